This design comes from an exercise in tuning for small area and a short achievable clock period on the open sky130 flow, not from production work. RTL that was checked went through simulation tests only; none was proved equivalent to the original. Runs are listed by start time; runs that overlapped did not see each other's results, and the first one shown may already differ from the original design. Not every run is shown, and edits may drop behaviour that the tests do not exercise. Function not checked in runs 2 to 9, 12, 13, 16, 18, 19, 22, 24, 26, 27, 29, 31, 32, 35 and 36: the RTL went through the layout flow alone. Power and IR drop assume default switching activity.

--- flow/run.sh ---
#!/bin/bash
# synth_recipe.tcl (not shown) runs the flow's synth.tcl, then flattens the netlist and writes it again
# the make line also repeats each setting of config.mk as NAME=value (left out here)
make -C /OpenROAD-flow-scripts/flow DESIGN_CONFIG=/design/flow/config.mk WORK_HOME=/design/flow/orfs CLKGATE_MAP_FILE= SYNTH_SCRIPT=/design/flow/synth_recipe.tcl finish
--- flow/config.mk ---
export PLATFORM = sky130hd
export DESIGN_NAME = arm16_core
export DESIGN_NICKNAME = arm16_core
export VERILOG_FILES = /design/flow/design.v
export SDC_FILE = /design/flow/constraint.sdc
export NUM_CORES = 4
export LEC_CHECK = 0
export CAP_MARGIN = 20
export CORE_MARGIN = 2
export CORE_UTILIZATION = 40
export SLEW_MARGIN = 20
--- flow/constraint.sdc ---
create_clock -name core_clock -period 8.5 [get_ports {clk}]
set_input_delay 1.7000 -clock core_clock [delete_from_list [all_inputs] [get_ports {clk}]]
set_output_delay 1.7000 -clock core_clock [all_outputs]
set_load 0.01 [all_outputs]
--- flow/design.v ---
`timescale 1ns / 1ps
module ALU(
    output [15:0] s,
    output C,
	 output N,
	 output Z,
	 output V,
    input [15:0] a,
    input [15:0] b,
    input cin,
	 input [2:0] op
    );
wire [16:0] r;
assign r =
  op == 0 ? b :
  op == 1 ? a & b :
  op == 2 ? ~b :
  op == 3 ? a ^ b :
  op == 4 ? a + b :
  op == 5 ? a + b + cin :
  op == 6 ? a + (~b) + 1 :
  op == 7 ? a + (~b) + cin : 0;
assign s = r[15:0];
assign C = r[16];
assign N = r[15];
assign Z = r[15:0] == 0;
assign V = (~a[15])&((~b[15])^op[1])&r[15] | a[15]&(b[15]^op[1])&(~r[15]);
endmodule
`timescale 1ns / 1ps
module register(
    output reg [15:0] q,
    input clk,
    input load,
    input [15:0] d
    );
always @ (posedge clk) begin
  if (load == 1)
    q <= d;
  else
    q <= q;
end
endmodule
`timescale 1ns / 1ps
module programcounter(
    output reg [15:0] q,
    input clk,
    input load,
    input [15:0] d,
    input count
    );
always @ (posedge clk) begin
  if (load == 1)
    q <= d;
  else
    if (count == 1)
      q <= q + 16'h2;
    else
	   q <= q;
end
endmodule
`timescale 1ns / 1ps
module arm16_core(
    input clk,
    input rst,
    output [15:0] mem_addr,
    input [15:0] mem_rdata,
    input [3:0] dbg_sel,
    output [15:0] dbg,
    output exec
    );
wire clock = clk;
wire [15:0] ir_reg;
wire [15:0] ir_data;
wire ir_load;
register ir_(ir_reg, clock, ir_load | rst, rst ? 16'h0 : ir_data);
wire r0_load, r1_load, r2_load, r3_load, r4_load, r5_load, r6_load, r7_load;
wire r7_count;
wire [15:0] out_reg;
wire [15:0] wr_data = rst ? 16'h0 : out_reg;
wire [15:0] r0_reg;
register r0_(r0_reg, clock, r0_load | rst, wr_data);
wire [15:0] r1_reg;
register r1_(r1_reg, clock, r1_load | rst, wr_data);
wire [15:0] r2_reg;
register r2_(r2_reg, clock, r2_load | rst, wr_data);
wire [15:0] r3_reg;
register r3_(r3_reg, clock, r3_load | rst, wr_data);
wire [15:0] r4_reg;
register r4_(r4_reg, clock, r4_load | rst, wr_data);
wire [15:0] r5_reg;
register r5_(r5_reg, clock, r5_load | rst, wr_data);
wire [15:0] r6_reg;
register r6_(r6_reg, clock, r6_load | rst, wr_data);
wire [15:0] r7_reg;
programcounter r7_(r7_reg, clock, r7_load | rst, wr_data, r7_count);
wire [15:0] in1_reg;
wire [2:0] in1_select;
assign in1_reg =
  in1_select == 0 ? r0_reg :
  in1_select == 1 ? r1_reg :
  in1_select == 2 ? r2_reg :
  in1_select == 3 ? r3_reg :
  in1_select == 4 ? r4_reg :
  in1_select == 5 ? r5_reg :
  in1_select == 6 ? r6_reg :
  in1_select == 7 ? r7_reg :
  0;
wire [15:0] in2_reg;
wire [2:0] in2_select;
assign in2_reg =
  in2_select == 0 ? r0_reg :
  in2_select == 1 ? r1_reg :
  in2_select == 2 ? r2_reg :
  in2_select == 3 ? r3_reg :
  in2_select == 4 ? r4_reg :
  in2_select == 5 ? r5_reg :
  in2_select == 6 ? r6_reg :
  in2_select == 7 ? r7_reg :
  0;
wire [15:0] in3_reg;
wire [15:0] alu_out;
wire [2:0] alu_op;
wire C, N, Z, V;
ALU alu_(alu_out, C, N, Z, V, in1_reg, in3_reg, 1'b0, alu_op);
wire [15:0] ram_out = mem_rdata;
assign mem_addr = alu_out;
wire out_ramnotalu;
assign out_reg = out_ramnotalu ? ram_out : alu_out;
assign ir_data = out_reg;
microcode microcode_(exec, clock, rst);
assign r7_count = ~exec;
assign in1_select
  = ~exec
  || ir_reg[15:13] == 3'b110
  || ir_reg[15:11] == 5'b11100 && ir_reg[7:4] == 4'b1111
  ? 3'd7  
  : ir_reg[10:8];
assign in2_select
  = ir_reg[15:14] == 2'b01
  ? ir_reg[13:11]  
  : ir_reg[2:0];  
assign in3_reg
  = ~exec
  ? 16'h0  
  : ir_reg[15:14] != 2'b11
  ? {8'b00000000, ir_reg[7:0]}  
  : ir_reg[15:13] == 3'b110
  ? { ir_reg[8], ir_reg[8], ir_reg[8], ir_reg[8], ir_reg[8], ir_reg[8], ir_reg[8], ir_reg[8:0] }  
  : ir_reg[15:11] == 5'b11100
  ? { 12'b000000000000, ir_reg[3:0] }  
  : in2_reg;  
assign alu_op =
	~exec ? 3'b100 :  
	ir_reg[15:14] == 2'b10 ? ir_reg[13:11] :  
	ir_reg[15:13] == 3'b110 ? 3'b100 :  
	ir_reg[6:4];  
assign out_ramnotalu = ~exec ? 1 : 0;
assign ir_load = ~exec;
wire [2:0] temp_load;
assign temp_load =
  ir_reg[15:14] == 2'b10 ? ir_reg[10:8] :  
  3'd7;  
assign r0_load = exec && temp_load == 3'b000;
assign r1_load = exec && temp_load == 3'b001;
assign r2_load = exec && temp_load == 3'b010;
assign r3_load = exec && temp_load == 3'b011;
assign r4_load = exec && temp_load == 3'b100;
assign r5_load = exec && temp_load == 3'b101;
assign r6_load = exec && temp_load == 3'b110;
assign r7_load = exec && temp_load == 3'b111;
wire [3:0] switches = dbg_sel;
assign dbg =
  switches == 0 ? r0_reg :
  switches == 1 ? r1_reg :
  switches == 2 ? r2_reg :
  switches == 3 ? r3_reg :
  switches == 4 ? r4_reg :
  switches == 5 ? r5_reg :
  switches == 6 ? r6_reg :
  switches == 7 ? r7_reg :
  switches == 8 ? ir_reg : 0;
endmodule
module microcode(
  output reg exec,
  input clk,
  input rst
  );
always @ (posedge clk) begin
 if (rst)
   exec <= 1'b0;
 else
   exec <= ~exec;
end
endmodule
==> results.sh, run 1 <==
export IMPL_status="no timing/DRC/antenna violations"
export IMPL_gr_usage_all_layers=0.329
export IMPL_pre_cts_ws_ns=0.365
export IMPL_seqCellArea_um2=4340
export IMPL_netlist_area_um2=11400
export IMPL_worst_slew_pin_slew_ns=1.16
export IMPL_insertion_delay_ns=0.45
export IMPL_cp_arrival_ns=6.55
export IMPL_cts_root_buffer="clkbuf_16"
export IMPL_fin_nets=1403
export IMPL_slew_headroom=0.228
export IMPL_grt_pass1_vias=11000
export IMPL_hold_ws_ns=0.942
export IMPL_fin_crit_sh=0.971
export IMPL_synth_edff_count=144
export IMPL_area_growth_syn_to_layout_pct=17.4
export IMPL_crit_path_start_kind="flip-flop"
export IMPL_cts_htree_levels=4
export IMPL_core_um2=27900
export IMPL_synth_net_count=1338
export IMPL_drt_initial_drc_count=2054
export IMPL_setup_viol=0
export IMPL_antenna_found_initial=0
export IMPL_grt_max_degree=34
export IMPL_ant_nets=0
export IMPL_finalHoldViolCount=0
export IMPL_avgSynthCellArea_um2=8.87
export IMPL_min_path_type="reg2reg"
export IMPL_grt_overflow_total=0
export IMPL_final_cell_mix="144 x edfxtp_1, 136 x nand2_1, 113 x nor2_1, 108 x a21oi_1, 75 x buf_4"
export IMPL_cts_setup_buffers=0
export IMPL_synth_cells=1281
export IMPL_wirelength_um=50200
export IMPL_clk_pin_slew_ns=0.07
export IMPL_vias=11800
export IMPL_diodes=0
export IMPL_viasPerCell=6.79
export IMPL_drtPass1Iterations=12
export IMPL_avgRoutedWirePerCell_um=28.9
export IMPL_die_area_um2=29800
export IMPL_fin_crit_ns=8.25
export IMPL_dp_hpwl_um=37100
export IMPL_cts_tree="yes"
export IMPL_power_density_nw_per_um2=239
export IMPL_gp_congestion=1.02
export IMPL_grt_pass1_wl_um=73200
export IMPL_clockBufferDepth=2
export IMPL_cts_made_buffers=17
export IMPL_port_buffers=54
export IMPL_crit_type="reg2out"
export IMPL_leakage_uw=0.00497
export IMPL_final_common_cell="edfxtp_1"
export IMPL_peakVddDrop_mv=0.140
export IMPL_fill_cells=2631
export IMPL_drive_above_1_share=0.121
export IMPL_rows=61
export IMPL_dieHeight_um=173
export IMPL_die_x_um=173
export IMPL_yosys_warnings=3
export IMPL_setup_tns_ns=0
export IMPL_async_reset_ff_frac=0
export IMPL_cp_end_kind="output port"
export IMPL_synth_distinct_cells=87
export IMPL_finalWorstSetupSlack_ns=0.249
export IMPL_synth_seq_area_share=0.382
export IMPL_report_final_slew_viol_count=0
export IMPL_worst_ep_required_time_ns=6.80
export IMPL_drv_cap=0
export IMPL_multi_input_area_um2=6650
export IMPL_rsz0062_at_grt="no"
export IMPL_skew_ns=0.0154
export IMPL_drc=0
export IMPL_pin_count=55
export IMPL_cts_sinks=145
export IMPL_path_max_fanout=13
export IMPL_initial_core_util=0.408
export IMPL_synth_seq_cells=145
export IMPL_synthFlopType="edfxtp_1"
export IMPL_max_freq_mhz=121
Yosys cell counts (6+ instances only):
| master | n | share of area |
|---|---|---|
| a211oi_1 | 25 | 0.017 |
| a21o_1 | 11 | 0.0073 |
| a21oi_1 | 112 | 0.049 |
| a221o_1 | 11 | 0.0097 |
| a221oi_1 | 23 | 0.018 |
| a222oi_1 | 27 | 0.024 |
| a22o_1 | 16 | 0.012 |
| a22oi_1 | 40 | 0.026 |
| a311oi_1 | 6 | 0.0046 |
| a31oi_1 | 17 | 0.0094 |
| a32oi_1 | 9 | 0.0069 |
| and2_1 | 11 | 0.0061 |
| and3_1 | 19 | 0.010 |
| buf_2 | 10 | 0.0044 |
| clkbuf_1 | 67 | 0.022 |
| edfxtp_1 | 144 | 0.38 |
| ha_1 | 33 | 0.036 |
| inv_1 | 51 | 0.017 |
| mux2i_1 | 30 | 0.026 |
| nand2_1 | 136 | 0.045 |
| nand2b_1 | 15 | 0.0083 |
| nand3_1 | 42 | 0.018 |
| nor2_1 | 118 | 0.039 |
| nor2b_1 | 9 | 0.0050 |
| nor3_1 | 19 | 0.0084 |
| o2111ai_1 | 6 | 0.0046 |
| o211ai_1 | 16 | 0.011 |
| o21a_1 | 9 | 0.0059 |
| o21ai_0 | 75 | 0.033 |
| o22ai_1 | 16 | 0.0088 |
| o31ai_1 | 10 | 0.0066 |
| o32ai_1 | 6 | 0.0046 |
| xnor2_1 | 26 | 0.020 |
| xor2_1 | 7 | 0.0054 |
path summary, 6_finish.rpt:
| check | slack, ns | end | cells after the start | from |
|---|---|---|---|---|
| max | 0.25 | mem_addr[15] | 18 | ir_.q[15] |
| min | 0.94 | r7_.q[15] | 3 | r7_.q[15] |
| max reg2reg | 2.25 | r6_.q[11] | 17 | ir_.q[15] |
| min reg2reg | 0.94 | r7_.q[15] | 3 | r7_.q[15] |
stage by stage:
step,util,instances,area (um2),power [uW]
global placement,0.455,1705,12700,2410
CTS,0.476,1737,13200,3130
detailed placement,0.455,1705,12700,2410
global route,0.479,1737,13300,3320
finish,0.479,1737,13300,3190
floorplan,-,1281,11400,1870
cell families (layout without fill, tap and decap cells):
| kind of cell | Yosys count | count (layout) | share of synthesized area |
|---|---|---|---|
| AO/OA/AOI/OAI | 487 | 487 | 0.304 |
| XOR/XNOR | 33 | 33 | 0.0254 |
| adder cells (fa/ha/maj) | 35 | 35 | 0.0399 |
| buffers and inverters | 136 | 214 | 0.0471 |
| flip-flops | 145 | 145 | 0.382 |
| multiplexers | 35 | 35 | 0.0314 |
| AND/OR/NAND/NOR | 410 | 410 | 0.170 |
worst max-delay path, stage by stage (launching register included):
cell and delay, ns:
edfxtp_1 0.41, buf_4 0.19, nor4bb_1 0.56, a31o_4 0.34, a221oi_1 0.13, a2111oi_1 0.56
a311oi_2 0.16, nand2b_1 0.24, ha_1 0.42, a211oi_1 0.27, o21bai_1 0.16, a21oi_1 0.28
xnor2_1 0.26, o2111ai_4 0.28, or4b_4 0.61, o311a_1 0.32, a211oi_2 0.34, inv_1 0.08
clkdlybuf4s50_1 0.48
sequential cells by signal (all words and copies together), names as in the netlist:
name and cells:
ir_.q 16, r0_.q 16, r1_.q 16, r2_.q 16, r3_.q 16, r4_.q 16
r5_.q 16, r6_.q 16, r7_.q 16, microcode_.exec 1
layout make-up:
| type | count | area share |
|---|---|---|
| tap | 378 | 0.0355 |
| timing repair buffer | 130 | 0.0842 |
| sequential | 145 | 0.326 |
| clock inverter | 15 | 0.00994 |
| inverter | 52 | 0.0146 |
| multi-input combinational | 1000 | 0.498 |
| clock buffer | 17 | 0.0319 |
where the power goes:
part           switching, uW  total, uW  internal (uW)
Clock                    319        722            403
Combinational            908       1460            548
Sequential               115       1010            895
timing repair:
action	CTS	global route
endpoints found under the setup margin	2	9
cloned	0	0
hold endpoints to repair	0	0
resized for setup	2	17
hold buffers	0	0
routing by layer:
metal | part of all wire | track usage | up-vias | wire length [um]
li1 | - | - | 5123 | -
met1 | 0.40 | 0.446 | 5693 | 20300
met2 | 0.45 | 0.511 | 809 | 22400
met3 | 0.11 | 0.0717 | 163 | 5410
met4 | 0.043 | 0.136 | 0 | 2140
met5 | 0 | 0 | - | 0
==> inputs of run 2 (changes only) <==
==> flow/design.v (replaced) <==
module ALU(
    output [15:0] s,
    input [15:0] a,
    input [15:0] b,
    input [2:0] op
    );
wire inv = op[2] & op[1];            
wire cin = op[2] & op[1] & ~op[0];   
wire [15:0] bx = b ^ {16{inv}};
wire [15:0] sum = a + bx + {15'd0, cin};
assign s =
  op[2]          ? sum :
  op[1:0] == 2'd0 ? b :
  op[1:0] == 2'd1 ? a & b :
  op[1:0] == 2'd2 ? ~b :
                    a ^ b;
endmodule
module arm16_core(
    input clk,
    input rst,
    output [15:0] mem_addr,
    input [15:0] mem_rdata,
    input [3:0] dbg_sel,
    output [15:0] dbg,
    output exec
    );
reg ex;
reg [15:0] ir;
reg [15:0] r0, r1, r2, r3, r4, r5, r6, r7;
assign exec = ex;
assign mem_addr = r7;
wire a_pc = ~ex | ir[15:13] == 3'b110 | (ir[15:11] == 5'b11100 & ir[7:4] == 4'b1111);
wire [2:0] a_sel = a_pc ? 3'd7 : ir[10:8];
reg [15:0] a;
always @* begin
  case (a_sel)
    3'd0: a = r0;
    3'd1: a = r1;
    3'd2: a = r2;
    3'd3: a = r3;
    3'd4: a = r4;
    3'd5: a = r5;
    3'd6: a = r6;
    default: a = r7;
  endcase
end
reg [15:0] rb;
always @* begin
  case (ir[2:0])
    3'd0: rb = r0;
    3'd1: rb = r1;
    3'd2: rb = r2;
    3'd3: rb = r3;
    3'd4: rb = r4;
    3'd5: rb = r5;
    3'd6: rb = r6;
    default: rb = r7;
  endcase
end
wire [15:0] b =
  ~ex                   ? 16'd2 :
  ir[15:14] != 2'b11    ? {8'h00, ir[7:0]} :
  ~ir[13]               ? {{7{ir[8]}}, ir[8:0]} :
  ir[12:11] == 2'b00    ? {12'h000, ir[3:0]} :
                          rb;
wire [2:0] op =
  ~ex                   ? 3'd4 :
  ir[15:14] == 2'b10    ? ir[13:11] :
  ir[15:13] == 3'b110   ? 3'd4 :
                          ir[6:4];
wire [15:0] y;
ALU alu_(y, a, b, op);
wire [15:0] wd = rst ? 16'h0 : y;
wire [2:0] dst = ir[15:14] == 2'b10 ? ir[10:8] : 3'd7;
wire we = ex & ~rst;
always @(posedge clk) begin
  ex <= ~rst & ~ex;
  if (rst | ~ex) ir <= rst ? 16'h0 : mem_rdata;
  if (rst | we & dst == 3'd0) r0 <= wd;
  if (rst | we & dst == 3'd1) r1 <= wd;
  if (rst | we & dst == 3'd2) r2 <= wd;
  if (rst | we & dst == 3'd3) r3 <= wd;
  if (rst | we & dst == 3'd4) r4 <= wd;
  if (rst | we & dst == 3'd5) r5 <= wd;
  if (rst | we & dst == 3'd6) r6 <= wd;
  if (rst | ~ex | we & dst == 3'd7) r7 <= wd;
end
reg [15:0] d;
always @* begin
  case (dbg_sel)
    4'd0: d = r0;
    4'd1: d = r1;
    4'd2: d = r2;
    4'd3: d = r3;
    4'd4: d = r4;
    4'd5: d = r5;
    4'd6: d = r6;
    4'd7: d = r7;
    4'd8: d = ir;
    default: d = 16'h0;
  endcase
end
assign dbg = d;
endmodule
==> run 2 against run 1 <==
  * Clock skew down 0.0085 ns
  * Combinational power down 61%
  * Highest routed layer unchanged
  * Critical endpoint is now dbg[8]
  * Critical path depth down 7
  * Largest cell class unchanged
  * Largest power group is now registers
  * Worst hold slack worse by 0.18 ns
  * First-iteration DRC count down 42%
  * Total power down 24%
==> results.sh, run 2 <==
export IMPL_holdPathStages=1
export IMPL_cts_made_buffers=17
export IMPL_place_inst=1171
export IMPL_drv_cap=0
export IMPL_setup_viol=0
export IMPL_cts_setup_buffers=0
export IMPL_path_depth=11
export IMPL_comb_power_share=0.232
export IMPL_synth_seq_cells=145
export IMPL_drt_initial_drc_count=1183
export IMPL_avgSynthCellArea_um2=10.7
export IMPL_async_reset_ff_frac=0
export IMPL_synth_distinct_cells=72
export IMPL_synth_cells=860
export IMPL_critPathMaxStageDelay_ns=0.60
export IMPL_path_max_fanout=29
export IMPL_leakage_uw=0.00391
export IMPL_vias=8111
export IMPL_switching_share=0.314
export IMPL_cp_end_kind="output port"
export IMPL_grt_overflow_total=0
export IMPL_setup_tns_ns=0
export IMPL_die_x_um=156
export IMPL_synth_net_count=914
export IMPL_viasPerCell=6.74
export IMPL_min_path_type="reg2reg"
export IMPL_grt_pass1_wl_um=48200
export IMPL_drc=0
export IMPL_cts_hold_buffers=0
export IMPL_path_cells="clkdlybuf4s50_1, buf_4, nand2b_1, nor2_1, buf_4, a22o_1, a221oi_1, and3_1, a21boi_0, o22ai_1, clkdlybuf4s50_1"
export IMPL_worst_path_max_delay_cell="clkdlybuf4s50_1"
export IMPL_synth_most_common_cell="edfxtp_1"
export IMPL_cp_arrival_ns=4.99
export IMPL_max_freq_mhz=149
export IMPL_fin_crit_ns=6.69
export IMPL_rows=55
export IMPL_antenna_found_initial=0
export IMPL_power_frac_clock=0.333
export IMPL_area_growth_syn_to_layout_pct=16.9
export IMPL_cts_resized=0
export IMPL_synthFlopType="edfxtp_1"
export IMPL_skew_ns=0.00691
export IMPL_cts_sinks=145
export IMPL_rsz0062_at_grt="no"
export IMPL_clockBufferDepth=2
export IMPL_clk_pin_slew_ns=0.06
export IMPL_synth_area_leaders="edfxtp_1 47%, a22oi_1 5.3%, ha_1 4.1%"
export IMPL_grt_pass1_vias=7531
export IMPL_core_um2=22600
export IMPL_gp_congestion=0.968
export IMPL_crit_path_start_kind="input pin"
export IMPL_gr_usage_all_layers=0.269
export IMPL_pin_count=55
export IMPL_fin_nets=959
export IMPL_wirelength_um=32700
export IMPL_intPower_uw=1660
export IMPL_diodes=0
export IMPL_cts_root_buffer="clkbuf_16"
export IMPL_avgRoutedWirePerCell_um=27.2
export IMPL_ant_nets=0
export IMPL_slew_headroom=0.261
export IMPL_drive_above_1_share=0.119
export IMPL_netlist_top_cell_by_area="edfxtp_1"
export IMPL_final_common_cell="edfxtp_1"
export IMPL_synth_seq_area_share=0.470
export IMPL_worst_ep_required_time_ns=6.80
export IMPL_grt_max_degree=47
export IMPL_fin_crit_sh=0.788
export IMPL_initial_core_util=0.408
export IMPL_synth_top_cell_area_share=0.468
export IMPL_cts_htree_levels=4
export IMPL_status="no timing/DRC/antenna violations"
export IMPL_dp_hpwl_um=22300
export IMPL_yosys_warnings=1
export IMPL_drtPass1Iterations=8
export IMPL_fill_cells=2074
export IMPL_insertion_delay_ns=0.43
export IMPL_hold_ws_ns=0.761
export IMPL_report_final_slew_viol_count=0
export IMPL_ys_top_cells_by_count="144 x edfxtp_1, 65 x a22oi_1, 55 x nand2_1, 51 x o21ai_0, 43 x nor2_1"
export IMPL_die_area_um2=24300
export IMPL_final_cells=1203
export IMPL_synth_edff_count=144
export IMPL_cp_top_family="buffers and inverters"
export IMPL_power_density_nw_per_um2=224
export IMPL_fin_util=0.477
export IMPL_finalHoldViolCount=0
export IMPL_worst_path_buf_inv=4
export IMPL_netlist_area_um2=9240
export IMPL_final_cell_mix="144 x edfxtp_1, 65 x a22oi_1, 55 x nand2_1, 54 x clkdlybuf4s50_1, 49 x o21ai_0"
export IMPL_worst_slew_pin_slew_ns=1.08
export IMPL_port_buffers=54
export IMPL_worstRegToRegCells=16
export IMPL_crit_type="in2out"
export IMPL_cts_tree="yes"
export IMPL_dieHeight_um=156
export IMPL_p_switching_uw=759
export IMPL_p_seq_frac=0.435
export IMPL_peakVddDrop_mv=0.143
-- run 2: kinds of logic (layout without fill, tap and decap cells) --
logic type,after synthesis,in the layout,share of synthesized area
buffers and inverters,76,134,0.0371
adders and majority gates,32,32,0.0449
muxes,35,35,0.0523
and+or+nand+nor,220,220,0.118
AOI/OAI and AO/OA,326,326,0.253
DFF,145,145,0.470
xor gates and xnor gates,26,26,0.0246
-- run 2: final timing paths --
path	start	end	slack, ns
setup / recovery	dbg_sel[3]	dbg[8]	1.81
hold reg to reg	ex	ex	0.76
hold / removal	ex	ex	0.76
setup reg to reg	ir[11]	r6[14]	2.08
-- run 2: area by class of cell --
type | instances | area [um2] | area share
clock inverters | 14 | 203 | 0.0188
well taps | 285 | 357 | 0.0330
flip-flops and latches | 145 | 4340 | 0.402
clock buffers | 18 | 429 | 0.0397
inverters | 17 | 63.8 | 0.00591
repair buffers | 85 | 773 | 0.0716
multi-input cells | 639 | 4640 | 0.429
-- run 2: power by group through the flow --
stage | Clock (uW) | Combinational (uW) | Sequential [uW]
floorplan | 0 | 344 | 1010
global placement | 0 | 545 | 1060
detailed placement | 0 | 548 | 1060
CTS | 811 | 551 | 1050
global route | 837 | 608 | 1060
finish | 805 | 563 | 1050
-- run 2: stage by stage --
stage,total power [uW],setup WS (ns),cell area [um2]
6_report,2420,1.81,10800
2_1_floorplan,1360,3.47,9240
5_1_grt,2510,1.72,10800
3_3_place_gp,1610,1.94,10200
3_5_place_dp,1610,1.90,10200
4_1_cts,2410,1.90,10800
-- run 2: routing by layer --
layer	global-route usage	routed length (um)	vias to the layer above
met3	0.0700	3830	94
met4	0.0957	1110	0
li1	-	-	3548
met2	0.397	14200	585
met1	0.384	13600	3884
met5	0	0	-
==> inputs of run 3 (changes only) <==
--- a/flow/config.mk
+++ b/flow/config.mk
@@ -9,3 +9,4 @@
 export CORE_MARGIN = 2
 export CORE_UTILIZATION = 40
+export SETUP_SLACK_MARGIN = 4
 export SLEW_MARGIN = 20
==> run 3 against run 2 <==
  * Global-route usage rose by 0.95 points
  * Non-clock buffer count rose by 66
  * Fmax increased by 35%
  * Register-to-register slack better by 1.9 ns
  * Sequential share of layout area decreased by 4.4 points
  * Cell area up 12%
  * Worst hold slack worse by 0.17 ns
  * Critical path depth unchanged
  * Area after synthesis unchanged
  * Combinational power grew 24%
  * Die area unchanged
==> results.sh, run 3 <==
export IMPL_status="no timing/DRC/antenna violations"
export IMPL_rows=55
export IMPL_min_path_type="reg2reg"
export IMPL_pre_cts_ws_ns=1.99
export IMPL_synthFlopType="edfxtp_1"
export IMPL_clk_pin_slew_ns=0.06
export IMPL_viasPerCell=6.74
export IMPL_avgRoutedWirePerCell_um=27.6
export IMPL_dieHeight_um=156
export IMPL_area_growth_syn_to_layout_pct=31.1
export IMPL_cts_tree="yes"
export IMPL_drv_cap=0
export IMPL_rsz0062_at_grt="yes"
export IMPL_synth_edff_count=144
export IMPL_peakVddDrop_mv=0.145
export IMPL_r2r_end="r6[13]"
export IMPL_synth_cells=860
export IMPL_cts_root_buffer="clkbuf_16"
export IMPL_critPathMaxStageDelay_ns=0.20
export IMPL_dp_hpwl_um=22200
export IMPL_cts_htree_levels=4
export IMPL_cp_common_cell="buf_12"
export IMPL_setup_tns_ns=0
export IMPL_r2r_start="ir[4]"
export IMPL_cts_hold_buffers=0
export IMPL_slew_headroom=0.272
export IMPL_avgSynthCellArea_um2=10.7
export IMPL_synth_net_count=914
export IMPL_crit_path_start_kind="input pin"
export IMPL_ant_nets=0
export IMPL_final_common_cell="edfxtp_1"
export IMPL_vias=8551
export IMPL_min_from="ex"
export IMPL_worst_ep_required_time_ns=6.80
export IMPL_diodes=0
export IMPL_drc=0
export IMPL_antenna_found_initial=0
export IMPL_core_um2=22600
export IMPL_netlist_area_um2=9240
export IMPL_fin_crit_sh=0.582
export IMPL_synth_area_leaders="edfxtp_1 47%, a22oi_1 5.3%, ha_1 4.1%"
export IMPL_grt_max_degree=47
export IMPL_grt_pass1_wl_um=49800
export IMPL_setup_viol=0
export IMPL_power_density_nw_per_um2=207
export IMPL_insertion_delay_ns=0.43
export IMPL_ys_top_cells_by_count="144 x edfxtp_1, 65 x a22oi_1, 55 x nand2_1, 51 x o21ai_0, 43 x nor2_1"
export IMPL_cp_top_family="compound AO/OA/AOI/OAI gates"
export IMPL_netlist_top_cell_by_area="edfxtp_1"
export IMPL_grt_pass1_vias=8100
export IMPL_final_cell_mix="144 x edfxtp_1, 69 x buf_4, 61 x a22oi_1, 50 x nand2_1"
export IMPL_worst_path_max_delay_cell="a22o_1"
export IMPL_worstRegToRegCells=17
export IMPL_drtPass1Iterations=6
export IMPL_finalHoldViolCount=0
export IMPL_leakage_uw=0.00452
export IMPL_clockBufferDepth=2
export IMPL_path_max_fanout=7
export IMPL_drt_initial_drc_count=1023
export IMPL_finalWorstSetupSlack_ns=3.55
export IMPL_synth_top_cell_area_share=0.468
export IMPL_synth_most_common_cell="edfxtp_1"
export IMPL_whs_endpoint="ex"
export IMPL_worst_path_buf_inv=4
export IMPL_drive_above_1_share=0.302
export IMPL_holdPathStages=2
export IMPL_synth_seq_area_share=0.470
export IMPL_cts_made_buffers=17
export IMPL_cts_sinks=145
export IMPL_max_freq_mhz=202
export IMPL_crit_type="in2out"
export IMPL_rrSetupSlack_ns=3.96
export IMPL_path_cells="buf_12, nand2b_4, nor3_4, buf_12, buf_12, a22o_1, a221oi_2, and3_1, a21boi_2, o22ai_2, buf_2"
export IMPL_gp_congestion=0.968
export IMPL_pin_count=55
export IMPL_grt_overflow_total=0
export IMPL_gr_usage_all_layers=0.279
export IMPL_cp_end_kind="output port"
export IMPL_yosys_warnings=1
export IMPL_initial_core_util=0.408
export IMPL_async_reset_ff_frac=0
export IMPL_wirelength_um=35000
export IMPL_worst_slew_pin_slew_ns=1.08
export IMPL_port_buffers=54
export IMPL_synth_seq_cells=145
export IMPL_report_final_slew_viol_count=0
export IMPL_skew_ns=0.00783
export IMPL_synth_distinct_cells=72
export IMPL_die_x_um=156
export IMPL_cp_arrival_ns=3.25
export IMPL_fin_crit_ns=4.95
export IMPL_fin_nets=1025
export IMPL_die_area_um2=24300
-- run 3: metrics by stage --
step | hold slack, ns | util | power, uW | cells | instance area [um2]
final | 0.595 | 0.535 | 2500 | 1269 | 12100
after global routing | 0.617 | 0.535 | 2580 | 1269 | 12100
after CTS | 0.632 | 0.509 | 2400 | 1250 | 11500
after detailed placement | 0.607 | 0.451 | 1610 | 1165 | 10200
after global placement | 0.607 | 0.451 | 1610 | 1165 | 10200
after floorplan | 0.798 | - | 1360 | 860 | 9430
-- run 3: repair_timing --
action,CTS,global route
buffers inserted,52,19
pin swaps,38,53
gates resized for setup,163,87
setup endpoints to repair,136,112
endpoints found under the hold margin,0,0
gates cloned,1,0
-- run 3: final cells by class --
class	count	area [um2]
Fill cell	1903	10500
Tap cell	285	357
Clock inverter	15	160
Multi-Input combinational cell	639	5310
Clock buffer	17	425
Sequential cell	145	4340
Inverter	17	67.6
Timing Repair Buffer	151	1460
-- run 3: routing by layer --
| metal | up-vias | wire (um) | global-route usage |
|---|---|---|---|
| met5 | - | 0 | 0 |
| met4 | 0 | 1620 | 0.136 |
| met3 | 140 | 4170 | 0.0856 |
| met2 | 624 | 15700 | 0.427 |
| met1 | 4114 | 13500 | 0.360 |
| li1 | 3673 | - | - |
-- run 3: logic make-up after synthesis --
| family | Yosys count | share of synthesized area |
|---|---|---|
| flip-flops | 145 | 0.470 |
| adder cells (fa/ha/maj) | 32 | 0.0449 |
| AND/OR/NAND/NOR | 220 | 0.118 |
| multiplexers | 35 | 0.0523 |
| XOR/XNOR | 26 | 0.0246 |
| AO/OA/AOI/OAI | 326 | 0.253 |
| buffers and inverters | 76 | 0.0371 |
-- run 3: worst max path at each step --
stage | from | to | slack [ns] | cells past startpoint
after detailed placement | dbg_sel[2] | dbg[8] | 1.99 | 8
after floorplan | dbg_sel[3] | dbg[13] | 3.89 | 8
after global placement | dbg_sel[2] | dbg[8] | 2.04 | 8
final | dbg_sel[0] | dbg[2] | 3.55 | 11
after global routing | dbg_sel[3] | dbg[10] | 3.52 | 10
after CTS | dbg_sel[0] | dbg[2] | 3.60 | 11
-- run 3: power breakdown --
group	internal (uW)	total (uW)	switching [uW]
logic	309	699	391
clock network	435	748	312
registers	935	1060	121
-- run 3: worst min-delay path: stages, from the launching register on --
cell and delay, ns:
dfxtp_1 0.31, buf_6 0.17, nor2_1 0.09
==> inputs of run 4 (changes only) <==
--- a/flow/config.mk
+++ b/flow/config.mk
@@ -9,4 +9,4 @@
 export CORE_MARGIN = 2
 export CORE_UTILIZATION = 40
-export SETUP_SLACK_MARGIN = 4
+export SETUP_SLACK_MARGIN = 3
 export SLEW_MARGIN = 20
==> run 4 against run 3 <==
  * Still clean
  * Fmax is 8.4% lower
  * Non-clock buffer count is 51 lower
  * Clock skew hardly changed
  * Clock power is 8.0% higher
  * First-iteration DRC count is 5.6% lower
  * Critical path depth stayed put
  * Via count is 4.2% lower
  * Critical path type unchanged
==> results.sh, run 4 <==
export IMPL_status="no timing/DRC/antenna violations"
export IMPL_dpl_cell_area_um2=10200
export IMPL_p_seq_frac=0.432
export IMPL_setup_viol=0
export IMPL_fin_nets=974
export IMPL_finalHoldViolCount=0
export IMPL_place_inst=1171
export IMPL_die_area_um2=24300
export IMPL_min_path_type="reg2reg"
export IMPL_insertion_delay_ns=0.43
export IMPL_drive_above_1_share=0.159
export IMPL_synth_distinct_cells=72
export IMPL_grt_overflow_total=0
export IMPL_antenna_found_initial=0
export IMPL_pre_cts_ws_ns=1.90
export IMPL_setup_tns_ns=0
export IMPL_comb_power_share=0.236
export IMPL_drv_cap=0
export IMPL_clockBufferDepth=2
export IMPL_fin_crit_sh=0.636
export IMPL_netlist_top_cell_by_area="edfxtp_1"
export IMPL_fin_crit_ns=5.40
export IMPL_synthFlopType="edfxtp_1"
export IMPL_cts_root_buffer="clkbuf_16"
export IMPL_dp_hpwl_um=22300
export IMPL_cp_arrival_ns=3.70
export IMPL_power_frac_clock=0.332
export IMPL_pin_count=55
export IMPL_port_buffers=54
export IMPL_path_max_fanout=10
export IMPL_vias=8194
export IMPL_intPower_uw=1670
export IMPL_worstRegToRegCells=18
export IMPL_cts_htree_levels=4
export IMPL_synth_seq_area_share=0.470
export IMPL_r2r_end="r1[11]"
export IMPL_drt_initial_drc_count=966
export IMPL_startpoint="dbg_sel[3]"
export IMPL_peakVddDrop_mv=0.143
export IMPL_grt_pass1_vias=7643
export IMPL_synth_cells=860
export IMPL_initial_core_util=0.408
export IMPL_report_final_slew_viol_count=0
export IMPL_cp_end_kind="output port"
export IMPL_viasPerCell=6.73
export IMPL_grt_pass1_wl_um=49000
export IMPL_power_density_nw_per_um2=221
export IMPL_synth_edff_count=144
export IMPL_p_total_uw=2440
export IMPL_rrSetupSlack_ns=3.25
export IMPL_drtPass1Iterations=8
export IMPL_core_um2=22600
export IMPL_diodes=0
export IMPL_finalWorstSetupSlack_ns=3.10
export IMPL_crit_type="in2out"
export IMPL_worst_slew_pin_slew_ns=1.02
export IMPL_yosys_warnings=1
export IMPL_stdcell_area_um2=11100
export IMPL_gr_usage_all_layers=0.275
export IMPL_crit_path_start_kind="input pin"
export IMPL_avgRoutedWirePerCell_um=27.3
export IMPL_r2r_start="ir[12]"
export IMPL_slew_headroom=0.318
export IMPL_leakage_uw=0.00407
export IMPL_synth_net_count=914
export IMPL_max_freq_mhz=185
export IMPL_skew_ns=0.00771
export IMPL_die_x_um=156
export IMPL_cts_made_buffers=17
export IMPL_gp_congestion=0.968
export IMPL_rows=55
export IMPL_wirelength_um=33200
export IMPL_final_cell_mix="144 x edfxtp_1, 65 x a22oi_1, 54 x nand2_1, 47 x o21ai_0"
export IMPL_ys_top_cells_by_count="144 x edfxtp_1, 65 x a22oi_1, 55 x nand2_1, 51 x o21ai_0, 43 x nor2_1"
export IMPL_cts_hold_buffers=0
export IMPL_drc=0
export IMPL_synth_top_cell_area_share=0.468
export IMPL_ant_nets=0
export IMPL_clk_pin_slew_ns=0.06
export IMPL_p_switching_uw=770
export IMPL_worstSetupEndpoint="dbg[3]"
export IMPL_cts_tree="yes"
export IMPL_switching_share=0.316
export IMPL_rsz0062_at_grt="no"
export IMPL_final_common_cell="edfxtp_1"
export IMPL_worst_ep_required_time_ns=6.80
export IMPL_avgSynthCellArea_um2=10.7
export IMPL_synth_most_common_cell="edfxtp_1"
export IMPL_synth_seq_cells=145
export IMPL_dieHeight_um=156
export IMPL_netlist_area_um2=9240
export IMPL_cts_sinks=145
export IMPL_async_reset_ff_frac=0
export IMPL_synth_area_leaders="edfxtp_1 47%, a22oi_1 5.3%, ha_1 4.1%"
export IMPL_area_growth_syn_to_layout_pct=19.6
export IMPL_final_cells=1218
export IMPL_grt_max_degree=47
[run 4: power groups by stage]
stage	Sequential, uW	Clock [uW]	Combinational, uW
detailed placement	1060	0	548
CTS	1050	811	557
floorplan	1010	0	344
finish	1050	808	576
global route	1060	839	621
global placement	1060	0	545
[run 4: logic make-up (layout without fill, tap and decap cells)]
kind of cell	after synthesis	after routing	share of synthesized area
AOI/OAI and AO/OA	326	326	0.253
and+or+nand+nor	220	220	0.118
DFF	145	145	0.470
buffers and inverters	76	149	0.0371
muxes	35	35	0.0523
adders and majority gates	32	32	0.0449
xor gates and xnor gates	26	26	0.0246
[run 4: per-stage QoR]
stage / utilization / hold slack (ns)
finish: 0.488 / 0.602
global route: 0.488 / 0.629
CTS: 0.486 / 0.599
detailed placement: 0.449 / 0.732
global placement: 0.449 / 0.720
floorplan: - / 0.798
[run 4: how the worst min path moves through the flow]
stage | startpoint | end | slack (ns) | depth (start not counted)
floorplan | ex | ex | 0.80 | 3
global placement | ex | ex | 0.72 | 1
detailed placement | ex | ex | 0.73 | 1
CTS | ex | ex | 0.60 | 1
global route | ex | ex | 0.63 | 1
finish | ex | ex | 0.60 | 1
[run 4: critical path: stages]
cell             delay, ns
clkdlybuf4s15_2       0.25
buf_12                0.11
nand2b_4              0.15
nor2_4                0.05
buf_4                 0.19
a22o_1                0.24
a221oi_1              0.19
and3_1                0.24
a21boi_1              0.17
o22ai_1               0.09
dlygate4sd2_1         0.30
[run 4: cell type report]
| type | count | area [um2] |
|---|---|---|
| fill | 2045 | 11600 |
| clock buffer | 18 | 429 |
| tap | 285 | 357 |
| clock inverter | 14 | 203 |
| inverter | 17 | 63.8 |
| timing repair buffer | 100 | 923 |
| sequential | 145 | 4350 |
| multi-input combinational | 639 | 4730 |
[run 4: timing repair]
| action | CTS | global route |
|---|---|---|
| setup buffers | 13 | 1 |
| pin swaps | 4 | 3 |
| gates resized for setup | 37 | 32 |
| cloned | 1 | 0 |
| setup endpoints to repair | 64 | 88 |
[run 4: per-layer routing]
| metal | up-vias | track usage | wire [um] |
|---|---|---|---|
| met5 | - | 0 | 0 |
| met4 | 0 | 0.108 | 1290 |
| met2 | 602 | 0.400 | 14200 |
| met1 | 3888 | 0.388 | 13200 |
| li1 | 3587 | - | - |
| met3 | 117 | 0.0758 | 4480 |
==> inputs of run 5 (changes only) <==
--- a/flow/config.mk
+++ b/flow/config.mk
@@ -8,5 +8,5 @@
 export CAP_MARGIN = 20
 export CORE_MARGIN = 2
-export CORE_UTILIZATION = 40
-export SETUP_SLACK_MARGIN = 3
+export CORE_UTILIZATION = 60
+export SETUP_SLACK_MARGIN = 4
 export SLEW_MARGIN = 20
==> run 5 against run 4 <==
  * Still clean
  * Die area decreased by 33%
  * Clock power decreased by 5.0%
  * Wire length increased by 13%
  * Cell area increased by 12%
  * Fmax increased by 8.1%
  * Sequential power about the same
  * Combinational power increased by about 30%
  * Global-route usage increased by 17 points
  * Critical endpoint is now dbg[8]
  * Largest cell class unchanged
  * Highest routed layer unchanged
==> results.sh, run 5 <==
export IMPL_status="no timing/DRC/antenna violations"
export IMPL_avgSynthCellArea_um2=10.7
export IMPL_setup_tns_ns=0
export IMPL_peakVddDrop_mv=0.172
export IMPL_path_max_fanout=7
export IMPL_p_total_uw=2580
export IMPL_crit_path_start_kind="input pin"
export IMPL_synth_net_count=914
export IMPL_core_um2=15100
export IMPL_setup_viol=0
export IMPL_ys_top_cells_by_count="144 x edfxtp_1, 65 x a22oi_1, 55 x nand2_1, 51 x o21ai_0, 43 x nor2_1"
export IMPL_rsz0062_at_grt="yes"
export IMPL_synth_distinct_cells=72
export IMPL_grt_use_met3=0.119
export IMPL_gp_congestion=0.989
export IMPL_cp_end_kind="output port"
export IMPL_die_x_um=128
export IMPL_viasPerCell=7.84
export IMPL_gr_usage_all_layers=0.444
export IMPL_min_path_type="reg2reg"
export IMPL_leakage_uw=0.00476
export IMPL_rows=45
export IMPL_clk_pin_slew_ns=0.06
export IMPL_report_final_slew_viol_count=0
export IMPL_finalWorstSetupSlack_ns=3.50
export IMPL_antenna_found_initial=0
export IMPL_area_growth_syn_to_layout_pct=34.1
export IMPL_critPathMaxStageDelay_ns=0.23
export IMPL_grt_pass1_vias=8661
export IMPL_cp_arrival_ns=3.30
export IMPL_synth_top_cell_area_share=0.468
export IMPL_fin_crit_sh=0.588
export IMPL_power_density_nw_per_um2=208
export IMPL_ant_nets=0
export IMPL_skew_ns=0.0183
export IMPL_port_buffers=54
export IMPL_netlist_area_um2=9240
export IMPL_drive_above_1_share=0.321
export IMPL_dieHeight_um=128
export IMPL_worstRegToRegCells=19
export IMPL_met1_usage=0.558
export IMPL_wirelength_um=37700
export IMPL_cts_sinks=145
export IMPL_grt_overflow_total=0
export IMPL_worst_ep_required_time_ns=6.80
export IMPL_diodes=0
export IMPL_synth_edff_count=144
export IMPL_netlist_top_cell_by_area="edfxtp_1"
export IMPL_fin_nets=1065
export IMPL_pin_count=55
export IMPL_synthFlopType="edfxtp_1"
export IMPL_synth_area_leaders="edfxtp_1 47%, a22oi_1 5.3%, ha_1 4.1%"
export IMPL_worst_slew_pin_slew_ns=1.20
export IMPL_synth_cells=860
export IMPL_finalHoldViolCount=0
export IMPL_cts_htree_levels=4
export IMPL_synth_seq_cells=145
export IMPL_async_reset_ff_frac=0
export IMPL_use_met2=0.669
export IMPL_synth_most_common_cell="edfxtp_1"
export IMPL_final_common_cell="edfxtp_1"
export IMPL_final_cell_mix="144 x edfxtp_1, 98 x buf_4, 64 x a22oi_1, 50 x nand2_1, 39 x o21ai_0"
export IMPL_initial_core_util=0.610
export IMPL_insertion_delay_ns=0.44
export IMPL_drc=0
export IMPL_pre_cts_ws_ns=1.91
export IMPL_cp_common_cell="buf_12"
export IMPL_drt_initial_drc_count=1784
export IMPL_drv_cap=0
export IMPL_vias=9498
export IMPL_worst_path_max_delay_cell="and3_1"
export IMPL_fin_util=0.818
export IMPL_die_area_um2=16400
export IMPL_path_cells="buf_16, nand2b_4, buf_12, nor2_4, buf_12, a22oi_1, and3_1, a21boi_2, o22ai_1, buf_2"
export IMPL_slew_headroom=0.195
export IMPL_grt_max_degree=47
export IMPL_fin_crit_ns=5.00
export IMPL_drtPass1Iterations=6
export IMPL_cts_root_buffer="clkbuf_16"
export IMPL_cts_tree="yes"
export IMPL_hold_ws_ns=0.575
export IMPL_synth_seq_area_share=0.470
export IMPL_cts_made_buffers=17
export IMPL_grt_pass1_wl_um=52900
export IMPL_yosys_warnings=1
export IMPL_dp_hpwl_um=21800
export IMPL_holdPathStages=1
export IMPL_avgRoutedWirePerCell_um=31.1
export IMPL_clockBufferDepth=2
export IMPL_max_freq_mhz=200
export IMPL_crit_type="in2out"
export IMPL_grt_busiest_layer="met2"
## run 5: worst max-delay path, delay by kind of cell
kind / cells / cell delay [ns]
AND/OR/NAND/NOR: 3 / 0.54
buffers and inverters: 4 / 0.59
AO/OA/AOI/OAI: 3 / 0.45
## run 5: layer usage
metal,up-vias,wire length [um]
met2,1045,16000
met1,4412,12500
met4,0,3670
li1,3768,-
met3,273,5540
met5,-,0
## run 5: cells by family after synthesis
logic type / Yosys count / synth area share
compound gates: 326 / 0.253
xor+xnor: 26 / 0.0246
fa+ha+maj: 32 / 0.0449
buf+inv: 76 / 0.0371
flops: 145 / 0.470
mux: 35 / 0.0523
simple gates: 220 / 0.118
## run 5: cell type report
type,instances,area (um2)
flip-flops and latches,145,4350
inverters,17,63.8
multi-input cells,639,5290
clock inverters,15,184
fillers,857,2750
clock buffers,17,425
repair buffers,191,1850
well taps,188,235
## run 5: per-stage QoR
step,std cells,area (um2)
after detailed placement,1067,10100
after CTS,1179,11800
after global placement,1067,10100
after floorplan,860,9430
after global routing,1212,12400
final,1212,12400
## run 5: power by group
group          switching, uW  leakage, uW  internal, uW
clock                    345     0.000295           423
sequential               125      0.00152           934
combinational            420      0.00295           329
## run 5: what timing repair did
item | 4_1_cts | 5_1_grt
hold buffers | 0 | 0
setup endpoints to repair | 136 | 114
resized for setup | 209 | 59
gates cloned | 2 | 1
buffers inserted | 78 | 32
pin swaps | 50 | 50
## run 5: worst paths after layout
check	slack, ns	endpoint	from
max	3.50	dbg[8]	dbg_sel[3]
min	0.58	ex	ex
max reg2reg	3.72	r5[15]	ir[12]
min reg2reg	0.58	ex	ex
==> inputs of run 6 (changes only) <==
--- a/flow/config.mk
+++ b/flow/config.mk
@@ -8,5 +8,8 @@
 export CAP_MARGIN = 20
 export CORE_MARGIN = 2
-export CORE_UTILIZATION = 60
+export CORE_UTILIZATION = 40
+export CTS_BUF_LIST = sky130_fd_sc_hd__clkbuf_8
+export CTS_CLUSTER_DIAMETER = 100
+export CTS_CLUSTER_SIZE = 40
 export SETUP_SLACK_MARGIN = 4
 export SLEW_MARGIN = 20
==> run 6 against run 5 <==
  * Sequential cell count did not move
  * First-iteration DRC count fell by 37%
  * Area after synthesis did not move
  * Cell count rose by 5.9%
  * Sequential power barely moved
  * Register-to-register slack improved by 0.24 ns
  * Worst hold slack improved by 0.071 ns
  * Sequential share of layout area rose by 0.75 points
  * Clock power fell by 28%
  * Via count fell by 8.4%
  * Synthesized cell count did not move
==> results.sh, run 6 <==
export IMPL_vias=8699
export IMPL_report_final_slew_viol_count=0
export IMPL_grt_pass1_vias=8159
export IMPL_leakage_uw=0.00454
export IMPL_synth_seq_cells=145
export IMPL_max_freq_mhz=202
export IMPL_cts_hold_buffers=0
export IMPL_viasPerCell=6.78
export IMPL_wirelength_um=35400
export IMPL_drtPass1Iterations=7
export IMPL_clockBufferDepth=2
export IMPL_status="no timing/DRC/antenna violations"
export IMPL_dieHeight_um=156
export IMPL_die_area_um2=24300
export IMPL_diodes=0
export IMPL_area_growth_syn_to_layout_pct=31.2
export IMPL_cts_root_buffer="clkbuf_8"
export IMPL_die_x_um=156
export IMPL_gr_usage_all_layers=0.282
export IMPL_ant_nets=0
export IMPL_cp_arrival_ns=3.26
export IMPL_place_inst=1165
export IMPL_path_max_fanout=7
export IMPL_skew_ns=0.0117
export IMPL_fin_nets=1039
export IMPL_insertion_delay_ns=0.45
export IMPL_initial_core_util=0.408
export IMPL_power_density_nw_per_um2=191
export IMPL_rsz0062_at_grt="yes"
export IMPL_avgSynthCellArea_um2=10.7
export IMPL_cp_end_kind="output port"
export IMPL_gp_congestion=0.968
export IMPL_core_um2=22600
export IMPL_finalHoldViolCount=0
export IMPL_netlist_area_um2=9240
export IMPL_fin_crit_sh=0.584
export IMPL_netlist_top_cell_by_area="edfxtp_1"
export IMPL_wl_met3_um=4270
export IMPL_async_reset_ff_frac=0
export IMPL_grt_max_degree=47
export IMPL_yosys_warnings=1
export IMPL_grt_overflow_total=0
export IMPL_setup_tns_ns=0
export IMPL_cts_sinks=145
export IMPL_synth_top_cell_area_share=0.468
export IMPL_synth_edff_count=144
export IMPL_synthFlopType="edfxtp_1"
export IMPL_cts_htree_levels=4
export IMPL_worst_ep_required_time_ns=6.80
export IMPL_min_path_type="reg2reg"
export IMPL_fin_crit_ns=4.96
export IMPL_final_common_cell="edfxtp_1"
export IMPL_grt_pass1_wl_um=50300
export IMPL_worst_slew_pin_slew_ns=1.06
export IMPL_port_buffers=54
export IMPL_ys_top_cells_by_count="144 x edfxtp_1, 65 x a22oi_1, 55 x nand2_1, 51 x o21ai_0, 43 x nor2_1"
export IMPL_wl_met2_um=15800
export IMPL_antenna_found_initial=0
export IMPL_top_layer="met4"
export IMPL_p_total_uw=2310
export IMPL_clk_pin_slew_ns=0.09
export IMPL_slew_headroom=0.288
export IMPL_synth_area_leaders="edfxtp_1 47%, a22oi_1 5.3%, ha_1 4.1%"
export IMPL_synth_distinct_cells=72
export IMPL_peakVddDrop_mv=0.109
export IMPL_cts_tree="yes"
export IMPL_avgRoutedWirePerCell_um=27.6
export IMPL_synth_most_common_cell="edfxtp_1"
export IMPL_pin_count=55
export IMPL_drive_above_1_share=0.322
export IMPL_synth_cells=860
export IMPL_setup_viol=0
export IMPL_drv_cap=0
export IMPL_rows=55
export IMPL_synth_net_count=914
export IMPL_drt_met1_wl_um=13500
export IMPL_final_cells=1283
export IMPL_synth_seq_area_share=0.470
export IMPL_crit_path_start_kind="input pin"
export IMPL_cts_made_buffers=17
export IMPL_drc=0
export IMPL_drt_initial_drc_count=1119
export IMPL_dp_hpwl_um=22200
export IMPL_final_cell_mix="144 x edfxtp_1, 71 x buf_4, 58 x a22oi_1, 48 x nand2_1, 38 x o21ai_0"
export IMPL_crit_type="in2out"
==> run 6: cell types whose count changed in the layout (fill, tap and decap cells not counted), moves of 6 or more <==
cell and change:
a22oi_2 +6, nand3_2 +6, clkbuf_8 +17, buf_6 +7
a22oi_1 -6, clkbuf_16 -18, nand3_1 -6, buf_4 -27
==> run 6: timing repair <==
item                       4_1_cts  5_1_grt
gates resized for setup        197       70
pin swaps                       57       46
gates cloned                     1        0
setup buffers                   63       22
setup endpoints to repair      136       88
hold endpoints to repair         0        0
==> run 6: worst max-delay path, stage by stage <==
cell and delay (ns):
buf_16 0.11, nand2b_4 0.15, buf_6 0.12, nor3_4 0.20
buf_12 0.17, buf_8 0.14, a22oi_2 0.06, and3_4 0.20
buf_4 0.13, o22ai_2 0.12, buf_2 0.15
==> run 6: final timing paths <==
check / slack, ns / depth (start not counted) / from / to
setup / recovery: 3.54 / 11 / dbg_sel[3] / dbg[0]
hold / removal: 0.65 / 2 / ex / ex
setup reg to reg: 3.96 / 19 / ir[11] / r4[13]
hold reg to reg: 0.65 / 2 / ex / ex
==> run 6: cell type report <==
type	instances	area (um2)
Clock buffer	17	234
Clock inverter	15	160
Fill cell	1904	10500
Inverter	17	67.6
Multi-Input combinational cell	639	5350
Sequential cell	145	4340
Tap cell	285	357
Timing Repair Buffer	165	1610
==> run 6: cells by family after synthesis <==
| family | synth area share |
|---|---|
| buf+inv | 0.0371 |
| xor+xnor | 0.0246 |
| simple gates | 0.118 |
| fa+ha+maj | 0.0449 |
| compound gates | 0.253 |
| mux | 0.0523 |
| flops | 0.470 |
==> run 6: through the flow <==
stage / util / setup slack [ns] / area (um2) / hold WS (ns)
global route: 0.535 / 3.49 / 12100 / 0.673
finish: 0.535 / 3.54 / 12100 / 0.646
global placement: 0.451 / 2.04 / 10200 / 0.607
CTS: 0.514 / 3.59 / 11600 / 0.645
detailed placement: 0.451 / 1.99 / 10200 / 0.607
floorplan: - / 3.89 / 9430 / 0.798
==> run 6: layer usage <==
layer  vias to the layer above  global-route usage
met4                         0               0.123
li1                       3694                   -
met1                      4159               0.372
met5                         -                   0
met3                       145              0.0733
met2                       701               0.440
==> run 6: where the power goes <==
part / leakage (uW) / internal [uW] / switching [uW]
clock network: 0.000188 / 264 / 286
logic: 0.00283 / 313 / 394
registers: 0.00152 / 933 / 122
total: 0.00454 / 1510 / 802
==> inputs of run 7 (changes only) <==
==> flow/design.v (replaced) <==
module ALU(
    output [15:0] s,
    input [15:0] a,
    input [15:0] b,
    input inv,
    input cin,
    input ar,
    input la
    );
wire [15:0] bx = b ^ {16{inv}};
wire [15:0] p = a ^ bx;
wire [15:0] g = a & bx;
wire [15:0] g1, p1, g2, p2, g3, p3, g4;
genvar i;
generate for (i = 0; i < 16; i = i + 1) begin : pf
  if (i == 0) begin
    assign g1[i] = g[0] | p[0] & cin; assign p1[i] = 1'b0;
  end else if (i == 1) begin
    assign g1[i] = g[1] | p[1] & g1[0]; assign p1[i] = 1'b0;
  end else if (i % 2 == 1) begin
    assign g1[i] = g[i] | p[i] & g[i-1]; assign p1[i] = p[i] & p[i-1];
  end else begin
    assign g1[i] = g[i]; assign p1[i] = p[i];
  end
  if (i % 4 >= 2) begin
    assign g2[i] = g1[i] | p1[i] & g1[(i/4)*4+1]; assign p2[i] = p1[i] & p1[(i/4)*4+1];
  end else begin
    assign g2[i] = g1[i]; assign p2[i] = p1[i];
  end
  if (i % 8 >= 4) begin
    assign g3[i] = g2[i] | p2[i] & g2[(i/8)*8+3]; assign p3[i] = p2[i] & p2[(i/8)*8+3];
  end else begin
    assign g3[i] = g2[i]; assign p3[i] = p2[i];
  end
  if (i >= 8) begin
    assign g4[i] = g3[i] | p3[i] & g3[7];
  end else begin
    assign g4[i] = g3[i];
  end
end endgenerate
wire [15:0] c = {g4[14:0], cin};   
assign s = la ? g : p ^ (c & {16{ar}});
endmodule
module regmux8(
    output [15:0] q,
    input [7:0] sel,
    input [15:0] r0, r1, r2, r3, r4, r5, r6, r7
    );
assign q =
  {16{sel[0]}} & r0 | {16{sel[1]}} & r1 | {16{sel[2]}} & r2 | {16{sel[3]}} & r3 |
  {16{sel[4]}} & r4 | {16{sel[5]}} & r5 | {16{sel[6]}} & r6 | {16{sel[7]}} & r7;
endmodule
module dbgmux(
    output [15:0] q,
    input [3:0] s,
    input [15:0] r0, r1, r2, r3, r4, r5, r6, r7, ir
    );
wire [8:0] h;
dbgdec dec_(h, s);
dbgsel sel_(q, h, r0, r1, r2, r3, r4, r5, r6, r7, ir);
endmodule
module dbgdec(
    output [8:0] h,
    input [3:0] s
    );
assign h[0] = s == 4'd0;
assign h[1] = s == 4'd1;
assign h[2] = s == 4'd2;
assign h[3] = s == 4'd3;
assign h[4] = s == 4'd4;
assign h[5] = s == 4'd5;
assign h[6] = s == 4'd6;
assign h[7] = s == 4'd7;
assign h[8] = s == 4'd8;
endmodule
module dbgsel(
    output [15:0] q,
    input [8:0] h,
    input [15:0] r0, r1, r2, r3, r4, r5, r6, r7, ir
    );
assign q =
  {16{h[0]}} & r0 | {16{h[1]}} & r1 | {16{h[2]}} & r2 | {16{h[3]}} & r3 |
  {16{h[4]}} & r4 | {16{h[5]}} & r5 | {16{h[6]}} & r6 | {16{h[7]}} & r7 |
  {16{h[8]}} & ir;
endmodule
module arm16_core(
    input clk,
    input rst,
    output [15:0] mem_addr,
    input [15:0] mem_rdata,
    input [3:0] dbg_sel,
    output [15:0] dbg,
    output exec
    );
reg ex;
reg [15:0] ir;
reg [15:0] r0, r1, r2, r3, r4, r5, r6, r7;
reg [7:0] asel;             
reg [7:0] bsel;             
reg bk_lo, bk_mid, bk_hi;   
reg inv, cin, ar, la;       
assign exec = ex;
assign mem_addr = r7;
wire [15:0] m = mem_rdata;
wire m_b = m[15:13] == 3'b110;
wire m_alui = m[15:14] == 2'b10;
wire m_a7 = m_b | (m[15:11] == 5'b11100 & m[7:4] == 4'b1111);
wire [2:0] m_asel = m_a7 ? 3'd7 : m[10:8];
wire m_breg = m[15:13] == 3'b111 & m[12:11] != 2'b00;
wire m_bk8 = m[15:14] != 2'b11;
wire m_bk4 = m[15:11] == 5'b11100;
wire [2:0] m_op = m_alui ? m[13:11] : m_b ? 3'd4 : m[6:4];
wire m_anone = m_op == 3'd0 | m_op == 3'd2;   
wire fetch_next = rst | ex;   
always @(posedge clk) begin
  ex <= ~rst & ~ex;
  if (fetch_next) begin
    asel <= 8'h80;            
    bsel <= 8'h00;
    bk_lo <= 1'b0;
    bk_mid <= 1'b0;
    bk_hi <= 1'b0;
    inv <= 1'b0;
    cin <= 1'b0;
    ar <= 1'b1;
    la <= 1'b0;
  end else begin
    asel <= m_anone ? 8'h00 : 8'h01 << m_asel;
    bsel <= m_breg ? 8'h01 << m[2:0] : 8'h00;
    bk_lo <= m_bk8 | m_b | m_bk4;
    bk_mid <= m_bk8 | m_b;
    bk_hi <= m_b;
    inv <= m_op == 3'd2 | m_op == 3'd6 | m_op == 3'd7;
    cin <= m_op == 3'd6;
    ar <= m_op[2];
    la <= m_op == 3'd1;
  end
end
wire [15:0] a, rb;
regmux8 amux_(a, asel, r0, r1, r2, r3, r4, r5, r6, r7);
regmux8 bmux_(rb, bsel, r0, r1, r2, r3, r4, r5, r6, r7);
wire [15:0] imm = {{7{bk_hi & ir[8]}}, bk_hi & ir[8], {4{bk_mid}} & ir[7:4], {4{bk_lo}} & ir[3:0]};
wire [15:0] b = rb | imm | {14'd0, ~ex, 1'b0};
wire [15:0] y;
ALU alu_(y, a, b, inv, cin, ar, la);
wire [15:0] wd = rst ? 16'h0 : y;
wire [2:0] dst = ir[15:14] == 2'b10 ? ir[10:8] : 3'd7;
wire we = ex & ~rst;
always @(posedge clk) begin
  if (rst | ~ex) ir <= rst ? 16'h0 : mem_rdata;
  if (rst | we & dst == 3'd0) r0 <= wd;
  if (rst | we & dst == 3'd1) r1 <= wd;
  if (rst | we & dst == 3'd2) r2 <= wd;
  if (rst | we & dst == 3'd3) r3 <= wd;
  if (rst | we & dst == 3'd4) r4 <= wd;
  if (rst | we & dst == 3'd5) r5 <= wd;
  if (rst | we & dst == 3'd6) r6 <= wd;
  if (rst | ~ex | we & dst == 3'd7) r7 <= wd;
end
dbgmux dbg_(dbg, dbg_sel, r0, r1, r2, r3, r4, r5, r6, r7, ir);
endmodule
--- a/flow/config.mk
+++ b/flow/config.mk
@@ -9,7 +9,6 @@
 export CORE_MARGIN = 2
 export CORE_UTILIZATION = 40
-export CTS_BUF_LIST = sky130_fd_sc_hd__clkbuf_8
-export CTS_CLUSTER_DIAMETER = 100
-export CTS_CLUSTER_SIZE = 40
+export CTS_BUF_LIST = sky130_fd_sc_hd__clkbuf_4 sky130_fd_sc_hd__clkbuf_8
 export SETUP_SLACK_MARGIN = 4
 export SLEW_MARGIN = 20
+export SYNTH_HIERARCHICAL = 1
==> run 7 against run 6 <==
  * Combinational power is 41% lower
  * Wire length is 9.0% lower
  * Clock power is 6.4% higher
  * Clock skew is 0.0081 ns higher
  * Critical path type unchanged
==> results.sh, run 7 <==
export IMPL_synth_fa_ha_area_frac=0.0222
export IMPL_synth_net_count=771
export IMPL_area_growth_syn_to_layout_pct=18.7
export IMPL_skew_ns=0.0198
export IMPL_setup_tns_ns=0
export IMPL_power_density_nw_per_um2=203
export IMPL_rsz0062_at_grt="yes"
export IMPL_pin_count=55
export IMPL_vias=7657
export IMPL_cts_sinks=168
export IMPL_cts_hold_buffers=0
export IMPL_viasPerCell=6.91
export IMPL_holdPathStages=2
export IMPL_place_inst=1032
export IMPL_avgSynthCellArea_um2=12.3
export IMPL_finalWorstSetupSlack_ns=3.76
export IMPL_grt_max_degree=40
export IMPL_max_freq_mhz=211
export IMPL_r2r_end="r2[15]"
export IMPL_cts_root_buffer="clkbuf_8"
export IMPL_initial_core_util=0.410
export IMPL_report_final_slew_viol_count=0
export IMPL_gp_congestion=0.933
export IMPL_drc=0
export IMPL_synth_edff_count=144
export IMPL_grt_pass1_wl_um=47400
export IMPL_dieHeight_um=154
export IMPL_grt_overflow_total=0
export IMPL_cp_end_kind="output port"
export IMPL_drv_cap=0
export IMPL_synth_distinct_cells=56
export IMPL_dp_hpwl_um=18600
export IMPL_netlist_top_cell_by_area="edfxtp_1"
export IMPL_cts_htree_levels=4
export IMPL_synth_cells=733
export IMPL_worst_slew_pin_slew_ns=1.07
export IMPL_ys_top_cells_by_count="144 x edfxtp_1, 139 x a22oi_1, 38 x nand2_1, 35 x nand4_1, 34 x buf_6"
export IMPL_synth_compound_area_frac=0.234
export IMPL_yosys_area_share_xor_xnor=0.0301
export IMPL_clk_pin_slew_ns=0.10
export IMPL_synth_seq_cells=168
export IMPL_synthSimpleGateAreaFrac=0.119
export IMPL_min_path_type="reg2reg"
export IMPL_ant_nets=0
export IMPL_yosys_warnings=7
export IMPL_async_reset_ff_frac=0
export IMPL_antenna_found_initial=0
export IMPL_diodes=0
export IMPL_worst_path_max_delay_cell="a22o_4"
export IMPL_synth_top_family_by_area="compound AO/OA/AOI/OAI gates"
export IMPL_dpl_cell_area_um2=9630
export IMPL_path_max_fanout=6
export IMPL_fin_crit_ns=4.74
export IMPL_grt_pass1_vias=7528
export IMPL_critPathMaxStageDelay_ns=0.24
export IMPL_setup_viol=0
export IMPL_drtPass1Iterations=9
export IMPL_gr_usage_all_layers=0.271
export IMPL_worst_ep_required_time_ns=6.80
export IMPL_synth_area_leaders="edfxtp_1 48%, a22oi_1 12%, dfxtp_1 5.3%"
export IMPL_finalHoldViolCount=0
export IMPL_pre_cts_ws_ns=2.81
export IMPL_port_buffers=54
export IMPL_fin_nets=853
export IMPL_cp_arrival_ns=3.04
export IMPL_clockBufferDepth=2
export IMPL_wirelength_um=32200
export IMPL_synth_seq_area_share=0.533
export IMPL_drive_above_1_share=0.208
export IMPL_rows=54
export IMPL_fin_crit_sh=0.558
export IMPL_core_um2=22000
export IMPL_die_area_um2=23700
export IMPL_synth_top_cell_area_share=0.480
export IMPL_crit_type="in2out"
export IMPL_r2r_start="bsel[2]"
export IMPL_whs_endpoint="inv"
export IMPL_path_cells="buf_12, nor4_4, buf_4, buf_6, buf_4, buf_6, a22o_4, a221oi_2, nand3_1, buf_2"
export IMPL_final_common_cell="edfxtp_1"
export IMPL_synth_most_common_cell="edfxtp_1"
export IMPL_final_cells=1108
export IMPL_peakVddDrop_mv=0.101
export IMPL_synth_mux_area_frac=0.00125
export IMPL_netlist_area_um2=9010
export IMPL_final_cell_mix="144 x edfxtp_1, 139 x a22oi_1, 37 x nand2_1, 35 x nand4_1, 34 x clkdlybuf4s50_1"
export IMPL_worstRegToRegCells=12
export IMPL_stdcell_area_um2=10700
export IMPL_min_from="ex"
export IMPL_drt_initial_drc_count=1341
export IMPL_cts_tree="yes"
export IMPL_slew_headroom=0.285
export IMPL_leakage_uw=0.00393
export IMPL_avgRoutedWirePerCell_um=29.0
export IMPL_cts_made_buffers=17
export IMPL_fin_util=0.487
export IMPL_die_x_um=154
export IMPL_crit_path_start_kind="input pin"
export IMPL_synthFlopType="edfxtp_1"
export IMPL_status="no timing/DRC/antenna violations"
export IMPL_rrSetupSlack_ns=4.27
export IMPL_insertion_delay_ns=0.48
run 7: worst max path at each step:
stage / from / to / slack, ns / cells after the start
floorplan: dbg_sel[1] / dbg[11] / 4.07 / 4
global placement: dbg_sel[3] / dbg[15] / 2.86 / 6
detailed placement: dbg_sel[2] / dbg[14] / 2.81 / 6
CTS: dbg_sel[2] / dbg[10] / 3.76 / 9
global route: dbg_sel[1] / dbg[2] / 3.72 / 10
finish: dbg_sel[1] / dbg[2] / 3.76 / 10
run 7: per-layer routing:
| layer | share of wire | GRT usage | vias to the layer above |
|---|---|---|---|
| li1 | - | - | 3169 |
| met1 | 0.37 | 0.346 | 3601 |
| met2 | 0.44 | 0.410 | 690 |
| met3 | 0.14 | 0.0862 | 197 |
| met4 | 0.057 | 0.144 | 0 |
| met5 | 0 | 0 | - |
run 7: Yosys stat by module, one instance, submodules excluded, excerpt:
module,cell area [um2],flip-flops and latches,copies in the design
ALU,966,0,1
dbgdec,90.1,0,1
dbgsel,801,0,1
regmux8,779,0,2
arm16_core,5600,168,1
run 7: kinds of logic after synthesis:
kind of cell / Yosys count
DFF: 168
adders and majority gates: 16
AOI/OAI and AO/OA: 261
muxes: 1
buffers and inverters: 66
xor gates and xnor gates: 31
and+or+nand+nor: 190
run 7: cell type report:
class                      count  area, um2
clock buffer                  17        234
clock inverter                15        176
fill                        1894      11300
inverter                       9       33.8
multi-input combinational    501       3860
sequential                   168       4810
tap                          280        350
timing repair buffer         118       1230
run 7: worst max-delay path, delay by kind of cell:
kind | cells | cell delay (ns)
and+or+nand+nor | 2 | 0.14
AOI/OAI and AO/OA | 2 | 0.45
buffers and inverters | 6 | 0.75
run 7: stage by stage:
stage	hold WS, ns	total power (uW)
final	0.936	2170
after global routing	0.963	2250
after CTS	0.909	2160
after detailed placement	0.879	1570
after global placement	0.885	1560
after floorplan	0.741	1380
run 7: report_power, final:
part / switching [uW] / total [uW] / internal (uW)
Combinational: 235 / 415 / 180
Clock: 335 / 585 / 250
Sequential: 122 / 1170 / 1050
Total: 692 / 2170 / 1480
run 7: what timing repair did:
action | in CTS | in global routing
buffers inserted | 33 | 3
endpoints found under the setup margin | 16 | 29
pin swaps | 32 | 11
resized for setup | 133 | 11
gates cloned | 7 | 0
==> inputs of run 8 (changes only) <==
--- a/flow/config.mk
+++ b/flow/config.mk
@@ -9,6 +9,6 @@
 export CORE_MARGIN = 2
 export CORE_UTILIZATION = 40
-export CTS_BUF_LIST = sky130_fd_sc_hd__clkbuf_4 sky130_fd_sc_hd__clkbuf_8
-export SETUP_SLACK_MARGIN = 4
+export CTS_BUF_LIST = sky130_fd_sc_hd__clkbuf_8
+export SETUP_SLACK_MARGIN = 4.3
 export SLEW_MARGIN = 20
 export SYNTH_HIERARCHICAL = 1
==> run 8 against run 7 <==
  * Sequential cell count is the same
  * Clock power about the same
  * Non-clock buffer count shrank 10
  * Clock skew decreased by 0.0055 ns
  * Cell count down 0.99%
  * Sequential power about the same
  * Largest power group unchanged
  * Highest routed layer unchanged
==> results.sh, run 8 <==
export IMPL_status="no timing/DRC/antenna violations"
export IMPL_worst_path_max_delay_cell="a221oi_4"
export IMPL_cts_htree_levels=4
export IMPL_gp_congestion=0.872
export IMPL_grt_overflow_total=0
export IMPL_synth_distinct_cells=56
export IMPL_avgSynthCellArea_um2=12.3
export IMPL_pin_count=55
export IMPL_gr_usage_all_layers=0.274
export IMPL_rows=54
export IMPL_fin_crit_ns=4.62
export IMPL_path_max_fanout=5
export IMPL_setup_tns_ns=0
export IMPL_ys_top_cells_by_count="144 x edfxtp_1, 139 x a22oi_1, 38 x nand2_1, 35 x nand4_1, 34 x buf_6"
export IMPL_cp_top_family="buffers and inverters"
export IMPL_finalWorstSetupSlack_ns=3.88
export IMPL_fill_cells=1883
export IMPL_drt_initial_drc_count=1242
export IMPL_worstRegToRegCells=10
export IMPL_final_cell_mix="144 x edfxtp_1, 133 x a22oi_1, 38 x nand2_1, 35 x nand4_1, 34 x clkdlybuf4s50_1"
export IMPL_worst_path_buf_inv=4
export IMPL_synth_most_common_cell="edfxtp_1"
export IMPL_final_cells=1097
export IMPL_die_area_um2=23700
export IMPL_worst_slew_pin_slew_ns=1.13
export IMPL_peakVddDrop_mv=0.0931
export IMPL_cts_sinks=168
export IMPL_netlist_top_cell_by_area="edfxtp_1"
export IMPL_dieHeight_um=154
export IMPL_die_x_um=154
export IMPL_cp_end_kind="output port"
export IMPL_avgRoutedWirePerCell_um=29.7
export IMPL_power_density_nw_per_um2=203
export IMPL_grt_pass1_vias=7413
export IMPL_synth_area_leaders="edfxtp_1 48%, a22oi_1 12%, dfxtp_1 5.3%"
export IMPL_port_buffers=54
export IMPL_clockBufferDepth=2
export IMPL_finalHoldViolCount=0
export IMPL_insertion_delay_ns=0.48
export IMPL_startpoint="dbg_sel[2]"
export IMPL_fin_nets=842
export IMPL_drive_above_1_share=0.212
export IMPL_dp_hpwl_um=18700
export IMPL_slew_headroom=0.244
export IMPL_final_common_cell="edfxtp_1"
export IMPL_place_inst=1027
export IMPL_setup_viol=0
export IMPL_skew_ns=0.0142
export IMPL_ant_nets=0
export IMPL_yosys_warnings=7
export IMPL_critPathMaxStageDelay_ns=0.29
export IMPL_async_reset_ff_frac=0
export IMPL_fin_crit_sh=0.544
export IMPL_cts_root_buffer="clkbuf_8"
export IMPL_drtPass1Iterations=8
export IMPL_core_um2=22000
export IMPL_initial_core_util=0.410
export IMPL_seqCellArea_um2=4810
export IMPL_netlist_area_um2=9010
export IMPL_r2r_end="r2[15]"
export IMPL_area_growth_syn_to_layout_pct=18.9
export IMPL_wirelength_um=32600
export IMPL_synth_net_count=771
export IMPL_cts_tree="yes"
export IMPL_antenna_found_initial=0
export IMPL_cts_made_buffers=17
export IMPL_synthFlopType="edfxtp_1"
export IMPL_crit_path_start_kind="input pin"
export IMPL_min_path_type="reg2reg"
export IMPL_drv_cap=0
export IMPL_synth_edff_count=144
export IMPL_path_cells="buf_12, and4bb_4, buf_12, buf_8, a221oi_4, nand3_2, buf_6"
export IMPL_viasPerCell=6.87
export IMPL_synth_seq_area_share=0.533
export IMPL_rrSetupSlack_ns=4.58
export IMPL_r2r_start="asel[2]"
export IMPL_crit_type="in2out"
export IMPL_path_depth=7
export IMPL_vias=7534
export IMPL_fin_util=0.488
export IMPL_cp_arrival_ns=2.92
export IMPL_drc=0
export IMPL_multi_input_area_um2=3950
export IMPL_grt_max_degree=40
export IMPL_leakage_uw=0.00393
export IMPL_synth_top_cell_area_share=0.480
export IMPL_worst_ep_required_time_ns=6.80
export IMPL_clk_pin_slew_ns=0.09
export IMPL_worstSetupEndpoint="dbg[6]"
export IMPL_report_final_slew_viol_count=0
export IMPL_grt_pass1_wl_um=47500
export IMPL_cts_hold_buffers=0
export IMPL_max_freq_mhz=216
export IMPL_diodes=0
export IMPL_cp_common_cell="buf_12"
export IMPL_synth_seq_cells=168
export IMPL_synth_cells=733
export IMPL_pre_cts_ws_ns=2.37
export IMPL_rsz0062_at_grt="yes"
run 8: cell counts after synthesis:
Identical to the previous run, type by type.
run 8: how the worst min path moves through the flow:
stage | start | endpoint | slack, ns | depth (start not counted)
final | ex | bk_lo | 0.91 | 2
after global routing | ex | bk_hi | 0.94 | 2
after CTS | ex | bk_mid | 0.91 | 2
after detailed placement | ex | bk_mid | 0.89 | 2
after global placement | ex | bk_mid | 0.89 | 2
after floorplan | ex | asel[0] | 0.74 | 2
run 8: where the power goes:
group	switching [uW]	total [uW]	internal, uW
Sequential	125	1180	1050
Clock	314	586	271
Combinational	230	414	184
Total	669	2180	1510
run 8: final cells by class:
cell class,count,share of cell area
Clock buffer,18,0.0231
Clock inverter,14,0.0133
Inverter,9,0.00315
Multi-Input combinational cell,500,0.369
Sequential cell,168,0.449
Tap cell,280,0.0327
Timing Repair Buffer,108,0.110
run 8: logic make-up after synthesis:
| family | Yosys count | share of synthesized area |
|---|---|---|
| mux | 1 | 0.00125 |
| xor+xnor | 31 | 0.0301 |
| compound gates | 261 | 0.234 |
| simple gates | 190 | 0.119 |
| buf+inv | 66 | 0.0604 |
| flops | 168 | 0.533 |
| fa+ha+maj | 16 | 0.0222 |
run 8: per-module statistics from Yosys (local to each module, per instance), a selection:
module | cells inside | copies in the design | area [um2]
regmux8 | 96 | 2 | 779
dbgsel | 93 | 1 | 801
arm16_core | 298 | 1 | 5600
dbgdec | 9 | 1 | 90.1
ALU | 141 | 1 | 966
run 8: layer usage:
layer  vias to the layer above  wire length (um)  track usage  share of wire
met2                       593             14600        0.427           0.45
met3                       125              4000       0.0784           0.12
met1                      3661             12500        0.354           0.38
li1                       3155                 -            -              -
met5                         -                 0            0              0
met4                         0              1520        0.129          0.047
run 8: tightest hold or removal path: cells and delay by family, from the launching register on:
kind,cells,cell delay [ns]
DFF,1,0.53
and+or+nand+nor,2,0.34
run 8: repair_timing:
item,CTS,global route
pin swaps,27,13
setup buffers,27,1
gates resized for setup,142,22
gates cloned,10,0
endpoints found under the setup margin,16,96
run 8: metrics by stage:
step | power (uW) | hold slack, ns | instance area [um2]
floorplan | 1390 | 0.741 | 9110
global placement | 1550 | 0.885 | 9650
detailed placement | 1570 | 0.891 | 9670
CTS | 2160 | 0.908 | 10600
global route | 2250 | 0.945 | 10700
finish | 2180 | 0.908 | 10700
==> inputs of run 9 (changes only) <==
--- a/flow/design.v
+++ b/flow/design.v
@@ -96,45 +96,21 @@
 reg [15:0] ir;
 reg [15:0] r0, r1, r2, r3, r4, r5, r6, r7;
-reg [7:0] asel;             
-reg [7:0] bsel;             
-reg bk_lo, bk_mid, bk_hi;   
-reg inv, cin, ar, la;       
 assign exec = ex;
 assign mem_addr = r7;
-wire [15:0] m = mem_rdata;
-wire m_b = m[15:13] == 3'b110;
-wire m_alui = m[15:14] == 2'b10;
-wire m_a7 = m_b | (m[15:11] == 5'b11100 & m[7:4] == 4'b1111);
-wire [2:0] m_asel = m_a7 ? 3'd7 : m[10:8];
-wire m_breg = m[15:13] == 3'b111 & m[12:11] != 2'b00;
-wire m_bk8 = m[15:14] != 2'b11;
-wire m_bk4 = m[15:11] == 5'b11100;
-wire [2:0] m_op = m_alui ? m[13:11] : m_b ? 3'd4 : m[6:4];
-wire m_anone = m_op == 3'd0 | m_op == 3'd2;   
-wire fetch_next = rst | ex;   
-always @(posedge clk) begin
-  ex <= ~rst & ~ex;
-  if (fetch_next) begin
-    asel <= 8'h80;            
-    bsel <= 8'h00;
-    bk_lo <= 1'b0;
-    bk_mid <= 1'b0;
-    bk_hi <= 1'b0;
-    inv <= 1'b0;
-    cin <= 1'b0;
-    ar <= 1'b1;
-    la <= 1'b0;
-  end else begin
-    asel <= m_anone ? 8'h00 : 8'h01 << m_asel;
-    bsel <= m_breg ? 8'h01 << m[2:0] : 8'h00;
-    bk_lo <= m_bk8 | m_b | m_bk4;
-    bk_mid <= m_bk8 | m_b;
-    bk_hi <= m_b;
-    inv <= m_op == 3'd2 | m_op == 3'd6 | m_op == 3'd7;
-    cin <= m_op == 3'd6;
-    ar <= m_op[2];
-    la <= m_op == 3'd1;
-  end
-end
+wire i_b = ir[15:13] == 3'b110;
+wire i_alui = ir[15:14] == 2'b10;
+wire i_a7 = i_b | (ir[15:11] == 5'b11100 & ir[7:4] == 4'b1111);
+wire [2:0] i_op = i_alui ? ir[13:11] : i_b ? 3'd4 : ir[6:4];
+wire i_anone = i_op == 3'd0 | i_op == 3'd2;   
+wire i_breg = ir[15:13] == 3'b111 & ir[12:11] != 2'b00;
+wire [7:0] asel = ~ex | i_a7 & ~i_anone ? 8'h80 : i_anone ? 8'h00 : 8'h01 << ir[10:8];
+wire [7:0] bsel = ex & i_breg ? 8'h01 << ir[2:0] : 8'h00;
+wire bk_lo = ex & (ir[15:14] != 2'b11 | i_b | ir[15:11] == 5'b11100);
+wire bk_mid = ex & (ir[15:14] != 2'b11 | i_b);
+wire bk_hi = ex & i_b;
+wire inv = ex & (i_op == 3'd2 | i_op == 3'd6 | i_op == 3'd7);
+wire cin = ex & i_op == 3'd6;
+wire ar = ~ex | i_op[2];
+wire la = ex & i_op == 3'd1;
 wire [15:0] a, rb;
 regmux8 amux_(a, asel, r0, r1, r2, r3, r4, r5, r6, r7);
@@ -145,7 +121,8 @@
 ALU alu_(y, a, b, inv, cin, ar, la);
 wire [15:0] wd = rst ? 16'h0 : y;
-wire [2:0] dst = ir[15:14] == 2'b10 ? ir[10:8] : 3'd7;
+wire [2:0] dst = i_alui ? ir[10:8] : 3'd7;
 wire we = ex & ~rst;
 always @(posedge clk) begin
+  ex <= ~rst & ~ex;
   if (rst | ~ex) ir <= rst ? 16'h0 : mem_rdata;
   if (rst | we & dst == 3'd0) r0 <= wd;
--- a/flow/config.mk
+++ b/flow/config.mk
@@ -9,6 +9,6 @@
 export CORE_MARGIN = 2
 export CORE_UTILIZATION = 40
-export CTS_BUF_LIST = sky130_fd_sc_hd__clkbuf_8
-export SETUP_SLACK_MARGIN = 4.3
+export CTS_BUF_LIST = sky130_fd_sc_hd__clkbuf_4 sky130_fd_sc_hd__clkbuf_8
+export SETUP_SLACK_MARGIN = 4
 export SLEW_MARGIN = 20
 export SYNTH_HIERARCHICAL = 1
==> run 9 against run 8 <==
  * Still clean
  * Clock power rose by 4.1%
  * Die area decreased by 4.6%
  * Critical path depth unchanged
==> results.sh, run 9 <==
export IMPL_switching_share=0.311
export IMPL_yosys_area_share_xor_xnor=0.0316
export IMPL_fin_crit_ns=4.69
export IMPL_synth_top_family_by_area="compound AO/OA/AOI/OAI gates"
export IMPL_path_cells="buf_12, and4b_4, buf_12, a22o_1, a221oi_2, nand3_1, buf_2"
export IMPL_finalHoldViolCount=0
export IMPL_status="no timing/DRC/antenna violations"
export IMPL_stdcell_area_um2=11000
export IMPL_comb_power_share=0.215
export IMPL_final_common_cell="edfxtp_1"
export IMPL_p_seq_frac=0.497
export IMPL_async_reset_ff_frac=0
export IMPL_synth_compound_area_frac=0.247
export IMPL_setup_viol=0
export IMPL_synth_seq_cells=145
export IMPL_skew_ns=0.0117
export IMPL_grt_max_degree=44
export IMPL_wirelength_um=33800
export IMPL_grt_pass1_wl_um=47500
export IMPL_report_final_slew_viol_count=0
export IMPL_fin_nets=881
export IMPL_intPower_uw=1460
export IMPL_synth_distinct_cells=65
export IMPL_synth_cells=709
export IMPL_clk_pin_slew_ns=0.09
export IMPL_dpl_cell_area_um2=9240
export IMPL_initial_core_util=0.408
export IMPL_synthFlopType="edfxtp_1"
export IMPL_crit_type="in2out"
export IMPL_ant_nets=0
export IMPL_synth_net_count=747
export IMPL_netlist_top_cell_by_area="edfxtp_1"
export IMPL_avgRoutedWirePerCell_um=29.8
export IMPL_port_buffers=54
export IMPL_gr_usage_all_layers=0.292
export IMPL_core_um2=21000
export IMPL_power_frac_clock=0.288
export IMPL_synth_most_common_cell="edfxtp_1"
export IMPL_drive_above_1_share=0.311
export IMPL_synth_mux_area_frac=0
export IMPL_ys_top_cells_by_count="144 x edfxtp_1, 140 x a22oi_1, 36 x nor2b_1, 35 x nand4_1, 34 x buf_6"
export IMPL_final_cell_mix="144 x edfxtp_1, 133 x a22oi_1, 80 x buf_4, 35 x nand4_1, 34 x clkdlybuf4s50_1"
export IMPL_leakage_uw=0.00407
export IMPL_antenna_found_initial=0
export IMPL_viasPerCell=7.06
export IMPL_power_density_nw_per_um2=192
export IMPL_cts_sinks=145
export IMPL_pre_cts_ws_ns=2.30
export IMPL_path_max_fanout=10
export IMPL_p_total_uw=2120
export IMPL_min_path_type="reg2reg"
export IMPL_cts_root_buffer="clkbuf_8"
export IMPL_fin_crit_sh=0.552
export IMPL_insertion_delay_ns=0.47
export IMPL_drt_initial_drc_count=1870
export IMPL_synth_edff_count=144
export IMPL_slew_headroom=0.278
export IMPL_cts_hold_buffers=0
export IMPL_worst_path_buf_inv=3
export IMPL_drc=0
export IMPL_crit_path_start_kind="input pin"
export IMPL_synth_top_cell_area_share=0.504
export IMPL_grt_overflow_total=0
export IMPL_rsz0062_at_grt="yes"
export IMPL_vias=7987
export IMPL_setup_tns_ns=0
export IMPL_grt_pass1_vias=7707
export IMPL_yosys_warnings=7
export IMPL_synthSimpleGateAreaFrac=0.130
export IMPL_cp_common_cell="buf_12"
export IMPL_area_growth_syn_to_layout_pct=28.5
export IMPL_max_freq_mhz=213
export IMPL_gp_congestion=0.907
export IMPL_worst_ep_required_time_ns=6.80
export IMPL_drtPass1Iterations=8
export IMPL_rows=53
export IMPL_netlist_area_um2=8590
export IMPL_fin_util=0.525
export IMPL_die_x_um=151
export IMPL_cp_top_family="compound AO/OA/AOI/OAI gates"
export IMPL_dieHeight_um=151
export IMPL_pin_count=55
export IMPL_cts_htree_levels=4
export IMPL_dp_hpwl_um=18100
export IMPL_cts_tree="yes"
export IMPL_worst_path_max_delay_cell="a221oi_2"
export IMPL_die_area_um2=22700
export IMPL_cp_arrival_ns=2.99
export IMPL_cts_made_buffers=17
export IMPL_synth_area_leaders="edfxtp_1 50%, a22oi_1 12%, buf_6 4.5%"
export IMPL_critPathMaxStageDelay_ns=0.29
export IMPL_synth_fa_ha_area_frac=0.0233
export IMPL_drv_cap=0
export IMPL_clockBufferDepth=2
export IMPL_peakVddDrop_mv=0.109
export IMPL_worst_slew_pin_slew_ns=1.08
export IMPL_p_switching_uw=658
export IMPL_finalWorstSetupSlack_ns=3.81
export IMPL_diodes=0
export IMPL_synth_seq_area_share=0.506
export IMPL_avgSynthCellArea_um2=12.1
export IMPL_cp_end_kind="output port"
run 9: cell types whose count changed after synthesis, moves of 5 or more:
| cell | delta |
|---|---|
| dfxtp_1 | -23 |
| nand2_1 | -9 |
| nand3b_1 | -5 |
| o21ai_0 | +6 |
| o21ai_1 | -7 |
run 9: worst paths after layout:
path             to  cells past startpoint       start  slack [ns]
max          dbg[6]                      7  dbg_sel[0]        3.81
min              ex                      1          ex        0.53
max reg2reg  r7[14]                     15      ir[12]        4.04
min reg2reg      ex                      1          ex        0.53
run 9: metrics by stage:
stage	cells	hold slack (ns)
after global routing	1131	0.576
after CTS	1106	0.553
final	1131	0.534
after floorplan	709	0.655
after global placement	1001	0.631
after detailed placement	1001	0.639
run 9: cell type report:
| class | count | area [um2] |
|---|---|---|
| Fill cell | 1738 | 9990 |
| Clock inverter | 15 | 206 |
| Inverter | 5 | 18.8 |
| Multi-Input combinational cell | 499 | 4150 |
| Clock buffer | 17 | 234 |
| Timing Repair Buffer | 175 | 1740 |
| Sequential cell | 145 | 4350 |
| Tap cell | 275 | 344 |
run 9: logic make-up (layout without fill, tap and decap cells):
logic type	Yosys count	count (layout)
buffers and inverters	65	212
DFF	145	145
xor gates and xnor gates	31	31
and+or+nand+nor	188	188
adders and majority gates	16	16
AOI/OAI and AO/OA	264	264
run 9: what timing repair did:
action | in CTS | in global routing
buffers inserted | 69 | 22
pin swaps | 47 | 34
gates cloned | 4 | 3
resized for setup | 152 | 56
endpoints found under the setup margin | 128 | 115
run 9: power by group through the flow:
stage | Clock [uW] | Combinational [uW] | Sequential [uW]
3_3_place_gp | 0 | 363 | 1050
4_1_cts | 609 | 404 | 1040
3_5_place_dp | 0 | 370 | 1060
2_1_floorplan | 0 | 223 | 1020
5_1_grt | 640 | 479 | 1060
6_report | 610 | 455 | 1050
run 9: per-module statistics from Yosys, one instance, submodules excluded, excerpt:
module | cells inside | copies in the design | cell area [um2] | flops+latches
dbgdec | 9 | 1 | 90.1 | 0
regmux8 | 96 | 2 | 779 | 0
ALU | 136 | 1 | 952 | 0
dbgsel | 93 | 1 | 801 | 0
arm16_core | 279 | 1 | 5180 | 145
run 9: per-layer routing:
| metal | track usage | wire (um) |
|---|---|---|
| met2 | 0.435 | 14800 |
| met4 | 0.167 | 1960 |
| met1 | 0.373 | 11800 |
| met5 | 0 | 0 |
| met3 | 0.0927 | 5130 |
run 9: worst register-to-register path, cell delays in order (launching register included):
cell and delay, ns:
edfxtp_1 0.45, buf_4 0.17, or4_4 0.56, nand3b_4 0.20
nor4_2 0.06, clkbuf_8 0.22, a22oi_1 0.21, nand4_1 0.23
ha_4 0.33, and4_4 0.21, a221o_1 0.39, a221oi_4 0.42
o21ai_2 0.15, xnor2_1 0.14, o21ai_0 0.14, nor2b_2 0.37
==> inputs of run 10 (changes only) <==
--- a/flow/design.v
+++ b/flow/design.v
@@ -42,4 +42,16 @@
 assign s = la ? g : p ^ (c & {16{ar}});
 endmodule
+module c_aoi222(output y, input a1, a2, b1, b2, c1, c2);
+assign y = ~(a1 & a2 | b1 & b2 | c1 & c2);
+endmodule
+module c_aoi22(output y, input a1, a2, b1, b2);
+assign y = ~(a1 & a2 | b1 & b2);
+endmodule
+module c_nand3(output y, input a, b, c);
+assign y = ~(a & b & c);
+endmodule
+module c_nand4(output y, input a, b, c, d);
+assign y = ~(a & b & c & d);
+endmodule
 module regmux8(
     output [15:0] q,
@@ -47,7 +59,33 @@
     input [15:0] r0, r1, r2, r3, r4, r5, r6, r7
     );
-assign q =
-  {16{sel[0]}} & r0 | {16{sel[1]}} & r1 | {16{sel[2]}} & r2 | {16{sel[3]}} & r3 |
-  {16{sel[4]}} & r4 | {16{sel[5]}} & r5 | {16{sel[6]}} & r6 | {16{sel[7]}} & r7;
+wire [15:0] t0, t1, t2;
+genvar i;
+generate for (i = 0; i < 16; i = i + 1) begin : sl
+  c_aoi222 u0(t0[i], sel[0], r0[i], sel[1], r1[i], sel[2], r2[i]);
+  c_aoi222 u1(t1[i], sel[3], r3[i], sel[4], r4[i], sel[5], r5[i]);
+  c_aoi22 u2(t2[i], sel[6], r6[i], sel[7], r7[i]);
+  c_nand3 u3(q[i], t0[i], t1[i], t2[i]);
+end endgenerate
+endmodule
+module bmux(
+    output [15:0] q,
+    input [7:0] sel,
+    input [15:0] r0, r1, r2, r3, r4, r5, r6, r7,
+    input [15:0] k,
+    input [15:0] x,
+    input two_n
+    );
+wire [15:0] t0, t1, t2;
+genvar i;
+generate for (i = 0; i < 16; i = i + 1) begin : sl
+  c_aoi222 u0(t0[i], sel[0], r0[i], sel[1], r1[i], sel[2], r2[i]);
+  c_aoi222 u1(t1[i], sel[3], r3[i], sel[4], r4[i], sel[5], r5[i]);
+  c_aoi222 u2(t2[i], sel[6], r6[i], sel[7], r7[i], k[i], x[i]);
+  if (i == 1) begin : two
+    c_nand4 u3(q[i], t0[i], t1[i], t2[i], two_n);
+  end else begin : one
+    c_nand3 u3(q[i], t0[i], t1[i], t2[i]);
+  end
+end endgenerate
 endmodule
 module dbgmux(
@@ -58,5 +96,12 @@
 wire [8:0] h;
 dbgdec dec_(h, s);
-dbgsel sel_(q, h, r0, r1, r2, r3, r4, r5, r6, r7, ir);
+wire [15:0] t0, t1, t2;
+genvar i;
+generate for (i = 0; i < 16; i = i + 1) begin : sl
+  c_aoi222 u0(t0[i], h[0], r0[i], h[1], r1[i], h[2], r2[i]);
+  c_aoi222 u1(t1[i], h[3], r3[i], h[4], r4[i], h[5], r5[i]);
+  c_aoi222 u2(t2[i], h[6], r6[i], h[7], r7[i], h[8], ir[i]);
+  c_nand3 u3(q[i], t0[i], t1[i], t2[i]);
+end endgenerate
 endmodule
 module dbgdec(
@@ -73,14 +118,4 @@
 assign h[7] = s == 4'd7;
 assign h[8] = s == 4'd8;
-endmodule
-module dbgsel(
-    output [15:0] q,
-    input [8:0] h,
-    input [15:0] r0, r1, r2, r3, r4, r5, r6, r7, ir
-    );
-assign q =
-  {16{h[0]}} & r0 | {16{h[1]}} & r1 | {16{h[2]}} & r2 | {16{h[3]}} & r3 |
-  {16{h[4]}} & r4 | {16{h[5]}} & r5 | {16{h[6]}} & r6 | {16{h[7]}} & r7 |
-  {16{h[8]}} & ir;
 endmodule
 module arm16_core(
@@ -113,9 +148,9 @@
 wire ar = ~ex | i_op[2];
 wire la = ex & i_op == 3'd1;
-wire [15:0] a, rb;
+wire [15:0] a;
 regmux8 amux_(a, asel, r0, r1, r2, r3, r4, r5, r6, r7);
-regmux8 bmux_(rb, bsel, r0, r1, r2, r3, r4, r5, r6, r7);
-wire [15:0] imm = {{7{bk_hi & ir[8]}}, bk_hi & ir[8], {4{bk_mid}} & ir[7:4], {4{bk_lo}} & ir[3:0]};
-wire [15:0] b = rb | imm | {14'd0, ~ex, 1'b0};
+wire [15:0] b;
+bmux bmux_(b, bsel, r0, r1, r2, r3, r4, r5, r6, r7,
+  {{8{bk_hi}}, {4{bk_mid}}, {4{bk_lo}}}, {{8{ir[8]}}, ir[7:0]}, ex);
 wire [15:0] y;
 ALU alu_(y, a, b, inv, cin, ar, la);
--- a/flow/config.mk
+++ b/flow/config.mk
@@ -9,6 +9,6 @@
 export CORE_MARGIN = 2
 export CORE_UTILIZATION = 40
-export CTS_BUF_LIST = sky130_fd_sc_hd__clkbuf_4 sky130_fd_sc_hd__clkbuf_8
-export SETUP_SLACK_MARGIN = 4
+export CTS_BUF_LIST = sky130_fd_sc_hd__clkbuf_8
+export SETUP_SLACK_MARGIN = 4.3
 export SLEW_MARGIN = 20
 export SYNTH_HIERARCHICAL = 1
==> run 10 against run 9 <==
  * Area after synthesis shrank 8.5%
  * Critical path depth stayed put
  * Wire length fell by 5.7%
  * Non-clock buffer count up 24
  * Clock power shrank 13%
  * Die area is 8.3% lower
  * Register-to-register slack lost 0.07 ns
  * Count of clock-buffer cells in the layout stayed put
  * Worst setup slack improved by 0.031 ns
  * Critical path type unchanged
==> results.sh, run 10 <==
export IMPL_rows=51
export IMPL_fin_crit_ns=4.66
export IMPL_skew_ns=0.0189
export IMPL_cts_root_buffer="clkbuf_8"
export IMPL_drc=0
export IMPL_power_density_nw_per_um2=187
export IMPL_setup_viol=0
export IMPL_synth_net_count=629
export IMPL_min_path_type="reg2reg"
export IMPL_cp_end_kind="output port"
export IMPL_rrSetupSlack_ns=3.97
export IMPL_wirelength_um=31800
export IMPL_area_growth_syn_to_layout_pct=39.5
export IMPL_crit_type="in2out"
export IMPL_synth_edff_count=144
export IMPL_synth_top_cell_area_share=0.550
export IMPL_r2r_end="r1[12]"
export IMPL_path_max_fanout=6
export IMPL_drtPass1Iterations=16
export IMPL_synth_most_common_cell="edfxtp_1"
export IMPL_grt_pass1_vias=7620
export IMPL_worst_slew_pin_slew_ns=1.09
export IMPL_clk_pin_slew_ns=0.09
export IMPL_die_x_um=144
export IMPL_avgSynthCellArea_um2=13.3
export IMPL_cts_sinks=145
export IMPL_rsz0062_at_grt="yes"
export IMPL_cts_tree="yes"
export IMPL_viasPerCell=7.08
export IMPL_core_um2=19400
export IMPL_cp_arrival_ns=2.96
export IMPL_grt_overflow_total=0
export IMPL_synth_area_leaders="edfxtp_1 55%, a222oi_1 16%, nand3_1 3.2%"
export IMPL_diodes=0
export IMPL_clockBufferDepth=2
export IMPL_dieHeight_um=144
export IMPL_avgRoutedWirePerCell_um=29.6
export IMPL_drv_cap=0
export IMPL_die_area_um2=20800
export IMPL_fill_cells=1561
export IMPL_synth_cells=591
export IMPL_crit_path_start_kind="input pin"
export IMPL_final_common_cell="edfxtp_1"
export IMPL_p_total_uw=2050
export IMPL_cts_hold_buffers=0
export IMPL_async_reset_ff_frac=0
export IMPL_netlist_top_cell_by_area="edfxtp_1"
export IMPL_worstSetupEndpoint="dbg[8]"
export IMPL_antenna_found_initial=0
export IMPL_gp_congestion=0.907
export IMPL_max_freq_mhz=215
export IMPL_ant_nets=0
export IMPL_cts_made_buffers=17
export IMPL_insertion_delay_ns=0.47
export IMPL_cts_htree_levels=4
export IMPL_fin_crit_sh=0.548
export IMPL_peakVddDrop_mv=0.119
export IMPL_r2r_start="ir[14]"
export IMPL_drive_above_1_share=0.353
export IMPL_fin_nets=835
export IMPL_drt_initial_drc_count=1863
export IMPL_startpoint="dbg_sel[3]"
export IMPL_setup_tns_ns=0
export IMPL_leakage_uw=0.00410
export IMPL_vias=7612
export IMPL_synth_seq_area_share=0.553
export IMPL_worst_ep_required_time_ns=6.80
export IMPL_synth_distinct_cells=63
export IMPL_netlist_area_um2=7860
export IMPL_gr_usage_all_layers=0.309
export IMPL_pin_count=55
export IMPL_dp_hpwl_um=16700
export IMPL_grt_pass1_wl_um=45900
export IMPL_synth_seq_cells=145
export IMPL_status="no timing/DRC/antenna violations"
export IMPL_port_buffers=54
export IMPL_initial_core_util=0.405
export IMPL_report_final_slew_viol_count=0
export IMPL_slew_headroom=0.270
export IMPL_min_from="ex"
export IMPL_yosys_warnings=7
export IMPL_worstRegToRegCells=15
export IMPL_ys_top_cells_by_count="144 x edfxtp_1, 128 x a222oi_1, 50 x nand3_1, 35 x nor2b_1, 27 x nand2_1"
export IMPL_finalHoldViolCount=0
export IMPL_grt_max_degree=37
export IMPL_final_cell_mix="144 x edfxtp_1, 128 x a222oi_1, 101 x buf_4, 50 x nand3_1, 34 x clkdlybuf4s50_1"
export IMPL_synthFlopType="edfxtp_1"
[run 10: cell types whose count changed in the layout (fill, tap and decap cells not counted), moves of 11 or more]
cell / previous run / this run
a22o_1: 12 / 1
a222oi_1: 16 / 128
nand4_1: 35 / 3
buf_4: 80 / 101
nand3_1: 22 / 50
a221oi_2: 16 / 0
a22oi_1: 133 / 0
[run 10: kinds of logic after synthesis]
group           Yosys count  share of synthesized area
compound gates          206                      0.248
simple gates            172                      0.124
xor+xnor                 30                     0.0334
fa+ha+maj                16                     0.0255
buf+inv                  21                     0.0142
mux                       1                    0.00143
flops                   145                      0.553
[run 10: what timing repair did]
item,in CTS,in global routing
hold endpoints to repair,0,0
resized for setup,184,19
setup buffers,110,3
pin swaps,84,32
gates cloned,11,1
endpoints found under the setup margin,144,120
[run 10: worst min path at each step]
stage	slack, ns	cells after the start	end
4_1_cts	0.56	1	ex
6_report	0.58	1	ex
5_1_grt	0.60	1	ex
3_3_place_gp	0.62	1	ex
2_1_floorplan	0.61	2	ex
3_5_place_dp	0.64	1	ex
[run 10: where the power goes]
part | total [uW] | internal (uW) | switching [uW]
combinational | 483 | 225 | 258
clock | 532 | 258 | 275
sequential | 1030 | 929 | 106
total | 2050 | 1410 | 638
[run 10: metal layers]
metal / share of wire / track usage / wire length, um
met5: 0 / 0 / 0
met4: 0.064 / 0.171 / 2050
met3: 0.14 / 0.100 / 4600
met2: 0.43 / 0.470 / 13800
met1: 0.36 / 0.390 / 11300
[run 10: layout make-up]
type                            count  area (um2)  share of cell area
Clock buffer                       17         234              0.0214
Clock inverter                     15         145              0.0132
Inverter                            6        22.5             0.00206
Multi-Input combinational cell    428        3950               0.360
Sequential cell                   145        4350               0.397
Tap cell                          265         332              0.0303
Timing Repair Buffer              199        1930               0.176
[run 10: per-stage QoR]
step	cell area, um2	hold slack [ns]	util	instances	setup slack, ns
after floorplan	8040	0.610	-	591	4.20
after global placement	9040	0.615	0.466	917	2.29
after detailed placement	9060	0.638	0.467	918	2.65
after CTS	10800	0.565	0.559	1071	3.88
after global routing	11000	0.598	0.565	1075	3.83
final	11000	0.583	0.565	1075	3.84
[run 10: Yosys stat by module (local to each module, per instance), excerpt]
module      cells inside  area [um2]  copies in the design  flops+latches
ALU                  136        1000                     1              0
c_aoi222               1        10.0                   128              0
c_nand3                1        5.00                    47              0
c_nand4                1        6.26                     1              0
c_aoi22                1        12.5                    16              0
arm16_core           254        5040                     1            145
dbgdec                 9        90.1                     1              0
[run 10: worst max-delay path, cell delays in order]
cell and delay [ns]:
buf_12 0.11, nor4b_4 0.13, buf_6 0.15, buf_12 0.15, a222oi_1 0.42, nand3_1 0.13, buf_2 0.17
==> inputs of run 11 (changes only) <==
==> flow/flow/run.sh (new file) <==
#!/bin/bash
# Own layout flow: the standard flow (standard synthesis, ORFS steps), with
#  - port buffers of the smallest buffer cell (every port still gets one),
#  - CTS without dummy clock loads.
# Each ORFS step writes its own log under orfs/logs/; make's output goes to make_finish.log.
set -euo pipefail
cd "$(dirname "$0")/.."
export BUFFER_PORTS_ARGS="-buffer_cell sky130_fd_sc_hd__buf_1"
export CTS_ARGS="-sink_clustering_enable -repair_clock_nets -buf_list sky130_fd_sc_hd__clkbuf_8 -dont_use_dummy_load"
bash standard.sh finish > make_finish.log 2>&1
==> flow/standard.sh (new file) <==
#!/bin/bash
# synth_recipe.tcl (not shown) runs the flow's synth.tcl, then flattens the netlist and writes it again
# the make line also repeats each setting of config.mk as NAME=value (left out here)
make -C /OpenROAD-flow-scripts/flow DESIGN_CONFIG=/design/flow/config.mk WORK_HOME=/design/flow/orfs CLKGATE_MAP_FILE= SYNTH_SCRIPT=/design/flow/synth_recipe.tcl "${@:-finish}"
removed: flow/run.sh
==> run 11 against run 10 <==
  * Still clean on timing, DRC and antenna
  * Utilization is 3.7 points lower
  * Sequential power barely moved
  * Worst hold slack got worse by 0.040 ns
  * Synthesized cell count stayed put
  * First-iteration DRC count down 1.6%
  * Non-clock buffer count is 43 lower
  * Total power fell by 7.9%
  * Register-to-register slack gained 0.07 ns
  * Clock power shrank 23%
  * Combinational power down 7.9%
  * Critical path type unchanged
  * Highest routed layer unchanged
==> results.sh, run 11 <==
export IMPL_status="no timing/DRC/antenna violations"
export IMPL_yosys_warnings=7
export IMPL_netlist_area_um2=7860
export IMPL_fin_nets=793
export IMPL_synth_seq_cells=145
export IMPL_p_seq_frac=0.549
export IMPL_worst_ep_required_time_ns=6.80
export IMPL_ys_top_cells_by_count="144 x edfxtp_1, 128 x a222oi_1, 50 x nand3_1, 35 x nor2b_1, 27 x nand2_1"
export IMPL_drc=0
export IMPL_cts_sinks=145
export IMPL_synthSimpleGateAreaFrac=0.124
export IMPL_cp_end_kind="output port"
export IMPL_area_growth_syn_to_layout_pct=30.3
export IMPL_switching_share=0.310
export IMPL_leakage_uw=0.00370
export IMPL_crit_type="in2out"
export IMPL_port_buffers=54
export IMPL_rsz0062_at_grt="yes"
export IMPL_clk_pin_slew_ns=0.06
export IMPL_max_freq_mhz=219
export IMPL_setup_viol=0
export IMPL_skew_ns=0.0220
export IMPL_cts_htree_levels=4
export IMPL_async_reset_ff_frac=0
export IMPL_synth_compound_area_frac=0.248
export IMPL_hold_ws_ns=0.543
export IMPL_crit_path_start_kind="input pin"
export IMPL_final_common_cell="edfxtp_1"
export IMPL_power_frac_clock=0.216
export IMPL_synth_distinct_cells=63
export IMPL_synth_most_common_cell="edfxtp_1"
export IMPL_initial_core_util=0.405
export IMPL_synth_top_family_by_area="compound AO/OA/AOI/OAI gates"
export IMPL_drtPass1Iterations=12
export IMPL_intPower_uw=1300
export IMPL_wirelength_um=30400
export IMPL_drt_initial_drc_count=1834
export IMPL_synthFlopType="edfxtp_1"
export IMPL_grt_max_degree=37
export IMPL_p_switching_uw=585
export IMPL_synth_fa_ha_area_frac=0.0255
export IMPL_core_um2=19400
export IMPL_avgSynthCellArea_um2=13.3
export IMPL_p_total_uw=1890
export IMPL_fin_crit_sh=0.537
export IMPL_viasPerCell=7.26
export IMPL_synth_edff_count=144
export IMPL_synth_area_leaders="edfxtp_1 55%, a222oi_1 16%, nand3_1 3.2%"
export IMPL_cts_made_buffers=17
export IMPL_gp_congestion=0.921
export IMPL_worst_path_max_delay_cell="a222oi_1"
export IMPL_synth_seq_area_share=0.553
export IMPL_netlist_top_cell_by_area="edfxtp_1"
export IMPL_pin_count=55
export IMPL_drv_cap=0
export IMPL_fin_crit_ns=4.56
export IMPL_whs_endpoint="ex"
export IMPL_r2r_start="ir[14]"
export IMPL_cp_top_family="simple AND/OR/NAND/NOR gates"
export IMPL_path_max_fanout=8
export IMPL_worst_path_buf_inv=2
export IMPL_finalHoldViolCount=0
export IMPL_cp_arrival_ns=2.86
export IMPL_avgRoutedWirePerCell_um=29.9
export IMPL_synth_top_cell_area_share=0.550
export IMPL_r2r_end="r0[12]"
export IMPL_startpoint="dbg_sel[0]"
export IMPL_insertion_delay_ns=0.47
export IMPL_diodes=0
export IMPL_grt_pass1_vias=7460
export IMPL_grt_pass1_wl_um=44400
export IMPL_peakVddDrop_mv=0.114
export IMPL_die_area_um2=20800
export IMPL_comb_power_share=0.236
export IMPL_antenna_found_initial=0
export IMPL_die_x_um=144
export IMPL_cts_hold_buffers=0
export IMPL_min_path_type="reg2reg"
export IMPL_setup_tns_ns=0
export IMPL_min_from="ex"
export IMPL_dieHeight_um=144
export IMPL_final_cell_mix="144 x edfxtp_1, 128 x a222oi_1, 73 x buf_4, 50 x nand3_1, 33 x buf_1"
export IMPL_fin_util=0.528
export IMPL_path_cells="buf_12, and4bb_4, a222oi_1, nand3_1, buf_2"
export IMPL_grt_overflow_total=0
export IMPL_fill_cells=1664
export IMPL_synth_mux_area_frac=0.00143
export IMPL_cts_tree="yes"
export IMPL_dp_hpwl_um=17100
export IMPL_drive_above_1_share=0.315
export IMPL_rrSetupSlack_ns=4.04
export IMPL_ant_nets=0
export IMPL_worst_slew_pin_slew_ns=1.22
export IMPL_gr_usage_all_layers=0.295
export IMPL_yosys_area_share_xor_xnor=0.0334
export IMPL_cts_root_buffer="clkbuf_8"
export IMPL_report_final_slew_viol_count=0
export IMPL_power_density_nw_per_um2=184
export IMPL_vias=7386
export IMPL_critPathMaxStageDelay_ns=0.44
export IMPL_slew_headroom=0.184
export IMPL_synth_cells=591
export IMPL_worstRegToRegCells=17
export IMPL_clockBufferDepth=2
export IMPL_rows=51
export IMPL_holdPathStages=1
export IMPL_synth_net_count=629
## run 11: power by group through the flow
stage                     clock network (uW)  registers (uW)  logic (uW)
final                                    407            1040         445
after global routing                     439            1050         475
after CTS                                410            1030         420
after detailed placement                   0            1050         334
after global placement                     0            1040         323
after floorplan                            0            1020         228
## run 11: layout make-up
class                           count  area [um2]  share of cell area
Sequential cell                   145        4350               0.424
Multi-Input combinational cell    429        3990               0.390
Timing Repair Buffer              156        1310               0.128
Tap cell                          265         332              0.0324
Clock buffer                       17         234              0.0228
Inverter                            6        22.5             0.00220
## run 11: worst max-delay path by stage
stage / cells after the start / to / slack [ns]
2_1_floorplan: 3 / dbg[0] / 4.20
3_3_place_gp: 14 / r4[13] / 3.01
3_5_place_dp: 14 / r1[13] / 2.96
4_1_cts: 5 / dbg[6] / 3.97
5_1_grt: 17 / r6[12] / 3.90
6_report: 5 / dbg[6] / 3.94
## run 11: layer usage
layer,track usage,vias up,part of all wire
met2,0.459,675,0.45
met3,0.0772,133,0.14
li1,-,3019,-
met5,0,-,0
met1,0.374,3559,0.36
met4,0.172,0,0.050
## run 11: what timing repair did
item,in CTS,in global routing
buffers inserted,65,8
gates resized for setup,104,13
pin swaps,79,12
gates cloned,11,0
setup endpoints to repair,144,120
## run 11: Yosys stat by module, one instance, submodules excluded, a selection
module      times used  flip-flops and latches
arm16_core           1                     145
ALU                  1                       0
dbgdec               1                       0
c_aoi22             16                       0
c_aoi222           128                       0
c_nand4              1                       0
c_nand3             47                       0
## run 11: through the flow
step	instance area, um2	worst slack, ns	instances
2_1_floorplan	8040	4.20	591
3_3_place_gp	8690	3.01	914
3_5_place_dp	8740	2.96	917
4_1_cts	10100	3.97	1010
5_1_grt	10200	3.90	1018
6_report	10200	3.94	1018
## run 11: cell families (layout without fill, tap and decap cells)
kind of cell / count (synthesis) / count (layout)
compound gates: 206 / 206
xor+xnor: 30 / 30
fa+ha+maj: 16 / 16
buf+inv: 21 / 179
flops: 145 / 145
mux: 1 / 1
simple gates: 172 / 176
==> inputs of run 12 (changes only) <==
--- a/flow/design.v
+++ b/flow/design.v
@@ -96,12 +96,5 @@
 wire [8:0] h;
 dbgdec dec_(h, s);
-wire [15:0] t0, t1, t2;
-genvar i;
-generate for (i = 0; i < 16; i = i + 1) begin : sl
-  c_aoi222 u0(t0[i], h[0], r0[i], h[1], r1[i], h[2], r2[i]);
-  c_aoi222 u1(t1[i], h[3], r3[i], h[4], r4[i], h[5], r5[i]);
-  c_aoi222 u2(t2[i], h[6], r6[i], h[7], r7[i], h[8], ir[i]);
-  c_nand3 u3(q[i], t0[i], t1[i], t2[i]);
-end endgenerate
+dbgsel sel_(q, h, r0, r1, r2, r3, r4, r5, r6, r7, ir);
 endmodule
 module dbgdec(
@@ -119,4 +112,14 @@
 assign h[8] = s == 4'd8;
 endmodule
+module dbgsel(
+    output [15:0] q,
+    input [8:0] h,
+    input [15:0] r0, r1, r2, r3, r4, r5, r6, r7, ir
+    );
+assign q =
+  {16{h[0]}} & r0 | {16{h[1]}} & r1 | {16{h[2]}} & r2 | {16{h[3]}} & r3 |
+  {16{h[4]}} & r4 | {16{h[5]}} & r5 | {16{h[6]}} & r6 | {16{h[7]}} & r7 |
+  {16{h[8]}} & ir;
+endmodule
 module arm16_core(
     input clk,
@@ -131,21 +134,45 @@
 reg [15:0] ir;
 reg [15:0] r0, r1, r2, r3, r4, r5, r6, r7;
+reg [7:0] asel;             
+reg [7:0] bsel;             
+reg bk_lo, bk_mid, bk_hi;   
+reg inv, cin, ar, la;       
 assign exec = ex;
 assign mem_addr = r7;
-wire i_b = ir[15:13] == 3'b110;
-wire i_alui = ir[15:14] == 2'b10;
-wire i_a7 = i_b | (ir[15:11] == 5'b11100 & ir[7:4] == 4'b1111);
-wire [2:0] i_op = i_alui ? ir[13:11] : i_b ? 3'd4 : ir[6:4];
-wire i_anone = i_op == 3'd0 | i_op == 3'd2;   
-wire i_breg = ir[15:13] == 3'b111 & ir[12:11] != 2'b00;
-wire [7:0] asel = ~ex | i_a7 & ~i_anone ? 8'h80 : i_anone ? 8'h00 : 8'h01 << ir[10:8];
-wire [7:0] bsel = ex & i_breg ? 8'h01 << ir[2:0] : 8'h00;
-wire bk_lo = ex & (ir[15:14] != 2'b11 | i_b | ir[15:11] == 5'b11100);
-wire bk_mid = ex & (ir[15:14] != 2'b11 | i_b);
-wire bk_hi = ex & i_b;
-wire inv = ex & (i_op == 3'd2 | i_op == 3'd6 | i_op == 3'd7);
-wire cin = ex & i_op == 3'd6;
-wire ar = ~ex | i_op[2];
-wire la = ex & i_op == 3'd1;
+wire [15:0] m = mem_rdata;
+wire m_b = m[15:13] == 3'b110;
+wire m_alui = m[15:14] == 2'b10;
+wire m_a7 = m_b | (m[15:11] == 5'b11100 & m[7:4] == 4'b1111);
+wire [2:0] m_asel = m_a7 ? 3'd7 : m[10:8];
+wire m_breg = m[15:13] == 3'b111 & m[12:11] != 2'b00;
+wire m_bk8 = m[15:14] != 2'b11;
+wire m_bk4 = m[15:11] == 5'b11100;
+wire [2:0] m_op = m_alui ? m[13:11] : m_b ? 3'd4 : m[6:4];
+wire m_anone = m_op == 3'd0 | m_op == 3'd2;   
+wire fetch_next = rst | ex;   
+always @(posedge clk) begin
+  ex <= ~rst & ~ex;
+  if (fetch_next) begin
+    asel <= 8'h80;            
+    bsel <= 8'h00;
+    bk_lo <= 1'b0;
+    bk_mid <= 1'b0;
+    bk_hi <= 1'b0;
+    inv <= 1'b0;
+    cin <= 1'b0;
+    ar <= 1'b1;
+    la <= 1'b0;
+  end else begin
+    asel <= m_anone ? 8'h00 : 8'h01 << m_asel;
+    bsel <= m_breg ? 8'h01 << m[2:0] : 8'h00;
+    bk_lo <= m_bk8 | m_b | m_bk4;
+    bk_mid <= m_bk8 | m_b;
+    bk_hi <= m_b;
+    inv <= m_op == 3'd2 | m_op == 3'd6 | m_op == 3'd7;
+    cin <= m_op == 3'd6;
+    ar <= m_op[2];
+    la <= m_op == 3'd1;
+  end
+end
 wire [15:0] a;
 regmux8 amux_(a, asel, r0, r1, r2, r3, r4, r5, r6, r7);
@@ -156,8 +183,7 @@
 ALU alu_(y, a, b, inv, cin, ar, la);
 wire [15:0] wd = rst ? 16'h0 : y;
-wire [2:0] dst = i_alui ? ir[10:8] : 3'd7;
+wire [2:0] dst = ir[15:14] == 2'b10 ? ir[10:8] : 3'd7;
 wire we = ex & ~rst;
 always @(posedge clk) begin
-  ex <= ~rst & ~ex;
   if (rst | ~ex) ir <= rst ? 16'h0 : mem_rdata;
   if (rst | we & dst == 3'd0) r0 <= wd;
==> flow/run.sh (new file) <==
#!/bin/bash
# synth_recipe.tcl (not shown) runs the flow's synth.tcl, then flattens the netlist and writes it again
# the make line also repeats each setting of config.mk as NAME=value (left out here)
make -C /OpenROAD-flow-scripts/flow DESIGN_CONFIG=/design/flow/config.mk WORK_HOME=/design/flow/orfs CLKGATE_MAP_FILE= SYNTH_SCRIPT=/design/flow/synth_recipe.tcl finish
removed: flow/flow/run.sh
removed: flow/standard.sh
==> run 12 against run 11 <==
  * Critical path depth rose by 3
  * Worst setup slack worse by 0.15 ns
  * Largest power group unchanged
  * Sequential cell count rose by 23
  * Utilization shrank 2.6 points
  * Wire length up 5.7%
  * Worst hold slack better by 0.35 ns
  * Critical path type unchanged
  * Still clean on timing, DRC and antenna
  * Clock power increased by 37%
  * Die area increased by 8.0%
  * Register-to-register slack improved by 0.37 ns
  * Area after synthesis is 8.3% higher
  * Synthesized cell count is 9.8% higher
  * Non-clock buffer count down 40
==> results.sh, run 12 <==
export IMPL_finalHoldViolCount=0
export IMPL_worstSetupEndpoint="dbg[5]"
export IMPL_grt_pass1_wl_um=46500
export IMPL_netlist_area_um2=8510
export IMPL_setup_viol=0
export IMPL_synth_seq_area_share=0.565
export IMPL_path_depth=8
export IMPL_vias=7496
export IMPL_initial_core_util=0.406
export IMPL_worst_ep_required_time_ns=6.80
export IMPL_grt_overflow_total=0
export IMPL_insertion_delay_ns=0.48
export IMPL_cts_made_buffers=17
export IMPL_worst_path_buf_inv=5
export IMPL_synthSimpleGateAreaFrac=0.114
export IMPL_final_cell_mix="144 x edfxtp_1, 96 x a222oi_1, 56 x nand3_1"
export IMPL_clk_pin_slew_ns=0.10
export IMPL_skew_ns=0.0152
export IMPL_fin_crit_ns=4.71
export IMPL_rows=53
export IMPL_pin_count=55
export IMPL_viasPerCell=7.15
export IMPL_peakVddDrop_mv=0.0970
export IMPL_yosys_warnings=7
export IMPL_power_density_nw_per_um2=205
export IMPL_synth_mux_area_frac=0.00132
export IMPL_synth_distinct_cells=56
export IMPL_min_path_type="reg2reg"
export IMPL_synth_net_count=687
export IMPL_die_area_um2=22500
export IMPL_slew_headroom=0.225
export IMPL_synth_area_leaders="edfxtp_1 51%, a222oi_1 11%, dfxtp_1 5.6%"
export IMPL_gr_usage_all_layers=0.287
export IMPL_worst_path_max_delay_cell="nor4b_4"
export IMPL_core_um2=21000
export IMPL_r2r_start="asel[1]"
export IMPL_drc=0
export IMPL_cp_common_cell="buf_4"
export IMPL_wirelength_um=32100
export IMPL_cts_tree="yes"
export IMPL_dpl_cell_area_um2=9490
export IMPL_grt_pass1_vias=7284
export IMPL_grt_max_degree=40
export IMPL_path_max_fanout=13
export IMPL_yosys_area_share_xor_xnor=0.0319
export IMPL_dp_hpwl_um=18000
export IMPL_leakage_uw=0.00386
export IMPL_worst_slew_pin_slew_ns=1.16
export IMPL_synth_fa_ha_area_frac=0.0235
export IMPL_drv_cap=0
export IMPL_startpoint="dbg_sel[0]"
export IMPL_fin_nets=798
export IMPL_setup_tns_ns=0
export IMPL_ys_top_cells_by_count="144 x edfxtp_1, 96 x a222oi_1, 56 x nand3_1, 35 x nand2_1, 32 x nor2b_1"
export IMPL_synth_cells=649
export IMPL_diodes=0
export IMPL_rrSetupSlack_ns=4.41
export IMPL_final_common_cell="edfxtp_1"
export IMPL_area_growth_syn_to_layout_pct=23.6
export IMPL_max_freq_mhz=212
export IMPL_cp_top_family="buffers and inverters"
export IMPL_netlist_top_cell_by_area="edfxtp_1"
export IMPL_cp_arrival_ns=3.01
export IMPL_synth_seq_cells=168
export IMPL_final_cells=1048
export IMPL_clockBufferDepth=2
export IMPL_ant_nets=0
export IMPL_stdcell_area_um2=10500
export IMPL_place_inst=966
export IMPL_status="no timing/DRC/antenna violations"
export IMPL_port_buffers=54
export IMPL_cp_end_kind="output port"
export IMPL_drive_above_1_share=0.247
export IMPL_cts_htree_levels=4
export IMPL_synth_top_family_by_area="compound AO/OA/AOI/OAI gates"
export IMPL_drt_initial_drc_count=1551
export IMPL_cts_sinks=168
export IMPL_rsz0062_at_grt="yes"
export IMPL_path_cells="buf_12, buf_4, nor4b_4, buf_6, buf_4, a22oi_1, nand3_1, buf_2"
export IMPL_synth_edff_count=144
export IMPL_synthFlopType="edfxtp_1"
export IMPL_worstRegToRegCells=10
export IMPL_antenna_found_initial=0
export IMPL_crit_path_start_kind="input pin"
export IMPL_die_x_um=150
export IMPL_avgRoutedWirePerCell_um=30.7
export IMPL_fin_crit_sh=0.554
export IMPL_critPathMaxStageDelay_ns=0.29
export IMPL_r2r_end="r7[15]"
export IMPL_synth_compound_area_frac=0.244
export IMPL_gp_congestion=0.930
export IMPL_avgSynthCellArea_um2=13.1
export IMPL_synth_most_common_cell="edfxtp_1"
export IMPL_holdPathStages=2
export IMPL_synth_top_cell_area_share=0.508
export IMPL_drtPass1Iterations=10
export IMPL_fill_cells=1829
export IMPL_async_reset_ff_frac=0
export IMPL_cts_root_buffer="clkbuf_8"
export IMPL_dieHeight_um=150
export IMPL_crit_type="in2out"
export IMPL_report_final_slew_viol_count=0
-- run 12: changes by cell type in the layout (fill, tap and decap cells not counted), moves of 11 or more --
cell	previous run	this run
a221oi_2	0	17
a22o_1	1	13
buf_4	73	34
a222oi_1	128	96
dfxtp_1	0	13
nor2b_4	11	0
buf_1	33	0
clkdlybuf4s50_1	0	34
a22oi_1	0	16
-- run 12: metal layers --
metal,track usage,up-vias,share of wire
li1,-,3065,-
met1,0.393,3622,0.38
met2,0.425,657,0.43
met3,0.0787,152,0.14
met4,0.132,0,0.050
met5,0,-,0
-- run 12: worst min-delay path by stage --
stage          start      end  slack (ns)
4_1_cts           ex   bk_mid        0.86
3_3_place_gp      ex    bk_lo        0.84
5_1_grt           ex    bk_lo        0.93
3_5_place_dp      ex   bk_mid        0.84
2_1_floorplan     ex  asel[0]        0.74
6_report          ex    bk_hi        0.89
-- run 12: final cells by class --
class	instances	area, um2	share of cell area
timing repair buffer	116	1190	0.113
clock buffer	18	248	0.0236
inverter	9	33.8	0.00321
multi-input combinational	448	3760	0.357
tap	275	344	0.0327
clock inverter	14	126	0.0120
sequential	168	4820	0.458
-- run 12: per-stage QoR --
step	hold slack (ns)	worst slack, ns	total power [uW]	utilization
final	0.895	3.79	2160	0.502
after global routing	0.925	3.74	2240	0.502
after CTS	0.855	3.82	2140	0.493
after detailed placement	0.841	2.56	1580	0.453
after global placement	0.839	2.66	1560	0.453
after floorplan	0.741	4.16	1390	-
-- run 12: logic make-up after synthesis --
logic type | count (synthesis)
buffers and inverters | 34
and+or+nand+nor | 179
adders and majority gates | 16
AOI/OAI and AO/OA | 220
DFF | 168
xor gates and xnor gates | 31
muxes | 1
-- run 12: worst reg2reg max path, cell delays in order (launching register included) --
cell and delay, ns:
dfxtp_1 1.07, a222oi_1 0.20, nand3_1 0.18, ha_1 0.28
a21o_1 0.24, a221o_1 0.39, a221oi_4 0.45, o21ai_2 0.19
a221oi_2 0.23, nand3b_1 0.13, nor2b_1 0.49
-- run 12: timing repair --
action / in CTS / in global routing
cloned: 4 / 2
buffers inserted: 35 / 9
hold buffers: 0 / 0
pin swaps: 14 / 14
endpoints found under the setup margin: 32 / 86
gates resized for setup: 125 / 24
-- run 12: where the power goes --
part           total (uW)  switching [uW]  leakage [uW]  internal (uW)
registers            1180             126       0.00172           1050
logic                 418             230       0.00195            188
clock network         559             336      0.000197            223
total                2160             692       0.00386           1460
-- run 12: per-module statistics from Yosys (local to each module, per instance), a selection --
| module | cell area [um2] | copies in the design |
|---|---|---|
| c_aoi22 | 12.5 | 16 |
| dbgsel | 801 | 1 |
| dbgdec | 90.1 | 1 |
| ALU | 977 | 1 |
| c_nand3 | 5.00 | 31 |
| c_aoi222 | 10.0 | 80 |
| c_nand4 | 6.26 | 1 |
| arm16_core | 5480 | 1 |
==> inputs of run 13 (changes only) <==
==> flow/flow/run.sh (new file) <==
#!/bin/bash
# Own layout flow: the standard flow (standard synthesis, ORFS steps), with
#  - port buffers of the smallest buffer cell (every port still gets one),
#  - CTS without dummy clock loads.
# Each ORFS step writes its own log under orfs/logs/; make's output goes to make_finish.log.
set -euo pipefail
cd "$(dirname "$0")/.."
export BUFFER_PORTS_ARGS="-buffer_cell sky130_fd_sc_hd__buf_1"
export CTS_ARGS="-sink_clustering_enable -repair_clock_nets -buf_list sky130_fd_sc_hd__clkbuf_8 -dont_use_dummy_load"
bash standard.sh finish > make_finish.log 2>&1
==> flow/standard.sh (new file) <==
#!/bin/bash
# synth_recipe.tcl (not shown) runs the flow's synth.tcl, then flattens the netlist and writes it again
# the make line also repeats each setting of config.mk as NAME=value (left out here)
make -C /OpenROAD-flow-scripts/flow DESIGN_CONFIG=/design/flow/config.mk WORK_HOME=/design/flow/orfs CLKGATE_MAP_FILE= SYNTH_SCRIPT=/design/flow/synth_recipe.tcl "${@:-finish}"
removed: flow/run.sh
==> run 13 against run 12 <==
  * Die area did not move
  * Critical endpoint is now dbg[4]
  * Worst hold slack barely moved
  * Critical path type unchanged
  * Total power fell by 7.4%
  * Highest routed layer unchanged
  * Still clean on timing, DRC and antenna
  * Fmax rose by 0.91%
  * Synthesized cell count did not move
==> results.sh, run 13 <==
export IMPL_skew_ns=0.0213
export IMPL_ant_nets=0
export IMPL_viasPerCell=7.32
export IMPL_netlist_area_um2=8510
export IMPL_path_cells="clkbuf_16, buf_4, nor4b_4, buf_6, a222oi_1, nand3_1, buf_2"
export IMPL_cp_top_family="buffers and inverters"
export IMPL_grt_pass1_vias=7108
export IMPL_cts_sinks=168
export IMPL_rrSetupSlack_ns=4.45
export IMPL_gr_usage_all_layers=0.284
export IMPL_slew_headroom=0.233
export IMPL_worst_ep_required_time_ns=6.80
export IMPL_final_cell_mix="144 x edfxtp_1, 96 x a222oi_1, 56 x nand3_1, 35 x nand2_1, 33 x buf_1"
export IMPL_avgSynthCellArea_um2=13.1
export IMPL_grt_max_degree=40
export IMPL_drtPass1Iterations=10
export IMPL_dieHeight_um=150
export IMPL_die_x_um=150
export IMPL_synth_cells=649
export IMPL_area_growth_syn_to_layout_pct=17.5
export IMPL_r2r_end="r1[12]"
export IMPL_crit_type="in2out"
export IMPL_place_inst=965
export IMPL_path_max_fanout=16
export IMPL_drive_above_1_share=0.206
export IMPL_fin_crit_ns=4.66
export IMPL_cts_hold_buffers=0
export IMPL_status="no timing/DRC/antenna violations"
export IMPL_avgRoutedWirePerCell_um=31.8
export IMPL_crit_path_start_kind="input pin"
export IMPL_power_density_nw_per_um2=200
export IMPL_cts_root_buffer="clkbuf_8"
export IMPL_fin_util=0.477
export IMPL_drc=0
export IMPL_die_area_um2=22500
export IMPL_worst_path_max_delay_cell="buf_6"
export IMPL_synth_distinct_cells=56
export IMPL_synth_seq_cells=168
export IMPL_cp_arrival_ns=2.96
export IMPL_final_common_cell="edfxtp_1"
export IMPL_max_freq_mhz=214
export IMPL_initial_core_util=0.406
export IMPL_cts_made_buffers=17
export IMPL_clockBufferDepth=2
export IMPL_dp_hpwl_um=18100
export IMPL_min_path_type="reg2reg"
export IMPL_diodes=0
export IMPL_synth_top_cell_area_share=0.508
export IMPL_async_reset_ff_frac=0
export IMPL_stdcell_area_um2=9990
export IMPL_antenna_found_initial=0
export IMPL_ys_top_cells_by_count="144 x edfxtp_1, 96 x a222oi_1, 56 x nand3_1, 35 x nand2_1, 32 x nor2b_1"
export IMPL_r2r_start="bsel[4]"
export IMPL_synth_edff_count=144
export IMPL_peakVddDrop_mv=0.0915
export IMPL_synthFlopType="edfxtp_1"
export IMPL_finalHoldViolCount=0
export IMPL_fin_crit_sh=0.549
export IMPL_grt_pass1_wl_um=45800
export IMPL_holdPathStages=2
export IMPL_final_cells=1007
export IMPL_port_buffers=54
export IMPL_clk_pin_slew_ns=0.08
export IMPL_min_from="ex"
export IMPL_yosys_warnings=7
export IMPL_setup_viol=0
export IMPL_worst_slew_pin_slew_ns=1.15
export IMPL_core_um2=21000
export IMPL_pin_count=55
export IMPL_insertion_delay_ns=0.46
export IMPL_fill_cells=1880
export IMPL_wirelength_um=32000
export IMPL_fin_nets=772
export IMPL_cp_end_kind="output port"
export IMPL_leakage_uw=0.00358
export IMPL_cts_htree_levels=4
export IMPL_cts_tree="yes"
export IMPL_dpl_cell_area_um2=9170
export IMPL_worstRegToRegCells=11
export IMPL_synth_most_common_cell="edfxtp_1"
export IMPL_worst_path_buf_inv=4
export IMPL_synth_net_count=687
export IMPL_whs_endpoint="bk_lo"
export IMPL_netlist_top_cell_by_area="edfxtp_1"
export IMPL_gp_congestion=0.898
export IMPL_drt_initial_drc_count=1775
export IMPL_critPathMaxStageDelay_ns=0.30
export IMPL_vias=7372
export IMPL_rows=53
export IMPL_setup_tns_ns=0
export IMPL_report_final_slew_viol_count=0
export IMPL_grt_overflow_total=0
export IMPL_synth_seq_area_share=0.565
export IMPL_drv_cap=0
export IMPL_rsz0062_at_grt="yes"
export IMPL_synth_area_leaders="edfxtp_1 51%, a222oi_1 11%, dfxtp_1 5.6%"
-- run 13: cell count changes in the layout (fill, tap and decap cells not counted), sizes merged --
| cell | previous run | this run |
|---|---|---|
| buf | 79 | 85 |
| clkbuf | 20 | 21 |
| clkdlybuf4s50 | 34 | 0 |
| clkinv | 4 | 0 |
| inv | 19 | 9 |
-- run 13: worst max-delay path by stage --
stage                     from  slack (ns)  depth (start not counted)  endpoint
finish              dbg_sel[3]        3.84                          7    dbg[4]
floorplan           dbg_sel[1]        4.16                          6   dbg[10]
global placement    dbg_sel[1]        3.37                          6   dbg[14]
detailed placement  dbg_sel[1]        3.31                          6   dbg[14]
CTS                 dbg_sel[2]        3.88                          7    dbg[5]
global route        dbg_sel[1]        3.81                          8    dbg[4]
-- run 13: power breakdown --
group | internal (uW) | switching (uW) | total (uW)
clock network | 177 | 253 | 430
registers | 1050 | 128 | 1180
logic | 158 | 229 | 386
-- run 13: timing repair --
item	CTS	global route
pin swaps	12	13
resized for setup	54	20
gates cloned	5	3
setup endpoints to repair	33	88
setup buffers	15	2
-- run 13: modules after synthesis (local to each module, per instance), excerpt --
module,flops+latches,area (um2),times used
arm16_core,168,5480,1
ALU,0,977,1
c_nand3,0,5.00,31
dbgsel,0,801,1
c_nand4,0,6.26,1
dbgdec,0,90.1,1
c_aoi22,0,12.5,16
c_aoi222,0,10.0,80
-- run 13: worst reg2reg max path, delay by kind of cell (launching register included) --
family / cells / cell delay [ns]
compound gates: 6 / 1.52
xor+xnor: 2 / 0.30
fa+ha+maj: 1 / 0.29
flops: 1 / 1.08
simple gates: 2 / 0.58
-- run 13: per-stage QoR --
stage	hold slack (ns)	total power [uW]	setup WS, ns
final	0.894	2000	3.84
after global routing	0.919	2070	3.81
after CTS	0.876	1980	3.88
after detailed placement	0.865	1540	3.31
after global placement	0.874	1520	3.37
after floorplan	0.741	1390	4.16
-- run 13: logic make-up (layout without fill, tap and decap cells) --
group           after synthesis  in the layout  share of synthesized area
compound gates              220            220                      0.244
simple gates                179            180                      0.114
flops                       168            168                      0.565
buf+inv                      34            116                     0.0206
xor+xnor                     31             31                     0.0319
fa+ha+maj                    16             16                     0.0235
mux                           1              1                    0.00132
-- run 13: area by class of cell --
class | instances | area (um2) | area share
Sequential cell | 168 | 4810 | 0.482
Multi-Input combinational cell | 448 | 3760 | 0.376
Timing Repair Buffer | 90 | 808 | 0.0809
Tap cell | 275 | 344 | 0.0344
Clock buffer | 17 | 234 | 0.0234
Inverter | 9 | 33.8 | 0.00338
-- run 13: routing by layer --
metal / track usage / part of all wire
met1: 0.393 / 0.38
met2: 0.412 / 0.42
met3: 0.0787 / 0.15
met4: 0.132 / 0.050
met5: 0 / 0
==> inputs of run 14 (changes only) <==
==> flow/design.v: back to that of run 10 <==
--- a/flow/config.mk
+++ b/flow/config.mk
@@ -10,5 +10,5 @@
 export CORE_UTILIZATION = 40
 export CTS_BUF_LIST = sky130_fd_sc_hd__clkbuf_8
-export SETUP_SLACK_MARGIN = 4.3
+export SETUP_SLACK_MARGIN = 3.0
 export SLEW_MARGIN = 20
 export SYNTH_HIERARCHICAL = 1
==> run 14 against run 13 <==
  * Largest power group unchanged
  * Count of clock-buffer cells in the layout is the same
  * Cell count down 6.4%
  * First-iteration DRC count shrank 7.9%
  * Sequential cell count down 23
  * Clock power down 5.1%
==> results.sh, run 14 <==
export IMPL_status="no timing/DRC/antenna violations"
export IMPL_yosys_warnings=7
export IMPL_antenna_found_initial=1
export IMPL_diodes=0
export IMPL_min_path_type="reg2reg"
export IMPL_drtPass1Iterations=10
export IMPL_wirelength_um=28600
export IMPL_vias=6894
export IMPL_fin_nets=718
export IMPL_drc=0
export IMPL_synth_net_count=629
export IMPL_async_reset_ff_frac=0
export IMPL_synth_cells=591
export IMPL_slew_headroom=0.239
export IMPL_netlist_area_um2=7860
export IMPL_fin_crit_ns=5.28
export IMPL_ant_nets=0
export IMPL_skew_ns=0.0173
export IMPL_area_growth_syn_to_layout_pct=13.6
export IMPL_worst_slew_pin_slew_ns=1.13
export IMPL_avgRoutedWirePerCell_um=30.4
export IMPL_cts_root_buffer="clkbuf_8"
export IMPL_synthFlopType="edfxtp_1"
export IMPL_grt_pass1_vias=6621
export IMPL_port_buffers=54
export IMPL_cts_htree_levels=4
export IMPL_cts_hold_buffers=0
export IMPL_grt_pass1_wl_um=41200
export IMPL_grt_overflow_total=0
export IMPL_insertion_delay_ns=0.46
export IMPL_crit_path_start_kind="flip-flop"
export IMPL_drive_above_1_share=0.158
export IMPL_core_um2=19400
export IMPL_die_area_um2=20800
export IMPL_final_cell_mix="144 x edfxtp_1, 128 x a222oi_1, 53 x buf_1, 50 x nand3_1, 35 x nor2b_1"
export IMPL_grt_max_degree=37
export IMPL_cts_sinks=145
export IMPL_clockBufferDepth=2
export IMPL_setup_tns_ns=0
export IMPL_report_final_slew_viol_count=0
export IMPL_gp_congestion=0.901
export IMPL_synth_area_leaders="edfxtp_1 55%, a222oi_1 16%, nand3_1 3.2%"
export IMPL_worst_ep_required_time_ns=8.68
export IMPL_crit_type="reg2reg"
export IMPL_seqCellArea_um2=4340
export IMPL_dieHeight_um=144
export IMPL_power_density_nw_per_um2=200
export IMPL_drv_cap=0
export IMPL_synth_most_common_cell="edfxtp_1"
export IMPL_path_max_fanout=16
export IMPL_setup_viol=0
export IMPL_multi_input_area_um2=3550
export IMPL_max_freq_mhz=189
export IMPL_final_common_cell="edfxtp_1"
export IMPL_ys_top_cells_by_count="144 x edfxtp_1, 128 x a222oi_1, 50 x nand3_1, 35 x nor2b_1, 27 x nand2_1"
export IMPL_cp_end_kind="flip-flop"
export IMPL_rows=51
export IMPL_gr_usage_all_layers=0.277
export IMPL_clk_pin_slew_ns=0.07
export IMPL_synth_seq_cells=145
export IMPL_cts_made_buffers=17
export IMPL_synth_distinct_cells=63
export IMPL_synth_seq_area_share=0.553
export IMPL_drt_initial_drc_count=1635
export IMPL_viasPerCell=7.31
export IMPL_fill_cells=1748
export IMPL_cp_arrival_ns=5.46
export IMPL_fin_crit_sh=0.621
export IMPL_finalHoldViolCount=0
export IMPL_pre_cts_ws_ns=3.24
export IMPL_synth_top_cell_area_share=0.550
export IMPL_netlist_top_cell_by_area="edfxtp_1"
export IMPL_initial_core_util=0.405
export IMPL_pin_count=55
export IMPL_die_x_um=144
export IMPL_avgSynthCellArea_um2=13.3
export IMPL_fin_util=0.460
export IMPL_finalWorstSetupSlack_ns=3.22
export IMPL_cts_tree="yes"
export IMPL_leakage_uw=0.00308
export IMPL_peakVddDrop_mv=0.0976
export IMPL_rsz0062_at_grt="no"
export IMPL_dp_hpwl_um=17300
export IMPL_synth_edff_count=144
[run 14: cell types whose count changed after synthesis, sizes merged, moves of 5 or more]
cell / before / now
a221oi: 19 / 0
xnor2: 13 / 7
clkbuf: 13 / 6
a22o: 19 / 1
xor2: 18 / 23
a22oi: 33 / 17
dfxtp: 24 / 1
a222oi: 96 / 128
nand3: 56 / 50
nand2: 35 / 27
[run 14: worst paths after layout]
| check | from | to | slack, ns | cells after the start |
|---|---|---|---|---|
| worst max-delay path | ir[14] | r6[15] | 3.22 | 14 |
| worst min-delay path | ex | ex | 0.63 | 1 |
| worst max register to register | ir[14] | r6[15] | 3.22 | 14 |
| worst min register to register | ex | ex | 0.63 | 1 |
[run 14: report_power, final]
part / switching, uW / total (uW) / internal [uW]
sequential: 108 / 1040 / 930
combinational: 213 / 340 / 127
clock: 232 / 408 / 176
total: 553 / 1790 / 1230
[run 14: cell type report]
cell class / instances / area share
tap: 265 / 0.0372
multi-input combinational: 425 / 0.398
sequential: 145 / 0.487
inverter: 6 / 0.00252
timing repair buffer: 85 / 0.0489
clock buffer: 17 / 0.0262
[run 14: per-module statistics from Yosys (local to each module, per instance), excerpt]
| module | flops+latches | cell area, um2 |
|---|---|---|
| c_nand3 | 0 | 5.00 |
| c_aoi22 | 0 | 12.5 |
| dbgdec | 0 | 90.1 |
| c_aoi222 | 0 | 10.0 |
| ALU | 0 | 1000 |
| c_nand4 | 0 | 6.26 |
| arm16_core | 145 | 5040 |
[run 14: what timing repair did]
item                                    CTS  global route
buffers inserted                          0             0
hold endpoints to repair                  0             0
gates resized for setup                   0             1
endpoints found under the setup margin    0            32
[run 14: metrics by stage]
step | area [um2] | total power (uW) | std cells | hold WS, ns
global placement | 8680 | 1360 | 926 | 0.598
floorplan | 7860 | 1240 | 591 | 0.600
finish | 8920 | 1790 | 943 | 0.629
CTS | 8910 | 1780 | 943 | 0.621
global route | 8920 | 1850 | 943 | 0.689
detailed placement | 8680 | 1380 | 926 | 0.605
[run 14: worst max-delay path, stage by stage (launching register included)]
cell and delay, ns:
edfxtp_1 0.77, nand4bb_1 0.23, o211ai_2 0.58, nor4_2 0.11, buf_4 0.27, a222oi_1 0.44, nand3_1 0.16, ha_1 0.38
a21o_1 0.24, a221o_1 0.34, a221o_1 0.51, a32oi_2 0.27, nand4b_1 0.12, o211ai_1 0.10, nor2b_1 0.49
[run 14: cells by family (layout without fill, tap and decap cells)]
logic type,after synthesis,in the layout,share of synthesized area
compound gates,206,206,0.248
simple gates,172,172,0.124
flops,145,145,0.553
xor+xnor,30,30,0.0334
buf+inv,21,108,0.0142
fa+ha+maj,16,16,0.0255
mux,1,1,0.00143
[run 14: layer usage]
layer,global-route usage,wire length (um)
met4,0.113,935
met3,0.0868,4230
met5,0,0
met2,0.409,12400
met1,0.379,11100
==> inputs of run 15 (changes only) <==
--- a/flow/design.v
+++ b/flow/design.v
@@ -94,14 +94,9 @@
     input [15:0] r0, r1, r2, r3, r4, r5, r6, r7, ir
     );
-wire [8:0] h;
-dbgdec dec_(h, s);
-wire [15:0] t0, t1, t2;
-genvar i;
-generate for (i = 0; i < 16; i = i + 1) begin : sl
-  c_aoi222 u0(t0[i], h[0], r0[i], h[1], r1[i], h[2], r2[i]);
-  c_aoi222 u1(t1[i], h[3], r3[i], h[4], r4[i], h[5], r5[i]);
-  c_aoi222 u2(t2[i], h[6], r6[i], h[7], r7[i], h[8], ir[i]);
-  c_nand3 u3(q[i], t0[i], t1[i], t2[i]);
-end endgenerate
+wire [8:0] hl, hh;
+dbgdec decl_(hl, s);
+dbgdec dech_(hh, s);
+dbgsel sell_(q[7:0], hl, r0[7:0], r1[7:0], r2[7:0], r3[7:0], r4[7:0], r5[7:0], r6[7:0], r7[7:0], ir[7:0]);
+dbgsel selh_(q[15:8], hh, r0[15:8], r1[15:8], r2[15:8], r3[15:8], r4[15:8], r5[15:8], r6[15:8], r7[15:8], ir[15:8]);
 endmodule
 module dbgdec(
@@ -119,4 +114,14 @@
 assign h[8] = s == 4'd8;
 endmodule
+module dbgsel(
+    output [7:0] q,
+    input [8:0] h,
+    input [7:0] r0, r1, r2, r3, r4, r5, r6, r7, ir
+    );
+assign q =
+  {8{h[0]}} & r0 | {8{h[1]}} & r1 | {8{h[2]}} & r2 | {8{h[3]}} & r3 |
+  {8{h[4]}} & r4 | {8{h[5]}} & r5 | {8{h[6]}} & r6 | {8{h[7]}} & r7 |
+  {8{h[8]}} & ir;
+endmodule
 module arm16_core(
     input clk,
@@ -131,21 +136,45 @@
 reg [15:0] ir;
 reg [15:0] r0, r1, r2, r3, r4, r5, r6, r7;
+reg [7:0] asel;             
+reg [7:0] bsel;             
+reg bk_lo, bk_mid, bk_hi;   
+reg inv, cin, ar, la;       
 assign exec = ex;
 assign mem_addr = r7;
-wire i_b = ir[15:13] == 3'b110;
-wire i_alui = ir[15:14] == 2'b10;
-wire i_a7 = i_b | (ir[15:11] == 5'b11100 & ir[7:4] == 4'b1111);
-wire [2:0] i_op = i_alui ? ir[13:11] : i_b ? 3'd4 : ir[6:4];
-wire i_anone = i_op == 3'd0 | i_op == 3'd2;   
-wire i_breg = ir[15:13] == 3'b111 & ir[12:11] != 2'b00;
-wire [7:0] asel = ~ex | i_a7 & ~i_anone ? 8'h80 : i_anone ? 8'h00 : 8'h01 << ir[10:8];
-wire [7:0] bsel = ex & i_breg ? 8'h01 << ir[2:0] : 8'h00;
-wire bk_lo = ex & (ir[15:14] != 2'b11 | i_b | ir[15:11] == 5'b11100);
-wire bk_mid = ex & (ir[15:14] != 2'b11 | i_b);
-wire bk_hi = ex & i_b;
-wire inv = ex & (i_op == 3'd2 | i_op == 3'd6 | i_op == 3'd7);
-wire cin = ex & i_op == 3'd6;
-wire ar = ~ex | i_op[2];
-wire la = ex & i_op == 3'd1;
+wire [15:0] m = mem_rdata;
+wire m_b = m[15:13] == 3'b110;
+wire m_alui = m[15:14] == 2'b10;
+wire m_a7 = m_b | (m[15:11] == 5'b11100 & m[7:4] == 4'b1111);
+wire [2:0] m_asel = m_a7 ? 3'd7 : m[10:8];
+wire m_breg = m[15:13] == 3'b111 & m[12:11] != 2'b00;
+wire m_bk8 = m[15:14] != 2'b11;
+wire m_bk4 = m[15:11] == 5'b11100;
+wire [2:0] m_op = m_alui ? m[13:11] : m_b ? 3'd4 : m[6:4];
+wire m_anone = m_op == 3'd0 | m_op == 3'd2;   
+wire fetch_next = rst | ex;   
+always @(posedge clk) begin
+  ex <= ~rst & ~ex;
+  if (fetch_next) begin
+    asel <= 8'h80;            
+    bsel <= 8'h00;
+    bk_lo <= 1'b0;
+    bk_mid <= 1'b0;
+    bk_hi <= 1'b0;
+    inv <= 1'b0;
+    cin <= 1'b0;
+    ar <= 1'b1;
+    la <= 1'b0;
+  end else begin
+    asel <= m_anone ? 8'h00 : 8'h01 << m_asel;
+    bsel <= m_breg ? 8'h01 << m[2:0] : 8'h00;
+    bk_lo <= m_bk8 | m_b | m_bk4;
+    bk_mid <= m_bk8 | m_b;
+    bk_hi <= m_b;
+    inv <= m_op == 3'd2 | m_op == 3'd6 | m_op == 3'd7;
+    cin <= m_op == 3'd6;
+    ar <= m_op[2];
+    la <= m_op == 3'd1;
+  end
+end
 wire [15:0] a;
 regmux8 amux_(a, asel, r0, r1, r2, r3, r4, r5, r6, r7);
@@ -156,8 +185,7 @@
 ALU alu_(y, a, b, inv, cin, ar, la);
 wire [15:0] wd = rst ? 16'h0 : y;
-wire [2:0] dst = i_alui ? ir[10:8] : 3'd7;
+wire [2:0] dst = ir[15:14] == 2'b10 ? ir[10:8] : 3'd7;
 wire we = ex & ~rst;
 always @(posedge clk) begin
-  ex <= ~rst & ~ex;
   if (rst | ~ex) ir <= rst ? 16'h0 : mem_rdata;
   if (rst | we & dst == 3'd0) r0 <= wd;
--- a/flow/config.mk
+++ b/flow/config.mk
@@ -10,5 +10,5 @@
 export CORE_UTILIZATION = 40
 export CTS_BUF_LIST = sky130_fd_sc_hd__clkbuf_8
-export SETUP_SLACK_MARGIN = 3.0
+export SETUP_SLACK_MARGIN = 3.6
 export SLEW_MARGIN = 20
 export SYNTH_HIERARCHICAL = 1
==> run 15 against run 14 <==
  * First-iteration DRC count increased by 6.1%
  * Die area rose by 9.8%
  * Clock skew is 0.011 ns higher
  * Utilization shrank 1.2 points
  * Synthesized cell count rose by 13%
  * Critical endpoint is now dbg[0]
  * Largest power group unchanged
==> results.sh, run 15 <==
export IMPL_port_buffers=54
export IMPL_slew_headroom=0.189
export IMPL_setup_viol=0
export IMPL_peakVddDrop_mv=0.127
export IMPL_drc=0
export IMPL_die_area_um2=22800
export IMPL_clk_pin_slew_ns=0.08
export IMPL_cts_root_buffer="clkbuf_8"
export IMPL_netlist_top_cell_by_area="edfxtp_1"
export IMPL_drtPass1Iterations=10
export IMPL_rsz0062_at_grt="no"
export IMPL_min_path_type="reg2reg"
export IMPL_report_final_slew_viol_count=0
export IMPL_cts_hold_buffers=0
export IMPL_ant_nets=0
export IMPL_antenna_found_initial=0
export IMPL_rows=53
export IMPL_path_max_fanout=18
export IMPL_diodes=0
export IMPL_synth_most_common_cell="edfxtp_1"
export IMPL_core_um2=21200
export IMPL_wirelength_um=30400
export IMPL_gr_usage_all_layers=0.268
export IMPL_dp_hpwl_um=18600
export IMPL_fill_cells=1895
export IMPL_synth_cells=670
export IMPL_grt_max_degree=40
export IMPL_use_met2=0.390
export IMPL_met1_usage=0.366
export IMPL_pin_count=55
export IMPL_grt_pass1_vias=6946
export IMPL_viasPerCell=7.30
export IMPL_final_cells=1003
export IMPL_place_inst=986
export IMPL_seqCellArea_um2=4800
export IMPL_cts_tree="yes"
export IMPL_cts_sinks=168
export IMPL_cts_made_buffers=17
export IMPL_final_common_cell="edfxtp_1"
export IMPL_power_density_nw_per_um2=207
export IMPL_synth_seq_area_share=0.555
export IMPL_synth_net_count=708
export IMPL_avgRoutedWirePerCell_um=30.3
export IMPL_dieHeight_um=151
export IMPL_avgSynthCellArea_um2=12.9
export IMPL_worst_slew_pin_slew_ns=1.22
export IMPL_insertion_delay_ns=0.47
export IMPL_fin_crit_sh=0.569
export IMPL_crit_path_start_kind="input pin"
export IMPL_synth_distinct_cells=53
export IMPL_grt_busiest_layer="met2"
export IMPL_final_cell_mix="144 x edfxtp_1, 96 x a222oi_1, 54 x nand3_1, 49 x buf_1, 36 x nand2_1"
export IMPL_grt_overflow_total=0
export IMPL_die_x_um=151
export IMPL_drt_initial_drc_count=1734
export IMPL_synth_edff_count=144
export IMPL_initial_core_util=0.409
export IMPL_cts_resized=4
export IMPL_synth_seq_cells=168
export IMPL_netlist_area_um2=8650
export IMPL_skew_ns=0.0281
export IMPL_synth_top_cell_area_share=0.500
export IMPL_gp_congestion=0.910
export IMPL_async_reset_ff_frac=0
export IMPL_leakage_uw=0.00324
export IMPL_status="no timing/DRC/antenna violations"
export IMPL_finalHoldViolCount=0
export IMPL_drv_cap=0
export IMPL_grt_use_met3=0.0892
export IMPL_cts_setup_buffers=0
export IMPL_r2r_start="bsel[6]"
export IMPL_synth_area_leaders="edfxtp_1 50%, a222oi_1 11%, dfxtp_1 5.6%"
export IMPL_min_from="ex"
export IMPL_cts_htree_levels=4
export IMPL_fin_nets=768
export IMPL_cp_end_kind="output port"
export IMPL_crit_type="in2out"
export IMPL_fin_crit_ns=4.83
export IMPL_cp_arrival_ns=3.13
export IMPL_synthFlopType="edfxtp_1"
export IMPL_startpoint="dbg_sel[2]"
export IMPL_rrSetupSlack_ns=4.30
export IMPL_grt_pass1_wl_um=44000
export IMPL_clockBufferDepth=2
export IMPL_multi_input_area_um2=3690
export IMPL_ys_top_cells_by_count="144 x edfxtp_1, 96 x a222oi_1, 54 x nand3_1, 38 x nand2_1, 32 x nor2b_1"
export IMPL_vias=7326
export IMPL_area_growth_syn_to_layout_pct=9.38
export IMPL_yosys_warnings=7
export IMPL_drive_above_1_share=0.132
export IMPL_max_freq_mhz=207
export IMPL_worst_ep_required_time_ns=6.80
export IMPL_p_total_uw=1960
export IMPL_setup_tns_ns=0
[run 15: changes by cell type after synthesis, moves of 6 or more]
cell and delta:
a221oi_2 +16, a222oi_1 -32, a22o_1 +19, a22oi_1 +17, clkbuf_1 +8, dfxtp_1 +23
inv_1 +9, nand2_1 +11, xnor2_1 +8, xor2_1 -6
[run 15: path summary, 6_finish.rpt]
path                 end  cells after the start
setup reg to reg  r5[13]                     11
setup / recovery  dbg[0]                      5
hold reg to reg    bk_lo                      2
hold / removal     bk_lo                      2
[run 15: final cells by class]
class	count	share of cell area
inverter	15	0.00595
timing repair buffer	71	0.0356
multi-input combinational	457	0.390
clock buffer	17	0.0247
sequential	168	0.508
tap	275	0.0364
[run 15: metrics by stage]
step                      instance area [um2]   util  hold slack (ns)  setup WS [ns]
after floorplan                          8650      -            0.741           4.23
after global placement                   9220  0.436            0.896           3.52
after detailed placement                 9220  0.436            0.894           3.46
after CTS                                9460  0.447            0.908           3.71
after global routing                     9470  0.447            0.958           3.62
final                                    9470  0.447            0.926           3.67
[run 15: per-layer routing]
| layer | wire length (um) | part of all wire | vias to the layer above |
|---|---|---|---|
| met2 | 12900 | 0.42 | 645 |
| met4 | 1200 | 0.040 | 0 |
| met1 | 11900 | 0.39 | 3550 |
| met5 | 0 | 0 | - |
| met3 | 4460 | 0.15 | 118 |
| li1 | - | - | 3013 |
[run 15: worst max-delay path: stages]
cell      delay, ns
buf_2          0.25
and4bb_2       0.40
a222oi_1       0.38
nand3_1        0.21
buf_1          0.17
[run 15: report_power, final]
| group | total (uW) | internal (uW) | switching, uW |
|---|---|---|---|
| Sequential | 1170 | 1050 | 123 |
| Clock | 434 | 177 | 257 |
| Combinational | 350 | 132 | 218 |
[run 15: cell families after synthesis]
| group | synth area share |
|---|---|
| xor+xnor | 0.0324 |
| compound gates | 0.245 |
| flops | 0.555 |
| buf+inv | 0.0252 |
| simple gates | 0.119 |
| fa+ha+maj | 0.0231 |
[run 15: Yosys stat by module, one instance, submodules excluded, excerpt]
module | times used | cells inside | cell area (um2) | flip-flops and latches
arm16_core | 1 | 280 | 5480 | 168
ALU | 1 | 146 | 987 | 0
dbgsel | 2 | 49 | 423 | 0
dbgdec | 2 | 9 | 90.1 | 0
c_aoi22 | 16 | 1 | 12.5 | 0
c_aoi222 | 80 | 1 | 10.0 | 0
c_nand4 | 1 | 1 | 6.26 | 0
c_nand3 | 31 | 1 | 5.00 | 0
==> inputs of run 16 (changes only) <==
--- a/flow/design.v
+++ b/flow/design.v
@@ -94,9 +94,7 @@
     input [15:0] r0, r1, r2, r3, r4, r5, r6, r7, ir
     );
-wire [8:0] hl, hh;
-dbgdec decl_(hl, s);
-dbgdec dech_(hh, s);
-dbgsel sell_(q[7:0], hl, r0[7:0], r1[7:0], r2[7:0], r3[7:0], r4[7:0], r5[7:0], r6[7:0], r7[7:0], ir[7:0]);
-dbgsel selh_(q[15:8], hh, r0[15:8], r1[15:8], r2[15:8], r3[15:8], r4[15:8], r5[15:8], r6[15:8], r7[15:8], ir[15:8]);
+wire [8:0] h;
+dbgdec dec_(h, s);
+dbgsel sel_(q, h, r0, r1, r2, r3, r4, r5, r6, r7, ir);
 endmodule
 module dbgdec(
@@ -115,12 +113,12 @@
 endmodule
 module dbgsel(
-    output [7:0] q,
+    output [15:0] q,
     input [8:0] h,
-    input [7:0] r0, r1, r2, r3, r4, r5, r6, r7, ir
+    input [15:0] r0, r1, r2, r3, r4, r5, r6, r7, ir
     );
 assign q =
-  {8{h[0]}} & r0 | {8{h[1]}} & r1 | {8{h[2]}} & r2 | {8{h[3]}} & r3 |
-  {8{h[4]}} & r4 | {8{h[5]}} & r5 | {8{h[6]}} & r6 | {8{h[7]}} & r7 |
-  {8{h[8]}} & ir;
+  {16{h[0]}} & r0 | {16{h[1]}} & r1 | {16{h[2]}} & r2 | {16{h[3]}} & r3 |
+  {16{h[4]}} & r4 | {16{h[5]}} & r5 | {16{h[6]}} & r6 | {16{h[7]}} & r7 |
+  {16{h[8]}} & ir;
 endmodule
 module arm16_core(
==> run 16 against run 15 <==
  * Non-clock buffer count is 5 lower
  * Worst setup slack got worse by 0.013 ns
  * Utilization shrank 0.21 points
  * Sequential share of layout area increased by 0.72 points
  * Clock skew is 0.0032 ns higher
  * Register-to-register slack got worse by 0.22 ns
  * Count of clock-buffer cells in the layout is the same
  * Critical endpoint is now dbg[6]
  * Largest cell class unchanged
==> results.sh, run 16 <==
export IMPL_status="no timing/DRC/antenna violations"
export IMPL_cts_sinks=168
export IMPL_initial_core_util=0.406
export IMPL_clk_pin_slew_ns=0.10
export IMPL_synth_net_count=687
export IMPL_port_buffers=54
export IMPL_drive_above_1_share=0.127
export IMPL_area_growth_syn_to_layout_pct=9.69
export IMPL_power_density_nw_per_um2=210
export IMPL_cts_made_buffers=17
export IMPL_die_area_um2=22500
export IMPL_drc=0
export IMPL_cts_htree_levels=4
export IMPL_fin_util=0.445
export IMPL_worst_ep_required_time_ns=6.80
export IMPL_ys_top_cells_by_count="144 x edfxtp_1, 96 x a222oi_1, 56 x nand3_1, 35 x nand2_1, 32 x nor2b_1"
export IMPL_cts_tree="yes"
export IMPL_setup_viol=0
export IMPL_drt_initial_drc_count=1728
export IMPL_synth_edff_count=144
export IMPL_wirelength_um=29800
export IMPL_report_final_slew_viol_count=0
export IMPL_cts_hold_buffers=0
export IMPL_max_freq_mhz=206
export IMPL_setup_tns_ns=0
export IMPL_diodes=0
export IMPL_crit_path_start_kind="input pin"
export IMPL_vias=7145
export IMPL_ant_nets=0
export IMPL_rows=53
export IMPL_avgRoutedWirePerCell_um=30.3
export IMPL_clockBufferDepth=2
export IMPL_cp_end_kind="output port"
export IMPL_cts_root_buffer="clkbuf_8"
export IMPL_min_path_type="reg2reg"
export IMPL_netlist_area_um2=8510
export IMPL_rsz0062_at_grt="no"
export IMPL_cp_arrival_ns=3.15
export IMPL_fill_cells=1946
export IMPL_gp_congestion=0.895
export IMPL_die_x_um=150
export IMPL_grt_overflow_total=0
export IMPL_worst_slew_pin_slew_ns=1.17
export IMPL_synth_distinct_cells=56
export IMPL_yosys_warnings=7
export IMPL_avgSynthCellArea_um2=13.1
export IMPL_antenna_found_initial=0
export IMPL_grt_pass1_wl_um=43100
export IMPL_viasPerCell=7.28
export IMPL_synth_seq_area_share=0.565
export IMPL_leakage_uw=0.00321
export IMPL_dp_hpwl_um=17900
export IMPL_netlist_top_cell_by_area="edfxtp_1"
export IMPL_final_cell_mix="144 x edfxtp_1, 96 x a222oi_1, 56 x nand3_1, 49 x buf_1, 34 x nand2_1"
export IMPL_peakVddDrop_mv=0.0875
export IMPL_dieHeight_um=150
export IMPL_insertion_delay_ns=0.48
export IMPL_finalHoldViolCount=0
export IMPL_p_total_uw=1960
export IMPL_gr_usage_all_layers=0.265
export IMPL_synth_seq_cells=168
export IMPL_core_um2=21000
export IMPL_drv_cap=0
export IMPL_fin_nets=747
export IMPL_drtPass1Iterations=10
export IMPL_path_max_fanout=16
export IMPL_slew_headroom=0.221
export IMPL_synth_most_common_cell="edfxtp_1"
export IMPL_synth_top_cell_area_share=0.508
export IMPL_grt_pass1_vias=6891
export IMPL_synth_area_leaders="edfxtp_1 51%, a222oi_1 11%, dfxtp_1 5.6%"
export IMPL_final_common_cell="edfxtp_1"
export IMPL_hold_ws_ns=0.945
export IMPL_async_reset_ff_frac=0
export IMPL_pin_count=55
export IMPL_stdcell_area_um2=9330
export IMPL_skew_ns=0.0312
export IMPL_dpl_cell_area_um2=9080
export IMPL_synth_cells=649
export IMPL_grt_max_degree=40
export IMPL_fin_crit_ns=4.85
export IMPL_crit_type="in2out"
export IMPL_synthFlopType="edfxtp_1"
export IMPL_fin_crit_sh=0.570
run 16: cell count changes in the layout (fill, tap and decap cells not counted), moves of 5 or more:
| cell | previous run | this run |
|---|---|---|
| a221oi_2 | 16 | 10 |
| a221oi_1 | 1 | 8 |
| a22o_1 | 20 | 13 |
| nor4b_1 | 7 | 1 |
| a22o_2 | 0 | 6 |
| buf_4 | 17 | 12 |
| inv_1 | 15 | 9 |
| and4bb_2 | 6 | 0 |
run 16: path summary, 6_finish.rpt:
| path | from | end | slack (ns) | depth (start not counted) |
|---|---|---|---|---|
| setup / recovery | dbg_sel[0] | dbg[6] | 3.65 | 7 |
| hold / removal | ex | inv | 0.94 | 2 |
| setup reg to reg | bsel[0] | r1[15] | 4.08 | 11 |
| hold reg to reg | ex | inv | 0.94 | 2 |
run 16: cells by family after synthesis:
logic type,count (synthesis),synth area share
buf+inv,34,0.0206
xor+xnor,31,0.0319
compound gates,220,0.244
flops,168,0.565
mux,1,0.00132
simple gates,179,0.114
fa+ha+maj,16,0.0235
run 16: layer usage:
metal	global-route usage	part of all wire	vias up
met5	0	0	-
met4	0.135	0.055	0
met3	0.0774	0.14	136
met2	0.391	0.43	662
met1	0.355	0.37	3417
li1	-	-	2930
run 16: layout make-up:
type / instances / area (um2) / share of cell area
clock buffer: 17 / 234 / 0.0251
inverter: 9 / 33.8 / 0.00362
multi-input combinational: 447 / 3620 / 0.388
sequential: 168 / 4800 / 0.515
tap: 275 / 344 / 0.0369
timing repair buffer: 66 / 299 / 0.0320
run 16: Yosys stat by module (local to each module, per instance), a selection:
module	copies in the design	cells
ALU	1	139
arm16_core	1	280
c_aoi22	16	1
c_aoi222	80	1
c_nand3	31	1
c_nand4	1	1
dbgdec	1	9
dbgsel	1	93
run 16: what timing repair did:
| item | in CTS | in global routing |
|---|---|---|
| setup endpoints to repair | 16 | 15 |
| resized for setup | 4 | 4 |
| pin swaps | 0 | 0 |
| buffers inserted | 0 | 0 |
| cloned | 0 | 0 |
| hold endpoints to repair | 0 | 0 |
run 16: metrics by stage:
step	cells	setup WS, ns
floorplan	649	3.81
global placement	965	3.52
detailed placement	965	3.48
CTS	982	3.60
global route	982	3.60
finish	982	3.65
run 16: critical path, stage by stage:
cell      delay (ns)
clkbuf_2        0.17
nor4_2          0.31
buf_4           0.36
a22o_1          0.23
a221oi_2        0.05
nand3_1         0.15
buf_1           0.17
run 16: power breakdown:
part	internal (uW)	leakage [uW]	switching (uW)
Combinational	135	0.00138	218
Sequential	1050	0.00171	123
Clock	177	0.000122	254
Total	1370	0.00321	595
==> inputs of run 17 (changes only) <==
==> flow/design.v: back to that of run 10 <==
==> run 17 against run 16 <==
  * Critical path depth shrank 2
  * Clock power shrank 7.7%
  * Count of clock-buffer cells in the layout is the same
  * Total power shrank 8.2%
  * Cell count shrank 1.2%
  * Via count shrank 2.5%
  * Worst hold slack lost 0.41 ns
==> results.sh, run 17 <==
export IMPL_status="no timing/DRC/antenna violations"
export IMPL_insertion_delay_ns=0.46
export IMPL_synth_seq_cells=145
export IMPL_peakVddDrop_mv=0.0927
export IMPL_ys_top_cells_by_count="144 x edfxtp_1, 128 x a222oi_1, 50 x nand3_1, 35 x nor2b_1, 27 x nand2_1"
export IMPL_grt_pass1_vias=6879
export IMPL_multi_input_area_um2=3660
export IMPL_die_x_um=144
export IMPL_rsz0062_at_grt="no"
export IMPL_synth_cells=591
export IMPL_finalWorstSetupSlack_ns=3.59
export IMPL_cp_end_kind="output port"
export IMPL_dieHeight_um=144
export IMPL_fin_nets=745
export IMPL_fin_crit_ns=4.91
export IMPL_dpl_cell_area_um2=8760
export IMPL_cts_sinks=145
export IMPL_seqCellArea_um2=4350
export IMPL_synth_most_common_cell="edfxtp_1"
export IMPL_crit_type="in2out"
export IMPL_worst_ep_required_time_ns=6.80
export IMPL_fin_crit_sh=0.578
export IMPL_vias=6967
export IMPL_pin_count=55
export IMPL_synth_distinct_cells=63
export IMPL_grt_overflow_total=0
export IMPL_netlist_top_cell_by_area="edfxtp_1"
export IMPL_rows=51
export IMPL_clk_pin_slew_ns=0.07
export IMPL_drtPass1Iterations=13
export IMPL_dp_hpwl_um=17900
export IMPL_min_path_type="reg2reg"
export IMPL_report_final_slew_viol_count=0
export IMPL_area_growth_syn_to_layout_pct=17.9
export IMPL_synth_area_leaders="edfxtp_1 55%, a222oi_1 16%, nand3_1 3.2%"
export IMPL_initial_core_util=0.405
export IMPL_cts_tree="yes"
export IMPL_grt_pass1_wl_um=41500
export IMPL_netlist_area_um2=7860
export IMPL_avgRoutedWirePerCell_um=29.4
export IMPL_finalHoldViolCount=0
export IMPL_cts_root_buffer="clkbuf_8"
export IMPL_avgSynthCellArea_um2=13.3
export IMPL_synth_net_count=629
export IMPL_cts_htree_levels=4
export IMPL_setup_tns_ns=0
export IMPL_synthFlopType="edfxtp_1"
export IMPL_antenna_found_initial=0
export IMPL_drv_cap=0
export IMPL_gr_usage_all_layers=0.277
export IMPL_setup_viol=0
export IMPL_power_density_nw_per_um2=194
export IMPL_synth_edff_count=144
export IMPL_slew_headroom=0.304
export IMPL_die_area_um2=20800
export IMPL_fill_cells=1749
export IMPL_clockBufferDepth=2
export IMPL_cp_arrival_ns=3.21
export IMPL_skew_ns=0.0297
export IMPL_leakage_uw=0.00327
export IMPL_diodes=0
export IMPL_p_total_uw=1800
export IMPL_final_common_cell="edfxtp_1"
export IMPL_synth_top_cell_area_share=0.550
export IMPL_synth_seq_area_share=0.553
export IMPL_drc=0
export IMPL_drt_initial_drc_count=1783
export IMPL_viasPerCell=7.18
export IMPL_core_um2=19400
export IMPL_stdcell_area_um2=9260
export IMPL_worst_slew_pin_slew_ns=1.04
export IMPL_async_reset_ff_frac=0
export IMPL_final_cell_mix="144 x edfxtp_1, 128 x a222oi_1, 56 x buf_4, 50 x nand3_1, 49 x buf_1"
export IMPL_max_freq_mhz=204
export IMPL_ant_nets=0
export IMPL_gp_congestion=0.941
export IMPL_crit_path_start_kind="input pin"
export IMPL_rrSetupSlack_ns=3.77
export IMPL_wirelength_um=28500
export IMPL_cts_made_buffers=17
export IMPL_pre_cts_ws_ns=3.19
export IMPL_drive_above_1_share=0.213
export IMPL_cts_hold_buffers=0
export IMPL_fin_util=0.477
export IMPL_yosys_warnings=7
export IMPL_port_buffers=54
export IMPL_grt_max_degree=37
export IMPL_path_max_fanout=16
## run 17: cell count changes after synthesis, moves of 8 or more
cell      change
a222oi_1     +32
a22o_1       -12
a221oi_1      -8
nand2_1       -8
a22oi_1      -17
dfxtp_1      -23
a221oi_2     -10
## run 17: cell type report
cell class | instances | area share
clock buffers | 17 | 0.0253
inverters | 6 | 0.00243
multi-input cells | 425 | 0.395
flip-flops and latches | 145 | 0.469
well taps | 265 | 0.0358
repair buffers | 112 | 0.0717
## run 17: cell families after synthesis
kind of cell | synth area share
multiplexers | 0.00143
AND/OR/NAND/NOR | 0.124
AO/OA/AOI/OAI | 0.248
flip-flops | 0.553
XOR/XNOR | 0.0334
adder cells (fa/ha/maj) | 0.0255
buffers and inverters | 0.0142
## run 17: power breakdown
group | total (uW) | leakage, uW | internal [uW] | switching [uW]
sequential | 1030 | 0.00153 | 930 | 104
clock | 397 | 0.000122 | 176 | 222
combinational | 368 | 0.00163 | 143 | 225
total | 1800 | 0.00327 | 1250 | 551
## run 17: final timing paths
check,start,end,cells past startpoint
worst max-delay path,dbg_sel[3],dbg[14],5
worst min-delay path,ex,ex,1
worst max register to register,ir[15],r0[12],15
worst min register to register,ex,ex,1
## run 17: worst max-delay path, cell delays in order
cell and delay, ns:
buf_2 0.23, and4b_2 0.46, a222oi_1 0.51, nand3_1 0.14, buf_1 0.15
## run 17: through the flow
stage / cells / hold WS [ns]
final: 970 / 0.539
after global routing: 970 / 0.568
after CTS: 950 / 0.631
after detailed placement: 930 / 0.594
after global placement: 929 / 0.587
after floorplan: 591 / 0.600
## run 17: per-module statistics from Yosys, one instance, submodules excluded, a selection
module	copies in the design	cells inside	cell area [um2]
ALU	1	136	1000
arm16_core	1	254	5040
c_aoi22	16	1	12.5
dbgdec	1	9	90.1
c_nand4	1	1	6.26
c_nand3	47	1	5.00
c_aoi222	128	1	10.0
## run 17: timing repair
| action | CTS | global route |
|---|---|---|
| setup endpoints to repair | 96 | 90 |
| resized for setup | 16 | 9 |
| buffers inserted | 3 | 20 |
| pin swaps | 1 | 2 |
| endpoints found under the hold margin | 0 | 0 |
## run 17: metal layers
layer,wire length [um],GRT usage,vias up
met3,3890,0.0808,130
li1,-,-,2907
met1,10700,0.367,3327
met5,0,0,-
met4,1460,0.150,0
met2,12400,0.410,603
==> inputs of run 18 (changes only) <==
--- a/flow/design.v
+++ b/flow/design.v
@@ -94,13 +94,16 @@
     input [15:0] r0, r1, r2, r3, r4, r5, r6, r7, ir
     );
-wire [8:0] h;
-dbgdec dec_(h, s);
-wire [15:0] t0, t1, t2;
+wire [8:0] hl, hh;
+dbgdec decl_(hl, s);
+dbgdec dech_(hh, s);
+wire [15:0] t0, t1, t2, t3;
 genvar i;
 generate for (i = 0; i < 16; i = i + 1) begin : sl
-  c_aoi222 u0(t0[i], h[0], r0[i], h[1], r1[i], h[2], r2[i]);
-  c_aoi222 u1(t1[i], h[3], r3[i], h[4], r4[i], h[5], r5[i]);
-  c_aoi222 u2(t2[i], h[6], r6[i], h[7], r7[i], h[8], ir[i]);
-  c_nand3 u3(q[i], t0[i], t1[i], t2[i]);
+  wire [8:0] h = i < 8 ? hl : hh;
+  c_aoi22 u0(t0[i], h[0], r0[i], h[1], r1[i]);
+  c_aoi22 u1(t1[i], h[2], r2[i], h[3], r3[i]);
+  c_aoi22 u2(t2[i], h[4], r4[i], h[5], r5[i]);
+  c_aoi222 u3(t3[i], h[6], r6[i], h[7], r7[i], h[8], ir[i]);
+  c_nand4 u4(q[i], t0[i], t1[i], t2[i], t3[i]);
 end endgenerate
 endmodule
==> run 18 against run 17 <==
  * Utilization is 0.23 points higher
  * Critical path type unchanged
  * Fmax grew 0.98%
  * Global-route usage fell by 0.88 points
  * Still clean on timing, DRC and antenna
  * Wire length increased by 2.6%
  * Largest cell class unchanged
==> results.sh, run 18 <==
export IMPL_netlist_top_cell_by_area="edfxtp_1"
export IMPL_ys_top_cells_by_count="144 x edfxtp_1, 96 x a222oi_1, 65 x a22oi_2, 35 x nor2b_1, 34 x nand3_1"
export IMPL_cts_sinks=145
export IMPL_drive_above_1_share=0.278
export IMPL_area_growth_syn_to_layout_pct=17.7
export IMPL_critPathMaxStageDelay_ns=0.53
export IMPL_p_seq_frac=0.578
export IMPL_worst_path_max_delay_cell="a222oi_1"
export IMPL_cp_top_family="simple AND/OR/NAND/NOR gates"
export IMPL_peakVddDrop_mv=0.101
export IMPL_place_inst=956
export IMPL_synth_distinct_cells=63
export IMPL_cp_arrival_ns=3.16
export IMPL_synth_seq_cells=145
export IMPL_worst_path_buf_inv=2
export IMPL_leakage_uw=0.00327
export IMPL_rows=52
export IMPL_fin_crit_sh=0.572
export IMPL_synth_area_leaders="edfxtp_1 52%, a222oi_1 12%, a22oi_2 9.9%"
export IMPL_drc=0
export IMPL_antenna_found_initial=0
export IMPL_clk_pin_slew_ns=0.07
export IMPL_p_total_uw=1810
export IMPL_final_cells=996
export IMPL_synth_edff_count=144
export IMPL_clockBufferDepth=2
export IMPL_setup_viol=0
export IMPL_cts_htree_levels=4
export IMPL_synth_seq_area_share=0.527
export IMPL_wirelength_um=29200
export IMPL_vias=7139
export IMPL_intPower_uw=1250
export IMPL_path_max_fanout=18
export IMPL_gp_congestion=0.928
export IMPL_cts_hold_buffers=0
export IMPL_grt_max_degree=37
export IMPL_core_um2=20200
export IMPL_fill_cells=1778
export IMPL_fin_util=0.480
export IMPL_grt_pass1_wl_um=42900
export IMPL_min_path_type="reg2reg"
export IMPL_cts_made_buffers=17
export IMPL_fin_crit_ns=4.86
export IMPL_async_reset_ff_frac=0
export IMPL_drv_cap=0
export IMPL_insertion_delay_ns=0.45
export IMPL_dieHeight_um=148
export IMPL_initial_core_util=0.408
export IMPL_skew_ns=0.0208
export IMPL_synth_most_common_cell="edfxtp_1"
export IMPL_die_area_um2=21800
export IMPL_ant_nets=0
export IMPL_worst_ep_required_time_ns=6.80
export IMPL_crit_path_start_kind="input pin"
export IMPL_cp_end_kind="output port"
export IMPL_yosys_warnings=7
export IMPL_crit_type="in2out"
export IMPL_avgSynthCellArea_um2=13.4
export IMPL_netlist_area_um2=8250
export IMPL_synth_cells=616
export IMPL_pre_cts_ws_ns=3.13
export IMPL_pin_count=55
export IMPL_comb_power_share=0.202
export IMPL_power_density_nw_per_um2=186
export IMPL_drt_initial_drc_count=1579
export IMPL_dp_hpwl_um=18300
export IMPL_switching_share=0.310
export IMPL_gr_usage_all_layers=0.268
export IMPL_finalHoldViolCount=0
export IMPL_synth_top_cell_area_share=0.524
export IMPL_setup_tns_ns=0
export IMPL_p_switching_uw=560
export IMPL_report_final_slew_viol_count=0
export IMPL_cts_tree="yes"
export IMPL_synthFlopType="edfxtp_1"
export IMPL_fin_nets=766
export IMPL_grt_overflow_total=0
export IMPL_finalWorstSetupSlack_ns=3.64
export IMPL_final_common_cell="edfxtp_1"
export IMPL_grt_pass1_vias=6935
export IMPL_cts_root_buffer="clkbuf_8"
export IMPL_synth_net_count=654
export IMPL_slew_headroom=0.284
export IMPL_rsz0062_at_grt="no"
export IMPL_viasPerCell=7.17
export IMPL_max_freq_mhz=206
export IMPL_final_cell_mix="144 x edfxtp_1, 96 x a222oi_1, 65 x a22oi_2, 50 x buf_4, 50 x buf_1"
export IMPL_die_x_um=148
export IMPL_status="no timing/DRC/antenna violations"
export IMPL_power_frac_clock=0.219
export IMPL_port_buffers=54
export IMPL_avgRoutedWirePerCell_um=29.3
export IMPL_worst_slew_pin_slew_ns=1.07
export IMPL_path_cells="buf_4, and4bb_4, a222oi_1, nand4_1, buf_1"
export IMPL_drtPass1Iterations=10
export IMPL_diodes=0
run 18: timing repair:
action / in CTS / in global routing
setup endpoints to repair: 96 / 81
setup buffers: 14 / 9
pin swaps: 3 / 4
gates resized for setup: 20 / 11
run 18: final timing paths:
| check | from | to | slack, ns | cells past startpoint |
|---|---|---|---|---|
| worst max-delay path | dbg_sel[3] | dbg[14] | 3.64 | 5 |
| worst min-delay path | ex | ex | 0.55 | 1 |
| worst max register to register | ir[13] | r2[12] | 3.79 | 14 |
| worst min register to register | ex | ex | 0.55 | 1 |
run 18: power by group through the flow:
stage	sequential (uW)	combinational [uW]	clock [uW]
after global routing	1060	395	435
after detailed placement	1060	343	0
after floorplan	1030	229	0
final	1050	366	397
after CTS	1040	355	408
after global placement	1050	330	0
run 18: layout make-up:
type,count,area (um2),area share
Clock buffer,17,234,0.0241
Timing Repair Buffer,108,693,0.0714
Sequential cell,145,4350,0.448
Inverter,6,22.5,0.00232
Tap cell,270,338,0.0348
Multi-Input combinational cell,450,4070,0.420
run 18: layer usage:
layer	GRT usage	wire, um
met1	0.371	11600
met2	0.390	12600
met4	0.138	1260
met5	0	0
met3	0.0688	3760
run 18: cells by family (layout without fill, tap and decap cells):
logic type | after synthesis | count (layout) | share of synthesized area
flip-flops | 145 | 145 | 0.527
multiplexers | 1 | 1 | 0.00137
adder cells (fa/ha/maj) | 16 | 16 | 0.0243
buffers and inverters | 21 | 131 | 0.0135
XOR/XNOR | 30 | 30 | 0.0319
AO/OA/AOI/OAI | 222 | 222 | 0.270
AND/OR/NAND/NOR | 181 | 181 | 0.132
run 18: Yosys stat by module, one instance, submodules excluded, a selection:
module	flops+latches	times used	cells
ALU	0	1	136
arm16_core	145	1	254
c_aoi22	0	64	1
c_aoi222	0	96	1
c_nand3	0	31	1
c_nand4	0	17	1
dbgdec	0	2	9
run 18: through the flow:
step / hold WS [ns] / cell area, um2
4_1_cts: 0.635 / 9560
5_1_grt: 0.573 / 9710
3_3_place_gp: 0.578 / 9110
6_report: 0.550 / 9710
3_5_place_dp: 0.615 / 9140
2_1_floorplan: 0.600 / 8300
run 18: worst register-to-register path, cell delays in order (launching register included):
cell and delay [ns]:
edfxtp_1 0.57, or4b_4 0.62, o31ai_4 0.17, nor4_2 0.09, buf_4 0.27, a222oi_1 0.42, nand3_1 0.16, ha_1 0.38
and4_4 0.20, a221o_1 0.28, a221o_2 0.50, a32oi_2 0.26, xor2_1 0.19, o21ai_1 0.07, nor2b_2 0.24
==> inputs of run 19 (changes only) <==
--- a/flow/design.v
+++ b/flow/design.v
@@ -134,21 +134,45 @@
 reg [15:0] ir;
 reg [15:0] r0, r1, r2, r3, r4, r5, r6, r7;
+reg [7:0] asel;             
+reg [7:0] bsel;             
+reg bk_lo, bk_mid, bk_hi;   
+reg inv, cin, ar, la;       
 assign exec = ex;
 assign mem_addr = r7;
-wire i_b = ir[15:13] == 3'b110;
-wire i_alui = ir[15:14] == 2'b10;
-wire i_a7 = i_b | (ir[15:11] == 5'b11100 & ir[7:4] == 4'b1111);
-wire [2:0] i_op = i_alui ? ir[13:11] : i_b ? 3'd4 : ir[6:4];
-wire i_anone = i_op == 3'd0 | i_op == 3'd2;   
-wire i_breg = ir[15:13] == 3'b111 & ir[12:11] != 2'b00;
-wire [7:0] asel = ~ex | i_a7 & ~i_anone ? 8'h80 : i_anone ? 8'h00 : 8'h01 << ir[10:8];
-wire [7:0] bsel = ex & i_breg ? 8'h01 << ir[2:0] : 8'h00;
-wire bk_lo = ex & (ir[15:14] != 2'b11 | i_b | ir[15:11] == 5'b11100);
-wire bk_mid = ex & (ir[15:14] != 2'b11 | i_b);
-wire bk_hi = ex & i_b;
-wire inv = ex & (i_op == 3'd2 | i_op == 3'd6 | i_op == 3'd7);
-wire cin = ex & i_op == 3'd6;
-wire ar = ~ex | i_op[2];
-wire la = ex & i_op == 3'd1;
+wire [15:0] m = mem_rdata;
+wire m_b = m[15:13] == 3'b110;
+wire m_alui = m[15:14] == 2'b10;
+wire m_a7 = m_b | (m[15:11] == 5'b11100 & m[7:4] == 4'b1111);
+wire [2:0] m_asel = m_a7 ? 3'd7 : m[10:8];
+wire m_breg = m[15:13] == 3'b111 & m[12:11] != 2'b00;
+wire m_bk8 = m[15:14] != 2'b11;
+wire m_bk4 = m[15:11] == 5'b11100;
+wire [2:0] m_op = m_alui ? m[13:11] : m_b ? 3'd4 : m[6:4];
+wire m_anone = m_op == 3'd0 | m_op == 3'd2;   
+wire fetch_next = rst | ex;   
+always @(posedge clk) begin
+  ex <= ~rst & ~ex;
+  if (fetch_next) begin
+    asel <= 8'h80;            
+    bsel <= 8'h00;
+    bk_lo <= 1'b0;
+    bk_mid <= 1'b0;
+    bk_hi <= 1'b0;
+    inv <= 1'b0;
+    cin <= 1'b0;
+    ar <= 1'b1;
+    la <= 1'b0;
+  end else begin
+    asel <= m_anone ? 8'h00 : 8'h01 << m_asel;
+    bsel <= m_breg ? 8'h01 << m[2:0] : 8'h00;
+    bk_lo <= m_bk8 | m_b | m_bk4;
+    bk_mid <= m_bk8 | m_b;
+    bk_hi <= m_b;
+    inv <= m_op == 3'd2 | m_op == 3'd6 | m_op == 3'd7;
+    cin <= m_op == 3'd6;
+    ar <= m_op[2];
+    la <= m_op == 3'd1;
+  end
+end
 wire [15:0] a;
 regmux8 amux_(a, asel, r0, r1, r2, r3, r4, r5, r6, r7);
@@ -159,8 +183,7 @@
 ALU alu_(y, a, b, inv, cin, ar, la);
 wire [15:0] wd = rst ? 16'h0 : y;
-wire [2:0] dst = i_alui ? ir[10:8] : 3'd7;
+wire [2:0] dst = ir[15:14] == 2'b10 ? ir[10:8] : 3'd7;
 wire we = ex & ~rst;
 always @(posedge clk) begin
-  ex <= ~rst & ~ex;
   if (rst | ~ex) ir <= rst ? 16'h0 : mem_rdata;
   if (rst | we & dst == 3'd0) r0 <= wd;
==> run 19 against run 18 <==
  * Largest power group unchanged
  * Die area rose by 5.2%
  * Wire length grew 4.3%
  * Sequential cell count increased by 23
  * Cell area up 0.72%
  * Critical path type unchanged
  * Synthesized cell count is 4.4% higher
  * Total power grew 9.3%
  * Critical endpoint is now dbg[7]
  * Sequential share of layout area is 4.4 points higher
==> results.sh, run 19 <==
export IMPL_cts_htree_levels=4
export IMPL_synthFlopType="edfxtp_1"
export IMPL_insertion_delay_ns=0.46
export IMPL_cts_root_buffer="clkbuf_8"
export IMPL_avgSynthCellArea_um2=13.5
export IMPL_ant_nets=0
export IMPL_cts_sinks=168
export IMPL_power_density_nw_per_um2=202
export IMPL_grt_overflow_total=0
export IMPL_setup_viol=0
export IMPL_worst_ep_required_time_ns=6.80
export IMPL_wirelength_um=30500
export IMPL_crit_path_start_kind="input pin"
export IMPL_antenna_found_initial=0
export IMPL_grt_pass1_wl_um=44200
export IMPL_final_common_cell="edfxtp_1"
export IMPL_core_um2=21200
export IMPL_port_buffers=54
export IMPL_finalHoldViolCount=0
export IMPL_gr_usage_all_layers=0.268
export IMPL_cp_arrival_ns=3.12
export IMPL_synth_edff_count=144
export IMPL_netlist_area_um2=8690
export IMPL_final_cell_mix="144 x edfxtp_1, 96 x a222oi_1, 67 x a22oi_2, 49 x buf_1, 38 x nand3_1"
export IMPL_drv_cap=0
export IMPL_pre_cts_ws_ns=3.04
export IMPL_yosys_warnings=7
export IMPL_clockBufferDepth=2
export IMPL_netlist_top_cell_by_area="edfxtp_1"
export IMPL_vias=7235
export IMPL_rsz0062_at_grt="no"
export IMPL_area_growth_syn_to_layout_pct=12.5
export IMPL_drt_initial_drc_count=1781
export IMPL_dieHeight_um=151
export IMPL_leakage_uw=0.00329
export IMPL_report_final_slew_viol_count=0
export IMPL_worst_slew_pin_slew_ns=1.11
export IMPL_diodes=0
export IMPL_fin_crit_sh=0.567
export IMPL_path_cells="buf_2, nor4b_1, buf_4, a222oi_1, nand4_1, buf_1"
export IMPL_worst_path_max_delay_cell="a222oi_1"
export IMPL_avgRoutedWirePerCell_um=30.5
export IMPL_dp_hpwl_um=18600
export IMPL_rows=53
export IMPL_setup_tns_ns=0
export IMPL_worst_path_buf_inv=3
export IMPL_status="no timing/DRC/antenna violations"
export IMPL_synth_area_leaders="edfxtp_1 50%, a222oi_1 11%, a22oi_2 9.6%"
export IMPL_critPathMaxStageDelay_ns=0.39
export IMPL_pin_count=55
export IMPL_synth_seq_cells=168
export IMPL_cts_tree="yes"
export IMPL_async_reset_ff_frac=0
export IMPL_synth_net_count=681
export IMPL_synth_cells=643
export IMPL_peakVddDrop_mv=0.104
export IMPL_min_path_type="reg2reg"
export IMPL_grt_pass1_vias=7054
export IMPL_synth_most_common_cell="edfxtp_1"
export IMPL_cp_end_kind="output port"
export IMPL_slew_headroom=0.257
export IMPL_grt_max_degree=40
export IMPL_cts_made_buffers=17
export IMPL_crit_type="in2out"
export IMPL_fill_cells=1845
export IMPL_die_area_um2=22900
export IMPL_max_freq_mhz=208
export IMPL_gp_congestion=0.904
export IMPL_drc=0
export IMPL_fin_crit_ns=4.82
export IMPL_path_max_fanout=18
export IMPL_synth_top_cell_area_share=0.498
export IMPL_cp_top_family="buffers and inverters"
export IMPL_hold_ws_ns=0.898
export IMPL_fin_nets=764
export IMPL_finalWorstSetupSlack_ns=3.68
export IMPL_synth_seq_area_share=0.553
export IMPL_initial_core_util=0.411
export IMPL_skew_ns=0.0293
export IMPL_clk_pin_slew_ns=0.08
export IMPL_synth_distinct_cells=54
export IMPL_drtPass1Iterations=12
export IMPL_viasPerCell=7.24
export IMPL_drive_above_1_share=0.200
export IMPL_die_x_um=151
export IMPL_ys_top_cells_by_count="144 x edfxtp_1, 96 x a222oi_1, 67 x a22oi_2, 38 x nand3_1, 34 x nor2b_1"
run 19: cell types whose count changed in the layout (fill, tap and decap cells not counted), sizes merged, moves of 4 or more:
cell / delta
a22oi: +4
buf: -30
dfxtp: +23
nand2: +6
nand3: +4
run 19: final cells by class:
class	instances	area (um2)	area share
Sequential cell	168	4800	0.491
Multi-Input combinational cell	453	3920	0.401
Timing Repair Buffer	79	443	0.0453
Tap cell	275	344	0.0352
Clock buffer	17	234	0.0239
Inverter	7	26.3	0.00269
run 19: logic make-up (layout without fill, tap and decap cells):
kind of cell,Yosys count,after routing,synth area share
and+or+nand+nor,185,185,0.123
DFF,168,168,0.553
xor gates and xnor gates,30,30,0.0302
adders and majority gates,16,16,0.0230
buffers and inverters,22,103,0.0105
AOI/OAI and AO/OA,222,222,0.260
run 19: per-layer routing:
layer  track usage  vias up  part of all wire
li1              -     3004                 -
met4         0.130        0             0.037
met2         0.395      623              0.44
met5             0        -                 0
met3        0.0747      108              0.14
met1         0.364     3500              0.38
run 19: what timing repair did:
| action | 4_1_cts | 5_1_grt |
|---|---|---|
| setup buffers | 3 | 0 |
| cloned | 0 | 0 |
| gates resized for setup | 10 | 5 |
| pin swaps | 1 | 0 |
| setup endpoints to repair | 16 | 15 |
| endpoints found under the hold margin | 0 | 0 |
| hold buffers | 0 | 0 |
run 19: final timing paths:
path                            cells past startpoint        from     end  slack [ns]
worst min register to register                      2          ex  bk_mid        0.90
worst max-delay path                                6  dbg_sel[1]  dbg[7]        3.68
worst max register to register                     11     bsel[2]  r6[10]        4.21
worst min-delay path                                2          ex  bk_mid        0.90
run 19: where the power goes:
part / total (uW) / switching (uW) / internal, uW
clock network: 434 / 257 / 177
logic: 371 / 230 / 141
registers: 1170 / 120 / 1050
total: 1980 / 607 / 1370
run 19: through the flow:
step                      area [um2]  power [uW]  cells   util
final                           9780        1980    999  0.462
after global routing            9780        2050    999  0.462
after detailed placement        9450        1550    978  0.447
after floorplan                 8740        1400    643      -
after CTS                       9760        1970    998  0.462
after global placement          9450        1530    978  0.447
run 19: Yosys stat by module (local to each module, per instance), excerpt:
module      cells inside  flops+latches  copies in the design
c_aoi222               1              0                    96
ALU                  137              0                     1
arm16_core           280            168                     1
c_nand3                1              0                    31
dbgdec                 9              0                     2
c_aoi22                1              0                    64
c_nand4                1              0                    17
run 19: tightest hold or removal path, cell delays in order (launching register included):
cell and delay (ns):
dfxtp_1 0.53, or2_2 0.26, a31oi_1 0.07
==> inputs of run 20 (changes only) <==
--- a/flow/design.v
+++ b/flow/design.v
@@ -97,14 +97,6 @@
 dbgdec decl_(hl, s);
 dbgdec dech_(hh, s);
-wire [15:0] t0, t1, t2, t3;
-genvar i;
-generate for (i = 0; i < 16; i = i + 1) begin : sl
-  wire [8:0] h = i < 8 ? hl : hh;
-  c_aoi22 u0(t0[i], h[0], r0[i], h[1], r1[i]);
-  c_aoi22 u1(t1[i], h[2], r2[i], h[3], r3[i]);
-  c_aoi22 u2(t2[i], h[4], r4[i], h[5], r5[i]);
-  c_aoi222 u3(t3[i], h[6], r6[i], h[7], r7[i], h[8], ir[i]);
-  c_nand4 u4(q[i], t0[i], t1[i], t2[i], t3[i]);
-end endgenerate
+dbgsel sell_(q[7:0], hl, r0[7:0], r1[7:0], r2[7:0], r3[7:0], r4[7:0], r5[7:0], r6[7:0], r7[7:0], ir[7:0]);
+dbgsel selh_(q[15:8], hh, r0[15:8], r1[15:8], r2[15:8], r3[15:8], r4[15:8], r5[15:8], r6[15:8], r7[15:8], ir[15:8]);
 endmodule
 module dbgdec(
@@ -121,4 +113,14 @@
 assign h[7] = s == 4'd7;
 assign h[8] = s == 4'd8;
+endmodule
+module dbgsel(
+    output [7:0] q,
+    input [8:0] h,
+    input [7:0] r0, r1, r2, r3, r4, r5, r6, r7, ir
+    );
+assign q =
+  {8{h[0]}} & r0 | {8{h[1]}} & r1 | {8{h[2]}} & r2 | {8{h[3]}} & r3 |
+  {8{h[4]}} & r4 | {8{h[5]}} & r5 | {8{h[6]}} & r6 | {8{h[7]}} & r7 |
+  {8{h[8]}} & ir;
 endmodule
 module arm16_core(
--- a/flow/config.mk
+++ b/flow/config.mk
@@ -10,5 +10,5 @@
 export CORE_UTILIZATION = 40
 export CTS_BUF_LIST = sky130_fd_sc_hd__clkbuf_8
-export SETUP_SLACK_MARGIN = 3.6
+export SETUP_SLACK_MARGIN = 3.9
 export SLEW_MARGIN = 20
 export SYNTH_HIERARCHICAL = 1
==> run 20 against run 19 <==
  * Non-clock buffer count up 3
  * Cell count up 1.5%
  * Register-to-register slack better by 0.02 ns
  * Critical endpoint is now dbg[6]
  * Utilization up 0.077 points
  * Sequential power about the same
  * Combinational power down 2%
  * Fmax up 5.0%
  * Largest cell class unchanged
  * Critical path depth up 1
  * Total power down 0.31%
  * Clock power about the same
==> results.sh, run 20 <==
export IMPL_status="no timing/DRC/antenna violations"
export IMPL_crit_type="in2out"
export IMPL_synth_top_cell_area_share=0.500
export IMPL_power_frac_clock=0.220
export IMPL_slew_headroom=0.194
export IMPL_synth_edff_count=144
export IMPL_ys_top_cells_by_count="144 x edfxtp_1, 96 x a222oi_1, 54 x nand3_1, 38 x nand2_1, 32 x nor2b_1"
export IMPL_final_cell_mix="144 x edfxtp_1, 96 x a222oi_1, 54 x nand3_1, 41 x buf_1, 36 x nand2_1"
export IMPL_grt_overflow_total=0
export IMPL_avgRoutedWirePerCell_um=30.4
export IMPL_switching_share=0.305
export IMPL_drc=0
export IMPL_report_final_slew_viol_count=0
export IMPL_final_cells=1014
export IMPL_clockBufferDepth=2
export IMPL_power_density_nw_per_um2=201
export IMPL_drv_cap=0
export IMPL_skew_ns=0.0315
export IMPL_wirelength_um=30800
export IMPL_synth_cells=670
export IMPL_core_um2=21200
export IMPL_intPower_uw=1370
export IMPL_leakage_uw=0.00339
export IMPL_cp_arrival_ns=2.88
export IMPL_dp_hpwl_um=18600
export IMPL_yosys_warnings=7
export IMPL_synth_distinct_cells=53
export IMPL_antenna_found_initial=0
export IMPL_synth_most_common_cell="edfxtp_1"
export IMPL_fin_crit_sh=0.539
export IMPL_worst_ep_required_time_ns=6.80
export IMPL_peakVddDrop_mv=0.127
export IMPL_final_common_cell="edfxtp_1"
export IMPL_synth_net_count=708
export IMPL_synthFlopType="edfxtp_1"
export IMPL_port_buffers=54
export IMPL_min_from="ex"
export IMPL_startpoint="dbg_sel[0]"
export IMPL_fin_crit_ns=4.58
export IMPL_area_growth_syn_to_layout_pct=13.2
export IMPL_cts_tree="yes"
export IMPL_max_freq_mhz=218
export IMPL_cp_end_kind="output port"
export IMPL_drt_initial_drc_count=1853
export IMPL_clk_pin_slew_ns=0.07
export IMPL_drtPass1Iterations=9
export IMPL_avgSynthCellArea_um2=12.9
export IMPL_gr_usage_all_layers=0.269
export IMPL_setup_viol=0
export IMPL_async_reset_ff_frac=0
export IMPL_path_max_fanout=18
export IMPL_setup_tns_ns=0
export IMPL_hold_ws_ns=0.921
export IMPL_synth_seq_cells=168
export IMPL_netlist_area_um2=8650
export IMPL_cts_sinks=168
export IMPL_cts_made_buffers=17
export IMPL_vias=7343
export IMPL_cts_htree_levels=4
export IMPL_netlist_top_cell_by_area="edfxtp_1"
export IMPL_cts_root_buffer="clkbuf_8"
export IMPL_die_x_um=151
export IMPL_synth_seq_area_share=0.555
export IMPL_worst_slew_pin_slew_ns=1.21
export IMPL_p_seq_frac=0.595
export IMPL_cts_hold_buffers=0
export IMPL_synth_area_leaders="edfxtp_1 50%, a222oi_1 11%, dfxtp_1 5.6%"
export IMPL_insertion_delay_ns=0.47
export IMPL_p_switching_uw=601
export IMPL_initial_core_util=0.409
export IMPL_dieHeight_um=151
export IMPL_ant_nets=0
export IMPL_crit_path_start_kind="input pin"
export IMPL_drive_above_1_share=0.162
export IMPL_place_inst=986
export IMPL_die_area_um2=22800
export IMPL_grt_pass1_vias=6991
export IMPL_rsz0062_at_grt="no"
export IMPL_diodes=0
export IMPL_rows=53
export IMPL_viasPerCell=7.24
export IMPL_finalHoldViolCount=0
export IMPL_grt_pass1_wl_um=44200
export IMPL_r2r_start="bsel[6]"
export IMPL_comb_power_share=0.185
export IMPL_pin_count=55
export IMPL_grt_max_degree=40
export IMPL_fin_nets=779
export IMPL_min_path_type="reg2reg"
export IMPL_gp_congestion=0.910
## run 20: changes by cell type after synthesis, moves of 8 or more
cell      change
a22o_1       +16
inv_1         +8
a221oi_2     +16
a22oi_2      -51
a22oi_1      +15
o21ai_0      +13
xnor2_1      +10
nand3_1      +16
nand4_1      -15
xor2_1        -8
## run 20: power by group through the flow
stage / clock, uW / sequential (uW) / combinational, uW
6_report: 433 / 1170 / 365
5_1_grt: 461 / 1180 / 396
4_1_cts: 437 / 1170 / 351
3_5_place_dp: 0 / 1180 / 344
3_3_place_gp: 0 / 1180 / 334
2_1_floorplan: 0 / 1150 / 228
## run 20: worst paths after layout
kind	endpoint	slack, ns	depth (start not counted)
setup reg to reg	r2[12]	4.23	11
setup / recovery	dbg[6]	3.92	7
hold reg to reg	bk_lo	0.92	2
hold / removal	bk_lo	0.92	2
## run 20: cells by family after synthesis
kind of cell | Yosys count | share of synthesized area
XOR/XNOR | 32 | 0.0324
AO/OA/AOI/OAI | 225 | 0.245
AND/OR/NAND/NOR | 184 | 0.119
buffers and inverters | 45 | 0.0252
flip-flops | 168 | 0.555
adder cells (fa/ha/maj) | 16 | 0.0231
## run 20: routing by layer
| metal | global-route usage | vias up | wire length (um) |
|---|---|---|---|
| met5 | 0 | - | 0 |
| met4 | 0.110 | 0 | 1010 |
| met3 | 0.0846 | 101 | 4510 |
| met2 | 0.397 | 675 | 13300 |
| met1 | 0.369 | 3533 | 12000 |
| li1 | - | 3034 | - |
## run 20: modules after synthesis (local to each module, per instance), excerpt
module      flip-flops and latches  cell area [um2]  cells inside  times used
arm16_core                     168             5480           280           1
ALU                              0              987           146           1
dbgsel                           0              423            49           2
dbgdec                           0             90.1             9           2
c_aoi22                          0             12.5             1          16
c_aoi222                         0             10.0             1          80
c_nand4                          0             6.26             1           1
c_nand3                          0             5.00             1          31
## run 20: repair_timing
item / in CTS / in global routing
resized for setup: 23 / 21
endpoints found under the setup margin: 16 / 16
cloned: 0 / 3
pin swaps: 4 / 14
buffers inserted: 4 / 4
## run 20: worst max-delay path: stages
cell,delay [ns]
buf_12,0.13
nor4b_2,0.28
buf_4,0.28
a22o_1,0.18
a221oi_2,0.04
nand3_1,0.11
buf_1,0.16
## run 20: per-stage QoR
stage	power [uW]	utilization	cell area (um2)	setup slack (ns)
3_5_place_dp	1530	0.436	9220	3.46
5_1_grt	2040	0.463	9790	3.89
3_3_place_gp	1510	0.436	9220	3.52
4_1_cts	1950	0.453	9580	3.88
2_1_floorplan	1380	-	8650	4.23
6_report	1970	0.463	9790	3.92
## run 20: final cells by class
class / count / area [um2]
fill: 1866 / 11400
sequential: 168 / 4800
multi-input combinational: 457 / 3770
timing repair buffer: 82 / 578
tap: 275 / 344
clock buffer: 17 / 234
inverter: 15 / 56.3
==> inputs of run 21 (changes only) <==
--- a/flow/config.mk
+++ b/flow/config.mk
@@ -10,5 +10,5 @@
 export CORE_UTILIZATION = 40
 export CTS_BUF_LIST = sky130_fd_sc_hd__clkbuf_8
-export SETUP_SLACK_MARGIN = 3.9
+export SETUP_SLACK_MARGIN = 4.2
 export SLEW_MARGIN = 20
 export SYNTH_HIERARCHICAL = 1
==> run 21 against run 20 <==
  * Clock skew shrank 0.0045 ns
  * Via count grew 0.99%
  * Area after synthesis is the same
  * Count of clock-buffer cells in the layout is the same
  * Worst setup slack gained 0.051 ns
  * Sequential cell count is the same
  * First-iteration DRC count shrank 0.70%
  * Combinational power grew 4%
  * Largest cell class unchanged
  * Cell count grew 1.1%
  * Sequential power is essentially flat
  * Sequential share of layout area shrank 1.5 points
  * Critical endpoint is now dbg[0]
  * Wire length grew 2.3%
==> results.sh, run 21 <==
export IMPL_status="no timing/DRC/antenna violations"
export IMPL_peakVddDrop_mv=0.128
export IMPL_fin_nets=790
export IMPL_grt_overflow_total=0
export IMPL_fin_util=0.478
export IMPL_fin_crit_sh=0.533
export IMPL_crit_path_start_kind="input pin"
export IMPL_drive_above_1_share=0.196
export IMPL_synth_area_leaders="edfxtp_1 50%, a222oi_1 11%, dfxtp_1 5.6%"
export IMPL_final_common_cell="edfxtp_1"
export IMPL_avgRoutedWirePerCell_um=30.7
export IMPL_core_um2=21200
export IMPL_ys_top_cells_by_count="144 x edfxtp_1, 96 x a222oi_1, 54 x nand3_1, 38 x nand2_1, 32 x nor2b_1"
export IMPL_r2r_start="bsel[1]"
export IMPL_rrSetupSlack_ns=4.29
export IMPL_holdPathStages=2
export IMPL_antenna_found_initial=0
export IMPL_drc=0
export IMPL_r2r_end="r2[12]"
export IMPL_area_growth_syn_to_layout_pct=16.9
export IMPL_cts_sinks=168
export IMPL_dieHeight_um=151
export IMPL_die_area_um2=22800
export IMPL_synth_most_common_cell="edfxtp_1"
export IMPL_min_from="ex"
export IMPL_synth_seq_cells=168
export IMPL_leakage_uw=0.00357
export IMPL_p_total_uw=1990
export IMPL_fin_crit_ns=4.53
export IMPL_synth_seq_area_share=0.555
export IMPL_whs_endpoint="bk_lo"
export IMPL_slew_headroom=0.221
export IMPL_synth_distinct_cells=53
export IMPL_cts_root_buffer="clkbuf_8"
export IMPL_netlist_top_cell_by_area="edfxtp_1"
export IMPL_grt_max_degree=40
export IMPL_path_max_fanout=9
export IMPL_pin_count=55
export IMPL_cp_arrival_ns=2.83
export IMPL_worstRegToRegCells=11
export IMPL_async_reset_ff_frac=0
export IMPL_cts_made_buffers=17
export IMPL_drv_cap=0
export IMPL_port_buffers=54
export IMPL_synthFlopType="edfxtp_1"
export IMPL_synth_top_cell_area_share=0.500
export IMPL_vias=7416
export IMPL_min_path_type="reg2reg"
export IMPL_die_x_um=151
export IMPL_final_cell_mix="144 x edfxtp_1, 96 x a222oi_1, 54 x nand3_1, 36 x nand2_1, 33 x buf_1"
export IMPL_cts_tree="yes"
export IMPL_worst_slew_pin_slew_ns=1.17
export IMPL_report_final_slew_viol_count=0
export IMPL_synth_edff_count=144
export IMPL_netlist_area_um2=8650
export IMPL_power_density_nw_per_um2=197
export IMPL_cp_end_kind="output port"
export IMPL_synth_cells=670
export IMPL_finalHoldViolCount=0
export IMPL_grt_pass1_vias=7216
export IMPL_grt_pass1_wl_um=45800
export IMPL_gr_usage_all_layers=0.278
export IMPL_clk_pin_slew_ns=0.07
export IMPL_dp_hpwl_um=18600
export IMPL_avgSynthCellArea_um2=12.9
export IMPL_wirelength_um=31500
export IMPL_drtPass1Iterations=13
export IMPL_rows=53
export IMPL_gp_congestion=0.910
export IMPL_drt_initial_drc_count=1840
export IMPL_max_freq_mhz=221
export IMPL_diodes=0
export IMPL_rsz0062_at_grt="yes"
export IMPL_viasPerCell=7.24
export IMPL_worst_ep_required_time_ns=6.80
export IMPL_synth_net_count=708
export IMPL_ant_nets=0
export IMPL_clockBufferDepth=2
export IMPL_insertion_delay_ns=0.47
export IMPL_cts_htree_levels=4
export IMPL_skew_ns=0.0270
export IMPL_setup_tns_ns=0
export IMPL_crit_type="in2out"
export IMPL_yosys_warnings=7
export IMPL_initial_core_util=0.409
export IMPL_setup_viol=0
## run 21: how the worst max path moves through the flow
stage | cells after the start | end | start | slack (ns)
2_1_floorplan | 5 | dbg[14] | dbg_sel[3] | 4.23
3_3_place_gp | 6 | dbg[14] | dbg_sel[1] | 3.52
3_5_place_dp | 5 | dbg[0] | dbg_sel[2] | 3.46
4_1_cts | 5 | dbg[0] | dbg_sel[1] | 3.99
5_1_grt | 6 | dbg[10] | dbg_sel[3] | 3.91
6_report | 5 | dbg[0] | dbg_sel[1] | 3.97
## run 21: cell families (layout without fill, tap and decap cells)
logic type,count (synthesis),in the layout,synth area share
flops,168,168,0.555
xor+xnor,32,32,0.0324
simple gates,184,184,0.119
compound gates,225,225,0.245
fa+ha+maj,16,16,0.0231
buf+inv,45,125,0.0252
## run 21: final cells by class
class	instances	area [um2]
Tap cell	275	344
Sequential cell	168	4810
Fill cell	1841	11000
Clock buffer	17	234
Multi-Input combinational cell	457	3820
Timing Repair Buffer	93	851
Inverter	15	56.3
## run 21: power by group
group          internal, uW  switching (uW)
combinational           156             224
clock                   177             258
sequential             1050             125
total                  1380             607
## run 21: through the flow
stage / setup slack [ns] / area (um2) / hold WS, ns / std cells
after detailed placement: 3.46 / 9220 / 0.894 / 986
after CTS: 3.99 / 10100 / 0.908 / 1024
after floorplan: 4.23 / 8650 / 0.741 / 670
final: 3.97 / 10100 / 0.941 / 1025
after global placement: 3.52 / 9220 / 0.896 / 986
after global routing: 3.91 / 10100 / 0.958 / 1025
## run 21: per-module statistics from Yosys (local to each module, per instance), a selection
module / flops+latches / cell area, um2
c_aoi22: 0 / 12.5
arm16_core: 168 / 5480
ALU: 0 / 987
c_aoi222: 0 / 10.0
dbgdec: 0 / 90.1
c_nand3: 0 / 5.00
## run 21: per-layer routing
| metal | part of all wire | GRT usage | vias to the layer above |
|---|---|---|---|
| met1 | 0.39 | 0.384 | 3572 |
| met2 | 0.43 | 0.408 | 665 |
| met4 | 0.037 | 0.121 | 0 |
| li1 | - | - | 3060 |
| met5 | 0 | 0.00682 | - |
| met3 | 0.14 | 0.0807 | 119 |
## run 21: worst max-delay path: stages
cell	delay [ns]
buf_16	0.12
and4bb_4	0.26
a222oi_1	0.35
nand3_1	0.21
buf_2	0.19
## run 21: timing repair
item / in CTS / in global routing
pin swaps: 46 / 17
hold buffers: 0 / 0
resized for setup: 72 / 7
setup endpoints to repair: 16 / 58
buffers inserted: 12 / 1
cloned: 9 / 0
==> inputs of run 22 (changes only) <==
--- a/flow/design.v
+++ b/flow/design.v
@@ -54,4 +54,15 @@
 assign y = ~(a & b & c & d);
 endmodule
+module c_a21o(output y, input a1, a2, b1);
+assign y = a1 & a2 | b1;
+endmodule
+module aomux8(
+    output y,
+    input [7:0] s,
+    input [7:0] r
+    );
+assign y = ~(~(s[0] & r[0] | s[1] & r[1]) & ~(s[2] & r[2] | s[3] & r[3]) &
+             ~(s[4] & r[4] | s[5] & r[5]) & ~(s[6] & r[6] | s[7] & r[7]));
+endmodule
 module regmux8(
     output [15:0] q,
@@ -59,11 +70,7 @@
     input [15:0] r0, r1, r2, r3, r4, r5, r6, r7
     );
-wire [15:0] t0, t1, t2;
 genvar i;
 generate for (i = 0; i < 16; i = i + 1) begin : sl
-  c_aoi222 u0(t0[i], sel[0], r0[i], sel[1], r1[i], sel[2], r2[i]);
-  c_aoi222 u1(t1[i], sel[3], r3[i], sel[4], r4[i], sel[5], r5[i]);
-  c_aoi22 u2(t2[i], sel[6], r6[i], sel[7], r7[i]);
-  c_nand3 u3(q[i], t0[i], t1[i], t2[i]);
+  aomux8 u(q[i], sel, {r7[i], r6[i], r5[i], r4[i], r3[i], r2[i], r1[i], r0[i]});
 end endgenerate
 endmodule
@@ -97,6 +104,11 @@
 dbgdec decl_(hl, s);
 dbgdec dech_(hh, s);
-dbgsel sell_(q[7:0], hl, r0[7:0], r1[7:0], r2[7:0], r3[7:0], r4[7:0], r5[7:0], r6[7:0], r7[7:0], ir[7:0]);
-dbgsel selh_(q[15:8], hh, r0[15:8], r1[15:8], r2[15:8], r3[15:8], r4[15:8], r5[15:8], r6[15:8], r7[15:8], ir[15:8]);
+wire [15:0] t;
+genvar i;
+generate for (i = 0; i < 16; i = i + 1) begin : sl
+  wire [8:0] h = i < 8 ? hl : hh;
+  aomux8 u0(t[i], h[7:0], {r7[i], r6[i], r5[i], r4[i], r3[i], r2[i], r1[i], r0[i]});
+  c_a21o u1(q[i], h[8], ir[i], t[i]);
+end endgenerate
 endmodule
 module dbgdec(
@@ -113,14 +125,4 @@
 assign h[7] = s == 4'd7;
 assign h[8] = s == 4'd8;
-endmodule
-module dbgsel(
-    output [7:0] q,
-    input [8:0] h,
-    input [7:0] r0, r1, r2, r3, r4, r5, r6, r7, ir
-    );
-assign q =
-  {8{h[0]}} & r0 | {8{h[1]}} & r1 | {8{h[2]}} & r2 | {8{h[3]}} & r3 |
-  {8{h[4]}} & r4 | {8{h[5]}} & r5 | {8{h[6]}} & r6 | {8{h[7]}} & r7 |
-  {8{h[8]}} & ir;
 endmodule
 module arm16_core(
--- a/flow/config.mk
+++ b/flow/config.mk
@@ -10,5 +10,5 @@
 export CORE_UTILIZATION = 40
 export CTS_BUF_LIST = sky130_fd_sc_hd__clkbuf_8
-export SETUP_SLACK_MARGIN = 4.2
+export SETUP_SLACK_MARGIN = 3.9
 export SLEW_MARGIN = 20
 export SYNTH_HIERARCHICAL = 1
==> run 22 against run 21 <==
  * Cell area decreased by 2.2%
  * Sequential share of layout area increased by 1.0 points
  * Register-to-register slack got worse by 0.07 ns
  * Wire length decreased by 1.5%
  * Fmax decreased by 2.7%
  * Non-clock buffer count decreased by 15
  * Critical endpoint is now dbg[7]
  * Largest cell class unchanged
==> results.sh, run 22 <==
export IMPL_drtPass1Iterations=8
export IMPL_die_x_um=150
export IMPL_drc=0
export IMPL_netlist_area_um2=8490
export IMPL_path_max_fanout=18
export IMPL_fin_nets=800
export IMPL_drive_above_1_share=0.133
export IMPL_grt_pass1_vias=7382
export IMPL_leakage_uw=0.00349
export IMPL_skew_ns=0.0443
export IMPL_seqCellArea_um2=4810
export IMPL_gr_usage_all_layers=0.272
export IMPL_fin_crit_sh=0.548
export IMPL_antenna_found_initial=0
export IMPL_pin_count=55
export IMPL_dieHeight_um=150
export IMPL_cts_root_buffer="clkbuf_8"
export IMPL_synth_cells=679
export IMPL_gp_congestion=0.946
export IMPL_setup_viol=0
export IMPL_final_common_cell="edfxtp_1"
export IMPL_port_buffers=54
export IMPL_synth_most_common_cell="edfxtp_1"
export IMPL_die_area_um2=22400
export IMPL_synth_seq_cells=168
export IMPL_hold_ws_ns=0.947
export IMPL_synth_area_leaders="edfxtp_1 51%, a22oi_1 11%, a222oi_1 5.7%"
export IMPL_fin_crit_ns=4.66
export IMPL_rsz0062_at_grt="yes"
export IMPL_cts_made_buffers=17
export IMPL_cts_tree="yes"
export IMPL_report_final_slew_viol_count=0
export IMPL_crit_path_start_kind="input pin"
export IMPL_grt_max_degree=40
export IMPL_cts_sinks=168
export IMPL_avgSynthCellArea_um2=12.5
export IMPL_synth_top_cell_area_share=0.509
export IMPL_area_growth_syn_to_layout_pct=16.5
export IMPL_min_path_type="reg2reg"
export IMPL_crit_type="in2out"
export IMPL_cp_arrival_ns=2.96
export IMPL_grt_overflow_total=0
export IMPL_ys_top_cells_by_count="144 x edfxtp_1, 130 x a22oi_1, 48 x a222oi_1, 36 x nand2_1, 35 x nand4_1"
export IMPL_initial_core_util=0.405
export IMPL_insertion_delay_ns=0.48
export IMPL_final_cells=1035
export IMPL_dp_hpwl_um=18600
export IMPL_drt_initial_drc_count=1547
export IMPL_place_inst=1004
export IMPL_peakVddDrop_mv=0.103
export IMPL_cts_hold_buffers=0
export IMPL_netlist_top_cell_by_area="edfxtp_1"
export IMPL_synth_seq_area_share=0.566
export IMPL_ant_nets=0
export IMPL_core_um2=21000
export IMPL_diodes=0
export IMPL_finalHoldViolCount=0
export IMPL_final_cell_mix="144 x edfxtp_1, 116 x a22oi_1, 48 x a222oi_1, 41 x buf_1"
export IMPL_yosys_warnings=7
export IMPL_worst_ep_required_time_ns=6.80
export IMPL_async_reset_ff_frac=0
export IMPL_fin_util=0.472
export IMPL_multi_input_area_um2=3870
export IMPL_viasPerCell=7.26
export IMPL_synth_net_count=717
export IMPL_status="no timing/DRC/antenna violations"
export IMPL_grt_pass1_wl_um=44300
export IMPL_rows=53
export IMPL_worst_slew_pin_slew_ns=1.16
export IMPL_cp_end_kind="output port"
export IMPL_synth_distinct_cells=52
export IMPL_avgRoutedWirePerCell_um=30.0
export IMPL_synthFlopType="edfxtp_1"
export IMPL_slew_headroom=0.225
export IMPL_cts_htree_levels=4
export IMPL_wirelength_um=31000
export IMPL_vias=7509
export IMPL_power_density_nw_per_um2=201
export IMPL_clk_pin_slew_ns=0.11
export IMPL_drv_cap=0
export IMPL_max_freq_mhz=215
export IMPL_fill_cells=1876
export IMPL_setup_tns_ns=0
export IMPL_clockBufferDepth=2
export IMPL_synth_edff_count=144
[run 22: repair_timing]
action                                  in CTS  in global routing
pin swaps                                   11                 17
cloned                                       0                  5
buffers inserted                             5                  4
gates resized for setup                     57                 27
endpoints found under the setup margin      16                 14
[run 22: final timing paths]
path / from / endpoint / slack [ns] / depth (start not counted)
max: dbg_sel[1] / dbg[7] / 3.84 / 7
min: ex / bk_lo / 0.95 / 2
max reg2reg: bsel[6] / r3[6] / 4.22 / 11
min reg2reg: ex / bk_lo / 0.95 / 2
[run 22: area by class of cell]
type,instances,area share
Tap cell,275,0.0348
Inverter,10,0.00379
Multi-Input combinational cell,487,0.392
Sequential cell,168,0.486
Clock buffer,17,0.0237
Timing Repair Buffer,78,0.0603
[run 22: kinds of logic after synthesis]
kind of cell	Yosys count	share of synthesized area
buffers and inverters	24	0.0106
adders and majority gates	16	0.0236
and+or+nand+nor	188	0.129
AOI/OAI and AO/OA	252	0.239
xor gates and xnor gates	31	0.0320
DFF	168	0.566
[run 22: per-layer routing]
metal / up-vias / track usage / wire, um / share of wire
li1: 3071 / - / - / -
met1: 3612 / 0.352 / 11600 / 0.37
met2: 657 / 0.407 / 13700 / 0.44
met3: 169 / 0.0710 / 3970 / 0.13
met4: 0 / 0.172 / 1820 / 0.059
met5: - / 0 / 0 / 0
[run 22: report_power, final]
part	switching, uW	leakage, uW	internal (uW)
logic	222	0.00166	148
clock network	258	0.000122	177
registers	128	0.00171	1050
[run 22: worst max-delay path, stage by stage]
cell	delay (ns)
buf_16	0.14
nor4b_2	0.33
buf_4	0.27
a22oi_1	0.12
nand4_1	0.12
a21o_1	0.10
buf_1	0.16
[run 22: per-module statistics from Yosys, one instance, submodules excluded, a selection]
module / flops+latches / cell area (um2) / cells / copies in the design
dbgdec: 0 / 90.1 / 9 / 2
c_nand4: 0 / 6.26 / 1 / 1
arm16_core: 168 / 5480 / 280 / 1
c_nand3: 0 / 5.00 / 1 / 15
c_a21o: 0 / 7.51 / 1 / 16
aomux8: 0 / 36.3 / 5 / 32
c_aoi222: 0 / 10.0 / 1 / 48
ALU: 0 / 991 / 141 / 1
[run 22: metrics by stage]
step           total power, uW  setup WS [ns]  cell area [um2]
6_report                  1990           3.84             9890
3_3_place_gp              1510           2.81             9140
4_1_cts                   1960           3.90             9640
3_5_place_dp              1530           3.05             9150
2_1_floorplan             1370           3.93             8500
5_1_grt                   2050           3.81             9890
==> inputs of run 23 (changes only) <==
--- a/flow/design.v
+++ b/flow/design.v
@@ -54,15 +54,4 @@
 assign y = ~(a & b & c & d);
 endmodule
-module c_a21o(output y, input a1, a2, b1);
-assign y = a1 & a2 | b1;
-endmodule
-module aomux8(
-    output y,
-    input [7:0] s,
-    input [7:0] r
-    );
-assign y = ~(~(s[0] & r[0] | s[1] & r[1]) & ~(s[2] & r[2] | s[3] & r[3]) &
-             ~(s[4] & r[4] | s[5] & r[5]) & ~(s[6] & r[6] | s[7] & r[7]));
-endmodule
 module regmux8(
     output [15:0] q,
@@ -70,7 +59,11 @@
     input [15:0] r0, r1, r2, r3, r4, r5, r6, r7
     );
+wire [15:0] t0, t1, t2;
 genvar i;
 generate for (i = 0; i < 16; i = i + 1) begin : sl
-  aomux8 u(q[i], sel, {r7[i], r6[i], r5[i], r4[i], r3[i], r2[i], r1[i], r0[i]});
+  c_aoi222 u0(t0[i], sel[0], r0[i], sel[1], r1[i], sel[2], r2[i]);
+  c_aoi222 u1(t1[i], sel[3], r3[i], sel[4], r4[i], sel[5], r5[i]);
+  c_aoi22 u2(t2[i], sel[6], r6[i], sel[7], r7[i]);
+  c_nand3 u3(q[i], t0[i], t1[i], t2[i]);
 end endgenerate
 endmodule
@@ -104,11 +97,6 @@
 dbgdec decl_(hl, s);
 dbgdec dech_(hh, s);
-wire [15:0] t;
-genvar i;
-generate for (i = 0; i < 16; i = i + 1) begin : sl
-  wire [8:0] h = i < 8 ? hl : hh;
-  aomux8 u0(t[i], h[7:0], {r7[i], r6[i], r5[i], r4[i], r3[i], r2[i], r1[i], r0[i]});
-  c_a21o u1(q[i], h[8], ir[i], t[i]);
-end endgenerate
+dbgsel sell_(q[7:0], hl, r0[7:0], r1[7:0], r2[7:0], r3[7:0], r4[7:0], r5[7:0], r6[7:0], r7[7:0], ir[7:0]);
+dbgsel selh_(q[15:8], hh, r0[15:8], r1[15:8], r2[15:8], r3[15:8], r4[15:8], r5[15:8], r6[15:8], r7[15:8], ir[15:8]);
 endmodule
 module dbgdec(
@@ -125,4 +113,14 @@
 assign h[7] = s == 4'd7;
 assign h[8] = s == 4'd8;
+endmodule
+module dbgsel(
+    output [7:0] q,
+    input [8:0] h,
+    input [7:0] r0, r1, r2, r3, r4, r5, r6, r7, ir
+    );
+assign q =
+  {8{h[0]}} & r0 | {8{h[1]}} & r1 | {8{h[2]}} & r2 | {8{h[3]}} & r3 |
+  {8{h[4]}} & r4 | {8{h[5]}} & r5 | {8{h[6]}} & r6 | {8{h[7]}} & r7 |
+  {8{h[8]}} & ir;
 endmodule
 module arm16_core(
--- a/flow/config.mk
+++ b/flow/config.mk
@@ -8,7 +8,7 @@
 export CAP_MARGIN = 20
 export CORE_MARGIN = 2
-export CORE_UTILIZATION = 40
+export CORE_UTILIZATION = 55
 export CTS_BUF_LIST = sky130_fd_sc_hd__clkbuf_8
-export SETUP_SLACK_MARGIN = 3.9
+export SETUP_SLACK_MARGIN = 4.2
 export SLEW_MARGIN = 20
 export SYNTH_HIERARCHICAL = 1
==> run 23 against run 22 <==
  * Critical path type unchanged
  * Largest cell class unchanged
  * Clock skew down 0.015 ns
  * Cell count down 6.2%
  * Sequential power about the same
  * Wire length down 2.2%
  * Critical path depth unchanged
  * Non-clock buffer count up 25
  * Register-to-register slack better by 0.14 ns
==> results.sh, run 23 <==
export IMPL_status="no timing/DRC/antenna violations"
export IMPL_crit_path_start_kind="input pin"
export IMPL_setup_tns_ns=0
export IMPL_synth_cells=670
export IMPL_ant_nets=0
export IMPL_finalWorstSetupSlack_ns=3.94
export IMPL_stdcell_area_um2=10200
export IMPL_clockBufferDepth=2
export IMPL_die_area_um2=16800
export IMPL_synth_distinct_cells=53
export IMPL_peakVddDrop_mv=0.115
export IMPL_grt_pass1_wl_um=43400
export IMPL_insertion_delay_ns=0.47
export IMPL_area_growth_syn_to_layout_pct=18.2
export IMPL_initial_core_util=0.565
export IMPL_synth_area_leaders="edfxtp_1 50%, a222oi_1 11%, dfxtp_1 5.6%"
export IMPL_gr_usage_all_layers=0.357
export IMPL_worst_ep_required_time_ns=6.80
export IMPL_dieHeight_um=129
export IMPL_die_x_um=129
export IMPL_skew_ns=0.0297
export IMPL_r2r_start="bsel[4]"
export IMPL_cts_made_buffers=17
export IMPL_place_inst=920
export IMPL_min_path_type="reg2reg"
export IMPL_crit_type="in2out"
export IMPL_drc=0
export IMPL_max_freq_mhz=219
export IMPL_viasPerCell=7.79
export IMPL_ys_top_cells_by_count="144 x edfxtp_1, 96 x a222oi_1, 54 x nand3_1, 38 x nand2_1, 32 x nor2b_1"
export IMPL_grt_overflow_total=0
export IMPL_synth_seq_area_share=0.555
export IMPL_final_cell_mix="144 x edfxtp_1, 96 x a222oi_1, 54 x nand3_1, 38 x nand2_1, 33 x buf_1"
export IMPL_holdPathStages=2
export IMPL_netlist_area_um2=8650
export IMPL_avgSynthCellArea_um2=12.9
export IMPL_grt_pass1_vias=7277
export IMPL_async_reset_ff_frac=0
export IMPL_pre_cts_ws_ns=3.42
export IMPL_port_buffers=54
export IMPL_setup_viol=0
export IMPL_antenna_found_initial=0
export IMPL_path_max_fanout=8
export IMPL_core_um2=15300
export IMPL_intPower_uw=1390
export IMPL_leakage_uw=0.00366
export IMPL_p_switching_uw=598
export IMPL_synthFlopType="edfxtp_1"
export IMPL_min_from="ex"
export IMPL_power_frac_clock=0.213
export IMPL_worst_slew_pin_slew_ns=1.19
export IMPL_yosys_warnings=7
export IMPL_cts_htree_levels=4
export IMPL_finalHoldViolCount=0
export IMPL_fin_nets=800
export IMPL_drive_above_1_share=0.212
export IMPL_pin_count=55
export IMPL_grt_max_degree=40
export IMPL_p_seq_frac=0.592
export IMPL_diodes=0
export IMPL_cts_root_buffer="clkbuf_8"
export IMPL_final_cells=971
export IMPL_synth_net_count=708
export IMPL_avgRoutedWirePerCell_um=31.3
export IMPL_comb_power_share=0.194
export IMPL_drtPass1Iterations=10
export IMPL_vias=7560
export IMPL_whs_endpoint="bk_lo"
export IMPL_cts_sinks=168
export IMPL_netlist_top_cell_by_area="edfxtp_1"
export IMPL_wirelength_um=30400
export IMPL_dp_hpwl_um=17400
export IMPL_cts_tree="yes"
export IMPL_slew_headroom=0.203
export IMPL_final_common_cell="edfxtp_1"
export IMPL_fin_crit_ns=4.56
export IMPL_clk_pin_slew_ns=0.07
export IMPL_switching_share=0.301
export IMPL_gp_congestion=0.901
export IMPL_rrSetupSlack_ns=4.36
export IMPL_synth_top_cell_area_share=0.500
export IMPL_r2r_end="r3[14]"
export IMPL_synth_most_common_cell="edfxtp_1"
export IMPL_report_final_slew_viol_count=0
export IMPL_synth_edff_count=144
export IMPL_worstRegToRegCells=11
export IMPL_power_density_nw_per_um2=194
export IMPL_fin_crit_sh=0.536
export IMPL_rows=45
export IMPL_rsz0062_at_grt="yes"
export IMPL_cp_arrival_ns=2.86
export IMPL_drt_initial_drc_count=1722
export IMPL_fill_cells=1163
export IMPL_synth_seq_cells=168
export IMPL_drv_cap=0
export IMPL_cp_end_kind="output port"
export IMPL_dpl_cell_area_um2=9130
## run 23: changes by cell type in the layout (fill, tap and decap cells not counted), moves of 16 or more
cell      previous run  this run
a22oi_1            116        13
a222oi_1            48        96
a21o_1              17         0
nand3_1             20        54
nand4_1             35         3
a22o_1               3        19
## run 23: layer usage
| metal | wire length [um] | GRT usage | vias up |
|---|---|---|---|
| met5 | 72 | 0.0324 | - |
| met3 | 4750 | 0.116 | 143 |
| met1 | 11200 | 0.489 | 3610 |
| li1 | - | - | 3073 |
| met2 | 13100 | 0.519 | 732 |
| met4 | 1250 | 0.163 | 2 |
## run 23: cells by family after synthesis
family | count (synthesis) | synth area share
buffers and inverters | 45 | 0.0252
adder cells (fa/ha/maj) | 16 | 0.0231
XOR/XNOR | 32 | 0.0324
AO/OA/AOI/OAI | 225 | 0.245
flip-flops | 168 | 0.555
AND/OR/NAND/NOR | 184 | 0.119
## run 23: timing repair
action,4_1_cts,5_1_grt
pin swaps,33,28
cloned,7,4
resized for setup,67,25
hold buffers,0,0
setup endpoints to repair,16,34
buffers inserted,15,6
## run 23: worst max-delay path: stages
cell and delay, ns:
buf_16 0.13, nor4_4 0.31, buf_6 0.22, a22o_1 0.19, a221oi_2 0.04, nand3_1 0.12
buf_2 0.13
## run 23: modules after synthesis, one instance, submodules excluded, a selection
module      flops+latches  copies in the design  cells
arm16_core            168                     1    280
ALU                     0                     1    146
dbgsel                  0                     2     49
dbgdec                  0                     2      9
c_aoi22                 0                    16      1
c_aoi222                0                    80      1
c_nand4                 0                     1      1
c_nand3                 0                    31      1
## run 23: worst max path at each step
stage / startpoint / endpoint / slack, ns / cells past startpoint
finish: dbg_sel[2] / dbg[8] / 3.94 / 7
global route: dbg_sel[0] / dbg[8] / 3.92 / 6
CTS: dbg_sel[1] / dbg[14] / 3.99 / 6
detailed placement: dbg_sel[1] / dbg[14] / 3.42 / 6
global placement: dbg_sel[1] / dbg[14] / 3.52 / 6
floorplan: dbg_sel[3] / dbg[14] / 4.23 / 5
## run 23: power by group through the flow
stage               logic (uW)  registers, uW  clock network, uW
floorplan                  228           1150                  0
global placement           330           1180                  0
detailed placement         337           1180                  0
CTS                        364           1170                429
global route               417           1180                453
finish                     386           1180                424
## run 23: metrics by stage
stage	hold WS, ns	util	total power, uW
5_1_grt	0.895	0.668	2050
2_1_floorplan	0.741	-	1380
3_5_place_dp	0.823	0.596	1520
4_1_cts	0.838	0.648	1960
3_3_place_gp	0.831	0.596	1510
6_report	0.851	0.668	1990
## run 23: cell type report
cell class / count / area, um2 / area share
Clock buffer: 17 / 234 / 0.0229
Multi-Input combinational cell: 457 / 3880 / 0.380
Sequential cell: 168 / 4810 / 0.470
Inverter: 15 / 56.3 / 0.00550
Timing Repair Buffer: 103 / 981 / 0.0959
Tap cell: 211 / 264 / 0.0258
==> inputs of run 24 (changes only) <==
--- a/flow/design.v
+++ b/flow/design.v
@@ -54,4 +54,15 @@
 assign y = ~(a & b & c & d);
 endmodule
+module c_a21o(output y, input a1, a2, b1);
+assign y = a1 & a2 | b1;
+endmodule
+module aomux8(
+    output y,
+    input [7:0] s,
+    input [7:0] r
+    );
+assign y = ~(~(s[0] & r[0] | s[1] & r[1]) & ~(s[2] & r[2] | s[3] & r[3]) &
+             ~(s[4] & r[4] | s[5] & r[5]) & ~(s[6] & r[6] | s[7] & r[7]));
+endmodule
 module regmux8(
     output [15:0] q,
@@ -59,11 +70,7 @@
     input [15:0] r0, r1, r2, r3, r4, r5, r6, r7
     );
-wire [15:0] t0, t1, t2;
 genvar i;
 generate for (i = 0; i < 16; i = i + 1) begin : sl
-  c_aoi222 u0(t0[i], sel[0], r0[i], sel[1], r1[i], sel[2], r2[i]);
-  c_aoi222 u1(t1[i], sel[3], r3[i], sel[4], r4[i], sel[5], r5[i]);
-  c_aoi22 u2(t2[i], sel[6], r6[i], sel[7], r7[i]);
-  c_nand3 u3(q[i], t0[i], t1[i], t2[i]);
+  aomux8 u(q[i], sel, {r7[i], r6[i], r5[i], r4[i], r3[i], r2[i], r1[i], r0[i]});
 end endgenerate
 endmodule
@@ -97,6 +104,11 @@
 dbgdec decl_(hl, s);
 dbgdec dech_(hh, s);
-dbgsel sell_(q[7:0], hl, r0[7:0], r1[7:0], r2[7:0], r3[7:0], r4[7:0], r5[7:0], r6[7:0], r7[7:0], ir[7:0]);
-dbgsel selh_(q[15:8], hh, r0[15:8], r1[15:8], r2[15:8], r3[15:8], r4[15:8], r5[15:8], r6[15:8], r7[15:8], ir[15:8]);
+wire [15:0] t;
+genvar i;
+generate for (i = 0; i < 16; i = i + 1) begin : sl
+  wire [8:0] h = i < 8 ? hl : hh;
+  aomux8 u0(t[i], h[7:0], {r7[i], r6[i], r5[i], r4[i], r3[i], r2[i], r1[i], r0[i]});
+  c_a21o u1(q[i], h[8], ir[i], t[i]);
+end endgenerate
 endmodule
 module dbgdec(
@@ -113,14 +125,4 @@
 assign h[7] = s == 4'd7;
 assign h[8] = s == 4'd8;
-endmodule
-module dbgsel(
-    output [7:0] q,
-    input [8:0] h,
-    input [7:0] r0, r1, r2, r3, r4, r5, r6, r7, ir
-    );
-assign q =
-  {8{h[0]}} & r0 | {8{h[1]}} & r1 | {8{h[2]}} & r2 | {8{h[3]}} & r3 |
-  {8{h[4]}} & r4 | {8{h[5]}} & r5 | {8{h[6]}} & r6 | {8{h[7]}} & r7 |
-  {8{h[8]}} & ir;
 endmodule
 module arm16_core(
--- a/flow/config.mk
+++ b/flow/config.mk
@@ -10,5 +10,5 @@
 export CORE_UTILIZATION = 55
 export CTS_BUF_LIST = sky130_fd_sc_hd__clkbuf_8
-export SETUP_SLACK_MARGIN = 4.2
+export SETUP_SLACK_MARGIN = 3.9
 export SLEW_MARGIN = 20
 export SYNTH_HIERARCHICAL = 1
==> run 24 against run 23 <==
  * Sequential share of layout area grew 3.2 points
  * Critical path depth is the same
  * Utilization shrank 3.6 points
  * Combinational power shrank 8.0%
  * Via count shrank 2.3%
  * Clock power grew 0.9%
  * Die area shrank 1.8%
  * Worst setup slack lost 0.048 ns
  * Cell count shrank 3.1%
  * Sequential power is essentially flat
  * First-iteration DRC count shrank 0.64%
  * Critical endpoint is now dbg[12]
  * Largest cell class unchanged
==> results.sh, run 24 <==
export IMPL_cts_tree="yes"
export IMPL_report_final_slew_viol_count=0
export IMPL_skew_ns=0.0318
export IMPL_ys_top_cells_by_count="144 x edfxtp_1, 130 x a22oi_1, 48 x a222oi_1, 36 x nand2_1, 35 x nand4_1"
export IMPL_viasPerCell=7.85
export IMPL_core_um2=15100
export IMPL_worst_path_max_delay_cell="buf_4"
export IMPL_max_freq_mhz=217
export IMPL_seqCellArea_um2=4810
export IMPL_crit_type="in2out"
export IMPL_status="no timing/DRC/antenna violations"
export IMPL_wl_met3_um=4620
export IMPL_leakage_uw=0.00338
export IMPL_dieHeight_um=128
export IMPL_cts_sinks=168
export IMPL_synth_most_common_cell="edfxtp_1"
export IMPL_cp_arrival_ns=2.91
export IMPL_fill_cells=1164
export IMPL_cts_root_buffer="clkbuf_8"
export IMPL_rrSetupSlack_ns=4.19
export IMPL_synth_net_count=717
export IMPL_cts_made_buffers=17
export IMPL_dp_hpwl_um=17800
export IMPL_pin_count=55
export IMPL_netlist_top_cell_by_area="edfxtp_1"
export IMPL_slew_headroom=0.190
export IMPL_fin_nets=793
export IMPL_gr_usage_all_layers=0.364
export IMPL_worst_path_buf_inv=3
export IMPL_synth_top_cell_area_share=0.509
export IMPL_fin_crit_sh=0.542
export IMPL_grt_pass1_wl_um=43200
export IMPL_drv_cap=0
export IMPL_whs_endpoint="bk_mid"
export IMPL_cts_htree_levels=4
export IMPL_setup_viol=0
export IMPL_clockBufferDepth=2
export IMPL_synth_seq_area_share=0.566
export IMPL_crit_path_start_kind="input pin"
export IMPL_wirelength_um=29900
export IMPL_peakVddDrop_mv=0.117
export IMPL_multi_input_area_um2=3790
export IMPL_grt_max_degree=40
export IMPL_worst_slew_pin_slew_ns=1.21
export IMPL_vias=7389
export IMPL_path_cells="buf_16, nor4b_2, buf_4, a22oi_1, nand4_1, a21o_1, buf_2"
export IMPL_antenna_found_initial=0
export IMPL_clk_pin_slew_ns=0.10
export IMPL_finalHoldViolCount=0
export IMPL_fin_crit_ns=4.61
export IMPL_setup_tns_ns=0
export IMPL_rows=45
export IMPL_avgRoutedWirePerCell_um=31.7
export IMPL_rsz0062_at_grt="yes"
export IMPL_critPathMaxStageDelay_ns=0.20
export IMPL_cp_end_kind="output port"
export IMPL_worst_ep_required_time_ns=6.80
export IMPL_async_reset_ff_frac=0
export IMPL_diodes=0
export IMPL_drc=0
export IMPL_port_buffers=54
export IMPL_netlist_area_um2=8490
export IMPL_final_common_cell="edfxtp_1"
export IMPL_holdPathStages=2
export IMPL_area_growth_syn_to_layout_pct=12.7
export IMPL_avgSynthCellArea_um2=12.5
export IMPL_min_from="ex"
export IMPL_r2r_start="bsel[6]"
export IMPL_top_layer="met4"
export IMPL_synth_distinct_cells=52
export IMPL_cp_top_family="buffers and inverters"
export IMPL_power_density_nw_per_um2=205
export IMPL_r2r_end="r0[6]"
export IMPL_drive_above_1_share=0.108
export IMPL_ant_nets=0
export IMPL_die_x_um=128
export IMPL_grt_overflow_total=0
export IMPL_initial_core_util=0.561
export IMPL_drt_met1_wl_um=11500
export IMPL_synth_cells=679
export IMPL_synth_edff_count=144
export IMPL_die_area_um2=16400
export IMPL_path_max_fanout=18
export IMPL_grt_pass1_vias=7139
export IMPL_gp_congestion=0.927
export IMPL_synth_area_leaders="edfxtp_1 51%, a22oi_1 11%, a222oi_1 5.7%"
export IMPL_drtPass1Iterations=8
export IMPL_worstRegToRegCells=11
export IMPL_insertion_delay_ns=0.47
export IMPL_min_path_type="reg2reg"
export IMPL_synth_seq_cells=168
export IMPL_wl_met2_um=12500
export IMPL_p_total_uw=1960
export IMPL_synthFlopType="edfxtp_1"
export IMPL_yosys_warnings=7
export IMPL_final_cell_mix="144 x edfxtp_1, 126 x a22oi_1, 48 x a222oi_1, 45 x buf_1, 35 x nand4_1"
export IMPL_drt_initial_drc_count=1711
export IMPL_cts_hold_buffers=0
run 24: cell count changes after synthesis, sizes merged, moves of 7 or more:
cell,delta
a22oi,+97
a222oi,-48
nand3,-34
nand4,+32
a21o,+17
a22o,-17
a221oi,-15
buf,-13
xnor2,-7
run 24: cells by family after synthesis:
logic type / count (synthesis) / synth area share
fa+ha+maj: 16 / 0.0236
flops: 168 / 0.566
compound gates: 252 / 0.239
buf+inv: 24 / 0.0106
xor+xnor: 31 / 0.0320
simple gates: 188 / 0.129
run 24: worst register-to-register path: cells and delay by family, from the launching register on:
family / cells / cell delay (ns)
compound gates: 5 / 1.57
xor+xnor: 2 / 0.31
fa+ha+maj: 1 / 0.28
flops: 1 / 1.07
simple gates: 3 / 0.79
run 24: metal layers:
layer / up-vias / track usage
li1: 3053 / -
met1: 3523 / 0.513
met2: 693 / 0.511
met3: 120 / 0.131
met4: 0 / 0.153
met5: - / 0
run 24: worst max path at each step:
stage | startpoint | endpoint | slack (ns) | cells after the start
after floorplan | dbg_sel[1] | dbg[0] | 3.93 | 4
after CTS | dbg_sel[1] | dbg[10] | 3.86 | 6
final | dbg_sel[2] | dbg[12] | 3.89 | 7
after global routing | dbg_sel[0] | dbg[8] | 3.82 | 7
after detailed placement | dbg_sel[1] | dbg[10] | 2.87 | 6
after global placement | dbg_sel[1] | dbg[10] | 3.02 | 6
run 24: cell type report:
| cell class | instances | share of cell area |
|---|---|---|
| Multi-Input combinational cell | 487 | 0.396 |
| Tap cell | 188 | 0.0246 |
| Sequential cell | 168 | 0.502 |
| Timing Repair Buffer | 71 | 0.0487 |
| Clock buffer | 17 | 0.0245 |
| Inverter | 10 | 0.00392 |
run 24: repair_timing:
| item | 4_1_cts | 5_1_grt |
|---|---|---|
| resized for setup | 24 | 23 |
| pin swaps | 3 | 10 |
| setup buffers | 3 | 3 |
| setup endpoints to repair | 16 | 16 |
| cloned | 0 | 0 |
run 24: through the flow:
| stage | worst slack (ns) | hold WS (ns) | util | std cells | cell area (um2) |
|---|---|---|---|---|---|
| 2_1_floorplan | 3.93 | 0.741 | - | 679 | 8500 |
| 3_3_place_gp | 3.02 | 0.862 | 0.596 | 918 | 9030 |
| 3_5_place_dp | 2.87 | 0.864 | 0.597 | 918 | 9040 |
| 4_1_cts | 3.86 | 0.906 | 0.622 | 938 | 9420 |
| 5_1_grt | 3.82 | 0.952 | 0.632 | 941 | 9570 |
| 6_report | 3.89 | 0.889 | 0.632 | 941 | 9570 |
run 24: power breakdown:
group / switching, uW / internal (uW) / leakage, uW
Combinational: 215 / 139 / 0.00155
Sequential: 124 / 1050 / 0.00171
Clock: 251 / 177 / 0.000122
run 24: per-module statistics from Yosys (local to each module, per instance), a selection:
module	cells	copies in the design	cell area, um2	flops+latches
c_nand3	1	15	5.00	0
arm16_core	280	1	5480	168
c_aoi222	1	48	10.0	0
c_a21o	1	16	7.51	0
ALU	141	1	991	0
dbgdec	9	2	90.1	0
c_nand4	1	1	6.26	0
aomux8	5	32	36.3	0
==> inputs of run 25 (changes only) <==
--- a/flow/design.v
+++ b/flow/design.v
@@ -54,15 +54,4 @@
 assign y = ~(a & b & c & d);
 endmodule
-module c_a21o(output y, input a1, a2, b1);
-assign y = a1 & a2 | b1;
-endmodule
-module aomux8(
-    output y,
-    input [7:0] s,
-    input [7:0] r
-    );
-assign y = ~(~(s[0] & r[0] | s[1] & r[1]) & ~(s[2] & r[2] | s[3] & r[3]) &
-             ~(s[4] & r[4] | s[5] & r[5]) & ~(s[6] & r[6] | s[7] & r[7]));
-endmodule
 module regmux8(
     output [15:0] q,
@@ -70,7 +59,11 @@
     input [15:0] r0, r1, r2, r3, r4, r5, r6, r7
     );
+wire [15:0] t0, t1, t2;
 genvar i;
 generate for (i = 0; i < 16; i = i + 1) begin : sl
-  aomux8 u(q[i], sel, {r7[i], r6[i], r5[i], r4[i], r3[i], r2[i], r1[i], r0[i]});
+  c_aoi222 u0(t0[i], sel[0], r0[i], sel[1], r1[i], sel[2], r2[i]);
+  c_aoi222 u1(t1[i], sel[3], r3[i], sel[4], r4[i], sel[5], r5[i]);
+  c_aoi22 u2(t2[i], sel[6], r6[i], sel[7], r7[i]);
+  c_nand3 u3(q[i], t0[i], t1[i], t2[i]);
 end endgenerate
 endmodule
@@ -104,11 +97,6 @@
 dbgdec decl_(hl, s);
 dbgdec dech_(hh, s);
-wire [15:0] t;
-genvar i;
-generate for (i = 0; i < 16; i = i + 1) begin : sl
-  wire [8:0] h = i < 8 ? hl : hh;
-  aomux8 u0(t[i], h[7:0], {r7[i], r6[i], r5[i], r4[i], r3[i], r2[i], r1[i], r0[i]});
-  c_a21o u1(q[i], h[8], ir[i], t[i]);
-end endgenerate
+dbgsel sell_(q[7:0], hl, r0[7:0], r1[7:0], r2[7:0], r3[7:0], r4[7:0], r5[7:0], r6[7:0], r7[7:0], ir[7:0]);
+dbgsel selh_(q[15:8], hh, r0[15:8], r1[15:8], r2[15:8], r3[15:8], r4[15:8], r5[15:8], r6[15:8], r7[15:8], ir[15:8]);
 endmodule
 module dbgdec(
@@ -125,4 +113,14 @@
 assign h[7] = s == 4'd7;
 assign h[8] = s == 4'd8;
+endmodule
+module dbgsel(
+    output [7:0] q,
+    input [8:0] h,
+    input [7:0] r0, r1, r2, r3, r4, r5, r6, r7, ir
+    );
+assign q =
+  {8{h[0]}} & r0 | {8{h[1]}} & r1 | {8{h[2]}} & r2 | {8{h[3]}} & r3 |
+  {8{h[4]}} & r4 | {8{h[5]}} & r5 | {8{h[6]}} & r6 | {8{h[7]}} & r7 |
+  {8{h[8]}} & ir;
 endmodule
 module arm16_core(
--- a/flow/config.mk
+++ b/flow/config.mk
@@ -8,5 +8,5 @@
 export CAP_MARGIN = 20
 export CORE_MARGIN = 2
-export CORE_UTILIZATION = 55
+export CORE_UTILIZATION = 65
 export CTS_BUF_LIST = sky130_fd_sc_hd__clkbuf_8
 export SETUP_SLACK_MARGIN = 3.9
==> run 25 against run 24 <==
  * Sequential cell count unchanged
  * Utilization increased by 9.5 points
  * Via count barely moved
  * Cell area down 0.27%
  * Sequential power hardly changed
  * Global-route usage is 2.6 points higher
  * Register-to-register slack gained 0.19 ns
  * Fmax grew 0.63%
  * Die area shrank 13%
  * Count of clock-buffer cells in the layout is the same
  * Critical path type unchanged
==> results.sh, run 25 <==
export IMPL_synth_net_count=708
export IMPL_vias=7388
export IMPL_dieHeight_um=119
export IMPL_peakVddDrop_mv=0.127
export IMPL_leakage_uw=0.00333
export IMPL_port_buffers=54
export IMPL_cts_hold_buffers=0
export IMPL_synth_edff_count=144
export IMPL_finalWorstSetupSlack_ns=3.92
export IMPL_status="no timing/DRC/antenna violations"
export IMPL_setup_viol=0
export IMPL_synth_cells=670
export IMPL_power_density_nw_per_um2=204
export IMPL_stdcell_area_um2=9540
export IMPL_final_common_cell="edfxtp_1"
export IMPL_cts_made_buffers=17
export IMPL_clockBufferDepth=2
export IMPL_initial_core_util=0.659
export IMPL_viasPerCell=8.10
export IMPL_dp_hpwl_um=16800
export IMPL_dpl_cell_area_um2=9080
export IMPL_rows=42
export IMPL_drv_cap=0
export IMPL_fin_util=0.726
export IMPL_report_final_slew_viol_count=0
export IMPL_ant_nets=0
export IMPL_synth_distinct_cells=53
export IMPL_setup_tns_ns=0
export IMPL_drc=0
export IMPL_clk_pin_slew_ns=0.09
export IMPL_synth_area_leaders="edfxtp_1 50%, a222oi_1 11%, dfxtp_1 5.6%"
export IMPL_wirelength_um=27800
export IMPL_slew_headroom=0.216
export IMPL_p_switching_uw=585
export IMPL_crit_path_start_kind="input pin"
export IMPL_avgSynthCellArea_um2=12.9
export IMPL_drt_initial_drc_count=1974
export IMPL_min_path_type="reg2reg"
export IMPL_path_max_fanout=18
export IMPL_ys_top_cells_by_count="144 x edfxtp_1, 96 x a222oi_1, 54 x nand3_1, 38 x nand2_1, 32 x nor2b_1"
export IMPL_synth_seq_area_share=0.555
export IMPL_rsz0062_at_grt="yes"
export IMPL_finalHoldViolCount=0
export IMPL_grt_pass1_wl_um=40800
export IMPL_final_cell_mix="144 x edfxtp_1, 96 x a222oi_1, 54 x nand3_1, 44 x buf_1, 38 x nand2_1"
export IMPL_fin_crit_sh=0.539
export IMPL_worst_slew_pin_slew_ns=1.17
export IMPL_grt_max_degree=40
export IMPL_fin_nets=776
export IMPL_power_frac_clock=0.218
export IMPL_cts_tree="yes"
export IMPL_crit_type="in2out"
export IMPL_comb_power_share=0.181
export IMPL_cts_sinks=168
export IMPL_max_freq_mhz=218
export IMPL_async_reset_ff_frac=0
export IMPL_synth_most_common_cell="edfxtp_1"
export IMPL_die_x_um=119
export IMPL_cp_end_kind="output port"
export IMPL_switching_share=0.300
export IMPL_die_area_um2=14300
export IMPL_netlist_top_cell_by_area="edfxtp_1"
export IMPL_intPower_uw=1370
export IMPL_drive_above_1_share=0.152
export IMPL_diodes=0
export IMPL_antenna_found_initial=0
export IMPL_insertion_delay_ns=0.46
export IMPL_fin_crit_ns=4.58
export IMPL_final_cells=912
export IMPL_skew_ns=0.0244
export IMPL_synth_seq_cells=168
export IMPL_grt_overflow_total=0
export IMPL_yosys_warnings=7
export IMPL_pre_cts_ws_ns=3.19
export IMPL_synth_top_cell_area_share=0.500
export IMPL_p_seq_frac=0.601
export IMPL_place_inst=883
export IMPL_cts_root_buffer="clkbuf_8"
export IMPL_area_growth_syn_to_layout_pct=10.3
export IMPL_avgRoutedWirePerCell_um=30.5
export IMPL_pin_count=55
export IMPL_gp_congestion=1.01
export IMPL_synthFlopType="edfxtp_1"
export IMPL_drtPass1Iterations=13
export IMPL_netlist_area_um2=8650
export IMPL_grt_pass1_vias=6976
export IMPL_cts_htree_levels=4
export IMPL_cp_arrival_ns=2.88
export IMPL_worst_ep_required_time_ns=6.80
export IMPL_gr_usage_all_layers=0.391
export IMPL_core_um2=13100
-- run 25: area by class of cell --
class                   count  area, um2
flip-flops and latches    168       4800
multi-input cells         457       3760
repair buffers             79        464
inverters                  15       56.3
well taps                 176        220
fillers                   927       3600
clock buffers              17        234
-- run 25: cell families (layout without fill, tap and decap cells) --
logic type               count (synthesis)  after routing  share of synthesized area
buffers and inverters                   45            111                     0.0252
adder cells (fa/ha/maj)                 16             16                     0.0231
XOR/XNOR                                32             32                     0.0324
AND/OR/NAND/NOR                        184            184                      0.119
AO/OA/AOI/OAI                          225            225                      0.245
flip-flops                             168            168                      0.555
-- run 25: per-module statistics from Yosys, one instance, submodules excluded, a selection --
module | copies in the design | flops+latches | cell area, um2 | cells inside
c_nand3 | 31 | 0 | 5.00 | 1
ALU | 1 | 0 | 987 | 146
arm16_core | 1 | 168 | 5480 | 280
c_nand4 | 1 | 0 | 6.26 | 1
dbgsel | 2 | 0 | 423 | 49
c_aoi22 | 16 | 0 | 12.5 | 1
-- run 25: timing repair --
action,4_1_cts,5_1_grt
hold endpoints to repair,0,0
resized for setup,20,17
cloned,0,0
setup endpoints to repair,16,16
pin swaps,3,7
buffers inserted,7,5
-- run 25: critical path, stage by stage --
cell and delay, ns:
buf_6 0.15, nor4b_1 0.34, buf_4 0.28, a222oi_1 0.12, nand3_1 0.13, buf_1 0.16
-- run 25: per-layer routing --
| metal | vias up | global-route usage | routed length [um] |
|---|---|---|---|
| met3 | 158 | 0.135 | 4970 |
| met1 | 3411 | 0.549 | 10100 |
| li1 | 3023 | - | - |
| met5 | - | 0 | 0 |
| met4 | 0 | 0.171 | 1270 |
| met2 | 796 | 0.552 | 11500 |
-- run 25: worst paths after layout --
kind	startpoint	end	slack (ns)	cells past startpoint
worst min-delay path	ex	inv	0.84	2
worst max register to register	bsel[0]	r0[14]	4.38	11
worst max-delay path	dbg_sel[0]	dbg[15]	3.92	6
worst min register to register	ex	inv	0.84	2
-- run 25: power groups by stage --
stage                     clock network (uW)  registers, uW  logic (uW)
after CTS                                425           1160         341
after floorplan                            0           1150         228
after global routing                     454           1180         380
after global placement                     0           1170         325
final                                    426           1170         353
after detailed placement                   0           1180         333
-- run 25: metrics by stage --
step                hold WS [ns]  total power, uW
floorplan                  0.741             1380
global placement           0.830             1500
detailed placement         0.850             1510
CTS                        0.842             1930
global route               0.872             2020
finish                     0.843             1950
==> inputs of run 26 (changes only) <==
--- a/flow/design.v
+++ b/flow/design.v
@@ -54,4 +54,15 @@
 assign y = ~(a & b & c & d);
 endmodule
+module c_a21o(output y, input a1, a2, b1);
+assign y = a1 & a2 | b1;
+endmodule
+module aomux8(
+    output y,
+    input [7:0] s,
+    input [7:0] r
+    );
+assign y = ~(~(s[0] & r[0] | s[1] & r[1]) & ~(s[2] & r[2] | s[3] & r[3]) &
+             ~(s[4] & r[4] | s[5] & r[5]) & ~(s[6] & r[6] | s[7] & r[7]));
+endmodule
 module regmux8(
     output [15:0] q,
@@ -59,11 +70,7 @@
     input [15:0] r0, r1, r2, r3, r4, r5, r6, r7
     );
-wire [15:0] t0, t1, t2;
 genvar i;
 generate for (i = 0; i < 16; i = i + 1) begin : sl
-  c_aoi222 u0(t0[i], sel[0], r0[i], sel[1], r1[i], sel[2], r2[i]);
-  c_aoi222 u1(t1[i], sel[3], r3[i], sel[4], r4[i], sel[5], r5[i]);
-  c_aoi22 u2(t2[i], sel[6], r6[i], sel[7], r7[i]);
-  c_nand3 u3(q[i], t0[i], t1[i], t2[i]);
+  aomux8 u(q[i], sel, {r7[i], r6[i], r5[i], r4[i], r3[i], r2[i], r1[i], r0[i]});
 end endgenerate
 endmodule
@@ -94,9 +101,16 @@
     input [15:0] r0, r1, r2, r3, r4, r5, r6, r7, ir
     );
-wire [8:0] hl, hh;
-dbgdec decl_(hl, s);
-dbgdec dech_(hh, s);
-dbgsel sell_(q[7:0], hl, r0[7:0], r1[7:0], r2[7:0], r3[7:0], r4[7:0], r5[7:0], r6[7:0], r7[7:0], ir[7:0]);
-dbgsel selh_(q[15:8], hh, r0[15:8], r1[15:8], r2[15:8], r3[15:8], r4[15:8], r5[15:8], r6[15:8], r7[15:8], ir[15:8]);
+wire [8:0] h0, h1, h2, h3;
+dbgdec dec0_(h0, s);
+dbgdec dec1_(h1, s);
+dbgdec dec2_(h2, s);
+dbgdec dec3_(h3, s);
+wire [15:0] t;
+genvar i;
+generate for (i = 0; i < 16; i = i + 1) begin : sl
+  wire [8:0] h = i < 4 ? h0 : i < 8 ? h1 : i < 12 ? h2 : h3;
+  aomux8 u0(t[i], h[7:0], {r7[i], r6[i], r5[i], r4[i], r3[i], r2[i], r1[i], r0[i]});
+  c_a21o u1(q[i], h[8], ir[i], t[i]);
+end endgenerate
 endmodule
 module dbgdec(
@@ -113,14 +127,4 @@
 assign h[7] = s == 4'd7;
 assign h[8] = s == 4'd8;
-endmodule
-module dbgsel(
-    output [7:0] q,
-    input [8:0] h,
-    input [7:0] r0, r1, r2, r3, r4, r5, r6, r7, ir
-    );
-assign q =
-  {8{h[0]}} & r0 | {8{h[1]}} & r1 | {8{h[2]}} & r2 | {8{h[3]}} & r3 |
-  {8{h[4]}} & r4 | {8{h[5]}} & r5 | {8{h[6]}} & r6 | {8{h[7]}} & r7 |
-  {8{h[8]}} & ir;
 endmodule
 module arm16_core(
--- a/flow/config.mk
+++ b/flow/config.mk
@@ -8,5 +8,5 @@
 export CAP_MARGIN = 20
 export CORE_MARGIN = 2
-export CORE_UTILIZATION = 65
+export CORE_UTILIZATION = 55
 export CTS_BUF_LIST = sky130_fd_sc_hd__clkbuf_8
 export SETUP_SLACK_MARGIN = 3.9
==> run 26 against run 25 <==
  * Fmax down 1.7%
  * Via count increased by 13%
  * Total power increased by 5.8%
  * Critical path type unchanged
  * Largest power group unchanged
==> results.sh, run 26 <==
export IMPL_cp_end_kind="output port"
export IMPL_cts_made_buffers=17
export IMPL_avgRoutedWirePerCell_um=33.8
export IMPL_finalHoldViolCount=0
export IMPL_setup_tns_ns=0
export IMPL_crit_type="in2out"
export IMPL_core_um2=15300
export IMPL_synth_net_count=735
export IMPL_worst_ep_required_time_ns=6.80
export IMPL_rows=45
export IMPL_path_cells="buf_16, clkbuf_16, and4bb_2, a22oi_1, nand4_1, a21o_1, clkbuf_2"
export IMPL_worst_slew_pin_slew_ns=1.20
export IMPL_grt_max_degree=40
export IMPL_fin_crit_ns=4.66
export IMPL_synth_seq_area_share=0.554
export IMPL_grt_pass1_wl_um=47400
export IMPL_setup_viol=0
export IMPL_hold_ws_ns=0.954
export IMPL_final_cell_mix="144 x edfxtp_1, 88 x a22oi_1, 48 x a222oi_1, 42 x a22oi_2, 35 x nand4_1"
export IMPL_fill_cells=1084
export IMPL_synth_area_leaders="edfxtp_1 50%, a22oi_1 11%, a222oi_1 5.5%"
export IMPL_ys_top_cells_by_count="144 x edfxtp_1, 130 x a22oi_1, 48 x a222oi_1, 36 x nand2_1, 35 x nand4_1"
export IMPL_dp_hpwl_um=18700
export IMPL_grt_overflow_total=0
export IMPL_area_growth_syn_to_layout_pct=24.1
export IMPL_initial_core_util=0.566
export IMPL_insertion_delay_ns=0.48
export IMPL_cts_tree="yes"
export IMPL_yosys_warnings=7
export IMPL_cts_htree_levels=4
export IMPL_drtPass1Iterations=12
export IMPL_path_max_fanout=7
export IMPL_synth_cells=697
export IMPL_min_path_type="reg2reg"
export IMPL_cts_root_buffer="clkbuf_8"
export IMPL_peakVddDrop_mv=0.164
export IMPL_worst_path_max_delay_cell="and4bb_2"
export IMPL_final_common_cell="edfxtp_1"
export IMPL_synth_distinct_cells=52
export IMPL_gr_usage_all_layers=0.390
export IMPL_wirelength_um=34200
export IMPL_multi_input_area_um2=4350
export IMPL_viasPerCell=8.26
export IMPL_avgSynthCellArea_um2=12.4
export IMPL_max_freq_mhz=215
export IMPL_drt_initial_drc_count=2193
export IMPL_gp_congestion=0.920
export IMPL_netlist_area_um2=8670
export IMPL_crit_path_start_kind="input pin"
export IMPL_synthFlopType="edfxtp_1"
export IMPL_die_area_um2=16800
export IMPL_clockBufferDepth=2
export IMPL_netlist_top_cell_by_area="edfxtp_1"
export IMPL_vias=8360
export IMPL_grt_pass1_vias=7701
export IMPL_fin_nets=841
export IMPL_critPathMaxStageDelay_ns=0.29
export IMPL_cts_hold_buffers=0
export IMPL_skew_ns=0.0384
export IMPL_drc=0
export IMPL_synth_seq_cells=168
export IMPL_drv_cap=0
export IMPL_cp_arrival_ns=2.96
export IMPL_seqCellArea_um2=4800
export IMPL_report_final_slew_viol_count=0
export IMPL_pin_count=55
export IMPL_ant_nets=0
export IMPL_synth_most_common_cell="edfxtp_1"
export IMPL_slew_headroom=0.199
export IMPL_power_density_nw_per_um2=192
export IMPL_dieHeight_um=130
export IMPL_port_buffers=54
export IMPL_synth_top_cell_area_share=0.499
export IMPL_status="no timing/DRC/antenna violations"
export IMPL_rsz0062_at_grt="yes"
export IMPL_diodes=0
export IMPL_die_x_um=130
export IMPL_cts_sinks=168
export IMPL_antenna_found_initial=0
export IMPL_drive_above_1_share=0.222
export IMPL_fin_crit_sh=0.548
export IMPL_synth_edff_count=144
export IMPL_clk_pin_slew_ns=0.08
export IMPL_async_reset_ff_frac=0
export IMPL_leakage_uw=0.00386
## run 26: cell types whose count changed after synthesis, sizes merged, moves of 13 or more
cell    before  now
buf         15    2
a21o         0   17
a22oi       33  130
a222oi      96   48
nand3       54   20
a22o        20    3
nand4        3   35
a221oi      17    2
## run 26: path summary, 6_finish.rpt
path	start	end	slack (ns)	cells past startpoint
setup / recovery	dbg_sel[2]	dbg[13]	3.84	7
hold / removal	ex	bk_lo	0.95	2
setup reg to reg	bsel[6]	r0[6]	4.06	11
hold reg to reg	ex	bk_lo	0.95	2
## run 26: Yosys stat by module, one instance, submodules excluded, excerpt
module	area, um2	cells	copies in the design	flip-flops and latches
arm16_core	5480	280	1	168
ALU	991	141	1	0
dbgdec	90.1	9	4	0
aomux8	36.3	5	32	0
c_aoi222	10.0	1	48	0
c_a21o	7.51	1	16	0
c_nand4	6.26	1	1	0
c_nand3	5.00	1	15	0
## run 26: stage by stage
| stage | utilization | worst slack (ns) | std cells | power (uW) | area, um2 |
|---|---|---|---|---|---|
| finish | 0.703 | 3.84 | 1012 | 2060 | 10800 |
| global route | 0.703 | 3.79 | 1012 | 2110 | 10800 |
| CTS | 0.671 | 3.87 | 997 | 2000 | 10300 |
| detailed placement | 0.601 | 3.10 | 957 | 1530 | 9210 |
| global placement | 0.600 | 3.11 | 957 | 1520 | 9200 |
| floorplan | - | 4.24 | 697 | 1370 | 8670 |
## run 26: area by class of cell
class,instances,share of cell area
clock buffers,17,0.0217
inverters,10,0.00349
multi-input cells,505,0.405
flip-flops and latches,168,0.447
well taps,211,0.0245
repair buffers,101,0.0990
## run 26: kinds of logic after synthesis
family / share of synthesized area
flip-flops: 0.554
adder cells (fa/ha/maj): 0.0231
AND/OR/NAND/NOR: 0.147
buffers and inverters: 0.0104
XOR/XNOR: 0.0313
AO/OA/AOI/OAI: 0.234
## run 26: repair_timing
action | CTS | global route
buffers inserted | 13 | 5
gates cloned | 10 | 10
setup endpoints to repair | 16 | 16
resized for setup | 100 | 57
pin swaps | 22 | 38
## run 26: critical path: cells and delay by family
family | cells | cell delay [ns]
AOI/OAI and AO/OA | 2 | 0.41
buffers and inverters | 3 | 0.43
and+or+nand+nor | 2 | 0.42
## run 26: per-layer routing
metal | track usage | wire length [um]
met4 | 0.211 | 2570
met2 | 0.565 | 14200
met5 | 0 | 0
met3 | 0.129 | 5550
met1 | 0.522 | 11900
## run 26: power by group
group	switching (uW)	leakage (uW)	total (uW)	internal [uW]
combinational	255	0.00203	433	178
sequential	143	0.00171	1200	1050
clock	256	0.000122	433	177
total	654	0.00386	2060	1410
==> inputs of run 27 (changes only) <==
--- a/flow/config.mk
+++ b/flow/config.mk
@@ -10,5 +10,5 @@
 export CORE_UTILIZATION = 55
 export CTS_BUF_LIST = sky130_fd_sc_hd__clkbuf_8
-export SETUP_SLACK_MARGIN = 3.9
+export SETUP_SLACK_MARGIN = 4.2
 export SLEW_MARGIN = 20
 export SYNTH_HIERARCHICAL = 1
==> run 27 against run 26 <==
  * Count of clock-buffer cells in the layout unchanged
  * Wire length up 0.31%
  * Via count down 0.61%
  * First-iteration DRC count up 0.73%
  * Cell area about the same
  * Sequential cell count unchanged
  * Non-clock buffer count down 1
  * Highest routed layer unchanged
  * Total power about the same
  * Cell count about the same
  * Clock power about the same
  * Register-to-register slack better by 0.34 ns
  * Sequential power about the same
==> results.sh, run 27 <==
export IMPL_status="no timing/DRC/antenna violations"
export IMPL_drc=0
export IMPL_synth_area_leaders="edfxtp_1 50%, a22oi_1 11%, a222oi_1 5.5%"
export IMPL_final_cell_mix="144 x edfxtp_1, 93 x a22oi_1, 48 x a222oi_1, 37 x a22oi_2, 35 x nand4_1"
export IMPL_drt_initial_drc_count=2209
export IMPL_die_x_um=130
export IMPL_skew_ns=0.0378
export IMPL_netlist_top_cell_by_area="edfxtp_1"
export IMPL_wirelength_um=34300
export IMPL_fin_crit_sh=0.551
export IMPL_initial_core_util=0.566
export IMPL_gr_usage_all_layers=0.401
export IMPL_synthSimpleGateAreaFrac=0.147
export IMPL_finalHoldViolCount=0
export IMPL_viasPerCell=8.22
export IMPL_cts_made_buffers=17
export IMPL_dieHeight_um=130
export IMPL_cts_root_buffer="clkbuf_8"
export IMPL_place_inst=957
export IMPL_final_cells=1011
export IMPL_synth_mux_area_frac=0
export IMPL_drtPass1Iterations=10
export IMPL_setup_tns_ns=0
export IMPL_vias=8309
export IMPL_clockBufferDepth=2
export IMPL_synth_top_cell_area_share=0.499
export IMPL_worst_ep_required_time_ns=6.80
export IMPL_setup_viol=0
export IMPL_max_freq_mhz=213
export IMPL_clk_pin_slew_ns=0.08
export IMPL_slew_headroom=0.231
export IMPL_avgRoutedWirePerCell_um=33.9
export IMPL_area_growth_syn_to_layout_pct=24.0
export IMPL_rows=45
export IMPL_min_path_type="reg2reg"
export IMPL_antenna_found_initial=0
export IMPL_synth_cells=697
export IMPL_cp_end_kind="output port"
export IMPL_diodes=0
export IMPL_port_buffers=54
export IMPL_crit_type="in2out"
export IMPL_die_area_um2=16800
export IMPL_fin_nets=840
export IMPL_grt_overflow_total=0
export IMPL_synth_seq_cells=168
export IMPL_worst_slew_pin_slew_ns=1.15
export IMPL_grt_pass1_wl_um=48500
export IMPL_min_from="ex"
export IMPL_r2r_start="asel[2]"
export IMPL_peakVddDrop_mv=0.160
export IMPL_netlist_area_um2=8670
export IMPL_startpoint="dbg_sel[0]"
export IMPL_synth_compound_area_frac=0.234
export IMPL_grt_max_degree=40
export IMPL_yosys_area_share_xor_xnor=0.0313
export IMPL_path_max_fanout=9
export IMPL_fin_crit_ns=4.68
export IMPL_rrSetupSlack_ns=4.40
export IMPL_drive_above_1_share=0.229
export IMPL_rsz0062_at_grt="yes"
export IMPL_synthFlopType="edfxtp_1"
export IMPL_power_density_nw_per_um2=192
export IMPL_core_um2=15300
export IMPL_drv_cap=0
export IMPL_ys_top_cells_by_count="144 x edfxtp_1, 130 x a22oi_1, 48 x a222oi_1, 36 x nand2_1, 35 x nand4_1"
export IMPL_finalWorstSetupSlack_ns=3.82
export IMPL_synth_edff_count=144
export IMPL_synth_top_family_by_area="compound AO/OA/AOI/OAI gates"
export IMPL_pre_cts_ws_ns=3.10
export IMPL_yosys_warnings=7
export IMPL_cts_tree="yes"
export IMPL_pin_count=55
export IMPL_crit_path_start_kind="input pin"
export IMPL_cts_sinks=168
export IMPL_synth_seq_area_share=0.554
export IMPL_report_final_slew_viol_count=0
export IMPL_leakage_uw=0.00386
export IMPL_grt_pass1_vias=7685
export IMPL_synth_distinct_cells=52
export IMPL_gp_congestion=0.920
export IMPL_avgSynthCellArea_um2=12.4
export IMPL_insertion_delay_ns=0.48
export IMPL_synth_fa_ha_area_frac=0.0231
export IMPL_synth_most_common_cell="edfxtp_1"
export IMPL_synth_net_count=735
export IMPL_cts_htree_levels=4
export IMPL_ant_nets=0
export IMPL_final_common_cell="edfxtp_1"
export IMPL_cp_arrival_ns=2.98
export IMPL_async_reset_ff_frac=0
export IMPL_dp_hpwl_um=18700
## run 27: cell type report
cell class              count  area (um2)
flip-flops and latches    168        4820
fillers                  1068        4570
multi-input cells         505        4320
repair buffers            100        1070
well taps                 211         264
clock buffers              17         234
inverters                  10        37.5
## run 27: routing by layer
| layer | wire length (um) | up-vias | GRT usage |
|---|---|---|---|
| met5 | 0 | - | 0 |
| met4 | 2350 | 0 | 0.204 |
| met3 | 5550 | 267 | 0.139 |
| met2 | 14500 | 970 | 0.585 |
| met1 | 11900 | 3854 | 0.533 |
| li1 | - | 3218 | - |
## run 27: repair_timing
| action | CTS | global route |
|---|---|---|
| pin swaps | 45 | 28 |
| gates resized for setup | 117 | 44 |
| hold buffers | 0 | 0 |
| buffers inserted | 14 | 3 |
| setup endpoints to repair | 16 | 32 |
| endpoints found under the hold margin | 0 | 0 |
| gates cloned | 15 | 5 |
## run 27: stage by stage
stage          hold WS (ns)  utilization  instance area, um2  power [uW]
6_report              0.975        0.702               10700        2060
5_1_grt               0.986        0.702               10700        2110
4_1_cts               0.950        0.683               10500        2010
3_5_place_dp          0.936        0.601                9210        1530
3_3_place_gp          0.943        0.600                9200        1520
2_1_floorplan         0.741            -                8670        1370
## run 27: where the power goes
group / internal [uW] / switching [uW] / leakage, uW
sequential: 1050 / 143 / 0.00172
clock: 176 / 259 / 0.000122
combinational: 179 / 251 / 0.00202
total: 1410 / 653 / 0.00386
## run 27: critical path, cell delays in order
cell and delay, ns:
buf_16 0.14, buf_16 0.16, and4b_2 0.27, a22oi_2 0.21, nand4_1 0.17, a21o_1 0.19, buf_2 0.13
## run 27: path summary, 6_finish.rpt
kind | to | cells past startpoint
setup / recovery | dbg[11] | 7
hold / removal | bk_lo | 2
setup reg to reg | r0[6] | 10
hold reg to reg | bk_lo | 2
## run 27: cell families (layout without fill, tap and decap cells)
| family | count (synthesis) | count (layout) |
|---|---|---|
| AOI/OAI and AO/OA | 252 | 252 |
| and+or+nand+nor | 206 | 206 |
| DFF | 168 | 168 |
| xor gates and xnor gates | 31 | 31 |
| buffers and inverters | 24 | 127 |
| adders and majority gates | 16 | 16 |
## run 27: per-module statistics from Yosys, one instance, submodules excluded, a selection
module      area (um2)  cells inside
ALU                991           141
aomux8            36.3             5
arm16_core        5480           280
c_a21o            7.51             1
c_aoi222          10.0             1
c_nand3           5.00             1
dbgdec            90.1             9
==> inputs of run 28 (changes only) <==
--- a/flow/design.v
+++ b/flow/design.v
@@ -54,15 +54,4 @@
 assign y = ~(a & b & c & d);
 endmodule
-module c_a21o(output y, input a1, a2, b1);
-assign y = a1 & a2 | b1;
-endmodule
-module aomux8(
-    output y,
-    input [7:0] s,
-    input [7:0] r
-    );
-assign y = ~(~(s[0] & r[0] | s[1] & r[1]) & ~(s[2] & r[2] | s[3] & r[3]) &
-             ~(s[4] & r[4] | s[5] & r[5]) & ~(s[6] & r[6] | s[7] & r[7]));
-endmodule
 module regmux8(
     output [15:0] q,
@@ -70,7 +59,11 @@
     input [15:0] r0, r1, r2, r3, r4, r5, r6, r7
     );
+wire [15:0] t0, t1, t2;
 genvar i;
 generate for (i = 0; i < 16; i = i + 1) begin : sl
-  aomux8 u(q[i], sel, {r7[i], r6[i], r5[i], r4[i], r3[i], r2[i], r1[i], r0[i]});
+  c_aoi222 u0(t0[i], sel[0], r0[i], sel[1], r1[i], sel[2], r2[i]);
+  c_aoi222 u1(t1[i], sel[3], r3[i], sel[4], r4[i], sel[5], r5[i]);
+  c_aoi22 u2(t2[i], sel[6], r6[i], sel[7], r7[i]);
+  c_nand3 u3(q[i], t0[i], t1[i], t2[i]);
 end endgenerate
 endmodule
@@ -101,16 +94,9 @@
     input [15:0] r0, r1, r2, r3, r4, r5, r6, r7, ir
     );
-wire [8:0] h0, h1, h2, h3;
-dbgdec dec0_(h0, s);
-dbgdec dec1_(h1, s);
-dbgdec dec2_(h2, s);
-dbgdec dec3_(h3, s);
-wire [15:0] t;
-genvar i;
-generate for (i = 0; i < 16; i = i + 1) begin : sl
-  wire [8:0] h = i < 4 ? h0 : i < 8 ? h1 : i < 12 ? h2 : h3;
-  aomux8 u0(t[i], h[7:0], {r7[i], r6[i], r5[i], r4[i], r3[i], r2[i], r1[i], r0[i]});
-  c_a21o u1(q[i], h[8], ir[i], t[i]);
-end endgenerate
+wire [8:0] hl, hh;
+dbgdec decl_(hl, s);
+dbgdec dech_(hh, s);
+dbgsel sell_(q[7:0], hl, r0[7:0], r1[7:0], r2[7:0], r3[7:0], r4[7:0], r5[7:0], r6[7:0], r7[7:0], ir[7:0]);
+dbgsel selh_(q[15:8], hh, r0[15:8], r1[15:8], r2[15:8], r3[15:8], r4[15:8], r5[15:8], r6[15:8], r7[15:8], ir[15:8]);
 endmodule
 module dbgdec(
@@ -127,4 +113,14 @@
 assign h[7] = s == 4'd7;
 assign h[8] = s == 4'd8;
+endmodule
+module dbgsel(
+    output [7:0] q,
+    input [8:0] h,
+    input [7:0] r0, r1, r2, r3, r4, r5, r6, r7, ir
+    );
+assign q =
+  {8{h[0]}} & r0 | {8{h[1]}} & r1 | {8{h[2]}} & r2 | {8{h[3]}} & r3 |
+  {8{h[4]}} & r4 | {8{h[5]}} & r5 | {8{h[6]}} & r6 | {8{h[7]}} & r7 |
+  {8{h[8]}} & ir;
 endmodule
 module arm16_core(
--- a/flow/config.mk
+++ b/flow/config.mk
@@ -10,5 +10,5 @@
 export CORE_UTILIZATION = 55
 export CTS_BUF_LIST = sky130_fd_sc_hd__clkbuf_8
-export SETUP_SLACK_MARGIN = 4.2
+export SETUP_SLACK_MARGIN = 3.9
 export SLEW_MARGIN = 20
 export SYNTH_HIERARCHICAL = 1
==> run 28 against run 27 <==
  * Sequential share of layout area up 5.2 points
  * Worst hold slack worse by 0.14 ns
  * Non-clock buffer count fell by 25
  * Sequential power hardly changed
  * Clock power decreased by 2%
  * First-iteration DRC count decreased by 24%
  * Critical endpoint is now dbg[15]
  * Wire length is 16% lower
  * Critical path type unchanged
==> results.sh, run 28 <==
export IMPL_grt_max_degree=40
export IMPL_async_reset_ff_frac=0
export IMPL_min_path_type="reg2reg"
export IMPL_drv_cap=0
export IMPL_crit_type="in2out"
export IMPL_cts_root_buffer="clkbuf_8"
export IMPL_skew_ns=0.0296
export IMPL_final_cell_mix="144 x edfxtp_1, 96 x a222oi_1, 54 x nand3_1, 46 x buf_1, 38 x nand2_1"
export IMPL_drive_above_1_share=0.146
export IMPL_synth_seq_area_share=0.555
export IMPL_die_area_um2=16800
export IMPL_netlist_area_um2=8650
export IMPL_holdPathStages=2
export IMPL_dp_hpwl_um=17400
export IMPL_clockBufferDepth=2
export IMPL_avgSynthCellArea_um2=12.9
export IMPL_worstRegToRegCells=11
export IMPL_use_met2=0.493
export IMPL_fin_crit_ns=4.58
export IMPL_worst_slew_pin_slew_ns=1.19
export IMPL_fin_crit_sh=0.539
export IMPL_vias=7391
export IMPL_power_density_nw_per_um2=203
export IMPL_viasPerCell=7.84
export IMPL_grt_use_met3=0.122
export IMPL_max_freq_mhz=218
export IMPL_cts_made_buffers=17
export IMPL_rows=45
export IMPL_drc=0
export IMPL_cts_htree_levels=4
export IMPL_insertion_delay_ns=0.47
export IMPL_gp_congestion=0.901
export IMPL_wirelength_um=28800
export IMPL_r2r_end="r4[14]"
export IMPL_cp_end_kind="output port"
export IMPL_ys_top_cells_by_count="144 x edfxtp_1, 96 x a222oi_1, 54 x nand3_1, 38 x nand2_1, 32 x nor2b_1"
export IMPL_initial_core_util=0.565
export IMPL_cts_tree="yes"
export IMPL_fin_nets=772
export IMPL_gr_usage_all_layers=0.347
export IMPL_synth_seq_cells=168
export IMPL_diodes=0
export IMPL_drtPass1Iterations=13
export IMPL_min_from="ex"
export IMPL_grt_pass1_wl_um=42000
export IMPL_cts_hold_buffers=0
export IMPL_synth_distinct_cells=53
export IMPL_synth_cells=670
export IMPL_area_growth_syn_to_layout_pct=11.0
export IMPL_crit_path_start_kind="input pin"
export IMPL_synth_top_cell_area_share=0.500
export IMPL_fill_cells=1244
export IMPL_rrSetupSlack_ns=4.19
export IMPL_slew_headroom=0.208
export IMPL_synth_most_common_cell="edfxtp_1"
export IMPL_ant_nets=0
export IMPL_status="no timing/DRC/antenna violations"
export IMPL_cts_sinks=168
export IMPL_port_buffers=54
export IMPL_clk_pin_slew_ns=0.07
export IMPL_core_um2=15300
export IMPL_setup_viol=0
export IMPL_grt_overflow_total=0
export IMPL_finalHoldViolCount=0
export IMPL_drt_initial_drc_count=1679
export IMPL_p_total_uw=1950
export IMPL_report_final_slew_viol_count=0
export IMPL_antenna_found_initial=0
export IMPL_final_common_cell="edfxtp_1"
export IMPL_netlist_top_cell_by_area="edfxtp_1"
export IMPL_die_x_um=129
export IMPL_yosys_warnings=7
export IMPL_synth_area_leaders="edfxtp_1 50%, a222oi_1 11%, dfxtp_1 5.6%"
export IMPL_synth_net_count=708
export IMPL_synthFlopType="edfxtp_1"
export IMPL_r2r_start="bsel[3]"
export IMPL_peakVddDrop_mv=0.115
export IMPL_path_max_fanout=18
export IMPL_whs_endpoint="bk_lo"
export IMPL_avgRoutedWirePerCell_um=30.5
export IMPL_pin_count=55
export IMPL_rsz0062_at_grt="no"
export IMPL_leakage_uw=0.00332
export IMPL_grt_busiest_layer="met2"
export IMPL_setup_tns_ns=0
export IMPL_cp_arrival_ns=2.88
export IMPL_worst_ep_required_time_ns=6.80
export IMPL_met1_usage=0.479
export IMPL_synth_edff_count=144
export IMPL_grt_pass1_vias=7030
export IMPL_dieHeight_um=129
run 28: cell count changes after synthesis, moves of 16 or more:
cell / delta
a22oi_1: -113
a222oi_1: +48
nand3_1: +34
nand4_1: -32
a21o_1: -17
a22o_1: +17
a221oi_2: +16
a22oi_2: +16
run 28: layout make-up:
class	count	area [um2]	area share
inverters	15	56.3	0.00586
well taps	211	264	0.0275
flip-flops and latches	168	4800	0.500
multi-input cells	457	3760	0.391
repair buffers	75	490	0.0510
clock buffers	17	234	0.0244
run 28: logic make-up (layout without fill, tap and decap cells):
logic type,Yosys count,in the layout,synth area share
compound gates,225,225,0.245
simple gates,184,184,0.119
flops,168,168,0.555
buf+inv,45,107,0.0252
xor+xnor,32,32,0.0324
fa+ha+maj,16,16,0.0231
run 28: modules after synthesis (local to each module, per instance), a selection:
module      times used  cell area [um2]  flip-flops and latches  cells inside
dbgdec               2             90.1                       0             9
c_nand3             31             5.00                       0             1
ALU                  1              987                       0           146
c_aoi22             16             12.5                       0             1
dbgsel               2              423                       0            49
arm16_core           1             5480                     168           280
run 28: critical path, cell delays in order:
cell and delay (ns):
buf_6 0.14, nor4b_2 0.17, buf_4 0.20, a222oi_1 0.33, nand3_1 0.18, buf_1 0.16
run 28: per-stage QoR:
step | hold WS [ns] | worst slack (ns) | cell area, um2 | std cells | util
after CTS | 0.838 | 3.88 | 9460 | 940 | 0.617
final | 0.837 | 3.92 | 9610 | 943 | 0.627
after global placement | 0.831 | 3.52 | 9130 | 920 | 0.596
after detailed placement | 0.823 | 3.42 | 9130 | 920 | 0.596
after global routing | 0.895 | 3.88 | 9610 | 943 | 0.627
after floorplan | 0.741 | 4.23 | 8650 | 670 | -
run 28: worst max path at each step:
| stage | start | end | cells after the start |
|---|---|---|---|
| 6_report | dbg_sel[2] | dbg[15] | 6 |
| 3_3_place_gp | dbg_sel[1] | dbg[14] | 6 |
| 5_1_grt | dbg_sel[0] | dbg[0] | 6 |
| 4_1_cts | dbg_sel[3] | dbg[4] | 6 |
| 2_1_floorplan | dbg_sel[3] | dbg[14] | 5 |
| 3_5_place_dp | dbg_sel[1] | dbg[14] | 6 |
run 28: where the power goes:
part           internal (uW)  switching (uW)  total [uW]
Clock                    177             248         425
Sequential              1050             123        1170
Combinational            140             216         356
Total                   1370             587        1950
run 28: layer usage:
metal | up-vias | share of wire
met5 | - | 0.0022
met4 | 2 | 0.040
met3 | 120 | 0.16
met2 | 704 | 0.42
met1 | 3552 | 0.38
li1 | 3013 | -
run 28: repair_timing:
action | 4_1_cts | 5_1_grt
setup buffers | 3 | 0
gates resized for setup | 17 | 18
cloned | 0 | 1
endpoints found under the setup margin | 16 | 16
pin swaps | 3 | 8
endpoints found under the hold margin | 0 | 0
==> inputs of run 29 (changes only) <==
--- a/flow/design.v
+++ b/flow/design.v
@@ -54,4 +54,15 @@
 assign y = ~(a & b & c & d);
 endmodule
+module c_a21o(output y, input a1, a2, b1);
+assign y = a1 & a2 | b1;
+endmodule
+module aomux8(
+    output y,
+    input [7:0] s,
+    input [7:0] r
+    );
+assign y = ~(~(s[0] & r[0] | s[1] & r[1]) & ~(s[2] & r[2] | s[3] & r[3]) &
+             ~(s[4] & r[4] | s[5] & r[5]) & ~(s[6] & r[6] | s[7] & r[7]));
+endmodule
 module regmux8(
     output [15:0] q,
@@ -59,11 +70,7 @@
     input [15:0] r0, r1, r2, r3, r4, r5, r6, r7
     );
-wire [15:0] t0, t1, t2;
 genvar i;
 generate for (i = 0; i < 16; i = i + 1) begin : sl
-  c_aoi222 u0(t0[i], sel[0], r0[i], sel[1], r1[i], sel[2], r2[i]);
-  c_aoi222 u1(t1[i], sel[3], r3[i], sel[4], r4[i], sel[5], r5[i]);
-  c_aoi22 u2(t2[i], sel[6], r6[i], sel[7], r7[i]);
-  c_nand3 u3(q[i], t0[i], t1[i], t2[i]);
+  aomux8 u(q[i], sel, {r7[i], r6[i], r5[i], r4[i], r3[i], r2[i], r1[i], r0[i]});
 end endgenerate
 endmodule
@@ -97,6 +104,11 @@
 dbgdec decl_(hl, s);
 dbgdec dech_(hh, s);
-dbgsel sell_(q[7:0], hl, r0[7:0], r1[7:0], r2[7:0], r3[7:0], r4[7:0], r5[7:0], r6[7:0], r7[7:0], ir[7:0]);
-dbgsel selh_(q[15:8], hh, r0[15:8], r1[15:8], r2[15:8], r3[15:8], r4[15:8], r5[15:8], r6[15:8], r7[15:8], ir[15:8]);
+wire [15:0] t;
+genvar i;
+generate for (i = 0; i < 16; i = i + 1) begin : sl
+  wire [8:0] h = i < 8 ? hl : hh;
+  aomux8 u0(t[i], h[7:0], {r7[i], r6[i], r5[i], r4[i], r3[i], r2[i], r1[i], r0[i]});
+  c_a21o u1(q[i], h[8], ir[i], t[i]);
+end endgenerate
 endmodule
 module dbgdec(
@@ -113,14 +125,4 @@
 assign h[7] = s == 4'd7;
 assign h[8] = s == 4'd8;
-endmodule
-module dbgsel(
-    output [7:0] q,
-    input [8:0] h,
-    input [7:0] r0, r1, r2, r3, r4, r5, r6, r7, ir
-    );
-assign q =
-  {8{h[0]}} & r0 | {8{h[1]}} & r1 | {8{h[2]}} & r2 | {8{h[3]}} & r3 |
-  {8{h[4]}} & r4 | {8{h[5]}} & r5 | {8{h[6]}} & r6 | {8{h[7]}} & r7 |
-  {8{h[8]}} & ir;
 endmodule
 module arm16_core(
--- a/flow/config.mk
+++ b/flow/config.mk
@@ -10,5 +10,5 @@
 export CORE_UTILIZATION = 55
 export CTS_BUF_LIST = sky130_fd_sc_hd__clkbuf_8
-export SETUP_SLACK_MARGIN = 3.9
+export SETUP_SLACK_MARGIN = 3.7
 export SLEW_MARGIN = 20
 export SYNTH_HIERARCHICAL = 1
==> run 29 against run 28 <==
  * Still clean on timing, DRC and antenna
  * Critical path depth did not move
  * Cell area decreased by 2.9%
  * Total power decreased by 0.54%
  * Register-to-register slack gained 0.04 ns
  * Cell count fell by 0.64%
  * Sequential cell count stayed put
  * Synthesized cell count up 1.3%
  * Die area decreased by 1.8%
  * Non-clock buffer count fell by 8
  * Utilization is 1.1 points lower
  * Area after synthesis down 1.9%
  * Count of clock-buffer cells in the layout unchanged
  * Critical endpoint is now dbg[11]
  * Largest cell class unchanged
  * Largest power group unchanged
==> results.sh, run 29 <==
export IMPL_initial_core_util=0.561
export IMPL_die_x_um=128
export IMPL_netlist_area_um2=8490
export IMPL_intPower_uw=1360
export IMPL_worst_slew_pin_slew_ns=1.21
export IMPL_synth_seq_cells=168
export IMPL_synth_cells=679
export IMPL_synth_distinct_cells=52
export IMPL_fill_cells=1207
export IMPL_die_area_um2=16400
export IMPL_finalWorstSetupSlack_ns=3.71
export IMPL_final_cell_mix="144 x edfxtp_1, 130 x a22oi_1, 49 x buf_1, 48 x a222oi_1, 36 x nand2_1"
export IMPL_drive_above_1_share=0.0828
export IMPL_rrSetupSlack_ns=4.23
export IMPL_vias=7369
export IMPL_netlist_top_cell_by_area="edfxtp_1"
export IMPL_finalHoldViolCount=0
export IMPL_setup_viol=0
export IMPL_status="no timing/DRC/antenna violations"
export IMPL_gr_usage_all_layers=0.356
export IMPL_peakVddDrop_mv=0.107
export IMPL_grt_pass1_wl_um=42100
export IMPL_avgSynthCellArea_um2=12.5
export IMPL_synth_net_count=717
export IMPL_grt_overflow_total=0
export IMPL_seqCellArea_um2=4810
export IMPL_drtPass1Iterations=9
export IMPL_worstSetupEndpoint="dbg[11]"
export IMPL_cts_root_buffer="clkbuf_8"
export IMPL_cts_tree="yes"
export IMPL_synth_most_common_cell="edfxtp_1"
export IMPL_synthFlopType="edfxtp_1"
export IMPL_power_density_nw_per_um2=208
export IMPL_drv_cap=0
export IMPL_port_buffers=54
export IMPL_async_reset_ff_frac=0
export IMPL_p_seq_frac=0.603
export IMPL_cp_end_kind="output port"
export IMPL_fin_nets=789
export IMPL_min_path_type="reg2reg"
export IMPL_grt_pass1_vias=6893
export IMPL_drc=0
export IMPL_comb_power_share=0.181
export IMPL_r2r_start="bsel[0]"
export IMPL_skew_ns=0.0302
export IMPL_drt_initial_drc_count=1550
export IMPL_final_common_cell="edfxtp_1"
export IMPL_fin_crit_ns=4.79
export IMPL_switching_share=0.299
export IMPL_gp_congestion=0.905
export IMPL_synth_top_cell_area_share=0.509
export IMPL_worstRegToRegCells=11
export IMPL_slew_headroom=0.195
export IMPL_max_freq_mhz=209
export IMPL_cts_hold_buffers=0
export IMPL_avgRoutedWirePerCell_um=31.1
export IMPL_path_max_fanout=18
export IMPL_area_growth_syn_to_layout_pct=9.92
export IMPL_grt_max_degree=40
export IMPL_fin_crit_sh=0.564
export IMPL_multi_input_area_um2=3700
export IMPL_wirelength_um=29100
export IMPL_viasPerCell=7.86
export IMPL_hold_ws_ns=0.886
export IMPL_power_frac_clock=0.216
export IMPL_synth_edff_count=144
export IMPL_pin_count=55
export IMPL_clockBufferDepth=2
export IMPL_antenna_found_initial=0
export IMPL_core_um2=15100
export IMPL_setup_tns_ns=0
export IMPL_dieHeight_um=128
export IMPL_leakage_uw=0.00330
export IMPL_synth_seq_area_share=0.566
export IMPL_crit_path_start_kind="input pin"
export IMPL_cp_arrival_ns=3.09
export IMPL_pre_cts_ws_ns=3.20
export IMPL_clk_pin_slew_ns=0.09
export IMPL_cts_setup_buffers=0
export IMPL_cts_sinks=168
export IMPL_r2r_end="r2[6]"
export IMPL_synth_area_leaders="edfxtp_1 51%, a22oi_1 11%, a222oi_1 5.7%"
export IMPL_ant_nets=0
export IMPL_cts_made_buffers=17
export IMPL_p_switching_uw=580
export IMPL_rows=45
export IMPL_startpoint="dbg_sel[2]"
export IMPL_cts_htree_levels=4
export IMPL_insertion_delay_ns=0.46
export IMPL_rsz0062_at_grt="no"
export IMPL_crit_type="in2out"
export IMPL_worst_ep_required_time_ns=6.80
export IMPL_diodes=0
export IMPL_report_final_slew_viol_count=0
export IMPL_dp_hpwl_um=17600
export IMPL_ys_top_cells_by_count="144 x edfxtp_1, 130 x a22oi_1, 48 x a222oi_1, 36 x nand2_1, 35 x nand4_1"
export IMPL_yosys_warnings=7
## run 29: modules after synthesis, one instance, submodules excluded, a selection
module      flip-flops and latches  cells  area, um2
arm16_core                     168    280       5480
c_a21o                           0      1       7.51
aomux8                           0      5       36.3
c_aoi222                         0      1       10.0
c_nand4                          0      1       6.26
ALU                              0    141        991
c_nand3                          0      1       5.00
## run 29: worst min-delay path by stage
stage | startpoint | end | slack, ns | depth (start not counted)
floorplan | ex | asel[0] | 0.74 | 2
global placement | ex | bk_lo | 0.85 | 2
detailed placement | ex | bk_hi | 0.91 | 2
CTS | ex | bk_mid | 0.89 | 2
global route | ex | bk_mid | 0.92 | 2
finish | ex | bk_mid | 0.89 | 2
## run 29: layout make-up
cell class | count | share of cell area
repair buffers | 67 | 0.0343
well taps | 188 | 0.0252
clock buffers | 17 | 0.0251
inverters | 10 | 0.00402
multi-input cells | 487 | 0.397
flip-flops and latches | 168 | 0.515
## run 29: power groups by stage
| stage | logic [uW] | clock network, uW | registers [uW] |
|---|---|---|---|
| 6_report | 352 | 420 | 1170 |
| 5_1_grt | 381 | 457 | 1180 |
| 4_1_cts | 343 | 426 | 1160 |
| 3_5_place_dp | 340 | 0 | 1180 |
| 3_3_place_gp | 332 | 0 | 1180 |
| 2_1_floorplan | 225 | 0 | 1150 |
## run 29: repair_timing
item,4_1_cts,5_1_grt
endpoints found under the setup margin,16,7
pin swaps,1,2
resized for setup,11,6
## run 29: cells by family after synthesis
| logic type | share of synthesized area |
|---|---|
| buffers and inverters | 0.0106 |
| XOR/XNOR | 0.0320 |
| AO/OA/AOI/OAI | 0.239 |
| AND/OR/NAND/NOR | 0.129 |
| flip-flops | 0.566 |
| adder cells (fa/ha/maj) | 0.0236 |
## run 29: per-layer routing
| metal | routed length (um) | track usage | part of all wire |
|---|---|---|---|
| met5 | 0 | 0 | 0 |
| met4 | 1510 | 0.202 | 0.052 |
| met3 | 4990 | 0.134 | 0.17 |
| met2 | 11700 | 0.478 | 0.40 |
| met1 | 10900 | 0.495 | 0.38 |
## run 29: worst max-delay path, cell delays in order
cell	delay, ns
buf_4	0.21
and4bb_4	0.34
a22oi_1	0.22
nand4_1	0.27
a21o_1	0.23
buf_1	0.12
## run 29: through the flow
stage / instance area (um2) / power [uW] / util / cells
6_report: 9330 / 1940 / 0.616 / 937
3_3_place_gp: 9030 / 1510 / 0.596 / 920
5_1_grt: 9330 / 2020 / 0.616 / 937
2_1_floorplan: 8490 / 1370 / - / 679
3_5_place_dp: 9040 / 1520 / 0.597 / 920
4_1_cts: 9310 / 1930 / 0.614 / 937
==> inputs of run 30 (changes only) <==
--- a/flow/design.v
+++ b/flow/design.v
@@ -54,15 +54,4 @@
 assign y = ~(a & b & c & d);
 endmodule
-module c_a21o(output y, input a1, a2, b1);
-assign y = a1 & a2 | b1;
-endmodule
-module aomux8(
-    output y,
-    input [7:0] s,
-    input [7:0] r
-    );
-assign y = ~(~(s[0] & r[0] | s[1] & r[1]) & ~(s[2] & r[2] | s[3] & r[3]) &
-             ~(s[4] & r[4] | s[5] & r[5]) & ~(s[6] & r[6] | s[7] & r[7]));
-endmodule
 module regmux8(
     output [15:0] q,
@@ -70,7 +59,11 @@
     input [15:0] r0, r1, r2, r3, r4, r5, r6, r7
     );
+wire [15:0] t0, t1, t2;
 genvar i;
 generate for (i = 0; i < 16; i = i + 1) begin : sl
-  aomux8 u(q[i], sel, {r7[i], r6[i], r5[i], r4[i], r3[i], r2[i], r1[i], r0[i]});
+  c_aoi222 u0(t0[i], sel[0], r0[i], sel[1], r1[i], sel[2], r2[i]);
+  c_aoi222 u1(t1[i], sel[3], r3[i], sel[4], r4[i], sel[5], r5[i]);
+  c_aoi22 u2(t2[i], sel[6], r6[i], sel[7], r7[i]);
+  c_nand3 u3(q[i], t0[i], t1[i], t2[i]);
 end endgenerate
 endmodule
@@ -104,11 +97,6 @@
 dbgdec decl_(hl, s);
 dbgdec dech_(hh, s);
-wire [15:0] t;
-genvar i;
-generate for (i = 0; i < 16; i = i + 1) begin : sl
-  wire [8:0] h = i < 8 ? hl : hh;
-  aomux8 u0(t[i], h[7:0], {r7[i], r6[i], r5[i], r4[i], r3[i], r2[i], r1[i], r0[i]});
-  c_a21o u1(q[i], h[8], ir[i], t[i]);
-end endgenerate
+dbgsel sell_(q[7:0], hl, r0[7:0], r1[7:0], r2[7:0], r3[7:0], r4[7:0], r5[7:0], r6[7:0], r7[7:0], ir[7:0]);
+dbgsel selh_(q[15:8], hh, r0[15:8], r1[15:8], r2[15:8], r3[15:8], r4[15:8], r5[15:8], r6[15:8], r7[15:8], ir[15:8]);
 endmodule
 module dbgdec(
@@ -125,4 +113,14 @@
 assign h[7] = s == 4'd7;
 assign h[8] = s == 4'd8;
+endmodule
+module dbgsel(
+    output [7:0] q,
+    input [8:0] h,
+    input [7:0] r0, r1, r2, r3, r4, r5, r6, r7, ir
+    );
+assign q =
+  {8{h[0]}} & r0 | {8{h[1]}} & r1 | {8{h[2]}} & r2 | {8{h[3]}} & r3 |
+  {8{h[4]}} & r4 | {8{h[5]}} & r5 | {8{h[6]}} & r6 | {8{h[7]}} & r7 |
+  {8{h[8]}} & ir;
 endmodule
 module arm16_core(
--- a/flow/config.mk
+++ b/flow/config.mk
@@ -10,5 +10,6 @@
 export CORE_UTILIZATION = 55
 export CTS_BUF_LIST = sky130_fd_sc_hd__clkbuf_8
-export SETUP_SLACK_MARGIN = 3.7
+export PLACE_DENSITY = 0.75
+export SETUP_SLACK_MARGIN = 3.9
 export SLEW_MARGIN = 20
 export SYNTH_HIERARCHICAL = 1
==> run 30 against run 29 <==
  * Area after synthesis increased by 1.9%
  * Largest power group unchanged
  * Register-to-register slack improved by 0.05 ns
  * Sequential cell count unchanged
  * Count of clock-buffer cells in the layout unchanged
  * Critical endpoint is now dbg[0]
  * Worst hold slack improved by 0.0017 ns
  * Utilization increased by 0.62 points
  * Via count increased by 0.42%
  * Sequential share of layout area decreased by 1.1 points
  * Still clean on timing, DRC and antenna
==> results.sh, run 30 <==
export IMPL_min_from="ex"
export IMPL_finalHoldViolCount=0
export IMPL_synth_edff_count=144
export IMPL_whs_endpoint="inv"
export IMPL_avgRoutedWirePerCell_um=30.3
export IMPL_grt_pass1_vias=7175
export IMPL_worst_ep_required_time_ns=6.80
export IMPL_dp_hpwl_um=17600
export IMPL_port_buffers=54
export IMPL_fin_nets=772
export IMPL_initial_core_util=0.565
export IMPL_worstRegToRegCells=11
export IMPL_cts_root_buffer="clkbuf_8"
export IMPL_rsz0062_at_grt="yes"
export IMPL_insertion_delay_ns=0.45
export IMPL_ys_top_cells_by_count="144 x edfxtp_1, 96 x a222oi_1, 54 x nand3_1, 38 x nand2_1, 32 x nor2b_1"
export IMPL_synth_top_cell_area_share=0.500
export IMPL_async_reset_ff_frac=0
export IMPL_max_freq_mhz=218
export IMPL_cts_made_buffers=17
export IMPL_die_area_um2=16800
export IMPL_cts_tree="yes"
export IMPL_path_max_fanout=18
export IMPL_rrSetupSlack_ns=4.28
export IMPL_place_inst=919
export IMPL_crit_path_start_kind="input pin"
export IMPL_ant_nets=0
export IMPL_drt_initial_drc_count=1749
export IMPL_final_cell_mix="144 x edfxtp_1, 96 x a222oi_1, 54 x nand3_1, 40 x buf_1, 38 x nand2_1"
export IMPL_setup_viol=0
export IMPL_slew_headroom=0.195
export IMPL_clockBufferDepth=2
export IMPL_grt_max_degree=40
export IMPL_report_final_slew_viol_count=0
export IMPL_hold_ws_ns=0.888
export IMPL_cts_sinks=168
export IMPL_min_path_type="reg2reg"
export IMPL_fin_crit_sh=0.540
export IMPL_final_cells=943
export IMPL_die_x_um=129
export IMPL_synth_net_count=708
export IMPL_drc=0
export IMPL_cp_arrival_ns=2.89
export IMPL_vias=7400
export IMPL_area_growth_syn_to_layout_pct=10.2
export IMPL_holdPathStages=2
export IMPL_viasPerCell=7.85
export IMPL_synth_distinct_cells=53
export IMPL_grt_overflow_total=0
export IMPL_cts_htree_levels=4
export IMPL_fin_util=0.622
export IMPL_power_density_nw_per_um2=205
export IMPL_netlist_area_um2=8650
export IMPL_p_total_uw=1960
export IMPL_clk_pin_slew_ns=0.08
export IMPL_synth_most_common_cell="edfxtp_1"
export IMPL_drv_cap=0
export IMPL_drive_above_1_share=0.150
export IMPL_cts_hold_buffers=0
export IMPL_dieHeight_um=129
export IMPL_worst_slew_pin_slew_ns=1.21
export IMPL_synth_cells=670
export IMPL_crit_type="in2out"
export IMPL_cp_end_kind="output port"
export IMPL_setup_tns_ns=0
export IMPL_grt_pass1_wl_um=42200
export IMPL_fin_crit_ns=4.59
export IMPL_synth_seq_cells=168
export IMPL_rows=45
export IMPL_core_um2=15300
export IMPL_diodes=0
export IMPL_drtPass1Iterations=14
export IMPL_r2r_start="bsel[6]"
export IMPL_gp_congestion=0.951
export IMPL_r2r_end="r6[10]"
export IMPL_wirelength_um=28600
export IMPL_synth_seq_area_share=0.555
export IMPL_status="no timing/DRC/antenna violations"
export IMPL_yosys_warnings=7
export IMPL_peakVddDrop_mv=0.114
export IMPL_synthFlopType="edfxtp_1"
export IMPL_synth_area_leaders="edfxtp_1 50%, a222oi_1 11%, dfxtp_1 5.6%"
export IMPL_antenna_found_initial=0
export IMPL_final_common_cell="edfxtp_1"
export IMPL_avgSynthCellArea_um2=12.9
export IMPL_leakage_uw=0.00332
export IMPL_gr_usage_all_layers=0.343
export IMPL_skew_ns=0.0250
export IMPL_pin_count=55
export IMPL_netlist_top_cell_by_area="edfxtp_1"
[run 30: kinds of logic (layout without fill, tap and decap cells)]
logic type	count (synthesis)	in the layout	synth area share
flip-flops	168	168	0.555
XOR/XNOR	32	32	0.0324
buffers and inverters	45	107	0.0252
AND/OR/NAND/NOR	184	184	0.119
AO/OA/AOI/OAI	225	225	0.245
adder cells (fa/ha/maj)	16	16	0.0231
[run 30: metrics by stage]
stage	area [um2]	setup WS [ns]
floorplan	8650	4.23
global placement	9120	3.54
detailed placement	9120	3.48
CTS	9440	3.90
global route	9530	3.89
finish	9530	3.91
[run 30: repair_timing]
action,in CTS,in global routing
resized for setup,22,13
endpoints found under the setup margin,16,16
setup buffers,2,3
pin swaps,2,7
[run 30: critical path: stages]
cell,delay (ns)
buf_6,0.14
nor4_2,0.27
buf_4,0.24
a22o_1,0.19
a221oi_2,0.05
nand3_1,0.13
buf_2,0.15
[run 30: area by class of cell]
| class | instances | area [um2] |
|---|---|---|
| multi-input combinational | 457 | 3730 |
| tap | 211 | 264 |
| fill | 1233 | 5780 |
| sequential | 168 | 4800 |
| clock buffer | 17 | 234 |
| inverter | 15 | 56.3 |
| timing repair buffer | 75 | 443 |
[run 30: worst max-delay path by stage]
stage	startpoint	endpoint
5_1_grt	dbg_sel[0]	dbg[0]
3_3_place_gp	dbg_sel[1]	dbg[14]
4_1_cts	dbg_sel[2]	dbg[14]
2_1_floorplan	dbg_sel[3]	dbg[14]
6_report	dbg_sel[0]	dbg[0]
3_5_place_dp	dbg_sel[1]	dbg[14]
[run 30: modules after synthesis, one instance, submodules excluded, excerpt]
module      cell area (um2)  cells inside  flops+latches
c_nand4                6.26             1              0
arm16_core             5480           280            168
ALU                     987           146              0
c_aoi22                12.5             1              0
c_nand3                5.00             1              0
c_aoi222               10.0             1              0
dbgdec                 90.1             9              0
dbgsel                  423            49              0
[run 30: routing by layer]
layer,track usage,wire length [um],up-vias
li1,-,-,3012
met1,0.450,10100,3486
met2,0.502,12300,760
met3,0.139,4780,142
met4,0.160,1440,0
met5,0,0,-
[run 30: where the power goes]
group / leakage (uW) / switching (uW) / internal [uW]
registers: 0.00171 / 124 / 1050
logic: 0.00148 / 217 / 138
clock network: 0.000122 / 249 / 177
total: 0.00332 / 591 / 1370
==> inputs of run 31 (changes only) <==
--- a/flow/design.v
+++ b/flow/design.v
@@ -54,4 +54,15 @@
 assign y = ~(a & b & c & d);
 endmodule
+module c_a21o(output y, input a1, a2, b1);
+assign y = a1 & a2 | b1;
+endmodule
+module aomux8(
+    output y,
+    input [7:0] s,
+    input [7:0] r
+    );
+assign y = ~(~(s[0] & r[0] | s[1] & r[1]) & ~(s[2] & r[2] | s[3] & r[3]) &
+             ~(s[4] & r[4] | s[5] & r[5]) & ~(s[6] & r[6] | s[7] & r[7]));
+endmodule
 module regmux8(
     output [15:0] q,
@@ -59,11 +70,7 @@
     input [15:0] r0, r1, r2, r3, r4, r5, r6, r7
     );
-wire [15:0] t0, t1, t2;
 genvar i;
 generate for (i = 0; i < 16; i = i + 1) begin : sl
-  c_aoi222 u0(t0[i], sel[0], r0[i], sel[1], r1[i], sel[2], r2[i]);
-  c_aoi222 u1(t1[i], sel[3], r3[i], sel[4], r4[i], sel[5], r5[i]);
-  c_aoi22 u2(t2[i], sel[6], r6[i], sel[7], r7[i]);
-  c_nand3 u3(q[i], t0[i], t1[i], t2[i]);
+  aomux8 u(q[i], sel, {r7[i], r6[i], r5[i], r4[i], r3[i], r2[i], r1[i], r0[i]});
 end endgenerate
 endmodule
@@ -97,6 +104,11 @@
 dbgdec decl_(hl, s);
 dbgdec dech_(hh, s);
-dbgsel sell_(q[7:0], hl, r0[7:0], r1[7:0], r2[7:0], r3[7:0], r4[7:0], r5[7:0], r6[7:0], r7[7:0], ir[7:0]);
-dbgsel selh_(q[15:8], hh, r0[15:8], r1[15:8], r2[15:8], r3[15:8], r4[15:8], r5[15:8], r6[15:8], r7[15:8], ir[15:8]);
+wire [15:0] t;
+genvar i;
+generate for (i = 0; i < 16; i = i + 1) begin : sl
+  wire [8:0] h = i < 8 ? hl : hh;
+  aomux8 u0(t[i], h[7:0], {r7[i], r6[i], r5[i], r4[i], r3[i], r2[i], r1[i], r0[i]});
+  c_a21o u1(q[i], h[8], ir[i], t[i]);
+end endgenerate
 endmodule
 module dbgdec(
@@ -113,14 +125,4 @@
 assign h[7] = s == 4'd7;
 assign h[8] = s == 4'd8;
-endmodule
-module dbgsel(
-    output [7:0] q,
-    input [8:0] h,
-    input [7:0] r0, r1, r2, r3, r4, r5, r6, r7, ir
-    );
-assign q =
-  {8{h[0]}} & r0 | {8{h[1]}} & r1 | {8{h[2]}} & r2 | {8{h[3]}} & r3 |
-  {8{h[4]}} & r4 | {8{h[5]}} & r5 | {8{h[6]}} & r6 | {8{h[7]}} & r7 |
-  {8{h[8]}} & ir;
 endmodule
 module arm16_core(
==> run 31 against run 30 <==
  * Critical endpoint is now dbg[10]
  * Via count rose by 0.45%
  * Count of clock-buffer cells in the layout unchanged
  * Clock power is 0.9% lower
  * Die area down 1.8%
  * Synthesized cell count increased by 1.3%
  * Utilization increased by 0.84 points
==> results.sh, run 31 <==
export IMPL_synth_seq_area_share=0.566
export IMPL_p_total_uw=1960
export IMPL_path_max_fanout=18
export IMPL_crit_type="in2out"
export IMPL_drtPass1Iterations=16
export IMPL_avgRoutedWirePerCell_um=30.5
export IMPL_grt_pass1_wl_um=42300
export IMPL_synthFlopType="edfxtp_1"
export IMPL_cts_tree="yes"
export IMPL_ys_top_cells_by_count="144 x edfxtp_1, 130 x a22oi_1, 48 x a222oi_1, 36 x nand2_1, 35 x nand4_1"
export IMPL_core_um2=15100
export IMPL_critPathMaxStageDelay_ns=0.31
export IMPL_synth_edff_count=144
export IMPL_seqCellArea_um2=4800
export IMPL_finalHoldViolCount=0
export IMPL_worstRegToRegCells=11
export IMPL_cp_end_kind="output port"
export IMPL_drv_cap=0
export IMPL_status="no timing/DRC/antenna violations"
export IMPL_rows=45
export IMPL_drc=0
export IMPL_grt_max_degree=40
export IMPL_vias=7433
export IMPL_gr_usage_all_layers=0.350
export IMPL_pin_count=55
export IMPL_final_common_cell="edfxtp_1"
export IMPL_synth_seq_cells=168
export IMPL_area_growth_syn_to_layout_pct=12.5
export IMPL_grt_pass1_vias=7208
export IMPL_cts_sinks=168
export IMPL_cts_root_buffer="clkbuf_8"
export IMPL_multi_input_area_um2=3760
export IMPL_gp_congestion=0.993
export IMPL_dp_hpwl_um=17200
export IMPL_fill_cells=1125
export IMPL_cts_htree_levels=4
export IMPL_leakage_uw=0.00340
export IMPL_grt_overflow_total=0
export IMPL_avgSynthCellArea_um2=12.5
export IMPL_path_cells="buf_12, and4bb_4, a22oi_1, nand4_1, a21o_1, clkbuf_2"
export IMPL_fin_crit_ns=4.62
export IMPL_async_reset_ff_frac=0
export IMPL_worst_path_max_delay_cell="and4bb_4"
export IMPL_yosys_warnings=7
export IMPL_max_freq_mhz=216
export IMPL_initial_core_util=0.561
export IMPL_insertion_delay_ns=0.47
export IMPL_rsz0062_at_grt="yes"
export IMPL_ant_nets=0
export IMPL_cts_hold_buffers=0
export IMPL_synth_net_count=717
export IMPL_fin_crit_sh=0.544
export IMPL_synth_most_common_cell="edfxtp_1"
export IMPL_cts_made_buffers=17
export IMPL_worst_slew_pin_slew_ns=1.13
export IMPL_setup_tns_ns=0
export IMPL_skew_ns=0.0392
export IMPL_drt_initial_drc_count=1931
export IMPL_wirelength_um=28700
export IMPL_netlist_top_cell_by_area="edfxtp_1"
export IMPL_clockBufferDepth=2
export IMPL_setup_viol=0
export IMPL_cp_arrival_ns=2.92
export IMPL_synth_top_cell_area_share=0.509
export IMPL_slew_headroom=0.245
export IMPL_viasPerCell=7.89
export IMPL_min_path_type="reg2reg"
export IMPL_die_x_um=128
export IMPL_synth_distinct_cells=52
export IMPL_holdPathStages=2
export IMPL_die_area_um2=16400
export IMPL_clk_pin_slew_ns=0.08
export IMPL_report_final_slew_viol_count=0
export IMPL_diodes=0
export IMPL_antenna_found_initial=0
export IMPL_synth_cells=679
export IMPL_drive_above_1_share=0.109
export IMPL_port_buffers=54
export IMPL_power_density_nw_per_um2=205
export IMPL_crit_path_start_kind="input pin"
export IMPL_fin_nets=794
export IMPL_final_cell_mix="144 x edfxtp_1, 124 x a22oi_1, 48 x a222oi_1, 43 x buf_1, 36 x nand2_1"
export IMPL_peakVddDrop_mv=0.146
export IMPL_synth_area_leaders="edfxtp_1 51%, a22oi_1 11%, a222oi_1 5.7%"
export IMPL_dieHeight_um=128
export IMPL_worst_ep_required_time_ns=6.80
export IMPL_netlist_area_um2=8490
[run 31: cell types whose count changed after synthesis, moves of 7 or more]
cell,before,now
nand4_1,3,35
a22oi_1,17,130
a21o_1,0,17
a22oi_2,16,0
a221oi_2,16,0
a222oi_1,96,48
a22o_1,20,3
xnor2_1,15,8
nand3_1,54,20
buf_2,7,0
[run 31: critical path, delay by kind of cell]
kind / cells / cell delay, ns
AND/OR/NAND/NOR: 2 / 0.55
AO/OA/AOI/OAI: 2 / 0.40
buffers and inverters: 2 / 0.26
[run 31: per-stage QoR]
step	utilization	area (um2)	worst slack (ns)	std cells	hold slack (ns)
2_1_floorplan	-	8500	3.93	679	0.741
3_3_place_gp	0.595	9010	3.10	917	0.823
3_5_place_dp	0.595	9010	2.94	917	0.828
4_1_cts	0.621	9400	3.90	939	0.850
5_1_grt	0.631	9560	3.89	942	0.883
6_report	0.631	9560	3.88	942	0.871
[run 31: what timing repair did]
action                                  4_1_cts  5_1_grt
gates resized for setup                      35       22
pin swaps                                     6        7
gates cloned                                  0        2
endpoints found under the setup margin       16       16
setup buffers                                 5        0
[run 31: routing by layer]
layer,routed length (um),global-route usage
met1,10300,0.470
met2,12300,0.514
met3,4880,0.151
met4,1220,0.118
met5,0,0
[run 31: kinds of logic (layout without fill, tap and decap cells)]
| logic type | count (synthesis) | in the layout | share of synthesized area |
|---|---|---|---|
| compound gates | 252 | 252 | 0.239 |
| simple gates | 188 | 188 | 0.129 |
| flops | 168 | 168 | 0.566 |
| xor+xnor | 31 | 31 | 0.0320 |
| buf+inv | 24 | 99 | 0.0106 |
| fa+ha+maj | 16 | 16 | 0.0236 |
[run 31: cell type report]
cell class,instances,area share
sequential,168,0.503
multi-input combinational,487,0.394
timing repair buffer,72,0.0503
tap,188,0.0246
clock buffer,17,0.0245
inverter,10,0.00393
[run 31: Yosys stat by module, one instance, submodules excluded, excerpt]
module	cells inside	flip-flops and latches
ALU	141	0
aomux8	5	0
arm16_core	280	168
c_a21o	1	0
c_aoi222	1	0
c_nand3	1	0
c_nand4	1	0
dbgdec	9	0
[run 31: worst paths after layout]
path	start	to	slack (ns)
setup / recovery	dbg_sel[3]	dbg[10]	3.88
hold / removal	ex	bk_mid	0.87
setup reg to reg	bsel[6]	r3[6]	4.23
hold reg to reg	ex	bk_mid	0.87
[run 31: power breakdown]
group          leakage (uW)  internal (uW)  switching [uW]
clock network      0.000122            176             246
logic               0.00156            140             218
registers           0.00171           1050             126
total               0.00340           1370             590
==> inputs of run 32 (changes only) <==
--- a/flow/flow/run.sh
+++ b/flow/flow/run.sh
@@ -7,4 +7,4 @@
 cd "$(dirname "$0")/.."
 export BUFFER_PORTS_ARGS="-buffer_cell sky130_fd_sc_hd__buf_1"
-export CTS_ARGS="-sink_clustering_enable -repair_clock_nets -buf_list sky130_fd_sc_hd__clkbuf_8 -dont_use_dummy_load"
+export CTS_ARGS="-sink_clustering_enable -repair_clock_nets -sink_clustering_size 50 -sink_clustering_max_diameter 300 -root_buf sky130_fd_sc_hd__clkbuf_8 -buf_list sky130_fd_sc_hd__clkbuf_16 -dont_use_dummy_load"
 bash standard.sh finish > make_finish.log 2>&1
--- a/flow/config.mk
+++ b/flow/config.mk
@@ -10,5 +10,4 @@
 export CORE_UTILIZATION = 55
 export CTS_BUF_LIST = sky130_fd_sc_hd__clkbuf_8
-export PLACE_DENSITY = 0.75
 export SETUP_SLACK_MARGIN = 3.9
 export SLEW_MARGIN = 20
==> run 32 against run 31 <==
  * Fmax about the same
  * Area after synthesis unchanged
  * Utilization increased by 1.3 points
  * Count of clock-buffer cells in the layout unchanged
  * First-iteration DRC count decreased by 5.5%
  * Synthesized cell count unchanged
  * Critical endpoint is now dbg[12]
==> results.sh, run 32 <==
export IMPL_status="no timing/DRC/antenna violations"
export IMPL_fill_cells=1126
export IMPL_antenna_found_initial=0
export IMPL_pre_cts_ws_ns=2.87
export IMPL_worst_ep_required_time_ns=6.80
export IMPL_drc=0
export IMPL_rows=45
export IMPL_crit_path_start_kind="input pin"
export IMPL_p_switching_uw=617
export IMPL_multi_input_area_um2=3780
export IMPL_drt_initial_drc_count=1824
export IMPL_async_reset_ff_frac=0
export IMPL_area_growth_syn_to_layout_pct=14.8
export IMPL_cts_made_buffers=17
export IMPL_stdcell_area_um2=9750
export IMPL_dieHeight_um=128
export IMPL_drive_above_1_share=0.105
export IMPL_diodes=0
export IMPL_skew_ns=0.0214
export IMPL_p_seq_frac=0.550
export IMPL_port_buffers=54
export IMPL_fin_util=0.644
export IMPL_cts_hold_buffers=0
export IMPL_rsz0062_at_grt="yes"
export IMPL_leakage_uw=0.00346
export IMPL_synth_most_common_cell="edfxtp_1"
export IMPL_seqCellArea_um2=4810
export IMPL_final_cell_mix="144 x edfxtp_1, 126 x a22oi_1, 48 x a222oi_1, 46 x buf_1, 35 x nand4_1"
export IMPL_synth_area_leaders="edfxtp_1 51%, a22oi_1 11%, a222oi_1 5.7%"
export IMPL_dpl_cell_area_um2=9040
export IMPL_clk_pin_slew_ns=0.07
export IMPL_intPower_uw=1530
export IMPL_setup_viol=0
export IMPL_vias=7510
export IMPL_wirelength_um=30000
export IMPL_peakVddDrop_mv=0.143
export IMPL_grt_overflow_total=0
export IMPL_drv_cap=0
export IMPL_setup_tns_ns=0
export IMPL_max_freq_mhz=216
export IMPL_pin_count=55
export IMPL_viasPerCell=7.99
export IMPL_synth_net_count=717
export IMPL_drtPass1Iterations=22
export IMPL_holdPathStages=2
export IMPL_finalHoldViolCount=0
export IMPL_synth_cells=679
export IMPL_cts_root_buffer="clkbuf_8"
export IMPL_synth_edff_count=144
export IMPL_switching_share=0.288
export IMPL_finalWorstSetupSlack_ns=3.88
export IMPL_core_um2=15100
export IMPL_ant_nets=0
export IMPL_synth_distinct_cells=52
export IMPL_slew_headroom=0.222
export IMPL_comb_power_share=0.166
export IMPL_final_common_cell="edfxtp_1"
export IMPL_cp_arrival_ns=2.92
export IMPL_cts_tree="yes"
export IMPL_ys_top_cells_by_count="144 x edfxtp_1, 130 x a22oi_1, 48 x a222oi_1, 36 x nand2_1, 35 x nand4_1"
export IMPL_yosys_warnings=7
export IMPL_worstRegToRegCells=11
export IMPL_avgRoutedWirePerCell_um=31.9
export IMPL_netlist_area_um2=8490
export IMPL_synth_seq_cells=168
export IMPL_gp_congestion=0.927
export IMPL_crit_type="in2out"
export IMPL_grt_pass1_wl_um=43400
export IMPL_synth_top_cell_area_share=0.509
export IMPL_final_cells=940
export IMPL_gr_usage_all_layers=0.367
export IMPL_synthFlopType="edfxtp_1"
export IMPL_dp_hpwl_um=17800
export IMPL_power_frac_clock=0.284
export IMPL_fin_crit_sh=0.544
export IMPL_netlist_top_cell_by_area="edfxtp_1"
export IMPL_path_max_fanout=18
export IMPL_place_inst=918
export IMPL_cts_sinks=168
export IMPL_fin_crit_ns=4.62
export IMPL_initial_core_util=0.561
export IMPL_report_final_slew_viol_count=0
export IMPL_cts_htree_levels=4
export IMPL_die_x_um=128
export IMPL_power_density_nw_per_um2=220
export IMPL_insertion_delay_ns=0.54
export IMPL_fin_nets=792
export IMPL_die_area_um2=16400
export IMPL_min_path_type="reg2reg"
export IMPL_grt_max_degree=40
export IMPL_cp_end_kind="output port"
export IMPL_avgSynthCellArea_um2=12.5
export IMPL_clockBufferDepth=2
export IMPL_worst_slew_pin_slew_ns=1.17
export IMPL_synth_seq_area_share=0.566
export IMPL_grt_pass1_vias=7173
## run 32: modules after synthesis (local to each module, per instance), excerpt
| module | cells | flip-flops and latches | copies in the design | area (um2) |
|---|---|---|---|---|
| c_nand3 | 1 | 0 | 15 | 5.00 |
| aomux8 | 5 | 0 | 32 | 36.3 |
| ALU | 141 | 0 | 1 | 991 |
| c_nand4 | 1 | 0 | 1 | 6.26 |
| arm16_core | 280 | 168 | 1 | 5480 |
| c_a21o | 1 | 0 | 16 | 7.51 |
| dbgdec | 9 | 0 | 2 | 90.1 |
| c_aoi222 | 1 | 0 | 48 | 10.0 |
## run 32: power by group through the flow
stage	Clock, uW	Combinational [uW]	Sequential [uW]
6_report	608	356	1180
4_1_cts	609	343	1170
3_5_place_dp	0	335	1190
3_3_place_gp	0	327	1180
5_1_grt	640	388	1190
2_1_floorplan	0	225	1150
## run 32: per-stage QoR
step / power (uW) / hold WS, ns
floorplan: 1370 / 0.741
global placement: 1510 / 0.862
detailed placement: 1520 / 0.864
CTS: 2120 / 0.892
global route: 2220 / 0.934
finish: 2140 / 0.887
## run 32: cell type report
type	instances	share of cell area
multi-input combinational	487	0.388
clock buffer	17	0.0425
inverter	10	0.00385
timing repair buffer	70	0.0484
tap	188	0.0241
sequential	168	0.493
## run 32: kinds of logic (layout without fill, tap and decap cells)
family                     Yosys count  count (layout)  share of synthesized area
buffers and inverters               24              97                     0.0106
AOI/OAI and AO/OA                  252             252                      0.239
DFF                                168             168                      0.566
and+or+nand+nor                    188             188                      0.129
adders and majority gates           16              16                     0.0236
xor gates and xnor gates            31              31                     0.0320
## run 32: what timing repair did
| action | in CTS | in global routing |
|---|---|---|
| pin swaps | 4 | 9 |
| setup buffers | 3 | 1 |
| gates resized for setup | 25 | 20 |
| endpoints found under the hold margin | 0 | 0 |
| gates cloned | 0 | 1 |
| setup endpoints to repair | 16 | 16 |
## run 32: layer usage
layer  track usage  share of wire  wire (um)  up-vias
met3         0.129           0.16       4730      144
met4         0.154          0.042       1250        0
met2         0.516           0.42      12500      720
li1              -              -          -     3064
met1         0.516           0.38      11500     3582
met5             0              0          0        -
## run 32: final timing paths
path	start	end	slack, ns
setup reg to reg	bsel[6]	r3[6]	4.24
setup / recovery	dbg_sel[2]	dbg[12]	3.88
hold / removal	ex	bk_mid	0.89
hold reg to reg	ex	bk_mid	0.89
## run 32: critical path, cell delays in order
cell and delay [ns]:
buf_12 0.14, nor4b_2 0.16, buf_4 0.20, a22oi_1 0.20
nand4_1 0.18, a21o_1 0.20, buf_2 0.14
==> inputs of run 33 (changes only) <==
--- a/flow/design.v
+++ b/flow/design.v
@@ -56,4 +56,19 @@
 module c_a21o(output y, input a1, a2, b1);
 assign y = a1 & a2 | b1;
+endmodule
+module c_a22o(output y, input a1, a2, b1, b2);
+assign y = a1 & a2 | b1 & b2;
+endmodule
+module regnext(
+    output [15:0] d,
+    input ld,
+    input hd,
+    input [15:0] n,
+    input [15:0] q
+    );
+genvar i;
+generate for (i = 0; i < 16; i = i + 1) begin : sl
+  c_a22o u(d[i], ld, n[i], hd, q[i]);
+end endgenerate
 endmodule
 module aomux8(
@@ -186,17 +201,30 @@
 wire [15:0] y;
 ALU alu_(y, a, b, inv, cin, ar, la);
-wire [15:0] wd = rst ? 16'h0 : y;
 wire [2:0] dst = ir[15:14] == 2'b10 ? ir[10:8] : 3'd7;
-wire we = ex & ~rst;
+wire [7:0] wsel = 8'h01 << dst;
+wire [7:0] ld = {8{~rst}} & ({8{ex}} & wsel | {~ex, 7'd0});
+wire [7:0] hd = {8{~rst}} & ~({8{ex}} & wsel | {~ex, 7'd0});
+wire ld_ir = ~rst & ~ex;
+wire hd_ir = ~rst & ex;
+wire [15:0] d0, d1, d2, d3, d4, d5, d6, d7, d_ir;
+regnext n0_(d0, ld[0], hd[0], y, r0);
+regnext n1_(d1, ld[1], hd[1], y, r1);
+regnext n2_(d2, ld[2], hd[2], y, r2);
+regnext n3_(d3, ld[3], hd[3], y, r3);
+regnext n4_(d4, ld[4], hd[4], y, r4);
+regnext n5_(d5, ld[5], hd[5], y, r5);
+regnext n6_(d6, ld[6], hd[6], y, r6);
+regnext n7_(d7, ld[7], hd[7], y, r7);
+regnext nir_(d_ir, ld_ir, hd_ir, mem_rdata, ir);
 always @(posedge clk) begin
-  if (rst | ~ex) ir <= rst ? 16'h0 : mem_rdata;
-  if (rst | we & dst == 3'd0) r0 <= wd;
-  if (rst | we & dst == 3'd1) r1 <= wd;
-  if (rst | we & dst == 3'd2) r2 <= wd;
-  if (rst | we & dst == 3'd3) r3 <= wd;
-  if (rst | we & dst == 3'd4) r4 <= wd;
-  if (rst | we & dst == 3'd5) r5 <= wd;
-  if (rst | we & dst == 3'd6) r6 <= wd;
-  if (rst | ~ex | we & dst == 3'd7) r7 <= wd;
+  ir <= d_ir;
+  r0 <= d0;
+  r1 <= d1;
+  r2 <= d2;
+  r3 <= d3;
+  r4 <= d4;
+  r5 <= d5;
+  r6 <= d6;
+  r7 <= d7;
 end
 dbgmux dbg_(dbg, dbg_sel, r0, r1, r2, r3, r4, r5, r6, r7, ir);
--- a/flow/flow/run.sh
+++ b/flow/flow/run.sh
@@ -7,4 +7,4 @@
 cd "$(dirname "$0")/.."
 export BUFFER_PORTS_ARGS="-buffer_cell sky130_fd_sc_hd__buf_1"
-export CTS_ARGS="-sink_clustering_enable -repair_clock_nets -sink_clustering_size 50 -sink_clustering_max_diameter 300 -root_buf sky130_fd_sc_hd__clkbuf_8 -buf_list sky130_fd_sc_hd__clkbuf_16 -dont_use_dummy_load"
+export CTS_ARGS="-sink_clustering_enable -repair_clock_nets -buf_list sky130_fd_sc_hd__clkbuf_8 -dont_use_dummy_load"
 bash standard.sh finish > make_finish.log 2>&1
--- a/flow/config.mk
+++ b/flow/config.mk
@@ -10,5 +10,5 @@
 export CORE_UTILIZATION = 55
 export CTS_BUF_LIST = sky130_fd_sc_hd__clkbuf_8
-export SETUP_SLACK_MARGIN = 3.9
+export SETUP_SLACK_MARGIN = 4.2
 export SLEW_MARGIN = 20
 export SYNTH_HIERARCHICAL = 1
==> run 33 against run 32 <==
  * Highest routed layer unchanged
  * Die area is 3.4% lower
  * Cell area is 2.3% higher
  * Clock skew grew 0.015 ns
  * Worst setup slack worse by 0.031 ns
  * Largest power group unchanged
  * Global-route usage is 7.9 points higher
  * Largest cell class is now multi-input combinational cells
==> results.sh, run 33 <==
export IMPL_status="no timing/DRC/antenna violations"
export IMPL_ys_top_cells_by_count="168 x dfxtp_1, 146 x a22o_1, 130 x a22oi_1, 48 x a222oi_1, 35 x nand4_1"
export IMPL_cts_made_buffers=17
export IMPL_synth_top_cell_area_share=0.411
export IMPL_die_area_um2=15900
export IMPL_port_buffers=54
export IMPL_ant_nets=0
export IMPL_grt_pass1_vias=9070
export IMPL_worst_slew_pin_slew_ns=1.22
export IMPL_grt_overflow_total=0
export IMPL_leakage_uw=0.00373
export IMPL_path_max_fanout=6
export IMPL_worst_ep_required_time_ns=6.80
export IMPL_rsz0062_at_grt="yes"
export IMPL_setup_viol=0
export IMPL_slew_headroom=0.184
export IMPL_core_um2=14500
export IMPL_antenna_found_initial=0
export IMPL_synth_cells=799
export IMPL_clockBufferDepth=2
export IMPL_dieHeight_um=126
export IMPL_synth_distinct_cells=57
export IMPL_wirelength_um=36200
export IMPL_diodes=0
export IMPL_crit_path_start_kind="input pin"
export IMPL_synth_net_count=837
export IMPL_netlist_top_cell_by_area="dfxtp_1"
export IMPL_cts_sinks=168
export IMPL_grt_max_degree=35
export IMPL_die_x_um=126
export IMPL_cp_end_kind="output port"
export IMPL_drive_above_1_share=0.190
export IMPL_insertion_delay_ns=0.48
export IMPL_worst_path_max_delay_cell="nor4b_4"
export IMPL_grt_pass1_wl_um=54000
export IMPL_drc=0
export IMPL_synth_edff_count=0
export IMPL_cts_tree="yes"
export IMPL_synthFlopType="dfxtp_1"
export IMPL_synth_seq_cells=168
export IMPL_rows=44
export IMPL_final_common_cell="dfxtp_1"
export IMPL_fin_crit_ns=4.65
export IMPL_yosys_warnings=7
export IMPL_crit_type="in2out"
export IMPL_area_growth_syn_to_layout_pct=21.7
export IMPL_fin_nets=945
export IMPL_drt_initial_drc_count=2511
export IMPL_finalHoldViolCount=0
export IMPL_drv_cap=0
export IMPL_cts_root_buffer="clkbuf_8"
export IMPL_skew_ns=0.0366
export IMPL_viasPerCell=8.54
export IMPL_report_final_slew_viol_count=0
export IMPL_netlist_area_um2=8190
export IMPL_p_total_uw=1550
export IMPL_drtPass1Iterations=13
export IMPL_cp_common_cell="buf_6"
export IMPL_gp_congestion=0.932
export IMPL_clk_pin_slew_ns=0.08
export IMPL_synth_most_common_cell="dfxtp_1"
export IMPL_avgSynthCellArea_um2=10.3
export IMPL_vias=9302
export IMPL_max_freq_mhz=215
export IMPL_dp_hpwl_um=20000
export IMPL_initial_core_util=0.564
export IMPL_power_density_nw_per_um2=155
export IMPL_async_reset_ff_frac=0
export IMPL_avgRoutedWirePerCell_um=33.2
export IMPL_synth_area_leaders="dfxtp_1 41%, a22o_1 16%, a22oi_1 12%"
export IMPL_synth_seq_area_share=0.411
export IMPL_critPathMaxStageDelay_ns=0.45
export IMPL_final_cell_mix="161 x dfxtp_1, 146 x a22o_1, 89 x a22oi_1, 48 x a222oi_1, 41 x a22oi_2"
export IMPL_cp_arrival_ns=2.95
export IMPL_cts_hold_buffers=0
export IMPL_setup_tns_ns=0
export IMPL_fin_crit_sh=0.547
export IMPL_peakVddDrop_mv=0.114
export IMPL_cts_htree_levels=4
export IMPL_min_path_type="reg2reg"
export IMPL_gr_usage_all_layers=0.446
export IMPL_path_cells="buf_16, nor4b_4, buf_6, a22oi_1, nand4_1, a21o_1, buf_6"
export IMPL_pin_count=55
-- run 33: routing by layer --
metal / part of all wire / vias up / wire (um) / global-route usage
met5: 0 / - / 0 / 0
met4: 0.081 / 0 / 2930 / 0.256
met3: 0.17 / 341 / 6090 / 0.190
met2: 0.40 / 1000 / 14500 / 0.637
met1: 0.35 / 4314 / 12700 / 0.562
li1: - / 3647 / - / -
-- run 33: area by class of cell --
| class | count | area, um2 |
|---|---|---|
| Clock buffer | 17 | 234 |
| Tap cell | 184 | 230 |
| Inverter | 7 | 27.5 |
| Fill cell | 1104 | 4560 |
| Timing Repair Buffer | 102 | 925 |
| Sequential cell | 168 | 3370 |
| Multi-Input combinational cell | 611 | 5180 |
-- run 33: path summary, 6_finish.rpt --
path / start / endpoint / slack, ns / depth (start not counted)
setup / recovery: dbg_sel[3] / dbg[1] / 3.85 / 7
setup reg to reg: bsel[4] / r0[9] / 4.18 / 11
hold / removal: ir[13] / ir[13] / 0.48 / 1
hold reg to reg: ir[13] / ir[13] / 0.48 / 1
-- run 33: kinds of logic after synthesis --
group	after synthesis	synth area share
xor gates and xnor gates	31	0.0331
and+or+nand+nor	163	0.117
AOI/OAI and AO/OA	401	0.405
DFF	168	0.411
buffers and inverters	20	0.0104
adders and majority gates	16	0.0244
-- run 33: worst max-delay path: cells and delay by family --
kind	cells	cell delay, ns
buffers and inverters	3	0.46
AND/OR/NAND/NOR	2	0.57
AO/OA/AOI/OAI	2	0.22
-- run 33: Yosys stat by module (local to each module, per instance), a selection --
| module | cells | area (um2) | flip-flops and latches | copies in the design |
|---|---|---|---|---|
| arm16_core | 256 | 3920 | 168 | 1 |
| ALU | 141 | 991 | 0 | 1 |
| dbgdec | 9 | 90.1 | 0 | 2 |
| aomux8 | 5 | 36.3 | 0 | 32 |
| c_aoi222 | 1 | 10.0 | 0 | 48 |
| c_a22o | 1 | 8.76 | 0 | 144 |
| c_a21o | 1 | 7.51 | 0 | 16 |
| c_nand4 | 1 | 6.26 | 0 | 1 |
| c_nand3 | 1 | 5.00 | 0 | 15 |
-- run 33: power by group --
group / internal (uW) / leakage [uW] / switching [uW] / total [uW]
clock network: 177 / 0.000122 / 258 / 435
registers: 806 / 0.00136 / 42.9 / 849
logic: 98.9 / 0.00224 / 164 / 263
-- run 33: what timing repair did --
item	in CTS	in global routing
pin swaps	53	31
setup endpoints to repair	24	96
cloned	10	1
setup buffers	23	0
resized for setup	112	27
-- run 33: metrics by stage --
stage          std cells  utilization  worst slack, ns  cell area (um2)  hold WS (ns)
2_1_floorplan        799            -             4.21             8270         0.440
3_3_place_gp        1038        0.605             2.90             8790         0.454
3_5_place_dp        1038        0.605             2.75             8790         0.460
4_1_cts             1088        0.678             4.02             9850         0.483
5_1_grt             1089        0.686             3.83             9970         0.501
6_report            1089        0.686             3.85             9970         0.481
==> inputs of run 34 (changes only) <==
--- a/flow/config.mk
+++ b/flow/config.mk
@@ -10,5 +10,5 @@
 export CORE_UTILIZATION = 55
 export CTS_BUF_LIST = sky130_fd_sc_hd__clkbuf_8
-export SETUP_SLACK_MARGIN = 4.2
+export SETUP_SLACK_MARGIN = 3.6
 export SLEW_MARGIN = 20
 export SYNTH_HIERARCHICAL = 1
==> run 34 against run 33 <==
  * Utilization is 6.0 points lower
  * Critical path depth is 1 lower
  * Combinational power is 15% lower
  * Sequential share of layout area is 3.2 points higher
  * Synthesized cell count stayed put
  * Register-to-register slack worse by 0.32 ns
  * Global-route usage is 3.5 points lower
  * Critical endpoint is now dbg[10]
==> results.sh, run 34 <==
export IMPL_synth_seq_area_share=0.411
export IMPL_p_seq_frac=0.563
export IMPL_crit_type="in2out"
export IMPL_skew_ns=0.0207
export IMPL_power_frac_clock=0.288
export IMPL_gp_congestion=0.932
export IMPL_path_cells="clkbuf_4, and4b_2, a22oi_1, nand4_1, a21o_1, buf_1"
export IMPL_peakVddDrop_mv=0.107
export IMPL_clockBufferDepth=2
export IMPL_rrSetupSlack_ns=3.86
export IMPL_netlist_area_um2=8190
export IMPL_leakage_uw=0.00336
export IMPL_core_um2=14500
export IMPL_min_path_type="reg2reg"
export IMPL_fin_nets=922
export IMPL_status="no timing/DRC/antenna violations"
export IMPL_final_cell_mix="167 x dfxtp_1, 146 x a22o_1, 130 x a22oi_1, 50 x buf_1, 48 x a222oi_1"
export IMPL_diodes=0
export IMPL_vias=8724
export IMPL_grt_pass1_wl_um=49700
export IMPL_fin_crit_ns=4.93
export IMPL_cp_end_kind="output port"
export IMPL_async_reset_ff_frac=0
export IMPL_rsz0062_at_grt="yes"
export IMPL_ant_nets=0
export IMPL_finalHoldViolCount=0
export IMPL_dp_hpwl_um=19600
export IMPL_comb_power_share=0.149
export IMPL_synth_distinct_cells=57
export IMPL_setup_viol=0
export IMPL_report_final_slew_viol_count=0
export IMPL_gr_usage_all_layers=0.410
export IMPL_setup_tns_ns=0
export IMPL_ys_top_cells_by_count="168 x dfxtp_1, 146 x a22o_1, 130 x a22oi_1, 48 x a222oi_1, 35 x nand4_1"
export IMPL_drive_above_1_share=0.0873
export IMPL_grt_overflow_total=0
export IMPL_synth_most_common_cell="dfxtp_1"
export IMPL_p_switching_uw=443
export IMPL_synth_seq_cells=168
export IMPL_area_growth_syn_to_layout_pct=11.0
export IMPL_final_common_cell="dfxtp_1"
export IMPL_antenna_found_initial=0
export IMPL_worst_path_buf_inv=2
export IMPL_drv_cap=0
export IMPL_slew_headroom=0.164
export IMPL_initial_core_util=0.564
export IMPL_pin_count=55
export IMPL_synthFlopType="dfxtp_1"
export IMPL_cts_htree_levels=4
export IMPL_place_inst=1047
export IMPL_fill_cells=1244
export IMPL_die_area_um2=15900
export IMPL_cp_top_family="simple AND/OR/NAND/NOR gates"
export IMPL_synth_area_leaders="dfxtp_1 41%, a22o_1 16%, a22oi_1 12%"
export IMPL_port_buffers=54
export IMPL_max_freq_mhz=203
export IMPL_netlist_top_cell_by_area="dfxtp_1"
export IMPL_final_cells=1066
export IMPL_dieHeight_um=126
export IMPL_synth_cells=799
export IMPL_synth_top_cell_area_share=0.411
export IMPL_synth_edff_count=0
export IMPL_critPathMaxStageDelay_ns=0.40
export IMPL_yosys_warnings=7
export IMPL_cp_arrival_ns=3.23
export IMPL_cts_tree="yes"
export IMPL_insertion_delay_ns=0.46
export IMPL_fin_crit_sh=0.579
export IMPL_crit_path_start_kind="input pin"
export IMPL_switching_share=0.296
export IMPL_cts_made_buffers=17
export IMPL_avgSynthCellArea_um2=10.3
export IMPL_cts_hold_buffers=0
export IMPL_rows=44
export IMPL_clk_pin_slew_ns=0.07
export IMPL_cts_root_buffer="clkbuf_8"
export IMPL_synth_net_count=837
export IMPL_intPower_uw=1050
export IMPL_drt_initial_drc_count=1869
export IMPL_worst_ep_required_time_ns=6.80
export IMPL_wirelength_um=33300
export IMPL_worst_slew_pin_slew_ns=1.25
export IMPL_path_max_fanout=18
export IMPL_grt_pass1_vias=8219
export IMPL_drtPass1Iterations=9
export IMPL_viasPerCell=8.18
export IMPL_worst_path_max_delay_cell="and4b_2"
export IMPL_die_x_um=126
export IMPL_drc=0
export IMPL_power_density_nw_per_um2=165
export IMPL_grt_max_degree=35
export IMPL_cts_sinks=168
export IMPL_avgRoutedWirePerCell_um=31.3
## run 34: worst paths after layout
kind	cells past startpoint	endpoint	start
setup / recovery	6	dbg[10]	dbg_sel[1]
hold / removal	1	ir[12]	ir[12]
setup reg to reg	11	r5[6]	bsel[0]
hold reg to reg	1	ir[12]	ir[12]
## run 34: power groups by stage
| stage | logic (uW) | clock network (uW) | registers (uW) |
|---|---|---|---|
| 6_report | 223 | 431 | 844 |
| 2_1_floorplan | 134 | 0 | 848 |
| 3_5_place_dp | 210 | 0 | 859 |
| 5_1_grt | 237 | 456 | 846 |
| 3_3_place_gp | 206 | 0 | 858 |
| 4_1_cts | 212 | 431 | 841 |
## run 34: cell type report
type	instances	area, um2	share of cell area
multi-input combinational	611	4830	0.531
sequential	168	3360	0.370
timing repair buffer	79	409	0.0450
clock buffer	17	234	0.0257
tap	184	230	0.0253
inverter	7	27.5	0.00303
## run 34: what timing repair did
action,in CTS,in global routing
pin swaps,0,3
gates resized for setup,6,6
setup buffers,0,1
endpoints found under the setup margin,16,7
## run 34: per-layer routing
metal,GRT usage,share of wire
met3,0.205,0.17
met4,0.209,0.061
met5,0,0
met2,0.557,0.40
met1,0.535,0.37
## run 34: logic make-up (layout without fill, tap and decap cells)
logic type                 count (synthesis)  count (layout)  share of synthesized area
AOI/OAI and AO/OA                        401             401                      0.405
buffers and inverters                     20             103                     0.0104
and+or+nand+nor                          163             163                      0.117
adders and majority gates                 16              16                     0.0244
xor gates and xnor gates                  31              31                     0.0331
DFF                                      168             168                      0.411
## run 34: per-stage QoR
step	total power [uW]	area (um2)	setup WS, ns	util	hold WS [ns]
2_1_floorplan	982	8190	3.90	-	0.440
3_3_place_gp	1060	8790	3.27	0.605	0.452
3_5_place_dp	1070	8790	3.22	0.605	0.457
4_1_cts	1480	9050	3.63	0.623	0.479
5_1_grt	1540	9090	3.59	0.626	0.515
6_report	1500	9090	3.57	0.626	0.480
## run 34: Yosys stat by module (local to each module, per instance), excerpt
| module | cell area [um2] | cells | times used | flip-flops and latches |
|---|---|---|---|---|
| c_nand4 | 6.26 | 1 | 1 | 0 |
| c_nand3 | 5.00 | 1 | 15 | 0 |
| c_a21o | 7.51 | 1 | 16 | 0 |
| dbgdec | 90.1 | 9 | 2 | 0 |
| c_aoi222 | 10.0 | 1 | 48 | 0 |
| aomux8 | 36.3 | 5 | 32 | 0 |
| ALU | 991 | 141 | 1 | 0 |
| c_a22o | 8.76 | 1 | 144 | 0 |
==> inputs of run 35 (changes only) <==
--- a/flow/design.v
+++ b/flow/design.v
@@ -111,4 +111,13 @@
 end endgenerate
 endmodule
+module c_inv(output y, input a);
+assign y = ~a;
+endmodule
+module c_nand2(output y, input a, b);
+assign y = ~(a & b);
+endmodule
+module c_nor2(output y, input a, b);
+assign y = ~(a | b);
+endmodule
 module dbgmux(
     output [15:0] q,
@@ -116,7 +125,24 @@
     input [15:0] r0, r1, r2, r3, r4, r5, r6, r7, ir
     );
-wire [8:0] hl, hh;
-dbgdec decl_(hl, s);
-dbgdec dech_(hh, s);
+wire [3:0] sn;
+c_inv i0_(sn[0], s[0]);
+c_inv i1_(sn[1], s[1]);
+c_inv i2_(sn[2], s[2]);
+c_inv i3_(sn[3], s[3]);
+wire [3:0] lo_n;   
+wire [2:0] hi_n;   
+c_nand2 l0_(lo_n[0], sn[1], sn[0]);
+c_nand2 l1_(lo_n[1], sn[1], s[0]);
+c_nand2 l2_(lo_n[2], s[1], sn[0]);
+c_nand2 l3_(lo_n[3], s[1], s[0]);
+c_nand2 h0_(hi_n[0], sn[3], sn[2]);
+c_nand2 h1_(hi_n[1], sn[3], s[2]);
+c_nand2 h2_(hi_n[2], s[3], sn[2]);
+wire [8:0] hl, hh;   
+genvar j;
+generate for (j = 0; j < 9; j = j + 1) begin : dec
+  c_nor2 ul(hl[j], lo_n[j % 4], hi_n[j / 4]);
+  c_nor2 uh(hh[j], lo_n[j % 4], hi_n[j / 4]);
+end endgenerate
 wire [15:0] t;
 genvar i;
@@ -126,18 +152,4 @@
   c_a21o u1(q[i], h[8], ir[i], t[i]);
 end endgenerate
-endmodule
-module dbgdec(
-    output [8:0] h,
-    input [3:0] s
-    );
-assign h[0] = s == 4'd0;
-assign h[1] = s == 4'd1;
-assign h[2] = s == 4'd2;
-assign h[3] = s == 4'd3;
-assign h[4] = s == 4'd4;
-assign h[5] = s == 4'd5;
-assign h[6] = s == 4'd6;
-assign h[7] = s == 4'd7;
-assign h[8] = s == 4'd8;
 endmodule
 module arm16_core(
--- a/flow/config.mk
+++ b/flow/config.mk
@@ -10,5 +10,5 @@
 export CORE_UTILIZATION = 55
 export CTS_BUF_LIST = sky130_fd_sc_hd__clkbuf_8
-export SETUP_SLACK_MARGIN = 3.6
+export SETUP_SLACK_MARGIN = 3.9
 export SLEW_MARGIN = 20
 export SYNTH_HIERARCHICAL = 1
==> run 35 against run 34 <==
  * Die area shrank 0.63%
  * Area after synthesis shrank 0.66%
  * Combinational power grew 13%
  * Worst hold slack is essentially flat
  * Wire length grew 1.8%
  * Cell count grew 1.5%
  * Largest power group unchanged
  * Utilization grew 2.9 points
  * Synthesized cell count grew 0.88%
==> results.sh, run 35 <==
export IMPL_worst_path_max_delay_cell="nand4_1"
export IMPL_gp_congestion=0.999
export IMPL_worst_ep_required_time_ns=6.80
export IMPL_cp_top_family="simple AND/OR/NAND/NOR gates"
export IMPL_skew_ns=0.0284
export IMPL_drtPass1Iterations=15
export IMPL_drv_cap=0
export IMPL_worstRegToRegCells=11
export IMPL_crit_type="in2out"
export IMPL_rrSetupSlack_ns=3.94
export IMPL_synth_seq_cells=168
export IMPL_netlist_area_um2=8140
export IMPL_insertion_delay_ns=0.48
export IMPL_cts_sinks=168
export IMPL_finalHoldViolCount=0
export IMPL_peakVddDrop_mv=0.145
export IMPL_dieHeight_um=126
export IMPL_final_cell_mix="168 x dfxtp_1, 147 x a22o_1, 119 x a22oi_1, 48 x a222oi_1, 40 x buf_1"
export IMPL_status="no timing/DRC/antenna violations"
export IMPL_pin_count=55
export IMPL_min_path_type="reg2reg"
export IMPL_cts_made_buffers=17
export IMPL_path_depth=9
export IMPL_gr_usage_all_layers=0.417
export IMPL_async_reset_ff_frac=0
export IMPL_rows=44
export IMPL_netlist_top_cell_by_area="dfxtp_1"
export IMPL_grt_max_degree=34
export IMPL_intPower_uw=1060
export IMPL_synth_cells=806
export IMPL_diodes=0
export IMPL_area_growth_syn_to_layout_pct=16.4
export IMPL_core_um2=14500
export IMPL_p_switching_uw=457
export IMPL_avgRoutedWirePerCell_um=31.4
export IMPL_max_freq_mhz=215
export IMPL_ant_nets=0
export IMPL_grt_overflow_total=0
export IMPL_grt_pass1_vias=8297
export IMPL_cp_end_kind="output port"
export IMPL_grt_pass1_wl_um=50600
export IMPL_fin_crit_ns=4.65
export IMPL_synth_most_common_cell="dfxtp_1"
export IMPL_avgSynthCellArea_um2=10.1
export IMPL_hold_ws_ns=0.481
export IMPL_critPathMaxStageDelay_ns=0.24
export IMPL_fin_nets=938
export IMPL_leakage_uw=0.00354
export IMPL_initial_core_util=0.562
export IMPL_port_buffers=54
export IMPL_comb_power_share=0.165
export IMPL_power_frac_clock=0.283
export IMPL_synth_distinct_cells=56
export IMPL_cts_root_buffer="clkbuf_8"
export IMPL_crit_path_start_kind="input pin"
export IMPL_synth_top_cell_area_share=0.413
export IMPL_cts_htree_levels=4
export IMPL_fin_crit_sh=0.547
export IMPL_antenna_found_initial=0
export IMPL_startpoint="dbg_sel[3]"
export IMPL_wirelength_um=33900
export IMPL_synth_area_leaders="dfxtp_1 41%, a22o_1 16%, a22oi_1 12%"
export IMPL_synth_net_count=844
export IMPL_drive_above_1_share=0.145
export IMPL_worst_slew_pin_slew_ns=1.29
export IMPL_switching_share=0.301
export IMPL_path_max_fanout=8
export IMPL_drc=0
export IMPL_ys_top_cells_by_count="168 x dfxtp_1, 147 x a22o_1, 130 x a22oi_1, 48 x a222oi_1, 40 x nor2_1"
export IMPL_report_final_slew_viol_count=0
export IMPL_dp_hpwl_um=20500
export IMPL_cp_arrival_ns=2.95
export IMPL_clk_pin_slew_ns=0.08
export IMPL_synth_edff_count=0
export IMPL_power_density_nw_per_um2=161
export IMPL_die_area_um2=15800
export IMPL_cts_tree="yes"
export IMPL_rsz0062_at_grt="yes"
export IMPL_vias=8882
export IMPL_drt_initial_drc_count=2664
export IMPL_clockBufferDepth=2
export IMPL_worstSetupEndpoint="dbg[12]"
export IMPL_r2r_start="bsel[0]"
export IMPL_synth_seq_area_share=0.413
export IMPL_worst_path_buf_inv=4
export IMPL_slew_headroom=0.139
export IMPL_r2r_end="r1[12]"
export IMPL_p_seq_frac=0.551
export IMPL_viasPerCell=8.21
export IMPL_die_x_um=126
export IMPL_synthFlopType="dfxtp_1"
export IMPL_final_common_cell="dfxtp_1"
export IMPL_yosys_warnings=7
export IMPL_path_cells="buf_8, inv_8, nand2_8, nor2_4, buf_12, a22oi_1, nand4_1, a21o_1, buf_2"
export IMPL_setup_viol=0
export IMPL_setup_tns_ns=0
[run 35: logic make-up (layout without fill, tap and decap cells)]
family,Yosys count,count (layout),share of synthesized area
xor gates and xnor gates,30,30,0.0323
adders and majority gates,16,16,0.0246
and+or+nand+nor,167,167,0.106
AOI/OAI and AO/OA,403,403,0.411
buffers and inverters,22,114,0.0125
DFF,168,168,0.413
[run 35: cell type report]
type | instances | area (um2)
Multi-Input combinational cell | 616 | 4990
Clock buffer | 17 | 234
Timing Repair Buffer | 89 | 612
Inverter | 8 | 46.3
Sequential cell | 168 | 3360
Tap cell | 184 | 230
Fill cell | 1173 | 5000
[run 35: what timing repair did]
action	in CTS	in global routing
endpoints found under the setup margin	16	16
pin swaps	13	16
buffers inserted	12	4
hold buffers	0	0
gates resized for setup	72	28
[run 35: per-module statistics from Yosys (local to each module, per instance), a selection]
module | flip-flops and latches | cells inside | area (um2) | times used
c_nand2 | 0 | 1 | 3.75 | 7
c_a22o | 0 | 1 | 8.76 | 144
c_a21o | 0 | 1 | 7.51 | 16
c_aoi222 | 0 | 1 | 10.0 | 48
c_inv | 0 | 1 | 3.75 | 4
ALU | 0 | 137 | 1010 | 1
arm16_core | 168 | 256 | 3920 | 1
c_nand4 | 0 | 1 | 6.26 | 1
c_nand3 | 0 | 1 | 5.00 | 15
aomux8 | 0 | 5 | 36.3 | 32
c_nor2 | 0 | 1 | 3.75 | 18
[run 35: metal layers]
| metal | routed length [um] | share of wire | global-route usage |
|---|---|---|---|
| met5 | 0 | 0 | 0.00619 |
| met4 | 2120 | 0.063 | 0.195 |
| met3 | 5630 | 0.17 | 0.170 |
| met2 | 13400 | 0.40 | 0.581 |
| met1 | 12800 | 0.38 | 0.564 |
[run 35: worst min path at each step]
stage | start | endpoint | slack [ns] | cells past startpoint
after detailed placement | ir[11] | ir[11] | 0.46 | 1
after floorplan | ir[11] | ir[11] | 0.44 | 1
after global placement | ir[12] | ir[12] | 0.45 | 1
after global routing | ir[12] | ir[12] | 0.53 | 1
after CTS | ir[11] | ir[11] | 0.48 | 1
final | ir[11] | ir[11] | 0.48 | 1
[run 35: worst reg2reg max path, delay by kind of cell (launching register included)]
kind / cells / cell delay (ns)
compound gates: 6 / 2.07
xor+xnor: 2 / 0.25
fa+ha+maj: 1 / 0.33
flops: 1 / 1.02
simple gates: 2 / 0.82
[run 35: metrics by stage]
step | total power, uW | util | instance area (um2) | instances | setup slack (ns)
6_report | 1520 | 0.654 | 9480 | 1082 | 3.85
5_1_grt | 1560 | 0.654 | 9480 | 1082 | 3.84
4_1_cts | 1500 | 0.644 | 9320 | 1078 | 3.90
3_5_place_dp | 1070 | 0.600 | 8690 | 1049 | 3.32
3_3_place_gp | 1060 | 0.600 | 8690 | 1049 | 3.38
2_1_floorplan | 983 | - | 8140 | 806 | 4.22
[run 35: power by group through the flow]
stage          Combinational [uW]  Clock, uW  Sequential [uW]
3_3_place_gp                  210          0              853
5_1_grt                       263        461              839
3_5_place_dp                  217          0              853
4_1_cts                       234        428              835
6_report                      251        431              839
2_1_floorplan                 135          0              848
==> inputs of run 36 (changes only) <==
--- a/flow/config.mk
+++ b/flow/config.mk
@@ -10,5 +10,5 @@
 export CORE_UTILIZATION = 55
 export CTS_BUF_LIST = sky130_fd_sc_hd__clkbuf_8
-export SETUP_SLACK_MARGIN = 3.9
+export SETUP_SLACK_MARGIN = 4.2
 export SLEW_MARGIN = 20
 export SYNTH_HIERARCHICAL = 1
==> run 36 against run 35 <==
  * Combinational power rose by 3%
  * Critical path type unchanged
  * Largest power group unchanged
  * Still clean on timing, DRC and antenna
  * Clock power barely moved
  * Area after synthesis did not move
  * Largest cell class unchanged
  * Via count rose by 0.82%
  * Highest routed layer unchanged
  * Sequential power barely moved
==> results.sh, run 36 <==
export IMPL_r2r_start="bsel[2]"
export IMPL_cts_sinks=168
export IMPL_ant_nets=0
export IMPL_synthFlopType="dfxtp_1"
export IMPL_clk_pin_slew_ns=0.08
export IMPL_antenna_found_initial=0
export IMPL_peakVddDrop_mv=0.146
export IMPL_stdcell_area_um2=9670
export IMPL_grt_overflow_total=0
export IMPL_clockBufferDepth=2
export IMPL_final_cell_mix="167 x dfxtp_1, 147 x a22o_1, 101 x a22oi_1, 48 x a222oi_1, 36 x buf_1"
export IMPL_fill_cells=1134
export IMPL_min_path_type="reg2reg"
export IMPL_avgSynthCellArea_um2=10.1
export IMPL_gr_usage_all_layers=0.421
export IMPL_setup_viol=0
export IMPL_final_common_cell="dfxtp_1"
export IMPL_fin_nets=940
export IMPL_vias=8955
export IMPL_synth_area_leaders="dfxtp_1 41%, a22o_1 16%, a22oi_1 12%"
export IMPL_die_area_um2=15800
export IMPL_cts_htree_levels=4
export IMPL_holdPathStages=1
export IMPL_startpoint="dbg_sel[3]"
export IMPL_initial_core_util=0.562
export IMPL_port_buffers=54
export IMPL_pin_count=55
export IMPL_dieHeight_um=126
export IMPL_synth_cells=806
export IMPL_core_um2=14500
export IMPL_place_inst=1049
export IMPL_drv_cap=0
export IMPL_slew_headroom=0.162
export IMPL_dp_hpwl_um=20500
export IMPL_power_density_nw_per_um2=158
export IMPL_max_freq_mhz=214
export IMPL_grt_pass1_wl_um=51000
export IMPL_die_x_um=126
export IMPL_async_reset_ff_frac=0
export IMPL_synth_edff_count=0
export IMPL_drive_above_1_share=0.178
export IMPL_rrSetupSlack_ns=4.18
export IMPL_cts_made_buffers=17
export IMPL_netlist_top_cell_by_area="dfxtp_1"
export IMPL_drt_initial_drc_count=2672
export IMPL_wirelength_um=34500
export IMPL_finalHoldViolCount=0
export IMPL_diodes=0
export IMPL_cp_end_kind="output port"
export IMPL_status="no timing/DRC/antenna violations"
export IMPL_rsz0062_at_grt="yes"
export IMPL_min_from="ir[11]"
export IMPL_synth_seq_area_share=0.413
export IMPL_grt_max_degree=34
export IMPL_crit_path_start_kind="input pin"
export IMPL_synth_top_cell_area_share=0.413
export IMPL_fin_crit_ns=4.66
export IMPL_viasPerCell=8.26
export IMPL_synth_distinct_cells=56
export IMPL_area_growth_syn_to_layout_pct=18.8
export IMPL_cts_tree="yes"
export IMPL_fin_crit_sh=0.549
export IMPL_worstRegToRegCells=10
export IMPL_whs_endpoint="ir[11]"
export IMPL_synth_most_common_cell="dfxtp_1"
export IMPL_path_max_fanout=8
export IMPL_cts_root_buffer="clkbuf_8"
export IMPL_yosys_warnings=7
export IMPL_worst_slew_pin_slew_ns=1.25
export IMPL_netlist_area_um2=8140
export IMPL_crit_type="in2out"
export IMPL_avgRoutedWirePerCell_um=31.8
export IMPL_ys_top_cells_by_count="168 x dfxtp_1, 147 x a22o_1, 130 x a22oi_1, 48 x a222oi_1, 40 x nor2_1"
export IMPL_synth_seq_cells=168
export IMPL_hold_ws_ns=0.478
export IMPL_drc=0
export IMPL_report_final_slew_viol_count=0
export IMPL_drtPass1Iterations=14
export IMPL_grt_pass1_vias=8285
export IMPL_setup_tns_ns=0
export IMPL_synth_net_count=844
export IMPL_cp_arrival_ns=2.96
export IMPL_dpl_cell_area_um2=8690
export IMPL_skew_ns=0.0265
export IMPL_insertion_delay_ns=0.48
export IMPL_leakage_uw=0.00358
export IMPL_rows=44
export IMPL_gp_congestion=0.999
export IMPL_r2r_end="r4[5]"
export IMPL_worst_ep_required_time_ns=6.80
export IMPL_final_cells=1084
-- run 36: worst max-delay path: stages --
cell	delay (ns)
buf_8	0.09
inv_8	0.04
nand2_8	0.12
nor2_4	0.06
buf_12	0.15
a22oi_2	0.15
nand4_1	0.26
a21o_1	0.24
buf_2	0.13
-- run 36: worst max-delay path by stage --
stage | depth (start not counted) | end | slack [ns]
2_1_floorplan | 6 | dbg[0] | 4.22
3_3_place_gp | 8 | dbg[10] | 3.38
3_5_place_dp | 7 | dbg[13] | 3.32
4_1_cts | 9 | dbg[12] | 3.94
5_1_grt | 9 | dbg[3] | 3.82
6_report | 9 | dbg[10] | 3.84
-- run 36: kinds of logic (layout without fill, tap and decap cells) --
kind of cell             Yosys count  count (layout)  share of synthesized area
adder cells (fa/ha/maj)           16              16                     0.0246
AO/OA/AOI/OAI                    403             403                      0.411
buffers and inverters             22             116                     0.0125
XOR/XNOR                          30              30                     0.0323
flip-flops                       168             168                      0.413
AND/OR/NAND/NOR                  167             167                      0.106
-- run 36: area by class of cell --
class / count / area [um2] / area share
clock buffer: 17 / 234 / 0.0242
inverter: 8 / 56.3 / 0.00583
multi-input combinational: 616 / 5120 / 0.530
sequential: 168 / 3360 / 0.348
tap: 184 / 230 / 0.0238
timing repair buffer: 91 / 662 / 0.0685
-- run 36: through the flow --
step	total power, uW	setup slack, ns	utilization
2_1_floorplan	983	4.22	-
3_3_place_gp	1060	3.38	0.600
3_5_place_dp	1070	3.32	0.600
4_1_cts	1500	3.94	0.652
5_1_grt	1570	3.82	0.668
6_report	1530	3.84	0.668
-- run 36: modules after synthesis, one instance, submodules excluded, excerpt --
module	cell area, um2	flops+latches
arm16_core	3920	168
c_nand3	5.00	0
aomux8	36.3	0
ALU	1010	0
c_inv	3.75	0
c_nor2	3.75	0
-- run 36: per-layer routing --
metal | share of wire | routed length [um] | vias to the layer above | GRT usage
li1 | - | - | 3619 | -
met1 | 0.37 | 12700 | 4147 | 0.570
met2 | 0.40 | 13800 | 951 | 0.584
met3 | 0.17 | 5860 | 238 | 0.178
met4 | 0.064 | 2210 | 0 | 0.187
met5 | 0 | 0 | - | 0
-- run 36: where the power goes --
group | internal (uW) | switching [uW] | leakage, uW | total (uW)
clock network | 176 | 253 | 0.000122 | 430
registers | 806 | 33.3 | 0.00136 | 839
logic | 84.5 | 174 | 0.00210 | 259
-- run 36: timing repair --
item | in CTS | in global routing
hold buffers | 0 | 0
pin swaps | 34 | 21
gates resized for setup | 103 | 35
buffers inserted | 13 | 5
endpoints found under the setup margin | 16 | 72
==> inputs of run 37 (changes only) <==
--- a/flow/design.v
+++ b/flow/design.v
@@ -119,4 +119,10 @@
 module c_nor2(output y, input a, b);
 assign y = ~(a | b);
+endmodule
+module c_aoi22n(output y, input a1, a2, b1, b2, c1, c2, d1, d2);
+assign y = ~(~(a1 & a2 | b1 & b2) & ~(c1 & c2 | d1 & d2));
+endmodule
+module c_a211o(output y, input a1, a2, b1, c1);
+assign y = a1 & a2 | b1 | c1;
 endmodule
 module dbgmux(
@@ -149,6 +155,8 @@
 generate for (i = 0; i < 16; i = i + 1) begin : sl
   wire [8:0] h = i < 8 ? hl : hh;
-  aomux8 u0(t[i], h[7:0], {r7[i], r6[i], r5[i], r4[i], r3[i], r2[i], r1[i], r0[i]});
-  c_a21o u1(q[i], h[8], ir[i], t[i]);
+  wire u, v;
+  c_aoi22n u0(u, h[0], r0[i], h[1], r1[i], h[2], r2[i], h[3], r3[i]);
+  c_aoi22n u1(v, h[4], r4[i], h[5], r5[i], h[6], r6[i], h[7], r7[i]);
+  c_a211o u2(q[i], h[8], ir[i], u, v);
 end endgenerate
 endmodule
==> run 37 against run 36 <==
  * Worst hold slack improved by 0.041 ns
  * Die area up 0.26%
  * Largest cell class unchanged
  * Area after synthesis up 0.28%
==> results.sh, run 37 <==
export IMPL_status="no timing/DRC/antenna violations"
export IMPL_grt_pass1_wl_um=50300
export IMPL_synthFlopType="dfxtp_1"
export IMPL_synth_area_leaders="dfxtp_1 41%, a22o_1 16%, a22oi_1 12%"
export IMPL_dp_hpwl_um=19800
export IMPL_synth_edff_count=0
export IMPL_drt_initial_drc_count=2157
export IMPL_drtPass1Iterations=12
export IMPL_ant_nets=0
export IMPL_initial_core_util=0.562
export IMPL_path_max_fanout=8
export IMPL_synth_seq_cells=168
export IMPL_clk_pin_slew_ns=0.06
export IMPL_diodes=0
export IMPL_final_common_cell="dfxtp_1"
export IMPL_p_total_uw=1530
export IMPL_fin_nets=959
export IMPL_rsz0062_at_grt="yes"
export IMPL_cts_tree="yes"
export IMPL_dpl_cell_area_um2=8700
export IMPL_yosys_warnings=7
export IMPL_cts_hold_buffers=0
export IMPL_power_density_nw_per_um2=157
export IMPL_port_buffers=54
export IMPL_cts_made_buffers=17
export IMPL_synth_distinct_cells=56
export IMPL_crit_path_start_kind="input pin"
export IMPL_leakage_uw=0.00371
export IMPL_grt_max_degree=35
export IMPL_grt_overflow_total=0
export IMPL_synth_net_count=864
export IMPL_drv_cap=0
export IMPL_fin_crit_ns=4.63
export IMPL_cts_root_buffer="clkbuf_8"
export IMPL_gr_usage_all_layers=0.420
export IMPL_skew_ns=0.0393
export IMPL_cts_htree_levels=4
export IMPL_finalHoldViolCount=0
export IMPL_synth_cells=826
export IMPL_die_area_um2=15800
export IMPL_netlist_area_um2=8160
export IMPL_dieHeight_um=126
export IMPL_crit_type="in2out"
export IMPL_report_final_slew_viol_count=0
export IMPL_antenna_found_initial=0
export IMPL_ys_top_cells_by_count="168 x dfxtp_1, 146 x a22o_1, 130 x a22oi_1, 68 x nand2_1, 48 x a222oi_1"
export IMPL_clockBufferDepth=2
export IMPL_drive_above_1_share=0.170
export IMPL_setup_tns_ns=0
export IMPL_worst_slew_pin_slew_ns=1.29
export IMPL_synth_most_common_cell="dfxtp_1"
export IMPL_pin_count=55
export IMPL_drc=0
export IMPL_final_cell_mix="163 x dfxtp_1, 146 x a22o_1, 99 x a22oi_1, 62 x nand2_1, 48 x a222oi_1"
export IMPL_min_path_type="reg2reg"
export IMPL_async_reset_ff_frac=0
export IMPL_avgRoutedWirePerCell_um=31.6
export IMPL_area_growth_syn_to_layout_pct=19.4
export IMPL_die_x_um=126
export IMPL_insertion_delay_ns=0.48
export IMPL_peakVddDrop_mv=0.141
export IMPL_wirelength_um=34800
export IMPL_fin_util=0.671
export IMPL_worst_ep_required_time_ns=6.80
export IMPL_cp_arrival_ns=2.93
export IMPL_grt_pass1_vias=8221
export IMPL_gp_congestion=0.923
export IMPL_rows=44
export IMPL_vias=8931
export IMPL_avgSynthCellArea_um2=9.88
export IMPL_core_um2=14500
export IMPL_cp_end_kind="output port"
export IMPL_fin_crit_sh=0.545
export IMPL_cts_sinks=168
export IMPL_synth_top_cell_area_share=0.412
export IMPL_stdcell_area_um2=9750
export IMPL_max_freq_mhz=216
export IMPL_setup_viol=0
export IMPL_viasPerCell=8.10
export IMPL_hold_ws_ns=0.519
export IMPL_slew_headroom=0.142
export IMPL_synth_seq_area_share=0.412
export IMPL_netlist_top_cell_by_area="dfxtp_1"
## run 37: cell count changes in the layout (fill, tap and decap cells not counted), sizes merged, moves of 3 or more
cell	previous run	this run
nand2	33	68
a21o	20	1
a211o	0	16
nand4	34	19
a22oi	133	130
inv	7	10
nor2	40	43
xnor2	5	8
## run 37: kinds of logic after synthesis
| family | share of synthesized area |
|---|---|
| compound gates | 0.409 |
| simple gates | 0.109 |
| flops | 0.412 |
| xor+xnor | 0.0333 |
| buf+inv | 0.0123 |
| fa+ha+maj | 0.0245 |
## run 37: power by group
group | internal (uW) | total, uW | switching [uW]
Clock | 177 | 437 | 260
Sequential | 806 | 848 | 41.9
Combinational | 84.7 | 248 | 163
## run 37: path summary, 6_finish.rpt
kind | from | endpoint | slack [ns] | cells after the start
worst max-delay path | dbg_sel[3] | dbg[12] | 3.87 | 10
worst min-delay path | ir[14] | ir[14] | 0.52 | 1
worst max register to register | bsel[2] | r4[15] | 4.33 | 11
worst min register to register | ir[14] | ir[14] | 0.52 | 1
## run 37: per-module statistics from Yosys (local to each module, per instance), excerpt
module | cells inside | cell area [um2] | flip-flops and latches
c_nand2 | 1 | 3.75 | 0
c_nand4 | 1 | 6.26 | 0
c_a22o | 1 | 8.76 | 0
c_aoi22n | 3 | 18.8 | 0
c_a211o | 1 | 8.76 | 0
arm16_core | 256 | 3920 | 168
aomux8 | 5 | 36.3 | 0
c_nor2 | 1 | 3.75 | 0
c_inv | 1 | 3.75 | 0
c_nand3 | 1 | 5.00 | 0
ALU | 141 | 991 | 0
c_aoi222 | 1 | 10.0 | 0
## run 37: metal layers
| metal | vias to the layer above | GRT usage | wire length (um) |
|---|---|---|---|
| met5 | - | 0 | 0 |
| met4 | 0 | 0.216 | 2150 |
| met3 | 222 | 0.166 | 5950 |
| met2 | 865 | 0.578 | 13900 |
| met1 | 4192 | 0.568 | 12800 |
| li1 | 3652 | - | - |
## run 37: critical path: stages
cell and delay (ns):
buf_8 0.09, inv_8 0.04, nand2_8 0.11, buf_4 0.14, nor2_4 0.04, buf_12 0.14, a22oi_2 0.16, nand2_1 0.08
a211o_1 0.27, buf_2 0.16
## run 37: metrics by stage
stage               worst slack (ns)  std cells
finish                          3.87       1103
global route                    3.87       1103
CTS                             3.95       1093
detailed placement              3.32       1067
global placement                3.43       1067
floorplan                       4.22        826
## run 37: area by class of cell
cell class | count | area [um2]
multi-input cells | 634 | 5140
fillers | 1171 | 4790
flip-flops and latches | 168 | 3370
repair buffers | 89 | 706
clock buffers | 17 | 234
well taps | 184 | 230
inverters | 11 | 67.6
## run 37: timing repair
| action | in CTS | in global routing |
|---|---|---|
| pin swaps | 28 | 29 |
| cloned | 0 | 0 |
| buffers inserted | 9 | 10 |
| gates resized for setup | 103 | 50 |
| endpoints found under the setup margin | 16 | 79 |
==> inputs of run 38 (changes only) <==
--- a/flow/design.v
+++ b/flow/design.v
@@ -111,19 +111,4 @@
 end endgenerate
 endmodule
-module c_inv(output y, input a);
-assign y = ~a;
-endmodule
-module c_nand2(output y, input a, b);
-assign y = ~(a & b);
-endmodule
-module c_nor2(output y, input a, b);
-assign y = ~(a | b);
-endmodule
-module c_aoi22n(output y, input a1, a2, b1, b2, c1, c2, d1, d2);
-assign y = ~(~(a1 & a2 | b1 & b2) & ~(c1 & c2 | d1 & d2));
-endmodule
-module c_a211o(output y, input a1, a2, b1, c1);
-assign y = a1 & a2 | b1 | c1;
-endmodule
 module dbgmux(
     output [15:0] q,
@@ -131,33 +116,28 @@
     input [15:0] r0, r1, r2, r3, r4, r5, r6, r7, ir
     );
-wire [3:0] sn;
-c_inv i0_(sn[0], s[0]);
-c_inv i1_(sn[1], s[1]);
-c_inv i2_(sn[2], s[2]);
-c_inv i3_(sn[3], s[3]);
-wire [3:0] lo_n;   
-wire [2:0] hi_n;   
-c_nand2 l0_(lo_n[0], sn[1], sn[0]);
-c_nand2 l1_(lo_n[1], sn[1], s[0]);
-c_nand2 l2_(lo_n[2], s[1], sn[0]);
-c_nand2 l3_(lo_n[3], s[1], s[0]);
-c_nand2 h0_(hi_n[0], sn[3], sn[2]);
-c_nand2 h1_(hi_n[1], sn[3], s[2]);
-c_nand2 h2_(hi_n[2], s[3], sn[2]);
-wire [8:0] hl, hh;   
-genvar j;
-generate for (j = 0; j < 9; j = j + 1) begin : dec
-  c_nor2 ul(hl[j], lo_n[j % 4], hi_n[j / 4]);
-  c_nor2 uh(hh[j], lo_n[j % 4], hi_n[j / 4]);
-end endgenerate
+wire [8:0] hl, hh;
+dbgdec decl_(hl, s);
+dbgdec dech_(hh, s);
 wire [15:0] t;
 genvar i;
 generate for (i = 0; i < 16; i = i + 1) begin : sl
   wire [8:0] h = i < 8 ? hl : hh;
-  wire u, v;
-  c_aoi22n u0(u, h[0], r0[i], h[1], r1[i], h[2], r2[i], h[3], r3[i]);
-  c_aoi22n u1(v, h[4], r4[i], h[5], r5[i], h[6], r6[i], h[7], r7[i]);
-  c_a211o u2(q[i], h[8], ir[i], u, v);
-end endgenerate
+  aomux8 u0(t[i], h[7:0], {r7[i], r6[i], r5[i], r4[i], r3[i], r2[i], r1[i], r0[i]});
+  c_a21o u1(q[i], h[8], ir[i], t[i]);
+end endgenerate
+endmodule
+module dbgdec(
+    output [8:0] h,
+    input [3:0] s
+    );
+assign h[0] = s == 4'd0;
+assign h[1] = s == 4'd1;
+assign h[2] = s == 4'd2;
+assign h[3] = s == 4'd3;
+assign h[4] = s == 4'd4;
+assign h[5] = s == 4'd5;
+assign h[6] = s == 4'd6;
+assign h[7] = s == 4'd7;
+assign h[8] = s == 4'd8;
 endmodule
 module arm16_core(
--- a/flow/config.mk
+++ b/flow/config.mk
@@ -10,5 +10,5 @@
 export CORE_UTILIZATION = 55
 export CTS_BUF_LIST = sky130_fd_sc_hd__clkbuf_8
-export SETUP_SLACK_MARGIN = 4.2
+export SETUP_SLACK_MARGIN = 3.9
 export SLEW_MARGIN = 20
 export SYNTH_HIERARCHICAL = 1
==> run 38 against run 37 <==
  * Worst setup slack got worse by 0.029 ns
  * Register-to-register slack got worse by 0.39 ns
  * Synthesized cell count decreased by 3.3%
  * Cell count decreased by 3.0%
  * Critical path depth decreased by 3
  * Sequential share of layout area increased by 1.3 points
  * Area after synthesis increased by 0.38%
  * Count of clock-buffer cells in the layout unchanged
  * Sequential cell count unchanged
  * Total power decreased by 1.1%
  * Non-clock buffer count decreased by 6
  * Global-route usage decreased by 0.83 points
  * Largest cell class unchanged
  * Highest routed layer unchanged
==> results.sh, run 38 <==
export IMPL_vias=8886
export IMPL_yosys_warnings=7
export IMPL_multi_input_area_um2=4960
export IMPL_clk_pin_slew_ns=0.07
export IMPL_grt_max_degree=35
export IMPL_setup_viol=0
export IMPL_synth_area_leaders="dfxtp_1 41%, a22o_1 16%, a22oi_1 12%"
export IMPL_netlist_area_um2=8190
export IMPL_final_cell_mix="167 x dfxtp_1, 146 x a22o_1, 120 x a22oi_1, 48 x a222oi_1, 46 x buf_1"
export IMPL_ant_nets=0
export IMPL_report_final_slew_viol_count=0
export IMPL_power_density_nw_per_um2=161
export IMPL_fin_nets=926
export IMPL_fill_cells=1200
export IMPL_dp_hpwl_um=20200
export IMPL_cts_hold_buffers=0
export IMPL_path_max_fanout=18
export IMPL_synth_compound_area_frac=0.405
export IMPL_async_reset_ff_frac=0
export IMPL_status="no timing/DRC/antenna violations"
export IMPL_synth_seq_area_share=0.411
export IMPL_port_buffers=54
export IMPL_max_freq_mhz=214
export IMPL_diodes=0
export IMPL_crit_path_start_kind="input pin"
export IMPL_drtPass1Iterations=12
export IMPL_ys_top_cells_by_count="168 x dfxtp_1, 146 x a22o_1, 130 x a22oi_1, 48 x a222oi_1, 35 x nand4_1"
export IMPL_synth_fa_ha_area_frac=0.0244
export IMPL_grt_overflow_total=0
export IMPL_cts_root_buffer="clkbuf_8"
export IMPL_synthFlopType="dfxtp_1"
export IMPL_crit_type="in2out"
export IMPL_clockBufferDepth=2
export IMPL_cts_htree_levels=4
export IMPL_synth_distinct_cells=57
export IMPL_core_um2=14500
export IMPL_grt_pass1_wl_um=49800
export IMPL_rows=44
export IMPL_antenna_found_initial=0
export IMPL_critPathMaxStageDelay_ns=0.30
export IMPL_synth_top_family_by_area="compound AO/OA/AOI/OAI gates"
export IMPL_yosys_area_share_xor_xnor=0.0331
export IMPL_final_common_cell="dfxtp_1"
export IMPL_fin_util=0.646
export IMPL_gr_usage_all_layers=0.412
export IMPL_synth_most_common_cell="dfxtp_1"
export IMPL_initial_core_util=0.564
export IMPL_synth_cells=799
export IMPL_peakVddDrop_mv=0.106
export IMPL_wirelength_um=34100
export IMPL_pin_count=55
export IMPL_insertion_delay_ns=0.47
export IMPL_gp_congestion=0.944
export IMPL_drive_above_1_share=0.115
export IMPL_setup_tns_ns=0
export IMPL_path_cells="buf_12, nor4_2, buf_4, a22oi_1, nand4_1, a21o_1, buf_1"
export IMPL_worst_slew_pin_slew_ns=1.19
export IMPL_synth_top_cell_area_share=0.411
export IMPL_netlist_top_cell_by_area="dfxtp_1"
export IMPL_synth_mux_area_frac=0
export IMPL_synth_net_count=837
export IMPL_min_path_type="reg2reg"
export IMPL_fin_crit_sh=0.549
export IMPL_avgRoutedWirePerCell_um=31.8
export IMPL_synth_seq_cells=168
export IMPL_die_area_um2=15900
export IMPL_finalHoldViolCount=0
export IMPL_seqCellArea_um2=3360
export IMPL_rsz0062_at_grt="yes"
export IMPL_drt_initial_drc_count=2002
export IMPL_slew_headroom=0.203
export IMPL_worst_path_max_delay_cell="nor4_2"
export IMPL_synth_edff_count=0
export IMPL_drv_cap=0
export IMPL_cts_tree="yes"
export IMPL_skew_ns=0.0290
export IMPL_worst_path_buf_inv=3
export IMPL_cts_made_buffers=17
export IMPL_dieHeight_um=126
export IMPL_cp_arrival_ns=2.96
export IMPL_die_x_um=126
export IMPL_leakage_uw=0.00346
export IMPL_cp_end_kind="output port"
export IMPL_viasPerCell=8.30
export IMPL_fin_crit_ns=4.66
export IMPL_avgSynthCellArea_um2=10.3
export IMPL_area_growth_syn_to_layout_pct=14.6
export IMPL_cts_sinks=168
export IMPL_drc=0
export IMPL_worst_ep_required_time_ns=6.80
export IMPL_cp_top_family="buffers and inverters"
export IMPL_synthSimpleGateAreaFrac=0.117
export IMPL_grt_pass1_vias=8348
run 38: changes by cell type in the layout (fill, tap and decap cells not counted), moves of 5 or more:
cell,before,now
nand2_1,62,29
a22oi_1,99,120
a22oi_2,31,10
nor2_4,21,2
a211o_1,16,0
a21o_1,1,17
nand4_1,19,35
buf_1,35,46
buf_2,10,0
buf_12,14,5
o21ai_0,8,16
o21ai_1,8,1
buf_6,5,0
nand2_8,5,0
run 38: timing repair:
action / in CTS / in global routing
endpoints found under the hold margin: 0 / 0
buffers inserted: 3 / 0
cloned: 0 / 2
resized for setup: 27 / 24
setup endpoints to repair: 16 / 24
pin swaps: 3 / 9
run 38: power breakdown:
group | total, uW | internal [uW] | switching [uW]
Combinational | 237 | 80.9 | 156
Sequential | 843 | 806 | 37.3
Clock | 436 | 177 | 260
Total | 1520 | 1060 | 453
run 38: final timing paths:
| path | slack (ns) | cells past startpoint | start | end |
|---|---|---|---|---|
| worst min register to register | 0.48 | 1 | ir[13] | ir[13] |
| worst min-delay path | 0.48 | 1 | ir[13] | ir[13] |
| worst max-delay path | 3.84 | 7 | dbg_sel[0] | dbg[9] |
| worst max register to register | 3.94 | 11 | bsel[2] | r5[6] |
run 38: stage by stage:
stage / cells / power (uW) / instance area [um2] / worst slack, ns / hold slack, ns
6_report: 1070 / 1520 / 9390 / 3.84 / 0.478
5_1_grt: 1070 / 1550 / 9390 / 3.84 / 0.488
4_1_cts: 1068 / 1490 / 9220 / 3.90 / 0.478
3_5_place_dp: 1048 / 1070 / 8810 / 3.05 / 0.456
3_3_place_gp: 1048 / 1060 / 8810 / 3.19 / 0.454
2_1_floorplan: 799 / 982 / 8210 / 3.93 / 0.440
run 38: cell families after synthesis:
| group | after synthesis |
|---|---|
| adders and majority gates | 16 |
| and+or+nand+nor | 163 |
| xor gates and xnor gates | 31 |
| buffers and inverters | 20 |
| AOI/OAI and AO/OA | 401 |
| DFF | 168 |
run 38: worst register-to-register path: stages (launching register included):
cell,delay [ns]
dfxtp_1,1.08
a222oi_1,0.22
nand3_1,0.17
xor2_1,0.17
ha_1,0.29
a211oi_1,0.43
nor3_1,0.20
a221oi_1,0.50
o21ai_0,0.22
xnor2_1,0.17
o21ai_0,0.77
a22o_1,0.28
run 38: Yosys stat by module, one instance, submodules excluded, excerpt:
module,cells,times used,area [um2]
ALU,141,1,991
aomux8,5,32,36.3
arm16_core,256,1,3920
c_a21o,1,16,7.51
c_aoi222,1,48,10.0
c_nand3,1,15,5.00
c_nand4,1,1,6.26
dbgdec,9,2,90.1
run 38: final cells by class:
cell class                      instances  area share
Tap cell                              184      0.0245
Inverter                                7     0.00293
Sequential cell                       168       0.358
Multi-Input combinational cell        611       0.528
Timing Repair Buffer                   83      0.0616
Clock buffer                           17      0.0249
run 38: layer usage:
| metal | part of all wire | global-route usage |
|---|---|---|
| met3 | 0.17 | 0.204 |
| met2 | 0.39 | 0.571 |
| met4 | 0.072 | 0.211 |
| met1 | 0.37 | 0.527 |
| met5 | 0 | 0 |
==> inputs of run 39 (changes only) <==
--- a/flow/design.v
+++ b/flow/design.v
@@ -111,4 +111,19 @@
 end endgenerate
 endmodule
+module c_inv(output y, input a);
+assign y = ~a;
+endmodule
+module c_nand2(output y, input a, b);
+assign y = ~(a & b);
+endmodule
+module c_nor2(output y, input a, b);
+assign y = ~(a | b);
+endmodule
+module c_aoi22n(output y, input a1, a2, b1, b2, c1, c2, d1, d2);
+assign y = ~(~(a1 & a2 | b1 & b2) & ~(c1 & c2 | d1 & d2));
+endmodule
+module c_a211o(output y, input a1, a2, b1, c1);
+assign y = a1 & a2 | b1 | c1;
+endmodule
 module dbgmux(
     output [15:0] q,
@@ -116,28 +131,33 @@
     input [15:0] r0, r1, r2, r3, r4, r5, r6, r7, ir
     );
-wire [8:0] hl, hh;
-dbgdec decl_(hl, s);
-dbgdec dech_(hh, s);
+wire [3:0] sn;
+c_inv i0_(sn[0], s[0]);
+c_inv i1_(sn[1], s[1]);
+c_inv i2_(sn[2], s[2]);
+c_inv i3_(sn[3], s[3]);
+wire [3:0] lo_n;   
+wire [2:0] hi_n;   
+c_nand2 l0_(lo_n[0], sn[1], sn[0]);
+c_nand2 l1_(lo_n[1], sn[1], s[0]);
+c_nand2 l2_(lo_n[2], s[1], sn[0]);
+c_nand2 l3_(lo_n[3], s[1], s[0]);
+c_nand2 h0_(hi_n[0], sn[3], sn[2]);
+c_nand2 h1_(hi_n[1], sn[3], s[2]);
+c_nand2 h2_(hi_n[2], s[3], sn[2]);
+wire [8:0] hl, hh;   
+genvar j;
+generate for (j = 0; j < 9; j = j + 1) begin : dec
+  c_nor2 ul(hl[j], lo_n[j % 4], hi_n[j / 4]);
+  c_nor2 uh(hh[j], lo_n[j % 4], hi_n[j / 4]);
+end endgenerate
 wire [15:0] t;
 genvar i;
 generate for (i = 0; i < 16; i = i + 1) begin : sl
   wire [8:0] h = i < 8 ? hl : hh;
-  aomux8 u0(t[i], h[7:0], {r7[i], r6[i], r5[i], r4[i], r3[i], r2[i], r1[i], r0[i]});
-  c_a21o u1(q[i], h[8], ir[i], t[i]);
-end endgenerate
-endmodule
-module dbgdec(
-    output [8:0] h,
-    input [3:0] s
-    );
-assign h[0] = s == 4'd0;
-assign h[1] = s == 4'd1;
-assign h[2] = s == 4'd2;
-assign h[3] = s == 4'd3;
-assign h[4] = s == 4'd4;
-assign h[5] = s == 4'd5;
-assign h[6] = s == 4'd6;
-assign h[7] = s == 4'd7;
-assign h[8] = s == 4'd8;
+  wire u, v;
+  c_aoi22n u0(u, h[0], r0[i], h[1], r1[i], h[2], r2[i], h[3], r3[i]);
+  c_aoi22n u1(v, h[4], r4[i], h[5], r5[i], h[6], r6[i], h[7], r7[i]);
+  c_a211o u2(q[i], h[8], ir[i], u, v);
+end endgenerate
 endmodule
 module arm16_core(
==> run 39 against run 38 <==
  * Still clean on timing, DRC and antenna
  * Die area fell by 0.37%
  * Utilization fell by 0.17 points
  * Total power barely moved
  * Fmax rose by 0.73%
  * Critical path type unchanged
==> results.sh, run 39 <==
export IMPL_ys_top_cells_by_count="168 x dfxtp_1, 146 x a22o_1, 130 x a22oi_1, 68 x nand2_1, 48 x a222oi_1"
export IMPL_power_frac_clock=0.287
export IMPL_p_switching_uw=457
export IMPL_rsz0062_at_grt="yes"
export IMPL_synth_seq_cells=168
export IMPL_slew_headroom=0.146
export IMPL_skew_ns=0.0357
export IMPL_hold_ws_ns=0.522
export IMPL_grt_overflow_total=0
export IMPL_peakVddDrop_mv=0.143
export IMPL_dieHeight_um=126
export IMPL_switching_share=0.302
export IMPL_synth_seq_area_share=0.412
export IMPL_avgRoutedWirePerCell_um=31.1
export IMPL_synth_net_count=864
export IMPL_clk_pin_slew_ns=0.06
export IMPL_cp_arrival_ns=2.93
export IMPL_gp_congestion=0.923
export IMPL_leakage_uw=0.00358
export IMPL_synth_cells=826
export IMPL_power_density_nw_per_um2=162
export IMPL_die_x_um=126
export IMPL_worst_slew_pin_slew_ns=1.28
export IMPL_comb_power_share=0.154
export IMPL_synth_area_leaders="dfxtp_1 41%, a22o_1 16%, a22oi_1 12%"
export IMPL_cts_htree_levels=4
export IMPL_drt_initial_drc_count=2047
export IMPL_max_freq_mhz=216
export IMPL_p_seq_frac=0.559
export IMPL_worst_ep_required_time_ns=6.80
export IMPL_avgSynthCellArea_um2=9.88
export IMPL_vias=8806
export IMPL_cts_tree="yes"
export IMPL_crit_type="in2out"
export IMPL_die_area_um2=15800
export IMPL_netlist_top_cell_by_area="dfxtp_1"
export IMPL_status="no timing/DRC/antenna violations"
export IMPL_crit_path_start_kind="input pin"
export IMPL_final_cells=1092
export IMPL_rows=44
export IMPL_initial_core_util=0.562
export IMPL_place_inst=1067
export IMPL_setup_viol=0
export IMPL_met1_usage=0.566
export IMPL_core_um2=14500
export IMPL_area_growth_syn_to_layout_pct=14.8
export IMPL_viasPerCell=8.06
export IMPL_yosys_warnings=7
export IMPL_cts_root_buffer="clkbuf_8"
export IMPL_cts_made_buffers=17
export IMPL_netlist_area_um2=8160
export IMPL_rrSetupSlack_ns=4.06
export IMPL_report_final_slew_viol_count=0
export IMPL_final_common_cell="dfxtp_1"
export IMPL_synth_distinct_cells=56
export IMPL_async_reset_ff_frac=0
export IMPL_synth_most_common_cell="dfxtp_1"
export IMPL_fin_crit_sh=0.545
export IMPL_final_cell_mix="165 x dfxtp_1, 146 x a22o_1, 125 x a22oi_1, 62 x nand2_1, 48 x a222oi_1"
export IMPL_pin_count=55
export IMPL_synthFlopType="dfxtp_1"
export IMPL_fin_crit_ns=4.63
export IMPL_drive_above_1_share=0.118
export IMPL_dp_hpwl_um=19800
export IMPL_wirelength_um=34000
export IMPL_diodes=0
export IMPL_port_buffers=54
export IMPL_intPower_uw=1060
export IMPL_grt_pass1_vias=8144
export IMPL_min_from="ir[14]"
export IMPL_gr_usage_all_layers=0.416
export IMPL_holdPathStages=1
export IMPL_fin_nets=948
export IMPL_r2r_end="r0[7]"
export IMPL_grt_pass1_wl_um=49700
export IMPL_grt_busiest_layer="met2"
export IMPL_clockBufferDepth=2
export IMPL_insertion_delay_ns=0.47
export IMPL_grt_max_degree=35
export IMPL_drc=0
export IMPL_whs_endpoint="ir[14]"
export IMPL_use_met2=0.570
export IMPL_antenna_found_initial=0
export IMPL_grt_use_met3=0.167
export IMPL_finalHoldViolCount=0
export IMPL_worstRegToRegCells=11
export IMPL_synth_edff_count=0
export IMPL_cts_sinks=168
export IMPL_drtPass1Iterations=10
export IMPL_setup_tns_ns=0
export IMPL_ant_nets=0
export IMPL_min_path_type="reg2reg"
export IMPL_synth_top_cell_area_share=0.412
export IMPL_path_max_fanout=8
export IMPL_r2r_start="bsel[5]"
export IMPL_drv_cap=0
export IMPL_cp_end_kind="output port"
export IMPL_fin_util=0.644
export IMPL_cts_hold_buffers=0
run 39: changes by cell type in the layout (fill, tap and decap cells not counted), sizes merged, moves of 3 or more:
cell    change
clkbuf      -3
nor2       +18
inv         +4
and4bb      -6
a21o       -16
nor4b       -8
a211o      +16
nand2      +39
nand4      -16
run 39: final cells by class:
cell class / instances / area, um2
repair buffers: 78 / 492
clock buffers: 17 / 234
flip-flops and latches: 168 / 3370
fillers: 1218 / 5170
multi-input cells: 634 / 4980
well taps: 184 / 230
inverters: 11 / 60.1
run 39: critical path, stage by stage:
cell and delay [ns]:
buf_6 0.09, inv_6 0.05, nand2_8 0.14, nor2_4 0.06
buf_12 0.15, a22oi_2 0.19, nand2_1 0.08, a211o_1 0.32
buf_2 0.16
run 39: Yosys stat by module, one instance, submodules excluded, excerpt:
module    flops+latches  cell area (um2)  cells
aomux8                0             36.3      5
c_a211o               0             8.76      1
c_a22o                0             8.76      1
c_aoi222              0             10.0      1
c_aoi22n              0             18.8      3
c_nand4               0             6.26      1
c_nor2                0             3.75      1
run 39: kinds of logic (layout without fill, tap and decap cells):
| logic type | after synthesis | count (layout) | share of synthesized area |
|---|---|---|---|
| fa+ha+maj | 16 | 16 | 0.0245 |
| xor+xnor | 31 | 31 | 0.0333 |
| buf+inv | 24 | 106 | 0.0123 |
| flops | 168 | 168 | 0.412 |
| compound gates | 401 | 401 | 0.409 |
| simple gates | 186 | 186 | 0.109 |
run 39: worst max path at each step:
stage | slack [ns] | from | endpoint
4_1_cts | 3.89 | dbg_sel[0] | dbg[3]
2_1_floorplan | 4.22 | dbg_sel[3] | dbg[0]
6_report | 3.87 | dbg_sel[3] | dbg[12]
3_3_place_gp | 3.43 | dbg_sel[2] | dbg[12]
5_1_grt | 3.88 | dbg_sel[3] | dbg[12]
3_5_place_dp | 3.32 | dbg_sel[3] | dbg[12]
run 39: power by group through the flow:
stage | sequential (uW) | combinational (uW) | clock (uW)
floorplan | 848 | 135 | 0
global placement | 861 | 201 | 0
detailed placement | 862 | 205 | 0
CTS | 844 | 221 | 430
global route | 848 | 246 | 462
finish | 848 | 233 | 435
run 39: per-layer routing:
metal | up-vias | wire length, um
met2 | 886 | 13500
met5 | - | 0
met3 | 190 | 5790
met4 | 0 | 2010
li1 | 3629 | -
met1 | 4101 | 12700
run 39: stage by stage:
stage	power (uW)	area [um2]	setup slack, ns
after floorplan	983	8160	4.22
after global placement	1060	8700	3.43
after detailed placement	1070	8700	3.32
after CTS	1490	9270	3.89
after global routing	1560	9370	3.88
final	1520	9370	3.87
run 39: repair_timing:
item,in CTS,in global routing
setup endpoints to repair,16,31
pin swaps,10,15
resized for setup,69,24
buffers inserted,7,0
==> inputs of run 40 (changes only) <==
--- a/flow/flow/run.sh
+++ b/flow/flow/run.sh
@@ -7,4 +7,5 @@
 cd "$(dirname "$0")/.."
 export BUFFER_PORTS_ARGS="-buffer_cell sky130_fd_sc_hd__buf_1"
+export SETUP_MOVE_SEQUENCE="sizeup,swap,buffer,clone"
 export CTS_ARGS="-sink_clustering_enable -repair_clock_nets -buf_list sky130_fd_sc_hd__clkbuf_8 -dont_use_dummy_load"
 bash standard.sh finish > make_finish.log 2>&1
--- a/flow/config.mk
+++ b/flow/config.mk
@@ -10,5 +10,5 @@
 export CORE_UTILIZATION = 55
 export CTS_BUF_LIST = sky130_fd_sc_hd__clkbuf_8
-export SETUP_SLACK_MARGIN = 3.9
+export SETUP_SLACK_MARGIN = 4.1
 export SLEW_MARGIN = 20
 export SYNTH_HIERARCHICAL = 1
==> run 40 against run 39 <==
  * Die area did not move
  * Clock skew rose by 0.0028 ns
  * Via count rose by 1.9%
  * Synthesized cell count did not move
  * Critical path depth rose by 1
  * Utilization rose by 2.6 points
  * Count of clock-buffer cells in the layout did not move
==> results.sh, run 40 <==
export IMPL_setup_tns_ns=0
export IMPL_yosys_warnings=7
export IMPL_report_final_slew_viol_count=0
export IMPL_synth_seq_area_share=0.412
export IMPL_insertion_delay_ns=0.48
export IMPL_cts_tree="yes"
export IMPL_final_cell_mix="164 x dfxtp_1, 146 x a22o_1, 99 x a22oi_1, 62 x nand2_1, 48 x a222oi_1"
export IMPL_dieHeight_um=126
export IMPL_leakage_uw=0.00371
export IMPL_worst_path_max_delay_cell="a211o_1"
export IMPL_viasPerCell=8.13
export IMPL_rows=44
export IMPL_path_max_fanout=8
export IMPL_vias=8970
export IMPL_synth_edff_count=0
export IMPL_synth_area_leaders="dfxtp_1 41%, a22o_1 16%, a22oi_1 12%"
export IMPL_dp_hpwl_um=19800
export IMPL_min_path_type="reg2reg"
export IMPL_avgSynthCellArea_um2=9.88
export IMPL_fin_crit_sh=0.546
export IMPL_rsz0062_at_grt="yes"
export IMPL_max_freq_mhz=216
export IMPL_grt_max_degree=35
export IMPL_drtPass1Iterations=14
export IMPL_synthFlopType="dfxtp_1"
export IMPL_area_growth_syn_to_layout_pct=19.4
export IMPL_cts_made_buffers=17
export IMPL_skew_ns=0.0386
export IMPL_cts_sinks=168
export IMPL_die_area_um2=15800
export IMPL_clockBufferDepth=2
export IMPL_crit_type="in2out"
export IMPL_worst_path_buf_inv=5
export IMPL_fill_cells=1172
export IMPL_finalHoldViolCount=0
export IMPL_slew_headroom=0.109
export IMPL_ys_top_cells_by_count="168 x dfxtp_1, 146 x a22o_1, 130 x a22oi_1, 68 x nand2_1, 48 x a222oi_1"
export IMPL_drv_cap=0
export IMPL_drt_initial_drc_count=2080
export IMPL_grt_pass1_wl_um=50300
export IMPL_fin_crit_ns=4.64
export IMPL_path_cells="buf_8, inv_8, nand2_8, buf_4, nor2_4, buf_12, a22oi_2, nand2_1, a211o_1, buf_2"
export IMPL_antenna_found_initial=0
export IMPL_synth_distinct_cells=56
export IMPL_port_buffers=54
export IMPL_fin_nets=959
export IMPL_synth_cells=826
export IMPL_synth_top_cell_area_share=0.412
export IMPL_die_x_um=126
export IMPL_setup_viol=0
export IMPL_cp_top_family="buffers and inverters"
export IMPL_grt_pass1_vias=8221
export IMPL_critPathMaxStageDelay_ns=0.28
export IMPL_cts_root_buffer="clkbuf_8"
export IMPL_clk_pin_slew_ns=0.06
export IMPL_seqCellArea_um2=3370
export IMPL_multi_input_area_um2=5140
export IMPL_avgRoutedWirePerCell_um=31.7
export IMPL_synth_most_common_cell="dfxtp_1"
export IMPL_synth_net_count=864
export IMPL_p_total_uw=1530
export IMPL_netlist_top_cell_by_area="dfxtp_1"
export IMPL_cp_arrival_ns=2.94
export IMPL_hold_ws_ns=0.518
export IMPL_drive_above_1_share=0.168
export IMPL_status="no timing/DRC/antenna violations"
export IMPL_wirelength_um=35000
export IMPL_worst_ep_required_time_ns=6.80
export IMPL_grt_overflow_total=0
export IMPL_power_density_nw_per_um2=157
export IMPL_gr_usage_all_layers=0.420
export IMPL_core_um2=14500
export IMPL_crit_path_start_kind="input pin"
export IMPL_async_reset_ff_frac=0
export IMPL_peakVddDrop_mv=0.142
export IMPL_worst_slew_pin_slew_ns=1.34
export IMPL_cts_hold_buffers=0
export IMPL_gp_congestion=0.923
export IMPL_initial_core_util=0.562
export IMPL_final_common_cell="dfxtp_1"
export IMPL_cp_end_kind="output port"
export IMPL_netlist_area_um2=8160
export IMPL_synth_seq_cells=168
export IMPL_pin_count=55
export IMPL_cts_htree_levels=4
export IMPL_ant_nets=0
export IMPL_drc=0
run 40: changes by cell type in the layout (fill, tap and decap cells not counted), moves of 2 or more:
cell     delta
buf_4       +3
nand2_4     -2
o21ai_0     -3
o21ai_1     +3
nand2_8     +2
buf_2       +8
a22oi_2    +26
inv_8       +2
a22oi_1    -26
buf_1       -9
buf_12     +10
run 40: final timing paths:
kind             end        from  slack (ns)  depth (start not counted)
min reg2reg   ir[14]      ir[14]        0.52                          1
max reg2reg    r2[9]     bsel[0]        4.21                         11
min           ir[14]      ir[14]        0.52                          1
max          dbg[12]  dbg_sel[3]        3.86                         10
run 40: report_power, final:
group | switching (uW) | leakage [uW] | internal (uW)
clock | 258 | 0.000122 | 177
sequential | 42.0 | 0.00136 | 806
combinational | 164 | 0.00222 | 84.2
run 40: repair_timing:
| action | 4_1_cts | 5_1_grt |
|---|---|---|
| pin swaps | 28 | 29 |
| resized for setup | 103 | 43 |
| setup buffers | 9 | 10 |
| endpoints found under the setup margin | 16 | 54 |
| cloned | 0 | 0 |
run 40: cell families (layout without fill, tap and decap cells):
logic type | count (synthesis) | in the layout | synth area share
compound gates | 401 | 401 | 0.409
xor+xnor | 31 | 31 | 0.0333
fa+ha+maj | 16 | 16 | 0.0245
buf+inv | 24 | 117 | 0.0123
flops | 168 | 168 | 0.412
other cells | 0 | 1 | 0
simple gates | 186 | 186 | 0.109
run 40: area by class of cell:
type                            instances  share of cell area
Antenna cell                            1            0.000257
Clock buffer                           17              0.0240
Inverter                               11             0.00693
Multi-Input combinational cell        634               0.527
Sequential cell                       168               0.346
Tap cell                              184              0.0236
Timing Repair Buffer                   89              0.0724
run 40: worst register-to-register path: stages (launching register included):
cell	delay, ns
dfxtp_1	0.66
a222oi_1	0.60
nand4_1	0.23
xor2_1	0.19
ha_1	0.34
o21ai_2	0.09
or3_4	0.43
o2bb2ai_4	0.27
a22oi_1	0.12
xor2_1	0.18
o21ai_0	0.81
a22o_1	0.28
run 40: stage by stage:
| stage | setup WS, ns | utilization | std cells | area (um2) |
|---|---|---|---|---|
| CTS | 3.95 | 0.649 | 1093 | 9430 |
| global route | 3.88 | 0.670 | 1103 | 9740 |
| global placement | 3.43 | 0.598 | 1067 | 8700 |
| floorplan | 4.22 | - | 826 | 8160 |
| detailed placement | 3.32 | 0.598 | 1067 | 8700 |
| finish | 3.86 | 0.670 | 1104 | 9740 |
run 40: Yosys stat by module (local to each module, per instance), excerpt:
module      cells inside  cell area (um2)
c_nand3                1             5.00
c_a22o                 1             8.76
c_nor2                 1             3.75
c_a211o                1             8.76
arm16_core           256             3920
c_inv                  1             3.75
ALU                  141              991
c_aoi222               1             10.0
aomux8                 5             36.3
c_nand4                1             6.26
c_nand2                1             3.75
c_aoi22n               3             18.8
run 40: per-layer routing:
metal / vias to the layer above / global-route usage / routed length (um)
met3: 233 / 0.166 / 5950
met4: 0 / 0.216 / 2090
met2: 878 / 0.578 / 14100
met5: - / 0 / 0
li1: 3652 / - / -
met1: 4207 / 0.568 / 12900
==> inputs of run 41 (changes only) <==
--- a/flow/flow/run.sh
+++ b/flow/flow/run.sh
@@ -7,5 +7,4 @@
 cd "$(dirname "$0")/.."
 export BUFFER_PORTS_ARGS="-buffer_cell sky130_fd_sc_hd__buf_1"
-export SETUP_MOVE_SEQUENCE="sizeup,swap,buffer,clone"
 export CTS_ARGS="-sink_clustering_enable -repair_clock_nets -buf_list sky130_fd_sc_hd__clkbuf_8 -dont_use_dummy_load"
 bash standard.sh finish > make_finish.log 2>&1
--- a/flow/config.mk
+++ b/flow/config.mk
@@ -8,7 +8,7 @@
 export CAP_MARGIN = 20
 export CORE_MARGIN = 2
-export CORE_UTILIZATION = 55
+export CORE_UTILIZATION = 65
 export CTS_BUF_LIST = sky130_fd_sc_hd__clkbuf_8
-export SETUP_SLACK_MARGIN = 4.1
+export SETUP_SLACK_MARGIN = 3.9
 export SLEW_MARGIN = 20
 export SYNTH_HIERARCHICAL = 1
==> run 41 against run 40 <==
  * Via count is 2.3% higher
  * Critical path depth is 2 lower
  * Largest cell class unchanged
  * Fmax is 0.92% higher
  * Cell count is 2.4% lower
==> results.sh, run 41 <==
export IMPL_avgSynthCellArea_um2=9.88
export IMPL_grt_use_met3=0.251
export IMPL_gr_usage_all_layers=0.493
export IMPL_worst_slew_pin_slew_ns=1.27
export IMPL_avgRoutedWirePerCell_um=31.9
export IMPL_status="no timing/DRC/antenna violations"
export IMPL_skew_ns=0.0361
export IMPL_grt_busiest_layer="met2"
export IMPL_dieHeight_um=116
export IMPL_drt_initial_drc_count=2296
export IMPL_synth_most_common_cell="dfxtp_1"
export IMPL_die_x_um=116
export IMPL_wirelength_um=34400
export IMPL_drc=0
export IMPL_worst_ep_required_time_ns=6.80
export IMPL_final_cells=1078
export IMPL_final_common_cell="dfxtp_1"
export IMPL_cts_tree="yes"
export IMPL_place_inst=1047
export IMPL_cts_sinks=168
export IMPL_netlist_top_cell_by_area="dfxtp_1"
export IMPL_p_seq_frac=0.555
export IMPL_initial_core_util=0.674
export IMPL_diodes=0
export IMPL_fin_crit_sh=0.541
export IMPL_yosys_warnings=7
export IMPL_use_met2=0.674
export IMPL_peakVddDrop_mv=0.145
export IMPL_finalHoldViolCount=0
export IMPL_viasPerCell=8.51
export IMPL_fill_cells=823
export IMPL_cp_arrival_ns=2.90
export IMPL_grt_pass1_vias=8596
export IMPL_p_switching_uw=469
export IMPL_min_from="r2[4]"
export IMPL_port_buffers=54
export IMPL_drtPass1Iterations=14
export IMPL_async_reset_ff_frac=0
export IMPL_fin_nets=950
export IMPL_cts_root_buffer="clkbuf_8"
export IMPL_power_density_nw_per_um2=162
export IMPL_pre_cts_ws_ns=3.41
export IMPL_antenna_found_initial=0
export IMPL_rsz0062_at_grt="yes"
export IMPL_synth_area_leaders="dfxtp_1 41%, a22o_1 16%, a22oi_1 12%"
export IMPL_synth_seq_cells=168
export IMPL_ant_nets=0
export IMPL_finalWorstSetupSlack_ns=3.90
export IMPL_report_final_slew_viol_count=0
export IMPL_setup_tns_ns=0
export IMPL_leakage_uw=0.00360
export IMPL_path_max_fanout=8
export IMPL_slew_headroom=0.154
export IMPL_fin_crit_ns=4.60
export IMPL_synth_top_cell_area_share=0.412
export IMPL_synth_edff_count=0
export IMPL_gp_congestion=0.974
export IMPL_switching_share=0.307
export IMPL_netlist_area_um2=8160
export IMPL_synth_distinct_cells=56
export IMPL_die_area_um2=13500
export IMPL_cp_end_kind="output port"
export IMPL_synthFlopType="dfxtp_1"
export IMPL_max_freq_mhz=218
export IMPL_grt_overflow_total=0
export IMPL_ys_top_cells_by_count="168 x dfxtp_1, 146 x a22o_1, 130 x a22oi_1, 68 x nand2_1, 48 x a222oi_1"
export IMPL_clockBufferDepth=2
export IMPL_setup_viol=0
export IMPL_power_frac_clock=0.286
export IMPL_comb_power_share=0.159
export IMPL_vias=9177
export IMPL_synth_net_count=864
export IMPL_met1_usage=0.626
export IMPL_crit_path_start_kind="input pin"
export IMPL_cts_htree_levels=4
export IMPL_drv_cap=0
export IMPL_crit_type="in2out"
export IMPL_intPower_uw=1060
export IMPL_p_total_uw=1530
export IMPL_r2r_start="bsel[6]"
export IMPL_pin_count=55
export IMPL_drive_above_1_share=0.134
export IMPL_startpoint="dbg_sel[3]"
export IMPL_clk_pin_slew_ns=0.06
export IMPL_grt_max_degree=35
export IMPL_rows=40
export IMPL_min_path_type="reg2reg"
export IMPL_dp_hpwl_um=19300
export IMPL_synth_seq_area_share=0.412
export IMPL_grt_pass1_wl_um=49200
export IMPL_cts_made_buffers=17
export IMPL_insertion_delay_ns=0.50
export IMPL_core_um2=12100
export IMPL_area_growth_syn_to_layout_pct=15.9
export IMPL_synth_cells=826
export IMPL_final_cell_mix="163 x dfxtp_1, 146 x a22o_1, 114 x a22oi_1, 62 x nand2_1, 48 x a222oi_1"
==> run 41: changes by cell type in the layout (fill, tap and decap cells not counted), sizes merged <==
| cell | previous run | this run |
|---|---|---|
| buf | 86 | 77 |
| diode | 1 | 0 |
==> run 41: worst paths after layout <==
check                               to  slack [ns]  depth (start not counted)
worst max-delay path            dbg[1]        3.90                          8
worst min-delay path             r2[4]        0.54                          1
worst max register to register   r4[6]        3.92                         11
worst min register to register   r2[4]        0.54                          1
==> run 41: logic make-up (layout without fill, tap and decap cells) <==
logic type,after synthesis,count (layout),share of synthesized area
compound gates,401,401,0.409
xor+xnor,31,31,0.0333
fa+ha+maj,16,16,0.0245
buf+inv,24,108,0.0123
flops,168,168,0.412
simple gates,186,186,0.109
==> run 41: routing by layer <==
layer / vias to the layer above / wire length [um]
li1: 3631 / -
met1: 4135 / 11600
met2: 1063 / 13300
met3: 348 / 6380
met4: 0 / 3050
met5: - / 0
==> run 41: layout make-up <==
type / count / area, um2 / share of cell area
clock buffer: 17 / 234 / 0.0247
inverter: 11 / 55.1 / 0.00582
multi-input combinational: 634 / 5050 / 0.534
sequential: 168 / 3370 / 0.356
tap: 168 / 210 / 0.0222
timing repair buffer: 80 / 546 / 0.0576
==> run 41: what timing repair did <==
item / 4_1_cts / 5_1_grt
hold buffers: 0 / 0
buffers inserted: 1 / 10
endpoints found under the setup margin: 16 / 32
pin swaps: 11 / 19
gates resized for setup: 66 / 40
==> run 41: power groups by stage <==
stage	combinational [uW]	clock (uW)	sequential (uW)
2_1_floorplan	135	0	848
3_3_place_gp	199	0	860
3_5_place_dp	205	0	861
4_1_cts	218	425	843
5_1_grt	250	459	848
6_report	243	437	848
==> run 41: modules after synthesis, one instance, submodules excluded, excerpt <==
module,copies in the design,flops+latches,cell area [um2]
aomux8,16,0,36.3
c_a211o,16,0,8.76
c_nand2,7,0,3.75
c_inv,4,0,3.75
ALU,1,0,991
arm16_core,1,168,3920
c_aoi22n,32,0,18.8
c_nand3,15,0,5.00
c_a22o,144,0,8.76
c_nand4,1,0,6.26
c_aoi222,48,0,10.0
c_nor2,18,0,3.75
==> run 41: worst max-delay path, stage by stage <==
cell     delay (ns)
buf_6          0.10
inv_6          0.08
nand2_8        0.11
nor2_4         0.36
a22oi_1        0.15
nand2_1        0.11
a211o_1        0.12
buf_1          0.15
==> run 41: stage by stage <==
stage	hold slack (ns)	cell area (um2)	util
detailed placement	0.511	8660	0.715
CTS	0.531	9150	0.755
floorplan	0.441	8160	-
global route	0.551	9460	0.781
finish	0.539	9460	0.781
global placement	0.477	8660	0.715

## separate check: timing with driven ports
In the flow no input, the clock included, has a driving cell. The finished layouts below were timed again as built, in two steps. Step 1 (the two cells are an assumption about what drives the block):
set clk [get_ports {clk}]
set_driving_cell -lib_cell sky130_fd_sc_hd__clkbuf_16 $clk
set_driving_cell -lib_cell sky130_fd_sc_hd__buf_2 [delete_from_list [all_inputs] $clk]
Step 2, shift: input delay + t, output delay - t, t = (earliest + latest rising clock arrival at the registers) / 2. This alone moves slack from input paths to output paths. Three values: ideal, step 1, step 2; two values: the first two.
run	shift t [ns]	setup WS [ns]	pins driven straight from the clock port
run 1	0.487	0.249 / 0.200 / 0.687	1
run 2	0.472	1.806 / 1.784 / 1.784	1
run 3	0.468	3.552 / 3.384 / 3.384	1
run 4	0.474	3.098 / 3.074 / 3.074	1
run 5	0.475	3.505 / 3.420 / 3.420	1
run 6	0.491	3.539 / 3.384 / 3.384	1
run 7	0.515	3.755 / 3.602 / 3.602	1
run 8	0.516	3.877 / 3.737 / 3.737	1
run 9	0.508	3.810 / 3.714 / 3.714	1
run 10	0.502	3.841 / 3.718 / 3.718	1
run 11	0.497	3.939 / 3.788 / 3.788	1
run 12	0.518	3.793 / 3.693 / 3.693	1
run 13	0.489	3.835 / 3.758 / 3.758	1
run 14	0.487	3.222 / 3.222 / 3.222	1
run 15	0.486	3.667 / 3.636 / 3.636	1
run 16	0.500	3.655 / 3.631 / 3.631	1
run 17	0.483	3.591 / 3.560 / 3.560	1
run 18	0.481	3.639 / 3.606 / 3.606	1
run 19	0.486	3.684 / 3.657 / 3.657	1
run 20	0.489	3.915 / 3.774 / 3.774	1
run 21	0.492	3.966 / 3.724 / 3.724	1
run 22	0.496	3.841 / 3.734 / 3.734	1
run 23	0.496	3.940 / 3.704 / 3.704	1
run 24	0.489	3.892 / 3.813 / 3.813	1
run 25	0.486	3.921 / 3.864 / 3.864	1
run 26	0.499	3.842 / 3.775 / 3.775	1
run 27	0.506	3.815 / 3.747 / 3.747	1
run 28	0.492	3.922 / 3.860 / 3.860	1
run 29	0.484	3.709 / 3.679 / 3.679	1
run 30	0.476	3.913 / 3.864 / 3.864	1
run 31	0.493	3.877 / 3.777 / 3.777	1
run 32	0.570	3.878 / 3.794 / 3.794	1
run 33	0.503	3.847 / 3.636 / 3.636	1
run 34	0.493	3.575 / 3.546 / 3.546	1
run 35	0.507	3.846 / 3.789 / 3.789	1
run 36	0.506	3.837 / 3.768 / 3.768	1
run 37	0.498	3.866 / 3.816 / 3.816	1
run 38	0.499	3.837 / 3.786 / 3.786	1
run 39	0.498	3.871 / 3.827 / 3.827	1
run 40	0.498	3.862 / 3.812 / 3.812	1
run 41	0.516	3.905 / 3.862 / 3.862	1
After both steps every run listed still meets setup and hold. The setup slack of run 21, which loses most, moves by -0.242 ns with the drivers and by -0.242 ns with both steps.
